What follows belongs to an exercise in optimizing a design on an open flow for small area, a short achievable clock period and few clock cycles; a production flow would make more cautious choices. Where RTL was checked, it was by simulation tests only, not by an equivalence proof against the original. Order is by start time. A run may have started before the one above it ended, and the first run may already hold edits. The series may have gaps, and a smaller design here may also do less where the tests do not look. For runs 3, 6, 7, 9 to 19 and 24, only the layout was checked, not whether the RTL still works.

==> run.sh <==
#!/bin/bash
# synth_recipe.tcl (not shown) runs the flow's synth.tcl, then flattens the netlist and writes it again
# the make line also repeats each setting of config.mk as NAME=value (left out here)
make -C /OpenROAD-flow-scripts/flow DESIGN_CONFIG=/design/flow/config.mk WORK_HOME=/design/flow/orfs CLKGATE_MAP_FILE= SYNTH_SCRIPT=/design/flow/synth_recipe.tcl finish
==> design.v <==
module RFC_CORDIC(
    input wire clk, 
    input wire rst_n, 
    input wire init,
    input wire mode,  
    input wire signed [20 : 0] x_init,  
    input wire signed [20 : 0] y_init,  
    output reg signed [22 : 0] result,  
    output reg done
    );
    parameter iter_num = 5'd16;   
    wire flag;       
    reg frac_done;   
    reg signed  [20 : 0] x, y, z, angle, out;  
    reg signed  [21 : 0 ] x_tmp;
    reg         [3 : 0] exp_int;         
    reg signed  [22 : 0] exp_out;
    (*dont_touch = "yes"*) reg [4:0] i;
    wire condition;  
    reg  [4:0] iter_cnt;     
    assign condition = (i >= iter_num) || (!mode & (y <= 'd1)) || (mode & (z <= 'd1)) || (en & (iter_cnt == 5'd31)); 
    wire flag_exp;   
    assign flag_exp  = (exp_int == 'd0);
    reg en, en_0;
    always @(posedge clk or negedge rst_n) begin
        if(!rst_n)              iter_cnt <= 5'd0;
        else if(init)           iter_cnt <= 5'd0;
        else if(en)             iter_cnt <= iter_cnt + 5'd1;
        else                    iter_cnt <= iter_cnt;
    end
    always @(posedge clk or negedge rst_n) begin
        if(!rst_n)              en <= 1'd0;
        else if(init)           en <= 1'd1;
        else if(condition)      en <= 1'd0;
        else                    en <= en;
    end
    always @(posedge clk or negedge rst_n) begin
        if(!rst_n)                      en_0 <= 1'd0;
        else if(init)                   en_0 <= 1'd1;
        else if(frac_done & flag_exp)   en_0 <= 1'd0;
        else                            en_0 <= en_0;
    end
    always @(posedge clk or negedge rst_n) begin
        if(!rst_n)                                      frac_done <= 1'b0;
        else if(mode & condition & en)                  frac_done <= 1'b1;
        else if(mode & frac_done & flag_exp & en_0)     frac_done <= 1'b0;
        else                                            frac_done <= frac_done;
    end
    always @(posedge clk or negedge rst_n) begin
        if(!rst_n)                                      done <= 1'b0;
        else if((!mode) && condition && en)             done <= 1'b1;
        else if(mode && frac_done && flag_exp && en_0)  done <= 1'b1;
        else                                            done <= 1'b0;
    end
    reg x_sign, y_sign;
    always @(posedge clk or negedge rst_n) begin
        if(!rst_n) begin
            x_sign <= 'd0;
            y_sign <= 'd0;
        end
        else if(init) begin
            x_sign <= x_init[20];
            y_sign <= y_init[20];
        end
        else begin
            x_sign <= x_sign;
            y_sign <= y_sign;
        end
    end
    always @(posedge clk or negedge rst_n) begin
        if(!rst_n)
        begin
            x <= 21'd0;
            y <= 21'd0;
            z <= 21'd0;
        end
        else if(init)
            begin
                if(mode) begin
                    x <= 21'd65536;                               
                    y <= 21'd0;                     
                    z <= { {5{x_init[20]}} , x_init[15:0] };    
                end
                else begin
                    x <= y_init[20] ? ~y_init+1 : y_init;  
                    y <= x_init[20] ? ~x_init+1 : x_init;
                    z <= 21'd0;                              
                end
            end
        else if(en) begin
            if(flag)
                begin
                    x <= mode? x - (y >>> i) : x;
                    y <= y - (x >>> i);
                    z <= z + angle;
                end
            else
                begin
                    x <= mode? x + (y >>> i) : x;
                    y <= y + (x >>> i);
                    z <= z - angle;
                end
        end
    end
    always @(posedge clk or negedge rst_n) begin  
        if(!rst_n)                      x_tmp <= 0;
        else if(init & (mode == 1'b0))  x_tmp <= (x_init[20] ? ~x_init+1 : x_init) + ((x_init[20] ? ~x_init+1 : x_init) >>> 1); 
        else if(en & (mode == 1'b0))    x_tmp <= x + (x >>> 1);
        else                            x_tmp <= 0;
    end
    wire signed [37:0] x_tmp_extend;                             
    assign x_tmp_extend = {{13{x_tmp[21]}}, x_tmp};     
    wire signed [20:0] target;
    wire signed [20:0] target_abs;
    assign target = mode? z: y;
    assign target_abs = target[20] ? ~target+21'd1 : target;     
    assign flag = mode? target[20]: ~target[20];  
    wire [16:0] rank;  
    assign rank[16] = (target_abs >= (mode?'d26369  : x_tmp_extend[22:2]));   
    assign rank[15] = (target_abs >= (mode?'d12487   : x_tmp_extend[23:3]));
    assign rank[14] = (target_abs >= (mode?'d6168   : x_tmp_extend[24:4]));
    assign rank[13] = (target_abs >= (mode?'d3075   : x_tmp_extend[25:5]));
    assign rank[12] = (target_abs >= (mode?'d1537   : x_tmp_extend[26:6]));
    assign rank[11] = (target_abs >= (mode?'d768    : x_tmp_extend[27:7]));
    assign rank[10] = (target_abs >= (mode?'d384    : x_tmp_extend[28:8]));
    assign rank[9] = (target_abs >=  (mode?'d192    : x_tmp_extend[29:9]));
    assign rank[8] = (target_abs >=  (mode?'d96     : x_tmp_extend[30:10]));
    assign rank[7] = (target_abs >=  (mode?'d48     : x_tmp_extend[31:11]));
    assign rank[6] = (target_abs >=  (mode?'d24     : x_tmp_extend[32:12]));
    assign rank[5] = (target_abs >=  (mode?'d12      : x_tmp_extend[33:13]));
    assign rank[4] = (target_abs >=  (mode?'d6      : x_tmp_extend[34:14]));
    assign rank[3] = (target_abs >=  (mode?'d3      : x_tmp_extend[35:15]));
    assign rank[2] = (target_abs >=  (mode?'d1      : x_tmp_extend[36:16]));
    assign rank[1] = (target_abs >=  (mode?'d0       : x_tmp_extend[37:17]));
    assign rank[0] = (target_abs <   (mode?'d0       : x_tmp_extend[37:17]));                                             
    always @(*) begin
        if(en) begin
        casez(rank)
            17'b1????????????????: i = 5'd1;
            17'b01???????????????: i = 5'd2;
            17'b001??????????????: i = 5'd3;
            17'b0001?????????????: i = 5'd4;
            17'b00001????????????: i = 5'd5;
            17'b000001???????????: i = 5'd6;
            17'b0000001??????????: i = 5'd7;
            17'b00000001?????????: i = 5'd8;
            17'b000000001????????: i = 5'd9;
            17'b0000000001???????: i = 5'd10;
            17'b00000000001??????: i = 5'd11;
            17'b000000000001?????: i = 5'd12;
            17'b0000000000001????: i = 5'd13;
            17'b00000000000001???: i = 5'd14;
            17'b000000000000001??: i = 5'd15;
            17'b0000000000000001?: i = 5'd16;
            17'b00000000000000001: i = 5'd17;
            default: i = 5'd0;
        endcase
        end 
        else         i = 5'd0;
    end
    always @(*) begin
        case(i)
            5'd1:  angle = mode? 21'd35999  : (21'b0_0000_1000000000000000);  
            5'd2:  angle = mode? 21'd16738  : (21'b0_0000_0100000000000000);
            5'd3:  angle = mode? 21'd8235   : (21'b0_0000_0010000000000000);
            5'd4:  angle = mode? 21'd4101   : (21'b0_0000_0001000000000000);
            5'd5:  angle = mode? 21'd2048   : (21'b0_0000_0000100000000000); 
            5'd6:  angle = mode? 21'd1024   : (21'b0_0000_0000010000000000);
            5'd7:  angle = 21'd512;
            5'd8:  angle = 21'd256;
            5'd9:  angle = 21'd128;
            5'd10: angle = 21'd64;
            5'd11: angle = 21'd32;
            5'd12: angle = 21'd16;
            5'd13: angle = 21'd8;
            5'd14: angle = 21'd4;
            5'd15: angle = 21'd2;
            5'd16: angle = 21'd1;
            5'd17: angle = 21'd1;
            default: angle = 21'd35999;
        endcase
    end
    reg [4:0] index_mem;
    always @(posedge clk or negedge rst_n) begin
        if (!rst_n)     index_mem <= 5'd0;
        else if(init)   index_mem <= 5'd0;
        else begin
                case (i)
                    4'd1: index_mem <= index_mem + 5'b00001;
                    4'd2: index_mem <= index_mem + 5'b00100;
                    4'd3: index_mem <= index_mem + 5'b01000;
                    4'd4: index_mem <= index_mem + 5'b10000;
                    default: index_mem <= index_mem;
                endcase
        end
    end
    always @(*) begin
        if (mode && condition)
            case (index_mem)  
                        5'd1:  out <= (x + y) + ((x + y) >>> 3) + ((x + y) >>> 5) - ((x + y) >>> 9) + ((x + y) >>> 12) + ((x + y) >>> 13) + ((x + y) >>> 15);
                        5'd4:  out <= (x + y) + ((x + y) >>> 5) + ((x + y) >>> 10) + ((x + y) >>> 11) + ((x + y) >>> 14) + ((x + y) >>> 16);
                        5'd5:  out <= (x + y) + ((x + y) >>> 3) + ((x + y) >>> 4) + ((x + y) >>> 8) + ((x + y) >>> 10) + ((x + y) >>> 13) + ((x + y) >>> 15) + ((x + y) >>> 16);
                        5'd8:  out <= (x + y) + ((x + y) >>> 7) + ((x + y) >>> 14) + ((x + y) >>> 15);
                        5'd9:  out <= (x + y) + ((x + y) >>> 3) + ((x + y) >>> 5) + ((x + y) >>> 7) - ((x + y) >>> 12);
                        5'd10: out <= (x + y) + ((x + y) >>> 2) + ((x + y) >>> 4) + ((x + y) >>> 5) + ((x + y) >>> 13);
                        5'd12: out <= (x + y) + ((x + y) >>> 5) + ((x + y) >>> 7) + ((x + y) >>> 9) - ((x + y) >>> 14);
                        5'd13: out <= (x + y) + ((x + y) >>> 3) + ((x + y) >>> 4) + ((x + y) >>> 6) - ((x + y) >>> 9) + ((x + y) >>> 11) + ((x + y) >>> 12);
                        5'd16: out <= (x + y) + ((x + y) >>> 9);
                        5'd17: out <= (x + y) + ((x + y) >>> 3) + ((x + y) >>> 5) + ((x + y) >>> 11) + ((x + y) >>> 12) - ((x + y) >>> 14);
                        5'd20: out <= (x + y) + ((x + y) >>> 5) + ((x + y) >>> 8) - ((x + y) >>> 11) + ((x + y) >>> 13) + ((x + y) >>> 16);
                        5'd21: out <= (x + y) + ((x + y) >>> 3) + ((x + y) >>> 4) + ((x + y) >>> 7) - ((x + y) >>> 11) + ((x + y) >>> 14);
                        5'd24: out <= (x + y) + ((x + y) >>> 7) + ((x + y) >>> 9) + ((x + y) >>> 13) - ((x + y) >>> 16);
                        5'd25: out <= (x + y) + ((x + y) >>> 3) + ((x + y) >>> 5) + ((x + y) >>> 7) + ((x + y) >>> 9) + ((x + y) >>> 14) + ((x + y) >>> 16);
                        default: out <= x + y;
                    endcase
        else
            out = 21'd0;
    end
    always @(posedge clk or negedge rst_n) begin
        if(!rst_n)   begin
            exp_out <= 'd0;
            exp_int <= 'd0;
        end
        else if(mode) begin
            if(init) begin
                exp_out <= 'd0;
                exp_int <= x_init[20] ? ~(x_init[19 : 16]) : x_init[19 : 16];
            end
            else if(condition) begin
                exp_out <= {3'b0, out};
                exp_int <= exp_int;
            end
            else if(frac_done) begin
                if(!flag_exp) begin
                    if(x_sign) begin
                        exp_out <= (exp_out>>>2) + (exp_out>>>3) - (exp_out>>>7) + (exp_out>>>11) + (exp_out>>>13) + (exp_out>>>16) + (exp_out>>>18) + (exp_out>>>20) + (exp_out>>>21);   
                        exp_int <= exp_int - 1;
                    end
                    else begin
                        exp_out <= (exp_out<<<1) + (exp_out>>>1) + (exp_out>>>3) + (exp_out>>>4) + (exp_out>>>5) - (exp_out>>>11) + (exp_out>>>16) + (exp_out>>>18) + (exp_out>>>20);  
                        exp_int <= exp_int - 1;
                    end
                end
                else begin
                    exp_out <= exp_out;
                    exp_int <= exp_int;
                end
            end
            else begin
                exp_out <= exp_out;
                exp_int <= exp_int;
            end
        end
        else begin
            exp_out <= 'd0;
            exp_int <= 'd0;
        end
    end
    always @(posedge clk or negedge rst_n) begin
        if(!rst_n)                                      result <= 'd0;
        else if(!mode & condition)                      result <= (x_sign ^ y_sign) ? (23'd0 - {3'b0, z[19:0]}) : {3'b0,z[19:0]};  
        else if(mode && frac_done && flag_exp && en_0)  result <= exp_out;   
        else                                            result <= 'd0;
    end
endmodule
module Dual_mode_neuron (
    input wire clk,
    input wire rstn,
    input wire mode,     
    input wire signed [26 : 0] i_in,    
    output reg signed [26 : 0] v,
    output reg signed [26:0] h_0,
    output reg done
);
reg  signed [26 : 0] v_0, w_0;
reg  [26:0] m_0, n_0;
reg  [ 5:0] cnt;
wire    cordic_done1, cordic_done2, cordic_done3;
reg     cordic_done_r1, cordic_done_r2, cordic_done_r3;
reg     cordic_en1, cordic_en2, cordic_en3;
reg     cordic_init1, cordic_init2, cordic_init3;
reg     cordic_mode1, cordic_mode2, cordic_mode3;
reg  signed [20 : 0] cordic_x1, cordic_x2, cordic_x3, cordic_y1, cordic_y2, cordic_y3;   
wire signed [22 : 0] cordic_out1, cordic_out2, cordic_out3;                              
reg  signed [26 : 0] cordic_out_r1, cordic_out_r2, cordic_out_r3;
reg  signed [26 : 0] temp1;
reg  signed [23 : 0] temp2;
reg  signed [20 : 0] temp3, temp4;
reg  signed [22 : 0] temp5;
reg  signed [26 : 0] mult_1, mult_2;
wire signed [26 : 0] mult_out;
reg  signed [27*2-1 : 0] mult_out_temp;
always @(posedge clk or negedge rstn) begin
    if(!rstn) mult_out_temp <= 0;
    else      mult_out_temp <= mult_1 * mult_2;
end
assign mult_out = {mult_out_temp[27*2-1], mult_out_temp[(27 + 19 - 2) : 19]};  
reg signed [26 : 0]  add_1, add_2, add_out1;
always @(posedge clk or negedge rstn) begin
    if(!rstn) add_out1 <= 0;
    else      add_out1 <= add_1 + add_2;
end
always @(posedge clk or negedge rstn) begin
    if(!rstn)                                                                                       cnt <= 0;
    else if(mode) begin  
        if(cnt == 11 && (cordic_done_r1 != 1 || cordic_done_r2 != 1 || cordic_done_r3 != 1))        cnt <= cnt;
        else if(cnt == 21 && (cordic_done_r1 != 1 || cordic_done_r2 != 1 || cordic_done_r3 != 1))   cnt <= cnt;
        else if(cnt == 30 && cordic_done_r3 != 1)                                                   cnt <= cnt;
        else if(cnt == 35)                                                                          cnt <= 0;
        else                                                                                        cnt <= cnt + 1;
    end
    else begin   
        if(cnt == 5 && cordic_done_r1 != 1)                                 cnt <= cnt;
        else if(cnt == 7 || (cnt == 1 && add_out1 >= $signed('d10485760)))   cnt <= 0;    
        else                                                                cnt <= cnt + 1;
    end
end
always @(*) begin
    if(mode) begin   
        case(cnt)
        6'd0:begin
            mult_1 = $signed(27'd52429);    
            mult_2 = v_0;
            add_1  = v_0;
            add_2  = $signed(27'd31457280);   
        end
        6'd1:begin
            mult_1 = add_out1;   
            mult_2 = $signed(27'd26215);    
            add_1  = 0;
            add_2  = 0;
        end
        6'd2:begin
            mult_1 = temp1;  
            mult_2 = $signed(27'd6554);    
            add_1  = 0; 
            add_2  = 0;
        end
        6'd3:begin
            mult_1 = temp1;    
            mult_2 = $signed(27'd29127);  
            add_1  = v_0;
            add_2  = $signed(27'd18350080);   
        end
        6'd4:begin
            mult_1 = add_out1;  
            mult_2 = $signed(27'd52429);  
            add_1  = v_0;
            add_2  = $signed(27'd26214400);   
        end
        6'd5:begin
            mult_1 = add_out1;   
            mult_2 = $signed(27'd5243);   
            add_1  = $signed(-27'd25910313);
            add_2  = ~v_0 + 1;
        end
        6'd6:begin
            mult_1 = $signed(27'd157286);  
            mult_2 = (add_out1 >>> 7);   
            add_1  = 0;
            add_2  = 0;
        end
        6'd7:begin
            mult_1 = n_0;
            mult_2 = n_0;
            add_1  = 0;
            add_2  = 0;
        end
        6'd8:begin 
            mult_1 = mult_out;   
            mult_2 = mult_out;
            add_1  = 0;
            add_2  = 0;
        end
        6'd9:begin
            mult_1 = mult_out;   
            mult_2 = $signed(27'd18874368);
            add_1  = $signed(-27'd37822136);
            add_2  = ~v_0 + 1;
        end
        6'd10:begin
            mult_1 = mult_out;   
            mult_2 = (add_out1 >>> 7);   
            add_1  = 0;
            add_2  = 0;
        end
        6'd11:begin  
            mult_1 = mult_out;   
            mult_2 = $signed(27'd524288);  
            add_1  = 0;
            add_2  = 0;
        end
        6'd12:begin 
            mult_1 = cordic_out_r1;  
            mult_2 = $signed(27'd317997);    
            add_1  = $signed(27'd524288);
            add_2  = cordic_out_r1;
        end
        6'd13:begin
            mult_1 = cordic_out_r1;  
            mult_2 = $signed(27'd70955);    
            add_1  = $signed(27'd524288);
            add_2  = ~mult_out+1;    
        end
        6'd14:begin
            mult_1 = m_0;
            mult_2 = m_0;
            add_1  = $signed(27'd524288);
            add_2  = ~mult_out+1;    
        end
        6'd15:begin 
            mult_1 = mult_out;
            mult_2 = m_0;
            add_1  = 0;
            add_2  = 0;
        end
        6'd16:begin
            mult_1 = mult_out;
            mult_2 = h_0;
            add_1  = 0;
            add_2  = 0;
        end
        6'd17:begin
            mult_1 = mult_out;
            mult_2 = $signed(27'd62914560);
            add_1  = $signed(27'd28898755);
            add_2  = ~v_0+1;
        end
        6'd18:begin
            mult_1 = mult_out;   
            mult_2 = (add_out1 >>> 7);
            add_1  = { {6{temp4[20]}} , temp4};  
            add_2  = { {4{temp5[22]}} , temp5};  
        end
        6'd19:begin
            mult_1 = { {3{temp2[23]}} , temp2};  
            mult_2 = $signed(27'd36700);  
            add_1  = add_out1;   
            add_2  = mult_out;   
        end
        6'd20:begin
            mult_1 = 0;
            mult_2 = 0;
            add_1  = add_out1;   
            add_2  = i_in;   
        end
        6'd21:begin  
            mult_1 = 0;
            mult_2 = 0;
            add_1  = add_out1;   
            add_2  = 0;        
        end
        6'd22:begin
            mult_1 = add_out1;   
            mult_2 = $signed(27'b0_0000001_0000000000000000000);
            add_1  = cordic_out_r1;
            add_2  = { {6{temp3[20]}} , temp3} >>> 3;
        end
        6'd23:begin
            mult_1 = add_out1;   
            mult_2 = n_0;
            add_1  = v_0;
            add_2  = mult_out;   
        end
        6'd24:begin
            mult_1 = 0;
            mult_2 = 0;
            add_1  = cordic_out_r1;
            add_2  = ~mult_out + 1;
        end
        6'd25:begin 
            mult_1 = 0;
            mult_2 = 0;
            add_1  = add_out1 >>> 7;   
            add_2  = n_0;
        end
        6'd26:begin
            mult_1 = 0;
            mult_2 = 0;
            add_1  = cordic_out_r2;
            add_2  = { {3{temp2[23]}} , temp2} <<< 2;
        end
        6'd27:begin
            mult_1 = add_out1;
            mult_2 = m_0;
            add_1  = 0;
            add_2  = 0;
        end
        6'd28:begin
            mult_1 = 0;
            mult_2 = 0;
            add_1  = cordic_out_r2;    
            add_2  = ~mult_out + 1;
        end
        6'd29:begin
            mult_1 = 0;
            mult_2 = 0;
            add_1  = add_out1 >>> 7;
            add_2  = m_0;
        end
        6'd30:begin  
            mult_1 = 0;
            mult_2 = 0;
            add_1  = add_out1;
            add_2  = 0;
        end
        6'd31:begin 
            mult_1 = 0;
            mult_2 = 0;
            add_1  = { {6{temp4[20]}} , temp4};
            add_2  = cordic_out_r3;
        end
        6'd32:begin
            mult_1 = add_out1;
            mult_2 = h_0;
            add_1  = 0;
            add_2  = 0;
        end
        6'd33:begin
            mult_1 = 0;
            mult_2 = 0;
            add_1  = { {6{temp4[20]}} , temp4};
            add_2  = ~mult_out + 1;
        end
        6'd34:begin
            mult_1 = 0;
            mult_2 = 0;
            add_1  = add_out1 >>> 7;     
            add_2  = h_0;
        end
        default:begin
            mult_1 = 0;
            mult_2 = 0;
            add_1  = 0;
            add_2  = 0;
        end
        endcase
    end
    else begin   
        case(cnt)
        6'd0:begin
            mult_1 = 27'd349;  
            mult_2 = v_0;
            add_1  = v_0;
            add_2  = 27'd26214400; 
        end
        6'd1:begin
            mult_1 = 27'd524113;
            mult_2 = w_0;
            add_1  = mult_out;
            add_2  = 27'd24466;
        end
        6'd2:begin
            mult_1 = 27'd524025;
            mult_2 = v_0;
            add_1  = mult_out;
            add_2  = add_out1;
        end
        6'd3:begin
            mult_1 = -27'd53;
            mult_2 = w_0;
            add_1  = mult_out;
            add_2  = i_in;   
        end
        6'd4:begin
            mult_1 = 0;
            mult_2 = 0;
            add_1  = mult_out >>> 1;
            add_2  = add_out1;
        end
        6'd5:begin
            mult_1 = 0;
            mult_2 = 0;
            add_1  = 0;
            add_2  = add_out1;
        end
        6'd6:begin
            mult_1 = 0;
            mult_2 = 0;
            add_1  = cordic_out_r1;
            add_2  = add_out1;
        end
        default:begin
            mult_1 = 0;
            mult_2 = 0;
            add_1  = 0;
            add_2  = 0;
        end
        endcase
    end
end
RFC_CORDIC cordic1(
    .clk(clk),               
    .rst_n(rstn),
    .init(cordic_init1),
    .x_init(cordic_x1),
    .y_init(cordic_y1),
    .mode(cordic_mode1),
    .result(cordic_out1),    
    .done(cordic_done1)
);
always @(posedge clk, negedge rstn) begin
    if(!rstn)                       cordic_en1 <= 0;
    else if(mode) begin
        if(cnt == 1 || cnt == 15)   cordic_en1 <= 1;
        else                        cordic_en1 <= 0;
    end
    else begin
        if(cnt == 1)                cordic_en1 <= 1;
        else                        cordic_en1 <= 0;
    end
end
always @(posedge clk, negedge rstn) begin
    if(!rstn)                       cordic_init1 <= 0;
    else if(cordic_en1)             cordic_init1 <= 1;
    else                            cordic_init1 <= 0;
end
always @(posedge clk, negedge rstn) begin
    if(!rstn)                       cordic_mode1 <= 0;
    else if(mode) begin
        if(cnt == 1)                cordic_mode1 <= 1;
        else if(cnt == 15)          cordic_mode1 <= 0;
        else                        cordic_mode1 <= cordic_mode1;
    end
    else                            cordic_mode1 <= 1;
end
always @(posedge clk, negedge rstn) begin
    if(!rstn) begin
            cordic_x1 <= 0;
            cordic_y1 <= 0;
    end
    else if(mode && cnt == 1) begin
            cordic_x1 <= ~({mult_out[26],mult_out[22:3]} + 21'd196608) + 1;    
            cordic_y1 <= 0;
        end
    else if(mode && cnt == 15) begin
            cordic_x1 <= { {6{temp3[20]}}, temp3[19:5]};        
            cordic_y1 <= {add_out1[26], add_out1[24:5]};     
    end
    else if(!mode && cnt == 1) begin
            cordic_x1 <= ( {add_out1[26], add_out1[23:4]} - $signed(21'd452706));   
            cordic_y1 <= 0;
        end
    else if(cordic_en1) begin
            cordic_x1 <= cordic_x1;
            cordic_y1 <= cordic_y1;
    end
    else begin
            cordic_x1 <= 0;
            cordic_y1 <= 0;
    end
end
always @(posedge clk, negedge rstn) begin
    if(!rstn)                               cordic_done_r1 <= 0;
    else if(cordic_done1)                   cordic_done_r1 <= 1;
    else if(mode &&(cnt == 12 ||cnt == 22)) cordic_done_r1 <= 0;
    else if(!mode && cnt == 6)              cordic_done_r1 <= 0;
    else                                    cordic_done_r1 <= cordic_done_r1;
end
always @(posedge clk, negedge rstn) begin
    if(!rstn)               cordic_out_r1 <= 0;
    else if(cordic_done1)   cordic_out_r1 <= {{2{cordic_out1[22]}}, cordic_out1[21:0], {3{cordic_out1[22]}}};    
    else                    cordic_out_r1 <= cordic_out_r1;
end
RFC_CORDIC cordic2(
    .clk(clk),               
    .rst_n(rstn),
    .init(cordic_init2),
    .x_init(cordic_x2),
    .y_init(cordic_y2),
    .mode(cordic_mode2),
    .result(cordic_out2),    
    .done(cordic_done2)
);
always @(posedge clk, negedge rstn) begin
    if(!rstn)                                   cordic_en2 <= 0;
    else if(mode && (cnt == 2 || cnt == 14))    cordic_en2 <= 1;
    else                                        cordic_en2 <= 0;
end
always @(posedge clk, negedge rstn) begin
    if(!rstn)                                   cordic_init2 <= 0;
    else if(cordic_en2)                         cordic_init2 <= 1;
    else                                        cordic_init2 <= 0;
end
always @(posedge clk, negedge rstn) begin
    if(!rstn)                                   cordic_mode2 <= 0;
    else if(mode && cnt == 2)                   cordic_mode2 <= 1;
    else if(mode && cnt == 14)                  cordic_mode2 <= 0;
    else                                        cordic_mode2 <= cordic_mode2;
end
always @(posedge clk, negedge rstn) begin
    if(!rstn) begin
            cordic_x2 <= 0;
            cordic_y2 <= 0;
    end
    else if(mode && cnt == 2) begin
            cordic_x2 <= ~({mult_out[26],mult_out[22:3]}) + 1;
            cordic_y2 <= 0;
        end
    else if(mode && cnt == 14) begin
            cordic_x2 <= { {3{temp2[23]}}, temp2[22:5]};     
            cordic_y2 <= {add_out1[26], add_out1[24:5]};     
    end
    else begin
            cordic_x2 <= cordic_x2;
            cordic_y2 <= cordic_y2;
    end
end
always @(posedge clk, negedge rstn) begin
    if(!rstn)                               cordic_done_r2 <= 0;
    else if(cordic_done2)                   cordic_done_r2 <= 1;
    else if(mode &&(cnt==12 || cnt==22))    cordic_done_r2 <= 0;
    else                                    cordic_done_r2 <= cordic_done_r2;
end
always @(posedge clk, negedge rstn) begin
    if(!rstn)                               cordic_out_r2 <= 0;
    else if(cordic_done2)                   cordic_out_r2 <= {{2{cordic_out2[22]}}, cordic_out2[21:0], {3{cordic_out2[22]}}};
    else                                    cordic_out_r2 <= cordic_out_r2;
end
RFC_CORDIC cordic3(
    .clk(clk),               
    .rst_n(rstn),
    .init(cordic_init3),
    .x_init(cordic_x3),
    .y_init(cordic_y3),
    .mode(cordic_mode3),
    .result(cordic_out3),    
    .done(cordic_done3)
);
always @(posedge clk, negedge rstn) begin
    if(!rstn)                                               cordic_en3 <= 0;
    else if(mode && (cnt == 3 || cnt == 12 || cnt ==22))    cordic_en3 <= 1;
    else                                                    cordic_en3 <= 0;
end
always @(posedge clk, negedge rstn) begin
    if(!rstn)                                               cordic_init3 <= 0;
    else if(cordic_en3)                                     cordic_init3 <= 1;
    else                                                    cordic_init3 <= 0;
end
always @(posedge clk, negedge rstn) begin
    if(!rstn)                                               cordic_mode3 <= 0;
    else if(mode && (cnt == 3 || cnt == 12))                cordic_mode3 <= 1;
    else if(mode && cnt == 22)                              cordic_mode3 <= 0;
    else                                                    cordic_mode3 <= cordic_mode3;
end
always @(posedge clk, negedge rstn) begin
    if(!rstn) begin
            cordic_x3 <= 0;
            cordic_y3 <= 0;
    end
    else if(mode && cnt == 3) begin
            cordic_x3 <= ~ ({mult_out[26],mult_out[22:3]}) + 1;  
            cordic_y3 <= 0;
        end
    else if(mode && cnt == 12) begin
            cordic_x3 <= {temp1[26],temp1[22:3]};    
            cordic_y3 <= 0;
    end
    else if(mode && cnt == 22) begin
            cordic_x3 <= $signed(21'd16384);        
            cordic_y3 <= {temp1[26],temp1[24:5]};   
    end
    else begin
            cordic_x3 <= cordic_x3;
            cordic_y3 <= cordic_y3;
    end
end
always @(posedge clk, negedge rstn) begin
    if(!rstn)                                       cordic_done_r3 <= 0;
    else if(cordic_done3)                           cordic_done_r3 <= 1;
    else if(mode &&(cnt==12 || cnt==22 || cnt==31)) cordic_done_r3 <= 0;
    else                                            cordic_done_r3 <= cordic_done_r3;
end
always @(posedge clk, negedge rstn) begin
    if(!rstn)                                       cordic_out_r3 <= 0;
    else if(cordic_done3)                           cordic_out_r3 <= {{2{cordic_out3[22]}}, cordic_out3[21:0], {3{cordic_out3[22]}}};
    else                                            cordic_out_r3 <= cordic_out_r3;
end
always @(posedge clk, negedge rstn) begin
    if(!rstn)               temp1 <= 0;
    else if(mode) begin
        if(cnt == 1)        temp1 <= add_out1;           
        else if(cnt == 4)   temp1 <= ~mult_out + 1;      
        else if(cnt == 13)  temp1 <= add_out1;           
        else                temp1 <= temp1;
    end
    else   
        if(cnt == 3)        temp1 <= add_out1;   
        else                temp1 <= temp1;
end
always @(posedge clk, negedge rstn) begin
    if(!rstn)               temp2 <= 0;  
    else if(mode) begin
        if(cnt == 5)        temp2 <= {mult_out[26], mult_out[22 : 0]};           
        else if(cnt == 15)  temp2 <= {cordic_out_r2[26], cordic_out_r2[22 : 0]};  
        else if(cnt == 22)  temp2 <= {cordic_out_r3[26], cordic_out_r3[22 : 0]};  
        else                temp2 <= temp2;
    end
    else                    temp2 <= 0;
end
always @(posedge clk, negedge rstn) begin
    if(!rstn)               temp3 <= 0;  
    else if(mode) begin
        if(cnt == 6)        temp3 <= {mult_out[26], mult_out[19 : 0]};   
        else if(cnt == 19)  temp3 <= {cordic_out_r3[26], cordic_out_r3[19 : 0]};  
        else                temp3 <= temp3;
    end
    else                    temp3 <= 0;
end
always @(posedge clk, negedge rstn) begin
    if(!rstn)                           temp4 <= 0;  
    else if(mode) begin
        if(cnt == 7 || cnt == 20)       temp4 <= {mult_out[26], mult_out[19 : 0]};   
        else                            temp4 <= temp4;
    end
    else                                temp4 <= 0;
end
always @(posedge clk, negedge rstn) begin
    if(!rstn)               temp5 <= 0;  
    else if(mode) begin
        if(cnt == 11)       temp5 <= {mult_out[26], mult_out[21 : 0]};   
        else                temp5 <= temp5;
    end
    else                    temp5 <= 0;
end
always @(posedge clk or negedge rstn) begin
    if(!rstn)                                       v_0 <= 0;
    else if(mode)  begin
        if(cnt == 24)                               v_0 <= add_out1;
        else                                        v_0 <= v_0;
    end
    else begin
        if(cnt == 7 && add_out1 < 0)        v_0 <= add_out1;
        else if((cnt == 7 && add_out1 >= 0) 
        || (cnt == 1 && add_out1 >= $signed('d10485760)))         v_0 <= -27'b0_0111010_0000000000000000000;
        else                                        v_0 <= v_0;
    end
end
always @(posedge clk or negedge rstn) begin
    if(!rstn)                                       w_0 <= 0;
    else if(!mode) begin
        if(cnt == 7 && add_out1 < 0)        w_0 <= temp1;
        else if((cnt == 7 && add_out1 >= 0) 
        || (cnt == 1 && add_out1 >= $signed('d10485760)))         w_0 <= temp1 + 0;
        else                                        w_0 <= w_0;
    end
    else                                            w_0 <= 0;
end
always @(posedge clk or negedge rstn) begin
    if(!rstn)                   m_0 <= 27'b0_0000000_0000110110001010111;
    else if(mode && cnt == 30)  m_0 <= add_out1;
    else                        m_0 <= m_0;
end
always @(posedge clk or negedge rstn) begin
    if(!rstn)                   n_0 <= 27'b0_0000000_0101000101010100110;
    else if(mode && cnt == 26)  n_0 <= add_out1;
    else                        n_0 <= n_0;
end
always @(posedge clk or negedge rstn) begin
    if(!rstn)                   h_0 <= 27'b0_0000000_1001100010011010000;
    else if(mode && cnt == 35)  h_0 <= add_out1;
    else                        h_0 <= h_0;
end
always @(posedge clk or negedge rstn) begin
    if(!rstn)   v <= 0;
    else        v <= v_0;
end
always @(posedge clk or negedge rstn) begin
    if(!rstn)                                   done <= 0;
    else if(mode && cnt == 35)                  done <= 1;
    else if(!mode && cnt == 7)                  done <= 1;
    else if(!mode && (cnt == 1 && add_out1 >= $signed('d10485760))) done <= 1;
    else                                        done <= 0;
end
 reg [20:0] itr_cnt;
 always @(posedge clk or negedge rstn) begin
     if(!rstn)                                   itr_cnt <= 0;
     else if(mode && cnt == 35)                  itr_cnt <= itr_cnt + 1'b1;
     else if(!mode && cnt == 7)                  itr_cnt <= itr_cnt + 1'b1;
     else                                        itr_cnt <= itr_cnt;
 end
endmodule
==> constraint.sdc <==
create_clock -name core_clock -period 11.0 [get_ports {clk}]
set_input_delay 2.2000 -clock core_clock [delete_from_list [all_inputs] [get_ports {clk}]]
set_output_delay 2.2000 -clock core_clock [all_outputs]
set_load 0.01 [all_outputs]
==> config.mk <==
export PLATFORM = sky130hd
export DESIGN_NAME = Dual_mode_neuron
export DESIGN_NICKNAME = Dual_mode_neuron
export VERILOG_FILES = /design/flow/design.v
export SDC_FILE = /design/flow/constraint.sdc
export NUM_CORES = 8
export LEC_CHECK = 0
export CAP_MARGIN = 20
export CORE_MARGIN = 2
export CORE_UTILIZATION = 40
export PLACE_DENSITY = 0.75
export SLEW_MARGIN = 20
==> results.py, run 1 <==
metrics = {
    "run_status": {
        "outcome": "no timing/DRC/antenna violations",
    },
    "worst_setup_path": {
        "r2r_start": "cnt[2]$_DFFE_PN0P_",
        "crit_path_max_fanout": 12,
        "critPathKind": "reg -> reg",
        "critPathSlowestCell": "a2111oi_1",
        "reg2reg_depth": 41,
        "endpoint_kind": "flip-flop",
        "r2r-end": "mult_out_temp[53]$_DFF_PN0_",
        "required_ps": 11770,
        "slowest_delay_ps": 640,
        "start_kind": "flip-flop",
        "startpoint": "cnt[2]$_DFFE_PN0P_",
        "cp_top_family": "adder cells",
        "reg2reg_setup_slack_ps": 270,
        "arrival_ps": 11500,
        "crit_buf_inv": 11,
    },
    "synth": {
        "synthCells": 25700,
        "yosysTopAreaCell": "fa_1",
        "netlist_area_um2": 221000,
        "yosys.cell_types.count": 122,
        "syn_nets": 31300,
        "synth-edff-count": 0,
        "ys_warn_count": 2,
        "synth_top_area_share": 0.197,
        "ys_seq_area_frac": 0.112,
        "async_flop_share": 1.00,
        "synth.avg_cell_area_um2": 8.61,
        "synth-seq-cells": 990,
        "synth_flop_cell": "dfrtp_1",
        "synthTopCellsByArea": "fa_1 (20%), ha_1 (19%), dfrtp_1 (11%)",
    },
    "worst_hold_path": {
        "min_path_type": "reg -> reg",
        "min_to": "cordic_init3$_DFF_PN0_",
        "min_from": "cordic_en3$_DFF_PN0_",
        "holdPathStages": 0,
    },
    "timing": {
        "post-route-min-period_ps": 10730,
        "tightest_slew_ps": 1240,
        "clock_skew_ps": 61.2,
        "fin_crit_sh": 0.975,
        "fmax_mhz": 93.2,
        "timing.hold.ws_ps": 334,
        "finalHoldViolCount": 0,
        "grt_setup_unrepaired": "yes",
        "maxSlewViolCount": 0,
        "setup_viol": 0,
        "relSlewSlack": 0.154,
    },
    "clock_tree": {
        "clockRootBuffer": "clkbuf_16",
        "htreeDepth": 4,
        "cts_buffers": 135,
        "clk_pin_slew_worst_paths_ps": 60,
        "tritoncts": "done",
        "cts.sinks": 990,
        "clk_latency_ps": 900,
        "ctsLongestPathBuffers": 4,
    },
    "route": {
        "avgRoutedWirePerCell_um": 26.6,
        "vias": 209000,
        "wl_um": 908000,
        "drt-initial-drc-count": 22800,
        "viasPerCell": 6.10,
        "first_pass_iters": 13,
        "drc": 0,
        "antenna_left": 0,
    },
    "layout": {
        "layout_commonest_cell": "ha_1",
        "fill_cells": 53000,
        "nets": 32300,
        "utilization": 0.452,
        "drive_gt1_frac": 0.107,
        "layout_common_cells": "ha_1 (3388), inv_1 (2995), nand2_1 (2195)",
        "area_growth_pct": 12.6,
        "fin_area_um2": 249000,
    },
    "global_routing": {
        "grt_max_degree": 154,
        "antenna_found_initial": 65,
        "grt_pass1_vias": 209000,
        "grt_overflow": 0,
        "grt_pass1_wl_um": 1350000,
        "grt_usage": 0.316,
    },
    "flow_run": {
        "max_cap_violations": 0,
    },
    "placed_design": {
        "dpl.hpwl_um": 719000,
        "placed_cell_area_um2": 243000,
        "gp_congestion": 1.07,
        "io_buffers": 84,
    },
    "floorplanning": {
        "fp.dieW_um": 748,
        "dieArea_um2": 559000,
        "die_y_um": 748,
        "initial_core_util": 0.401,
        "row_count": 273,
        "fp.coreArea_um2": 552000,
        "ioPinCount": 85,
    },
}
[state kept, by name (all words and copies together) (netlist names), 24 cells and up]
| signal | flops |
|---|---|
| v_0 | 27 |
| temp1 | 27 |
| add_out1 | 27 |
| m_0 | 27 |
| mult_out_temp | 27 |
| v | 27 |
| h_0 | 27 |
| w_0 | 27 |
| n_0 | 27 |
| temp2 | 24 |
[worst max-delay path by stage]
stage	end	slack (ps)	cells after the start
after floorplan	cordic2.exp_out[18]$_DFFE_PN0P_	-80	38
after global placement	mult_out_temp[53]$_DFF_PN0_	-810	36
after detailed placement	mult_out_temp[53]$_DFF_PN0_	-840	36
after CTS	cordic1.y[20]$_DFFE_PN0P_	40	48
after global routing	cordic3.x[20]$_DFFE_PN0P_	-150	49
final	mult_out_temp[53]$_DFF_PN0_	270	41
[cell type report]
class | instances | area (um^2) | area share
multi-input combinational | 20700 | 184000 | 0.736
sequential | 990 | 24800 | 0.0996
timing repair buffer | 1917 | 15800 | 0.0635
inverter | 3012 | 11300 | 0.0454
tap | 7287 | 9120 | 0.0366
clock buffer | 181 | 3740 | 0.0150
clock inverter | 55 | 875 | 0.00351
antenna | 49 | 123 | 0.000492
[cell families after synthesis]
| kind of cell | after synthesis | synth area share |
|---|---|---|
| xor+xnor | 2184 | 0.0865 |
| buf+inv | 4022 | 0.0688 |
| compound gates | 6670 | 0.197 |
| mux | 567 | 0.0269 |
| fa+ha+maj | 5584 | 0.389 |
| flops | 990 | 0.112 |
| simple gates | 5684 | 0.119 |
[stage by stage]
| step | setup WS [ps] | TNS [ps] | cells |
|---|---|---|---|
| global route | -155 | -297 | 34100 |
| floorplan | -75.3 | -75.3 | 25700 |
| CTS | 44.5 | 0 | 34100 |
| detailed placement | -840 | -3300 | 33800 |
| global placement | -812 | -3990 | 33800 |
| finish | 273 | 0 | 34200 |
[cells in the mapped netlist, drive strengths merged, types with 48 or more instances]
| library cell | number |
|---|---|
| buf | 146 |
| nor3 | 364 |
| nor4 | 113 |
| a22o | 142 |
| inv | 3007 |
| mux2i | 368 |
| nand3 | 315 |
| a21oi | 1893 |
| o21bai | 474 |
| or3 | 118 |
| a211o | 59 |
| o2111ai | 69 |
| a21o | 533 |
| nand2b | 272 |
| xor2 | 653 |
| a221oi | 249 |
| and2 | 152 |
| o21a | 246 |
| a221o | 48 |
| a21boi | 57 |
| nor2b | 253 |
| nor2 | 1292 |
| dfrtp | 966 |
| a222oi | 96 |
| mux2 | 197 |
| fa | 2175 |
| a31oi | 165 |
| clkbuf | 864 |
| a22oi | 219 |
| nand2 | 2199 |
| o21ai | 1216 |
| o211ai | 102 |
| o31ai | 129 |
| nand4 | 115 |
| xnor2 | 1530 |
| and3 | 152 |
| a211oi | 174 |
| or2 | 162 |
| o22ai | 304 |
| a2111oi | 54 |
| o221ai | 110 |
| ha | 3393 |
[per-layer routing]
layer | up-vias | GRT usage | share of wire
li1 | 91400 | - | -
met5 | - | 0.00144 | 0.00045
met3 | 3392 | 0.0752 | 0.10
met1 | 103000 | 0.395 | 0.38
met4 | 40 | 0.214 | 0.084
met2 | 11300 | 0.485 | 0.43
[worst reg2reg max path, delay by kind of cell (launching register included)]
kind	cells	cell delay [ps]
xor gates and xnor gates	1	150
AOI/OAI and AO/OA	9	2480
buffers and inverters	11	1650
DFF	1	470
and+or+nand+nor	12	2180
adders and majority gates	8	3680
[what timing repair did]
item	CTS	global route
setup endpoints to repair	5	76
buffers inserted	0	45
pin swaps	0	42
resized for setup	2	253
hold endpoints to repair	0	0
hold buffers	0	0
gates cloned	0	0
Testbench counts, summed over its fixed seeds: cycles 894,796.
Power of run 1 is left out: the tool's default activity adds up to more than one toggle a clock period on the data nets, which glitch-free logic cannot reach.
==> run 2, diff against run 1 <==
==> design.v (replaced) <==
module RFC_CORDIC(
    input  wire        clk,
    input  wire        rst_n,
    input  wire        start,        
    input  wire        op_div,       
    input  wire        op_leak,      
    input  wire [2:0]  op_tag,
    input  wire signed [20:0] x_init,
    input  wire signed [20:0] y_init,
    input  wire        abort,        
    output wire        ready,
    output wire        busy,
    output wire        cond,         
    output wire        fdone,        
    output wire [2:0]  ftag,
    output wire [22:0] fres,
    output wire        idone,        
    output wire [2:0]  itag,
    output wire [22:0] ires,
    output wire        ishort        
    );
    reg               fb;           
    reg               md;           
    reg signed [20:0] x, y, z;
    reg signed [21:0] x_tmp;
    reg        [4:0]  it;           
    reg        [4:0]  idx;          
    reg               xs, ys;       
    reg        [3:0]  ei;           
    reg               lk;
    reg        [2:0]  tg;
    assign busy = fb;
    wire signed [37:0] x_tmp_extend = {{16{x_tmp[21]}}, x_tmp};
    wire signed [20:0] target = md ? z : y;
    wire signed [20:0] target_abs = target[20] ? ~target + 21'd1 : target;
    wire flag = md ? target[20] : ~target[20];
    wire [16:0] rank;
    assign rank[16] = (target_abs >= (md ? 'd26369 : x_tmp_extend[22:2]));
    assign rank[15] = (target_abs >= (md ? 'd12487 : x_tmp_extend[23:3]));
    assign rank[14] = (target_abs >= (md ? 'd6168  : x_tmp_extend[24:4]));
    assign rank[13] = (target_abs >= (md ? 'd3075  : x_tmp_extend[25:5]));
    assign rank[12] = (target_abs >= (md ? 'd1537  : x_tmp_extend[26:6]));
    assign rank[11] = (target_abs >= (md ? 'd768   : x_tmp_extend[27:7]));
    assign rank[10] = (target_abs >= (md ? 'd384   : x_tmp_extend[28:8]));
    assign rank[9]  = (target_abs >= (md ? 'd192   : x_tmp_extend[29:9]));
    assign rank[8]  = (target_abs >= (md ? 'd96    : x_tmp_extend[30:10]));
    assign rank[7]  = (target_abs >= (md ? 'd48    : x_tmp_extend[31:11]));
    assign rank[6]  = (target_abs >= (md ? 'd24    : x_tmp_extend[32:12]));
    assign rank[5]  = (target_abs >= (md ? 'd12    : x_tmp_extend[33:13]));
    assign rank[4]  = (target_abs >= (md ? 'd6     : x_tmp_extend[34:14]));
    assign rank[3]  = (target_abs >= (md ? 'd3     : x_tmp_extend[35:15]));
    assign rank[2]  = (target_abs >= (md ? 'd1     : x_tmp_extend[36:16]));
    assign rank[1]  = (target_abs >= (md ? 'd0     : x_tmp_extend[37:17]));
    assign rank[0]  = (target_abs <  (md ? 'd0     : x_tmp_extend[37:17]));
    reg [4:0] i;
    always @(*) begin
        casez(rank)
            17'b1????????????????: i = 5'd1;
            17'b01???????????????: i = 5'd2;
            17'b001??????????????: i = 5'd3;
            17'b0001?????????????: i = 5'd4;
            17'b00001????????????: i = 5'd5;
            17'b000001???????????: i = 5'd6;
            17'b0000001??????????: i = 5'd7;
            17'b00000001?????????: i = 5'd8;
            17'b000000001????????: i = 5'd9;
            17'b0000000001???????: i = 5'd10;
            17'b00000000001??????: i = 5'd11;
            17'b000000000001?????: i = 5'd12;
            17'b0000000000001????: i = 5'd13;
            17'b00000000000001???: i = 5'd14;
            17'b000000000000001??: i = 5'd15;
            17'b0000000000000001?: i = 5'd16;
            17'b00000000000000001: i = 5'd17;
            default: i = 5'd0;
        endcase
    end
    reg signed [20:0] angle;
    always @(*) begin
        case(i)
            5'd1:  angle = md ? 21'd35999 : 21'd32768;
            5'd2:  angle = md ? 21'd16738 : 21'd16384;
            5'd3:  angle = md ? 21'd8235  : 21'd8192;
            5'd4:  angle = md ? 21'd4101  : 21'd4096;
            5'd5:  angle = 21'd2048;
            5'd6:  angle = 21'd1024;
            5'd7:  angle = 21'd512;
            5'd8:  angle = 21'd256;
            5'd9:  angle = 21'd128;
            5'd10: angle = 21'd64;
            5'd11: angle = 21'd32;
            5'd12: angle = 21'd16;
            5'd13: angle = 21'd8;
            5'd14: angle = 21'd4;
            5'd15: angle = 21'd2;
            default: angle = 21'd1;
        endcase
    end
    assign cond = fb & ((i >= 5'd16) | (md ? (z <= 'd1) : (y <= 'd1)) | (it == 5'd31));
    wire signed [20:0] s = x + y;
    reg  signed [20:0] out;
    always @(*) begin
        case (idx)
            5'd1:  out = s + (s >>> 3) + (s >>> 5) - (s >>> 9) + (s >>> 12) + (s >>> 13) + (s >>> 15);
            5'd4:  out = s + (s >>> 5) + (s >>> 10) + (s >>> 11) + (s >>> 14) + (s >>> 16);
            5'd5:  out = s + (s >>> 3) + (s >>> 4) + (s >>> 8) + (s >>> 10) + (s >>> 13) + (s >>> 15) + (s >>> 16);
            5'd8:  out = s + (s >>> 7) + (s >>> 14) + (s >>> 15);
            5'd9:  out = s + (s >>> 3) + (s >>> 5) + (s >>> 7) - (s >>> 12);
            5'd10: out = s + (s >>> 2) + (s >>> 4) + (s >>> 5) + (s >>> 13);
            5'd12: out = s + (s >>> 5) + (s >>> 7) + (s >>> 9) - (s >>> 14);
            5'd13: out = s + (s >>> 3) + (s >>> 4) + (s >>> 6) - (s >>> 9) + (s >>> 11) + (s >>> 12);
            5'd16: out = s + (s >>> 9);
            5'd17: out = s + (s >>> 3) + (s >>> 5) + (s >>> 11) + (s >>> 12) - (s >>> 14);
            5'd20: out = s + (s >>> 5) + (s >>> 8) - (s >>> 11) + (s >>> 13) + (s >>> 16);
            5'd21: out = s + (s >>> 3) + (s >>> 4) + (s >>> 7) - (s >>> 11) + (s >>> 14);
            5'd24: out = s + (s >>> 7) + (s >>> 9) + (s >>> 13) - (s >>> 16);
            5'd25: out = s + (s >>> 3) + (s >>> 5) + (s >>> 7) + (s >>> 9) + (s >>> 14) + (s >>> 16);
            default: out = s;
        endcase
    end
    reg               ib;
    reg signed [22:0] eo;
    reg        [3:0]  eic;
    reg               isg;
    reg        [2:0]  itg;
    reg               ish;
    wire ilast = ib & (eic == 4'd0);
    wire ifree = ~ib | ilast;
    wire fin   = cond & (~md | ifree);
    assign ready = ~fb | fin;
    assign fdone = cond & ~md;
    assign ftag  = tg;
    assign fres  = (xs ^ ys) ? (23'd0 - {3'b0, z[19:0]}) : {3'b0, z[19:0]};
    assign idone = ilast;
    assign itag  = itg;
    assign ires  = eo;
    assign ishort = ish;
    wire [3:0] ei_load = lk ? (ei - it[3:0]) : ei;
    always @(posedge clk or negedge rst_n) begin
        if (!rst_n)                 fb <= 1'b0;
        else if (start)             fb <= 1'b1;
        else if (abort)             fb <= 1'b0;
        else if (fin)               fb <= 1'b0;
    end
    always @(posedge clk) begin
        if (start) begin
            md <= ~op_div;
            lk <= op_leak;
            tg <= op_tag;
            it <= 5'd0;
            idx <= 5'd0;
            xs <= x_init[20];
            ys <= y_init[20];
            ei <= x_init[20] ? ~x_init[19:16] : x_init[19:16];
            if (!op_div) begin
                x <= 21'd65536;
                y <= 21'd0;
                z <= {{5{x_init[20]}}, x_init[15:0]};
            end
            else begin
                x <= y_init[20] ? ~y_init + 1 : y_init;
                y <= x_init[20] ? ~x_init + 1 : x_init;
                z <= 21'd0;
                x_tmp <= (x_init[20] ? ~x_init + 1 : x_init) + ((x_init[20] ? ~x_init + 1 : x_init) >>> 1);
            end
        end
        else if (fb & ~cond) begin
            if (flag) begin
                x <= md ? x - (y >>> i) : x;
                y <= y - (x >>> i);
                z <= z + angle;
            end
            else begin
                x <= md ? x + (y >>> i) : x;
                y <= y + (x >>> i);
                z <= z - angle;
            end
            x_tmp <= x + (x >>> 1);
            it <= it + 5'd1;
            case (i)
                5'd1: idx <= idx + 5'b00001;
                5'd2: idx <= idx + 5'b00100;
                5'd3: idx <= idx + 5'b01000;
                5'd4: idx <= idx + 5'b10000;
                default: idx <= idx;
            endcase
        end
    end
    wire iload = fin & md & ~abort;
    always @(posedge clk or negedge rst_n) begin
        if (!rst_n)                 ib <= 1'b0;
        else if (abort)             ib <= 1'b0;
        else if (iload)             ib <= 1'b1;
        else if (ilast)             ib <= 1'b0;
    end
    always @(posedge clk) begin
        if (iload) begin
            eo  <= {2'b00, out};
            eic <= ei_load;
            isg <= xs;
            itg <= tg;
            ish <= (it == 5'd0 && ei <= 4'd1) || (it == 5'd1 && ei == 4'd0);
        end
        else if (ib & ~ilast) begin
            if (isg)
                eo <= (eo>>>2) + (eo>>>3) - (eo>>>7) + (eo>>>11) + (eo>>>13) + (eo>>>16) + (eo>>>18) + (eo>>>20) + (eo>>>21);
            else
                eo <= (eo<<<1) + (eo>>>1) + (eo>>>3) + (eo>>>4) + (eo>>>5) - (eo>>>11) + (eo>>>16) + (eo>>>18) + (eo>>>20);
            eic <= eic - 4'd1;
        end
    end
endmodule
module Dual_mode_neuron (
    input wire clk,
    input wire rstn,
    input wire mode,     
    input wire signed [26 : 0] i_in,    
    output reg signed [26 : 0] v,
    output reg signed [26:0] h_0,
    output reg done
);
reg  signed [26:0] V, W, m_0, n_0;
reg  signed [26:0] TA;
reg         [20:0] TAH;
reg  signed [26:0] ma, mb;
reg  signed [41:0] plo;      
reg  signed [30:0] phi;      
reg                psg;
reg  signed [26:0] MO;
wire               go;       
wire signed [41:0] plo_n = ma * $signed({1'b0, mb[13:0]});
wire signed [39:0] phi_n = ma * $signed(mb[26:14]);
wire signed [44:0] psum  = {{3{plo[41]}}, plo} + {phi, 14'd0};
always @(posedge clk) begin
    if (go) begin
        plo <= plo_n;
        phi <= phi_n[30:0];
        psg <= (ma != 27'sd0) & (mb != 27'sd0) & (ma[26] ^ mb[26]);
        MO  <= {psg, psum[44:19]};
    end
end
reg  signed [26:0] aa, ab;
reg                asub;
reg  signed [26:0] AO;
wire signed [26:0] asum = aa + (asub ? ~ab : ab) + {26'd0, asub};
always @(posedge clk) begin
    if (go) AO <= asum;
end
reg  [20:0] SX1, SX2, SX3, SX4, SD2x, SD2y, SD1x, SD1y, SD3y;
reg  [6:0]  sv;              
reg  [2:0]  ep;              
reg  [22:0] R1, R2, R3, R4, RD1, RD2, RD3;
reg  [6:0]  rv;              
reg         e4s;             
wire        e_ready, e_busy, e_cond, e_fdone, e_idone, e_ishort;
wire [2:0]  e_ftag, e_itag;
wire [22:0] e_fres, e_ires;
reg         ad_start;        
reg  [20:0] ad_x;
reg         ad_leak;
reg         ad_abort;
wire        hh_start = mode & sv[ep] & e_ready;
wire        e_start  = hh_start | (ad_start & go);
reg         e_div;
reg  [20:0] e_x, e_y;
always @(*) begin
    e_div = 1'b0; e_x = SX1; e_y = 21'd0;
    if (mode) begin
        case (ep)
            3'd0: begin e_div = 1'b0; e_x = SX1;  e_y = 21'd0; end
            3'd1: begin e_div = 1'b0; e_x = SX2;  e_y = 21'd0; end
            3'd2: begin e_div = 1'b0; e_x = SX3;  e_y = 21'd0; end
            3'd3: begin e_div = 1'b0; e_x = SX4;  e_y = 21'd0; end
            3'd4: begin e_div = 1'b1; e_x = SD2x; e_y = SD2y;  end
            3'd5: begin e_div = 1'b1; e_x = SD1x; e_y = SD1y;  end
            default: begin e_div = 1'b1; e_x = 21'd16384; e_y = SD3y; end
        endcase
    end
    else begin
        e_div = 1'b0; e_x = ad_x; e_y = 21'd0;
    end
end
RFC_CORDIC engine (
    .clk(clk), .rst_n(rstn),
    .start(e_start), .op_div(e_div), .op_leak(mode ? 1'b0 : ad_leak),
    .op_tag(mode ? ep : 3'd0),
    .x_init(e_x), .y_init(e_y), .abort(ad_abort & go),
    .ready(e_ready), .busy(e_busy), .cond(e_cond),
    .fdone(e_fdone), .ftag(e_ftag), .fres(e_fres),
    .idone(e_idone), .itag(e_itag), .ires(e_ires), .ishort(e_ishort)
);
always @(posedge clk or negedge rstn) begin
    if (!rstn)          ep <= 3'd0;
    else if (hh_start)  ep <= (ep == 3'd6) ? 3'd0 : ep + 3'd1;
end
always @(posedge clk) begin
    if (e_fdone) begin
        case (e_ftag)
            3'd4: RD2 <= e_fres;
            3'd5: RD1 <= e_fres;
            3'd6: RD3 <= e_fres;
            default: ;
        endcase
    end
    if (e_idone) begin
        case (e_itag)
            3'd0: R1 <= e_ires;
            3'd1: R2 <= e_ires;
            3'd2: R3 <= e_ires;
            3'd3: begin R4 <= e_ires; e4s <= e_ishort; end
            default: ;
        endcase
    end
end
wire        r1_now = e_idone & (e_itag == 3'd0);
wire        r1_ok  = rv[0] | r1_now;
wire [22:0] r1_val = r1_now ? e_ires : R1;
function [26:0] ext;     
    input [22:0] c;
    ext = {{2{c[22]}}, c[21:0], {3{c[22]}}};
endfunction
wire signed [26:0] r1  = ext(r1_val);
wire signed [26:0] r2  = ext(R2);
wire signed [26:0] r3  = ext(e4s ? R4 : R3);
wire signed [26:0] r4  = ext(R4);
wire signed [26:0] rd1 = ext(RD1);
wire signed [26:0] rd2 = ext(RD2);
wire signed [26:0] rd3 = ext(RD3);
wire [23:0] t2b = {r2[26], r2[22:0]};
wire [20:0] t3b = {r3[26], r3[19:0]};
wire [23:0] t2c = {r4[26], r4[22:0]};
wire signed [26:0] beta_n = { {6{t3b[20]}} , t3b} >>> 3;
wire signed [26:0] beta_m = { {3{t2c[23]}} , t2c} <<< 2;
wire signed [26:0] ah_ext = { {6{TAH[20]}} , TAH};
localparam [5:0]
    C0 = 6'd0,  C1 = 6'd1,  C2 = 6'd2,  C3 = 6'd3,  C4 = 6'd4,  C5 = 6'd5,  C6 = 6'd6,
    G0 = 6'd7,  G1 = 6'd8,  G2 = 6'd9,  G3 = 6'd10, G4 = 6'd11, G5 = 6'd12, G6 = 6'd13,
    G7 = 6'd14, G8 = 6'd15, G9 = 6'd16, G10 = 6'd17, G11 = 6'd18, G12 = 6'd19,
    D0 = 6'd20, D1 = 6'd21, D2 = 6'd22, D3 = 6'd23, D4 = 6'd24, D5 = 6'd25, D6 = 6'd26, D7 = 6'd27,
    E0 = 6'd28, E1 = 6'd29, E2 = 6'd30,
    F0 = 6'd31, F1 = 6'd32, F2 = 6'd33, F3 = 6'd34, F4 = 6'd35, F5 = 6'd36, F6 = 6'd37, F7 = 6'd38,
    F8 = 6'd39, F9 = 6'd40, F10 = 6'd41, F11 = 6'd42, F12 = 6'd43, F13 = 6'd44, F14 = 6'd45,
    H0 = 6'd48, H1 = 6'd49, H2 = 6'd50, H3 = 6'd51, H4 = 6'd52, H5 = 6'd53, H6 = 6'd54,
    AX = 6'd55, S1 = 6'd56, S2 = 6'd57;
reg [5:0] pc;
reg       first;         
reg       wt;            
reg [6:0] rclr;          
reg [6:0] sset;          
reg       sp_c1, sp_e0;  
wire signed [26:0] ad_p   = (pc == AX) ? 27'sd0 : r1;
wire signed [26:0] ad_q   = (pc == AX) ? V : AO;
wire signed [26:0] a6     = ad_p + ad_q;
wire signed [26:0] a6v    = ad_p + ad_q + $signed(27'd26214400);
wire        [20:0] x_new  = {a6v[26], a6v[23:4]} - $signed(21'd452706);
wire               esp    = a6v >= $signed('d10485760);
wire signed [26:0] a0_vr  = $signed(-27'b0_0111010_0000000000000000000) + $signed(27'd26214400);
wire        [20:0] x_vr   = {a0_vr[26], a0_vr[23:4]} - $signed(21'd452706);
wire        [3:0]  ei_new = x_new[20] ? ~x_new[19:16] : x_new[19:16];
assign go = ~wt;
always @(*) begin
    ma = 27'sd0; mb = 27'sd0;
    aa = 27'sd0; ab = 27'sd0; asub = 1'b0;
    wt = 1'b0; rclr = 7'd0;
    ad_start = 1'b0; ad_x = x_new; ad_leak = 1'b0; ad_abort = 1'b0;
    case (pc)
    C0: begin wt = |sv[3:0];
              ma = $signed(27'd52429); mb = V; aa = V; ab = $signed(27'd31457280); end
    C1: begin ma = AO; mb = $signed(27'd26215); end
    C2: begin ma = TA; mb = $signed(27'd6554);
              aa = {6'd0, ~{MO[26], MO[22:3]}}; ab = $signed(27'd1) - $signed(27'd196608); end
    C3: begin ma = TA; mb = $signed(27'd29127);
              aa = {6'd0, ~{MO[26], MO[22:3]}}; ab = 27'sd1; end
    C4: begin aa = {6'd0, ~{MO[26], MO[22:3]}}; ab = 27'sd1; end
    C5: begin aa = ~MO; ab = 27'sd1; end
    C6: ;
    G0: begin wt = ~(rv[4] & rv[3]); rclr[4] = 1'b1; rclr[3] = 1'b1;
              aa = rd2; ab = beta_m; end
    G1: begin ma = AO; mb = m_0; end
    G2: begin wt = ~(rv[5] & rv[2]); rclr[5] = 1'b1; rclr[2] = 1'b1;
              aa = rd1; ab = beta_n; end
    G3: begin ma = AO; mb = n_0; aa = rd2; ab = MO; asub = 1'b1; end
    G4: begin aa = AO >>> 7; ab = m_0; end
    G5: begin aa = rd1; ab = MO; asub = 1'b1; end
    G6: begin aa = AO >>> 7; ab = n_0; end
    G7: begin wt = ~rv[6]; rclr[6] = 1'b1;
              aa = ah_ext; ab = rd3; end
    G8: begin ma = AO; mb = h_0; end
    G9: ;
    G10: begin aa = ah_ext; ab = MO; asub = 1'b1; end
    G11: begin aa = AO >>> 7; ab = h_0; end
    G12: ;
    D0: begin wt = ~r1_ok | (|sv[6:4]); rclr[0] = 1'b1;
              ma = r1; mb = $signed(27'd317997); aa = $signed(27'd524288); ab = r1; end
    D1: begin ma = ext(R1); mb = $signed(27'd70955); aa = V; ab = $signed(27'd18350080); end
    D2: begin ma = AO; mb = $signed(27'd52429); aa = $signed(27'd524288); ab = MO; asub = 1'b1; end
    D3: begin aa = $signed(27'd524288); ab = MO; asub = 1'b1; end
    D4: begin aa = V; ab = $signed(27'd26214400); end
    D5: begin ma = AO; mb = $signed(27'd5243); end
    D6: ;
    D7: ;
    E0: begin wt = ~rv[1]; rclr[1] = 1'b1;
              ma = { {3{t2b[23]}} , t2b}; mb = $signed(27'd36700); end
    E1: ;
    E2: ;
    F0: begin ma = n_0; mb = n_0; aa = $signed(-27'd25910313); ab = V; asub = 1'b1; end
    F1: begin ma = $signed(27'd157286); mb = AO >>> 7; end
    F2: begin ma = MO; mb = MO; end
    F3: begin ma = m_0; mb = m_0; aa = V; ab = { {6{MO[26]}}, MO[26], MO[19:0]}; end
    F4: begin ma = MO; mb = $signed(27'd18874368); aa = AO; ab = i_in; end
    F5: begin ma = MO; mb = m_0; aa = $signed(-27'd37822136); ab = V; asub = 1'b1; end
    F6: begin ma = MO; mb = AO >>> 7; end
    F7: begin ma = MO; mb = h_0; end
    F8: begin aa = TA; ab = { {4{MO[26]}}, MO[26], MO[21:0]}; end
    F9: begin ma = MO; mb = $signed(27'd62914560); end
    F10: begin aa = $signed(27'd28898755); ab = V; asub = 1'b1; end
    F11: begin ma = MO; mb = AO >>> 7; end
    F12: ;
    F13: begin aa = TA; ab = MO; end
    F14: ;
    H0: begin ma = $signed(27'd349); mb = V; end
    H1: begin ma = $signed(27'd524113); mb = W; end
    H2: begin ma = $signed(27'd524025); mb = V; aa = MO; ab = $signed(27'd24466); end
    H3: begin ma = $signed(-27'd53); mb = W; aa = MO; ab = AO; end
    H4: begin aa = MO; ab = i_in; end
    H5: begin aa = MO >>> 1; ab = AO; end
    H6: begin wt = ~r1_ok; rclr[0] = 1'b1;
              ad_start = 1'b1; ad_x = (a6 >= 27'sd0) ? x_vr : x_new; end
    AX: begin ad_start = 1'b1; ad_x = x_new; end
    S1: ;
    S2: begin ad_abort = ~(sp_c1 & sp_e0);
              ad_start = ~(sp_c1 & sp_e0); ad_x = x_vr;
              ad_leak = sp_c1 | e_cond; end
    default: ;
    endcase
end
reg [5:0] pc_n;
always @(*) begin
    pc_n = pc + 6'd1;
    case (pc)
        C6:  pc_n = first ? D0 : G0;
        G12: pc_n = D0;
        F14: pc_n = C0;
        H6:  pc_n = ((a6 < 27'sd0) & esp) ? S1 : H0;
        AX:  pc_n = esp ? S1 : H0;
        S2:  pc_n = H0;
        default: ;
    endcase
end
always @(posedge clk or negedge rstn) begin
    if (!rstn) begin
        pc    <= 6'd0;
        first <= 1'b1;
    end
    else if (go) begin
        if (pc == 6'd0 && first && !mode) pc <= AX;    
        else                              pc <= pc_n;
        if (pc == C6) first <= 1'b0;
    end
end
always @(*) begin
    sset = 7'd0;
    if (go) case (pc)
        C3: sset[0] = 1'b1;
        C4: sset[1] = 1'b1;
        C5: sset[2] = 1'b1;
        C6: sset[3] = 1'b1;
        D4: sset[4] = 1'b1;
        D5: sset[6] = 1'b1;
        D7: sset[5] = 1'b1;
        default: ;
    endcase
end
always @(posedge clk or negedge rstn) begin
    if (!rstn) sv <= 7'd0;
    else begin
        sv <= (sv & ~(hh_start ? (7'd1 << ep) : 7'd0)) | sset;
    end
end
always @(posedge clk) begin
    if (go) case (pc)
        C1: TA <= AO;
        C3: SX1 <= AO[20:0];
        C4: SX2 <= AO[20:0];
        C5: SX3 <= AO[20:0];
        C6: SX4 <= {AO[26], AO[22:3]};
        D1: SD3y <= {AO[26], AO[24:5]};
        D3: SD2y <= {AO[26], AO[24:5]};
        D4: begin SD1y <= {AO[26], AO[24:5]}; SD2x <= { {3{MO[26]}}, MO[22:5]}; end
        D7: SD1x <= { {6{MO[26]}}, MO[19:5]};
        E2: TAH <= {MO[26], MO[19:0]};
        F5: TA <= AO;
        F9: TA <= AO;
        H4: TA <= AO;
        default: ;
    endcase
end
always @(posedge clk or negedge rstn) begin
    if (!rstn) rv <= 7'd0;
    else begin
        rv <= (rv | (e_fdone ? (7'd1 << e_ftag) : 7'd0) | (e_idone ? (7'd1 << e_itag) : 7'd0))
              & ~(go ? rclr : 7'd0);
    end
end
always @(posedge clk) begin
    if (pc == H6 || pc == AX) sp_e0 <= (ei_new == 4'd0);
    if (pc == S1) sp_c1 <= e_cond;
end
always @(posedge clk or negedge rstn) begin
    if (!rstn) begin
        V    <= 0;
        W    <= 0;
        m_0  <= 27'b0_0000000_0000110110001010111;
        n_0  <= 27'b0_0000000_0101000101010100110;
        h_0  <= 27'b0_0000000_1001100010011010000;
        done <= 1'b0;
    end
    else begin
        done <= 1'b0;
        if (go) case (pc)
            G5:  m_0 <= AO;
            G7:  n_0 <= AO;
            G12: begin h_0 <= AO; done <= 1'b1; end
            F14: V <= AO;
            H6:  begin
                    V <= (a6 < 27'sd0) ? a6 : $signed(-27'b0_0111010_0000000000000000000);
                    W <= TA;
                    done <= 1'b1;
                 end
            S2:  begin V <= $signed(-27'b0_0111010_0000000000000000000); done <= 1'b1; end
            default: ;
        endcase
    end
end
always @(posedge clk or negedge rstn) begin
    if (!rstn)  v <= 0;
    else        v <= V;
end
endmodule
==> run 2 against run 1 <==
Compared with the run above: wire length down 53%; maximum frequency grew 0.64%; first-iteration DRC count shrank 45%; count of clock-buffer cells in the layout decreased by 66; critical path type unchanged; largest cell class unchanged.
==> results.py, run 2 <==
metrics = {
    "worst_setup_path": {
        "endpoint_kind": "flip-flop",
        "crit_path_max_fanout": 21,
        "critPathKind": "reg -> reg",
        "path_common_cell": "a21o_1",
        "slowest_delay_ps": 690,
        "required_ps": 11460,
        "start_kind": "flip-flop",
        "arrival_ps": 11120,
        "critPathSlowestCell": "or4_1",
    },
    "global_routing": {
        "grt_overflow": 0,
        "grt_pass1_wl_um": 636000,
        "grt_usage": 0.297,
        "antenna_found_initial": 20,
        "grt_pass1_vias": 96600,
        "grt_max_degree": 91,
    },
    "synth": {
        "yosys.cell_types.count": 110,
        "yosysTopAreaCell": "fa_1",
        "async_flop_share": 0.231,
        "netlist_area_um2": 112000,
        "synthCells": 12100,
        "ys_seq_area_frac": 0.210,
        "synth_top_area_share": 0.194,
        "synth_flop_cell": "edfxtp_1",
        "synth-seq-cells": 818,
        "synth.most_common_cell": "inv_1",
        "yosys-top-cells-count": "inv_1 (1394), ha_1 (1307), nand2_1 (1141)",
        "synth-edff-count": 617,
        "ys_warn_count": 2,
        "synthTopCellsByArea": "fa_1 (19%), edfxtp_1 (17%), ha_1 (15%)",
        "synth.avg_cell_area_um2": 9.26,
        "syn_nets": 14500,
    },
    "layout": {
        "largest_reg_flops": 31,
        "fin_area_um2": 124000,
        "area_growth_pct": 10.8,
        "drive_gt1_frac": 0.0873,
        "fill_cells": 26700,
        "top_register": "phi",
        "reg_top3": "phi: 31 flops, plo: 28 flops",
        "nets": 14700,
        "layout_common_cells": "inv_1 (1390), ha_1 (1306), nand2_1 (1138)",
        "layout_commonest_cell": "inv_1",
        "fin_cells": 16100,
    },
    "clock_tree": {
        "tritoncts": "done",
        "clk_latency_ps": 780,
        "ctsLongestPathBuffers": 3,
        "htreeDepth": 3,
        "cts_buffers": 94,
        "cts.sinks": 818,
        "clk_pin_slew_worst_paths_ps": 70,
        "clockRootBuffer": "clkbuf_16",
    },
    "placed_design": {
        "gp_congestion": 1.07,
        "post-place-ws_ps": 20.0,
        "io_buffers": 84,
        "placed_cell_area_um2": 120000,
        "dpl.hpwl_um": 335000,
        "dp_cells": 15900,
    },
    "timing": {
        "clock_skew_ps": 67.4,
        "relSlewSlack": 0.188,
        "layout_setup_ws_ps": 341,
        "fin_crit_sh": 0.969,
        "tightest_slew_ps": 1190,
        "post-route-min-period_ps": 10660,
        "setup_viol": 0,
        "fmax_mhz": 93.8,
        "finalHoldViolCount": 0,
        "maxSlewViolCount": 0,
    },
    "floorplanning": {
        "fp.coreArea_um2": 279000,
        "die_y_um": 533,
        "dieArea_um2": 284000,
        "ioPinCount": 85,
        "row_count": 194,
        "fp.dieW_um": 533,
        "initial_core_util": 0.401,
    },
    "route": {
        "drc": 0,
        "avgRoutedWirePerCell_um": 26.7,
        "vias": 98600,
        "first_pass_iters": 10,
        "wl_um": 430000,
        "drt-initial-drc-count": 12600,
        "antenna_left": 0,
        "viasPerCell": 6.12,
    },
    "run_status": {
        "outcome": "no timing/DRC/antenna violations",
    },
    "flow_run": {
        "max_cap_violations": 0,
    },
    "worst_hold_path": {
        "min_path_type": "reg -> reg",
    },
}
run 2: cell types whose count changed in the layout (fill, tap and decap cells not counted), sizes merged, moves of 1056 or more:
cell   previous run  this run
inv            3013      1410
buf            1834       528
ha             3393      1307
a21oi          1893       691
nand2          2199      1143
fa             2175      1085
run 2: layer usage:
layer  up-vias  part of all wire  GRT usage
li1      42900                 -          -
met3      1564              0.12     0.0705
met1     48000              0.38      0.381
met5         -           0.00089   0.000675
met2      6183              0.42      0.441
met4        28             0.085      0.205
run 2: logic make-up (layout without fill, tap and decap cells):
family,after synthesis,in the layout,share of synthesized area
muxes,254,254,0.0241
and+or+nand+nor,3096,3096,0.128
xor gates and xnor gates,827,827,0.0648
adders and majority gates,2395,2395,0.341
buffers and inverters,1878,2189,0.0635
AOI/OAI and AO/OA,2810,2810,0.169
DFF,818,818,0.210
other,0,7,0
run 2: critical path: cells and delay by family (launching register included):
kind | cells | cell delay, ps
AOI/OAI and AO/OA | 17 | 3220
xor gates and xnor gates | 1 | 80
adders and majority gates | 7 | 3310
buffers and inverters | 4 | 1000
DFF | 1 | 640
and+or+nand+nor | 7 | 2030
run 2: repair_timing:
action | in CTS | in global routing
endpoints found under the setup margin | 0 | 24
hold buffers | 0 | 0
setup buffers | 0 | 8
gates resized for setup | 0 | 46
run 2: per-stage QoR:
stage	util	TNS [ps]	hold WS, ps
after CTS	0.443	0	421
after detailed placement	0.431	0	405
after floorplan	-	0	400
after global placement	0.431	0	402
final	0.444	0	419
after global routing	0.444	-82.8	438
run 2: worst paths after layout:
path	startpoint	to	slack, ps	cells after the start
setup / recovery	pc[5]$_DFFE_PN0N_	plo[41]$_DFFE_PN_	340	36
hold / removal	engine.ish$_DFFE_PP_	e4s$_DFFE_PP_	420	0
setup reg to reg	pc[5]$_DFFE_PN0N_	plo[41]$_DFFE_PN_	340	36
hold reg to reg	engine.ish$_DFFE_PP_	e4s$_DFFE_PP_	420	0
max in group asynchronous	rstn	rv[2]$_DFF_PN0_	8120	2
min in group asynchronous	rstn	pc[1]$_DFFE_PN0N_	1490	1
run 2: cell type report:
cell class                 count  area, um^2  share of cell area
tap                         3724        4660              0.0376
multi-input combinational   9382       81900               0.661
inverter                    1398        5260              0.0424
antenna                        7        17.5            0.000141
timing repair buffer         613        5050              0.0408
sequential                   818       23500               0.190
clock buffer                 115        2620              0.0211
clock inverter                63         826             0.00667
Testbench counts for the RTL of run 2, summed over its fixed seeds: cycles 779,498.
Power of run 2 is left out for the same reason.
==> run 3, diff against run 2 <==
--- a/design.v
+++ b/design.v
@@ -98,26 +98,99 @@
     end
     assign cond = fb & ((i >= 5'd16) | (md ? (z <= 'd1) : (y <= 'd1)) | (it == 5'd31));
     wire signed [20:0] s = x + y;
-    reg  signed [20:0] out;
+    wire [20:0] su0 = {~s[20], s[19:0]};
+    wire [18:0] su2 = {~s[20], s[19:2]};
+    wire gp2 = (idx == 5'd10);
+    wire [18:0] sw2 = gp2 ? su2 : 19'd0;
+    wire [17:0] su3 = {~s[20], s[19:3]};
+    wire gp3 = (idx == 5'd1) | (idx == 5'd5) | (idx == 5'd9) | (idx == 5'd13) | (idx == 5'd17) | (idx == 5'd21) | (idx == 5'd25);
+    wire [17:0] sw3 = gp3 ? su3 : 18'd0;
+    wire [16:0] su4 = {~s[20], s[19:4]};
+    wire gp4 = (idx == 5'd5) | (idx == 5'd10) | (idx == 5'd13) | (idx == 5'd21);
+    wire [16:0] sw4 = gp4 ? su4 : 17'd0;
+    wire [15:0] su5 = {~s[20], s[19:5]};
+    wire gp5 = (idx == 5'd1) | (idx == 5'd4) | (idx == 5'd9) | (idx == 5'd10) | (idx == 5'd12) | (idx == 5'd17) | (idx == 5'd20) | (idx == 5'd25);
+    wire [15:0] sw5 = gp5 ? su5 : 16'd0;
+    wire [14:0] su6 = {~s[20], s[19:6]};
+    wire gp6 = (idx == 5'd13);
+    wire [14:0] sw6 = gp6 ? su6 : 15'd0;
+    wire [13:0] su7 = {~s[20], s[19:7]};
+    wire gp7 = (idx == 5'd8) | (idx == 5'd9) | (idx == 5'd12) | (idx == 5'd21) | (idx == 5'd24) | (idx == 5'd25);
+    wire [13:0] sw7 = gp7 ? su7 : 14'd0;
+    wire [12:0] su8 = {~s[20], s[19:8]};
+    wire gp8 = (idx == 5'd5) | (idx == 5'd20);
+    wire [12:0] sw8 = gp8 ? su8 : 13'd0;
+    wire [11:0] su9 = {~s[20], s[19:9]};
+    wire gp9 = (idx == 5'd12) | (idx == 5'd16) | (idx == 5'd24) | (idx == 5'd25);
+    wire gn9 = (idx == 5'd1) | (idx == 5'd13);
+    wire [11:0] sw9 = gp9 ? su9 : gn9 ? ~su9 : 12'd0;
+    wire [10:0] su10 = {~s[20], s[19:10]};
+    wire gp10 = (idx == 5'd4) | (idx == 5'd5);
+    wire [10:0] sw10 = gp10 ? su10 : 11'd0;
+    wire [9:0] su11 = {~s[20], s[19:11]};
+    wire gp11 = (idx == 5'd4) | (idx == 5'd13) | (idx == 5'd17);
+    wire gn11 = (idx == 5'd20) | (idx == 5'd21);
+    wire [9:0] sw11 = gp11 ? su11 : gn11 ? ~su11 : 10'd0;
+    wire [8:0] su12 = {~s[20], s[19:12]};
+    wire gp12 = (idx == 5'd1) | (idx == 5'd13) | (idx == 5'd17);
+    wire gn12 = (idx == 5'd9);
+    wire [8:0] sw12 = gp12 ? su12 : gn12 ? ~su12 : 9'd0;
+    wire [7:0] su13 = {~s[20], s[19:13]};
+    wire gp13 = (idx == 5'd1) | (idx == 5'd5) | (idx == 5'd10) | (idx == 5'd20) | (idx == 5'd24);
+    wire [7:0] sw13 = gp13 ? su13 : 8'd0;
+    wire [6:0] su14 = {~s[20], s[19:14]};
+    wire gp14 = (idx == 5'd4) | (idx == 5'd8) | (idx == 5'd21) | (idx == 5'd25);
+    wire gn14 = (idx == 5'd12) | (idx == 5'd17);
+    wire [6:0] sw14 = gp14 ? su14 : gn14 ? ~su14 : 7'd0;
+    wire [5:0] su15 = {~s[20], s[19:15]};
+    wire gp15 = (idx == 5'd1) | (idx == 5'd5) | (idx == 5'd8);
+    wire [5:0] sw15 = gp15 ? su15 : 6'd0;
+    wire [4:0] su16 = {~s[20], s[19:16]};
+    wire gp16 = (idx == 5'd4) | (idx == 5'd5) | (idx == 5'd20) | (idx == 5'd25);
+    wire gn16 = (idx == 5'd24);
+    wire [4:0] sw16 = gp16 ? su16 : gn16 ? ~su16 : 5'd0;
+    reg [20:0] sc;
     always @(*) begin
         case (idx)
-            5'd1:  out = s + (s >>> 3) + (s >>> 5) - (s >>> 9) + (s >>> 12) + (s >>> 13) + (s >>> 15);
-            5'd4:  out = s + (s >>> 5) + (s >>> 10) + (s >>> 11) + (s >>> 14) + (s >>> 16);
-            5'd5:  out = s + (s >>> 3) + (s >>> 4) + (s >>> 8) + (s >>> 10) + (s >>> 13) + (s >>> 15) + (s >>> 16);
-            5'd8:  out = s + (s >>> 7) + (s >>> 14) + (s >>> 15);
-            5'd9:  out = s + (s >>> 3) + (s >>> 5) + (s >>> 7) - (s >>> 12);
-            5'd10: out = s + (s >>> 2) + (s >>> 4) + (s >>> 5) + (s >>> 13);
-            5'd12: out = s + (s >>> 5) + (s >>> 7) + (s >>> 9) - (s >>> 14);
-            5'd13: out = s + (s >>> 3) + (s >>> 4) + (s >>> 6) - (s >>> 9) + (s >>> 11) + (s >>> 12);
-            5'd16: out = s + (s >>> 9);
-            5'd17: out = s + (s >>> 3) + (s >>> 5) + (s >>> 11) + (s >>> 12) - (s >>> 14);
-            5'd20: out = s + (s >>> 5) + (s >>> 8) - (s >>> 11) + (s >>> 13) + (s >>> 16);
-            5'd21: out = s + (s >>> 3) + (s >>> 4) + (s >>> 7) - (s >>> 11) + (s >>> 14);
-            5'd24: out = s + (s >>> 7) + (s >>> 9) + (s >>> 13) - (s >>> 16);
-            5'd25: out = s + (s >>> 3) + (s >>> 5) + (s >>> 7) + (s >>> 9) + (s >>> 14) + (s >>> 16);
-            default: out = s;
+            5'd1: sc = 21'd882273;
+            5'd4: sc = 21'd1014192;
+            5'd5: sc = 21'd846672;
+            5'd8: sc = 21'd1040288;
+            5'd9: sc = 21'd876289;
+            5'd10: sc = 21'd688000;
+            5'd12: sc = 21'd1005505;
+            5'd13: sc = 21'd832769;
+            5'd16: sc = 21'd1046528;
+            5'd17: sc = 21'd883905;
+            5'd20: sc = 21'd1011057;
+            5'd21: sc = 21'd843201;
+            5'd24: sc = 21'd1038193;
+            5'd25: sc = 21'd874416;
+            default: sc = 21'd1048576;
         endcase
     end
+    wire [20:0] out = su0 + sw2 + sw3 + sw4 + sw5 + sw6 + sw7 + sw8 + sw9 + sw10 + sw11 + sw12 + sw13 + sw14 + sw15 + sw16 + sc;
+    wire [21:0] eo_e_t1 = {~eo[22], eo[21:1]};
+    wire [19:0] eo_e_t3 = {~eo[22], eo[21:3]};
+    wire [18:0] eo_e_t4 = {~eo[22], eo[21:4]};
+    wire [17:0] eo_e_t5 = {~eo[22], eo[21:5]};
+    wire [11:0] eo_e_t11_u = {~eo[22], eo[21:11]};
+    wire [11:0] eo_e_t11 = ~eo_e_t11_u;
+    wire [6:0] eo_e_t16 = {~eo[22], eo[21:16]};
+    wire [4:0] eo_e_t18 = {~eo[22], eo[21:18]};
+    wire [2:0] eo_e_t20 = {~eo[22], eo[21:20]};
+    wire [22:0] eo_e = {eo[21:0], 1'b0} + eo_e_t1 + eo_e_t3 + eo_e_t4 + eo_e_t5 + eo_e_t11 + eo_e_t16 + eo_e_t18 + eo_e_t20 + 23'd5371821;
+    wire [20:0] eo_ie_t2 = {~eo[22], eo[21:2]};
+    wire [19:0] eo_ie_t3 = {~eo[22], eo[21:3]};
+    wire [15:0] eo_ie_t7_u = {~eo[22], eo[21:7]};
+    wire [15:0] eo_ie_t7 = ~eo_ie_t7_u;
+    wire [11:0] eo_ie_t11 = {~eo[22], eo[21:11]};
+    wire [9:0] eo_ie_t13 = {~eo[22], eo[21:13]};
+    wire [6:0] eo_ie_t16 = {~eo[22], eo[21:16]};
+    wire [4:0] eo_ie_t18 = {~eo[22], eo[21:18]};
+    wire [2:0] eo_ie_t20 = {~eo[22], eo[21:20]};
+    wire [1:0] eo_ie_t21 = {~eo[22], eo[21:21]};
+    wire [22:0] eo_ie = eo_ie_t2 + eo_ie_t3 + eo_ie_t7 + eo_ie_t11 + eo_ie_t13 + eo_ie_t16 + eo_ie_t18 + eo_ie_t20 + eo_ie_t21 + 23'd6780331;
     reg               ib;
     reg signed [22:0] eo;
     reg        [3:0]  eic;
@@ -202,10 +275,7 @@
             ish <= (it == 5'd0 && ei <= 4'd1) || (it == 5'd1 && ei == 4'd0);
         end
         else if (ib & ~ilast) begin
-            if (isg)
-                eo <= (eo>>>2) + (eo>>>3) - (eo>>>7) + (eo>>>11) + (eo>>>13) + (eo>>>16) + (eo>>>18) + (eo>>>20) + (eo>>>21);
-            else
-                eo <= (eo<<<1) + (eo>>>1) + (eo>>>3) + (eo>>>4) + (eo>>>5) - (eo>>>11) + (eo>>>16) + (eo>>>18) + (eo>>>20);
+            eo <= isg ? eo_ie : eo_e;    
             eic <= eic - 4'd1;
         end
     end
--- a/config.mk
+++ b/config.mk
@@ -5,8 +5,10 @@
 export SDC_FILE = /design/flow/constraint.sdc
 export NUM_CORES = 8
 export LEC_CHECK = 0
+export ABC_CLOCK_PERIOD_IN_PS = 5000
 export CAP_MARGIN = 20
 export CORE_MARGIN = 2
 export CORE_UTILIZATION = 40
 export PLACE_DENSITY = 0.75
+export SETUP_SLACK_MARGIN = 5
 export SLEW_MARGIN = 20
==> run 3 against run 2 <==
Compared with the run above: via count shrank 9.3%; still clean on timing, DRC and antenna; critical path depth up 11; non-clock buffer count up 928; die area decreased by 17%; highest routed layer unchanged; first-iteration DRC count grew 4.6%; cell count shrank 12%; register-to-register slack improved by 570 ps; critical path type unchanged; global-route usage up 6.7 points.
==> results.py, run 3 <==
metrics = {
    "worst_setup_path": {
        "slowest_delay_ps": 570,
        "critPathSlowestCell": "edfxtp_1",
        "crit_path_max_fanout": 6,
        "endpoint_kind": "flip-flop",
        "r2r_start": "engine.z[8]$_DFFE_PP_",
        "reg2reg_depth": 47,
        "required_ps": 11560,
        "critPathKind": "reg -> reg",
        "startpoint": "engine.z[8]$_DFFE_PP_",
        "start_kind": "flip-flop",
        "path_common_cell": "a21oi_2",
        "arrival_ps": 10650,
    },
    "floorplanning": {
        "fp.coreArea_um2": 230000,
        "ioPinCount": 85,
        "die_y_um": 484,
        "row_count": 176,
        "fp.dieW_um": 484,
        "dieArea_um2": 235000,
        "initial_core_util": 0.402,
    },
    "route": {
        "wl_um": 452000,
        "antenna_left": 0,
        "viasPerCell": 6.34,
        "avgRoutedWirePerCell_um": 32.0,
        "drc": 0,
        "vias": 89500,
        "drt-initial-drc-count": 13200,
        "first_pass_iters": 10,
    },
    "global_routing": {
        "grt_pass1_vias": 85800,
        "grt_max_degree": 81,
        "grt_overflow": 0,
        "antenna_found_initial": 46,
        "grt_pass1_wl_um": 620000,
        "grt_usage": 0.364,
    },
    "synth": {
        "synth-edff-count": 617,
        "synthCells": 9774,
        "synth.avg_cell_area_um2": 9.44,
        "synth-simple-area-share": 0.136,
        "synth_compound_area_frac": 0.152,
        "muxShareOfSynthArea": 0.0362,
        "synth_top_area_share": 0.201,
        "ys_seq_area_frac": 0.259,
        "yosys.cell_types.count": 118,
        "synth-xor-area-share": 0.0454,
        "yosys-top-cells-count": "inv_1 (1111), nand2_1 (1096), fa_1 (899)",
        "ys_warn_count": 2,
        "netlist_area_um2": 92300,
        "synth.most_common_cell": "inv_1",
        "async_flop_share": 0.226,
        "syn_nets": 11500,
        "synthTopCellsByArea": "edfxtp_1 (20%), fa_1 (19%), ha_1 (11%)",
        "synth-seq-cells": 836,
        "synth_flop_cell": "edfxtp_1",
        "yosysTopAreaCell": "edfxtp_1",
        "synth_fa_ha_area_frac": 0.307,
        "synth_top_family_by_area": "adder cells",
    },
    "timing": {
        "finalHoldViolCount": 0,
        "setup_tns_ps": 0,
        "tightest_slew_ps": 1270,
        "fin_crit_sh": 0.917,
        "fmax_mhz": 99.2,
        "setup_viol": 0,
        "clock_skew_ps": 85.5,
        "relSlewSlack": 0.156,
        "maxSlewViolCount": 0,
        "post-route-min-period_ps": 10080,
        "grt_setup_unrepaired": "yes",
        "layout_setup_ws_ps": 916,
    },
    "layout": {
        "nets": 12700,
        "drive_gt1_frac": 0.274,
        "area_growth_pct": 30.3,
        "fill_cells": 19400,
        "layout_commonest_cell": "buf_4",
        "top_register": "phi",
        "fin_cells": 14100,
        "layout_common_cells": "buf_4 (1067), inv_1 (1061), nand2_1 (1032)",
        "largest_reg_flops": 31,
        "reg_top3": "phi: 31 flops, plo: 28 flops",
    },
    "worst_hold_path": {
        "min_from": "V[23]$_DFFE_PN0P_",
        "holdPathStages": 0,
        "min_path_type": "reg -> reg",
    },
    "clock_tree": {
        "clockRootBuffer": "clkbuf_16",
        "cts_buffers": 95,
        "ctsLongestPathBuffers": 3,
        "hold_buffers": 0,
        "tritoncts": "done",
        "clk_pin_slew_worst_paths_ps": 70,
        "clk_latency_ps": 800,
        "htreeDepth": 3,
        "cts.sinks": 836,
    },
    "placed_design": {
        "io_buffers": 84,
        "gp_congestion": 1.11,
        "dpl.hpwl_um": 308000,
        "post-place-ws_ps": 223,
        "dp_cells": 12900,
    },
    "run_status": {
        "outcome": "no timing/DRC/antenna violations",
    },
    "flow_run": {
        "max_cap_violations": 0,
    },
}
run 3: metrics by stage:
stage	hold slack (ps)	utilization	area [um^2]
after floorplan	400	-	93900
after global placement	376	0.437	100000
after detailed placement	371	0.437	100000
after CTS	383	0.499	115000
after global routing	391	0.523	120000
final	388	0.524	120000
run 3: critical path: cells and delay by family, from the launching register on:
kind | cells | cell delay, ps
AO/OA/AOI/OAI | 21 | 4050
AND/OR/NAND/NOR | 13 | 2720
XOR/XNOR | 4 | 810
adder cells (fa/ha/maj) | 2 | 610
buffers and inverters | 6 | 610
flip-flops | 1 | 570
multiplexers | 1 | 490
run 3: kinds of logic after synthesis:
family	count (synthesis)
buffers and inverters	1576
xor gates and xnor gates	478
muxes	304
and+or+nand+nor	2778
DFF	836
adders and majority gates	1722
AOI/OAI and AO/OA	2080
run 3: worst paths after layout:
check                                         end  slack [ps]
min in group asynchronous       V[24]$_DFFE_PN0P_        1490
max reg2reg                engine.y[20]$_DFFE_PP_         920
max                        engine.y[20]$_DFFE_PP_         920
max in group asynchronous       W[20]$_DFFE_PN0P_        7270
min                               v[23]$_DFF_PN0_         390
min reg2reg                       v[23]$_DFF_PN0_         390
run 3: area by class of cell:
| class | instances | area (um^2) | share of cell area |
|---|---|---|---|
| inverter | 1120 | 4300 | 0.0358 |
| timing repair buffer | 1541 | 14600 | 0.122 |
| tap | 3026 | 3790 | 0.0315 |
| clock buffer | 124 | 2600 | 0.0216 |
| clock inverter | 55 | 668 | 0.00556 |
| antenna | 25 | 62.6 | 0.000520 |
| sequential | 836 | 23900 | 0.199 |
| multi-input combinational | 7380 | 70300 | 0.584 |
| timing repair inverter | 4 | 61.3 | 0.000510 |
run 3: what timing repair did:
item	in CTS	in global routing
cloned	45	8
setup endpoints to repair	439	411
setup buffers	635	291
endpoints found under the hold margin	0	0
pin swaps	442	475
resized for setup	1054	648
run 3: metal layers:
| layer | vias up | GRT usage | part of all wire |
|---|---|---|---|
| li1 | 36500 | - | - |
| met1 | 43600 | 0.429 | 0.34 |
| met2 | 7091 | 0.523 | 0.41 |
| met3 | 2312 | 0.139 | 0.14 |
| met4 | 34 | 0.304 | 0.11 |
| met5 | - | 0.000816 | 0.00058 |
Power of run 3 is left out for the same reason.
## Run 4: large edit since run 3, in outline
design.v: 609 -> 1722 lines; modules unchanged: 0
  RFC_CORDIC: edited, 282 -> 314 lines, not shown
  Dual_mode_neuron: edited, 327 -> 331 lines, not shown
  mul27_cs: new, 1077 lines, shown in part
==> module mul27_cs as of run 4, first 31 of 1077 lines <==
module mul27_cs(input wire [26:0] a, input wire [26:0] b, output wire [44:0] r0, output wire [44:0] r1);
    wire [27:0] ax = {a[26], a};
    wire [28:0] bx = {b[26], b, 1'b0};    
    wire one0 = bx[1] ^ bx[0];
    wire two0 = (bx[2] ^ bx[1]) & ~(bx[1] ^ bx[0]);
    wire neg0 = bx[2];
    wire pp0_0 = (one0 & ax[0]) ^ neg0;
    wire pp0_1 = ((one0 & ax[1]) | (two0 & ax[0])) ^ neg0;
    wire pp0_2 = ((one0 & ax[2]) | (two0 & ax[1])) ^ neg0;
    wire pp0_3 = ((one0 & ax[3]) | (two0 & ax[2])) ^ neg0;
    wire pp0_4 = ((one0 & ax[4]) | (two0 & ax[3])) ^ neg0;
    wire pp0_5 = ((one0 & ax[5]) | (two0 & ax[4])) ^ neg0;
    wire pp0_6 = ((one0 & ax[6]) | (two0 & ax[5])) ^ neg0;
    wire pp0_7 = ((one0 & ax[7]) | (two0 & ax[6])) ^ neg0;
    wire pp0_8 = ((one0 & ax[8]) | (two0 & ax[7])) ^ neg0;
    wire pp0_9 = ((one0 & ax[9]) | (two0 & ax[8])) ^ neg0;
    wire pp0_10 = ((one0 & ax[10]) | (two0 & ax[9])) ^ neg0;
    wire pp0_11 = ((one0 & ax[11]) | (two0 & ax[10])) ^ neg0;
    wire pp0_12 = ((one0 & ax[12]) | (two0 & ax[11])) ^ neg0;
    wire pp0_13 = ((one0 & ax[13]) | (two0 & ax[12])) ^ neg0;
    wire pp0_14 = ((one0 & ax[14]) | (two0 & ax[13])) ^ neg0;
    wire pp0_15 = ((one0 & ax[15]) | (two0 & ax[14])) ^ neg0;
    wire pp0_16 = ((one0 & ax[16]) | (two0 & ax[15])) ^ neg0;
    wire pp0_17 = ((one0 & ax[17]) | (two0 & ax[16])) ^ neg0;
    wire pp0_18 = ((one0 & ax[18]) | (two0 & ax[17])) ^ neg0;
    wire pp0_19 = ((one0 & ax[19]) | (two0 & ax[18])) ^ neg0;
    wire pp0_20 = ((one0 & ax[20]) | (two0 & ax[19])) ^ neg0;
    wire pp0_21 = ((one0 & ax[21]) | (two0 & ax[20])) ^ neg0;
    wire pp0_22 = ((one0 & ax[22]) | (two0 & ax[21])) ^ neg0;
    wire pp0_23 = ((one0 & ax[23]) | (two0 & ax[22])) ^ neg0;
    wire pp0_24 = ((one0 & ax[24]) | (two0 & ax[23])) ^ neg0;
--- a/config.mk
+++ b/config.mk
@@ -5,10 +5,9 @@
 export SDC_FILE = /design/flow/constraint.sdc
 export NUM_CORES = 8
 export LEC_CHECK = 0
-export ABC_CLOCK_PERIOD_IN_PS = 5000
 export CAP_MARGIN = 20
 export CORE_MARGIN = 2
 export CORE_UTILIZATION = 40
 export PLACE_DENSITY = 0.75
-export SETUP_SLACK_MARGIN = 5
+export SETUP_SLACK_MARGIN = 2
 export SLEW_MARGIN = 20
==> run 4 against run 3 <==
Compared with the run above: global-route usage decreased by 3.8 points; count of clock-buffer cells in the layout increased by 8; flip-flop and latch count increased by 75; hold slack got worse by 40 ps; register-to-register slack improved by 980 ps; wire length decreased by 14%; utilization decreased by 7.6 points; critical endpoint is now TA[26]$_DFFE_PP_; largest cell class unchanged.
==> results.py, run 4 <==
metrics = {
    "route": {
        "drc": 0,
        "drt-initial-drc-count": 14300,
        "wl_um": 390000,
        "avgRoutedWirePerCell_um": 29.3,
        "viasPerCell": 6.52,
        "first_pass_iters": 22,
        "antenna_left": 0,
        "vias": 86800,
    },
    "timing": {
        "fmax_mhz": 110,
        "relSlewSlack": 0.134,
        "post-route-min-period_ps": 9100,
        "clock_skew_ps": 132,
        "maxSlewViolCount": 0,
        "setup_tns_ps": 0,
        "tightest_slew_ps": 1290,
        "setup_viol": 0,
        "fin_crit_sh": 0.827,
        "finalHoldViolCount": 0,
        "grt_setup_unrepaired": "yes",
        "layout_setup_ws_ps": 1900,
    },
    "clock_tree": {
        "clk_pin_slew_worst_paths_ps": 60,
        "ctsLongestPathBuffers": 3,
        "tritoncts": "done",
        "clockRootBuffer": "clkbuf_16",
        "cts.sinks": 911,
        "cts_buffers": 104,
        "htreeDepth": 3,
        "clk_latency_ps": 860,
    },
    "floorplanning": {
        "die_y_um": 482,
        "fp.coreArea_um2": 227000,
        "row_count": 175,
        "fp.dieW_um": 482,
        "initial_core_util": 0.402,
        "ioPinCount": 85,
        "dieArea_um2": 232000,
    },
    "worst_setup_path": {
        "required_ps": 11520,
        "start_kind": "flip-flop",
        "reg2reg_setup_slack_ps": 1900,
        "reg2reg_depth": 26,
        "crit_path_max_fanout": 24,
        "endpoint_kind": "flip-flop",
        "critPathKind": "reg -> reg",
        "arrival_ps": 9620,
        "r2r-end": "TA[26]$_DFFE_PP_",
        "r2r_start": "engine.eic[0]$_DFFE_PP_",
    },
    "synth": {
        "syn_nets": 11600,
        "synthCells": 10200,
        "yosys.cell_types.count": 110,
        "yosys-top-cells-count": "nand2_1 (923), inv_1 (890), ha_1 (777)",
        "synth_flop_cell": "edfxtp_1",
        "synth-seq-cells": 911,
        "ys_warn_count": 2,
        "synth-edff-count": 548,
        "synth.avg_cell_area_um2": 8.97,
        "synth_top_area_share": 0.180,
        "synthTopCellsByArea": "edfxtp_1 (18%), fa_1 (14%), ha_1 (11%)",
        "synth.most_common_cell": "nand2_1",
        "yosysTopAreaCell": "edfxtp_1",
        "netlist_area_um2": 91400,
        "ys_seq_area_frac": 0.270,
        "async_flop_share": 0.207,
    },
    "run_status": {
        "outcome": "no timing/DRC/antenna violations",
    },
    "global_routing": {
        "grt_usage": 0.326,
        "grt_pass1_vias": 81700,
        "grt_max_degree": 75,
        "antenna_found_initial": 45,
        "grt_pass1_wl_um": 560000,
        "grt_overflow": 0,
    },
    "layout": {
        "largest_reg_flops": 45,
        "drive_gt1_frac": 0.0970,
        "nets": 11600,
        "layout_common_cells": "nand2_1 (916), inv_1 (883), ha_1 (774)",
        "layout_commonest_cell": "nand2_1",
        "area_growth_pct": 11.2,
        "fill_cells": 21600,
        "top_register": "pr0",
        "reg_top3": "pr0: 45 flops, pr1: 44 flops",
    },
    "worst_hold_path": {
        "min_to": "MO[26]$_DFF_P_",
        "min_path_type": "reg -> reg",
        "min_from": "psg$_DFF_P_",
        "holdPathStages": 0,
    },
    "placed_design": {
        "post-place-ws_ps": 1710,
        "gp_congestion": 1.13,
        "dpl.hpwl_um": 278000,
        "io_buffers": 84,
    },
    "flow_run": {
        "max_cap_violations": 0,
    },
}
==> run 4: logic make-up after synthesis <==
family / count (synthesis) / share of synthesized area
AO/OA/AOI/OAI: 2657 / 0.188
XOR/XNOR: 730 / 0.0699
adder cells (fa/ha/maj): 1399 / 0.242
buffers and inverters: 1549 / 0.0645
flip-flops: 911 / 0.270
multiplexers: 209 / 0.0243
AND/OR/NAND/NOR: 2743 / 0.141
==> run 4: how the worst max path moves through the flow <==
stage,from,end,cells after the start
detailed placement,engine.idx[3]$_SDFFE_PN0P_,engine.eo[20]$_DFFE_PP_,35
finish,engine.eic[0]$_DFFE_PP_,TA[26]$_DFFE_PP_,26
global route,engine.idx[3]$_SDFFE_PN0P_,engine.eo[20]$_DFFE_PP_,36
global placement,engine.x_tmp[21]$_DFFE_PP_,engine.s[20]$_SDFFCE_PN0P_,38
floorplan,engine.x_tmp[21]$_DFFE_PP_,engine.y[15]$_DFFE_PP_,37
CTS,engine.idx[3]$_SDFFE_PN0P_,engine.eo[20]$_DFFE_PP_,36
==> run 4: worst max-delay path, stage by stage, from the launching register on <==
cell and delay, ps:
edfxtp_1 410, inv_1 80, ha_1 210, nor4bb_2 580
nand2_1 410, buf_4 470, mux2i_1 400, nand2b_1 480
nand4_1 150, a21oi_1 270, xor2_1 440, ha_1 360
a21oi_1 230, o21bai_1 170, a21oi_1 280, o21bai_1 290
a21oi_1 690, o311ai_0 320, a311o_1 410, a21o_1 230
a2111o_1 430, a31oi_1 290, nor2b_1 140, o21ai_0 330
a21oi_1 180, xnor2_1 370, o21ai_0 130
==> run 4: final cells by class <==
type                       count  area (um^2)  area share
multi-input combinational   7738        61800       0.607
sequential                   911        24700       0.243
timing repair buffer         503         4120      0.0405
tap                         3009         3760      0.0370
inverter                     913         3450      0.0339
clock buffer                 132         2990      0.0294
clock inverter                66          764     0.00752
antenna                       47          118     0.00116
timing repair inverter         1         7.51   0.0000738
==> run 4: per-layer routing <==
metal,up-vias,track usage,part of all wire
met5,-,0.00817,0.00095
met4,32,0.210,0.082
met3,2035,0.148,0.16
met2,7264,0.452,0.40
met1,41300,0.405,0.36
li1,36200,-,-
==> run 4: metrics by stage <==
| step | instance area (um^2) | instances | utilization | hold WS [ps] |
|---|---|---|---|---|
| 3_3_place_gp | 96600 | 13000 | 0.425 | 312 |
| 3_5_place_dp | 96600 | 13000 | 0.425 | 318 |
| 6_report | 102000 | 13300 | 0.447 | 348 |
| 4_1_cts | 100000 | 13200 | 0.442 | 333 |
| 5_1_grt | 102000 | 13300 | 0.447 | 345 |
| 2_1_floorplan | 91400 | 10200 | - | 310 |
==> run 4: repair_timing <==
item / CTS / global route
pin swaps: 0 / 6
gates resized for setup: 18 / 67
buffers inserted: 0 / 91
gates cloned: 0 / 1
hold buffers: 0 / 0
endpoints found under the setup margin: 15 / 59
endpoints found under the hold margin: 0 / 0
Testbench counts for the RTL of run 4, summed over its fixed seeds: cycles 801,219.
Power of run 4 is left out for the same reason.
==> run 5, diff against run 4 <==
--- a/config.mk
+++ b/config.mk
@@ -9,5 +9,5 @@
 export CORE_MARGIN = 2
 export CORE_UTILIZATION = 40
 export PLACE_DENSITY = 0.75
-export SETUP_SLACK_MARGIN = 2
+export SETUP_SLACK_MARGIN = 4
 export SLEW_MARGIN = 20
==> run 5 against run 4 <==
Compared with the run above: first-iteration DRC count is 8.5% higher; critical path depth rose by 12; cell count increased by 3.9%; maximum frequency rose by 17%; count of clock-buffer cells in the layout rose by 10; still clean.
==> results.py, run 5 <==
metrics = {
    "global_routing": {
        "grt_pass1_wl_um": 588000,
        "grtUsageMet1": 0.422,
        "use_met2": 0.476,
        "grt_usage": 0.342,
        "met3_usage": 0.156,
        "busiest_layer": "met2",
        "antenna_found_initial": 37,
        "grt_pass1_vias": 86000,
        "grt_max_degree": 107,
        "grt_overflow": 0,
    },
    "route": {
        "avgRoutedWirePerCell_um": 29.8,
        "viasPerCell": 6.55,
        "wl_um": 413000,
        "antenna_left": 0,
        "drt-initial-drc-count": 15600,
        "vias": 90600,
        "first_pass_iters": 17,
        "drc": 0,
    },
    "timing": {
        "setup_viol": 0,
        "clock_skew_ps": 82.6,
        "finalHoldViolCount": 0,
        "maxSlewViolCount": 0,
        "fmax_mhz": 129,
        "relSlewSlack": 0.0924,
        "tightest_slew_ps": 1350,
        "fin_crit_sh": 0.707,
        "layout_setup_ws_ps": 3220,
        "grt_setup_unrepaired": "yes",
        "post-route-min-period_ps": 7780,
        "timing.hold.ws_ps": 330,
        "setup_tns_ps": 0,
    },
    "worst_setup_path": {
        "path_common_cell": "buf_4",
        "r2r_start": "engine.y[2]$_DFFE_PP_",
        "arrival_ps": 8320,
        "slowest_delay_ps": 630,
        "endpoint_kind": "flip-flop",
        "crit_buf_inv": 9,
        "reg2reg_setup_slack_ps": 3220,
        "critPathSlowestCell": "edfxtp_1",
        "cp_top_family": "compound AO/OA/AOI/OAI gates",
        "critPathKind": "reg -> reg",
        "start_kind": "flip-flop",
        "required_ps": 11550,
        "r2r-end": "engine.y[7]$_DFFE_PP_",
        "reg2reg_depth": 38,
        "crit_path_max_fanout": 10,
    },
    "synth": {
        "ys_warn_count": 2,
        "synth_top_area_share": 0.180,
        "yosys-top-cells-count": "nand2_1 (923), inv_1 (890), ha_1 (777)",
        "synth.avg_cell_area_um2": 8.97,
        "yosysTopAreaCell": "edfxtp_1",
        "synth-edff-count": 548,
        "syn_nets": 11600,
        "synthCells": 10200,
        "yosys.cell_types.count": 110,
        "synth.most_common_cell": "nand2_1",
        "synth_flop_cell": "edfxtp_1",
        "ys_seq_area_frac": 0.270,
        "async_flop_share": 0.207,
        "synthTopCellsByArea": "edfxtp_1 (18%), fa_1 (14%), ha_1 (11%)",
        "synth-seq-cells": 911,
        "netlist_area_um2": 91400,
    },
    "placed_design": {
        "gp_congestion": 1.09,
        "dpl.hpwl_um": 279000,
        "io_buffers": 84,
        "dp_cells": 13000,
        "post-place-ws_ps": 1750,
    },
    "clock_tree": {
        "cts.sinks": 911,
        "clk_pin_slew_worst_paths_ps": 70,
        "tritoncts": "done",
        "clk_latency_ps": 820,
        "hold_buffers": 0,
        "cts_buffers": 106,
        "htreeDepth": 3,
        "clockRootBuffer": "clkbuf_16",
        "ctsLongestPathBuffers": 3,
    },
    "run_status": {
        "outcome": "no timing/DRC/antenna violations",
    },
    "layout": {
        "layout_common_cells": "nand2_1 (885), inv_1 (849), buf_4 (782)",
        "fin_cells": 13800,
        "nets": 12100,
        "top_register": "pr0",
        "reg_top3": "pr0: 45 flops, pr1: 44 flops",
        "fill_cells": 20700,
        "largest_reg_flops": 45,
        "area_growth_pct": 20.2,
        "drive_gt1_frac": 0.189,
        "layout_commonest_cell": "nand2_1",
    },
    "floorplanning": {
        "initial_core_util": 0.402,
        "fp.coreArea_um2": 227000,
        "row_count": 175,
        "die_y_um": 482,
        "ioPinCount": 85,
        "fp.dieW_um": 482,
        "dieArea_um2": 232000,
    },
    "worst_hold_path": {
        "holdPathStages": 0,
        "min_from": "psg$_DFF_P_",
        "min_path_type": "reg -> reg",
        "min_to": "MO[26]$_DFF_P_",
    },
    "flow_run": {
        "max_cap_violations": 0,
    },
}
-- run 5: cell type report --
class	instances	area (um^2)	area share
inverters	913	3560	0.0324
clock buffers	142	3040	0.0276
well taps	3009	3760	0.0343
diodes	38	95.1	0.000865
clock inverters	59	648	0.00590
repair inverters	2	38.8	0.000353
flip-flops and latches	911	24700	0.225
multi-input cells	7744	65000	0.592
repair buffers	1021	9000	0.0819
-- run 5: cells by family (layout without fill, tap and decap cells) --
logic type                 Yosys count  count (layout)  share of synthesized area
xor gates and xnor gates           730             733                     0.0699
DFF                                911             911                      0.270
adders and majority gates         1399            1399                      0.242
muxes                              209             209                     0.0243
AOI/OAI and AO/OA                 2657            2657                      0.188
and+or+nand+nor                   2743            2746                      0.141
buffers and inverters             1549            2137                     0.0645
other                                0              38                          0
-- run 5: what timing repair did --
action,4_1_cts,5_1_grt
gates cloned,16,5
gates resized for setup,622,351
endpoints found under the hold margin,0,0
pin swaps,245,180
setup endpoints to repair,249,134
buffers inserted,454,152
-- run 5: metal layers --
metal  wire length, um  share of wire
met5               570         0.0014
met4             36700          0.089
met3             68100           0.17
met2            162000           0.39
met1            145000           0.35
-- run 5: worst max path at each step --
stage                     slack (ps)  cells after the start                        from                          to
after detailed placement        1750                     32       engine.z[5]$_DFFE_PP_      engine.y[18]$_DFFE_PP_
after CTS                       3580                     38  engine.x_tmp[21]$_DFFE_PP_  engine.s[20]$_SDFFCE_PN0P_
after global routing            3150                     40       engine.y[0]$_DFFE_PP_       engine.y[7]$_DFFE_PP_
after floorplan                 3840                     38       engine.y[0]$_DFFE_PP_  engine.s[20]$_SDFFCE_PN0P_
after global placement          1870                     32       engine.z[5]$_DFFE_PP_      engine.y[18]$_DFFE_PP_
final                           3220                     38       engine.y[2]$_DFFE_PP_       engine.y[7]$_DFFE_PP_
-- run 5: through the flow --
stage / util / cell area (um^2)
after CTS: 0.471 / 107000
after global routing: 0.483 / 110000
after detailed placement: 0.426 / 96900
final: 0.484 / 110000
after global placement: 0.426 / 96900
after floorplan: - / 92000
Power of run 5 is left out for the same reason.
## Run 6: large edit since run 5, in outline
design.v: 1722 -> 1764 lines; modules unchanged: 0
  RFC_CORDIC_exp: new, 261 lines, not shown
  RFC_CORDIC_div: new, 132 lines
  Dual_mode_neuron: edited, 331 -> 460 lines, not shown
  mul27_cs4: new, 911 lines, shown in part
  removed: RFC_CORDIC, mul27_cs
==> module RFC_CORDIC_div as of run 6 <==
module RFC_CORDIC_div(
    input  wire        clk,
    input  wire        rst_n,
    input  wire        start,        
    input  wire [1:0]  op_tag,
    input  wire signed [20:0] x_init,
    input  wire signed [20:0] y_init,
    output wire        ready,
    output wire        fdone,        
    output wire [1:0]  ftag,
    output wire [22:0] fres
    );
    reg               fb;
    reg signed [20:0] x;            
    reg signed [20:0] y;            
    reg               ysg;          
    reg signed [20:0] z;
    reg signed [21:0] x_tmp;        
    reg        [4:0]  it;
    reg               xs, ys;
    reg        [1:0]  tg;
    wire signed [37:0] x_tmp_extend = {3'b000, {13{x_tmp[21]}}, x_tmp};    
    function ge21;
        input [20:0] a, b;
        reg [31:0] g, l;
        integer k, w;
        begin
            g = 32'd0; l = 32'd0;
            for (k = 0; k < 21; k = k + 1) begin
                g[k] = a[k] & ~b[k];
                l[k] = ~a[k] & b[k];
            end
            for (w = 1; w < 32; w = w * 2)
                for (k = 0; k + w < 32; k = k + 2 * w) begin
                    g[k] = g[k + w] | (~l[k + w] & g[k]);
                    l[k] = l[k + w] | (~g[k + w] & l[k]);
                end
            ge21 = ~l[0];
        end
    endfunction
    wire [16:0] rk;
    assign rk[16] = ge21(y, x_tmp_extend[22:2]);
    assign rk[15] = ge21(y, x_tmp_extend[23:3]);
    assign rk[14] = ge21(y, x_tmp_extend[24:4]);
    assign rk[13] = ge21(y, x_tmp_extend[25:5]);
    assign rk[12] = ge21(y, x_tmp_extend[26:6]);
    assign rk[11] = ge21(y, x_tmp_extend[27:7]);
    assign rk[10] = ge21(y, x_tmp_extend[28:8]);
    assign rk[9] = ge21(y, x_tmp_extend[29:9]);
    assign rk[8] = ge21(y, x_tmp_extend[30:10]);
    assign rk[7] = ge21(y, x_tmp_extend[31:11]);
    assign rk[6] = ge21(y, x_tmp_extend[32:12]);
    assign rk[5] = ge21(y, x_tmp_extend[33:13]);
    assign rk[4] = ge21(y, x_tmp_extend[34:14]);
    assign rk[3] = ge21(y, x_tmp_extend[35:15]);
    assign rk[2] = ge21(y, x_tmp_extend[36:16]);
    assign rk[1] = ge21(y, x_tmp_extend[37:17]);
    assign rk[0] = ~ge21(y, x_tmp_extend[37:17]);
    wire [16:0] rank = (it == 5'd0) ? 17'h10000 : rk;
    wire [17:1] oh;
    assign oh[1] = rank[16];
    assign oh[2] = rank[15] & ~(|rank[16:16]);
    assign oh[3] = rank[14] & ~(|rank[16:15]);
    assign oh[4] = rank[13] & ~(|rank[16:14]);
    assign oh[5] = rank[12] & ~(|rank[16:13]);
    assign oh[6] = rank[11] & ~(|rank[16:12]);
    assign oh[7] = rank[10] & ~(|rank[16:11]);
    assign oh[8] = rank[9] & ~(|rank[16:10]);
    assign oh[9] = rank[8] & ~(|rank[16:9]);
    assign oh[10] = rank[7] & ~(|rank[16:8]);
    assign oh[11] = rank[6] & ~(|rank[16:7]);
    assign oh[12] = rank[5] & ~(|rank[16:6]);
    assign oh[13] = rank[4] & ~(|rank[16:5]);
    assign oh[14] = rank[3] & ~(|rank[16:4]);
    assign oh[15] = rank[2] & ~(|rank[16:3]);
    assign oh[16] = rank[1] & ~(|rank[16:2]);
    assign oh[17] = rank[0] & ~(|rank[16:1]);
    wire flag = ~ysg;
    assign cond = fb & (oh[16] | oh[17] | (~ysg & (y <= 'd1)) | (it == 5'd31));
    wire signed [20:0] xs1 = x >>> 1;
    wire signed [20:0] xs2 = x >>> 2;
    wire signed [20:0] xs3 = x >>> 3;
    wire signed [20:0] xs4 = x >>> 4;
    wire signed [20:0] xs5 = x >>> 5;
    wire signed [20:0] xs6 = x >>> 6;
    wire signed [20:0] xs7 = x >>> 7;
    wire signed [20:0] xs8 = x >>> 8;
    wire signed [20:0] xs9 = x >>> 9;
    wire signed [20:0] xs10 = x >>> 10;
    wire signed [20:0] xs11 = x >>> 11;
    wire signed [20:0] xs12 = x >>> 12;
    wire signed [20:0] xs13 = x >>> 13;
    wire signed [20:0] xs14 = x >>> 14;
    wire signed [20:0] xs15 = x >>> 15;
    wire signed [20:0] xs16 = x >>> 16;
    wire signed [20:0] xs17 = x >>> 17;
    wire signed [20:0] xsh = ({21{oh[1]}} & xs1) | ({21{oh[2]}} & xs2) | ({21{oh[3]}} & xs3) | ({21{oh[4]}} & xs4) | ({21{oh[5]}} & xs5) | ({21{oh[6]}} & xs6) | ({21{oh[7]}} & xs7) | ({21{oh[8]}} & xs8) | ({21{oh[9]}} & xs9) | ({21{oh[10]}} & xs10) | ({21{oh[11]}} & xs11) | ({21{oh[12]}} & xs12) | ({21{oh[13]}} & xs13) | ({21{oh[14]}} & xs14) | ({21{oh[15]}} & xs15) | ({21{oh[16]}} & xs16) | ({21{oh[17]}} & xs17);
    wire [20:0] angle = ({21{oh[1]}} & 21'd32768) | ({21{oh[2]}} & 21'd16384) | ({21{oh[3]}} & 21'd8192) | ({21{oh[4]}} & 21'd4096) | ({21{oh[5]}} & 21'd2048) | ({21{oh[6]}} & 21'd1024) | ({21{oh[7]}} & 21'd512) | ({21{oh[8]}} & 21'd256) | ({21{oh[9]}} & 21'd128) | ({21{oh[10]}} & 21'd64) | ({21{oh[11]}} & 21'd32) | ({21{oh[12]}} & 21'd16) | ({21{oh[13]}} & 21'd8) | ({21{oh[14]}} & 21'd4) | ({21{oh[15]}} & 21'd2) | ({21{oh[16]}} & 21'd1) | ({21{oh[17]}} & 21'd1);
    wire signed [20:0] yd = y - xsh;         
    wire signed [20:0] ye = xsh - y;         
    wire cond_w = cond;
    assign ready = ~fb | cond_w;
    assign fdone = cond_w;
    assign ftag  = tg;
    assign fres  = (xs ^ ys) ? (23'd0 - {3'b0, z[19:0]}) : {3'b0, z[19:0]};
    wire signed [20:0] ax = x_init[20] ? ~x_init + 21'sd1 : x_init;    
    wire signed [20:0] ay = y_init[20] ? ~y_init + 21'sd1 : y_init;    
    always @(posedge clk or negedge rst_n) begin
        if (!rst_n)                 fb <= 1'b0;
        else if (start)             fb <= 1'b1;
        else if (cond_w)            fb <= 1'b0;
    end
    always @(posedge clk) begin
        if (start) begin
            tg <= op_tag;
            it <= 5'd0;
            xs <= x_init[20];
            ys <= y_init[20];
            x <= ay;
            y <= ax;
            ysg <= ax[20];
            z <= 21'sd0;
        end
        else if (fb & ~cond_w) begin
            y <= yd[20] ? ye : yd;                  
            ysg <= ysg ? ye[20] : yd[20];           
            z <= flag ? z + $signed(angle) : z - $signed(angle);
            x_tmp <= x + (x >>> 1);
            it <= it + 5'd1;
        end
    end
endmodule
==> module mul27_cs4 as of run 6, first 30 of 911 lines <==
module mul27_cs4(input wire [26:0] a, input wire [26:0] b, output wire [44:0] r0, output wire [44:0] r1, output wire [44:0] r2, output wire [44:0] r3);
    wire [27:0] ax = {a[26], a};
    wire [28:0] bx = {b[26], b, 1'b0};    
    wire one0 = bx[1] ^ bx[0];
    wire two0 = (bx[2] ^ bx[1]) & ~(bx[1] ^ bx[0]);
    wire neg0 = bx[2];
    wire pp0_0 = (one0 & ax[0]) ^ neg0;
    wire pp0_1 = ((one0 & ax[1]) | (two0 & ax[0])) ^ neg0;
    wire pp0_2 = ((one0 & ax[2]) | (two0 & ax[1])) ^ neg0;
    wire pp0_3 = ((one0 & ax[3]) | (two0 & ax[2])) ^ neg0;
    wire pp0_4 = ((one0 & ax[4]) | (two0 & ax[3])) ^ neg0;
    wire pp0_5 = ((one0 & ax[5]) | (two0 & ax[4])) ^ neg0;
    wire pp0_6 = ((one0 & ax[6]) | (two0 & ax[5])) ^ neg0;
    wire pp0_7 = ((one0 & ax[7]) | (two0 & ax[6])) ^ neg0;
    wire pp0_8 = ((one0 & ax[8]) | (two0 & ax[7])) ^ neg0;
    wire pp0_9 = ((one0 & ax[9]) | (two0 & ax[8])) ^ neg0;
    wire pp0_10 = ((one0 & ax[10]) | (two0 & ax[9])) ^ neg0;
    wire pp0_11 = ((one0 & ax[11]) | (two0 & ax[10])) ^ neg0;
    wire pp0_12 = ((one0 & ax[12]) | (two0 & ax[11])) ^ neg0;
    wire pp0_13 = ((one0 & ax[13]) | (two0 & ax[12])) ^ neg0;
    wire pp0_14 = ((one0 & ax[14]) | (two0 & ax[13])) ^ neg0;
    wire pp0_15 = ((one0 & ax[15]) | (two0 & ax[14])) ^ neg0;
    wire pp0_16 = ((one0 & ax[16]) | (two0 & ax[15])) ^ neg0;
    wire pp0_17 = ((one0 & ax[17]) | (two0 & ax[16])) ^ neg0;
    wire pp0_18 = ((one0 & ax[18]) | (two0 & ax[17])) ^ neg0;
    wire pp0_19 = ((one0 & ax[19]) | (two0 & ax[18])) ^ neg0;
    wire pp0_20 = ((one0 & ax[20]) | (two0 & ax[19])) ^ neg0;
    wire pp0_21 = ((one0 & ax[21]) | (two0 & ax[20])) ^ neg0;
    wire pp0_22 = ((one0 & ax[22]) | (two0 & ax[21])) ^ neg0;
    wire pp0_23 = ((one0 & ax[23]) | (two0 & ax[22])) ^ neg0;
==> run 6 against run 5 <==
Compared with the run above: synthesized cell count grew 11%; flip-flop and latch count increased by 391; design area rose by 13%; non-clock buffer count decreased by 95; cell count increased by 11%; clock skew increased by 25 ps; utilization is 1.0 points lower.
==> results.py, run 6 <==
metrics = {
    "clock_tree": {
        "ctsLongestPathBuffers": 4,
        "clockRootBuffer": "clkbuf_16",
        "cts.sinks": 1302,
        "clk_latency_ps": 920,
        "cts_buffers": 164,
        "clk_pin_slew_worst_paths_ps": 60,
        "tritoncts": "done",
        "htreeDepth": 4,
    },
    "synth": {
        "ys_warn_count": 5,
        "synth-edff-count": 824,
        "ys_seq_area_frac": 0.337,
        "synth.avg_cell_area_um2": 9.30,
        "synth.most_common_cell": "nand2_1",
        "netlist_area_um2": 105000,
        "synthCells": 11300,
        "syn_nets": 12500,
        "synth_flop_cell": "edfxtp_1",
        "synth-seq-cells": 1302,
        "yosysTopAreaCell": "edfxtp_1",
        "yosys-top-cells-count": "nand2_1 (1214), edfxtp_1 (824), inv_1 (760)",
        "synth_top_area_share": 0.235,
        "async_flop_share": 0.166,
        "synthTopCellsByArea": "edfxtp_1 (24%), fa_1 (11%), ha_1 (6.9%)",
        "yosys.cell_types.count": 113,
    },
    "worst_setup_path": {
        "crit_end": "uexp.eo[20]$_DFFE_PP_",
        "required_ps": 11620,
        "arrival_ps": 8010,
        "endpoint_kind": "flip-flop",
        "slowest_delay_ps": 620,
        "start_kind": "flip-flop",
        "path_common_cell": "fa_1",
        "reg2reg_setup_slack_ps": 3610,
        "r2r_start": "uexp.sidx_oh[4]$_SDFFCE_PP0P_",
        "crit_path_max_fanout": 3,
        "r2r-end": "uexp.eo[20]$_DFFE_PP_",
        "critPathSlowestCell": "fa_1",
        "critPathKind": "reg -> reg",
        "reg2reg_depth": 28,
        "startpoint": "uexp.sidx_oh[4]$_SDFFCE_PP0P_",
    },
    "timing": {
        "setup_tns_ps": 0,
        "clock_skew_ps": 108,
        "setup_viol": 0,
        "relSlewSlack": 0.0922,
        "tightest_slew_ps": 1350,
        "finalHoldViolCount": 0,
        "fin_crit_sh": 0.672,
        "post-route-min-period_ps": 7390,
        "grt_setup_unrepaired": "yes",
        "fmax_mhz": 135,
        "maxSlewViolCount": 0,
    },
    "floorplanning": {
        "fp.coreArea_um2": 262000,
        "die_y_um": 517,
        "dieArea_um2": 267000,
        "row_count": 188,
        "fp.dieW_um": 517,
        "ioPinCount": 85,
        "initial_core_util": 0.401,
    },
    "flow_run": {
        "max_cap_violations": 0,
    },
    "global_routing": {
        "grt_pass1_vias": 93500,
        "antenna_found_initial": 93,
        "grt_overflow": 0,
        "grt_usage": 0.388,
        "grt_max_degree": 98,
        "grt_pass1_wl_um": 734000,
    },
    "route": {
        "first_pass_iters": 14,
        "antenna_left": 0,
        "drc": 0,
        "drt-initial-drc-count": 18500,
        "wl_um": 533000,
        "viasPerCell": 6.60,
        "vias": 101000,
        "avgRoutedWirePerCell_um": 34.7,
    },
    "worst_hold_path": {
        "min_path_type": "reg -> reg",
    },
    "run_status": {
        "outcome": "no timing/DRC/antenna violations",
    },
    "layout": {
        "nets": 12800,
        "drive_gt1_frac": 0.164,
        "area_growth_pct": 17.9,
        "largest_reg_flops": 45,
        "layout_common_cells": "nand2_1 (1194), edfxtp_1 (824), inv_1 (723)",
        "reg_top3": "pr0: 45 flops, pr1: 44 flops, pr2: 42 flops",
        "layout_commonest_cell": "nand2_1",
        "top_register": "pr0",
        "fill_cells": 24400,
    },
    "placed_design": {
        "dpl.hpwl_um": 380000,
        "io_buffers": 84,
        "gp_congestion": 1.11,
    },
}
-- run 6: cell count changes in the layout (fill, tap and decap cells not counted), moves of 91 or more --
cell,delta
edfxtp_1,+276
dfxtp_1,+93
nor2_1,+135
ha_1,-182
a222oi_1,+91
nand2_1,+309
inv_1,-126
-- run 6: how the worst min path moves through the flow --
stage                     depth (start not counted)                     start               endpoint  slack [ps]
after floorplan                                   0        uexp.ish$_DFFE_PP_          e4s$_DFFE_PP_         400
after CTS                                         0  uexp.tg[1]$_SDFFCE_PN0N_  uexp.itg[1]$_DFFE_PP_         440
after detailed placement                          0  uexp.tg[0]$_SDFFCE_PN0N_  uexp.itg[0]$_DFFE_PP_         420
after global placement                            0  uexp.tg[0]$_SDFFCE_PN0N_  uexp.itg[0]$_DFFE_PP_         420
after global routing                              0  uexp.tg[1]$_SDFFCE_PN0N_  uexp.itg[1]$_DFFE_PP_         440
final                                             0  uexp.tg[1]$_SDFFCE_PN0N_  uexp.itg[1]$_DFFE_PP_         430
-- run 6: area by class of cell --
cell class | count | area [um^2] | area share
Multi-Input combinational cell | 8441 | 67300 | 0.542
Sequential cell | 1302 | 35400 | 0.286
Timing Repair Buffer | 926 | 8180 | 0.0659
Clock buffer | 205 | 4470 | 0.0361
Tap cell | 3515 | 4400 | 0.0355
Inverter | 783 | 3090 | 0.0249
Clock inverter | 88 | 943 | 0.00761
Antenna cell | 88 | 220 | 0.00178
Timing Repair inverter | 2 | 10.0 | 0.0000807
-- run 6: per-stage QoR --
stage | hold slack [ps] | instance area (um^2) | instances | setup WS [ps] | util
after floorplan | 400 | 105000 | 11300 | 3950 | -
after global placement | 415 | 111000 | 14500 | 1750 | 0.425
after detailed placement | 422 | 111000 | 14500 | 1680 | 0.425
after CTS | 436 | 121000 | 15100 | 3720 | 0.461
after global routing | 441 | 124000 | 15300 | 3310 | 0.473
final | 428 | 124000 | 15400 | 3610 | 0.473
-- run 6: what timing repair did --
action / CTS / global route
endpoints found under the setup margin: 425 / 277
buffers inserted: 242 / 171
gates resized for setup: 410 / 334
gates cloned: 15 / 5
hold buffers: 0 / 0
pin swaps: 148 / 186
-- run 6: logic make-up (layout without fill, tap and decap cells) --
kind of cell | Yosys count | after routing | share of synthesized area
AO/OA/AOI/OAI | 2955 | 2956 | 0.188
XOR/XNOR | 726 | 729 | 0.0605
adder cells (fa/ha/maj) | 1216 | 1216 | 0.185
buffers and inverters | 1581 | 2004 | 0.0579
flip-flops | 1302 | 1302 | 0.337
multiplexers | 313 | 313 | 0.0313
other | 0 | 88 | 0
AND/OR/NAND/NOR | 3223 | 3227 | 0.141
-- run 6: critical path, delay by kind of cell (launching register included) --
family,cells,cell delay [ps]
DFF,1,440
and+or+nand+nor,4,840
xor gates and xnor gates,1,140
adders and majority gates,8,3570
AOI/OAI and AO/OA,11,1760
buffers and inverters,4,330
-- run 6: layer usage --
metal,wire (um),share of wire,GRT usage,vias up
li1,-,-,-,41500
met1,193000,0.36,0.480,49200
met2,212000,0.40,0.537,8338
met3,78000,0.15,0.164,2190
met4,48600,0.091,0.283,56
met5,1160,0.0022,0.00973,-
Power of run 6 is left out for the same reason.
==> run 7, diff against run 6 <==
--- a/design.v
+++ b/design.v
@@ -396,7 +396,7 @@
     input wire rstn,
     input wire mode,     
     input wire signed [26 : 0] i_in,    
-    output reg signed [26 : 0] v,
+    output wire signed [26 : 0] v,
     output reg signed [26:0] h_0,
     output reg done
 );
@@ -404,9 +404,8 @@
     input [22:0] c;
     ext = {{2{c[22]}}, c[21:0], {3{c[22]}}};
 endfunction
-reg  signed [26:0] V, W, m_0, n_0;
-reg  signed [26:0] TA, TB;           
-reg  signed [26:0] ACC, P15;         
+reg  signed [26:0] V, m_0, n_0;      
+reg  signed [26:0] ACC;              
 reg         [20:0] TAH;              
 reg                aflag;            
 reg                pflag;            
@@ -417,8 +416,8 @@
 reg         [44:0] pr0, pr1, pr2, pr3;
 reg                psg;
 reg         [2:0]  tag1;
-reg  signed [26:0] MO_X, MO_M, MO_N, MO_Z;
-reg                mvM, mvN, mvZ;
+reg  signed [26:0] MO_X, MO_M, MO_N;
+reg                mvM, mvN;
 wire [44:0] pr0_n, pr1_n, pr2_n, pr3_n;
 mul27_cs4 mul (.a(ma), .b(mb), .r0(pr0_n), .r1(pr1_n), .r2(pr2_n), .r3(pr3_n));
 wire [44:0] psum = pr0 + pr1 + pr2 + pr3;
@@ -431,7 +430,6 @@
     psg <= (ma != 27'sd0) & (mb != 27'sd0) & (ma[26] ^ mb[26]);
     if (tag1 == 3'd1) MO_X <= mres;
     if (tag1 == 3'd2) MO_M <= mres;
-    if (tag1 == 3'd3) MO_Z <= mres;
     if (tag1 == 3'd4) MO_N <= mres;
 end
 always @(posedge clk or negedge rstn) begin
@@ -564,10 +562,10 @@
 reg               okZ, umZ, uaZ;  reg signed [26:0] maZ, mbZ, aaZ, abZ; reg asZ;
 reg       sp_c1, sp_c2, sp_e0;
 wire signed [26:0] tb_p   = (pcX == AX) ? 27'sd0 : r1;
-wire signed [26:0] tb_q   = (pcX == AX) ? V : TA;
+wire signed [26:0] tb_q   = (pcX == AX) ? V : AO_X;
 wire signed [26:0] tb_n   = tb_p + tb_q + $signed(27'd26214400);
-wire        [20:0] x_new  = {TB[26], TB[23:4]} - $signed(21'd452706);
-wire               esp    = TB >= $signed('d10485760);
+wire        [20:0] x_new  = {ACC[26], ACC[23:4]} - $signed(21'd452706);
+wire               esp    = ACC >= $signed('d10485760);
 wire signed [26:0] a0_vr  = $signed(-27'b0_0111010_0000000000000000000) + $signed(27'd26214400);
 wire        [20:0] x_vr   = {a0_vr[26], a0_vr[23:4]} - $signed(21'd452706);
 wire        [3:0]  ei_new = x_new[20] ? ~x_new[19:16] : x_new[19:16];
@@ -581,36 +579,36 @@
     XT0: begin okX = ~(|sxv) & ~sd1xv & ~sd2xv;
                umX = 1'b1; maX = $signed(27'd52429); mbX = AO_X;
                uaX = 1'b1; aaX = AO_X; abX = $signed(27'd31457280); end
-    XT1: begin okX = mvX; umX = 1'b1; maX = AO_X; mbX = $signed(27'd29127);
+    XT1: begin okX = mvX; umX = 1'b1; maX = AO_X; mbX = $signed(27'd29127); end
+    XT2: begin okX = mvX; umX = 1'b1; maX = AO_X; mbX = $signed(27'd6554); end
+    XT3: begin okX = mvX; umX = 1'b1; maX = AO_X; mbX = $signed(27'd26215);
                uaX = 1'b1; aaX = V; abX = $signed(27'd26214400); end
-    XT2: begin okX = mvX; umX = 1'b1; maX = TB; mbX = $signed(27'd5243); end
-    XT3: begin okX = mvX; umX = 1'b1; maX = AO_X; mbX = $signed(27'd6554);
+    XT4: begin okX = mvX; umX = 1'b1; maX = AO_X; mbX = $signed(27'd5243);
                uaX = 1'b1; aaX = V; abX = $signed(27'd18350080); end
-    XT4: begin okX = mvX; umX = 1'b1; maX = TB; mbX = $signed(27'd52429); end
-    XT5: begin okX = mvX; umX = 1'b1; maX = AO_X; mbX = $signed(27'd26215);
+    XT5: begin okX = mvX; umX = 1'b1; maX = AO_X; mbX = $signed(27'd52429);
                uaX = 1'b1; aaX = $signed(-27'd25910313); abX = V; asX = 1'b1; end
-    XT6: begin okX = mvX; umX = 1'b1; maX = $signed(27'd157286); mbX = TB >>> 7; end
+    XT6: begin okX = mvX; umX = 1'b1; maX = $signed(27'd157286); mbX = AO_X >>> 7; end
     XT7: begin okX = mvX & ~bflag; uaX = 1'b1; aaX = V; abX = { {6{MO_X[26]}}, MO_X[26], MO_X[19:0]}; end
-    XQ0: begin okX = pflag; umX = 1'b1; maX = P15; mbX = h_0;
-               uaX = 1'b1; aaX = $signed(27'd28898755); abX = V; asX = 1'b1; end
+    XQ0: begin okX = pflag; umX = 1'b1; maX = MO_M; mbX = h_0; end
     XH0: begin okX = rdv[2] & tah_v; uaX = 1'b1; aaX = ah_ext; abX = rd3; end
     XH1: begin umX = 1'b1; maX = AO_X; mbX = h_0; end
-    XH2: begin uaX = 1'b1; aaX = $signed(27'd28898755); abX = V; asX = 1'b1; end
+    XH2: ;
     XH3: begin okX = mvX; uaX = 1'b1; aaX = ah_ext; abX = MO_X; asX = 1'b1; end
     XH4: begin uaX = 1'b1; aaX = AO_X >>> 7; abX = h_0; end
     XH5: ;
-    XH6: begin okX = pflag; umX = 1'b1; maX = P15; mbX = h_0; end
-    XV1: begin okX = mvX; umX = 1'b1; maX = MO_X; mbX = $signed(27'd62914560); end
-    XV3: begin okX = mvX & aflag; umX = 1'b1; maX = MO_X; mbX = TA >>> 7;
+    XH6: begin okX = pflag; umX = 1'b1; maX = MO_M; mbX = h_0; end
+    XV1: begin okX = mvX; umX = 1'b1; maX = MO_X; mbX = $signed(27'd62914560);
+               uaX = 1'b1; aaX = $signed(27'd28898755); abX = V; asX = 1'b1; end
+    XV3: begin okX = mvX & aflag; umX = 1'b1; maX = MO_X; mbX = AO_X >>> 7;
                uaX = 1'b1; aaX = ACC; abX = i_in; end
     XV5: begin okX = mvX; uaX = 1'b1; aaX = AO_X; abX = MO_X; end
     H0: begin umX = 1'b1; maX = $signed(27'd349); mbX = V; end
-    H1: begin umX = 1'b1; maX = $signed(27'd524113); mbX = W; end
+    H1: begin umX = 1'b1; maX = $signed(27'd524113); mbX = m_0; end
     H2: begin umX = 1'b1; maX = $signed(27'd524025); mbX = V; uaX = 1'b1; aaX = MO_X; abX = $signed(27'd24466); end
-    H3: begin umX = 1'b1; maX = $signed(-27'd53); mbX = W; uaX = 1'b1; aaX = MO_X; abX = AO_X; end
+    H3: begin umX = 1'b1; maX = $signed(-27'd53); mbX = m_0; uaX = 1'b1; aaX = MO_X; abX = AO_X; end
     H4: begin uaX = 1'b1; aaX = MO_X; abX = i_in; end
     H5: begin uaX = 1'b1; aaX = MO_X >>> 1; abX = AO_X; end
-    H6: begin okX = r1_ok; uaX = 1'b1; aaX = r1; abX = TA; end
+    H6: begin okX = r1_ok; uaX = 1'b1; aaX = r1; abX = AO_X; end
     H7: begin ad_start = 1'b1; ad_x = vneg ? x_new : x_vr; end
     AX: ;
     AXS: begin ad_start = 1'b1; ad_x = x_new; end
@@ -626,7 +624,7 @@
     maM = 27'sd0; mbM = 27'sd0; aaM = 27'sd0; abM = 27'sd0; asM = 1'b0;
     case (pcM)
     YP0: begin umM = 1'b1; maM = m_0; mbM = m_0; end
-    YA0: begin okM = rxv[1] & ~tah_v; umM = 1'b1; maM = { {3{t2b[23]}} , t2b}; mbM = $signed(27'd36700); end
+    YA0: begin okM = rxv[1] & ~tah_v & ~pflag; umM = 1'b1; maM = { {3{t2b[23]}} , t2b}; mbM = $signed(27'd36700); end
     YA1: begin okM = mvM; end
     YM0: begin okM = rdv[1] & rxv[3]; uaM = 1'b1; aaM = rd2; abM = beta_m; end
     YM1: begin umM = 1'b1; maM = AO_M; mbM = m_0; end
@@ -634,7 +632,7 @@
     YM3: begin uaM = 1'b1; aaM = AO_M >>> 7; abM = m_0; end
     YM4: begin umM = 1'b1; maM = AO_M; mbM = AO_M; end
     YM5: begin okM = mvM; umM = 1'b1; maM = MO_M; mbM = m_0; end
-    YM6: begin okM = mvM & ~pflag; end
+    YM6: begin okM = mvM; end
     default: ;
     endcase
 end
@@ -663,9 +661,9 @@
     Z0: begin okZ = r1_ok & ~sd2yv & ~sd1yv & ~sd3yv;
               umZ = 1'b1; maZ = r1; mbZ = $signed(27'd70955);
               uaZ = 1'b1; aaZ = $signed(27'd524288); abZ = r1; end
-    Z1: begin okZ = mvZ; umZ = 1'b1; maZ = ext(R1); mbZ = $signed(27'd317997);
-              uaZ = 1'b1; aaZ = $signed(27'd524288); abZ = MO_Z; asZ = 1'b1; end
-    Z2: begin okZ = mvZ; uaZ = 1'b1; aaZ = $signed(27'd524288); abZ = MO_Z; asZ = 1'b1; end
+    Z1: begin umZ = 1'b1; maZ = ext(R1); mbZ = $signed(27'd317997);
+              uaZ = 1'b1; aaZ = $signed(27'd524288); abZ = mres; asZ = 1'b1; end
+    Z2: begin uaZ = 1'b1; aaZ = $signed(27'd524288); abZ = mres; asZ = 1'b1; end
     default: ;
     endcase
 end
@@ -694,17 +692,16 @@
 end
 always @(posedge clk or negedge rstn) begin
     if (!rstn) begin
-        mvX <= 1'b0; mvM <= 1'b0; mvN <= 1'b0; mvZ <= 1'b0;
+        mvX <= 1'b0; mvM <= 1'b0; mvN <= 1'b0;
     end
     else begin
         if (gX & umX) mvX <= 1'b0; else if (tag1 == 3'd1) mvX <= 1'b1;
         if (gM & umM) mvM <= 1'b0; else if (tag1 == 3'd2) mvM <= 1'b1;
         if (gN & umN) mvN <= 1'b0; else if (tag1 == 3'd4) mvN <= 1'b1;
-        if (gZ & umZ) mvZ <= 1'b0; else if (tag1 == 3'd3) mvZ <= 1'b1;
     end
 end
 always @(posedge clk) begin
-    if (gX & uaX & ~(pcX == XT1 || pcX == XT3 || pcX == XT5)) AO_X <= asum;    
+    if (gX & uaX) AO_X <= asum;
     if (gM & uaM) AO_M <= asum;
     if (gN & uaN) AO_N <= asum;
 end
@@ -753,22 +750,18 @@
 end
 always @(posedge clk) begin
     if (gX) case (pcX)
-        XT1: begin SX1 <= ou_x1; TB <= asum; end
+        XT1: SX1 <= ou_x1;
         XT2: SX4 <= ou_x4;
-        XT3: begin SD1x <= { {6{MO_X[26]}}, MO_X[19:5]}; TB <= asum; end
-        XT4: SX3 <= ou_x23;
-        XT5: begin SD2x <= { {3{MO_X[26]}}, MO_X[22:5]}; TB <= asum; end
-        XT6: SX2 <= ou_x23;
+        XT3: SX3 <= ou_x23;
+        XT4: SX2 <= ou_x23;
+        XT5: SD1x <= { {6{MO_X[26]}}, MO_X[19:5]};
+        XT6: SD2x <= { {3{MO_X[26]}}, MO_X[22:5]};
         XT7: ACC <= asum;
-        XQ0: TA <= asum;
-        XH2: TA <= asum;
-        H5:  TA <= asum;
-        H6:  TB <= tb_n;
-        AX:  TB <= tb_n;
+        H6:  ACC <= tb_n;
+        AX:  ACC <= tb_n;
         default: ;
     endcase
     if (gM && pcM == YA1) TAH <= {MO_M[26], MO_M[19:0]};
-    if (gM && pcM == YM6) P15 <= MO_M;
     if (gN && pcN == YK4) ACC <= asum;
     if (gZ) case (pcZ)
         Z0:  SD3y <= {asum[26], asum[24:5]};
@@ -778,7 +771,7 @@
     endcase
 end
 wire [3:0] sx_set = (gX && pcX == XT1) ? 4'b0001 : (gX && pcX == XT2) ? 4'b1000 :
-                    (gX && pcX == XT4) ? 4'b0100 : (gX && pcX == XT6) ? 4'b0010 : 4'b0000;
+                    (gX && pcX == XT3) ? 4'b0100 : (gX && pcX == XT4) ? 4'b0010 : 4'b0000;
 wire [3:0] rx_clr = {(gM && pcM == YM0), (gN && pcN == YN0), (gM && pcM == YA0), (gZ && pcZ == Z1) | (gX && pcX == H6)};
 wire [2:0] rd_clr = {(gX && pcX == XH0), (gM && pcM == YM2), (gN && pcN == YN2)};
 always @(posedge clk or negedge rstn) begin
@@ -792,12 +785,12 @@
         sxv <= (sxv & ~(hx_start ? (4'd1 << xtag) : 4'd0)) | sx_set;
         if (hd_start && dtag == 2'd0) begin sd1xv <= 1'b0; sd1yv <= 1'b0; end
         else begin
-            if (gX && pcX == XT3) sd1xv <= 1'b1;
+            if (gX && pcX == XT5) sd1xv <= 1'b1;
             if (gZ && pcZ == Z1)  sd1yv <= 1'b1;
         end
         if (hd_start && dtag == 2'd1) begin sd2xv <= 1'b0; sd2yv <= 1'b0; end
         else begin
-            if (gX && pcX == XT5) sd2xv <= 1'b1;
+            if (gX && pcX == XT6) sd2xv <= 1'b1;
             if (gZ && pcZ == Z2)  sd2yv <= 1'b1;
         end
         if (hd_start && dtag == 2'd2) sd3yv <= 1'b0;
@@ -823,7 +816,6 @@
 always @(posedge clk or negedge rstn) begin
     if (!rstn) begin
         V    <= 0;
-        W    <= 0;
         m_0  <= 27'b0_0000000_0000110110001010111;
         n_0  <= 27'b0_0000000_0101000101010100110;
         h_0  <= 27'b0_0000000_1001100010011010000;
@@ -832,24 +824,21 @@
     else begin
         done <= 1'b0;
         if (gX) case (pcX)
+            XP0: if (!mode) m_0 <= 0;
             XH5: begin h_0 <= AO_X; done <= 1'b1; end
             XT0: V <= AO_X;
-            H4:  W <= AO_X;
-            H7:  begin
-                    V <= vneg ? AO_X : $signed(-27'b0_0111010_0000000000000000000);
-                    done <= 1'b1;
-                 end
-            S2:  begin V <= $signed(-27'b0_0111010_0000000000000000000); done <= 1'b1; end
+            H4:  m_0 <= AO_X;
+            H6:  done <= 1'b1;                   
+            H7:  V <= vneg ? AO_X : $signed(-27'b0_0111010_0000000000000000000);
+            S1:  done <= 1'b1;
+            S2:  V <= $signed(-27'b0_0111010_0000000000000000000);
             default: ;
         endcase
         if (gM && pcM == YM4) m_0 <= AO_M;
         if (gN && pcN == YN4 && !nfirst) n_0 <= AO_N;
     end
 end
-always @(posedge clk or negedge rstn) begin
-    if (!rstn)  v <= 0;
-    else        v <= V;
-end
+assign v = V;
 endmodule
 module mul27_cs4(input wire [26:0] a, input wire [26:0] b, output wire [44:0] r0, output wire [44:0] r1, output wire [44:0] r2, output wire [44:0] r3);
     wire [27:0] ax = {a[26], a};
==> run 7 against run 6 <==
Compared with the run above: still clean on timing, DRC and antenna; global-route usage decreased by 2.4 points; maximum frequency increased by 2.0%; first-iteration DRC count decreased by 15%; clock skew decreased by 35 ps; non-clock buffer count decreased by 121.
==> results.py, run 7 <==
metrics = {
    "synth": {
        "yosys.cell_types.count": 114,
        "synth_fa_ha_area_frac": 0.194,
        "synth-seq-cells": 1139,
        "netlist_area_um2": 100000,
        "synth_flop_cell": "edfxtp_1",
        "yosysTopAreaCell": "edfxtp_1",
        "synth_top_area_share": 0.215,
        "synth_compound_area_frac": 0.199,
        "synth-simple-area-share": 0.151,
        "synth-xor-area-share": 0.0643,
        "synthTopCellsByArea": "edfxtp_1 (21%), fa_1 (12%), ha_1 (7.2%)",
        "synth.most_common_cell": "nand2_1",
        "async_flop_share": 0.141,
        "syn_nets": 12300,
        "synth_top_family_by_area": "compound AO/OA/AOI/OAI gates",
        "synth-edff-count": 716,
        "ys_warn_count": 5,
        "synth.avg_cell_area_um2": 9.00,
        "muxShareOfSynthArea": 0.0240,
        "ys_seq_area_frac": 0.308,
        "yosys-top-cells-count": "nand2_1 (1271), o21ai_0 (762), inv_1 (720)",
        "synthCells": 11100,
    },
    "layout": {
        "layout_common_cells": "nand2_1 (1249), edfxtp_1 (716), o21ai_0 (704)",
        "multi_input_area_um2": 66400,
        "nets": 12400,
        "layout_commonest_cell": "nand2_1",
        "drive_gt1_frac": 0.146,
        "regArea_um2": 30800,
        "reg_top3": "pr0: 45 flops, pr1: 44 flops, pr2: 42 flops",
        "fin_cells": 14700,
        "top_register": "pr0",
        "utilization": 0.466,
        "largest_reg_flops": 45,
        "fill_cells": 23300,
        "area_growth_pct": 15.8,
    },
    "timing": {
        "fin_crit_sh": 0.659,
        "tightest_slew_ps": 1300,
        "fmax_mhz": 138,
        "post-route-min-period_ps": 7250,
        "setup_tns_ps": 0,
        "setup_viol": 0,
        "clock_skew_ps": 72.7,
        "timing.hold.ws_ps": 466,
        "relSlewSlack": 0.128,
        "maxSlewViolCount": 0,
        "finalHoldViolCount": 0,
        "grt_setup_unrepaired": "yes",
    },
    "global_routing": {
        "grt_pass1_wl_um": 674000,
        "grt_usage": 0.364,
        "antenna_found_initial": 36,
        "grt_pass1_vias": 90800,
        "grt_overflow": 0,
        "grt_max_degree": 83,
    },
    "floorplanning": {
        "die_y_um": 504,
        "dieArea_um2": 254000,
        "ioPinCount": 85,
        "row_count": 183,
        "initial_core_util": 0.403,
        "fp.dieW_um": 504,
        "fp.coreArea_um2": 249000,
    },
    "worst_setup_path": {
        "r2r_start": "uexp.sidx_oh[24]$_SDFFCE_PN0P_",
        "critPathSlowestCell": "o31ai_2",
        "crit_path_max_fanout": 6,
        "arrival_ps": 7720,
        "start_kind": "flip-flop",
        "startpoint": "uexp.sidx_oh[24]$_SDFFCE_PN0P_",
        "endpoint_kind": "flip-flop",
        "required_ps": 11470,
        "slowest_delay_ps": 1000,
        "critPathKind": "reg -> reg",
        "path_cells": "nor2_1 > nand2_1 > or2_4 > and2_1 > fa_1 > fa_1 > fa_1 > fa_1 > fa_1 > fa_1 > inv_1 > fa_2 > nor2b_4 > o21ai_4 > a21boi_2 > o21ai_2 > a21boi_2 > o21ai_2 > nand2_1 > nor2_1 > o31ai_2",
        "path_common_cell": "fa_1",
    },
    "route": {
        "drt-initial-drc-count": 15700,
        "viasPerCell": 6.62,
        "vias": 97400,
        "wl_um": 485000,
        "antenna_left": 0,
        "avgRoutedWirePerCell_um": 32.9,
        "drc": 0,
        "first_pass_iters": 13,
    },
    "worst_hold_path": {
        "min_from": "uexp.tg[1]$_SDFFCE_PN0N_",
        "min_path_type": "reg -> reg",
    },
    "placed_design": {
        "io_buffers": 84,
        "dpl.hpwl_um": 339000,
        "dp_cells": 14100,
        "gp_congestion": 1.10,
    },
    "clock_tree": {
        "cts.sinks": 1139,
        "hold_buffers": 0,
        "tritoncts": "done",
        "htreeDepth": 4,
        "clk_pin_slew_worst_paths_ps": 60,
        "clk_latency_ps": 880,
        "cts_buffers": 140,
        "ctsLongestPathBuffers": 3,
        "clockRootBuffer": "clkbuf_16",
    },
    "flow_run": {
        "max_cap_violations": 0,
    },
    "run_status": {
        "outcome": "no timing/DRC/antenna violations",
    },
}
## run 7: cell types whose count changed in the layout (fill, tap and decap cells not counted), sizes merged, moves of 31 or more
cell,delta
dfrtp,-55
inv,-44
buf,-119
mux2,-51
diode,-62
mux2i,-31
a21oi,-130
a22oi,-37
o21ai,+94
nand2,+58
a221o,+31
edfxtp,-108
## run 7: worst paths after layout
check	slack, ps	endpoint	cells past startpoint
worst max-delay path	3750	uexp.eo[10]$_DFFE_PP_	21
worst min-delay path	470	uexp.itg[1]$_DFFE_PP_	0
worst max register to register	3750	uexp.eo[10]$_DFFE_PP_	21
worst min register to register	470	uexp.itg[1]$_DFFE_PP_	0
max in group asynchronous	7560	pcX[3]$_DFFE_PN0P_	3
min in group asynchronous	1420	V[10]$_DFFE_PN0P_	1
## run 7: logic make-up after synthesis
logic type | after synthesis
flip-flops | 1139
adder cells (fa/ha/maj) | 1212
multiplexers | 230
AO/OA/AOI/OAI | 2961
AND/OR/NAND/NOR | 3287
buffers and inverters | 1568
XOR/XNOR | 733
## run 7: per-stage QoR
| step | worst slack, ps | cell area (um^2) |
|---|---|---|
| after global placement | 2280 | 106000 |
| after CTS | 3770 | 113000 |
| final | 3750 | 116000 |
| after detailed placement | 1990 | 106000 |
| after floorplan | 3890 | 100000 |
| after global routing | 3400 | 116000 |
## run 7: critical path: cells and delay by family, from the launching register on
kind / cells / cell delay, ps
AO/OA/AOI/OAI: 6 / 1600
adder cells (fa/ha/maj): 7 / 3580
buffers and inverters: 1 / 70
flip-flops: 1 / 480
AND/OR/NAND/NOR: 7 / 1130
## run 7: cell type report
| cell class | instances | area share |
|---|---|---|
| multi-input combinational | 8425 | 0.573 |
| inverter | 740 | 0.0249 |
| clock buffer | 184 | 0.0329 |
| timing repair buffer | 805 | 0.0596 |
| sequential | 1139 | 0.266 |
| timing repair inverter | 1 | 0.0000431 |
| tap | 3330 | 0.0359 |
| clock inverter | 76 | 0.00785 |
| antenna | 26 | 0.000561 |
## run 7: repair_timing
action,4_1_cts,5_1_grt
buffers inserted,167,153
gates cloned,5,8
gates resized for setup,304,352
pin swaps,84,127
endpoints found under the setup margin,365,307
## run 7: layer usage
layer	GRT usage	wire length (um)	vias to the layer above
met4	0.289	49300	32
met1	0.432	169000	46900
met5	0.000563	291	-
li1	-	-	40300
met2	0.520	197000	7901
met3	0.147	69400	2334
Power of run 7 is left out for the same reason.
==> run 8, diff against run 7 <==
--- a/design.v
+++ b/design.v
@@ -57,7 +57,7 @@
     assign oh[14] = rank[3] & ~rank[4];
     assign oh[15] = rank[2] & ~rank[3];
     assign oh[16] = rank[1] & ~rank[2];
-    wire flag = z[20];
+    wire flag = z[17];
     assign cond = fb & ((z == 18'sd0) | (z == 18'sd1) | (it == 5'd31));
     wire signed [17:0] xs1 = x >>> 1;
     wire signed [17:0] xs2 = x >>> 2;
@@ -96,57 +96,36 @@
     wire signed [17:0] angle = ({18{oh[1]}} & 18'd35999) | ({18{oh[2]}} & 18'd16738) | ({18{oh[3]}} & 18'd8235) | ({18{oh[4]}} & 18'd4101) | ({18{oh[5]}} & 18'd2048) | ({18{oh[6]}} & 18'd1024) | ({18{oh[7]}} & 18'd512) | ({18{oh[8]}} & 18'd256) | ({18{oh[9]}} & 18'd128) | ({18{oh[10]}} & 18'd64) | ({18{oh[11]}} & 18'd32) | ({18{oh[12]}} & 18'd16) | ({18{oh[13]}} & 18'd8) | ({18{oh[14]}} & 18'd4) | ({18{oh[15]}} & 18'd2) | ({18{oh[16]}} & 18'd1);
     wire [20:0] su0 = {~ss[20], ss[19:0]};
     wire [18:0] su2 = {~ss[20], ss[19:2]};
-    wire gp2 = sidx_oh[10];
-    wire [18:0] sw2 = gp2 ? su2 : 19'd0;
+    wire [18:0] sw2 = sgates[19] ? su2 : 19'd0;
     wire [17:0] su3 = {~ss[20], ss[19:3]};
-    wire gp3 = sidx_oh[1] | sidx_oh[5] | sidx_oh[9] | sidx_oh[13] | sidx_oh[17] | sidx_oh[21] | sidx_oh[25];
-    wire [17:0] sw3 = gp3 ? su3 : 18'd0;
+    wire [17:0] sw3 = sgates[18] ? su3 : 18'd0;
     wire [16:0] su4 = {~ss[20], ss[19:4]};
-    wire gp4 = sidx_oh[5] | sidx_oh[10] | sidx_oh[13] | sidx_oh[21];
-    wire [16:0] sw4 = gp4 ? su4 : 17'd0;
+    wire [16:0] sw4 = sgates[17] ? su4 : 17'd0;
     wire [15:0] su5 = {~ss[20], ss[19:5]};
-    wire gp5 = sidx_oh[1] | sidx_oh[4] | sidx_oh[9] | sidx_oh[10] | sidx_oh[12] | sidx_oh[17] | sidx_oh[20] | sidx_oh[25];
-    wire [15:0] sw5 = gp5 ? su5 : 16'd0;
+    wire [15:0] sw5 = sgates[16] ? su5 : 16'd0;
     wire [14:0] su6 = {~ss[20], ss[19:6]};
-    wire gp6 = sidx_oh[13];
-    wire [14:0] sw6 = gp6 ? su6 : 15'd0;
+    wire [14:0] sw6 = sgates[15] ? su6 : 15'd0;
     wire [13:0] su7 = {~ss[20], ss[19:7]};
-    wire gp7 = sidx_oh[8] | sidx_oh[9] | sidx_oh[12] | sidx_oh[21] | sidx_oh[24] | sidx_oh[25];
-    wire [13:0] sw7 = gp7 ? su7 : 14'd0;
+    wire [13:0] sw7 = sgates[14] ? su7 : 14'd0;
     wire [12:0] su8 = {~ss[20], ss[19:8]};
-    wire gp8 = sidx_oh[5] | sidx_oh[20];
-    wire [12:0] sw8 = gp8 ? su8 : 13'd0;
+    wire [12:0] sw8 = sgates[13] ? su8 : 13'd0;
     wire [11:0] su9 = {~ss[20], ss[19:9]};
-    wire gp9 = sidx_oh[12] | sidx_oh[16] | sidx_oh[24] | sidx_oh[25];
-    wire gn9 = sidx_oh[1] | sidx_oh[13];
-    wire [11:0] sw9 = gp9 ? su9 : gn9 ? ~su9 : 12'd0;
+    wire [11:0] sw9 = sgates[12] ? su9 : sgates[11] ? ~su9 : 12'd0;
     wire [10:0] su10 = {~ss[20], ss[19:10]};
-    wire gp10 = sidx_oh[4] | sidx_oh[5];
-    wire [10:0] sw10 = gp10 ? su10 : 11'd0;
+    wire [10:0] sw10 = sgates[10] ? su10 : 11'd0;
     wire [9:0] su11 = {~ss[20], ss[19:11]};
-    wire gp11 = sidx_oh[4] | sidx_oh[13] | sidx_oh[17];
-    wire gn11 = sidx_oh[20] | sidx_oh[21];
-    wire [9:0] sw11 = gp11 ? su11 : gn11 ? ~su11 : 10'd0;
+    wire [9:0] sw11 = sgates[9] ? su11 : sgates[8] ? ~su11 : 10'd0;
     wire [8:0] su12 = {~ss[20], ss[19:12]};
-    wire gp12 = sidx_oh[1] | sidx_oh[13] | sidx_oh[17];
-    wire gn12 = sidx_oh[9];
-    wire [8:0] sw12 = gp12 ? su12 : gn12 ? ~su12 : 9'd0;
+    wire [8:0] sw12 = sgates[7] ? su12 : sgates[6] ? ~su12 : 9'd0;
     wire [7:0] su13 = {~ss[20], ss[19:13]};
-    wire gp13 = sidx_oh[1] | sidx_oh[5] | sidx_oh[10] | sidx_oh[20] | sidx_oh[24];
-    wire [7:0] sw13 = gp13 ? su13 : 8'd0;
+    wire [7:0] sw13 = sgates[5] ? su13 : 8'd0;
     wire [6:0] su14 = {~ss[20], ss[19:14]};
-    wire gp14 = sidx_oh[4] | sidx_oh[8] | sidx_oh[21] | sidx_oh[25];
-    wire gn14 = sidx_oh[12] | sidx_oh[17];
-    wire [6:0] sw14 = gp14 ? su14 : gn14 ? ~su14 : 7'd0;
+    wire [6:0] sw14 = sgates[4] ? su14 : sgates[3] ? ~su14 : 7'd0;
     wire [5:0] su15 = {~ss[20], ss[19:15]};
-    wire gp15 = sidx_oh[1] | sidx_oh[5] | sidx_oh[8];
-    wire [5:0] sw15 = gp15 ? su15 : 6'd0;
+    wire [5:0] sw15 = sgates[2] ? su15 : 6'd0;
     wire [4:0] su16 = {~ss[20], ss[19:16]};
-    wire gp16 = sidx_oh[4] | sidx_oh[5] | sidx_oh[20] | sidx_oh[25];
-    wire gn16 = sidx_oh[24];
-    wire [4:0] sw16 = gp16 ? su16 : gn16 ? ~su16 : 5'd0;
-    wire [20:0] sc = ({21{sidx_oh[1]}} & 21'd882273) | ({21{sidx_oh[4]}} & 21'd1014192) | ({21{sidx_oh[5]}} & 21'd846672) | ({21{sidx_oh[8]}} & 21'd1040288) | ({21{sidx_oh[9]}} & 21'd876289) | ({21{sidx_oh[10]}} & 21'd688000) | ({21{sidx_oh[12]}} & 21'd1005505) | ({21{sidx_oh[13]}} & 21'd832769) | ({21{sidx_oh[16]}} & 21'd1046528) | ({21{sidx_oh[17]}} & 21'd883905) | ({21{sidx_oh[20]}} & 21'd1011057) | ({21{sidx_oh[21]}} & 21'd843201) | ({21{sidx_oh[24]}} & 21'd1038193) | ({21{sidx_oh[25]}} & 21'd874416) | ({21{|{sidx_oh[0], sidx_oh[2], sidx_oh[3], sidx_oh[6], sidx_oh[7], sidx_oh[11], sidx_oh[14], sidx_oh[15], sidx_oh[18], sidx_oh[19], sidx_oh[22], sidx_oh[23], sidx_oh[26], sidx_oh[27], sidx_oh[28], sidx_oh[29], sidx_oh[30], sidx_oh[31]}}} & 21'd1048576);
-    wire [20:0] out = su0 + sw2 + sw3 + sw4 + sw5 + sw6 + sw7 + sw8 + sw9 + sw10 + sw11 + sw12 + sw13 + sw14 + sw15 + sw16 + sc;
+    wire [4:0] sw16 = sgates[1] ? su16 : sgates[0] ? ~su16 : 5'd0;
+    wire [20:0] out = su0 + sw2 + sw3 + sw4 + sw5 + sw6 + sw7 + sw8 + sw9 + sw10 + sw11 + sw12 + sw13 + sw14 + sw15 + sw16 + ssc;
     wire [21:0] eo_e_t1 = {~eo[22], eo[21:1]};
     wire [19:0] eo_e_t3 = {~eo[22], eo[21:3]};
     wire [18:0] eo_e_t4 = {~eo[22], eo[21:4]};
@@ -178,7 +157,8 @@
     reg               ib;
     reg               isc;          
     reg        [17:0] ssr;          
-    reg        [31:0] sidx_oh;      
+    reg        [19:0] sgates;       
+    reg        [20:0] ssc;          
     wire signed [20:0] ss = {3'b000, ssr};
     reg signed [22:0] eo;
     reg        [3:0]  eic;
@@ -198,6 +178,47 @@
     wire        [17:0] s_h  = cond ? s : s_n;
     wire        [4:0]  idx_h = cond ? idx : idx_n;
     wire        [4:0]  it_h = cond ? it : it_n;
+    wire hgp2 = (idx_h == 5'd10);
+    wire hgp3 = (idx_h == 5'd1) | (idx_h == 5'd5) | (idx_h == 5'd9) | (idx_h == 5'd13) | (idx_h == 5'd17) | (idx_h == 5'd21) | (idx_h == 5'd25);
+    wire hgp4 = (idx_h == 5'd5) | (idx_h == 5'd10) | (idx_h == 5'd13) | (idx_h == 5'd21);
+    wire hgp5 = (idx_h == 5'd1) | (idx_h == 5'd4) | (idx_h == 5'd9) | (idx_h == 5'd10) | (idx_h == 5'd12) | (idx_h == 5'd17) | (idx_h == 5'd20) | (idx_h == 5'd25);
+    wire hgp6 = (idx_h == 5'd13);
+    wire hgp7 = (idx_h == 5'd8) | (idx_h == 5'd9) | (idx_h == 5'd12) | (idx_h == 5'd21) | (idx_h == 5'd24) | (idx_h == 5'd25);
+    wire hgp8 = (idx_h == 5'd5) | (idx_h == 5'd20);
+    wire hgp9 = (idx_h == 5'd12) | (idx_h == 5'd16) | (idx_h == 5'd24) | (idx_h == 5'd25);
+    wire hgn9 = (idx_h == 5'd1) | (idx_h == 5'd13);
+    wire hgp10 = (idx_h == 5'd4) | (idx_h == 5'd5);
+    wire hgp11 = (idx_h == 5'd4) | (idx_h == 5'd13) | (idx_h == 5'd17);
+    wire hgn11 = (idx_h == 5'd20) | (idx_h == 5'd21);
+    wire hgp12 = (idx_h == 5'd1) | (idx_h == 5'd13) | (idx_h == 5'd17);
+    wire hgn12 = (idx_h == 5'd9);
+    wire hgp13 = (idx_h == 5'd1) | (idx_h == 5'd5) | (idx_h == 5'd10) | (idx_h == 5'd20) | (idx_h == 5'd24);
+    wire hgp14 = (idx_h == 5'd4) | (idx_h == 5'd8) | (idx_h == 5'd21) | (idx_h == 5'd25);
+    wire hgn14 = (idx_h == 5'd12) | (idx_h == 5'd17);
+    wire hgp15 = (idx_h == 5'd1) | (idx_h == 5'd5) | (idx_h == 5'd8);
+    wire hgp16 = (idx_h == 5'd4) | (idx_h == 5'd5) | (idx_h == 5'd20) | (idx_h == 5'd25);
+    wire hgn16 = (idx_h == 5'd24);
+    reg [20:0] hsc;
+    always @(*) begin
+        case (idx_h)
+            5'd1: hsc = 21'd882273;
+            5'd4: hsc = 21'd1014192;
+            5'd5: hsc = 21'd846672;
+            5'd8: hsc = 21'd1040288;
+            5'd9: hsc = 21'd876289;
+            5'd10: hsc = 21'd688000;
+            5'd12: hsc = 21'd1005505;
+            5'd13: hsc = 21'd832769;
+            5'd16: hsc = 21'd1046528;
+            5'd17: hsc = 21'd883905;
+            5'd20: hsc = 21'd1011057;
+            5'd21: hsc = 21'd843201;
+            5'd24: hsc = 21'd1038193;
+            5'd25: hsc = 21'd874416;
+            default: hsc = 21'd1048576;
+        endcase
+    end
+    wire [19:0] hgates = {hgp2, hgp3, hgp4, hgp5, hgp6, hgp7, hgp8, hgp9, hgn9, hgp10, hgp11, hgn11, hgp12, hgn12, hgp13, hgp14, hgn14, hgp15, hgp16, hgn16};
     always @(posedge clk or negedge rst_n) begin
         if (!rst_n)         hand <= 1'b0;
         else if (start)     hand <= 1'b0;
@@ -243,7 +264,8 @@
         if (iload) begin
             isc <= 1'b1;
             ssr <= s_h;
-            sidx_oh <= 32'd1 << idx_h;
+            sgates <= hgates;
+            ssc <= hsc;
             eic <= ei_load;
             isg <= xs;
             itg <= tg;
@@ -336,6 +358,7 @@
     assign oh[15] = rank[2] & ~(|rank[16:3]);
     assign oh[16] = rank[1] & ~(|rank[16:2]);
     assign oh[17] = rank[0] & ~(|rank[16:1]);
+    wire cond;
     wire flag = ~ysg;
     assign cond = fb & (oh[16] | oh[17] | (~ysg & (y <= 'd1)) | (it == 5'd31));
     wire signed [20:0] xs1 = x >>> 1;
@@ -404,7 +427,7 @@
     input [22:0] c;
     ext = {{2{c[22]}}, c[21:0], {3{c[22]}}};
 endfunction
-reg  signed [26:0] V, m_0, n_0;      
+reg  signed [26:0] Vm, m_0, n_0;      
 reg  signed [26:0] ACC;              
 reg         [20:0] TAH;              
 reg                aflag;            
@@ -419,7 +442,7 @@
 reg  signed [26:0] MO_X, MO_M, MO_N;
 reg                mvM, mvN;
 wire [44:0] pr0_n, pr1_n, pr2_n, pr3_n;
-mul27_cs4 mul (.a(ma), .b(mb), .r0(pr0_n), .r1(pr1_n), .r2(pr2_n), .r3(pr3_n));
+mul27_cs4 mul (.a(ma), .b(mb), .r0(pr0_n), .e1r(pr1_n), .e2r(pr2_n), .e3r(pr3_n));
 wire [44:0] psum = pr0 + pr1 + pr2 + pr3;
 wire signed [26:0] mres = {psg, psum[44:19]};
 always @(posedge clk) begin
@@ -513,16 +536,16 @@
 wire        r1_now = x_idone & (x_itag == 2'd0);
 wire        r1_ok  = rxv[0] | r1_now;
 wire [22:0] r1_val = r1_now ? x_ires : R1;
-wire signed [26:0] r1  = ext(r1_val);
-wire signed [26:0] r2  = ext(R2);
-wire signed [26:0] r3  = ext(R3);
-wire signed [26:0] r4  = ext(R4);
-wire signed [26:0] rd1 = ext(RD1);
-wire signed [26:0] rd2 = ext(RD2);
-wire signed [26:0] rd3 = ext(RD3);
-wire [23:0] t2b = {r2[26], r2[22:0]};
-wire [20:0] t3b = {r3[26], r3[19:0]};
-wire [23:0] t2c = {r4[26], r4[22:0]};
+wire signed [26:0] e1r  = ext(r1_val);
+wire signed [26:0] e2r  = ext(R2);
+wire signed [26:0] e3r  = ext(R3);
+wire signed [26:0] e4r  = ext(R4);
+wire signed [26:0] d1r = ext(RD1);
+wire signed [26:0] d2r = ext(RD2);
+wire signed [26:0] d3r = ext(RD3);
+wire [23:0] t2b = {e2r[26], e2r[22:0]};
+wire [20:0] t3b = {e3r[26], e3r[19:0]};
+wire [23:0] t2c = {e4r[26], e4r[22:0]};
 wire signed [26:0] beta_n = { {6{t3b[20]}} , t3b} >>> 3;
 wire signed [26:0] beta_m = { {3{t2c[23]}} , t2c} <<< 2;
 wire signed [26:0] ah_ext = { {6{TAH[20]}} , TAH};
@@ -561,8 +584,8 @@
 reg               okN, umN, uaN;  reg signed [26:0] maN, mbN, aaN, abN; reg asN;
 reg               okZ, umZ, uaZ;  reg signed [26:0] maZ, mbZ, aaZ, abZ; reg asZ;
 reg       sp_c1, sp_c2, sp_e0;
-wire signed [26:0] tb_p   = (pcX == AX) ? 27'sd0 : r1;
-wire signed [26:0] tb_q   = (pcX == AX) ? V : AO_X;
+wire signed [26:0] tb_p   = (pcX == AX) ? 27'sd0 : e1r;
+wire signed [26:0] tb_q   = (pcX == AX) ? Vm : AO_X;
 wire signed [26:0] tb_n   = tb_p + tb_q + $signed(27'd26214400);
 wire        [20:0] x_new  = {ACC[26], ACC[23:4]} - $signed(21'd452706);
 wire               esp    = ACC >= $signed('d10485760);
@@ -575,22 +598,22 @@
     maX = 27'sd0; mbX = 27'sd0; aaX = 27'sd0; abX = 27'sd0; asX = 1'b0;
     ad_start = 1'b0; ad_x = x_new; ad_leak = 1'b0; ad_abort = 1'b0;
     case (pcX)
-    XP0: begin uaX = mode; aaX = V; end
+    XP0: begin uaX = mode; aaX = Vm; end
     XT0: begin okX = ~(|sxv) & ~sd1xv & ~sd2xv;
                umX = 1'b1; maX = $signed(27'd52429); mbX = AO_X;
                uaX = 1'b1; aaX = AO_X; abX = $signed(27'd31457280); end
     XT1: begin okX = mvX; umX = 1'b1; maX = AO_X; mbX = $signed(27'd29127); end
     XT2: begin okX = mvX; umX = 1'b1; maX = AO_X; mbX = $signed(27'd6554); end
     XT3: begin okX = mvX; umX = 1'b1; maX = AO_X; mbX = $signed(27'd26215);
-               uaX = 1'b1; aaX = V; abX = $signed(27'd26214400); end
+               uaX = 1'b1; aaX = Vm; abX = $signed(27'd26214400); end
     XT4: begin okX = mvX; umX = 1'b1; maX = AO_X; mbX = $signed(27'd5243);
-               uaX = 1'b1; aaX = V; abX = $signed(27'd18350080); end
+               uaX = 1'b1; aaX = Vm; abX = $signed(27'd18350080); end
     XT5: begin okX = mvX; umX = 1'b1; maX = AO_X; mbX = $signed(27'd52429);
-               uaX = 1'b1; aaX = $signed(-27'd25910313); abX = V; asX = 1'b1; end
+               uaX = 1'b1; aaX = $signed(-27'd25910313); abX = Vm; asX = 1'b1; end
     XT6: begin okX = mvX; umX = 1'b1; maX = $signed(27'd157286); mbX = AO_X >>> 7; end
-    XT7: begin okX = mvX & ~bflag; uaX = 1'b1; aaX = V; abX = { {6{MO_X[26]}}, MO_X[26], MO_X[19:0]}; end
+    XT7: begin okX = mvX & ~bflag; uaX = 1'b1; aaX = Vm; abX = { {6{MO_X[26]}}, MO_X[26], MO_X[19:0]}; end
     XQ0: begin okX = pflag; umX = 1'b1; maX = MO_M; mbX = h_0; end
-    XH0: begin okX = rdv[2] & tah_v; uaX = 1'b1; aaX = ah_ext; abX = rd3; end
+    XH0: begin okX = rdv[2] & tah_v; uaX = 1'b1; aaX = ah_ext; abX = d3r; end
     XH1: begin umX = 1'b1; maX = AO_X; mbX = h_0; end
     XH2: ;
     XH3: begin okX = mvX; uaX = 1'b1; aaX = ah_ext; abX = MO_X; asX = 1'b1; end
@@ -598,17 +621,17 @@
     XH5: ;
     XH6: begin okX = pflag; umX = 1'b1; maX = MO_M; mbX = h_0; end
     XV1: begin okX = mvX; umX = 1'b1; maX = MO_X; mbX = $signed(27'd62914560);
-               uaX = 1'b1; aaX = $signed(27'd28898755); abX = V; asX = 1'b1; end
+               uaX = 1'b1; aaX = $signed(27'd28898755); abX = Vm; asX = 1'b1; end
     XV3: begin okX = mvX & aflag; umX = 1'b1; maX = MO_X; mbX = AO_X >>> 7;
                uaX = 1'b1; aaX = ACC; abX = i_in; end
     XV5: begin okX = mvX; uaX = 1'b1; aaX = AO_X; abX = MO_X; end
-    H0: begin umX = 1'b1; maX = $signed(27'd349); mbX = V; end
+    H0: begin umX = 1'b1; maX = $signed(27'd349); mbX = Vm; end
     H1: begin umX = 1'b1; maX = $signed(27'd524113); mbX = m_0; end
-    H2: begin umX = 1'b1; maX = $signed(27'd524025); mbX = V; uaX = 1'b1; aaX = MO_X; abX = $signed(27'd24466); end
+    H2: begin umX = 1'b1; maX = $signed(27'd524025); mbX = Vm; uaX = 1'b1; aaX = MO_X; abX = $signed(27'd24466); end
     H3: begin umX = 1'b1; maX = $signed(-27'd53); mbX = m_0; uaX = 1'b1; aaX = MO_X; abX = AO_X; end
     H4: begin uaX = 1'b1; aaX = MO_X; abX = i_in; end
     H5: begin uaX = 1'b1; aaX = MO_X >>> 1; abX = AO_X; end
-    H6: begin okX = r1_ok; uaX = 1'b1; aaX = r1; abX = AO_X; end
+    H6: begin okX = r1_ok; uaX = 1'b1; aaX = e1r; abX = AO_X; end
     H7: begin ad_start = 1'b1; ad_x = vneg ? x_new : x_vr; end
     AX: ;
     AXS: begin ad_start = 1'b1; ad_x = x_new; end
@@ -626,9 +649,9 @@
     YP0: begin umM = 1'b1; maM = m_0; mbM = m_0; end
     YA0: begin okM = rxv[1] & ~tah_v & ~pflag; umM = 1'b1; maM = { {3{t2b[23]}} , t2b}; mbM = $signed(27'd36700); end
     YA1: begin okM = mvM; end
-    YM0: begin okM = rdv[1] & rxv[3]; uaM = 1'b1; aaM = rd2; abM = beta_m; end
+    YM0: begin okM = rdv[1] & rxv[3]; uaM = 1'b1; aaM = d2r; abM = beta_m; end
     YM1: begin umM = 1'b1; maM = AO_M; mbM = m_0; end
-    YM2: begin okM = mvM; uaM = 1'b1; aaM = rd2; abM = MO_M; asM = 1'b1; end
+    YM2: begin okM = mvM; uaM = 1'b1; aaM = d2r; abM = MO_M; asM = 1'b1; end
     YM3: begin uaM = 1'b1; aaM = AO_M >>> 7; abM = m_0; end
     YM4: begin umM = 1'b1; maM = AO_M; mbM = AO_M; end
     YM5: begin okM = mvM; umM = 1'b1; maM = MO_M; mbM = m_0; end
@@ -640,12 +663,12 @@
     okN = 1'b1; umN = 1'b0; uaN = 1'b0;
     maN = 27'sd0; mbN = 27'sd0; aaN = 27'sd0; abN = 27'sd0; asN = 1'b0;
     case (pcN)
-    YN0: begin okN = rdv[0] & rxv[2]; uaN = 1'b1; aaN = rd1; abN = beta_n; end
+    YN0: begin okN = rdv[0] & rxv[2]; uaN = 1'b1; aaN = d1r; abN = beta_n; end
     YN1: begin umN = 1'b1; maN = AO_N; mbN = n_0; end
-    YN2: begin okN = mvN; uaN = 1'b1; aaN = rd1; abN = MO_N; asN = 1'b1; end
+    YN2: begin okN = mvN; uaN = 1'b1; aaN = d1r; abN = MO_N; asN = 1'b1; end
     YN3: begin uaN = 1'b1; aaN = AO_N >>> 7; abN = n_0; end
     YN4: begin umN = 1'b1; maN = nfirst ? n_0 : AO_N; mbN = nfirst ? n_0 : AO_N; end
-    YK0: begin okN = vflag | nfirst; uaN = 1'b1; aaN = $signed(-27'd37822136); abN = V; asN = 1'b1; end
+    YK0: begin okN = vflag | nfirst; uaN = 1'b1; aaN = $signed(-27'd37822136); abN = Vm; asN = 1'b1; end
     YK1: begin okN = mvN; umN = 1'b1; maN = MO_N; mbN = MO_N; end
     YK2: begin okN = mvN; umN = 1'b1; maN = MO_N; mbN = $signed(27'd18874368); end
     YK3: begin okN = mvN; umN = 1'b1; maN = MO_N; mbN = AO_N >>> 7; end
@@ -659,8 +682,8 @@
     maZ = 27'sd0; mbZ = 27'sd0; aaZ = 27'sd0; abZ = 27'sd0; asZ = 1'b0;
     case (pcZ)
     Z0: begin okZ = r1_ok & ~sd2yv & ~sd1yv & ~sd3yv;
-              umZ = 1'b1; maZ = r1; mbZ = $signed(27'd70955);
-              uaZ = 1'b1; aaZ = $signed(27'd524288); abZ = r1; end
+              umZ = 1'b1; maZ = e1r; mbZ = $signed(27'd70955);
+              uaZ = 1'b1; aaZ = $signed(27'd524288); abZ = e1r; end
     Z1: begin umZ = 1'b1; maZ = ext(R1); mbZ = $signed(27'd317997);
               uaZ = 1'b1; aaZ = $signed(27'd524288); abZ = mres; asZ = 1'b1; end
     Z2: begin uaZ = 1'b1; aaZ = $signed(27'd524288); abZ = mres; asZ = 1'b1; end
@@ -815,7 +838,7 @@
 end
 always @(posedge clk or negedge rstn) begin
     if (!rstn) begin
-        V    <= 0;
+        Vm    <= 0;
         m_0  <= 27'b0_0000000_0000110110001010111;
         n_0  <= 27'b0_0000000_0101000101010100110;
         h_0  <= 27'b0_0000000_1001100010011010000;
@@ -826,21 +849,21 @@
         if (gX) case (pcX)
             XP0: if (!mode) m_0 <= 0;
             XH5: begin h_0 <= AO_X; done <= 1'b1; end
-            XT0: V <= AO_X;
+            XT0: Vm <= AO_X;
             H4:  m_0 <= AO_X;
             H6:  done <= 1'b1;                   
-            H7:  V <= vneg ? AO_X : $signed(-27'b0_0111010_0000000000000000000);
+            H7:  Vm <= vneg ? AO_X : $signed(-27'b0_0111010_0000000000000000000);
             S1:  done <= 1'b1;
-            S2:  V <= $signed(-27'b0_0111010_0000000000000000000);
+            S2:  Vm <= $signed(-27'b0_0111010_0000000000000000000);
             default: ;
         endcase
         if (gM && pcM == YM4) m_0 <= AO_M;
         if (gN && pcN == YN4 && !nfirst) n_0 <= AO_N;
     end
 end
-assign v = V;
+assign v = Vm;
 endmodule
-module mul27_cs4(input wire [26:0] a, input wire [26:0] b, output wire [44:0] r0, output wire [44:0] r1, output wire [44:0] r2, output wire [44:0] r3);
+module mul27_cs4(input wire [26:0] a, input wire [26:0] b, output wire [44:0] r0, output wire [44:0] e1r, output wire [44:0] e2r, output wire [44:0] e3r);
     wire [27:0] ax = {a[26], a};
     wire [28:0] bx = {b[26], b, 1'b0};    
     wire one0 = bx[1] ^ bx[0];
@@ -1747,7 +1770,7 @@
     wire fs493 = 1'b1 ^ hs341 ^ fc340;
     wire fc494 = (1'b1 & hs341) | (1'b1 & fc340) | (hs341 & fc340);
     assign r0 = {fs491, fs487, fs483, fs479, fs475, fs471, fs467, fs463, fs459, fs455, fs451, fs447, fs443, fs439, fs435, fs431, fs427, fs423, fs419, fs415, fs411, fs407, fs403, fs399, fs395, fs391, fs387, fs383, fs379, fs375, fs371, fs367, fs363, fs359, fs355, fs351, neg4, pp2_3, pp2_2, pp0_5, pp0_4, pp0_3, pp0_2, pp0_1, pp0_0};
-    assign r1 = {fs493, fs489, fs485, fs481, fs477, fs473, fs469, fs465, fs461, fs457, fs453, fs449, fs445, fs441, fs437, fs433, fs429, fs425, fs421, fs417, fs413, fs409, fs405, fs401, fs397, fs393, fs389, fs385, fs381, fs377, fs373, fs369, fs365, fs361, fs357, hs353, fs347, pp3_1, pp3_0, pp1_3, pp1_2, pp1_1, pp1_0, 1'b0, neg0};
-    assign r2 = {fc488, fc484, fc480, fc476, fc472, fc468, fc464, fc460, fc456, fc452, fc448, fc444, fc440, fc436, fc432, fc428, fc424, fc420, fc416, fc412, fc408, fc404, fc400, fc396, fc392, fc388, fc384, fc380, fc376, fc372, fc368, fc364, fc360, fc356, fc352, fc348, hs349, hs345, neg3, pp2_1, pp2_0, 1'b0, neg1, 1'b0, 1'b0};
-    assign r3 = {fc490, fc486, fc482, fc478, fc474, fc470, fc466, fc462, fc458, fc454, fc450, fc446, fc442, fc438, fc434, fc430, fc426, fc422, fc418, fc414, fc410, fc406, fc402, fc398, fc394, fc390, fc386, fc382, fc378, fc374, fc370, fc366, fc362, fc358, hc354, hc350, hc346, hc344, hs343, 1'b0, neg2, 1'b0, 1'b0, 1'b0, 1'b0};
+    assign e1r = {fs493, fs489, fs485, fs481, fs477, fs473, fs469, fs465, fs461, fs457, fs453, fs449, fs445, fs441, fs437, fs433, fs429, fs425, fs421, fs417, fs413, fs409, fs405, fs401, fs397, fs393, fs389, fs385, fs381, fs377, fs373, fs369, fs365, fs361, fs357, hs353, fs347, pp3_1, pp3_0, pp1_3, pp1_2, pp1_1, pp1_0, 1'b0, neg0};
+    assign e2r = {fc488, fc484, fc480, fc476, fc472, fc468, fc464, fc460, fc456, fc452, fc448, fc444, fc440, fc436, fc432, fc428, fc424, fc420, fc416, fc412, fc408, fc404, fc400, fc396, fc392, fc388, fc384, fc380, fc376, fc372, fc368, fc364, fc360, fc356, fc352, fc348, hs349, hs345, neg3, pp2_1, pp2_0, 1'b0, neg1, 1'b0, 1'b0};
+    assign e3r = {fc490, fc486, fc482, fc478, fc474, fc470, fc466, fc462, fc458, fc454, fc450, fc446, fc442, fc438, fc434, fc430, fc426, fc422, fc418, fc414, fc410, fc406, fc402, fc398, fc394, fc390, fc386, fc382, fc378, fc374, fc370, fc366, fc362, fc358, hc354, hc350, hc346, hc344, hs343, 1'b0, neg2, 1'b0, 1'b0, 1'b0, 1'b0};
 endmodule
==> run 8 against run 7 <==
Compared with the run above: still clean; wire length rose by 5.3%; via count grew 4.7%; die area rose by 1.7%; cell count grew 3.3%; clock skew grew 30 ps.
==> results.py, run 8 <==
metrics = {
    "synth": {
        "async_flop_share": 0.141,
        "ys_warn_count": 3,
        "yosys-top-cells-count": "nand2_1 (1035), nor2_1 (806), a21oi_1 (765)",
        "yosys.cell_types.count": 107,
        "syn_nets": 12500,
        "synth_top_area_share": 0.213,
        "synth-seq-cells": 1145,
        "synth-edff-count": 722,
        "synth_flop_cell": "edfxtp_1",
        "synthCells": 11300,
        "yosysTopAreaCell": "edfxtp_1",
        "synth.most_common_cell": "nand2_1",
        "netlist_area_um2": 102000,
        "synth.avg_cell_area_um2": 9.00,
        "synthTopCellsByArea": "edfxtp_1 (21%), fa_1 (12%), ha_1 (7.4%)",
        "ys_seq_area_frac": 0.304,
    },
    "global_routing": {
        "busiest_layer": "met2",
        "met3_usage": 0.158,
        "grt_max_degree": 77,
        "grt_pass1_vias": 93800,
        "grt_pass1_wl_um": 702000,
        "grt_overflow": 0,
        "grt_usage": 0.377,
        "grtUsageMet1": 0.458,
        "antenna_found_initial": 59,
        "use_met2": 0.535,
    },
    "clock_tree": {
        "ctsLongestPathBuffers": 3,
        "cts_buffers": 142,
        "tritoncts": "done",
        "clk_pin_slew_worst_paths_ps": 70,
        "clk_latency_ps": 900,
        "clockRootBuffer": "clkbuf_16",
        "cts.sinks": 1145,
        "hold_buffers": 0,
        "htreeDepth": 4,
    },
    "layout": {
        "largest_reg_flops": 45,
        "drive_gt1_frac": 0.177,
        "fill_cells": 23400,
        "top_register": "pr0",
        "layout_common_cells": "nand2_1 (1016), buf_4 (797), nor2_1 (740)",
        "nets": 12900,
        "fin_cells": 15200,
        "reg_top3": "pr0: 45 flops, pr1: 44 flops, pr2: 42 flops",
        "multi_input_area_um2": 68900,
        "layout_commonest_cell": "nand2_1",
        "regArea_um2": 31000,
        "area_growth_pct": 19.2,
    },
    "route": {
        "wl_um": 510000,
        "avgRoutedWirePerCell_um": 33.6,
        "vias": 102000,
        "drt-initial-drc-count": 18200,
        "viasPerCell": 6.71,
        "antenna_left": 0,
        "drc": 0,
        "first_pass_iters": 14,
    },
    "timing": {
        "relSlewSlack": 0.0563,
        "tightest_slew_ps": 1420,
        "timing.hold.ws_ps": 429,
        "grt_setup_unrepaired": "yes",
        "post-route-min-period_ps": 7570,
        "fmax_mhz": 132,
        "fin_crit_sh": 0.688,
        "setup_viol": 0,
        "finalHoldViolCount": 0,
        "clock_skew_ps": 103,
        "maxSlewViolCount": 0,
        "setup_tns_ps": 0,
    },
    "floorplanning": {
        "row_count": 185,
        "die_y_um": 509,
        "fp.dieW_um": 509,
        "fp.coreArea_um2": 254000,
        "dieArea_um2": 259000,
        "initial_core_util": 0.402,
        "ioPinCount": 85,
    },
    "flow_run": {
        "max_cap_violations": 0,
    },
    "worst_setup_path": {
        "critPathKind": "reg -> reg",
        "arrival_ps": 8200,
        "critPathSlowestCell": "xor2_1",
        "start_kind": "flip-flop",
        "endpoint_kind": "flip-flop",
        "required_ps": 11630,
        "slowest_delay_ps": 710,
        "path_common_cell": "a21o_1",
        "crit_path_max_fanout": 5,
    },
    "placed_design": {
        "gp_congestion": 1.12,
        "dp_cells": 14400,
        "io_buffers": 84,
        "dpl.hpwl_um": 358000,
    },
    "worst_hold_path": {
        "min_path_type": "reg -> reg",
    },
    "run_status": {
        "outcome": "no timing/DRC/antenna violations",
    },
}
## run 8: cell types whose count changed after synthesis, sizes merged, moves of 40 or more
cell    before   now
a21oi      601   766
a221oi     210   154
buf        202   153
clkbuf     626   680
mux2i      150   110
nand2     1272  1035
nor2       700   806
o21ai      797   757
xnor2      541   647
## run 8: worst paths after layout
path	start	to	slack [ps]	cells after the start
setup / recovery	pr2[16]$_DFF_P_	ACC[26]$_DFFE_PP_	3430	25
hold / removal	uexp.ish$_DFFE_PP_	e4s$_DFFE_PP_	430	0
setup reg to reg	pr2[16]$_DFF_P_	ACC[26]$_DFFE_PP_	3430	25
hold reg to reg	uexp.ish$_DFFE_PP_	e4s$_DFFE_PP_	430	0
max in group asynchronous	rstn	pcX[3]$_DFFE_PN0P_	7250	3
min in group asynchronous	rstn	uexp.hand$_DFFE_PN0P_	1300	1
## run 8: critical path, delay by kind of cell (launching register included)
family,cells,cell delay [ps]
AOI/OAI and AO/OA,15,3520
muxes,1,270
adders and majority gates,4,1800
xor gates and xnor gates,2,820
DFF,1,320
buffers and inverters,2,310
and+or+nand+nor,1,250
## run 8: logic make-up after synthesis
family | share of synthesized area
XOR/XNOR | 0.0688
adder cells (fa/ha/maj) | 0.197
buffers and inverters | 0.0601
multiplexers | 0.0199
AND/OR/NAND/NOR | 0.145
flip-flops | 0.304
AO/OA/AOI/OAI | 0.205
## run 8: metrics by stage
step                      worst slack (ps)  instance area, um^2   util
after floorplan                       3820               102000      -
after global placement                2410               108000  0.425
after detailed placement              2320               108000  0.425
after CTS                             3630               117000  0.462
after global routing                  3350               121000  0.478
final                                 3430               121000  0.479
## run 8: final cells by class
class                      count  area share
timing repair inverter         1   0.0000618
clock buffer                 173      0.0314
clock inverter                90      0.0110
tap                         3366      0.0347
multi-input combinational   8578       0.567
timing repair buffer        1036      0.0749
inverter                     769      0.0245
sequential                  1145       0.255
antenna                       48    0.000989
## run 8: metal layers
layer | routed length (um) | vias to the layer above
met2 | 207000 | 8589
met4 | 47500 | 24
met5 | 295 | -
met1 | 181000 | 49200
met3 | 74500 | 2507
li1 | - | 41600
## run 8: timing repair
action,in CTS,in global routing
endpoints found under the hold margin,0,0
cloned,8,13
setup buffers,289,229
pin swaps,203,279
setup endpoints to repair,395,330
gates resized for setup,462,507
Testbench counts for the RTL of run 8, summed over its fixed seeds: cycles 571,752.
Power of run 8 is left out for the same reason.
==> run 9, diff against run 8 <==
--- a/design.v
+++ b/design.v
@@ -728,6 +728,68 @@
     if (gM & uaM) AO_M <= asum;
     if (gN & uaN) AO_N <= asum;
 end
+function [4:0] succX;
+    input [4:0] p;
+    begin
+        case (p)
+            5'd0: succX = 5'd1;
+            5'd1: succX = 5'd2;
+            5'd2: succX = 5'd3;
+            5'd3: succX = 5'd4;
+            5'd4: succX = 5'd5;
+            5'd5: succX = 5'd6;
+            5'd6: succX = 5'd7;
+            5'd7: succX = 5'd8;
+            5'd8: succX = 5'd9;
+            5'd9: succX = 5'd10;
+            5'd10: succX = 5'd11;
+            5'd11: succX = 5'd12;
+            5'd12: succX = 5'd13;
+            5'd13: succX = 5'd14;
+            5'd14: succX = 5'd15;
+            5'd15: succX = 5'd16;
+            5'd16: succX = 5'd17;
+            5'd17: succX = 5'd18;
+            5'd18: succX = 5'd19;
+            5'd19: succX = 5'd20;
+            5'd20: succX = 5'd21;
+            5'd21: succX = 5'd22;
+            5'd22: succX = 5'd23;
+            5'd23: succX = 5'd24;
+            5'd24: succX = 5'd25;
+            5'd25: succX = 5'd26;
+            5'd26: succX = 5'd27;
+            5'd27: succX = 5'd28;
+            5'd28: succX = 5'd29;
+            5'd29: succX = 5'd30;
+            5'd30: succX = 5'd31;
+            default: succX = 5'd0;
+        endcase
+    end
+endfunction
+function [3:0] succ4;
+    input [3:0] p;
+    begin
+        case (p)
+            4'd0: succ4 = 4'd1;
+            4'd1: succ4 = 4'd2;
+            4'd2: succ4 = 4'd3;
+            4'd3: succ4 = 4'd4;
+            4'd4: succ4 = 4'd5;
+            4'd5: succ4 = 4'd6;
+            4'd6: succ4 = 4'd7;
+            4'd7: succ4 = 4'd8;
+            4'd8: succ4 = 4'd9;
+            4'd9: succ4 = 4'd10;
+            4'd10: succ4 = 4'd11;
+            4'd11: succ4 = 4'd12;
+            4'd12: succ4 = 4'd13;
+            4'd13: succ4 = 4'd14;
+            4'd14: succ4 = 4'd15;
+            default: succ4 = 4'd0;
+        endcase
+    end
+endfunction
 always @(posedge clk or negedge rstn) begin
     if (!rstn) begin
         pcX <= XP0;
@@ -751,7 +813,7 @@
                 H7:   pcX <= (vneg & esp) ? S1 : H0;
                 AXS:  pcX <= esp ? S1 : H0;
                 S2:   pcX <= H0;
-                default: pcX <= pcX + 5'd1;
+                default: pcX <= succX(pcX);
             endcase
         end
         if (gM) begin
@@ -759,16 +821,16 @@
                 YP0:  pcM <= YM5;
                 YA1:  pcM <= YM0;
                 YM6:  pcM <= YA0;
-                default: pcM <= pcM + 4'd1;
+                default: pcM <= succ4(pcM);
             endcase
         end
         if (gN) begin
             case (pcN)
                 YK4:  begin pcN <= YN0; nfirst <= 1'b0; end
-                default: pcN <= pcN + 4'd1;
+                default: pcN <= succ4(pcN);
             endcase
         end
-        if (gZ) pcZ <= (pcZ == Z2) ? Z0 : pcZ + 2'd1;
+        if (gZ) pcZ <= (pcZ == Z0) ? Z1 : (pcZ == Z1) ? Z2 : Z0;
     end
 end
 always @(posedge clk) begin
==> run 9 against run 8 <==
Compared with the run above: register-to-register slack lost 410 ps; wire length fell by 0.23%; global-route usage grew 0.37 points; design area fell by 0.44%; count of clock-buffer cells in the layout grew 5; largest cell class unchanged; first-iteration DRC count fell by 1.8%.
==> results.py, run 9 <==
metrics = {
    "placed_design": {
        "dpl.hpwl_um": 354000,
        "io_buffers": 84,
        "gp_congestion": 1.15,
    },
    "route": {
        "antenna_left": 0,
        "drt-initial-drc-count": 17900,
        "first_pass_iters": 17,
        "viasPerCell": 6.65,
        "drc": 0,
        "wl_um": 509000,
        "avgRoutedWirePerCell_um": 33.8,
        "vias": 100000,
    },
    "layout": {
        "reg_top3": "pr0: 45 flops, pr1: 44 flops, pr2: 42 flops",
        "top_register": "pr0",
        "drive_gt1_frac": 0.176,
        "layout_commonest_cell": "nand2_1",
        "layout_common_cells": "nand2_1 (1107), buf_4 (759), inv_1 (735)",
        "fill_cells": 22900,
        "multi_input_area_um2": 68400,
        "nets": 12800,
        "area_growth_pct": 19.4,
        "largest_reg_flops": 45,
        "regArea_um2": 31000,
    },
    "worst_setup_path": {
        "crit_buf_inv": 4,
        "critPathSlowestCell": "a2111o_1",
        "slowest_delay_ps": 450,
        "cp_top_family": "compound AO/OA/AOI/OAI gates",
        "endpoint_kind": "flip-flop",
        "required_ps": 11600,
        "startpoint": "udiv.y[0]$_DFFE_PP_",
        "critPathKind": "reg -> reg",
        "reg2reg_depth": 33,
        "start_kind": "flip-flop",
        "crit_path_max_fanout": 14,
        "path_common_cell": "a21o_1",
        "r2r_start": "udiv.y[0]$_DFFE_PP_",
        "arrival_ps": 8590,
        "reg2reg_setup_slack_ps": 3020,
        "crit_end": "udiv.y[17]$_DFFE_PP_",
        "worst-path-stages": 33,
        "r2r-end": "udiv.y[17]$_DFFE_PP_",
    },
    "global_routing": {
        "grt_pass1_vias": 92600,
        "grt_overflow": 0,
        "grt_pass1_wl_um": 700000,
        "grt_usage": 0.380,
        "grt_max_degree": 71,
        "antenna_found_initial": 52,
    },
    "floorplanning": {
        "initial_core_util": 0.402,
        "dieArea_um2": 257000,
        "row_count": 184,
        "die_y_um": 507,
        "ioPinCount": 85,
        "fp.coreArea_um2": 252000,
        "fp.dieW_um": 507,
    },
    "clock_tree": {
        "tritoncts": "done",
        "cts_buffers": 138,
        "clk_pin_slew_worst_paths_ps": 60,
        "clk_latency_ps": 890,
        "cts.sinks": 1145,
        "clockRootBuffer": "clkbuf_16",
        "ctsLongestPathBuffers": 3,
        "htreeDepth": 4,
        "hold_buffers": 0,
    },
    "synth": {
        "netlist_area_um2": 101000,
        "syn_nets": 12400,
        "synth_top_area_share": 0.214,
        "yosys-top-cells-count": "nand2_1 (1128), inv_1 (767), a21oi_1 (729)",
        "yosysTopAreaCell": "edfxtp_1",
        "synthTopCellsByArea": "edfxtp_1 (21%), fa_1 (12%), ha_1 (7.5%)",
        "synthCells": 11200,
        "synth-edff-count": 722,
        "synth.most_common_cell": "nand2_1",
        "async_flop_share": 0.141,
        "synth-seq-cells": 1145,
        "synth.avg_cell_area_um2": 9.04,
        "ys_seq_area_frac": 0.306,
        "yosys.cell_types.count": 115,
        "ys_warn_count": 3,
        "synth_flop_cell": "edfxtp_1",
    },
    "timing": {
        "clock_skew_ps": 59.3,
        "tightest_slew_ps": 1340,
        "fin_crit_sh": 0.726,
        "relSlewSlack": 0.107,
        "maxSlewViolCount": 0,
        "setup_viol": 0,
        "fmax_mhz": 125,
        "post-route-min-period_ps": 7980,
        "grt_setup_unrepaired": "yes",
        "setup_tns_ps": 0,
        "finalHoldViolCount": 0,
    },
    "worst_hold_path": {
        "holdPathStages": 2,
        "min_path_type": "reg -> reg",
    },
    "run_status": {
        "outcome": "no timing/DRC/antenna violations",
    },
    "flow_run": {
        "max_cap_violations": 0,
    },
}
-- run 9: cell type report --
class | instances | share of cell area
Antenna cell | 42 | 0.000869
Inverter | 789 | 0.0253
Clock buffer | 178 | 0.0310
Sequential cell | 1145 | 0.256
Multi-Input combinational cell | 8449 | 0.565
Timing Repair inverter | 5 | 0.000310
Clock inverter | 79 | 0.00947
Tap cell | 3348 | 0.0346
Timing Repair Buffer | 1020 | 0.0765
-- run 9: routing by layer --
metal,track usage,share of wire,vias to the layer above
li1,-,-,41100
met1,0.450,0.35,48300
met2,0.543,0.41,8365
met3,0.155,0.14,2463
met4,0.301,0.10,23
met5,0.00519,0.00063,-
-- run 9: kinds of logic after synthesis --
logic type | count (synthesis) | synth area share
compound gates | 3109 | 0.204
xor+xnor | 780 | 0.0682
fa+ha+maj | 1263 | 0.199
buf+inv | 1618 | 0.0618
flops | 1145 | 0.306
mux | 205 | 0.0213
simple gates | 3080 | 0.140
-- run 9: metrics by stage --
stage          area, um^2  setup slack, ps  cells  utilization  hold WS [ps]
2_1_floorplan      102000             3640  11200            -           400
3_3_place_gp       107000             1460  14200        0.426           463
3_5_place_dp       107000             1550  14200        0.426           465
4_1_cts            117000             3210  14800        0.464           477
5_1_grt            121000             2860  15000        0.480           498
6_report           121000             3020  15100        0.480           479
-- run 9: worst reg2reg max path, delay by kind of cell, from the launching register on --
kind,cells,cell delay [ps]
AO/OA/AOI/OAI,18,4220
XOR/XNOR,1,190
adder cells (fa/ha/maj),5,1780
buffers and inverters,4,690
flip-flops,1,400
multiplexers,1,120
AND/OR/NAND/NOR,4,320
-- run 9: worst min-delay path by stage --
| stage | from | end | slack [ps] |
|---|---|---|---|
| after CTS | uexp.it[4]$_SDFFE_PN0P_ | uexp.it[4]$_SDFFE_PN0P_ | 480 |
| after detailed placement | uexp.ish$_DFFE_PP_ | e4s$_DFFE_PP_ | 470 |
| after floorplan | uexp.ish$_DFFE_PP_ | e4s$_DFFE_PP_ | 400 |
| after global routing | uexp.it[4]$_SDFFE_PN0P_ | uexp.it[4]$_SDFFE_PN0P_ | 500 |
| after global placement | uexp.it[4]$_SDFFE_PN0P_ | uexp.it[4]$_SDFFE_PN0P_ | 460 |
| final | uexp.it[4]$_SDFFE_PN0P_ | uexp.it[4]$_SDFFE_PN0P_ | 480 |
-- run 9: timing repair --
| action | 4_1_cts | 5_1_grt |
|---|---|---|
| gates resized for setup | 451 | 418 |
| hold endpoints to repair | 0 | 0 |
| gates cloned | 20 | 19 |
| buffers inserted | 313 | 186 |
| setup endpoints to repair | 495 | 326 |
| pin swaps | 178 | 259 |
Power of run 9 is left out for the same reason.
==> run 10, diff against run 9 <==
--- a/design.v
+++ b/design.v
@@ -153,7 +153,8 @@
     wire signed [17:0] z_n = flag ? z + angle : z - angle;
     wire        [4:0]  idx_n = idx + {oh[4], oh[3], oh[2], 1'b0, oh[1]};
     wire        [4:0]  it_n = it + 5'd1;
-    assign la = fb & ~cond & ((z_n == 18'sd0) | (z_n == 18'sd1) | (it_n == 5'd31));
+    wire z_last = (z == -18'sd35999) | (z == -18'sd35998) | (z == -18'sd16738) | (z == -18'sd16737) | (z == -18'sd8235) | (z == -18'sd8234) | (z == -18'sd4101) | (z == -18'sd4100) | (z == -18'sd2048) | (z == -18'sd2047) | (z == -18'sd1024) | (z == -18'sd1023) | (z == -18'sd512) | (z == -18'sd511) | (z == -18'sd256) | (z == -18'sd255) | (z == -18'sd128) | (z == -18'sd127) | (z == -18'sd64) | (z == -18'sd63) | (z == -18'sd32) | (z == -18'sd31) | (z == -18'sd16) | (z == -18'sd15) | (z == -18'sd8) | (z == -18'sd7) | (z == -18'sd4) | (z == -18'sd3) | (z == -18'sd2) | (z == -18'sd1) | (z == 18'sd2) | (z == 18'sd4) | (z == 18'sd5) | (z == 18'sd8) | (z == 18'sd9) | (z == 18'sd16) | (z == 18'sd17) | (z == 18'sd32) | (z == 18'sd33) | (z == 18'sd64) | (z == 18'sd65) | (z == 18'sd128) | (z == 18'sd129) | (z == 18'sd256) | (z == 18'sd257) | (z == 18'sd512) | (z == 18'sd513) | (z == 18'sd1024) | (z == 18'sd1025) | (z == 18'sd2048) | (z == 18'sd2049) | (z == 18'sd4101) | (z == 18'sd4102) | (z == 18'sd8235) | (z == 18'sd8236) | (z == 18'sd16738) | (z == 18'sd16739) | (z == 18'sd35999) | (z == 18'sd36000);    
+    assign la = fb & ~cond & (z_last | (it == 5'd30));
     reg               ib;
     reg               isc;          
     reg        [17:0] ssr;          
@@ -170,7 +171,7 @@
     reg  hand;                      
     wire lah   = la & ifree;        
     wire fin   = cond & (hand | ifree);
-    assign ready = ~fb | fin;
+    assign ready = ~fb | fin | lah;    
     assign idone = ilast;
     assign itag  = itg;
     assign ires  = eo;
@@ -439,8 +440,8 @@
 reg         [44:0] pr0, pr1, pr2, pr3;
 reg                psg;
 reg         [2:0]  tag1;
-reg  signed [26:0] MO_X, MO_M, MO_N;
-reg                mvM, mvN;
+reg  signed [26:0] MO_X, MO_M, MO_N, MO_H;
+reg                mvM, mvN, mvH;
 wire [44:0] pr0_n, pr1_n, pr2_n, pr3_n;
 mul27_cs4 mul (.a(ma), .b(mb), .r0(pr0_n), .e1r(pr1_n), .e2r(pr2_n), .e3r(pr3_n));
 wire [44:0] psum = pr0 + pr1 + pr2 + pr3;
@@ -454,7 +455,13 @@
     if (tag1 == 3'd1) MO_X <= mres;
     if (tag1 == 3'd2) MO_M <= mres;
     if (tag1 == 3'd4) MO_N <= mres;
+    if (tag1 == 3'd5) MO_H <= mres;
 end
+wire t1 = (tag1 == 3'd1), t2 = (tag1 == 3'd2), t4 = (tag1 == 3'd4), t5 = (tag1 == 3'd5);
+wire signed [26:0] PX = t1 ? mres : MO_X;
+wire signed [26:0] PM = t2 ? mres : MO_M;
+wire signed [26:0] PN = t4 ? mres : MO_N;
+wire signed [26:0] PH = t5 ? mres : MO_H;
 always @(posedge clk or negedge rstn) begin
     if (!rstn) tag1 <= 3'd0;
     else       tag1 <= mtag;
@@ -462,7 +469,10 @@
 reg  signed [26:0] aa, ab;
 reg                asub;
 wire signed [26:0] asum = aa + (asub ? ~ab : ab) + {26'd0, asub};
-reg  signed [26:0] AO_X, AO_M, AO_N;
+reg  signed [26:0] ba, bb;
+reg                bsub;
+wire signed [26:0] bsum = ba + (bsub ? ~bb : bb) + {26'd0, bsub};
+reg  signed [26:0] AO_X, AO_M, AO_N, AO_H;
 reg  [20:0] SX1, SX2, SX3, SX4;
 reg  [3:0]  sxv;                 
 reg  [1:0]  xp;                  
@@ -549,17 +559,15 @@
 wire signed [26:0] beta_n = { {6{t3b[20]}} , t3b} >>> 3;
 wire signed [26:0] beta_m = { {3{t2c[23]}} , t2c} <<< 2;
 wire signed [26:0] ah_ext = { {6{TAH[20]}} , TAH};
-wire [20:0] sl_n   = ~{MO_X[26], MO_X[22:3]};                        
+wire [20:0] sl_n   = ~{PX[26], PX[22:3]};                        
 wire [20:0] ou_x1  = sl_n + 21'd1 - 21'd196608;                     
 wire [20:0] ou_x23 = sl_n + 21'd1;                                  
-wire signed [26:0] mneg = -MO_X;
+wire signed [26:0] mneg = -PX;
 wire [20:0] ou_x4  = {mneg[26], mneg[22:3]};                        
 localparam [4:0]
     XT0 = 5'd0,  XT1 = 5'd1,  XT2 = 5'd2,  XT3 = 5'd3,                 
     XT4 = 5'd4,  XT5 = 5'd5,  XT6 = 5'd6,  XT7 = 5'd7,                 
-    XH0 = 5'd8,  XH1 = 5'd9,  XH2 = 5'd10, XH3 = 5'd11, XH4 = 5'd12, XH5 = 5'd13, XH6 = 5'd14,  
-    XV1 = 5'd15, XV3 = 5'd16, XV5 = 5'd17,                             
-    XP0 = 5'd18, XQ0 = 5'd19,                                          
+    XP0 = 5'd18,                                                       
     H0 = 5'd20, H1 = 5'd21, H2 = 5'd22, H3 = 5'd23, H4 = 5'd24, H5 = 5'd25, H6 = 5'd26, H7 = 5'd27,
     AX = 5'd28, AXS = 5'd29, S1 = 5'd30, S2 = 5'd31;
 localparam [3:0]
@@ -569,12 +577,20 @@
 localparam [3:0]
     YN0 = 4'd0,  YN1 = 4'd1,  YN2 = 4'd2,  YN3 = 4'd3,  YN4 = 4'd4,
     YK0 = 4'd5,  YK1 = 4'd6,  YK2 = 4'd7,  YK3 = 4'd8,  YK4 = 4'd9;
-localparam [1:0]
-    Z0  = 2'd0, Z1  = 2'd1, Z2  = 2'd2;                                
+localparam [2:0]
+    Z0  = 3'd0, Z1  = 3'd1, Z2  = 3'd2,                                
+    ZA0 = 3'd3, ZA1 = 3'd4;                                            
+localparam [3:0]
+    HH0 = 4'd0, HH1 = 4'd1, HH2 = 4'd2, HH3 = 4'd3, HH4 = 4'd4, HH5 = 4'd5,   
+    HV1 = 4'd6, HV3 = 4'd7, HV5 = 4'd8,                                 
+    HQ0 = 4'd9;                                                        
 reg [4:0] pcX;
 reg [3:0] pcM;
 reg [3:0] pcN;
-reg [1:0] pcZ;
+reg [2:0] pcZ;
+reg [3:0] pcH;
+reg       vr;            
+reg       xtb;           
 reg       xfirst;        
 reg       nfirst;        
 reg       tah_v;         
@@ -583,6 +599,7 @@
 reg               okM, umM, uaM;  reg signed [26:0] maM, mbM, aaM, abM; reg asM;
 reg               okN, umN, uaN;  reg signed [26:0] maN, mbN, aaN, abN; reg asN;
 reg               okZ, umZ, uaZ;  reg signed [26:0] maZ, mbZ, aaZ, abZ; reg asZ;
+reg               okH, umH, uaH;  reg signed [26:0] maH, mbH, aaH, abH; reg asH;
 reg       sp_c1, sp_c2, sp_e0;
 wire signed [26:0] tb_p   = (pcX == AX) ? 27'sd0 : e1r;
 wire signed [26:0] tb_q   = (pcX == AX) ? Vm : AO_X;
@@ -593,46 +610,38 @@
 wire        [20:0] x_vr   = {a0_vr[26], a0_vr[23:4]} - $signed(21'd452706);
 wire        [3:0]  ei_new = x_new[20] ? ~x_new[19:16] : x_new[19:16];
 wire               vneg   = AO_X[26];
+wire        [20:0] x_newc = {tb_n[26], tb_n[23:4]} - $signed(21'd452706);
+wire               espc   = tb_n >= $signed('d10485760);
+wire               vnegc  = bsum[26];
+wire        [3:0]  ei_newc = x_newc[20] ? ~x_newc[19:16] : x_newc[19:16];
 always @(*) begin
     okX = 1'b1; umX = 1'b0; uaX = 1'b0;
     maX = 27'sd0; mbX = 27'sd0; aaX = 27'sd0; abX = 27'sd0; asX = 1'b0;
     ad_start = 1'b0; ad_x = x_new; ad_leak = 1'b0; ad_abort = 1'b0;
     case (pcX)
     XP0: begin uaX = mode; aaX = Vm; end
-    XT0: begin okX = ~(|sxv) & ~sd1xv & ~sd2xv;
-               umX = 1'b1; maX = $signed(27'd52429); mbX = AO_X;
-               uaX = 1'b1; aaX = AO_X; abX = $signed(27'd31457280); end
-    XT1: begin okX = mvX; umX = 1'b1; maX = AO_X; mbX = $signed(27'd29127); end
-    XT2: begin okX = mvX; umX = 1'b1; maX = AO_X; mbX = $signed(27'd6554); end
-    XT3: begin okX = mvX; umX = 1'b1; maX = AO_X; mbX = $signed(27'd26215);
+    XT0: begin okX = ~(|sxv) & ~sd1xv & ~sd2xv & (vr | xfirst);
+               umX = 1'b1; maX = $signed(27'd52429); mbX = Vm;
+               uaX = 1'b1; aaX = Vm; abX = $signed(27'd31457280); end
+    XT1: begin okX = mvX | t1; umX = 1'b1; maX = AO_X; mbX = $signed(27'd29127); end
+    XT2: begin okX = mvX | t1; umX = 1'b1; maX = AO_X; mbX = $signed(27'd6554); end
+    XT3: begin okX = mvX | t1; umX = 1'b1; maX = AO_X; mbX = $signed(27'd26215);
                uaX = 1'b1; aaX = Vm; abX = $signed(27'd26214400); end
-    XT4: begin okX = mvX; umX = 1'b1; maX = AO_X; mbX = $signed(27'd5243);
+    XT4: begin okX = mvX | t1; umX = 1'b1; maX = AO_X; mbX = $signed(27'd5243);
                uaX = 1'b1; aaX = Vm; abX = $signed(27'd18350080); end
-    XT5: begin okX = mvX; umX = 1'b1; maX = AO_X; mbX = $signed(27'd52429);
+    XT5: begin okX = mvX | t1; umX = 1'b1; maX = AO_X; mbX = $signed(27'd52429);
                uaX = 1'b1; aaX = $signed(-27'd25910313); abX = Vm; asX = 1'b1; end
-    XT6: begin okX = mvX; umX = 1'b1; maX = $signed(27'd157286); mbX = AO_X >>> 7; end
-    XT7: begin okX = mvX & ~bflag; uaX = 1'b1; aaX = Vm; abX = { {6{MO_X[26]}}, MO_X[26], MO_X[19:0]}; end
-    XQ0: begin okX = pflag; umX = 1'b1; maX = MO_M; mbX = h_0; end
-    XH0: begin okX = rdv[2] & tah_v; uaX = 1'b1; aaX = ah_ext; abX = d3r; end
-    XH1: begin umX = 1'b1; maX = AO_X; mbX = h_0; end
-    XH2: ;
-    XH3: begin okX = mvX; uaX = 1'b1; aaX = ah_ext; abX = MO_X; asX = 1'b1; end
-    XH4: begin uaX = 1'b1; aaX = AO_X >>> 7; abX = h_0; end
-    XH5: ;
-    XH6: begin okX = pflag; umX = 1'b1; maX = MO_M; mbX = h_0; end
-    XV1: begin okX = mvX; umX = 1'b1; maX = MO_X; mbX = $signed(27'd62914560);
-               uaX = 1'b1; aaX = $signed(27'd28898755); abX = Vm; asX = 1'b1; end
-    XV3: begin okX = mvX & aflag; umX = 1'b1; maX = MO_X; mbX = AO_X >>> 7;
-               uaX = 1'b1; aaX = ACC; abX = i_in; end
-    XV5: begin okX = mvX; uaX = 1'b1; aaX = AO_X; abX = MO_X; end
-    H0: begin umX = 1'b1; maX = $signed(27'd349); mbX = Vm; end
-    H1: begin umX = 1'b1; maX = $signed(27'd524113); mbX = m_0; end
+    XT6: begin okX = mvX | t1; umX = 1'b1; maX = $signed(27'd157286); mbX = AO_X >>> 7; end
+    XT7: begin okX = (mvX | t1) & ~bflag; uaX = 1'b1; aaX = Vm; abX = { {6{PX[26]}}, PX[26], PX[19:0]}; end
+    H0: begin umX = 1'b1; maX = $signed(27'd524113); mbX = m_0; end
+    H1: begin umX = 1'b1; maX = $signed(27'd349); mbX = Vm; end
     H2: begin umX = 1'b1; maX = $signed(27'd524025); mbX = Vm; uaX = 1'b1; aaX = MO_X; abX = $signed(27'd24466); end
     H3: begin umX = 1'b1; maX = $signed(-27'd53); mbX = m_0; uaX = 1'b1; aaX = MO_X; abX = AO_X; end
     H4: begin uaX = 1'b1; aaX = MO_X; abX = i_in; end
     H5: begin uaX = 1'b1; aaX = MO_X >>> 1; abX = AO_X; end
-    H6: begin okX = r1_ok; uaX = 1'b1; aaX = e1r; abX = AO_X; end
-    H7: begin ad_start = 1'b1; ad_x = vneg ? x_new : x_vr; end
+    H6: begin okX = r1_ok; uaX = 1'b1; aaX = e1r; abX = AO_X;
+              ad_start = 1'b1; ad_x = vnegc ? x_newc : x_vr; end
+    H7: begin umX = 1'b1; maX = $signed(27'd524113); mbX = m_0; end     
     AX: ;
     AXS: begin ad_start = 1'b1; ad_x = x_new; end
     S1: ;
@@ -647,15 +656,13 @@
     maM = 27'sd0; mbM = 27'sd0; aaM = 27'sd0; abM = 27'sd0; asM = 1'b0;
     case (pcM)
     YP0: begin umM = 1'b1; maM = m_0; mbM = m_0; end
-    YA0: begin okM = rxv[1] & ~tah_v & ~pflag; umM = 1'b1; maM = { {3{t2b[23]}} , t2b}; mbM = $signed(27'd36700); end
-    YA1: begin okM = mvM; end
     YM0: begin okM = rdv[1] & rxv[3]; uaM = 1'b1; aaM = d2r; abM = beta_m; end
-    YM1: begin umM = 1'b1; maM = AO_M; mbM = m_0; end
-    YM2: begin okM = mvM; uaM = 1'b1; aaM = d2r; abM = MO_M; asM = 1'b1; end
+    YM1: begin okM = ~pflag; umM = 1'b1; maM = AO_M; mbM = m_0; end
+    YM2: begin okM = mvM | t2; uaM = 1'b1; aaM = d2r; abM = PM; asM = 1'b1; end
     YM3: begin uaM = 1'b1; aaM = AO_M >>> 7; abM = m_0; end
     YM4: begin umM = 1'b1; maM = AO_M; mbM = AO_M; end
     YM5: begin okM = mvM; umM = 1'b1; maM = MO_M; mbM = m_0; end
-    YM6: begin okM = mvM; end
+    YM6: begin okM = mvM | t2; end
     default: ;
     endcase
 end
@@ -665,15 +672,15 @@
     case (pcN)
     YN0: begin okN = rdv[0] & rxv[2]; uaN = 1'b1; aaN = d1r; abN = beta_n; end
     YN1: begin umN = 1'b1; maN = AO_N; mbN = n_0; end
-    YN2: begin okN = mvN; uaN = 1'b1; aaN = d1r; abN = MO_N; asN = 1'b1; end
+    YN2: begin okN = mvN | t4; uaN = 1'b1; aaN = d1r; abN = PN; asN = 1'b1; end
     YN3: begin uaN = 1'b1; aaN = AO_N >>> 7; abN = n_0; end
     YN4: begin umN = 1'b1; maN = nfirst ? n_0 : AO_N; mbN = nfirst ? n_0 : AO_N; end
     YK0: begin okN = vflag | nfirst; uaN = 1'b1; aaN = $signed(-27'd37822136); abN = Vm; asN = 1'b1; end
     YK1: begin okN = mvN; umN = 1'b1; maN = MO_N; mbN = MO_N; end
     YK2: begin okN = mvN; umN = 1'b1; maN = MO_N; mbN = $signed(27'd18874368); end
     YK3: begin okN = mvN; umN = 1'b1; maN = MO_N; mbN = AO_N >>> 7; end
-    YK4: begin okN = mvN & bflag & ~aflag;
-               uaN = 1'b1; aaN = ACC; abN = { {4{MO_N[26]}}, MO_N[26], MO_N[21:0]}; end
+    YK4: begin okN = (mvN | t4) & bflag & ~aflag;
+               uaN = 1'b1; aaN = ACC; abN = { {4{PN[26]}}, PN[26], PN[21:0]}; end
     default: ;
     endcase
 end
@@ -687,46 +694,75 @@
     Z1: begin umZ = 1'b1; maZ = ext(R1); mbZ = $signed(27'd317997);
               uaZ = 1'b1; aaZ = $signed(27'd524288); abZ = mres; asZ = 1'b1; end
     Z2: begin uaZ = 1'b1; aaZ = $signed(27'd524288); abZ = mres; asZ = 1'b1; end
+    ZA0: begin okZ = rxv[1] & ~tah_v; umZ = 1'b1; maZ = { {3{t2b[23]}} , t2b}; mbZ = $signed(27'd36700); end
+    ZA1: ;
+    default: ;
+    endcase
+end
+always @(*) begin
+    okH = 1'b1; umH = 1'b0; uaH = 1'b0;
+    maH = 27'sd0; mbH = 27'sd0; aaH = 27'sd0; abH = 27'sd0; asH = 1'b0;
+    case (pcH)
+    HQ0: begin okH = pflag; umH = 1'b1; maH = MO_M; mbH = h_0; end
+    HH0: begin okH = rdv[2] & tah_v; uaH = 1'b1; aaH = ah_ext; abH = d3r; end
+    HH1: begin umH = 1'b1; maH = AO_H; mbH = h_0; end
+    HH2: ;
+    HH3: begin okH = mvH | t5; uaH = 1'b1; aaH = ah_ext; abH = PH; asH = 1'b1; end
+    HH4: begin uaH = 1'b1; aaH = AO_H >>> 7; abH = h_0; end
+    HH5: begin okH = pflag; umH = 1'b1; maH = MO_M; mbH = AO_H; end
+    HV1: begin okH = mvH; umH = 1'b1; maH = MO_H; mbH = $signed(27'd62914560);
+               uaH = 1'b1; aaH = $signed(27'd28898755); abH = Vm; asH = 1'b1; end
+    HV3: begin okH = mvH & aflag; umH = 1'b1; maH = MO_H; mbH = AO_H >>> 7;
+               uaH = 1'b1; aaH = ACC; abH = i_in; end
+    HV5: begin okH = (mvH | t5) & ~vr & ~xtb & ~vflag; uaH = 1'b1; aaH = AO_H; abH = PH; end
     default: ;
     endcase
 end
 wire hh = mode;
-wire rZ = hh & okZ, rX = okX, rM = hh & okM, rN = hh & okN;
+wire rZ = hh & okZ, rH = hh & okH, rX = okX, rM = hh & okM, rN = hh & okN;
 wire sMZ = rZ & umZ;
-wire sMX = rX & umX & ~sMZ;
-wire sMM = rM & umM & ~sMZ & ~(rX & umX);
-wire sMN = rN & umN & ~sMZ & ~(rX & umX) & ~(rM & umM);
+wire sMH = rH & umH & ~sMZ;
+wire sMX = rX & umX & ~sMZ & ~(rH & umH);
+wire sMM = rM & umM & ~sMZ & ~(rH & umH) & ~(rX & umX);
+wire sMN = rN & umN & ~sMZ & ~(rH & umH) & ~(rX & umX) & ~(rM & umM);
 wire sAZ = rZ & uaZ;
-wire sAX = rX & uaX & ~sAZ;
-wire sAM = rM & uaM & ~sAZ & ~(rX & uaX);
-wire sAN = rN & uaN & ~sAZ & ~(rX & uaX) & ~(rM & uaM);
+wire sAM = rM & uaM & ~sAZ;
+wire sAN = rN & uaN & ~sAZ & ~(rM & uaM);
+wire sAH = rH & uaH;
+wire sAX = rX & uaX & ~(rH & uaH);
 wire gZ = rZ & (~umZ | sMZ) & (~uaZ | sAZ);
+wire gH = rH & (~umH | sMH) & (~uaH | sAH);
 wire gX = rX & (~umX | sMX) & (~uaX | sAX);
 wire gM = rM & (~umM | sMM) & (~uaM | sAM);
 wire gN = rN & (~umN | sMN) & (~uaN | sAN);
 assign xgo = gX;
 always @(*) begin
-    ma = sMZ ? maZ : sMX ? maX : sMM ? maM : maN;
-    mb = sMZ ? mbZ : sMX ? mbX : sMM ? mbM : mbN;
-    mtag = (sMZ & gZ) ? 3'd3 : (sMX & gX) ? 3'd1 : (sMM & gM) ? 3'd2 : (sMN & gN) ? 3'd4 : 3'd0;
-    aa = sAZ ? aaZ : sAX ? aaX : sAM ? aaM : aaN;
-    ab = sAZ ? abZ : sAX ? abX : sAM ? abM : abN;
-    asub = sAZ ? asZ : sAX ? asX : sAM ? asM : asN;
+    ma = sMZ ? maZ : sMH ? maH : sMX ? maX : sMM ? maM : maN;
+    mb = sMZ ? mbZ : sMH ? mbH : sMX ? mbX : sMM ? mbM : mbN;
+    mtag = (sMZ & gZ) ? 3'd3 : (sMH & gH) ? 3'd5 : (sMX & gX) ? 3'd1 : (sMM & gM) ? 3'd2 : (sMN & gN) ? 3'd4 : 3'd0;
+    aa = sAZ ? aaZ : sAM ? aaM : aaN;
+    ab = sAZ ? abZ : sAM ? abM : abN;
+    asub = sAZ ? asZ : sAM ? asM : asN;
+    ba = sAH ? aaH : aaX;
+    bb = sAH ? abH : abX;
+    bsub = sAH ? asH : asX;
 end
 always @(posedge clk or negedge rstn) begin
     if (!rstn) begin
-        mvX <= 1'b0; mvM <= 1'b0; mvN <= 1'b0;
+        mvX <= 1'b0; mvM <= 1'b0; mvN <= 1'b0; mvH <= 1'b0;
     end
     else begin
+        if (gH & umH) mvH <= 1'b0; else if (tag1 == 3'd5) mvH <= 1'b1;
         if (gX & umX) mvX <= 1'b0; else if (tag1 == 3'd1) mvX <= 1'b1;
         if (gM & umM) mvM <= 1'b0; else if (tag1 == 3'd2) mvM <= 1'b1;
         if (gN & umN) mvN <= 1'b0; else if (tag1 == 3'd4) mvN <= 1'b1;
     end
 end
 always @(posedge clk) begin
-    if (gX & uaX) AO_X <= asum;
+    if (gX & uaX) AO_X <= bsum;
     if (gM & uaM) AO_M <= asum;
     if (gN & uaN) AO_N <= asum;
+    if (gH & uaH) AO_H <= bsum;
 end
 function [4:0] succX;
     input [4:0] p;
@@ -796,6 +832,7 @@
         pcM <= YP0;
         pcN <= YN4;
         pcZ <= Z0;
+        pcH <= HQ0;
         xfirst <= 1'b1;
         nfirst <= 1'b1;
     end
@@ -803,14 +840,9 @@
         if (gX) begin
             case (pcX)
                 XP0:  pcX <= mode ? XT0 : AX;
-                XT7:  pcX <= xfirst ? XQ0 : XH0;
-                XQ0:  begin pcX <= XV1; xfirst <= 1'b0; end
-                XH5:  pcX <= XH6;
-                XH6:  pcX <= XV1;
-                XV1:  pcX <= XV3;
-                XV3:  pcX <= XV5;
-                XV5:  pcX <= XT0;
-                H7:   pcX <= (vneg & esp) ? S1 : H0;
+                XT7:  begin pcX <= XT0; xfirst <= 1'b0; end
+                H6:   pcX <= (vnegc & espc) ? S1 : H7;
+                H7:   pcX <= H1;
                 AXS:  pcX <= esp ? S1 : H0;
                 S2:   pcX <= H0;
                 default: pcX <= succX(pcX);
@@ -819,8 +851,7 @@
         if (gM) begin
             case (pcM)
                 YP0:  pcM <= YM5;
-                YA1:  pcM <= YM0;
-                YM6:  pcM <= YA0;
+                YM6:  pcM <= YM0;
                 default: pcM <= succ4(pcM);
             endcase
         end
@@ -830,7 +861,18 @@
                 default: pcN <= succ4(pcN);
             endcase
         end
-        if (gZ) pcZ <= (pcZ == Z0) ? Z1 : (pcZ == Z1) ? Z2 : Z0;
+        if (gZ) pcZ <= (pcZ == Z0) ? Z1 : (pcZ == Z1) ? Z2 : (pcZ == Z2) ? ZA0 : (pcZ == ZA0) ? ZA1 : Z0;
+        if (gH) begin
+            case (pcH)
+                HQ0:  pcH <= HV1;
+                HH1:  pcH <= HH3;
+                HH5:  pcH <= HV1;
+                HV1:  pcH <= HV3;
+                HV3:  pcH <= HV5;
+                HV5:  pcH <= HH0;
+                default: pcH <= succ4(pcH);
+            endcase
+        end
     end
 end
 always @(posedge clk) begin
@@ -839,14 +881,14 @@
         XT2: SX4 <= ou_x4;
         XT3: SX3 <= ou_x23;
         XT4: SX2 <= ou_x23;
-        XT5: SD1x <= { {6{MO_X[26]}}, MO_X[19:5]};
-        XT6: SD2x <= { {3{MO_X[26]}}, MO_X[22:5]};
-        XT7: ACC <= asum;
+        XT5: SD1x <= { {6{PX[26]}}, PX[19:5]};
+        XT6: SD2x <= { {3{PX[26]}}, PX[22:5]};
+        XT7: ACC <= bsum;
         H6:  ACC <= tb_n;
         AX:  ACC <= tb_n;
         default: ;
     endcase
-    if (gM && pcM == YA1) TAH <= {MO_M[26], MO_M[19:0]};
+    if (gZ && pcZ == ZA1) TAH <= {mres[26], mres[19:0]};
     if (gN && pcN == YK4) ACC <= asum;
     if (gZ) case (pcZ)
         Z0:  SD3y <= {asum[26], asum[24:5]};
@@ -857,14 +899,15 @@
 end
 wire [3:0] sx_set = (gX && pcX == XT1) ? 4'b0001 : (gX && pcX == XT2) ? 4'b1000 :
                     (gX && pcX == XT3) ? 4'b0100 : (gX && pcX == XT4) ? 4'b0010 : 4'b0000;
-wire [3:0] rx_clr = {(gM && pcM == YM0), (gN && pcN == YN0), (gM && pcM == YA0), (gZ && pcZ == Z1) | (gX && pcX == H6)};
-wire [2:0] rd_clr = {(gX && pcX == XH0), (gM && pcM == YM2), (gN && pcN == YN2)};
+wire [3:0] rx_clr = {(gM && pcM == YM0), (gN && pcN == YN0), (gZ && pcZ == ZA0), (gZ && pcZ == Z1) | (gX && pcX == H6)};
+wire [2:0] rd_clr = {(gH && pcH == HH0), (gM && pcM == YM2), (gN && pcN == YN2)};
 always @(posedge clk or negedge rstn) begin
     if (!rstn) begin
         sxv <= 4'd0;
         sd1xv <= 1'b0; sd1yv <= 1'b0; sd2xv <= 1'b0; sd2yv <= 1'b0; sd3yv <= 1'b0;
         rxv <= 4'd0; rdv <= 3'd0;
         aflag <= 1'b0; pflag <= 1'b0; vflag <= 1'b0; bflag <= 1'b0; tah_v <= 1'b0;
+        vr <= 1'b0; xtb <= 1'b0;
     end
     else begin
         sxv <= (sxv & ~(hx_start ? (4'd1 << xtag) : 4'd0)) | sx_set;
@@ -883,19 +926,26 @@
         rxv <= (rxv | (x_idone ? (4'd1 << x_itag) : 4'd0)) & ~rx_clr;
         rdv <= (rdv | (d_fdone ? (3'd1 << d_ftag) : 3'd0)) & ~rd_clr;
         if (gN && pcN == YK4) aflag <= 1'b1;
-        else if (gX && pcX == XV3) aflag <= 1'b0;
+        else if (gH && pcH == HV3) aflag <= 1'b0;
         if (gM && pcM == YM6) pflag <= 1'b1;
-        else if (gX && (pcX == XH6 || pcX == XQ0)) pflag <= 1'b0;
-        if (gX && pcX == XT0 && !xfirst) vflag <= 1'b1;
+        else if (gH && (pcH == HH5 || pcH == HQ0)) pflag <= 1'b0;
+        if (gH && pcH == HV5) vflag <= 1'b1;
         else if (gN && pcN == YK0 && !nfirst) vflag <= 1'b0;
         if (gX && pcX == XT7) bflag <= 1'b1;
         else if (gN && pcN == YK4) bflag <= 1'b0;
-        if (gM && pcM == YA1) tah_v <= 1'b1;
-        else if (gX && pcX == XH3) tah_v <= 1'b0;
+        if (gZ && pcZ == ZA1) tah_v <= 1'b1;
+        else if (gH && pcH == HH3) tah_v <= 1'b0;
+        if (gH && pcH == HV5) vr <= 1'b1;
+        else if (gX && pcX == XT0) vr <= 1'b0;
+        if (gX && pcX == XT0 && mode) xtb <= 1'b1;
+        else if (gX && pcX == XT7) xtb <= 1'b0;
     end
 end
+reg x6;                  
 always @(posedge clk) begin
-    if (pcX == H7 || pcX == AXS) sp_e0 <= (ei_new == 4'd0);
+    x6 <= gX & (pcX == H6);
+    if (pcX == H6) sp_e0 <= (ei_newc == 4'd0);
+    if (pcX == AXS) sp_e0 <= (ei_new == 4'd0);
     if (pcX == S1) begin sp_c1 <= x_cond; sp_c2 <= x_la; end    
 end
 always @(posedge clk or negedge rstn) begin
@@ -910,15 +960,15 @@
         done <= 1'b0;
         if (gX) case (pcX)
             XP0: if (!mode) m_0 <= 0;
-            XH5: begin h_0 <= AO_X; done <= 1'b1; end
-            XT0: Vm <= AO_X;
             H4:  m_0 <= AO_X;
             H6:  done <= 1'b1;                   
             H7:  Vm <= vneg ? AO_X : $signed(-27'b0_0111010_0000000000000000000);
-            S1:  done <= 1'b1;
+            S1:  begin done <= 1'b1; if (x6) Vm <= AO_X; end    
             S2:  Vm <= $signed(-27'b0_0111010_0000000000000000000);
             default: ;
         endcase
+        if (gH && pcH == HH5) begin h_0 <= AO_H; done <= 1'b1; end
+        if (gH && pcH == HV5) Vm <= bsum;
         if (gM && pcM == YM4) m_0 <= AO_M;
         if (gN && pcN == YN4 && !nfirst) n_0 <= AO_N;
     end
--- a/config.mk
+++ b/config.mk
@@ -9,5 +9,5 @@
 export CORE_MARGIN = 2
 export CORE_UTILIZATION = 40
 export PLACE_DENSITY = 0.75
-export SETUP_SLACK_MARGIN = 4
+export SETUP_SLACK_MARGIN = 3.5
 export SLEW_MARGIN = 20
==> run 10 against run 9 <==
Compared with the run above: non-clock buffer count down 189; critical path type unchanged; clock skew up 45 ps; sequential share of layout area decreased by 0.30 points; largest cell class unchanged; critical path depth decreased by 15; wire length grew 10%; setup slack improved by 280 ps; flip-flop and latch count up 63; hold slack got worse by 51 ps; area after synthesis is 7.3% higher; maximum frequency is 3.7% higher; design area up 3.7%.
==> results.py, run 10 <==
metrics = {
    "run_status": {
        "outcome": "no timing/DRC/antenna violations",
    },
    "synth": {
        "netlist_area_um2": 109000,
        "yosys.cell_types.count": 129,
        "synth-edff-count": 668,
        "synth_flop_cell": "edfxtp_1",
        "synth.avg_cell_area_um2": 8.77,
        "synthCells": 12400,
        "async_flop_share": 0.140,
        "yosysTopAreaCell": "edfxtp_1",
        "yosys-top-cells-count": "nand2_1 (1326), nor2_1 (945), a21oi_1 (928)",
        "ys_seq_area_frac": 0.292,
        "synthTopCellsByArea": "edfxtp_1 (18%), fa_1 (11%), ha_1 (7.3%)",
        "ys_warn_count": 3,
        "synth-seq-cells": 1208,
        "syn_nets": 13700,
        "synth.most_common_cell": "nand2_1",
        "synth_top_area_share": 0.185,
    },
    "timing": {
        "fin_crit_sh": 0.700,
        "layout_setup_ws_ps": 3300,
        "clock_skew_ps": 104,
        "grt_setup_unrepaired": "yes",
        "fmax_mhz": 130,
        "setup_tns_ps": 0,
        "tightest_slew_ps": 1380,
        "post-route-min-period_ps": 7700,
        "setup_viol": 0,
        "relSlewSlack": 0.0774,
        "finalHoldViolCount": 0,
        "maxSlewViolCount": 0,
    },
    "worst_setup_path": {
        "arrival_ps": 8450,
        "start_kind": "flip-flop",
        "reg2reg_depth": 18,
        "required_ps": 11750,
        "crit_path_max_fanout": 31,
        "critPathKind": "reg -> reg",
        "endpoint_kind": "flip-flop",
    },
    "placed_design": {
        "io_buffers": 84,
        "gp_congestion": 1.19,
        "dpl.hpwl_um": 408000,
        "post-place-ws_ps": 1370,
    },
    "layout": {
        "fill_cells": 25500,
        "top_register": "pr0",
        "layout_commonest_cell": "nand2_1",
        "reg_top3": "pr0: 45 flops, pr1: 44 flops, pr2: 42 flops",
        "area_growth_pct": 15.3,
        "regArea_um2": 31800,
        "drive_gt1_frac": 0.140,
        "largest_reg_flops": 45,
        "nets": 13800,
        "multi_input_area_um2": 73500,
        "layout_common_cells": "nand2_1 (1304), nor2_1 (905), a21oi_1 (864)",
    },
    "floorplanning": {
        "ioPinCount": 85,
        "fp.coreArea_um2": 271000,
        "row_count": 191,
        "fp.dieW_um": 525,
        "initial_core_util": 0.402,
        "die_y_um": 525,
        "dieArea_um2": 276000,
    },
    "clock_tree": {
        "clk_pin_slew_worst_paths_ps": 60,
        "clockRootBuffer": "clkbuf_16",
        "clk_latency_ps": 940,
        "htreeDepth": 4,
        "cts.sinks": 1208,
        "ctsLongestPathBuffers": 4,
        "tritoncts": "done",
        "hold_buffers": 0,
        "cts_buffers": 156,
    },
    "worst_hold_path": {
        "holdPathStages": 0,
        "min_path_type": "reg -> reg",
    },
    "route": {
        "antenna_left": 0,
        "wl_um": 561000,
        "viasPerCell": 6.67,
        "drt-initial-drc-count": 18700,
        "first_pass_iters": 17,
        "drc": 0,
        "vias": 108000,
        "avgRoutedWirePerCell_um": 34.6,
    },
    "global_routing": {
        "grt_usage": 0.391,
        "grt_overflow": 0,
        "grt_pass1_wl_um": 774000,
        "antenna_found_initial": 68,
        "grt_pass1_vias": 101000,
        "grt_max_degree": 102,
    },
    "flow_run": {
        "max_cap_violations": 0,
    },
}
[run 10: worst max-delay path, cell delays in order, from the launching register on]
cell and delay [ps]:
dfstp_2 720, nor2b_1 270, and2_1 170, buf_6 430, or3_1 450, nand2_1 360
or4_2 920, a311oi_1 740, nor3_1 130, nor3_2 220, inv_1 350, ha_1 800
nand3_1 120, o21ai_0 180, xnor2_1 200, fa_1 480, fa_1 520, inv_1 50
fa_1 450
[run 10: routing by layer]
layer / vias to the layer above / track usage / wire, um
met5: - / 0.00502 / 428
met4: 28 / 0.323 / 59300
met3: 2515 / 0.161 / 78600
met2: 8697 / 0.555 / 227000
met1: 52200 / 0.459 / 196000
li1: 44900 / - / -
[run 10: path summary, 6_finish.rpt]
path                                     from                  to  slack (ps)
max in group asynchronous                rstn  Vm[19]$_DFFE_PN0P_        8310
setup reg to reg           pcM[3]$_DFFE_PN1P_     pr0[31]$_DFF_P_        3300
setup / recovery           pcM[3]$_DFFE_PN1P_     pr0[31]$_DFF_P_        3300
hold / removal             uexp.ish$_DFFE_PN_       e4s$_DFFE_PP_         430
hold reg to reg            uexp.ish$_DFFE_PN_       e4s$_DFFE_PP_         430
min in group asynchronous                rstn   sd2xv$_DFFE_PN0P_        1380
[run 10: final cells by class]
cell class,instances,share of cell area
Antenna cell,62,0.00124
Clock inverter,90,0.00971
Clock buffer,191,0.0337
Sequential cell,1208,0.253
Multi-Input combinational cell,9487,0.587
Tap cell,3570,0.0356
Timing Repair Buffer,831,0.0548
Inverter,809,0.0247
[run 10: cells by family after synthesis]
group                    Yosys count  synth area share
AO/OA/AOI/OAI                   3569             0.217
XOR/XNOR                         874            0.0708
adder cells (fa/ha/maj)         1275             0.187
buffers and inverters           1699            0.0615
flip-flops                      1208             0.292
multiplexers                     224            0.0217
AND/OR/NAND/NOR                 3539             0.149
[run 10: stage by stage]
| step | area (um^2) | instances | util | hold WS [ps] |
|---|---|---|---|---|
| 3_5_place_dp | 115000 | 15600 | 0.425 | 417 |
| 6_report | 125000 | 16200 | 0.463 | 428 |
| 4_1_cts | 122000 | 16000 | 0.452 | 437 |
| 3_3_place_gp | 115000 | 15600 | 0.425 | 412 |
| 5_1_grt | 125000 | 16200 | 0.463 | 453 |
| 2_1_floorplan | 109000 | 12400 | - | 400 |
[run 10: what timing repair did]
action | in CTS | in global routing
resized for setup | 243 | 362
endpoints found under the setup margin | 291 | 226
setup buffers | 104 | 155
gates cloned | 3 | 5
pin swaps | 47 | 119
hold endpoints to repair | 0 | 0
Power of run 10 is left out for the same reason.
==> run 11, diff against run 10 <==
--- a/config.mk
+++ b/config.mk
@@ -9,5 +9,5 @@
 export CORE_MARGIN = 2
 export CORE_UTILIZATION = 40
 export PLACE_DENSITY = 0.75
-export SETUP_SLACK_MARGIN = 3.5
+export SETUP_SLACK_MARGIN = 4
 export SLEW_MARGIN = 20
==> run 11 against run 10 <==
Compared with the run above: still clean on timing, DRC and antenna; critical endpoint is now uexp.z[10]$_DFFE_PP_; clock skew is 12 ps higher; design area is 4.4% higher; via count is 3.7% higher; utilization is 2.0 points higher; register-to-register slack better by 120 ps; count of clock-buffer cells in the layout is 6 lower; hold slack worse by 0.81 ps; highest routed layer unchanged; maximum frequency is 1.6% higher; sequential share of layout area is 1.1 points lower.
==> results.py, run 11 <==
metrics = {
    "route": {
        "drc": 0,
        "wl_um": 562000,
        "viasPerCell": 6.75,
        "drt-initial-drc-count": 20400,
        "avgRoutedWirePerCell_um": 33.8,
        "first_pass_iters": 22,
        "antenna_left": 0,
        "vias": 112000,
    },
    "clock_tree": {
        "clockRootBuffer": "clkbuf_16",
        "cts_buffers": 152,
        "tritoncts": "done",
        "cts.sinks": 1208,
        "clk_pin_slew_worst_paths_ps": 60,
        "hold_buffers": 0,
        "clk_latency_ps": 980,
        "ctsLongestPathBuffers": 4,
        "htreeDepth": 4,
    },
    "layout": {
        "nets": 14100,
        "reg_top3": "pr0: 45 flops, pr1: 44 flops, pr2: 42 flops",
        "fill_cells": 24700,
        "top_register": "pr0",
        "layout_common_cells": "nand2_1 (1291), buf_4 (908), nor2_1 (877)",
        "largest_reg_flops": 45,
        "area_growth_pct": 20.4,
        "drive_gt1_frac": 0.189,
        "layout_commonest_cell": "nand2_1",
    },
    "synth": {
        "synth.avg_cell_area_um2": 8.77,
        "yosys-top-cells-count": "nand2_1 (1326), nor2_1 (945), a21oi_1 (928)",
        "ys_warn_count": 3,
        "synth_top_area_share": 0.185,
        "yosys.cell_types.count": 129,
        "synth.most_common_cell": "nand2_1",
        "synthCells": 12400,
        "synth-edff-count": 668,
        "syn_nets": 13700,
        "ys_seq_area_frac": 0.292,
        "synth_flop_cell": "edfxtp_1",
        "async_flop_share": 0.140,
        "netlist_area_um2": 109000,
        "yosysTopAreaCell": "edfxtp_1",
        "synth-seq-cells": 1208,
        "synthTopCellsByArea": "edfxtp_1 (18%), fa_1 (11%), ha_1 (7.3%)",
    },
    "global_routing": {
        "grt_usage": 0.388,
        "grt_pass1_vias": 101000,
        "grt_max_degree": 78,
        "antenna_found_initial": 75,
        "grt_pass1_wl_um": 771000,
        "grt_overflow": 0,
    },
    "worst_setup_path": {
        "arrival_ps": 8210,
        "r2r-end": "uexp.z[10]$_DFFE_PP_",
        "slowest_delay_ps": 620,
        "path_common_cell": "buf_4",
        "crit_path_max_fanout": 9,
        "required_ps": 11630,
        "reg2reg_depth": 31,
        "critPathSlowestCell": "a2111oi_4",
        "start_kind": "flip-flop",
        "reg2reg_setup_slack_ps": 3420,
        "endpoint_kind": "flip-flop",
        "critPathKind": "reg -> reg",
        "startpoint": "pr0[20]$_DFF_P_",
        "r2r_start": "pr0[20]$_DFF_P_",
    },
    "timing": {
        "fmax_mhz": 132,
        "post-route-min-period_ps": 7580,
        "fin_crit_sh": 0.689,
        "maxSlewViolCount": 0,
        "grt_setup_unrepaired": "yes",
        "clock_skew_ps": 116,
        "setup_tns_ps": 0,
        "relSlewSlack": 0.0989,
        "tightest_slew_ps": 1350,
        "finalHoldViolCount": 0,
        "setup_viol": 0,
    },
    "floorplanning": {
        "dieArea_um2": 276000,
        "initial_core_util": 0.402,
        "fp.dieW_um": 525,
        "fp.coreArea_um2": 271000,
        "row_count": 191,
        "ioPinCount": 85,
        "die_y_um": 525,
    },
    "worst_hold_path": {
        "min_from": "uexp.tg[1]$_SDFFCE_PN0N_",
        "holdPathStages": 0,
        "min_path_type": "reg -> reg",
        "min_to": "uexp.itg[1]$_DFFE_PN_",
    },
    "placed_design": {
        "dpl.hpwl_um": 388000,
        "gp_congestion": 1.15,
        "io_buffers": 84,
    },
    "flow_run": {
        "max_cap_violations": 0,
    },
    "run_status": {
        "outcome": "no timing/DRC/antenna violations",
    },
}
run 11: cell counts after synthesis:
No cell type changed its count.
run 11: final cells by class:
cell class / count / area (um^2) / share of cell area
tap: 3570 / 4470 / 0.0341
multi-input combinational: 9495 / 75900 / 0.580
timing repair buffer: 1175 / 10300 / 0.0785
clock inverter: 85 / 835 / 0.00638
clock buffer: 185 / 4090 / 0.0313
timing repair inverter: 4 / 20.0 / 0.000153
antenna: 103 / 258 / 0.00197
sequential: 1208 / 31800 / 0.243
inverter: 809 / 3190 / 0.0244
run 11: worst max-delay path: cells and delay by family, from the launching register on:
kind	cells	cell delay (ps)
flip-flops	1	320
buffers and inverters	5	870
adder cells (fa/ha/maj)	4	1700
AND/OR/NAND/NOR	7	1070
XOR/XNOR	3	460
AO/OA/AOI/OAI	12	2820
run 11: cells by family (layout without fill, tap and decap cells):
group / after synthesis / in the layout / share of synthesized area
fa+ha+maj: 1275 / 1275 / 0.187
simple gates: 3539 / 3548 / 0.149
mux: 224 / 224 / 0.0217
buf+inv: 1699 / 2258 / 0.0615
xor+xnor: 874 / 878 / 0.0708
compound gates: 3569 / 3570 / 0.217
other cells: 0 / 103 / 0
flops: 1208 / 1208 / 0.292
run 11: per-stage QoR:
stage | std cells | hold WS (ps) | worst slack [ps] | utilization | instance area (um^2)
final | 16600 | 427 | 3420 | 0.484 | 131000
after global routing | 16600 | 446 | 3180 | 0.483 | 131000
after CTS | 16200 | 426 | 3440 | 0.462 | 125000
after detailed placement | 15600 | 411 | 1620 | 0.423 | 114000
after global placement | 15600 | 402 | 1620 | 0.423 | 114000
after floorplan | 12400 | 400 | 3510 | - | 109000
run 11: how the worst max path moves through the flow:
stage	endpoint	slack, ps	depth (start not counted)
after floorplan	pr0[26]$_DFF_P_	3510	29
after global placement	uexp.z[8]$_DFFE_PP_	1620	21
after detailed placement	uexp.z[3]$_DFFE_PP_	1620	21
after CTS	uexp.eo[20]$_DFFE_PP_	3440	29
after global routing	uexp.z[10]$_DFFE_PP_	3180	33
final	uexp.z[10]$_DFFE_PP_	3420	31
run 11: repair_timing:
action / in CTS / in global routing
pin swaps: 218 / 344
endpoints found under the hold margin: 0 / 0
resized for setup: 645 / 591
setup endpoints to repair: 422 / 311
cloned: 16 / 9
buffers inserted: 347 / 316
run 11: per-layer routing:
layer / wire length [um] / share of wire / GRT usage / vias up
li1: - / - / - / 45700
met1: 192000 / 0.34 / 0.452 / 53500
met2: 222000 / 0.39 / 0.533 / 10100
met3: 86500 / 0.15 / 0.184 / 3013
met4: 60600 / 0.11 / 0.316 / 44
met5: 918 / 0.0016 / 0.0391 / -
Power of run 11 is left out for the same reason.
==> run 12, diff against run 11 <==
--- a/design.v
+++ b/design.v
@@ -125,7 +125,6 @@
     wire [5:0] sw15 = sgates[2] ? su15 : 6'd0;
     wire [4:0] su16 = {~ss[20], ss[19:16]};
     wire [4:0] sw16 = sgates[1] ? su16 : sgates[0] ? ~su16 : 5'd0;
-    wire [20:0] out = su0 + sw2 + sw3 + sw4 + sw5 + sw6 + sw7 + sw8 + sw9 + sw10 + sw11 + sw12 + sw13 + sw14 + sw15 + sw16 + ssc;
     wire [21:0] eo_e_t1 = {~eo[22], eo[21:1]};
     wire [19:0] eo_e_t3 = {~eo[22], eo[21:3]};
     wire [18:0] eo_e_t4 = {~eo[22], eo[21:4]};
@@ -135,7 +134,6 @@
     wire [6:0] eo_e_t16 = {~eo[22], eo[21:16]};
     wire [4:0] eo_e_t18 = {~eo[22], eo[21:18]};
     wire [2:0] eo_e_t20 = {~eo[22], eo[21:20]};
-    wire [22:0] eo_e = {eo[21:0], 1'b0} + eo_e_t1 + eo_e_t3 + eo_e_t4 + eo_e_t5 + eo_e_t11 + eo_e_t16 + eo_e_t18 + eo_e_t20 + 23'd5371821;
     wire [20:0] eo_ie_t2 = {~eo[22], eo[21:2]};
     wire [19:0] eo_ie_t3 = {~eo[22], eo[21:3]};
     wire [15:0] eo_ie_t7_u = {~eo[22], eo[21:7]};
@@ -146,7 +144,17 @@
     wire [4:0] eo_ie_t18 = {~eo[22], eo[21:18]};
     wire [2:0] eo_ie_t20 = {~eo[22], eo[21:20]};
     wire [1:0] eo_ie_t21 = {~eo[22], eo[21:21]};
-    wire [22:0] eo_ie = eo_ie_t2 + eo_ie_t3 + eo_ie_t7 + eo_ie_t11 + eo_ie_t13 + eo_ie_t16 + eo_ie_t18 + eo_ie_t20 + eo_ie_t21 + 23'd6780331;
+    wire [22:0] a0  = isc ? {2'b00, su0} : isg ? {2'b00, eo_ie_t2} : {eo[21:0], 1'b0};
+    wire [22:0] a1  = isc ? {4'd0, sw2} : isg ? {7'd0, eo_ie_t7} : {1'b0, eo_e_t1};
+    wire [22:0] a2  = isc ? {5'd0, sw3} : {3'd0, eo_e_t3};
+    wire [22:0] a3  = isc ? {6'd0, sw4} : isg ? {11'd0, eo_ie_t11} : {4'd0, eo_e_t4};
+    wire [22:0] a4  = isc ? {7'd0, sw5} : isg ? {13'd0, eo_ie_t13} : {5'd0, eo_e_t5};
+    wire [22:0] a5  = isc ? {8'd0, sw6} : isg ? {21'd0, eo_ie_t21} : {11'd0, eo_e_t11};
+    wire [22:0] a6  = isc ? {9'd0, sw7} : {16'd0, eo_e_t16};
+    wire [22:0] a7  = isc ? {10'd0, sw8} : {18'd0, eo_e_t18};
+    wire [22:0] a8  = isc ? {11'd0, sw9} : {20'd0, eo_e_t20};
+    wire [22:0] a16 = isc ? {2'b00, ssc} : isg ? 23'd6780331 : 23'd5371821;
+    wire [22:0] uni = a0 + a1 + a2 + a3 + a4 + a5 + a6 + a7 + a8 + sw10 + sw11 + sw12 + sw13 + sw14 + sw15 + sw16 + a16;
     wire signed [17:0] x_n = flag ? x - ysh : x + ysh;
     wire signed [17:0] y_n = flag ? y - xsh : y + xsh;
     wire        [17:0] s_n = flag ? s - xsh - ysh : s + xsh + ysh;
@@ -273,11 +281,12 @@
             ish <= (it_h == 5'd0 && ei <= 4'd1) || (it_h == 5'd1 && ei == 4'd0);
         end
         else if (ib & isc) begin
-            eo  <= {2'b00, out};
+            eo  <= {2'b00, uni[20:0]};
             isc <= 1'b0;
+            sgates <= 20'd0;
         end
         else if (ib & ~ilast) begin
-            eo <= isg ? eo_ie : eo_e;    
+            eo <= uni;                   
             eic <= eic - 4'd1;
         end
     end
==> run 12 against run 11 <==
Compared with the run above: now fails the layout checks on max-capacitance violations, max-slew violations; sequential share of layout area up 1.3 points; maximum frequency up 0.39%; first-iteration DRC count down 3.0%; via count down 4.3%; hold slack worse by 11 ps; non-clock buffer count down 158; global-route usage up 2.5 points; register-to-register slack better by 30 ps; critical path depth down 4; clock skew down 69 ps; area after synthesis down 5.0%; critical path type unchanged; largest cell class unchanged.
==> results.py, run 12 <==
metrics = {
    "synth": {
        "synth_compound_area_frac": 0.225,
        "synth-xor-area-share": 0.0707,
        "synth_top_area_share": 0.194,
        "syn_nets": 12900,
        "yosys.cell_types.count": 123,
        "synth.most_common_cell": "nand2_1",
        "ys_warn_count": 3,
        "ys_seq_area_frac": 0.307,
        "synth-simple-area-share": 0.156,
        "netlist_area_um2": 103000,
        "synth-edff-count": 668,
        "synthCells": 11900,
        "synth_flop_cell": "edfxtp_1",
        "async_flop_share": 0.140,
        "synth-seq-cells": 1208,
        "synth.avg_cell_area_um2": 8.70,
        "synth_fa_ha_area_frac": 0.160,
        "synth_top_family_by_area": "compound AO/OA/AOI/OAI gates",
        "synthTopCellsByArea": "edfxtp_1 (19%), fa_1 (9.7%), dfxtp_1 (7.2%)",
        "muxShareOfSynthArea": 0.0233,
        "yosys-top-cells-count": "nand2_1 (1266), o21ai_0 (878), nor2_1 (861)",
        "yosysTopAreaCell": "edfxtp_1",
    },
    "layout": {
        "drive_gt1_frac": 0.177,
        "fill_cells": 23900,
        "area_growth_pct": 20.0,
        "layout_commonest_cell": "nand2_1",
        "layout_common_cells": "nand2_1 (1234), nor2_1 (809), buf_4 (771)",
        "nets": 13200,
        "reg_top3": "pr0: 45 flops, pr1: 44 flops, pr2: 42 flops",
        "largest_reg_flops": 45,
        "top_register": "pr0",
        "fin_area_um2": 124000,
    },
    "worst_setup_path": {
        "r2r-end": "uexp.ei[2]$_DFFE_PN_",
        "reg2reg_setup_slack_ps": 3450,
        "reg2reg_depth": 27,
        "arrival_ps": 8170,
        "start_kind": "flip-flop",
        "crit_path_max_fanout": 7,
        "endpoint_kind": "flip-flop",
        "slowest_delay_ps": 570,
        "required_ps": 11620,
        "r2r_start": "pr0[22]$_DFF_P_",
        "critPathSlowestCell": "fa_1",
        "critPathKind": "reg -> reg",
    },
    "timing": {
        "fmax_mhz": 132,
        "setup_viol": 0,
        "timing.hold.ws_ps": 417,
        "relSlewSlack": -0.0567,
        "setup_tns_ps": 0,
        "finalHoldViolCount": 0,
        "grt_setup_unrepaired": "yes",
        "clock_skew_ps": 47.2,
        "maxSlewViolCount": 2,
        "fin_crit_sh": 0.686,
        "layout_setup_ws_ps": 3450,
        "tightest_slew_ps": 1570,
        "post-route-min-period_ps": 7550,
    },
    "route": {
        "drc": 0,
        "wl_um": 563000,
        "viasPerCell": 6.82,
        "first_pass_iters": 15,
        "antenna_left": 0,
        "avgRoutedWirePerCell_um": 35.7,
        "vias": 108000,
        "drt-initial-drc-count": 19800,
    },
    "run_status": {
        "outcome": "failed layout checks",
        "so_faults": "max-capacitance violations, max-slew violations",
    },
    "placed_design": {
        "placed_cell_area_um2": 109000,
        "post-place-ws_ps": 1890,
        "gp_congestion": 1.14,
        "io_buffers": 84,
        "dpl.hpwl_um": 397000,
    },
    "flow_run": {
        "max_cap_violations": 1,
    },
    "worst_hold_path": {
        "min_to": "e4s$_DFFE_PP_",
        "min_from": "uexp.ish$_DFFE_PP_",
        "min_path_type": "reg -> reg",
        "holdPathStages": 0,
    },
    "global_routing": {
        "grt_pass1_vias": 97800,
        "grt_max_degree": 100,
        "grt_usage": 0.412,
        "grt_pass1_wl_um": 770000,
        "antenna_found_initial": 88,
        "grt_overflow": 0,
    },
    "floorplanning": {
        "row_count": 186,
        "initial_core_util": 0.402,
        "dieArea_um2": 262000,
        "fp.dieW_um": 512,
        "ioPinCount": 85,
        "fp.coreArea_um2": 257000,
        "die_y_um": 512,
    },
    "clock_tree": {
        "clockRootBuffer": "clkbuf_16",
        "cts.sinks": 1208,
        "tritoncts": "done",
        "clk_latency_ps": 900,
        "htreeDepth": 4,
        "clk_pin_slew_worst_paths_ps": 60,
        "ctsLongestPathBuffers": 3,
        "cts_buffers": 150,
    },
}
-- run 12: changes by cell type in the layout (fill, tap and decap cells not counted), moves of 66 or more --
cell     previous run  this run
a21oi_1           802       731
buf_4             908       771
fa_1              576       493
ha_1              589       439
inv_1             744       615
nand3_1           351       484
nor2_1            877       809
o21ai_0           605       721
o21ai_1           160        94
xnor2_1           622       556
-- run 12: worst max-delay path, delay by kind of cell, from the launching register on --
| kind | cells | cell delay [ps] |
|---|---|---|
| AO/OA/AOI/OAI | 9 | 2370 |
| flip-flops | 1 | 310 |
| XOR/XNOR | 3 | 440 |
| buffers and inverters | 3 | 750 |
| AND/OR/NAND/NOR | 8 | 1570 |
| adder cells (fa/ha/maj) | 4 | 1820 |
-- run 12: cell type report --
class | count | area [um^2] | area share
Antenna cell | 91 | 228 | 0.00184
Inverter | 677 | 2660 | 0.0214
Tap cell | 3384 | 4230 | 0.0342
Sequential cell | 1208 | 31800 | 0.256
Clock inverter | 81 | 1080 | 0.00873
Timing Repair Buffer | 1017 | 9090 | 0.0733
Clock buffer | 199 | 4150 | 0.0335
Timing Repair inverter | 1 | 5.00 | 0.0000404
Multi-Input combinational cell | 9105 | 70700 | 0.571
-- run 12: kinds of logic after synthesis --
family                     count (synthesis)
and+or+nand+nor                         3489
buffers and inverters                   1565
muxes                                    230
adders and majority gates               1029
DFF                                     1208
AOI/OAI and AO/OA                       3521
xor gates and xnor gates                 830
-- run 12: per-layer routing --
layer	wire, um	vias to the layer above	GRT usage
met4	61600	48	0.347
met1	192000	51400	0.478
met5	549	-	0.00840
met3	84400	2860	0.190
li1	-	43800	-
met2	224000	9464	0.572
-- run 12: how the worst max path moves through the flow --
stage | startpoint | endpoint | slack (ps) | cells past startpoint
floorplan | mode | ACC[26]$_DFFE_PP_ | 3900 | 23
global placement | mode | pr0[27]$_DFF_P_ | 1930 | 21
detailed placement | mode | pr0[27]$_DFF_P_ | 1890 | 21
CTS | pr0[4]$_DFF_P_ | ACC[26]$_DFFE_PP_ | 3770 | 33
global route | udiv.y[0]$_DFFE_PP_ | udiv.y[9]$_DFFE_PP_ | 3370 | 35
finish | pr0[22]$_DFF_P_ | uexp.ei[2]$_DFFE_PN_ | 3450 | 27
-- run 12: timing repair --
item                       CTS  global route
hold buffers                 0             0
setup buffers              305           167
pin swaps                  186           244
setup endpoints to repair  433           284
resized for setup          673           497
gates cloned                11             6
-- run 12: metrics by stage --
| stage | utilization | cells |
|---|---|---|
| after floorplan | - | 11900 |
| after global placement | 0.425 | 14900 |
| after detailed placement | 0.425 | 14900 |
| after CTS | 0.467 | 15500 |
| after global routing | 0.482 | 15700 |
| final | 0.482 | 15800 |
Power of run 12 is left out for the same reason.
==> run 13, diff against run 12 <==
--- a/design.v
+++ b/design.v
@@ -578,7 +578,7 @@
     XT4 = 5'd4,  XT5 = 5'd5,  XT6 = 5'd6,  XT7 = 5'd7,                 
     XP0 = 5'd18,                                                       
     H0 = 5'd20, H1 = 5'd21, H2 = 5'd22, H3 = 5'd23, H4 = 5'd24, H5 = 5'd25, H6 = 5'd26, H7 = 5'd27,
-    AX = 5'd28, AXS = 5'd29, S1 = 5'd30, S2 = 5'd31;
+    AX = 5'd28, S1 = 5'd30, S2 = 5'd31;
 localparam [3:0]
     YA0 = 4'd0,  YA1 = 4'd1,                                           
     YM0 = 4'd2,  YM1 = 4'd3,  YM2 = 4'd4,  YM3 = 4'd5,  YM4 = 4'd6,  YM5 = 4'd7,  YM6 = 4'd8,
@@ -613,11 +613,8 @@
 wire signed [26:0] tb_p   = (pcX == AX) ? 27'sd0 : e1r;
 wire signed [26:0] tb_q   = (pcX == AX) ? Vm : AO_X;
 wire signed [26:0] tb_n   = tb_p + tb_q + $signed(27'd26214400);
-wire        [20:0] x_new  = {ACC[26], ACC[23:4]} - $signed(21'd452706);
-wire               esp    = ACC >= $signed('d10485760);
 wire signed [26:0] a0_vr  = $signed(-27'b0_0111010_0000000000000000000) + $signed(27'd26214400);
 wire        [20:0] x_vr   = {a0_vr[26], a0_vr[23:4]} - $signed(21'd452706);
-wire        [3:0]  ei_new = x_new[20] ? ~x_new[19:16] : x_new[19:16];
 wire               vneg   = AO_X[26];
 wire        [20:0] x_newc = {tb_n[26], tb_n[23:4]} - $signed(21'd452706);
 wire               espc   = tb_n >= $signed('d10485760);
@@ -626,7 +623,7 @@
 always @(*) begin
     okX = 1'b1; umX = 1'b0; uaX = 1'b0;
     maX = 27'sd0; mbX = 27'sd0; aaX = 27'sd0; abX = 27'sd0; asX = 1'b0;
-    ad_start = 1'b0; ad_x = x_new; ad_leak = 1'b0; ad_abort = 1'b0;
+    ad_start = 1'b0; ad_x = x_newc; ad_leak = 1'b0; ad_abort = 1'b0;
     case (pcX)
     XP0: begin uaX = mode; aaX = Vm; end
     XT0: begin okX = ~(|sxv) & ~sd1xv & ~sd2xv & (vr | xfirst);
@@ -651,8 +648,7 @@
     H6: begin okX = r1_ok; uaX = 1'b1; aaX = e1r; abX = AO_X;
               ad_start = 1'b1; ad_x = vnegc ? x_newc : x_vr; end
     H7: begin umX = 1'b1; maX = $signed(27'd524113); mbX = m_0; end     
-    AX: ;
-    AXS: begin ad_start = 1'b1; ad_x = x_new; end
+    AX: begin ad_start = 1'b1; ad_x = x_newc; end
     S1: ;
     S2: begin ad_abort = ~(sp_c1 & sp_e0);
               ad_start = ~(sp_c1 & sp_e0); ad_x = x_vr;
@@ -852,7 +848,7 @@
                 XT7:  begin pcX <= XT0; xfirst <= 1'b0; end
                 H6:   pcX <= (vnegc & espc) ? S1 : H7;
                 H7:   pcX <= H1;
-                AXS:  pcX <= esp ? S1 : H0;
+                AX:   pcX <= espc ? S1 : H0;
                 S2:   pcX <= H0;
                 default: pcX <= succX(pcX);
             endcase
@@ -893,8 +889,6 @@
         XT5: SD1x <= { {6{PX[26]}}, PX[19:5]};
         XT6: SD2x <= { {3{PX[26]}}, PX[22:5]};
         XT7: ACC <= bsum;
-        H6:  ACC <= tb_n;
-        AX:  ACC <= tb_n;
         default: ;
     endcase
     if (gZ && pcZ == ZA1) TAH <= {mres[26], mres[19:0]};
@@ -953,8 +947,7 @@
 reg x6;                  
 always @(posedge clk) begin
     x6 <= gX & (pcX == H6);
-    if (pcX == H6) sp_e0 <= (ei_newc == 4'd0);
-    if (pcX == AXS) sp_e0 <= (ei_new == 4'd0);
+    if (pcX == H6 || pcX == AX) sp_e0 <= (ei_newc == 4'd0);
     if (pcX == S1) begin sp_c1 <= x_cond; sp_c2 <= x_la; end    
 end
 always @(posedge clk or negedge rstn) begin
--- a/config.mk
+++ b/config.mk
@@ -9,5 +9,5 @@
 export CORE_MARGIN = 2
 export CORE_UTILIZATION = 40
 export PLACE_DENSITY = 0.75
-export SETUP_SLACK_MARGIN = 4
+export SETUP_SLACK_MARGIN = 3.5
 export SLEW_MARGIN = 20
==> run 13 against run 12 <==
Compared with the run above: the run now finishes clean; register-to-register slack worse by 240 ps; synthesized cell count is 1.7% lower; wire length is 7.3% lower; area after synthesis is 0.94% lower; global-route usage is 2.5 points lower; non-clock buffer count is 218 lower; hold slack better by 2.6 ps; clock skew is 29 ps higher; largest cell class unchanged.
==> results.py, run 13 <==
metrics = {
    "layout": {
        "fill_cells": 23800,
        "drive_gt1_frac": 0.145,
        "layout_commonest_cell": "nand2_1",
        "reg_top3": "pr0: 45 flops, pr1: 44 flops, pr2: 42 flops",
        "area_growth_pct": 16.0,
        "top_register": "pr0",
        "largest_reg_flops": 45,
        "nets": 12700,
        "layout_common_cells": "nand2_1 (1188), o21ai_0 (794), a21oi_1 (768)",
    },
    "global_routing": {
        "grt_overflow": 0,
        "grt_pass1_wl_um": 722000,
        "grt_max_degree": 82,
        "grt_usage": 0.387,
        "grt_pass1_vias": 95000,
        "antenna_found_initial": 55,
    },
    "placed_design": {
        "io_buffers": 84,
        "post-place-ws_ps": 1760,
        "gp_congestion": 1.16,
        "dpl.hpwl_um": 367000,
    },
    "timing": {
        "setup_tns_ps": 0,
        "layout_setup_ws_ps": 3210,
        "clock_skew_ps": 75.8,
        "grt_setup_unrepaired": "yes",
        "fin_crit_sh": 0.708,
        "finalHoldViolCount": 0,
        "post-route-min-period_ps": 7790,
        "maxSlewViolCount": 0,
        "setup_viol": 0,
        "tightest_slew_ps": 1260,
        "relSlewSlack": 0.149,
        "fmax_mhz": 128,
    },
    "synth": {
        "synth_flop_cell": "edfxtp_1",
        "synth.avg_cell_area_um2": 8.77,
        "ys_warn_count": 3,
        "synth.most_common_cell": "nand2_1",
        "netlist_area_um2": 102000,
        "yosys.cell_types.count": 121,
        "yosys-top-cells-count": "nand2_1 (1207), o21ai_0 (879), a21oi_1 (837)",
        "synthCells": 11700,
        "synth-seq-cells": 1208,
        "syn_nets": 12700,
        "yosysTopAreaCell": "edfxtp_1",
        "async_flop_share": 0.140,
        "synthTopCellsByArea": "edfxtp_1 (20%), fa_1 (9.8%), dfxtp_1 (7.3%)",
        "synth-edff-count": 668,
        "synth_top_area_share": 0.196,
        "ys_seq_area_frac": 0.310,
    },
    "clock_tree": {
        "htreeDepth": 4,
        "tritoncts": "done",
        "clk_latency_ps": 900,
        "cts_buffers": 146,
        "clockRootBuffer": "clkbuf_16",
        "ctsLongestPathBuffers": 3,
        "clk_pin_slew_worst_paths_ps": 60,
        "cts.sinks": 1208,
    },
    "worst_setup_path": {
        "endpoint_kind": "flip-flop",
        "critPathKind": "reg -> reg",
        "r2r_start": "udiv.y[0]$_DFFE_PP_",
        "slowest_delay_ps": 490,
        "cp_top_family": "compound AO/OA/AOI/OAI gates",
        "crit_path_max_fanout": 7,
        "startpoint": "udiv.y[0]$_DFFE_PP_",
        "reg2reg_depth": 32,
        "crit_buf_inv": 4,
        "start_kind": "flip-flop",
        "path_common_cell": "maj3_2",
        "reg2reg_setup_slack_ps": 3210,
        "crit_end": "udiv.y[19]$_DFFE_PP_",
        "r2r-end": "udiv.y[19]$_DFFE_PP_",
        "critPathSlowestCell": "edfxtp_1",
        "arrival_ps": 8420,
        "worst-path-stages": 32,
        "required_ps": 11630,
    },
    "floorplanning": {
        "dieArea_um2": 260000,
        "initial_core_util": 0.403,
        "row_count": 185,
        "die_y_um": 510,
        "fp.coreArea_um2": 254000,
        "ioPinCount": 85,
        "fp.dieW_um": 510,
    },
    "run_status": {
        "outcome": "no timing/DRC/antenna violations",
    },
    "route": {
        "vias": 103000,
        "antenna_left": 0,
        "wl_um": 522000,
        "viasPerCell": 6.78,
        "drt-initial-drc-count": 19100,
        "drc": 0,
        "first_pass_iters": 15,
        "avgRoutedWirePerCell_um": 34.2,
    },
    "worst_hold_path": {
        "min_path_type": "reg -> reg",
    },
    "flow_run": {
        "max_cap_violations": 0,
    },
}
run 13: worst reg2reg max path, delay by kind of cell (launching register included):
| kind | cells | cell delay (ps) |
|---|---|---|
| AOI/OAI and AO/OA | 13 | 2660 |
| adders and majority gates | 6 | 1850 |
| buffers and inverters | 4 | 560 |
| DFF | 1 | 490 |
| muxes | 1 | 100 |
| and+or+nand+nor | 8 | 1870 |
run 13: worst min path at each step:
stage                                        start               endpoint  slack [ps]  cells past startpoint
after detailed placement  uexp.tg[1]$_SDFFCE_PN0N_  uexp.itg[1]$_DFFE_PP_         410                      0
final                     uexp.tg[1]$_SDFFCE_PN0N_  uexp.itg[1]$_DFFE_PP_         420                      0
after global placement    uexp.tg[1]$_SDFFCE_PN0N_  uexp.itg[1]$_DFFE_PP_         400                      0
after CTS                 uexp.tg[1]$_SDFFCE_PN0N_  uexp.itg[1]$_DFFE_PP_         430                      0
after floorplan                 uexp.ish$_DFFE_PP_          e4s$_DFFE_PP_         400                      0
after global routing      uexp.tg[1]$_SDFFCE_PN0N_  uexp.itg[1]$_DFFE_PP_         440                      0
run 13: area by class of cell:
class	count	area [um^2]	area share
Antenna cell	41	103	0.000864
Clock buffer	178	3870	0.0326
Clock inverter	94	1100	0.00924
Inverter	664	2560	0.0216
Multi-Input combinational cell	8918	67900	0.572
Sequential cell	1208	31800	0.268
Tap cell	3366	4210	0.0355
Timing Repair Buffer	799	7120	0.0600
Timing Repair inverter	2	12.5	0.000105
run 13: metrics by stage:
step	instance area [um^2]	util	instances	hold WS, ps
finish	119000	0.467	15300	419
detailed placement	108000	0.424	14600	407
CTS	115000	0.454	15100	428
floorplan	102000	-	11700	400
global route	119000	0.467	15200	437
global placement	108000	0.424	14600	404
run 13: what timing repair did:
action,CTS,global route
endpoints found under the setup margin,334,249
setup buffers,147,155
pin swaps,84,176
cloned,10,12
resized for setup,299,409
hold buffers,0,0
run 13: routing by layer:
metal,vias to the layer above,global-route usage,share of wire
met2,9015,0.541,0.40
met4,40,0.308,0.10
li1,42500,-,-
met3,2523,0.158,0.15
met5,-,0,0.00076
met1,49400,0.468,0.35
run 13: cell families after synthesis:
family / share of synthesized area
XOR/XNOR: 0.0678
multiplexers: 0.0245
buffers and inverters: 0.0582
flip-flops: 0.310
adder cells (fa/ha/maj): 0.162
AO/OA/AOI/OAI: 0.222
AND/OR/NAND/NOR: 0.155
Power of run 13 is not shown: the default activity estimate is doubtful for this run.
==> run 14, diff against run 13 <==
--- a/design.v
+++ b/design.v
@@ -135,14 +135,10 @@
     wire [4:0] eo_e_t18 = {~eo[22], eo[21:18]};
     wire [2:0] eo_e_t20 = {~eo[22], eo[21:20]};
     wire [20:0] eo_ie_t2 = {~eo[22], eo[21:2]};
-    wire [19:0] eo_ie_t3 = {~eo[22], eo[21:3]};
     wire [15:0] eo_ie_t7_u = {~eo[22], eo[21:7]};
     wire [15:0] eo_ie_t7 = ~eo_ie_t7_u;
     wire [11:0] eo_ie_t11 = {~eo[22], eo[21:11]};
     wire [9:0] eo_ie_t13 = {~eo[22], eo[21:13]};
-    wire [6:0] eo_ie_t16 = {~eo[22], eo[21:16]};
-    wire [4:0] eo_ie_t18 = {~eo[22], eo[21:18]};
-    wire [2:0] eo_ie_t20 = {~eo[22], eo[21:20]};
     wire [1:0] eo_ie_t21 = {~eo[22], eo[21:21]};
     wire [22:0] a0  = isc ? {2'b00, su0} : isg ? {2'b00, eo_ie_t2} : {eo[21:0], 1'b0};
     wire [22:0] a1  = isc ? {4'd0, sw2} : isg ? {7'd0, eo_ie_t7} : {1'b0, eo_e_t1};
@@ -448,7 +444,7 @@
 reg         [2:0]  mtag;             
 reg         [44:0] pr0, pr1, pr2, pr3;
 reg                psg;
-reg         [2:0]  tag1;
+reg                t1, t2, t4, t5;   
 reg  signed [26:0] MO_X, MO_M, MO_N, MO_H;
 reg                mvM, mvN, mvH;
 wire [44:0] pr0_n, pr1_n, pr2_n, pr3_n;
@@ -461,19 +457,22 @@
     pr2 <= pr2_n;
     pr3 <= pr3_n;
     psg <= (ma != 27'sd0) & (mb != 27'sd0) & (ma[26] ^ mb[26]);
-    if (tag1 == 3'd1) MO_X <= mres;
-    if (tag1 == 3'd2) MO_M <= mres;
-    if (tag1 == 3'd4) MO_N <= mres;
-    if (tag1 == 3'd5) MO_H <= mres;
+    if (t1) MO_X <= mres;
+    if (t2) MO_M <= mres;
+    if (t4) MO_N <= mres;
+    if (t5) MO_H <= mres;
 end
-wire t1 = (tag1 == 3'd1), t2 = (tag1 == 3'd2), t4 = (tag1 == 3'd4), t5 = (tag1 == 3'd5);
 wire signed [26:0] PX = t1 ? mres : MO_X;
 wire signed [26:0] PM = t2 ? mres : MO_M;
 wire signed [26:0] PN = t4 ? mres : MO_N;
 wire signed [26:0] PH = t5 ? mres : MO_H;
 always @(posedge clk or negedge rstn) begin
-    if (!rstn) tag1 <= 3'd0;
-    else       tag1 <= mtag;
+    if (!rstn) begin
+        t1 <= 1'b0; t2 <= 1'b0; t4 <= 1'b0; t5 <= 1'b0;
+    end
+    else begin
+        t1 <= (mtag == 3'd1); t2 <= (mtag == 3'd2); t4 <= (mtag == 3'd4); t5 <= (mtag == 3'd5);
+    end
 end
 reg  signed [26:0] aa, ab;
 reg                asub;
@@ -487,6 +486,7 @@
 reg  [1:0]  xp;                  
 reg  [20:0] SD1x, SD1y, SD2x, SD2y, SD3y;
 reg         sd1xv, sd1yv, sd2xv, sd2yv, sd3yv;
+reg         zfree;               
 reg  [1:0]  dp;                  
 reg  [22:0] R1, R2, R3, R4, RD1, RD2, RD3;
 reg  [3:0]  rxv;                 
@@ -580,7 +580,6 @@
     H0 = 5'd20, H1 = 5'd21, H2 = 5'd22, H3 = 5'd23, H4 = 5'd24, H5 = 5'd25, H6 = 5'd26, H7 = 5'd27,
     AX = 5'd28, S1 = 5'd30, S2 = 5'd31;
 localparam [3:0]
-    YA0 = 4'd0,  YA1 = 4'd1,                                           
     YM0 = 4'd2,  YM1 = 4'd3,  YM2 = 4'd4,  YM3 = 4'd5,  YM4 = 4'd6,  YM5 = 4'd7,  YM6 = 4'd8,
     YP0 = 4'd9;                                                        
 localparam [3:0]
@@ -693,7 +692,7 @@
     okZ = 1'b1; umZ = 1'b0; uaZ = 1'b0;
     maZ = 27'sd0; mbZ = 27'sd0; aaZ = 27'sd0; abZ = 27'sd0; asZ = 1'b0;
     case (pcZ)
-    Z0: begin okZ = r1_ok & ~sd2yv & ~sd1yv & ~sd3yv;
+    Z0: begin okZ = r1_ok & zfree;
               umZ = 1'b1; maZ = e1r; mbZ = $signed(27'd70955);
               uaZ = 1'b1; aaZ = $signed(27'd524288); abZ = e1r; end
     Z1: begin umZ = 1'b1; maZ = ext(R1); mbZ = $signed(27'd317997);
@@ -757,10 +756,10 @@
         mvX <= 1'b0; mvM <= 1'b0; mvN <= 1'b0; mvH <= 1'b0;
     end
     else begin
-        if (gH & umH) mvH <= 1'b0; else if (tag1 == 3'd5) mvH <= 1'b1;
-        if (gX & umX) mvX <= 1'b0; else if (tag1 == 3'd1) mvX <= 1'b1;
-        if (gM & umM) mvM <= 1'b0; else if (tag1 == 3'd2) mvM <= 1'b1;
-        if (gN & umN) mvN <= 1'b0; else if (tag1 == 3'd4) mvN <= 1'b1;
+        if (gH & umH) mvH <= 1'b0; else if (t5) mvH <= 1'b1;
+        if (gX & umX) mvX <= 1'b0; else if (t1) mvX <= 1'b1;
+        if (gM & umM) mvM <= 1'b0; else if (t2) mvM <= 1'b1;
+        if (gN & umN) mvN <= 1'b0; else if (t4) mvN <= 1'b1;
     end
 end
 always @(posedge clk) begin
@@ -908,6 +907,7 @@
     if (!rstn) begin
         sxv <= 4'd0;
         sd1xv <= 1'b0; sd1yv <= 1'b0; sd2xv <= 1'b0; sd2yv <= 1'b0; sd3yv <= 1'b0;
+        zfree <= 1'b1;
         rxv <= 4'd0; rdv <= 3'd0;
         aflag <= 1'b0; pflag <= 1'b0; vflag <= 1'b0; bflag <= 1'b0; tah_v <= 1'b0;
         vr <= 1'b0; xtb <= 1'b0;
@@ -926,6 +926,8 @@
         end
         if (hd_start && dtag == 2'd2) sd3yv <= 1'b0;
         else if (gZ && pcZ == Z0)     sd3yv <= 1'b1;
+        if (gZ && pcZ == Z0)               zfree <= 1'b0;
+        else if (hd_start && dtag == 2'd2) zfree <= 1'b1;
         rxv <= (rxv | (x_idone ? (4'd1 << x_itag) : 4'd0)) & ~rx_clr;
         rdv <= (rdv | (d_fdone ? (3'd1 << d_ftag) : 3'd0)) & ~rd_clr;
         if (gN && pcN == YK4) aflag <= 1'b1;
==> run 14 against run 13 <==
Compared with the run above: synthesized cell count decreased by 1.2%; first-iteration DRC count decreased by 6.4%; clock skew decreased by 12 ps; largest cell class unchanged; utilization increased by 0.93 points; count of clock-buffer cells in the layout increased by 17; critical path depth decreased by 3; critical path type unchanged; still clean; via count decreased by 0.30%; global-route usage increased by 2.2 points; die area decreased by 0.35%.
==> results.py, run 14 <==
metrics = {
    "run_status": {
        "outcome": "no timing/DRC/antenna violations",
    },
    "synth": {
        "syn_nets": 12500,
        "synth.most_common_cell": "nand2_1",
        "ys_warn_count": 3,
        "synth-seq-cells": 1210,
        "yosys-top-cells-count": "nand2_1 (1072), a21oi_1 (911), nor2_1 (871)",
        "netlist_area_um2": 102000,
        "synthTopCellsByArea": "edfxtp_1 (20%), fa_1 (9.8%), dfxtp_1 (7.3%)",
        "synth_top_area_share": 0.197,
        "ys_seq_area_frac": 0.312,
        "synthCells": 11500,
        "yosys.cell_types.count": 113,
        "synth-edff-count": 668,
        "async_flop_share": 0.141,
        "yosysTopAreaCell": "edfxtp_1",
        "synth_flop_cell": "edfxtp_1",
        "synth.avg_cell_area_um2": 8.84,
    },
    "worst_setup_path": {
        "crit_buf_inv": 1,
        "slowest_delay_ps": 1030,
        "path_common_cell": "a21oi_1",
        "start_kind": "flip-flop",
        "reg2reg_setup_slack_ps": 3080,
        "required_ps": 11600,
        "critPathSlowestCell": "a2111oi_0",
        "critPathKind": "reg -> reg",
        "cp_top_family": "compound AO/OA/AOI/OAI gates",
        "arrival_ps": 8520,
        "crit_path_max_fanout": 7,
        "endpoint_kind": "flip-flop",
    },
    "route": {
        "wl_um": 548000,
        "drt-initial-drc-count": 17900,
        "vias": 103000,
        "avgRoutedWirePerCell_um": 35.8,
        "viasPerCell": 6.75,
        "antenna_left": 0,
        "drc": 0,
        "first_pass_iters": 15,
    },
    "timing": {
        "finalHoldViolCount": 0,
        "post-route-min-period_ps": 7920,
        "tightest_slew_ps": 1370,
        "setup_tns_ps": 0,
        "clock_skew_ps": 64.1,
        "relSlewSlack": 0.0818,
        "grt_setup_unrepaired": "yes",
        "maxSlewViolCount": 0,
        "layout_setup_ws_ps": 3080,
        "fmax_mhz": 126,
        "fin_crit_sh": 0.720,
        "setup_viol": 0,
    },
    "layout": {
        "reg_top3": "pr0: 45 flops, pr1: 44 flops, pr2: 42 flops",
        "largest_reg_flops": 45,
        "top_register": "pr0",
        "nets": 12700,
        "layout_common_cells": "nand2_1 (1045), a21oi_1 (835), nor2_1 (815)",
        "layout_commonest_cell": "nand2_1",
        "drive_gt1_frac": 0.169,
        "area_growth_pct": 18.5,
    },
    "floorplanning": {
        "dieArea_um2": 259000,
        "fp.dieW_um": 509,
        "fp.coreArea_um2": 254000,
        "row_count": 185,
        "die_y_um": 509,
        "ioPinCount": 85,
        "initial_core_util": 0.402,
    },
    "global_routing": {
        "grt_pass1_wl_um": 751000,
        "grt_pass1_vias": 95500,
        "grt_max_degree": 73,
        "grt_overflow": 0,
        "grt_usage": 0.409,
        "antenna_found_initial": 73,
    },
    "placed_design": {
        "post-place-ws_ps": 1100,
        "io_buffers": 84,
        "dpl.hpwl_um": 395000,
        "gp_congestion": 1.16,
    },
    "clock_tree": {
        "cts_buffers": 148,
        "clk_pin_slew_worst_paths_ps": 90,
        "htreeDepth": 4,
        "cts.sinks": 1210,
        "clockRootBuffer": "clkbuf_16",
        "ctsLongestPathBuffers": 3,
        "clk_latency_ps": 900,
        "tritoncts": "done",
    },
    "worst_hold_path": {
        "min_path_type": "reg -> reg",
    },
    "flow_run": {
        "max_cap_violations": 0,
    },
}
run 14: changes by cell type after synthesis, moves of 41 or more:
cell      change
nand2_1     -135
o21ai_0      -89
a21oi_1      +74
o21ai_1      +69
mux2_2       +68
nor2_1       +66
a211oi_1     -41
run 14: per-stage QoR:
step | util | hold slack (ps) | cell area, um^2 | cells
2_1_floorplan | - | 400 | 102000 | 11500
3_3_place_gp | 0.424 | 405 | 108000 | 14600
3_5_place_dp | 0.424 | 405 | 108000 | 14600
4_1_cts | 0.462 | 419 | 117000 | 15100
5_1_grt | 0.476 | 442 | 121000 | 15200
6_report | 0.476 | 419 | 121000 | 15300
run 14: cell type report:
class	instances	area, um^2
clock buffer	195	4100
clock inverter	83	1140
tap	3366	4210
timing repair buffer	899	7980
antenna	66	165
sequential	1210	31800
fill	23800	133000
inverter	692	2680
timing repair inverter	1	5.00
multi-input combinational	8781	68700
run 14: cell families (layout without fill, tap and decap cells):
group,after synthesis,after routing,share of synthesized area
other cells,0,66,0
compound gates,3483,3484,0.225
fa+ha+maj,1044,1044,0.163
flops,1210,1210,0.312
simple gates,3137,3140,0.140
buf+inv,1547,1870,0.0585
xor+xnor,796,799,0.0685
mux,313,314,0.0327
run 14: routing by layer:
metal	up-vias	wire length (um)	GRT usage
li1	42400	-	-
met3	2305	77300	0.173
met1	50000	193000	0.487
met2	8433	225000	0.585
met4	30	51700	0.307
met5	-	494	0.00833
run 14: path summary, 6_finish.rpt:
kind | from | end | cells after the start
worst max-delay path | pr0[36]$_DFF_P_ | uexp.ei[1]$_DFFE_PN_ | 29
worst min-delay path | uexp.tg[0]$_SDFFCE_PN0N_ | uexp.itg[0]$_DFFE_PP_ | 0
worst max register to register | pr0[36]$_DFF_P_ | uexp.ei[1]$_DFFE_PN_ | 29
worst min register to register | uexp.tg[0]$_SDFFCE_PN0N_ | uexp.itg[0]$_DFFE_PP_ | 0
max in group asynchronous | rstn | m_0[7]$_DFFE_PN0P_ | 3
min in group asynchronous | rstn | n_0[0]$_DFFE_PN0P_ | 1
run 14: what timing repair did:
| action | CTS | global route |
|---|---|---|
| setup endpoints to repair | 394 | 279 |
| hold buffers | 0 | 0 |
| buffers inserted | 219 | 152 |
| pin swaps | 94 | 255 |
| gates cloned | 13 | 6 |
| gates resized for setup | 509 | 465 |
Power of run 14 is left out: the tool's default activity adds up to more than one toggle a clock period on the data nets, which glitch-free logic cannot reach.
==> run 15, diff against run 14 <==
--- a/design.v
+++ b/design.v
@@ -461,6 +461,8 @@
     if (t2) MO_M <= mres;
     if (t4) MO_N <= mres;
     if (t5) MO_H <= mres;
+    if (gN && pcN == YK2) MO_N <= {PN[26], asum[25:0]};
+    if (gH && pcH == HV1) MO_H <= {PH[26], bsum[25:0]};
 end
 wire signed [26:0] PX = t1 ? mres : MO_X;
 wire signed [26:0] PM = t2 ? mres : MO_M;
@@ -591,7 +593,8 @@
 localparam [3:0]
     HH0 = 4'd0, HH1 = 4'd1, HH2 = 4'd2, HH3 = 4'd3, HH4 = 4'd4, HH5 = 4'd5,   
     HV1 = 4'd6, HV3 = 4'd7, HV5 = 4'd8,                                 
-    HQ0 = 4'd9;                                                        
+    HQ0 = 4'd9,                                                        
+    HV2 = 4'd10;
 reg [4:0] pcX;
 reg [3:0] pcM;
 reg [3:0] pcN;
@@ -681,7 +684,7 @@
     YN4: begin umN = 1'b1; maN = nfirst ? n_0 : AO_N; mbN = nfirst ? n_0 : AO_N; end
     YK0: begin okN = vflag | nfirst; uaN = 1'b1; aaN = $signed(-27'd37822136); abN = Vm; asN = 1'b1; end
     YK1: begin okN = mvN; umN = 1'b1; maN = MO_N; mbN = MO_N; end
-    YK2: begin okN = mvN; umN = 1'b1; maN = MO_N; mbN = $signed(27'd18874368); end
+    YK2: begin okN = mvN | t4; uaN = 1'b1; aaN = PN <<< 5; abN = PN <<< 2; end      
     YK3: begin okN = mvN; umN = 1'b1; maN = MO_N; mbN = AO_N >>> 7; end
     YK4: begin okN = (mvN | t4) & bflag & ~aflag;
                uaN = 1'b1; aaN = ACC; abN = { {4{PN[26]}}, PN[26], PN[21:0]}; end
@@ -714,8 +717,8 @@
     HH3: begin okH = mvH | t5; uaH = 1'b1; aaH = ah_ext; abH = PH; asH = 1'b1; end
     HH4: begin uaH = 1'b1; aaH = AO_H >>> 7; abH = h_0; end
     HH5: begin okH = pflag; umH = 1'b1; maH = MO_M; mbH = AO_H; end
-    HV1: begin okH = mvH; umH = 1'b1; maH = MO_H; mbH = $signed(27'd62914560);
-               uaH = 1'b1; aaH = $signed(27'd28898755); abH = Vm; asH = 1'b1; end
+    HV1: begin okH = mvH | t5; uaH = 1'b1; aaH = PH <<< 7; abH = PH <<< 3; asH = 1'b1; end    
+    HV2: begin uaH = 1'b1; aaH = $signed(27'd28898755); abH = Vm; asH = 1'b1; end
     HV3: begin okH = mvH & aflag; umH = 1'b1; maH = MO_H; mbH = AO_H >>> 7;
                uaH = 1'b1; aaH = ACC; abH = i_in; end
     HV5: begin okH = (mvH | t5) & ~vr & ~xtb & ~vflag; uaH = 1'b1; aaH = AO_H; abH = PH; end
@@ -756,16 +759,16 @@
         mvX <= 1'b0; mvM <= 1'b0; mvN <= 1'b0; mvH <= 1'b0;
     end
     else begin
-        if (gH & umH) mvH <= 1'b0; else if (t5) mvH <= 1'b1;
+        if (gH & umH) mvH <= 1'b0; else if (t5 | (gH && pcH == HV1)) mvH <= 1'b1;
         if (gX & umX) mvX <= 1'b0; else if (t1) mvX <= 1'b1;
         if (gM & umM) mvM <= 1'b0; else if (t2) mvM <= 1'b1;
-        if (gN & umN) mvN <= 1'b0; else if (t4) mvN <= 1'b1;
+        if (gN & umN) mvN <= 1'b0; else if (t4 | (gN && pcN == YK2)) mvN <= 1'b1;
     end
 end
 always @(posedge clk) begin
     if (gX & uaX) AO_X <= bsum;
     if (gM & uaM) AO_M <= asum;
-    if (gN & uaN) AO_N <= asum;
+    if (gN & uaN & (pcN != YK2)) AO_N <= asum;
     if (gH & uaH) AO_H <= bsum;
 end
 function [4:0] succX;
@@ -871,7 +874,8 @@
                 HQ0:  pcH <= HV1;
                 HH1:  pcH <= HH3;
                 HH5:  pcH <= HV1;
-                HV1:  pcH <= HV3;
+                HV1:  pcH <= HV2;
+                HV2:  pcH <= HV3;
                 HV3:  pcH <= HV5;
                 HV5:  pcH <= HH0;
                 default: pcH <= succ4(pcH);
==> run 15 against run 14 <==
Compared with the run above: still clean on timing, DRC and antenna; critical endpoint is now ACC[26]$_DFFE_PP_; register-to-register slack barely moved; setup slack improved by 12 ps; count of clock-buffer cells in the layout rose by 7; highest routed layer unchanged.
==> results.py, run 15 <==
metrics = {
    "layout": {
        "nets": 12900,
        "top_register": "pr0",
        "drive_gt1_frac": 0.148,
        "reg_top3": "pr0: 45 flops, pr1: 44 flops, pr2: 42 flops",
        "layout_commonest_cell": "nand2_1",
        "largest_reg_flops": 45,
        "layout_common_cells": "nand2_1 (1087), nor2_1 (859), a21oi_1 (740)",
        "area_growth_pct": 15.9,
        "fin_area_um2": 120000,
        "fill_cells": 24200,
    },
    "route": {
        "wl_um": 545000,
        "viasPerCell": 6.80,
        "first_pass_iters": 16,
        "drc": 0,
        "drt-initial-drc-count": 20100,
        "vias": 105000,
        "avgRoutedWirePerCell_um": 35.3,
        "antenna_left": 0,
    },
    "global_routing": {
        "grt_usage": 0.397,
        "grt_pass1_vias": 95700,
        "grt_overflow": 0,
        "grt_pass1_wl_um": 748000,
        "antenna_found_initial": 70,
        "grt_max_degree": 75,
    },
    "synth": {
        "synth.most_common_cell": "nand2_1",
        "yosys-top-cells-count": "nand2_1 (1098), nor2_1 (897), o21ai_0 (807)",
        "synthCells": 11800,
        "synth-seq-cells": 1210,
        "async_flop_share": 0.141,
        "synth_top_area_share": 0.193,
        "syn_nets": 12800,
        "yosys.cell_types.count": 123,
        "synth_flop_cell": "edfxtp_1",
        "netlist_area_um2": 104000,
        "synth.avg_cell_area_um2": 8.81,
        "ys_seq_area_frac": 0.307,
        "synth-edff-count": 668,
        "synthTopCellsByArea": "edfxtp_1 (19%), fa_1 (9.7%), dfxtp_1 (7.2%)",
        "yosysTopAreaCell": "edfxtp_1",
        "ys_warn_count": 3,
    },
    "worst_setup_path": {
        "critPathKind": "reg -> reg",
        "required_ps": 11610,
        "critPathSlowestCell": "fa_2",
        "crit_path_max_fanout": 6,
        "slowest_delay_ps": 670,
        "arrival_ps": 8510,
        "reg2reg_setup_slack_ps": 3090,
        "start_kind": "flip-flop",
        "endpoint_kind": "flip-flop",
        "reg2reg_depth": 31,
    },
    "placed_design": {
        "io_buffers": 84,
        "placed_cell_area_um2": 109000,
        "dpl.hpwl_um": 395000,
        "gp_congestion": 1.14,
        "post-place-ws_ps": 1320,
    },
    "clock_tree": {
        "clk_latency_ps": 880,
        "clockRootBuffer": "clkbuf_16",
        "cts.sinks": 1210,
        "ctsLongestPathBuffers": 3,
        "hold_buffers": 0,
        "clk_pin_slew_worst_paths_ps": 60,
        "tritoncts": "done",
        "htreeDepth": 4,
        "cts_buffers": 145,
    },
    "worst_hold_path": {
        "holdPathStages": 0,
        "min_path_type": "reg -> reg",
    },
    "timing": {
        "setup_tns_ps": 0,
        "maxSlewViolCount": 0,
        "tightest_slew_ps": 1300,
        "finalHoldViolCount": 0,
        "setup_viol": 0,
        "fin_crit_sh": 0.719,
        "clock_skew_ps": 54.2,
        "fmax_mhz": 126,
        "relSlewSlack": 0.135,
        "grt_setup_unrepaired": "yes",
        "layout_setup_ws_ps": 3090,
        "post-route-min-period_ps": 7910,
    },
    "floorplanning": {
        "fp.coreArea_um2": 257000,
        "dieArea_um2": 263000,
        "die_y_um": 513,
        "ioPinCount": 85,
        "fp.dieW_um": 513,
        "row_count": 186,
        "initial_core_util": 0.403,
    },
    "run_status": {
        "outcome": "no timing/DRC/antenna violations",
    },
    "flow_run": {
        "max_cap_violations": 0,
    },
}
-- run 15: changes by cell type after synthesis, moves of 35 or more --
cell	before	now
a21oi_1	911	795
o21ai_1	120	32
mux2i_1	162	233
clkbuf_1	656	709
a22o_1	35	86
o31ai_1	30	81
and3_1	134	85
a31oi_1	130	175
mux2_2	150	108
nand2b_1	56	98
nand3_1	411	450
a221oi_1	176	138
nor3_1	154	189
-- run 15: cells by family (layout without fill, tap and decap cells) --
| logic type | count (synthesis) | count (layout) | synth area share |
|---|---|---|---|
| mux | 341 | 341 | 0.0342 |
| fa+ha+maj | 1041 | 1041 | 0.160 |
| flops | 1210 | 1210 | 0.307 |
| simple gates | 3375 | 3377 | 0.152 |
| compound gates | 3435 | 3435 | 0.222 |
| other cells | 0 | 64 | 0 |
| xor+xnor | 803 | 807 | 0.0679 |
| buf+inv | 1567 | 1789 | 0.0578 |
-- run 15: routing by layer --
metal | GRT usage | share of wire | up-vias
met3 | 0.155 | 0.14 | 2349
li1 | - | - | 43100
met2 | 0.557 | 0.40 | 8912
met4 | 0.299 | 0.096 | 36
met1 | 0.490 | 0.36 | 50600
met5 | 0 | 0.00085 | -
-- run 15: per-stage QoR --
step	hold slack (ps)	cells	utilization
final	407	15400	0.467
after global routing	420	15400	0.467
after CTS	409	15200	0.455
after detailed placement	407	14800	0.425
after global placement	406	14800	0.425
after floorplan	400	11800	-
-- run 15: worst max-delay path: cells and delay by family (launching register included) --
kind | cells | cell delay (ps)
buffers and inverters | 5 | 730
adder cells (fa/ha/maj) | 4 | 1810
flip-flops | 1 | 330
multiplexers | 1 | 270
XOR/XNOR | 2 | 400
AND/OR/NAND/NOR | 7 | 1090
AO/OA/AOI/OAI | 12 | 3000
-- run 15: worst paths after layout --
check                                         startpoint                    end
worst max-delay path                     pr2[25]$_DFF_P_      ACC[26]$_DFFE_PP_
worst min-delay path            uexp.tg[1]$_SDFFCE_PN0N_  uexp.itg[1]$_DFFE_PP_
worst max register to register           pr2[25]$_DFF_P_      ACC[26]$_DFFE_PP_
worst min register to register  uexp.tg[1]$_SDFFCE_PN0N_  uexp.itg[1]$_DFFE_PP_
max in group asynchronous                           rstn     pcX[3]$_DFFE_PN0P_
min in group asynchronous                           rstn    udiv.fb$_DFFE_PN0P_
-- run 15: timing repair --
item	CTS	global route
pin swaps	78	172
gates cloned	2	5
setup buffers	157	156
gates resized for setup	352	370
endpoints found under the setup margin	386	252
-- run 15: area by class of cell --
cell class	instances	area, um^2	area share
Multi-Input combinational cell	9001	69400	0.577
Sequential cell	1210	31800	0.265
Timing Repair Buffer	840	7030	0.0585
Tap cell	3384	4230	0.0352
Clock buffer	202	4190	0.0349
Inverter	678	2620	0.0218
Clock inverter	69	828	0.00689
Antenna cell	64	160	0.00133
Power of run 15 is left out for the same reason.
==> run 16, diff against run 15 <==
--- a/config.mk
+++ b/config.mk
@@ -9,5 +9,5 @@
 export CORE_MARGIN = 2
 export CORE_UTILIZATION = 40
 export PLACE_DENSITY = 0.75
-export SETUP_SLACK_MARGIN = 3.5
+export SETUP_SLACK_MARGIN = 3
 export SLEW_MARGIN = 20
==> run 16 against run 15 <==
Compared with the run above: clock skew up 40 ps; hold slack better by 14 ps; synthesized cell count unchanged; non-clock buffer count decreased by 127; area after synthesis stayed put; global-route usage decreased by 0.26 points; die area is the same; still clean on timing, DRC and antenna; highest routed layer unchanged; flip-flop and latch count unchanged; sequential share of layout area up 0.47 points.
==> results.py, run 16 <==
metrics = {
    "run_status": {
        "outcome": "no timing/DRC/antenna violations",
    },
    "timing": {
        "setup_viol": 0,
        "clock_skew_ps": 93.8,
        "tightest_slew_ps": 1410,
        "setup_tns_ps": 0,
        "grt_setup_unrepaired": "yes",
        "maxSlewViolCount": 0,
        "relSlewSlack": 0.0614,
        "post-route-min-period_ps": 8000,
        "fin_crit_sh": 0.727,
        "fmax_mhz": 125,
        "finalHoldViolCount": 0,
    },
    "synth": {
        "synth_top_area_share": 0.193,
        "synth.avg_cell_area_um2": 8.81,
        "yosys-top-cells-count": "nand2_1 (1098), nor2_1 (897), o21ai_0 (807)",
        "synth-edff-count": 668,
        "ys_warn_count": 3,
        "async_flop_share": 0.141,
        "synth-seq-cells": 1210,
        "syn_nets": 12800,
        "yosys.cell_types.count": 123,
        "synth.most_common_cell": "nand2_1",
        "synth_flop_cell": "edfxtp_1",
        "yosysTopAreaCell": "edfxtp_1",
        "netlist_area_um2": 104000,
        "ys_seq_area_frac": 0.307,
        "synthCells": 11800,
        "synthTopCellsByArea": "edfxtp_1 (19%), fa_1 (9.7%), dfxtp_1 (7.2%)",
    },
    "layout": {
        "drive_gt1_frac": 0.127,
        "layout_commonest_cell": "nand2_1",
        "utilization": 0.459,
        "nets": 12800,
        "top_register": "pr0",
        "fill_cells": 24600,
        "largest_reg_flops": 45,
        "layout_common_cells": "nand2_1 (1086), nor2_1 (866), o21ai_0 (765)",
        "reg_top3": "pr0: 45 flops, pr1: 44 flops, pr2: 42 flops",
        "area_growth_pct": 13.9,
    },
    "global_routing": {
        "antenna_found_initial": 61,
        "grt_pass1_vias": 94500,
        "grt_pass1_wl_um": 743000,
        "grt_usage": 0.395,
        "grt_max_degree": 113,
        "grt_overflow": 0,
    },
    "route": {
        "vias": 103000,
        "antenna_left": 0,
        "wl_um": 539000,
        "drt-initial-drc-count": 18600,
        "avgRoutedWirePerCell_um": 35.2,
        "viasPerCell": 6.71,
        "drc": 0,
        "first_pass_iters": 14,
    },
    "flow_run": {
        "max_cap_violations": 0,
    },
    "worst_setup_path": {
        "arrival_ps": 8640,
        "critPathSlowestCell": "o211ai_1",
        "cp_top_family": "compound AO/OA/AOI/OAI gates",
        "crit_path_max_fanout": 6,
        "endpoint_kind": "flip-flop",
        "required_ps": 11640,
        "slowest_delay_ps": 610,
        "start_kind": "flip-flop",
        "critPathKind": "reg -> reg",
        "crit_buf_inv": 4,
    },
    "clock_tree": {
        "ctsLongestPathBuffers": 3,
        "cts.sinks": 1210,
        "tritoncts": "done",
        "clk_latency_ps": 900,
        "htreeDepth": 4,
        "hold_buffers": 0,
        "cts_buffers": 150,
        "clk_pin_slew_worst_paths_ps": 60,
        "clockRootBuffer": "clkbuf_16",
    },
    "floorplanning": {
        "dieArea_um2": 263000,
        "initial_core_util": 0.403,
        "row_count": 186,
        "fp.dieW_um": 513,
        "ioPinCount": 85,
        "fp.coreArea_um2": 257000,
        "die_y_um": 513,
    },
    "placed_design": {
        "dpl.hpwl_um": 400000,
        "io_buffers": 84,
        "gp_congestion": 1.13,
    },
    "worst_hold_path": {
        "min_path_type": "reg -> reg",
    },
}
run 16: cell counts after synthesis:
No cell type changed its count.
run 16: through the flow:
stage          instance area, um^2  hold slack (ps)  setup WS (ps)  std cells
2_1_floorplan               104000              400           3100      11800
3_3_place_gp                110000              406            999      14800
3_5_place_dp                110000              406            933      14800
4_1_cts                     116000              421           3000      15100
5_1_grt                     118000              431           2910      15300
6_report                    118000              421           3000      15300
run 16: layer usage:
| layer | vias to the layer above | share of wire | global-route usage |
|---|---|---|---|
| li1 | 42900 | - | - |
| met3 | 1936 | 0.14 | 0.143 |
| met5 | - | 0.00046 | 0 |
| met4 | 32 | 0.090 | 0.291 |
| met2 | 8053 | 0.40 | 0.554 |
| met1 | 49800 | 0.37 | 0.495 |
run 16: layout make-up:
class                      instances  area [um^2]  share of cell area
multi-input combinational       8996        68200               0.577
sequential                      1210        31800               0.269
timing repair buffer             713         5860              0.0496
tap                             3384         4230              0.0358
clock buffer                     179         3930              0.0333
inverter                         678         2600              0.0220
clock inverter                   102         1360              0.0115
antenna                           48          120             0.00102
run 16: cells by family after synthesis:
family | Yosys count | synth area share
compound gates | 3435 | 0.222
buf+inv | 1567 | 0.0578
simple gates | 3375 | 0.152
fa+ha+maj | 1041 | 0.160
mux | 341 | 0.0342
xor+xnor | 803 | 0.0679
flops | 1210 | 0.307
run 16: worst reg2reg max path, delay by kind of cell (launching register included):
kind	cells	cell delay [ps]
fa+ha+maj	4	1810
xor+xnor	2	440
flops	1	320
buf+inv	4	730
mux	1	290
compound gates	12	3380
simple gates	7	830
run 16: what timing repair did:
item | 4_1_cts | 5_1_grt
setup endpoints to repair | 292 | 201
gates resized for setup | 154 | 248
setup buffers | 50 | 122
gates cloned | 1 | 1
pin swaps | 19 | 74
run 16: final timing paths:
| check | from | to | slack [ps] | depth (start not counted) |
|---|---|---|---|---|
| worst max-delay path | pr2[20]$_DFF_P_ | ACC[26]$_DFFE_PP_ | 3000 | 30 |
| min in group asynchronous | rstn | udiv.fb$_DFFE_PN0P_ | 1340 | 1 |
| worst min register to register | uexp.tg[1]$_SDFFCE_PN0N_ | uexp.itg[1]$_DFFE_PP_ | 420 | 0 |
| worst min-delay path | uexp.tg[1]$_SDFFCE_PN0N_ | uexp.itg[1]$_DFFE_PP_ | 420 | 0 |
| max in group asynchronous | rstn | m_0[20]$_DFFE_PN0P_ | 8280 | 2 |
| worst max register to register | pr2[20]$_DFF_P_ | ACC[26]$_DFFE_PP_ | 3000 | 30 |
Power of run 16 is left out for the same reason.
==> run 17, diff against run 16 <==
--- a/design.v
+++ b/design.v
@@ -479,9 +479,13 @@
 reg  signed [26:0] aa, ab;
 reg                asub;
 wire signed [26:0] asum = aa + (asub ? ~ab : ab) + {26'd0, asub};
+wire signed [26:0] zsum = (pcZ == Z0) ? $signed(27'd524288) + e1r : $signed(27'd524288) - mres;
 reg  signed [26:0] ba, bb;
 reg                bsub;
 wire signed [26:0] bsum = ba + (bsub ? ~bb : bb) + {26'd0, bsub};
+reg  signed [26:0] aaX, abX;         
+reg                asX;
+wire signed [26:0] xsum = aaX + (asX ? ~abX : abX) + {26'd0, asX};
 reg  signed [26:0] AO_X, AO_M, AO_N, AO_H;
 reg  [20:0] SX1, SX2, SX3, SX4;
 reg  [3:0]  sxv;                 
@@ -606,10 +610,10 @@
 reg       nfirst;        
 reg       tah_v;         
 reg       mvX;
-reg               okX, umX, uaX;  reg signed [26:0] maX, mbX, aaX, abX; reg asX;
+reg               okX, umX, uaX;  reg signed [26:0] maX, mbX;
 reg               okM, umM, uaM;  reg signed [26:0] maM, mbM, aaM, abM; reg asM;
 reg               okN, umN, uaN;  reg signed [26:0] maN, mbN, aaN, abN; reg asN;
-reg               okZ, umZ, uaZ;  reg signed [26:0] maZ, mbZ, aaZ, abZ; reg asZ;
+reg               okZ, umZ;  reg signed [26:0] maZ, mbZ;
 reg               okH, umH, uaH;  reg signed [26:0] maH, mbH, aaH, abH; reg asH;
 reg       sp_c1, sp_c2, sp_e0;
 wire signed [26:0] tb_p   = (pcX == AX) ? 27'sd0 : e1r;
@@ -620,7 +624,7 @@
 wire               vneg   = AO_X[26];
 wire        [20:0] x_newc = {tb_n[26], tb_n[23:4]} - $signed(21'd452706);
 wire               espc   = tb_n >= $signed('d10485760);
-wire               vnegc  = bsum[26];
+wire               vnegc  = xsum[26];
 wire        [3:0]  ei_newc = x_newc[20] ? ~x_newc[19:16] : x_newc[19:16];
 always @(*) begin
     okX = 1'b1; umX = 1'b0; uaX = 1'b0;
@@ -640,7 +644,7 @@
     XT5: begin okX = mvX | t1; umX = 1'b1; maX = AO_X; mbX = $signed(27'd52429);
                uaX = 1'b1; aaX = $signed(-27'd25910313); abX = Vm; asX = 1'b1; end
     XT6: begin okX = mvX | t1; umX = 1'b1; maX = $signed(27'd157286); mbX = AO_X >>> 7; end
-    XT7: begin okX = (mvX | t1) & ~bflag; uaX = 1'b1; aaX = Vm; abX = { {6{PX[26]}}, PX[26], PX[19:0]}; end
+    XT7: begin okX = mvX & ~bflag; uaX = 1'b1; aaX = Vm; abX = { {6{MO_X[26]}}, MO_X[26], MO_X[19:0]}; end
     H0: begin umX = 1'b1; maX = $signed(27'd524113); mbX = m_0; end
     H1: begin umX = 1'b1; maX = $signed(27'd349); mbX = Vm; end
     H2: begin umX = 1'b1; maX = $signed(27'd524025); mbX = Vm; uaX = 1'b1; aaX = MO_X; abX = $signed(27'd24466); end
@@ -692,15 +696,12 @@
     endcase
 end
 always @(*) begin
-    okZ = 1'b1; umZ = 1'b0; uaZ = 1'b0;
-    maZ = 27'sd0; mbZ = 27'sd0; aaZ = 27'sd0; abZ = 27'sd0; asZ = 1'b0;
+    okZ = 1'b1; umZ = 1'b0;
+    maZ = 27'sd0; mbZ = 27'sd0;
     case (pcZ)
-    Z0: begin okZ = r1_ok & zfree;
-              umZ = 1'b1; maZ = e1r; mbZ = $signed(27'd70955);
-              uaZ = 1'b1; aaZ = $signed(27'd524288); abZ = e1r; end
-    Z1: begin umZ = 1'b1; maZ = ext(R1); mbZ = $signed(27'd317997);
-              uaZ = 1'b1; aaZ = $signed(27'd524288); abZ = mres; asZ = 1'b1; end
-    Z2: begin uaZ = 1'b1; aaZ = $signed(27'd524288); abZ = mres; asZ = 1'b1; end
+    Z0: begin okZ = r1_ok & zfree; umZ = 1'b1; maZ = e1r; mbZ = $signed(27'd70955); end
+    Z1: begin umZ = 1'b1; maZ = ext(R1); mbZ = $signed(27'd317997); end
+    Z2: ;
     ZA0: begin okZ = rxv[1] & ~tah_v; umZ = 1'b1; maZ = { {3{t2b[23]}} , t2b}; mbZ = $signed(27'd36700); end
     ZA1: ;
     default: ;
@@ -732,12 +733,11 @@
 wire sMX = rX & umX & ~sMZ & ~(rH & umH);
 wire sMM = rM & umM & ~sMZ & ~(rH & umH) & ~(rX & umX);
 wire sMN = rN & umN & ~sMZ & ~(rH & umH) & ~(rX & umX) & ~(rM & umM);
-wire sAZ = rZ & uaZ;
-wire sAM = rM & uaM & ~sAZ;
-wire sAN = rN & uaN & ~sAZ & ~(rM & uaM);
+wire sAM = rM & uaM;
+wire sAN = rN & uaN & ~(rM & uaM);
 wire sAH = rH & uaH;
-wire sAX = rX & uaX & ~(rH & uaH);
-wire gZ = rZ & (~umZ | sMZ) & (~uaZ | sAZ);
+wire sAX = rX & uaX;
+wire gZ = rZ & (~umZ | sMZ);
 wire gH = rH & (~umH | sMH) & (~uaH | sAH);
 wire gX = rX & (~umX | sMX) & (~uaX | sAX);
 wire gM = rM & (~umM | sMM) & (~uaM | sAM);
@@ -747,12 +747,12 @@
     ma = sMZ ? maZ : sMH ? maH : sMX ? maX : sMM ? maM : maN;
     mb = sMZ ? mbZ : sMH ? mbH : sMX ? mbX : sMM ? mbM : mbN;
     mtag = (sMZ & gZ) ? 3'd3 : (sMH & gH) ? 3'd5 : (sMX & gX) ? 3'd1 : (sMM & gM) ? 3'd2 : (sMN & gN) ? 3'd4 : 3'd0;
-    aa = sAZ ? aaZ : sAM ? aaM : aaN;
-    ab = sAZ ? abZ : sAM ? abM : abN;
-    asub = sAZ ? asZ : sAM ? asM : asN;
-    ba = sAH ? aaH : aaX;
-    bb = sAH ? abH : abX;
-    bsub = sAH ? asH : asX;
+    aa = sAM ? aaM : aaN;
+    ab = sAM ? abM : abN;
+    asub = sAM ? asM : asN;
+    ba = aaH;
+    bb = abH;
+    bsub = asH;
 end
 always @(posedge clk or negedge rstn) begin
     if (!rstn) begin
@@ -766,7 +766,7 @@
     end
 end
 always @(posedge clk) begin
-    if (gX & uaX) AO_X <= bsum;
+    if (gX & uaX) AO_X <= xsum;
     if (gM & uaM) AO_M <= asum;
     if (gN & uaN & (pcN != YK2)) AO_N <= asum;
     if (gH & uaH) AO_H <= bsum;
@@ -891,15 +891,15 @@
         XT4: SX2 <= ou_x23;
         XT5: SD1x <= { {6{PX[26]}}, PX[19:5]};
         XT6: SD2x <= { {3{PX[26]}}, PX[22:5]};
-        XT7: ACC <= bsum;
+        XT7: ACC <= xsum;
         default: ;
     endcase
     if (gZ && pcZ == ZA1) TAH <= {mres[26], mres[19:0]};
     if (gN && pcN == YK4) ACC <= asum;
     if (gZ) case (pcZ)
-        Z0:  SD3y <= {asum[26], asum[24:5]};
-        Z1:  SD1y <= {asum[26], asum[24:5]};     
-        Z2:  SD2y <= {asum[26], asum[24:5]};     
+        Z0:  SD3y <= {zsum[26], zsum[24:5]};
+        Z1:  SD1y <= {zsum[26], zsum[24:5]};     
+        Z2:  SD2y <= {zsum[26], zsum[24:5]};     
         default: ;
     endcase
 end
--- a/config.mk
+++ b/config.mk
@@ -9,5 +9,5 @@
 export CORE_MARGIN = 2
 export CORE_UTILIZATION = 40
 export PLACE_DENSITY = 0.75
-export SETUP_SLACK_MARGIN = 3
+export SETUP_SLACK_MARGIN = 3.5
 export SLEW_MARGIN = 20
==> run 17 against run 16 <==
Compared with the run above: still clean; clock skew shrank 18 ps; first-iteration DRC count grew 9.4%; die area grew 0.82%; register-to-register slack gained 30 ps; flip-flop and latch count is the same; synthesized cell count grew 1.0%; wire length shrank 0.60%; cell count grew 2.1%; area after synthesis grew 0.83%; design area grew 2.1%; via count grew 2.9%; hold slack gained 3.4 ps; critical path type unchanged; highest routed layer unchanged.
==> results.py, run 17 <==
metrics = {
    "layout": {
        "largest_reg_flops": 45,
        "layout_commonest_cell": "nand2_1",
        "drive_gt1_frac": 0.139,
        "area_growth_pct": 15.3,
        "top_register": "pr0",
        "nets": 13000,
        "fill_cells": 24500,
        "layout_common_cells": "nand2_1 (1082), nor2_1 (905), o21ai_0 (812)",
        "reg_top3": "pr0: 45 flops, pr1: 44 flops, pr2: 42 flops",
    },
    "clock_tree": {
        "clk_latency_ps": 890,
        "cts_buffers": 151,
        "clockRootBuffer": "clkbuf_16",
        "htreeDepth": 4,
        "clk_pin_slew_worst_paths_ps": 60,
        "ctsLongestPathBuffers": 3,
        "cts.sinks": 1210,
        "tritoncts": "done",
        "hold_buffers": 0,
    },
    "worst_setup_path": {
        "critPathKind": "reg -> reg",
        "endpoint_kind": "flip-flop",
        "reg2reg_depth": 28,
        "startpoint": "pr0[25]$_DFF_P_",
        "arrival_ps": 8590,
        "slowest_delay_ps": 880,
        "crit_end": "ACC[26]$_DFFE_PP_",
        "required_ps": 11630,
        "critPathSlowestCell": "a222oi_1",
        "r2r_start": "pr0[25]$_DFF_P_",
        "r2r-end": "ACC[26]$_DFFE_PP_",
        "start_kind": "flip-flop",
        "reg2reg_setup_slack_ps": 3030,
        "crit_path_max_fanout": 5,
    },
    "synth": {
        "synth_flop_cell": "edfxtp_1",
        "async_flop_share": 0.141,
        "synth-edff-count": 668,
        "synth_top_area_share": 0.192,
        "yosys-top-cells-count": "nand2_1 (1089), nor2_1 (947), o21ai_0 (865)",
        "synthTopCellsByArea": "edfxtp_1 (19%), fa_1 (9.6%), dfxtp_1 (7.1%)",
        "synth.most_common_cell": "nand2_1",
        "yosys.cell_types.count": 122,
        "synthCells": 11900,
        "synth-seq-cells": 1210,
        "synth.avg_cell_area_um2": 8.80,
        "syn_nets": 12900,
        "ys_warn_count": 3,
        "ys_seq_area_frac": 0.304,
        "netlist_area_um2": 105000,
        "yosysTopAreaCell": "edfxtp_1",
    },
    "global_routing": {
        "antenna_found_initial": 54,
        "grt_pass1_vias": 95800,
        "grt_overflow": 0,
        "grt_pass1_wl_um": 735000,
        "grt_usage": 0.386,
        "grt_max_degree": 77,
    },
    "placed_design": {
        "dpl.hpwl_um": 389000,
        "io_buffers": 84,
        "gp_congestion": 1.14,
    },
    "floorplanning": {
        "die_y_um": 515,
        "initial_core_util": 0.402,
        "fp.coreArea_um2": 260000,
        "ioPinCount": 85,
        "fp.dieW_um": 515,
        "dieArea_um2": 266000,
        "row_count": 187,
    },
    "run_status": {
        "outcome": "no timing/DRC/antenna violations",
    },
    "timing": {
        "finalHoldViolCount": 0,
        "fin_crit_sh": 0.724,
        "clock_skew_ps": 75.7,
        "maxSlewViolCount": 0,
        "setup_tns_ps": 0,
        "fmax_mhz": 126,
        "post-route-min-period_ps": 7970,
        "setup_viol": 0,
        "tightest_slew_ps": 1410,
        "grt_setup_unrepaired": "yes",
        "relSlewSlack": 0.0626,
    },
    "flow_run": {
        "max_cap_violations": 0,
    },
    "worst_hold_path": {
        "min_path_type": "reg -> reg",
    },
    "route": {
        "drc": 0,
        "antenna_left": 0,
        "viasPerCell": 6.76,
        "first_pass_iters": 14,
        "drt-initial-drc-count": 20400,
        "wl_um": 536000,
        "vias": 106000,
        "avgRoutedWirePerCell_um": 34.3,
    },
}
[run 17: cell types whose count changed after synthesis, moves of 28 or more]
cell | before | now
a22o_1 | 86 | 58
mux2_2 | 108 | 136
nor2_1 | 897 | 947
o21a_1 | 44 | 72
o21ai_0 | 807 | 865
o31ai_1 | 81 | 53
xnor2_1 | 608 | 636
[run 17: cell families after synthesis]
logic type      synth area share
compound gates             0.221
simple gates               0.149
buf+inv                   0.0575
flops                      0.304
fa+ha+maj                  0.161
xor+xnor                  0.0686
mux                       0.0395
[run 17: what timing repair did]
| action | 4_1_cts | 5_1_grt |
|---|---|---|
| resized for setup | 291 | 313 |
| gates cloned | 5 | 6 |
| endpoints found under the setup margin | 348 | 221 |
| buffers inserted | 162 | 118 |
| pin swaps | 87 | 160 |
[run 17: worst min-delay path by stage]
stage	start	endpoint	slack, ps	depth (start not counted)
6_report	uexp.tg[1]$_SDFFCE_PN0N_	uexp.itg[1]$_DFFE_PP_	420	0
5_1_grt	uexp.tg[1]$_SDFFCE_PN0N_	uexp.itg[1]$_DFFE_PP_	440	0
2_1_floorplan	uexp.ish$_DFFE_PP_	e4s$_DFFE_PP_	400	0
3_5_place_dp	uexp.tg[1]$_SDFFCE_PN0N_	uexp.itg[1]$_DFFE_PP_	410	0
4_1_cts	uexp.tg[1]$_SDFFCE_PN0N_	uexp.itg[1]$_DFFE_PP_	420	0
3_3_place_gp	uexp.tg[1]$_SDFFCE_PN0N_	uexp.itg[1]$_DFFE_PP_	410	0
[run 17: metrics by stage]
stage / hold WS, ps / cells / area (um^2) / utilization / setup slack, ps
detailed placement: 409 / 15000 / 110000 / 0.423 / 1330
global placement: 408 / 15000 / 110000 / 0.423 / 1140
floorplan: 400 / 11900 / 105000 / - / 3480
global route: 439 / 15600 / 120000 / 0.463 / 2990
finish: 424 / 15600 / 121000 / 0.464 / 3030
CTS: 425 / 15400 / 118000 / 0.454 / 3040
[run 17: per-layer routing]
metal	part of all wire	up-vias	routed length (um)	global-route usage
met4	0.089	30	47900	0.272
met1	0.36	50700	194000	0.478
li1	-	43400	-	-
met5	0.0010	-	536	0.00658
met2	0.39	9172	211000	0.534
met3	0.15	2326	81900	0.165
[run 17: area by class of cell]
| class | count | area [um^2] | share of cell area |
|---|---|---|---|
| Antenna cell | 64 | 160 | 0.00133 |
| Clock buffer | 189 | 4030 | 0.0334 |
| Clock inverter | 95 | 1280 | 0.0106 |
| Inverter | 686 | 2690 | 0.0223 |
| Multi-Input combinational cell | 9114 | 69800 | 0.579 |
| Sequential cell | 1210 | 31800 | 0.264 |
| Tap cell | 3496 | 4370 | 0.0363 |
| Timing Repair Buffer | 768 | 6380 | 0.0529 |
| Timing Repair inverter | 2 | 13.8 | 0.000114 |
[run 17: worst max-delay path: cells and delay by family, from the launching register on]
kind | cells | cell delay (ps)
muxes | 2 | 540
AOI/OAI and AO/OA | 13 | 3600
and+or+nand+nor | 4 | 710
xor gates and xnor gates | 3 | 560
adders and majority gates | 4 | 1650
DFF | 1 | 320
buffers and inverters | 2 | 300
Power of run 17 is left out for the same reason.
==> run 18, diff against run 17 <==
--- a/config.mk
+++ b/config.mk
@@ -5,9 +5,10 @@
 export SDC_FILE = /design/flow/constraint.sdc
 export NUM_CORES = 8
 export LEC_CHECK = 0
-export CAP_MARGIN = 20
+export CAP_MARGIN = 30
 export CORE_MARGIN = 2
 export CORE_UTILIZATION = 40
+export CTS_BUF_LIST = sky130_fd_sc_hd__clkbuf_8
 export PLACE_DENSITY = 0.75
 export SETUP_SLACK_MARGIN = 3.5
-export SLEW_MARGIN = 20
+export SLEW_MARGIN = 30
==> run 18 against run 17 <==
Compared with the run above: largest cell class unchanged; hold slack got worse by 1.8 ps; first-iteration DRC count rose by 2.4%; via count is 0.72% higher; area after synthesis unchanged; design area fell by 0.15%; still clean; synthesized cell count did not move; die area unchanged; maximum frequency fell by 1.8%.
==> results.py, run 18 <==
metrics = {
    "run_status": {
        "outcome": "no timing/DRC/antenna violations",
    },
    "clock_tree": {
        "clk_latency_ps": 1180,
        "clockRootBuffer": "clkbuf_8",
        "cts_buffers": 227,
        "tritoncts": "done",
        "hold_buffers": 0,
        "clk_pin_slew_worst_paths_ps": 70,
        "htreeDepth": 4,
        "cts.sinks": 1210,
        "ctsLongestPathBuffers": 4,
    },
    "layout": {
        "top_register": "pr0",
        "layout_commonest_cell": "nand2_1",
        "area_growth_pct": 15.1,
        "multi_input_area_um2": 69800,
        "fill_cells": 24600,
        "regArea_um2": 31800,
        "layout_common_cells": "nand2_1 (1079), nor2_1 (905), o21ai_0 (804)",
        "reg_top3": "pr0: 45 flops, pr1: 44 flops, pr2: 42 flops",
        "largest_reg_flops": 45,
        "nets": 13100,
        "drive_gt1_frac": 0.147,
    },
    "timing": {
        "setup_tns_ps": 0,
        "setup_viol": 0,
        "finalHoldViolCount": 0,
        "fin_crit_sh": 0.737,
        "grt_setup_unrepaired": "yes",
        "fmax_mhz": 123,
        "post-route-min-period_ps": 8110,
        "clock_skew_ps": 166,
        "relSlewSlack": 0.116,
        "maxSlewViolCount": 0,
        "tightest_slew_ps": 1330,
    },
    "synth": {
        "syn_nets": 12900,
        "ys_warn_count": 3,
        "synth.avg_cell_area_um2": 8.80,
        "synthCells": 11900,
        "yosysTopAreaCell": "edfxtp_1",
        "synth-seq-cells": 1210,
        "synth-edff-count": 668,
        "synth.most_common_cell": "nand2_1",
        "async_flop_share": 0.141,
        "netlist_area_um2": 105000,
        "synth_top_area_share": 0.192,
        "synthTopCellsByArea": "edfxtp_1 (19%), fa_1 (9.6%), dfxtp_1 (7.1%)",
        "ys_seq_area_frac": 0.304,
        "yosys.cell_types.count": 122,
        "yosys-top-cells-count": "nand2_1 (1089), nor2_1 (947), o21ai_0 (865)",
        "synth_flop_cell": "edfxtp_1",
    },
    "global_routing": {
        "antenna_found_initial": 59,
        "grt_max_degree": 77,
        "grt_pass1_vias": 97100,
        "grt_overflow": 0,
        "grt_usage": 0.388,
        "grt_pass1_wl_um": 742000,
    },
    "floorplanning": {
        "ioPinCount": 85,
        "fp.coreArea_um2": 260000,
        "row_count": 187,
        "die_y_um": 515,
        "fp.dieW_um": 515,
        "initial_core_util": 0.402,
        "dieArea_um2": 266000,
    },
    "route": {
        "wl_um": 537000,
        "drt-initial-drc-count": 20800,
        "vias": 106000,
        "first_pass_iters": 15,
        "viasPerCell": 6.74,
        "drc": 0,
        "antenna_left": 0,
        "avgRoutedWirePerCell_um": 34.1,
    },
    "worst_setup_path": {
        "cp_top_family": "compound AO/OA/AOI/OAI gates",
        "required_ps": 11870,
        "arrival_ps": 8980,
        "crit_path_max_fanout": 9,
        "endpoint_kind": "flip-flop",
        "critPathKind": "reg -> reg",
        "start_kind": "flip-flop",
        "crit_buf_inv": 0,
        "slowest_delay_ps": 850,
        "critPathSlowestCell": "a222oi_1",
    },
    "placed_design": {
        "io_buffers": 84,
        "dpl.hpwl_um": 389000,
        "gp_congestion": 1.14,
    },
    "flow_run": {
        "max_cap_violations": 0,
    },
    "worst_hold_path": {
        "min_path_type": "reg -> reg",
    },
}
## run 18: cell counts after synthesis
No cell type changed its count.
## run 18: final timing paths
kind	startpoint	slack [ps]	cells after the start	to
min reg2reg	uexp.tg[1]$_SDFFCE_PN0N_	420	0	uexp.itg[1]$_DFFE_PP_
min in group asynchronous	rstn	1160	1	n_0[13]$_DFFE_PN0P_
max in group asynchronous	rstn	8240	2	pcZ[1]$_DFFE_PN0P_
min	uexp.tg[1]$_SDFFCE_PN0N_	420	0	uexp.itg[1]$_DFFE_PP_
max	pr0[18]$_DFF_P_	2890	26	ACC[26]$_DFFE_PP_
max reg2reg	pr0[18]$_DFF_P_	2890	26	ACC[26]$_DFFE_PP_
## run 18: layout make-up
| class | count | area share |
|---|---|---|
| Antenna cell | 64 | 0.00133 |
| Clock buffer | 260 | 0.0297 |
| Clock inverter | 166 | 0.0115 |
| Inverter | 686 | 0.0225 |
| Multi-Input combinational cell | 9112 | 0.580 |
| Sequential cell | 1210 | 0.264 |
| Tap cell | 3496 | 0.0363 |
| Timing Repair Buffer | 779 | 0.0546 |
| Timing Repair inverter | 1 | 0.0000416 |
## run 18: kinds of logic after synthesis
family,Yosys count,synth area share
compound gates,3467,0.221
simple gates,3381,0.149
buf+inv,1570,0.0575
flops,1210,0.304
fa+ha+maj,1050,0.161
xor+xnor,817,0.0686
mux,396,0.0395
## run 18: worst reg2reg max path: cells and delay by family, from the launching register on
kind | cells | cell delay [ps]
muxes | 2 | 570
and+or+nand+nor | 3 | 660
xor gates and xnor gates | 2 | 580
adders and majority gates | 4 | 1720
AOI/OAI and AO/OA | 15 | 3960
DFF | 1 | 320
## run 18: routing by layer
metal  vias to the layer above  share of wire  routed length (um)  global-route usage
li1                      43600              -                   -                   -
met2                      9294           0.39              210000               0.534
met5                         -        0.00051                 276             0.00201
met4                        23          0.091               48600               0.270
met1                     51000           0.36              194000               0.481
met3                      2470           0.16               83700               0.173
## run 18: timing repair
item,in CTS,in global routing
cloned,6,4
endpoints found under the hold margin,0,0
setup buffers,164,117
pin swaps,96,161
gates resized for setup,272,338
endpoints found under the setup margin,306,213
## run 18: stage by stage
stage               instances  setup slack, ps  utilization  instance area, um^2  hold slack, ps
global route            15700             2910        0.463               120000             437
global placement        15000             1140        0.423               110000             408
finish                  15800             2890        0.463               120000             422
floorplan               11900             3480            -               105000             400
detailed placement      15000             1430        0.424               110000             409
CTS                     15600             3030        0.453               118000             424
Power of run 18 is left out for the same reason.
==> run 19, diff against run 18 <==
==> config.mk (replaced) <==
export PLATFORM = sky130hd
export DESIGN_NAME = Dual_mode_neuron
export DESIGN_NICKNAME = Dual_mode_neuron
export VERILOG_FILES = /design/flow/design.v
export SDC_FILE = /design/flow/constraint.sdc
export NUM_CORES = 8
export LEC_CHECK = 0
export CAP_MARGIN = 20
export CORE_MARGIN = 2
export CORE_UTILIZATION = 50
export PLACE_DENSITY = 0.75
export SETUP_SLACK_MARGIN = 3.5
export SLEW_MARGIN = 20
==> run 19 against run 18 <==
Compared with the run above: still clean; wire length shrank 2.1%; setup slack better by 62 ps; die area fell by 20%; cell count fell by 5.5%; sequential share of layout area rose by 0.27 points; global-route usage rose by 8.8 points; clock skew decreased by 120 ps; critical endpoint unchanged; largest cell class unchanged.
==> results.py, run 19 <==
metrics = {
    "run_status": {
        "outcome": "no timing/DRC/antenna violations",
    },
    "route": {
        "wirelength_met1_um": 182000,
        "vias": 107000,
        "topRoutingLayerUsed": "met5",
        "antenna_left": 0,
        "wl_met2_um": 212000,
        "first_pass_iters": 14,
        "drt-initial-drc-count": 19800,
        "dr_wl_met3_um": 79000,
        "drc": 0,
        "avgRoutedWirePerCell_um": 35.3,
        "wl_um": 526000,
        "viasPerCell": 7.20,
    },
    "synth": {
        "synth_top_family_by_area": "compound AO/OA/AOI/OAI gates",
        "synthTopCellsByArea": "edfxtp_1 (19%), fa_1 (9.6%), dfxtp_1 (7.1%)",
        "synth-xor-area-share": 0.0686,
        "netlist_area_um2": 105000,
        "yosys-top-cells-count": "nand2_1 (1089), nor2_1 (947), o21ai_0 (865)",
        "synthCells": 11900,
        "synth_top_area_share": 0.192,
        "synth-simple-area-share": 0.149,
        "synth_fa_ha_area_frac": 0.161,
        "async_flop_share": 0.141,
        "ys_warn_count": 3,
        "yosys.cell_types.count": 122,
        "synth_compound_area_frac": 0.221,
        "synth.avg_cell_area_um2": 8.80,
        "syn_nets": 12900,
        "muxShareOfSynthArea": 0.0395,
        "ys_seq_area_frac": 0.304,
        "synth-seq-cells": 1210,
        "synth-edff-count": 668,
        "synth_flop_cell": "edfxtp_1",
        "yosysTopAreaCell": "edfxtp_1",
        "synth.most_common_cell": "nand2_1",
    },
    "clock_tree": {
        "clockRootBuffer": "clkbuf_16",
        "hold_buffers": 0,
        "htreeDepth": 4,
        "ctsLongestPathBuffers": 3,
        "cts.sinks": 1210,
        "cts_buffers": 149,
        "tritoncts": "done",
        "clk_latency_ps": 850,
        "clk_pin_slew_worst_paths_ps": 60,
    },
    "floorplanning": {
        "dieArea_um2": 213000,
        "initial_core_util": 0.504,
        "ioPinCount": 85,
        "row_count": 167,
        "fp.dieW_um": 461,
        "die_y_um": 461,
        "fp.coreArea_um2": 207000,
    },
    "placed_design": {
        "dpl.hpwl_um": 380000,
        "gp_congestion": 1.16,
        "io_buffers": 84,
        "placed_cell_area_um2": 109000,
    },
    "flow_run": {
        "max_cap_violations": 0,
    },
    "worst_hold_path": {
        "min_from": "uexp.tg[0]$_SDFFCE_PN0N_",
        "holdPathStages": 0,
        "min_path_type": "reg -> reg",
    },
    "layout": {
        "reg_top3": "pr0: 45 flops, pr1: 44 flops, pr2: 42 flops",
        "layout_common_cells": "nand2_1 (1078), nor2_1 (901), o21ai_0 (804)",
        "multi_input_area_um2": 69600,
        "utilization": 0.574,
        "fill_cells": 18200,
        "area_growth_pct": 13.9,
        "drive_gt1_frac": 0.136,
        "nets": 13000,
        "largest_reg_flops": 45,
        "fin_area_um2": 119000,
        "regArea_um2": 31800,
        "top_register": "pr0",
        "layout_commonest_cell": "nand2_1",
    },
    "timing": {
        "setup_viol": 0,
        "setup_tns_ps": 0,
        "fin_crit_sh": 0.732,
        "finalHoldViolCount": 0,
        "relSlewSlack": 0.0662,
        "tightest_slew_ps": 1400,
        "maxSlewViolCount": 0,
        "fmax_mhz": 124,
        "clock_skew_ps": 47.5,
        "post-route-min-period_ps": 8050,
        "grt_setup_unrepaired": "yes",
    },
    "worst_setup_path": {
        "start_kind": "flip-flop",
        "cp_top_family": "compound AO/OA/AOI/OAI gates",
        "critPathKind": "reg -> reg",
        "arrival_ps": 8630,
        "endpoint_kind": "flip-flop",
        "slowest_delay_ps": 540,
        "critPathSlowestCell": "fa_2",
        "crit_buf_inv": 3,
        "reg2reg_depth": 32,
        "crit_path_max_fanout": 5,
        "r2r_start": "pr0[4]$_DFF_P_",
        "worst-path-stages": 32,
        "startpoint": "pr0[4]$_DFF_P_",
        "required_ps": 11580,
    },
    "global_routing": {
        "antenna_found_initial": 72,
        "grt_usage": 0.476,
        "grt_overflow": 0,
        "grt_max_degree": 73,
        "grt_pass1_wl_um": 733000,
        "grt_pass1_vias": 100000,
    },
}
[run 19: cell types whose count changed in the layout (fill, tap and decap cells not counted), moves of 14 or more]
cell       delta
clkbuf_8    -242
clkbuf_16   +153
inv_1        -53
clkbuf_1     +22
buf_2        -21
clkinv_1     -18
clkinv_2     -14
[run 19: cell families (layout without fill, tap and decap cells)]
kind of cell / count (synthesis) / after routing
flops: 1210 / 1210
buf+inv: 1570 / 1721
fa+ha+maj: 1050 / 1050
xor+xnor: 817 / 817
other cells: 0 / 73
simple gates: 3381 / 3384
mux: 396 / 396
compound gates: 3467 / 3467
[run 19: layout make-up]
type,count,area share
timing repair inverter,2,0.0000840
sequential,1210,0.267
timing repair buffer,759,0.0536
antenna,73,0.00153
clock inverter,81,0.00736
clock buffer,193,0.0348
tap,2788,0.0293
multi-input combinational,9114,0.584
inverter,686,0.0226
[run 19: final timing paths]
path | endpoint | slack (ps)
worst max-delay path | ACC[26]$_DFFE_PP_ | 2950
worst min register to register | uexp.itg[0]$_DFFE_PP_ | 420
worst min-delay path | uexp.itg[0]$_DFFE_PP_ | 420
max in group asynchronous | dp[0]$_DFFE_PN0P_ | 7930
worst max register to register | ACC[26]$_DFFE_PP_ | 2950
min in group asynchronous | pcH[2]$_DFFE_PN0P_ | 1420
[run 19: per-stage QoR]
step	hold slack, ps	cells	setup slack [ps]
2_1_floorplan	400	11900	3480
3_3_place_gp	409	14300	1230
3_5_place_dp	405	14300	1330
4_1_cts	419	14700	3070
5_1_grt	433	14800	2820
6_report	421	14900	2950
[run 19: worst register-to-register path: cells and delay by family (launching register included)]
family	cells	cell delay, ps
fa+ha+maj	4	1640
simple gates	2	240
buf+inv	3	320
xor+xnor	3	580
compound gates	18	4110
flops	1	320
mux	2	580
[run 19: layer usage]
metal / up-vias / global-route usage
met1: 51400 / 0.574
met4: 34 / 0.368
met2: 9686 / 0.677
met5: - / 0.00459
met3: 2858 / 0.189
li1: 43400 / -
[run 19: timing repair]
item,in CTS,in global routing
endpoints found under the hold margin,0,0
pin swaps,50,139
gates resized for setup,237,319
cloned,2,10
buffers inserted,148,128
endpoints found under the setup margin,328,220
Power of run 19 is left out for the same reason.
## Run 20: large edit since run 19, in outline
design.v: 1896 -> 2200 lines; modules unchanged: 1
  RFC_CORDIC_exp: edited, 289 -> 300 lines
  Dual_mode_neuron: edited, 563 -> 775 lines, not shown
  mul27_cs3: new, 992 lines, shown in part
  removed: mul27_cs4
==> module RFC_CORDIC_exp, changes in run 20 <==
@@ -10,6 +10,7 @@
     output wire        cond,         
     output wire        la,           
     output wire        idone,        
+    output reg         idone0,       
     output wire [1:0]  itag,
     output wire [22:0] ires,
     output wire        ishort        
@@ -170,7 +171,7 @@
     reg               isg;
     reg        [1:0]  itg;
     reg               ish;
-    wire ilast = ib & ~isc & (eic == 4'd0);
+    reg  ilast;                     
     wire ifree = ~ib | ilast;
     reg  hand;                      
     wire lah   = la & ifree;        
@@ -265,6 +266,16 @@
         else if (iload)             ib <= 1'b1;
         else if (ilast)             ib <= 1'b0;
     end
+    always @(posedge clk or negedge rst_n) begin
+        if (!rst_n) begin
+            ilast <= 1'b0;
+            idone0 <= 1'b0;
+        end
+        else begin
+            ilast <= ~abort & ~iload & ~ilast & ib & (isc ? (eic == 4'd0) : (eic == 4'd1));
+            idone0 <= ~abort & ~iload & ~ilast & ib & (isc ? (eic == 4'd0) : (eic == 4'd1)) & (itg == 2'd0);
+        end
+    end
     always @(posedge clk) begin
         if (iload) begin
             isc <= 1'b1;
==> module mul27_cs3 as of run 20, first 30 of 992 lines <==
module mul27_cs3(input wire [26:0] a, input wire [26:0] b, output wire [44:0] r0, output wire [44:0] e1r, output wire [44:0] e2r);
    wire [27:0] ax = {a[26], a};
    wire [28:0] bx = {b[26], b, 1'b0};    
    wire one0 = bx[1] ^ bx[0];
    wire two0 = (bx[2] ^ bx[1]) & ~(bx[1] ^ bx[0]);
    wire neg0 = bx[2];
    wire pp0_0 = (one0 & ax[0]) ^ neg0;
    wire pp0_1 = ((one0 & ax[1]) | (two0 & ax[0])) ^ neg0;
    wire pp0_2 = ((one0 & ax[2]) | (two0 & ax[1])) ^ neg0;
    wire pp0_3 = ((one0 & ax[3]) | (two0 & ax[2])) ^ neg0;
    wire pp0_4 = ((one0 & ax[4]) | (two0 & ax[3])) ^ neg0;
    wire pp0_5 = ((one0 & ax[5]) | (two0 & ax[4])) ^ neg0;
    wire pp0_6 = ((one0 & ax[6]) | (two0 & ax[5])) ^ neg0;
    wire pp0_7 = ((one0 & ax[7]) | (two0 & ax[6])) ^ neg0;
    wire pp0_8 = ((one0 & ax[8]) | (two0 & ax[7])) ^ neg0;
    wire pp0_9 = ((one0 & ax[9]) | (two0 & ax[8])) ^ neg0;
    wire pp0_10 = ((one0 & ax[10]) | (two0 & ax[9])) ^ neg0;
    wire pp0_11 = ((one0 & ax[11]) | (two0 & ax[10])) ^ neg0;
    wire pp0_12 = ((one0 & ax[12]) | (two0 & ax[11])) ^ neg0;
    wire pp0_13 = ((one0 & ax[13]) | (two0 & ax[12])) ^ neg0;
    wire pp0_14 = ((one0 & ax[14]) | (two0 & ax[13])) ^ neg0;
    wire pp0_15 = ((one0 & ax[15]) | (two0 & ax[14])) ^ neg0;
    wire pp0_16 = ((one0 & ax[16]) | (two0 & ax[15])) ^ neg0;
    wire pp0_17 = ((one0 & ax[17]) | (two0 & ax[16])) ^ neg0;
    wire pp0_18 = ((one0 & ax[18]) | (two0 & ax[17])) ^ neg0;
    wire pp0_19 = ((one0 & ax[19]) | (two0 & ax[18])) ^ neg0;
    wire pp0_20 = ((one0 & ax[20]) | (two0 & ax[19])) ^ neg0;
    wire pp0_21 = ((one0 & ax[21]) | (two0 & ax[20])) ^ neg0;
    wire pp0_22 = ((one0 & ax[22]) | (two0 & ax[21])) ^ neg0;
    wire pp0_23 = ((one0 & ax[23]) | (two0 & ax[22])) ^ neg0;
--- a/config.mk
+++ b/config.mk
@@ -5,9 +5,9 @@
 export SDC_FILE = /design/flow/constraint.sdc
 export NUM_CORES = 8
 export LEC_CHECK = 0
-export CAP_MARGIN = 20
+export CAP_MARGIN = 30
 export CORE_MARGIN = 2
-export CORE_UTILIZATION = 50
+export CORE_UTILIZATION = 40
 export PLACE_DENSITY = 0.75
 export SETUP_SLACK_MARGIN = 3.5
-export SLEW_MARGIN = 20
+export SLEW_MARGIN = 30
==> run 20 against run 19 <==
Compared with the run above: maximum frequency increased by 5.0%; critical endpoint is now pr1[27]$_DFF_P_; global-route usage is 12 points lower; flip-flop and latch count is 37 higher; largest cell class unchanged.
==> results.py, run 20 <==
metrics = {
    "placed_design": {
        "post-place-ws_ps": 1540,
        "io_buffers": 84,
        "placed_cell_area_um2": 113000,
        "dpl.hpwl_um": 376000,
        "gp_congestion": 1.13,
    },
    "global_routing": {
        "grt_max_degree": 88,
        "antenna_found_initial": 68,
        "grt_pass1_wl_um": 714000,
        "grt_overflow": 0,
        "use_met2": 0.502,
        "grt_pass1_vias": 95200,
        "grtUsageMet1": 0.459,
        "busiest_layer": "met2",
        "met3_usage": 0.142,
        "grt_usage": 0.361,
    },
    "floorplanning": {
        "ioPinCount": 85,
        "fp.coreArea_um2": 268000,
        "initial_core_util": 0.402,
        "dieArea_um2": 273000,
        "fp.dieW_um": 522,
        "row_count": 190,
        "die_y_um": 522,
    },
    "timing": {
        "maxSlewViolCount": 0,
        "grt_setup_unrepaired": "yes",
        "layout_setup_ws_ps": 3340,
        "finalHoldViolCount": 0,
        "relSlewSlack": 0.197,
        "clock_skew_ps": 88.8,
        "tightest_slew_ps": 1200,
        "fmax_mhz": 130,
        "setup_tns_ps": 0,
        "setup_viol": 0,
        "fin_crit_sh": 0.697,
        "post-route-min-period_ps": 7660,
    },
    "route": {
        "drc": 0,
        "drt-initial-drc-count": 19600,
        "first_pass_iters": 19,
        "avgRoutedWirePerCell_um": 32.2,
        "vias": 105000,
        "wl_um": 511000,
        "antenna_left": 0,
        "viasPerCell": 6.63,
    },
    "layout": {
        "top_register": "pr0",
        "layout_common_cells": "nand2_1 (1098), nor2_1 (909), a21oi_1 (871)",
        "reg_top3": "pr0: 45 flops, pr1: 44 flops, pr2: 42 flops",
        "nets": 13200,
        "layout_commonest_cell": "nand2_1",
        "largest_reg_flops": 45,
        "fill_cells": 25600,
        "drive_gt1_frac": 0.118,
        "fin_area_um2": 121000,
        "area_growth_pct": 12.9,
    },
    "clock_tree": {
        "clockRootBuffer": "clkbuf_16",
        "ctsLongestPathBuffers": 4,
        "cts.sinks": 1247,
        "htreeDepth": 4,
        "clk_latency_ps": 900,
        "clk_pin_slew_worst_paths_ps": 60,
        "tritoncts": "done",
        "cts_buffers": 159,
    },
    "synth": {
        "synthCells": 12200,
        "synth_top_area_share": 0.187,
        "ys_warn_count": 3,
        "synth.most_common_cell": "nand2_1",
        "synth-edff-count": 668,
        "synthTopCellsByArea": "edfxtp_1 (19%), fa_1 (9.3%), ha_1 (6.2%)",
        "yosysTopAreaCell": "edfxtp_1",
        "async_flop_share": 0.199,
        "synth_flop_cell": "edfxtp_1",
        "yosys.cell_types.count": 116,
        "syn_nets": 13300,
        "ys_seq_area_frac": 0.307,
        "yosys-top-cells-count": "nand2_1 (1105), nor2_1 (936), a21oi_1 (890)",
        "netlist_area_um2": 107000,
        "synth.avg_cell_area_um2": 8.79,
        "synth-seq-cells": 1247,
    },
    "worst_setup_path": {
        "required_ps": 11690,
        "start_kind": "flip-flop",
        "arrival_ps": 8360,
        "startpoint": "sH[7]$_DFF_PN0_",
        "path_cells": "buf_4 > buf_4 > a222oi_1 > nor2_1 > nor3_1 > o22ai_1 > a21oi_2 > buf_4 > nand2b_1 > buf_4 > nor2_1 > a21oi_1 > fa_1 > inv_1 > fa_1 > inv_1 > fa_1 > fa_1 > fa_1",
        "path_common_cell": "fa_1",
        "endpoint_kind": "flip-flop",
        "reg2reg_setup_slack_ps": 3340,
        "slowest_delay_ps": 940,
        "crit_path_max_fanout": 51,
        "critPathSlowestCell": "a222oi_1",
        "critPathKind": "reg -> reg",
        "r2r_start": "sH[7]$_DFF_PN0_",
    },
    "run_status": {
        "outcome": "no timing/DRC/antenna violations",
    },
    "flow_run": {
        "max_cap_violations": 0,
    },
    "worst_hold_path": {
        "min_path_type": "reg -> reg",
        "min_from": "uexp.xs$_DFFE_PN_",
    },
}
-- run 20: cell types whose count changed in the layout (fill, tap and decap cells not counted), sizes merged, moves of 50 or more --
| cell | previous run | this run |
|---|---|---|
| a21oi | 811 | 891 |
| a22o | 58 | 108 |
| buf | 669 | 550 |
| dfrtp | 137 | 201 |
| inv | 676 | 771 |
| mux2i | 260 | 161 |
| nand3 | 450 | 523 |
| o21ai | 892 | 829 |
-- run 20: worst paths after layout --
| path | depth (start not counted) | to |
|---|---|---|
| min in group asynchronous | 1 | udiv.fb$_DFFE_PN0P_ |
| worst min-delay path | 0 | uexp.isg$_DFFE_PP_ |
| worst max register to register | 19 | pr1[27]$_DFF_P_ |
| worst min register to register | 0 | uexp.isg$_DFFE_PP_ |
| max in group asynchronous | 3 | pcM[2]$_DFF_PN0_ |
| worst max-delay path | 19 | pr1[27]$_DFF_P_ |
-- run 20: through the flow --
step	std cells	util	hold WS, ps
finish	15900	0.454	429
global route	15800	0.453	446
CTS	15700	0.446	427
detailed placement	15400	0.422	412
global placement	15300	0.422	412
floorplan	12200	-	400
-- run 20: worst max-delay path, delay by kind of cell (launching register included) --
family | cells | cell delay, ps
AO/OA/AOI/OAI | 4 | 1610
AND/OR/NAND/NOR | 4 | 1050
buffers and inverters | 6 | 1550
flip-flops | 1 | 650
adder cells (fa/ha/maj) | 5 | 2570
-- run 20: routing by layer --
metal / vias to the layer above / wire, um
li1: 44200 / -
met1: 50500 / 187000
met2: 8481 / 202000
met3: 2060 / 77500
met4: 26 / 43400
met5: - / 794
-- run 20: cell families after synthesis --
logic type | after synthesis | share of synthesized area
compound gates | 3497 | 0.218
xor+xnor | 841 | 0.0688
fa+ha+maj | 1072 | 0.159
buf+inv | 1661 | 0.0590
flops | 1247 | 0.307
mux | 332 | 0.0329
simple gates | 3578 | 0.156
-- run 20: final cells by class --
class / count / area (um^2) / area share
sequential: 1247 / 33000 / 0.272
timing repair buffer: 639 / 5360 / 0.0441
antenna: 54 / 135 / 0.00111
clock buffer: 192 / 4360 / 0.0359
inverter: 784 / 3040 / 0.0250
clock inverter: 87 / 960 / 0.00791
multi-input combinational: 9324 / 70100 / 0.578
tap: 3552 / 4440 / 0.0366
-- run 20: what timing repair did --
| action | in CTS | in global routing |
|---|---|---|
| gates cloned | 6 | 2 |
| setup buffers | 55 | 126 |
| hold buffers | 0 | 0 |
| endpoints found under the hold margin | 0 | 0 |
| resized for setup | 117 | 173 |
| pin swaps | 11 | 35 |
| setup endpoints to repair | 159 | 139 |
Testbench counts for the RTL of run 20, summed over its fixed seeds: cycles 489,012.
Power of run 20 is not shown: the default activity estimate is doubtful for this run.
--- run 21: outline of the changes from run 20 ---
design.v: 2200 -> 1899 lines; modules unchanged: 1
  RFC_CORDIC_exp: edited, 300 -> 289 lines
  Dual_mode_neuron: edited, 775 -> 566 lines, not shown
  mul27_cs4: new, 911 lines, shown in part
  removed: mul27_cs3
==> module RFC_CORDIC_exp, changes in run 21 <==
@@ -10,7 +10,6 @@
     output wire        cond,         
     output wire        la,           
     output wire        idone,        
-    output reg         idone0,       
     output wire [1:0]  itag,
     output wire [22:0] ires,
     output wire        ishort        
@@ -171,7 +170,7 @@
     reg               isg;
     reg        [1:0]  itg;
     reg               ish;
-    reg  ilast;                     
+    wire ilast = ib & ~isc & (eic == 4'd0);
     wire ifree = ~ib | ilast;
     reg  hand;                      
     wire lah   = la & ifree;        
@@ -266,16 +265,6 @@
         else if (iload)             ib <= 1'b1;
         else if (ilast)             ib <= 1'b0;
     end
-    always @(posedge clk or negedge rst_n) begin
-        if (!rst_n) begin
-            ilast <= 1'b0;
-            idone0 <= 1'b0;
-        end
-        else begin
-            ilast <= ~abort & ~iload & ~ilast & ib & (isc ? (eic == 4'd0) : (eic == 4'd1));
-            idone0 <= ~abort & ~iload & ~ilast & ib & (isc ? (eic == 4'd0) : (eic == 4'd1)) & (itg == 2'd0);
-        end
-    end
     always @(posedge clk) begin
         if (iload) begin
             isc <= 1'b1;
==> module mul27_cs4 as of run 21, first 30 of 911 lines <==
module mul27_cs4(input wire [26:0] a, input wire [26:0] b, output wire [44:0] r0, output wire [44:0] e1r, output wire [44:0] e2r, output wire [44:0] e3r);
    wire [27:0] ax = {a[26], a};
    wire [28:0] bx = {b[26], b, 1'b0};    
    wire one0 = bx[1] ^ bx[0];
    wire two0 = (bx[2] ^ bx[1]) & ~(bx[1] ^ bx[0]);
    wire neg0 = bx[2];
    wire pp0_0 = (one0 & ax[0]) ^ neg0;
    wire pp0_1 = ((one0 & ax[1]) | (two0 & ax[0])) ^ neg0;
    wire pp0_2 = ((one0 & ax[2]) | (two0 & ax[1])) ^ neg0;
    wire pp0_3 = ((one0 & ax[3]) | (two0 & ax[2])) ^ neg0;
    wire pp0_4 = ((one0 & ax[4]) | (two0 & ax[3])) ^ neg0;
    wire pp0_5 = ((one0 & ax[5]) | (two0 & ax[4])) ^ neg0;
    wire pp0_6 = ((one0 & ax[6]) | (two0 & ax[5])) ^ neg0;
    wire pp0_7 = ((one0 & ax[7]) | (two0 & ax[6])) ^ neg0;
    wire pp0_8 = ((one0 & ax[8]) | (two0 & ax[7])) ^ neg0;
    wire pp0_9 = ((one0 & ax[9]) | (two0 & ax[8])) ^ neg0;
    wire pp0_10 = ((one0 & ax[10]) | (two0 & ax[9])) ^ neg0;
    wire pp0_11 = ((one0 & ax[11]) | (two0 & ax[10])) ^ neg0;
    wire pp0_12 = ((one0 & ax[12]) | (two0 & ax[11])) ^ neg0;
    wire pp0_13 = ((one0 & ax[13]) | (two0 & ax[12])) ^ neg0;
    wire pp0_14 = ((one0 & ax[14]) | (two0 & ax[13])) ^ neg0;
    wire pp0_15 = ((one0 & ax[15]) | (two0 & ax[14])) ^ neg0;
    wire pp0_16 = ((one0 & ax[16]) | (two0 & ax[15])) ^ neg0;
    wire pp0_17 = ((one0 & ax[17]) | (two0 & ax[16])) ^ neg0;
    wire pp0_18 = ((one0 & ax[18]) | (two0 & ax[17])) ^ neg0;
    wire pp0_19 = ((one0 & ax[19]) | (two0 & ax[18])) ^ neg0;
    wire pp0_20 = ((one0 & ax[20]) | (two0 & ax[19])) ^ neg0;
    wire pp0_21 = ((one0 & ax[21]) | (two0 & ax[20])) ^ neg0;
    wire pp0_22 = ((one0 & ax[22]) | (two0 & ax[21])) ^ neg0;
    wire pp0_23 = ((one0 & ax[23]) | (two0 & ax[22])) ^ neg0;
--- a/config.mk
+++ b/config.mk
@@ -5,6 +5,7 @@
 export SDC_FILE = /design/flow/constraint.sdc
 export NUM_CORES = 8
 export LEC_CHECK = 0
+export ABC_AREA = 1
 export CAP_MARGIN = 30
 export CORE_MARGIN = 2
 export CORE_UTILIZATION = 40
==> run 21 against run 20 <==
Compared with the run above: sequential share of layout area fell by 1.6 points; maximum frequency is 2.3% higher; cell count up 21%; hold slack got worse by 7.5 ps; synthesized cell count increased by 25%; flip-flop and latch count is 37 lower; via count up 14%; critical path depth increased by 8; critical path type unchanged; highest routed layer unchanged.
==> results.py, run 21 <==
metrics = {
    "synth": {
        "yosysTopAreaCell": "edfxtp_1",
        "synth-xor-area-share": 0.0482,
        "synth_top_area_share": 0.180,
        "syn_nets": 16400,
        "synth_compound_area_frac": 0.175,
        "async_flop_share": 0.141,
        "synth.most_common_cell": "nand2_1",
        "muxShareOfSynthArea": 0.000448,
        "yosys-top-cells-count": "nand2_1 (3760), inv_1 (1770), nor2_1 (1180)",
        "synth.avg_cell_area_um2": 7.29,
        "netlist_area_um2": 112000,
        "synth_flop_cell": "edfxtp_1",
        "synth_top_family_by_area": "simple AND/OR/NAND/NOR gates",
        "ys_seq_area_frac": 0.285,
        "synth_fa_ha_area_frac": 0.149,
        "yosys.cell_types.count": 92,
        "synthCells": 15300,
        "synth-edff-count": 668,
        "synth-seq-cells": 1210,
        "synthTopCellsByArea": "edfxtp_1 (18%), nand2_1 (13%), fa_1 (9.0%)",
        "ys_warn_count": 3,
        "synth-simple-area-share": 0.252,
    },
    "worst_setup_path": {
        "crit_path_max_fanout": 30,
        "start_kind": "flip-flop",
        "required_ps": 11770,
        "arrival_ps": 8260,
        "endpoint_kind": "flip-flop",
        "critPathKind": "reg -> reg",
    },
    "placed_design": {
        "dpl.hpwl_um": 478000,
        "gp_congestion": 1.12,
        "io_buffers": 84,
        "post-place-ws_ps": 1760,
    },
    "route": {
        "topRoutingLayerUsed": "met5",
        "avgRoutedWirePerCell_um": 32.1,
        "antenna_left": 0,
        "vias": 120000,
        "wl_met2_um": 254000,
        "drt-initial-drc-count": 18900,
        "wl_um": 620000,
        "drc": 0,
        "viasPerCell": 6.21,
        "dr_wl_met3_um": 81000,
        "first_pass_iters": 9,
        "wirelength_met1_um": 231000,
    },
    "layout": {
        "fill_cells": 28500,
        "drive_gt1_frac": 0.0841,
        "layout_commonest_cell": "nand2_1",
        "reg_top3": "pr0: 45 flops, pr1: 44 flops, pr2: 42 flops",
        "regArea_um2": 31800,
        "nets": 16400,
        "layout_common_cells": "nand2_1 (3740), inv_1 (1743), nor2_1 (1136)",
        "multi_input_area_um2": 70800,
        "largest_reg_flops": 45,
        "area_growth_pct": 11.3,
        "top_register": "pr0",
    },
    "global_routing": {
        "grt_usage": 0.420,
        "grt_max_degree": 80,
        "antenna_found_initial": 92,
        "grt_overflow": 0,
        "grt_pass1_vias": 108000,
        "grt_pass1_wl_um": 848000,
    },
    "clock_tree": {
        "clockRootBuffer": "clkbuf_16",
        "clk_latency_ps": 920,
        "cts_buffers": 156,
        "htreeDepth": 4,
        "hold_buffers": 0,
        "tritoncts": "done",
        "ctsLongestPathBuffers": 4,
        "clk_pin_slew_worst_paths_ps": 60,
        "cts.sinks": 1210,
    },
    "timing": {
        "layout_setup_ws_ps": 3510,
        "post-route-min-period_ps": 7490,
        "grt_setup_unrepaired": "no",
        "fmax_mhz": 133,
        "relSlewSlack": 0.159,
        "clock_skew_ps": 65.6,
        "fin_crit_sh": 0.681,
        "setup_viol": 0,
        "timing.hold.ws_ps": 422,
        "finalHoldViolCount": 0,
        "setup_tns_ps": 0,
        "maxSlewViolCount": 0,
        "tightest_slew_ps": 1250,
    },
    "floorplanning": {
        "die_y_um": 533,
        "row_count": 194,
        "ioPinCount": 85,
        "fp.coreArea_um2": 279000,
        "initial_core_util": 0.401,
        "dieArea_um2": 284000,
        "fp.dieW_um": 533,
    },
    "worst_hold_path": {
        "min_path_type": "reg -> reg",
    },
    "flow_run": {
        "max_cap_violations": 0,
    },
    "run_status": {
        "outcome": "no timing/DRC/antenna violations",
    },
}
-- run 21: cell count changes in the layout (fill, tap and decap cells not counted), sizes merged, moves of 156 or more --
cell / change
o22ai: +263
xor2: +285
nand3: +610
a222oi: -207
nand2: +2713
o21ai: +372
mux2i: -156
xnor2: -510
inv: +1064
nor2: +291
mux2: -171
-- run 21: path summary, 6_finish.rpt --
kind                                           from               endpoint  slack (ps)  cells after the start
setup / recovery                 pcX[0]$_DFFE_PN0P_        pr0[27]$_DFF_P_        3510                     27
hold / removal             uexp.tg[0]$_SDFFCE_PN0N_  uexp.itg[0]$_DFFE_PP_         420                      0
setup reg to reg                 pcX[0]$_DFFE_PN0P_        pr0[27]$_DFF_P_        3510                     27
hold reg to reg            uexp.tg[0]$_SDFFCE_PN0N_  uexp.itg[0]$_DFFE_PP_         420                      0
max in group asynchronous                      rstn      Vm[8]$_DFFE_PN0P_        7790                      3
min in group asynchronous                      rstn     h_0[5]$_DFFE_PN0P_        1290                      1
-- run 21: kinds of logic after synthesis --
kind of cell	after synthesis
simple gates	6665
compound gates	3221
buf+inv	2581
flops	1210
fa+ha+maj	1033
xor+xnor	615
mux	5
-- run 21: worst max-delay path, cell delays in order (launching register included) --
cell	delay, ps
dfrtp_1	420
inv_1	170
ha_1	210
nand2_1	100
nor2_2	590
nor2_2	210
nand2_4	280
nor2_2	110
nand3_1	160
nand3_4	250
nand2_8	290
clkinvlp_4	110
buf_4	170
a21oi_1	670
nand2_1	150
nand3_1	310
nand3_1	230
nand2_2	150
buf_4	340
o22ai_2	150
nand2_1	90
nand2_1	90
fa_1	500
inv_1	60
fa_1	540
inv_1	80
fa_1	530
fa_1	410
-- run 21: timing repair --
action / in CTS / in global routing
endpoints found under the setup margin: 182 / 145
pin swaps: 4 / 9
gates cloned: 4 / 5
resized for setup: 71 / 159
buffers inserted: 29 / 88
-- run 21: cell type report --
class | instances | share of cell area
diodes | 84 | 0.00169
well taps | 3724 | 0.0375
flip-flops and latches | 1210 | 0.256
clock inverters | 72 | 0.00664
inverters | 1885 | 0.0582
clock buffers | 211 | 0.0346
repair buffers | 548 | 0.0362
multi-input cells | 11500 | 0.569
repair inverters | 6 | 0.000262
-- run 21: through the flow --
step                instances  utilization  area, um^2
global route            19200        0.446      124000
CTS                     19100        0.441      123000
detailed placement      18800        0.421      117000
floorplan               15300            -      112000
global placement        18800        0.420      117000
finish                  19300        0.446      124000
-- run 21: per-layer routing --
metal | vias up | global-route usage
li1 | 51600 | -
met1 | 56900 | 0.526
met2 | 9101 | 0.602
met3 | 2106 | 0.139
met4 | 36 | 0.306
met5 | - | 0.00118
Testbench counts for the RTL of run 21, summed over its fixed seeds: cycles 489,012.
Power of run 21 is not shown: default switching activity piles up to over one toggle a cycle in this logic, so the estimate is an artifact.
==> run 22, diff against run 21 <==
==> design.v: back to that of run 20 <==
==> run 22 against run 21 <==
Compared with the run above: clock skew shrank 4.4 ps; flip-flop and latch count grew 37; setup slack lost 65 ps; utilization is essentially flat; first-iteration DRC count shrank 1.3%; area after synthesis shrank 0.55%; wire length shrank 9.7%; maximum frequency shrank 0.86%; synthesized cell count shrank 3.1%; die area shrank 0.55%; critical path depth shrank 3; global-route usage shrank 3.6 points.
==> results.py, run 22 <==
metrics = {
    "timing": {
        "fmax_mhz": 132,
        "grt_setup_unrepaired": "yes",
        "relSlewSlack": 0.168,
        "clock_skew_ps": 61.2,
        "post-route-min-period_ps": 7560,
        "maxSlewViolCount": 0,
        "finalHoldViolCount": 0,
        "setup_viol": 0,
        "fin_crit_sh": 0.687,
        "setup_tns_ps": 0,
        "tightest_slew_ps": 1250,
    },
    "placed_design": {
        "io_buffers": 84,
        "dp_cells": 18300,
        "dpl.hpwl_um": 436000,
        "gp_congestion": 1.13,
    },
    "clock_tree": {
        "tritoncts": "done",
        "cts.sinks": 1247,
        "ctsLongestPathBuffers": 4,
        "clockRootBuffer": "clkbuf_16",
        "htreeDepth": 4,
        "cts_buffers": 157,
        "clk_pin_slew_worst_paths_ps": 60,
        "hold_buffers": 0,
        "clk_latency_ps": 900,
    },
    "worst_setup_path": {
        "critPathSlowestCell": "fa_1",
        "reg2reg_depth": 26,
        "slowest_delay_ps": 520,
        "crit_end": "pr1[28]$_DFF_P_",
        "crit_path_max_fanout": 24,
        "endpoint_kind": "flip-flop",
        "arrival_ps": 8280,
        "reg2reg_setup_slack_ps": 3470,
        "r2r-end": "Vm[16]$_DFFE_PN0P_",
        "critPathKind": "in -> reg",
        "startpoint": "mode",
        "required_ps": 11720,
        "path_cells": "clkdlybuf4s15_2 > buf_12 > inv_2 > a21oi_1 > nand2_2 > inv_1 > nor2_1 > nand2_2 > buf_6 > nor2_1 > nor2_4 > buf_4 > nand2_1 > nand2_1 > buf_4 > nand2_2 > buf_4 > o22ai_1 > xor2_1 > fa_1 > fa_1 > inv_1 > fa_1 > fa_1",
        "r2r_start": "pr1[2]$_DFF_P_",
        "start_kind": "input port",
        "path_common_cell": "fa_1",
    },
    "route": {
        "first_pass_iters": 10,
        "wl_um": 560000,
        "viasPerCell": 6.15,
        "avgRoutedWirePerCell_um": 29.8,
        "drc": 0,
        "antenna_left": 0,
        "vias": 115000,
        "drt-initial-drc-count": 18600,
    },
    "synth": {
        "synth-seq-cells": 1247,
        "yosys-top-cells-count": "nand2_1 (3272), inv_1 (1801), nor2_1 (1267)",
        "synth.avg_cell_area_um2": 7.48,
        "synth_top_area_share": 0.180,
        "yosysTopAreaCell": "edfxtp_1",
        "netlist_area_um2": 111000,
        "async_flop_share": 0.199,
        "syn_nets": 15900,
        "synthTopCellsByArea": "edfxtp_1 (18%), nand2_1 (11%), fa_1 (9.0%)",
        "synthCells": 14900,
        "synth_flop_cell": "edfxtp_1",
        "ys_warn_count": 3,
        "synth.most_common_cell": "nand2_1",
        "synth-edff-count": 668,
        "yosys.cell_types.count": 97,
        "ys_seq_area_frac": 0.296,
    },
    "layout": {
        "layout_common_cells": "nand2_1 (3250), inv_1 (1777), nor2_1 (1236)",
        "drive_gt1_frac": 0.0786,
        "fin_cells": 18800,
        "layout_commonest_cell": "nand2_1",
        "fill_cells": 27900,
        "area_growth_pct": 11.1,
        "largest_reg_flops": 45,
        "multi_input_area_um2": 69000,
        "reg_top3": "pr0: 45 flops, pr1: 44 flops, pr2: 42 flops",
        "regArea_um2": 33000,
        "nets": 15900,
        "top_register": "pr0",
    },
    "floorplanning": {
        "dieArea_um2": 282000,
        "initial_core_util": 0.402,
        "fp.dieW_um": 531,
        "die_y_um": 531,
        "row_count": 193,
        "fp.coreArea_um2": 276000,
        "ioPinCount": 85,
    },
    "global_routing": {
        "grtUsageMet1": 0.507,
        "met3_usage": 0.141,
        "busiest_layer": "met2",
        "use_met2": 0.539,
        "grt_usage": 0.384,
        "grt_pass1_wl_um": 779000,
        "antenna_found_initial": 83,
        "grt_pass1_vias": 104000,
        "grt_overflow": 0,
        "grt_max_degree": 88,
    },
    "worst_hold_path": {
        "min_path_type": "reg -> reg",
    },
    "flow_run": {
        "max_cap_violations": 0,
    },
    "run_status": {
        "outcome": "no timing/DRC/antenna violations",
    },
}
run 22: cell types whose count changed after synthesis, moves of 38 or more:
cell     before   now
nand2_1    3760  3272
nand3_1    1101   616
xor2_1      499   694
o22ai_1     293   448
o21ai_0    1138  1233
nor2_1     1180  1267
dfrtp_1     137   201
a21oi_1     790   853
a22o_1       14    70
o22ai_2      48     0
dfxtp_1     371   331
a22oi_1      64    26
run 22: area by class of cell:
cell class,instances,area share
Antenna cell,85,0.00172
Multi-Input combinational cell,11100,0.559
Clock buffer,206,0.0350
Timing Repair Buffer,483,0.0332
Sequential cell,1247,0.267
Inverter,1904,0.0594
Tap cell,3705,0.0375
Clock inverter,81,0.00731
Timing Repair inverter,3,0.000162
run 22: critical path: cells and delay by family:
| kind | cells | cell delay (ps) |
|---|---|---|
| buf+inv | 9 | 2210 |
| fa+ha+maj | 4 | 1990 |
| simple gates | 8 | 1230 |
| compound gates | 2 | 330 |
| xor+xnor | 1 | 250 |
run 22: kinds of logic (layout without fill, tap and decap cells):
group                    after synthesis  count (layout)  synth area share
adder cells (fa/ha/maj)             1034            1034             0.150
AO/OA/AOI/OAI                       3418            3418             0.180
AND/OR/NAND/NOR                     5785            5787             0.218
multiplexers                           6               6          0.000585
flip-flops                          1247            1247             0.296
XOR/XNOR                             808             808            0.0639
buffers and inverters               2556            2677            0.0899
other                                  0              85                 0
run 22: timing repair:
| action | 4_1_cts | 5_1_grt |
|---|---|---|
| buffers inserted | 31 | 88 |
| setup endpoints to repair | 146 | 102 |
| gates resized for setup | 95 | 116 |
| pin swaps | 8 | 12 |
| hold endpoints to repair | 0 | 0 |
| cloned | 6 | 1 |
run 22: worst min-delay path by stage:
stage	cells after the start	endpoint	startpoint
after floorplan	0	e4s$_DFFE_PP_	uexp.ish$_DFFE_PP_
after global placement	0	uexp.itg[1]$_DFFE_PP_	uexp.tg[1]$_SDFFCE_PN0N_
after detailed placement	0	uexp.itg[1]$_DFFE_PP_	uexp.tg[1]$_SDFFCE_PN0N_
after CTS	2	xfirst$_DFFE_PN1P_	xfirst$_DFFE_PN1P_
after global routing	0	uexp.itg[1]$_DFFE_PP_	uexp.tg[1]$_SDFFCE_PN0N_
final	2	uexp.s[3]$_SDFFE_PN0P_	uexp.s[3]$_SDFFE_PN0P_
run 22: stage by stage:
stage	hold slack, ps	worst slack [ps]	utilization	area, um^2
final	460	3440	0.447	123000
after floorplan	400	3660	-	111000
after CTS	457	3510	0.442	122000
after global routing	465	3440	0.446	123000
after detailed placement	416	1010	0.420	116000
after global placement	433	1020	0.420	116000
run 22: routing by layer:
layer / share of wire / wire (um)
met5: 0.00039 / 218
met1: 0.39 / 218000
met4: 0.066 / 37100
met3: 0.14 / 80500
met2: 0.40 / 224000
Testbench counts for the RTL of run 22, summed over its fixed seeds: cycles 489,012.
Power of run 22 is left out for the same reason.
==> run 23, diff against run 22 <==
--- a/config.mk
+++ b/config.mk
@@ -9,6 +9,6 @@
 export CAP_MARGIN = 30
 export CORE_MARGIN = 2
 export CORE_UTILIZATION = 40
-export PLACE_DENSITY = 0.75
+export PLACE_DENSITY = 0.65
 export SETUP_SLACK_MARGIN = 3.5
 export SLEW_MARGIN = 30
==> run 23 against run 22 <==
Compared with the run above: still clean on timing, DRC and antenna; die area unchanged; wire length up 3.3%; maximum frequency up 1.0%; flip-flop and latch count unchanged; count of clock-buffer cells in the layout down 9; global-route usage up 1.4 points; first-iteration DRC count down 3.3%; hold slack worse by 38 ps; utilization about the same; setup slack better by 76 ps; area after synthesis unchanged; design area about the same; largest cell class unchanged.
==> results.py, run 23 <==
metrics = {
    "flow_run": {
        "max_cap_violations": 0,
    },
    "worst_setup_path": {
        "reg2reg_setup_slack_ps": 3520,
        "required_ps": 11710,
        "endpoint_kind": "flip-flop",
        "reg2reg_depth": 16,
        "critPathKind": "in -> reg",
        "arrival_ps": 8200,
        "r2r_start": "nfirst$_DFFE_PN1P_",
        "start_kind": "input port",
        "crit_path_max_fanout": 26,
        "startpoint": "mode",
        "crit_end": "pr1[30]$_DFF_P_",
        "r2r-end": "pr1[27]$_DFF_P_",
    },
    "synth": {
        "synth_top_area_share": 0.180,
        "syn_nets": 15900,
        "yosys-top-cells-count": "nand2_1 (3272), inv_1 (1801), nor2_1 (1267)",
        "yosys.cell_types.count": 97,
        "synthTopCellsByArea": "edfxtp_1 (18%), nand2_1 (11%), fa_1 (9.0%)",
        "synth-xor-area-share": 0.0639,
        "synth-edff-count": 668,
        "ys_warn_count": 3,
        "synth.most_common_cell": "nand2_1",
        "netlist_area_um2": 111000,
        "synth_flop_cell": "edfxtp_1",
        "yosysTopAreaCell": "edfxtp_1",
        "synth-seq-cells": 1247,
        "synth-simple-area-share": 0.218,
        "synth_top_family_by_area": "simple AND/OR/NAND/NOR gates",
        "ys_seq_area_frac": 0.296,
        "synthCells": 14900,
        "synth.avg_cell_area_um2": 7.48,
        "async_flop_share": 0.199,
        "synth_compound_area_frac": 0.180,
        "synth_fa_ha_area_frac": 0.150,
        "muxShareOfSynthArea": 0.000585,
    },
    "layout": {
        "top_register": "pr0",
        "multi_input_area_um2": 68800,
        "layout_commonest_cell": "nand2_1",
        "nets": 15900,
        "area_growth_pct": 11.0,
        "drive_gt1_frac": 0.0788,
        "regArea_um2": 33000,
        "largest_reg_flops": 45,
        "reg_top3": "pr0: 45 flops, pr1: 44 flops, pr2: 42 flops",
        "layout_common_cells": "nand2_1 (3256), inv_1 (1778), nor2_1 (1237)",
        "fill_cells": 28300,
    },
    "clock_tree": {
        "clk_pin_slew_worst_paths_ps": 60,
        "cts.sinks": 1247,
        "ctsLongestPathBuffers": 4,
        "cts_buffers": 159,
        "clockRootBuffer": "clkbuf_16",
        "tritoncts": "done",
        "htreeDepth": 4,
        "clk_latency_ps": 900,
    },
    "global_routing": {
        "grt_max_degree": 141,
        "grt_usage": 0.399,
        "antenna_found_initial": 90,
        "grt_pass1_vias": 104000,
        "grt_pass1_wl_um": 800000,
        "grt_overflow": 0,
    },
    "timing": {
        "fin_crit_sh": 0.680,
        "relSlewSlack": 0.142,
        "fmax_mhz": 134,
        "tightest_slew_ps": 1290,
        "clock_skew_ps": 67.0,
        "post-route-min-period_ps": 7480,
        "setup_viol": 0,
        "maxSlewViolCount": 0,
        "grt_setup_unrepaired": "yes",
        "setup_tns_ps": 0,
        "finalHoldViolCount": 0,
    },
    "route": {
        "wl_um": 578000,
        "viasPerCell": 6.07,
        "drt-initial-drc-count": 18000,
        "first_pass_iters": 10,
        "vias": 114000,
        "antenna_left": 0,
        "drc": 0,
        "avgRoutedWirePerCell_um": 30.8,
    },
    "floorplanning": {
        "dieArea_um2": 282000,
        "die_y_um": 531,
        "initial_core_util": 0.402,
        "fp.coreArea_um2": 276000,
        "ioPinCount": 85,
        "fp.dieW_um": 531,
        "row_count": 193,
    },
    "placed_design": {
        "dpl.hpwl_um": 456000,
        "io_buffers": 84,
        "gp_congestion": 1.11,
    },
    "worst_hold_path": {
        "min_path_type": "reg -> reg",
    },
    "run_status": {
        "outcome": "no timing/DRC/antenna violations",
    },
}
-- run 23: final cells by class --
class / instances / area share
Sequential cell: 1247 / 0.267
Clock inverter: 94 / 0.00880
Tap cell: 3705 / 0.0376
Clock buffer: 197 / 0.0353
Timing Repair inverter: 2 / 0.000101
Timing Repair Buffer: 485 / 0.0329
Multi-Input combinational cell: 11100 / 0.558
Inverter: 1904 / 0.0590
Antenna cell: 68 / 0.00138
-- run 23: stage by stage --
step           instances  area, um^2  setup slack, ps  utilization  hold WS (ps)
2_1_floorplan      14900      111000             3660            -           400
3_3_place_gp       18300      116000             1380        0.420           403
3_5_place_dp       18300      116000             1190        0.421           406
4_1_cts            18600      122000             3500        0.442           421
5_1_grt            18700      123000             3450        0.446           429
6_report           18800      123000             3520        0.446           421
-- run 23: worst min-delay path by stage --
stage	from	endpoint	slack, ps	cells past startpoint
after floorplan	uexp.ish$_DFFE_PP_	e4s$_DFFE_PP_	400	0
after global placement	uexp.tg[0]$_SDFFCE_PN0N_	uexp.itg[0]$_DFFE_PP_	400	0
after detailed placement	uexp.tg[0]$_SDFFCE_PN0N_	uexp.itg[0]$_DFFE_PP_	410	0
after CTS	uexp.tg[0]$_SDFFCE_PN0N_	uexp.itg[0]$_DFFE_PP_	420	0
after global routing	uexp.tg[0]$_SDFFCE_PN0N_	uexp.itg[0]$_DFFE_PP_	430	0
final	uexp.tg[0]$_SDFFCE_PN0N_	uexp.itg[0]$_DFFE_PP_	420	0
-- run 23: logic make-up (layout without fill, tap and decap cells) --
group | Yosys count | count (layout)
fa+ha+maj | 1034 | 1034
xor+xnor | 808 | 808
mux | 6 | 6
other cells | 0 | 68
flops | 1247 | 1247
buf+inv | 2556 | 2682
simple gates | 5785 | 5787
compound gates | 3418 | 3418
-- run 23: critical path: stages --
cell and delay (ps):
clkbuf_4 240, nand2_4 120, inv_2 130, nand2_8 130, inv_8 210, nor2_1 90, nand2_2 100, buf_6 300
a21oi_1 110, nor3_1 900, nand2_1 630, inv_2 430, o22ai_1 160, xor2_1 200, fa_1 510, inv_1 60
fa_1 530, inv_1 50, fa_1 520, fa_1 500
-- run 23: routing by layer --
layer | wire length (um) | GRT usage | share of wire
met5 | 477 | 0.00171 | 0.00082
met4 | 37000 | 0.213 | 0.064
met3 | 75400 | 0.139 | 0.13
met2 | 235000 | 0.569 | 0.41
met1 | 231000 | 0.526 | 0.40
-- run 23: what timing repair did --
action	4_1_cts	5_1_grt
buffers inserted	10	88
hold buffers	0	0
hold endpoints to repair	0	0
cloned	2	2
endpoints found under the setup margin	136	88
resized for setup	59	79
pin swaps	5	7
Power of run 23 is left out for the same reason.
==> run 24, diff against run 23 <==
--- a/design.v
+++ b/design.v
@@ -6,6 +6,8 @@
     input  wire [1:0]  op_tag,
     input  wire signed [20:0] x_init,
     input  wire        abort,        
+    input  wire        pre,          
+    input  wire signed [20:0] x_pre,   
     output wire        ready,
     output wire        cond,         
     output wire        la,           
@@ -237,6 +239,49 @@
         else if (abort)             fb <= 1'b0;
         else if (fin)               fb <= 1'b0;
     end
+    wire signed [17:0] z0 = {{2{x_pre[20]}}, x_pre[15:0]};
+    wire [16:1] rk0;
+    assign rk0[16] = (z0 >= $signed(18'sd26369)) | (z0 <= -$signed(18'sd26369));
+    assign rk0[15] = (z0 >= $signed(18'sd12487)) | (z0 <= -$signed(18'sd12487));
+    assign rk0[14] = (z0 >= $signed(18'sd6168)) | (z0 <= -$signed(18'sd6168));
+    assign rk0[13] = (z0 >= $signed(18'sd3075)) | (z0 <= -$signed(18'sd3075));
+    assign rk0[12] = (z0 >= $signed(18'sd1537)) | (z0 <= -$signed(18'sd1537));
+    assign rk0[11] = (z0 >= $signed(18'sd768)) | (z0 <= -$signed(18'sd768));
+    assign rk0[10] = (z0 >= $signed(18'sd384)) | (z0 <= -$signed(18'sd384));
+    assign rk0[9] = (z0 >= $signed(18'sd192)) | (z0 <= -$signed(18'sd192));
+    assign rk0[8] = (z0 >= $signed(18'sd96)) | (z0 <= -$signed(18'sd96));
+    assign rk0[7] = (z0 >= $signed(18'sd48)) | (z0 <= -$signed(18'sd48));
+    assign rk0[6] = (z0 >= $signed(18'sd24)) | (z0 <= -$signed(18'sd24));
+    assign rk0[5] = (z0 >= $signed(18'sd12)) | (z0 <= -$signed(18'sd12));
+    assign rk0[4] = (z0 >= $signed(18'sd6)) | (z0 <= -$signed(18'sd6));
+    assign rk0[3] = (z0 >= $signed(18'sd3)) | (z0 <= -$signed(18'sd3));
+    assign rk0[2] = (z0 >= $signed(18'sd1)) | (z0 <= -$signed(18'sd1));
+    assign rk0[1] = 1'b1;
+    wire [16:1] oh0;
+    assign oh0[1] = rk0[16];
+    assign oh0[2] = rk0[15] & ~rk0[16];
+    assign oh0[3] = rk0[14] & ~rk0[15];
+    assign oh0[4] = rk0[13] & ~rk0[14];
+    assign oh0[5] = rk0[12] & ~rk0[13];
+    assign oh0[6] = rk0[11] & ~rk0[12];
+    assign oh0[7] = rk0[10] & ~rk0[11];
+    assign oh0[8] = rk0[9] & ~rk0[10];
+    assign oh0[9] = rk0[8] & ~rk0[9];
+    assign oh0[10] = rk0[7] & ~rk0[8];
+    assign oh0[11] = rk0[6] & ~rk0[7];
+    assign oh0[12] = rk0[5] & ~rk0[6];
+    assign oh0[13] = rk0[4] & ~rk0[5];
+    assign oh0[14] = rk0[3] & ~rk0[4];
+    assign oh0[15] = rk0[2] & ~rk0[3];
+    assign oh0[16] = rk0[1] & ~rk0[2];
+    wire signed [17:0] ang0 = ({18{oh0[1]}} & 18'd35999) | ({18{oh0[2]}} & 18'd16738) | ({18{oh0[3]}} & 18'd8235) | ({18{oh0[4]}} & 18'd4101) | ({18{oh0[5]}} & 18'd2048) | ({18{oh0[6]}} & 18'd1024) | ({18{oh0[7]}} & 18'd512) | ({18{oh0[8]}} & 18'd256) | ({18{oh0[9]}} & 18'd128) | ({18{oh0[10]}} & 18'd64) | ({18{oh0[11]}} & 18'd32) | ({18{oh0[12]}} & 18'd16) | ({18{oh0[13]}} & 18'd8) | ({18{oh0[14]}} & 18'd4) | ({18{oh0[15]}} & 18'd2) | ({18{oh0[16]}} & 18'd1);
+    wire signed [17:0] p0   = ({18{oh0[1]}} & 18'd32768) | ({18{oh0[2]}} & 18'd16384) | ({18{oh0[3]}} & 18'd8192) | ({18{oh0[4]}} & 18'd4096) | ({18{oh0[5]}} & 18'd2048) | ({18{oh0[6]}} & 18'd1024) | ({18{oh0[7]}} & 18'd512) | ({18{oh0[8]}} & 18'd256) | ({18{oh0[9]}} & 18'd128) | ({18{oh0[10]}} & 18'd64) | ({18{oh0[11]}} & 18'd32) | ({18{oh0[12]}} & 18'd16) | ({18{oh0[13]}} & 18'd8) | ({18{oh0[14]}} & 18'd4) | ({18{oh0[15]}} & 18'd2) | ({18{oh0[16]}} & 18'd1);    
+    wire               fl0  = z0[17];
+    wire               cond0 = (z0 == 18'sd0) | (z0 == 18'sd1);
+    wire signed [17:0] y1   = fl0 ? -p0 : p0;
+    wire        [17:0] s1   = fl0 ? 18'd65536 - p0 : 18'd65536 + p0;
+    wire signed [17:0] z1   = fl0 ? z0 + ang0 : z0 - ang0;
+    wire        [4:0]  idx1 = {oh0[4], oh0[3], oh0[2], 1'b0, oh0[1]};
     always @(posedge clk) begin
         if (start) begin
             lk <= op_leak;
@@ -246,9 +291,18 @@
             xs <= x_init[20];
             ei <= x_init[20] ? ~x_init[19:16] : x_init[19:16];
             x <= 18'sd65536;
-            y <= 18'sd0;
-            s <= 18'd65536;
-            z <= {{2{x_init[20]}}, x_init[15:0]};
+            if (pre & ~cond0) begin
+                y <= y1;
+                s <= s1;
+                z <= z1;
+                it <= 5'd1;
+                idx <= idx1;
+            end
+            else begin
+                y <= 18'sd0;
+                s <= 18'd65536;
+                z <= {{2{x_init[20]}}, x_init[15:0]};
+            end
         end
         else if (fb & ~cond) begin
             x <= x_n;
@@ -411,16 +465,29 @@
         else if (start)             fb <= 1'b1;
         else if (cond_w)            fb <= 1'b0;
     end
+    wire               cond0 = ~ax[20] & (ax <= 'd1);
+    wire signed [20:0] xsh0 = ay >>> 1;
+    wire signed [20:0] yd0 = ax - xsh0;
+    wire signed [20:0] ye0 = xsh0 - ax;
     always @(posedge clk) begin
         if (start) begin
             tg <= op_tag;
-            it <= 5'd0;
             xs <= x_init[20];
             ys <= y_init[20];
             x <= ay;
-            y <= ax;
-            ysg <= ax[20];
-            z <= 21'sd0;
+            if (cond0) begin
+                it <= 5'd0;
+                y <= ax;
+                ysg <= ax[20];
+                z <= 21'sd0;
+            end
+            else begin
+                it <= 5'd1;
+                y <= yd0[20] ? ye0 : yd0;
+                ysg <= ax[20] ? ye0[20] : yd0[20];
+                z <= ax[20] ? -21'sd32768 : 21'sd32768;
+                x_tmp <= ay + (ay >>> 1);
+            end
         end
         else if (fb & ~cond_w) begin
             y <= yd[20] ? ye : yd;                  
@@ -534,7 +601,7 @@
     .clk(clk), .rst_n(rstn),
     .start(hx_start | (ad_start & xgo)), .op_leak(mode ? 1'b0 : ad_leak),
     .op_tag(mode ? xtag : 2'd0),
-    .x_init(mode ? xslot : ad_x), .abort(ad_abort & xgo),
+    .x_init(mode ? xslot : ad_x), .abort(ad_abort & xgo), .pre(mode), .x_pre(xslot),
     .ready(x_ready), .cond(x_cond), .la(x_la),
     .idone(x_idone), .idone0(x_idone0), .itag(x_itag), .ires(x_ires), .ishort(x_ishort)
 );
--- a/config.mk
+++ b/config.mk
@@ -9,6 +9,6 @@
 export CAP_MARGIN = 30
 export CORE_MARGIN = 2
 export CORE_UTILIZATION = 40
-export PLACE_DENSITY = 0.65
-export SETUP_SLACK_MARGIN = 3.5
+export PLACE_DENSITY = 0.75
+export SETUP_SLACK_MARGIN = 4
 export SLEW_MARGIN = 30
==> run 24 against run 23 <==
Compared with the run above: still clean; setup slack better by 270 ps; hold slack better by 24 ps; maximum frequency is 3.8% higher; global-route usage is 1.5 points higher; wire length is 9.0% higher; non-clock buffer count is 175 higher; critical path depth is 13 higher; sequential share of layout area is 1.3 points lower; area after synthesis is 5.0% higher; design area is 7.5% higher; critical path type is now reg -> reg.
==> results.py, run 24 <==
metrics = {
    "timing": {
        "layout_setup_ws_ps": 3790,
        "clock_skew_ps": 69.6,
        "maxSlewViolCount": 0,
        "fmax_mhz": 139,
        "post-route-min-period_ps": 7210,
        "setup_tns_ps": 0,
        "setup_viol": 0,
        "finalHoldViolCount": 0,
        "fin_crit_sh": 0.656,
        "tightest_slew_ps": 1190,
        "relSlewSlack": 0.205,
        "grt_setup_unrepaired": "yes",
    },
    "worst_hold_path": {
        "min_from": "xfirst$_DFFE_PN1P_",
        "min_to": "xfirst$_DFFE_PN1P_",
        "min_path_type": "reg -> reg",
        "holdPathStages": 2,
    },
    "clock_tree": {
        "clockRootBuffer": "clkbuf_16",
        "htreeDepth": 4,
        "ctsLongestPathBuffers": 4,
        "clk_pin_slew_worst_paths_ps": 60,
        "cts.sinks": 1247,
        "cts_buffers": 159,
        "clk_latency_ps": 910,
        "tritoncts": "done",
    },
    "worst_setup_path": {
        "critPathSlowestCell": "nand2_1",
        "path_common_cell": "nand2_1",
        "start_kind": "flip-flop",
        "endpoint_kind": "flip-flop",
        "r2r_start": "pr0[7]$_DFF_P_",
        "crit_path_max_fanout": 6,
        "required_ps": 11790,
        "r2r-end": "Vm[26]$_DFFE_PN0P_",
        "reg2reg_setup_slack_ps": 3790,
        "critPathKind": "reg -> reg",
        "slowest_delay_ps": 620,
        "arrival_ps": 8000,
        "reg2reg_depth": 33,
    },
    "global_routing": {
        "grt_usage": 0.414,
        "grt_pass1_vias": 112000,
        "grt_overflow": 0,
        "grt_max_degree": 77,
        "grt_pass1_wl_um": 866000,
        "antenna_found_initial": 72,
    },
    "synth": {
        "ys_warn_count": 3,
        "yosys-top-cells-count": "nand2_1 (3402), inv_1 (1934), o21ai_0 (1357)",
        "syn_nets": 16800,
        "ys_seq_area_frac": 0.289,
        "synth-seq-cells": 1247,
        "synth_flop_cell": "edfxtp_1",
        "async_flop_share": 0.199,
        "synth.most_common_cell": "nand2_1",
        "synthTopCellsByArea": "edfxtp_1 (19%), nand2_1 (11%), fa_1 (8.7%)",
        "synth-edff-count": 739,
        "netlist_area_um2": 117000,
        "synthCells": 15700,
        "yosysTopAreaCell": "edfxtp_1",
        "synth.avg_cell_area_um2": 7.44,
        "yosys.cell_types.count": 88,
        "synth_top_area_share": 0.190,
    },
    "flow_run": {
        "max_cap_violations": 0,
    },
    "placed_design": {
        "post-place-ws_ps": 620,
        "io_buffers": 84,
        "gp_congestion": 1.22,
        "dpl.hpwl_um": 486000,
        "dp_cells": 19300,
    },
    "floorplanning": {
        "ioPinCount": 85,
        "initial_core_util": 0.401,
        "fp.dieW_um": 544,
        "fp.coreArea_um2": 291000,
        "dieArea_um2": 296000,
        "die_y_um": 544,
        "row_count": 198,
    },
    "layout": {
        "fin_cells": 19900,
        "utilization": 0.456,
        "fill_cells": 29000,
        "reg_top3": "pr0: 45 flops, pr1: 44 flops, pr2: 42 flops",
        "nets": 17000,
        "top_register": "pr0",
        "drive_gt1_frac": 0.0974,
        "layout_common_cells": "nand2_1 (3339), inv_1 (1886), nor2_1 (1283)",
        "area_growth_pct": 13.7,
        "largest_reg_flops": 45,
        "layout_commonest_cell": "nand2_1",
    },
    "route": {
        "drt-initial-drc-count": 17600,
        "antenna_left": 0,
        "drc": 0,
        "viasPerCell": 6.15,
        "wl_um": 631000,
        "first_pass_iters": 9,
        "vias": 123000,
        "avgRoutedWirePerCell_um": 31.6,
    },
    "run_status": {
        "outcome": "no timing/DRC/antenna violations",
    },
}
[run 24: cell types whose count changed in the layout (fill, tap and decap cells not counted), sizes merged, moves of 71 or more]
cell	change
o21ai	+164
buf	+161
nand2	+114
inv	+92
ha	+76
dfxtp	-71
edfxtp	+71
[run 24: how the worst max path moves through the flow]
stage	start	depth (start not counted)	endpoint	slack [ps]
finish	pr0[7]$_DFF_P_	33	Vm[26]$_DFFE_PN0P_	3790
global route	pr0[7]$_DFF_P_	33	Vm[26]$_DFFE_PN0P_	3590
CTS	mode	26	pr1[28]$_DFF_P_	3990
floorplan	mode	24	pr1[29]$_DFF_P_	3970
global placement	mode	24	pr1[34]$_DFF_P_	650
detailed placement	mode	25	pr1[28]$_DFF_P_	620
[run 24: timing repair]
item,4_1_cts,5_1_grt
pin swaps,19,65
gates resized for setup,261,310
hold endpoints to repair,0,0
buffers inserted,102,114
endpoints found under the setup margin,269,162
hold buffers,0,0
cloned,11,12
[run 24: final cells by class]
class	count	area [um^2]	share of cell area
Clock buffer	222	4540	0.0343
Antenna cell	79	198	0.00149
Sequential cell	1247	33700	0.254
Timing Repair Buffer	660	6030	0.0455
Tap cell	3900	4880	0.0368
Clock inverter	66	905	0.00682
Inverter	2026	7870	0.0594
Multi-Input combinational cell	11700	74400	0.561
Timing Repair inverter	7	38.8	0.000293
[run 24: through the flow]
| step | hold slack, ps | cell area [um^2] |
|---|---|---|
| 3_5_place_dp | 437 | 122000 |
| 3_3_place_gp | 432 | 122000 |
| 6_report | 445 | 133000 |
| 4_1_cts | 445 | 130000 |
| 2_1_floorplan | 400 | 117000 |
| 5_1_grt | 461 | 132000 |
[run 24: kinds of logic (layout without fill, tap and decap cells)]
| logic type | Yosys count | after routing | synth area share |
|---|---|---|---|
| compound gates | 3706 | 3706 | 0.188 |
| xor+xnor | 828 | 828 | 0.0624 |
| fa+ha+maj | 1113 | 1113 | 0.152 |
| buf+inv | 2708 | 2981 | 0.0911 |
| flops | 1247 | 1247 | 0.289 |
| mux | 15 | 15 | 0.00135 |
| other cells | 2 | 81 | 0.0000644 |
| simple gates | 6064 | 6067 | 0.217 |
[run 24: worst max-delay path: cells and delay by family, from the launching register on]
family	cells	cell delay [ps]
AO/OA/AOI/OAI	5	1290
adder cells (fa/ha/maj)	3	1380
buffers and inverters	4	890
flip-flops	1	310
AND/OR/NAND/NOR	21	3170
[run 24: routing by layer]
layer / track usage / up-vias / share of wire
met5: 0.00357 / - / 0.00085
met4: 0.345 / 36 / 0.10
met3: 0.135 / 2316 / 0.12
met2: 0.602 / 8807 / 0.41
met1: 0.494 / 58200 / 0.36
li1: - / 53200 / -
Power of run 24 is left out for the same reason.
==> run 25, diff against run 24 <==
==> design.v: back to that of run 20 <==
--- a/config.mk
+++ b/config.mk
@@ -10,5 +10,5 @@
 export CORE_MARGIN = 2
 export CORE_UTILIZATION = 40
 export PLACE_DENSITY = 0.75
-export SETUP_SLACK_MARGIN = 4
+export SETUP_SLACK_MARGIN = 5
 export SLEW_MARGIN = 30
==> run 25 against run 24 <==
Compared with the run above: area after synthesis decreased by 4.7%; sequential share of layout area down 1.6 points; via count fell by 0.33%; utilization up 4.5 points; wire length is 4.2% lower; global-route usage is 0.90 points lower; maximum frequency grew 4.3%; non-clock buffer count is 569 higher; count of clock-buffer cells in the layout decreased by 13; register-to-register slack better by 290 ps; setup slack better by 290 ps; critical endpoint is now uexp.eo[22]$_SDFFCE_PP0P_.
==> results.py, run 25 <==
metrics = {
    "layout": {
        "area_growth_pct": 24.6,
        "reg_top3": "pr0: 45 flops, pr1: 44 flops, pr2: 42 flops",
        "fin_area_um2": 138000,
        "layout_common_cells": "nand2_1 (3040), inv_1 (1666), nor2_1 (1115)",
        "layout_commonest_cell": "nand2_1",
        "drive_gt1_frac": 0.194,
        "fin_cells": 19500,
        "largest_reg_flops": 45,
        "nets": 16700,
        "top_register": "pr0",
    },
    "synth": {
        "synth.most_common_cell": "nand2_1",
        "yosys-top-cells-count": "nand2_1 (3272), inv_1 (1801), nor2_1 (1267)",
        "netlist_area_um2": 111000,
        "yosys.cell_types.count": 97,
        "synth-seq-cells": 1247,
        "synthCells": 14900,
        "synthTopCellsByArea": "edfxtp_1 (18%), nand2_1 (11%), fa_1 (9.0%)",
        "async_flop_share": 0.199,
        "syn_nets": 15900,
        "synth_flop_cell": "edfxtp_1",
        "synth-edff-count": 668,
        "synth_top_area_share": 0.180,
        "yosysTopAreaCell": "edfxtp_1",
        "ys_seq_area_frac": 0.296,
        "ys_warn_count": 3,
        "synth.avg_cell_area_um2": 7.48,
    },
    "global_routing": {
        "grt_overflow": 0,
        "grt_pass1_wl_um": 817000,
        "grt_usage": 0.405,
        "antenna_found_initial": 69,
        "grt_pass1_vias": 109000,
        "grt_max_degree": 111,
    },
    "worst_setup_path": {
        "reg2reg_setup_slack_ps": 4080,
        "r2r-end": "uexp.eo[22]$_SDFFCE_PP0P_",
        "slowest_delay_ps": 620,
        "reg2reg_depth": 28,
        "start_kind": "flip-flop",
        "required_ps": 11620,
        "r2r_start": "uexp.eo[16]$_DFFE_PP_",
        "path_common_cell": "fa_1",
        "critPathKind": "reg -> reg",
        "critPathSlowestCell": "fa_1",
        "startpoint": "uexp.eo[16]$_DFFE_PP_",
        "crit_path_max_fanout": 7,
        "endpoint_kind": "flip-flop",
        "arrival_ps": 7530,
    },
    "clock_tree": {
        "cts_buffers": 160,
        "clockRootBuffer": "clkbuf_16",
        "hold_buffers": 0,
        "cts.sinks": 1247,
        "clk_pin_slew_worst_paths_ps": 60,
        "clk_latency_ps": 910,
        "htreeDepth": 4,
        "ctsLongestPathBuffers": 4,
        "tritoncts": "done",
    },
    "run_status": {
        "outcome": "no timing/DRC/antenna violations",
    },
    "floorplanning": {
        "initial_core_util": 0.402,
        "fp.dieW_um": 531,
        "row_count": 193,
        "die_y_um": 531,
        "fp.coreArea_um2": 276000,
        "dieArea_um2": 282000,
        "ioPinCount": 85,
    },
    "flow_run": {
        "max_cap_violations": 0,
    },
    "timing": {
        "fmax_mhz": 145,
        "relSlewSlack": 0.180,
        "post-route-min-period_ps": 6920,
        "clock_skew_ps": 78.5,
        "layout_setup_ws_ps": 4080,
        "grt_setup_unrepaired": "yes",
        "fin_crit_sh": 0.629,
        "tightest_slew_ps": 1230,
        "maxSlewViolCount": 0,
        "finalHoldViolCount": 0,
        "setup_viol": 0,
        "setup_tns_ps": 0,
    },
    "placed_design": {
        "gp_congestion": 1.14,
        "post-place-ws_ps": 1380,
        "io_buffers": 84,
        "dp_cells": 18200,
        "dpl.hpwl_um": 434000,
        "placed_cell_area_um2": 116000,
    },
    "worst_hold_path": {
        "min_path_type": "reg -> reg",
        "min_to": "uexp.itg[1]$_DFFE_PP_",
        "holdPathStages": 0,
        "min_from": "uexp.tg[1]$_SDFFCE_PN0N_",
    },
    "route": {
        "antenna_left": 0,
        "first_pass_iters": 15,
        "drc": 0,
        "viasPerCell": 6.26,
        "avgRoutedWirePerCell_um": 31.0,
        "wl_um": 604000,
        "vias": 122000,
        "drt-initial-drc-count": 21100,
    },
}
==> run 25: cell types whose count changed in the layout (fill, tap and decap cells not counted), moves of 122 or more <==
cell / change
buf_4: +393
nand2_1: -299
o21ai_0: -248
inv_1: -220
nor2_1: -168
ha_1: -141
nand2_2: +122
==> run 25: metrics by stage <==
stage / util / hold WS (ps)
finish: 0.501 / 418
floorplan: - / 400
global route: 0.501 / 429
CTS: 0.474 / 418
global placement: 0.421 / 402
detailed placement: 0.421 / 405
==> run 25: kinds of logic after synthesis <==
logic type	after synthesis	synth area share
simple gates	5785	0.218
compound gates	3418	0.180
buf+inv	2556	0.0899
flops	1247	0.296
fa+ha+maj	1034	0.150
xor+xnor	808	0.0639
mux	6	0.000585
==> run 25: critical path: cells and delay by family, from the launching register on <==
family	cells	cell delay, ps
flip-flops	1	610
buffers and inverters	2	430
XOR/XNOR	1	130
AND/OR/NAND/NOR	13	1360
AO/OA/AOI/OAI	5	750
adder cells (fa/ha/maj)	7	3370
==> run 25: cell type report <==
class	count	area, um^2
Antenna cell	48	120
Clock buffer	209	4470
Clock inverter	80	796
Fill cell	26000	138000
Inverter	1904	7810
Multi-Input combinational cell	11100	75400
Sequential cell	1247	33000
Tap cell	3705	4640
Timing Repair Buffer	1229	12100
Timing Repair inverter	17	158
==> run 25: worst max path at each step <==
stage                           endpoint  slack [ps]
2_1_floorplan            pr1[27]$_DFF_P_        4460
3_3_place_gp             pr1[27]$_DFF_P_        1490
3_5_place_dp             pr1[25]$_DFF_P_        1380
4_1_cts        uexp.eo[22]$_SDFFCE_PP0P_        4250
5_1_grt        uexp.eo[22]$_SDFFCE_PP0P_        3910
6_report       uexp.eo[22]$_SDFFCE_PP0P_        4080
==> run 25: timing repair <==
action | in CTS | in global routing
resized for setup | 1036 | 1131
cloned | 58 | 14
setup endpoints to repair | 502 | 251
pin swaps | 252 | 495
endpoints found under the hold margin | 0 | 0
setup buffers | 509 | 345
==> run 25: routing by layer <==
| metal | up-vias | track usage | share of wire |
|---|---|---|---|
| met4 | 58 | 0.253 | 0.083 |
| met2 | 9999 | 0.555 | 0.39 |
| met3 | 2679 | 0.177 | 0.16 |
| li1 | 51300 | - | - |
| met5 | - | 0.00803 | 0.0017 |
| met1 | 58100 | 0.516 | 0.37 |
Testbench counts for the RTL of run 25, summed over its fixed seeds: cycles 489,012.
Power of run 25 is left out for the same reason.
==> run 26, diff against run 25 <==
--- a/config.mk
+++ b/config.mk
@@ -10,5 +10,5 @@
 export CORE_MARGIN = 2
 export CORE_UTILIZATION = 40
 export PLACE_DENSITY = 0.75
-export SETUP_SLACK_MARGIN = 5
+export SETUP_SLACK_MARGIN = 4
 export SLEW_MARGIN = 30
==> run 26 against run 25 <==
Compared with the run above: flip-flop and latch count unchanged; critical path depth is 10 lower; synthesized cell count unchanged; clock skew is 16 ps lower; cell count fell by 3.5%; first-iteration DRC count fell by 6.9%; utilization decreased by 4.8 points; sequential share of layout area grew 2.5 points; setup slack worse by 180 ps; count of clock-buffer cells in the layout shrank 9; register-to-register slack worse by 180 ps; non-clock buffer count fell by 664; highest routed layer unchanged.
==> results.py, run 26 <==
metrics = {
    "run_status": {
        "outcome": "no timing/DRC/antenna violations",
    },
    "route": {
        "wl_um": 576000,
        "first_pass_iters": 9,
        "antenna_left": 0,
        "drt-initial-drc-count": 19700,
        "avgRoutedWirePerCell_um": 30.6,
        "drc": 0,
        "vias": 116000,
        "viasPerCell": 6.14,
    },
    "timing": {
        "timing.hold.ws_ps": 444,
        "fin_crit_sh": 0.645,
        "post-route-min-period_ps": 7100,
        "fmax_mhz": 141,
        "clock_skew_ps": 62.1,
        "maxSlewViolCount": 0,
        "setup_tns_ps": 0,
        "tightest_slew_ps": 1210,
        "setup_viol": 0,
        "grt_setup_unrepaired": "yes",
        "finalHoldViolCount": 0,
        "relSlewSlack": 0.187,
    },
    "clock_tree": {
        "clockRootBuffer": "clkbuf_16",
        "cts.sinks": 1247,
        "cts_buffers": 156,
        "tritoncts": "done",
        "clk_latency_ps": 900,
        "clk_pin_slew_worst_paths_ps": 60,
        "htreeDepth": 4,
        "hold_buffers": 0,
        "ctsLongestPathBuffers": 4,
    },
    "layout": {
        "drive_gt1_frac": 0.0923,
        "nets": 16000,
        "area_growth_pct": 12.6,
        "top_register": "pr0",
        "fill_cells": 27700,
        "largest_reg_flops": 45,
        "layout_common_cells": "nand2_1 (3241), inv_1 (1754), nor2_1 (1216)",
        "multi_input_area_um2": 69700,
        "reg_top3": "pr0: 45 flops, pr1: 44 flops, pr2: 42 flops",
        "layout_commonest_cell": "nand2_1",
        "regArea_um2": 33000,
    },
    "synth": {
        "syn_nets": 15900,
        "synth-seq-cells": 1247,
        "synth_flop_cell": "edfxtp_1",
        "ys_seq_area_frac": 0.296,
        "synth_top_area_share": 0.180,
        "ys_warn_count": 3,
        "synth-edff-count": 668,
        "yosys.cell_types.count": 97,
        "synthTopCellsByArea": "edfxtp_1 (18%), nand2_1 (11%), fa_1 (9.0%)",
        "async_flop_share": 0.199,
        "synth.avg_cell_area_um2": 7.48,
        "netlist_area_um2": 111000,
        "synth.most_common_cell": "nand2_1",
        "yosys-top-cells-count": "nand2_1 (3272), inv_1 (1801), nor2_1 (1267)",
        "synthCells": 14900,
        "yosysTopAreaCell": "edfxtp_1",
    },
    "worst_setup_path": {
        "endpoint_kind": "flip-flop",
        "arrival_ps": 7870,
        "critPathKind": "reg -> reg",
        "required_ps": 11770,
        "crit_path_max_fanout": 15,
        "start_kind": "flip-flop",
    },
    "worst_hold_path": {
        "min_path_type": "reg -> reg",
    },
    "floorplanning": {
        "fp.coreArea_um2": 276000,
        "initial_core_util": 0.402,
        "dieArea_um2": 282000,
        "ioPinCount": 85,
        "die_y_um": 531,
        "row_count": 193,
        "fp.dieW_um": 531,
    },
    "global_routing": {
        "antenna_found_initial": 81,
        "grt_usage": 0.395,
        "grt_pass1_vias": 104000,
        "grt_max_degree": 78,
        "grt_pass1_wl_um": 797000,
        "grt_overflow": 0,
    },
    "placed_design": {
        "io_buffers": 84,
        "dpl.hpwl_um": 446000,
        "gp_congestion": 1.13,
    },
    "flow_run": {
        "max_cap_violations": 0,
    },
}
[run 26: kinds of logic (layout without fill, tap and decap cells)]
logic type / Yosys count / count (layout) / share of synthesized area
multiplexers: 6 / 6 / 0.000585
AND/OR/NAND/NOR: 5785 / 5789 / 0.218
buffers and inverters: 2556 / 2756 / 0.0899
AO/OA/AOI/OAI: 3418 / 3418 / 0.180
adder cells (fa/ha/maj): 1034 / 1034 / 0.150
other: 0 / 68 / 0
XOR/XNOR: 808 / 808 / 0.0639
flip-flops: 1247 / 1247 / 0.296
[run 26: cell type report]
cell class	count	share of cell area
clock inverters	84	0.00842
repair inverters	3	0.000170
well taps	3705	0.0371
flip-flops and latches	1247	0.263
diodes	68	0.00136
clock buffers	200	0.0345
inverters	1904	0.0592
repair buffers	565	0.0391
multi-input cells	11100	0.557
[run 26: per-stage QoR]
| stage | cells | util | setup WS (ps) | area, um^2 |
|---|---|---|---|---|
| after floorplan | 14900 | - | 3990 | 111000 |
| after global placement | 18300 | 0.421 | 1420 | 116000 |
| after detailed placement | 18300 | 0.421 | 1230 | 117000 |
| after CTS | 18600 | 0.445 | 4000 | 123000 |
| after global routing | 18800 | 0.452 | 3870 | 125000 |
| final | 18800 | 0.452 | 3900 | 125000 |
[run 26: final timing paths]
path	slack [ps]	start	to	cells after the start
hold / removal	440	uexp.tg[1]$_SDFFCE_PN0N_	uexp.itg[1]$_DFFE_PP_	0
max in group asynchronous	8140	rstn	Vm[11]$_DFFE_PN0P_	2
hold reg to reg	440	uexp.tg[1]$_SDFFCE_PN0N_	uexp.itg[1]$_DFFE_PP_	0
min in group asynchronous	1330	rstn	sN[7]$_DFF_PN0_	1
setup reg to reg	3900	sH[5]$_DFF_PN0_	pr1[20]$_DFF_P_	18
setup / recovery	3900	sH[5]$_DFF_PN0_	pr1[20]$_DFF_P_	18
[run 26: timing repair]
| item | in CTS | in global routing |
|---|---|---|
| pin swaps | 19 | 45 |
| setup buffers | 66 | 110 |
| cloned | 5 | 6 |
| resized for setup | 169 | 252 |
| setup endpoints to repair | 200 | 146 |
[run 26: per-layer routing]
metal	up-vias	wire length, um	track usage
li1	50000	-	-
met5	-	574	0
met2	8669	230000	0.550
met3	1902	83500	0.156
met4	74	40300	0.227
met1	54900	222000	0.516
[run 26: worst max-delay path, cell delays in order, from the launching register on]
cell	delay [ps]
dfrtp_1	690
nor2_2	190
buf_4	310
inv_1	530
nand2_1	480
and3_1	330
o21ai_0	140
a31oi_1	570
nand2_1	180
nor2_2	820
buf_4	370
o22ai_1	130
xor2_1	190
fa_1	490
inv_1	50
fa_1	480
inv_1	50
fa_1	480
fa_1	470
Power of run 26 is left out for the same reason.
==> run 27, diff against run 26 <==
--- a/config.mk
+++ b/config.mk
@@ -9,6 +9,6 @@
 export CAP_MARGIN = 30
 export CORE_MARGIN = 2
 export CORE_UTILIZATION = 40
-export PLACE_DENSITY = 0.75
+export PLACE_DENSITY = 0.65
 export SETUP_SLACK_MARGIN = 4
 export SLEW_MARGIN = 30
==> run 27 against run 26 <==
Compared with the run above: design area about the same; sequential share of layout area about the same; setup slack better by 110 ps; still clean on timing, DRC and antenna; critical endpoint is now pr1[27]$_DFF_P_; first-iteration DRC count down 9.8%; critical path depth up 2; wire length up 2.5%; global-route usage up 1.0 points; non-clock buffer count down 9; hold slack worse by 32 ps.
==> results.py, run 27 <==
metrics = {
    "synth": {
        "synth_top_area_share": 0.180,
        "synth.avg_cell_area_um2": 7.48,
        "yosysTopAreaCell": "edfxtp_1",
        "ys_seq_area_frac": 0.296,
        "synthCells": 14900,
        "syn_nets": 15900,
        "synth-edff-count": 668,
        "synth_flop_cell": "edfxtp_1",
        "yosys.cell_types.count": 97,
        "async_flop_share": 0.199,
        "synth-seq-cells": 1247,
        "synthTopCellsByArea": "edfxtp_1 (18%), nand2_1 (11%), fa_1 (9.0%)",
        "synth.most_common_cell": "nand2_1",
        "yosys-top-cells-count": "nand2_1 (3272), inv_1 (1801), nor2_1 (1267)",
        "ys_warn_count": 3,
        "netlist_area_um2": 111000,
    },
    "route": {
        "drt-initial-drc-count": 17700,
        "drc": 0,
        "avgRoutedWirePerCell_um": 31.4,
        "wl_um": 591000,
        "antenna_left": 0,
        "first_pass_iters": 7,
        "viasPerCell": 6.12,
        "vias": 115000,
    },
    "worst_setup_path": {
        "endpoint_kind": "flip-flop",
        "r2r_start": "uexp.isg$_DFFE_PP_",
        "critPathKind": "in -> reg",
        "required_ps": 11700,
        "reg2reg_setup_slack_ps": 4040,
        "start_kind": "input port",
        "crit_path_max_fanout": 26,
        "arrival_ps": 7690,
        "reg2reg_depth": 31,
        "r2r-end": "uexp.eo[22]$_SDFFCE_PP0P_",
    },
    "timing": {
        "fin_crit_sh": 0.635,
        "setup_viol": 0,
        "maxSlewViolCount": 0,
        "tightest_slew_ps": 1260,
        "clock_skew_ps": 76.8,
        "finalHoldViolCount": 0,
        "relSlewSlack": 0.151,
        "setup_tns_ps": 0,
        "fmax_mhz": 143,
        "post-route-min-period_ps": 6990,
        "grt_setup_unrepaired": "yes",
    },
    "floorplanning": {
        "fp.dieW_um": 531,
        "initial_core_util": 0.402,
        "dieArea_um2": 282000,
        "row_count": 193,
        "ioPinCount": 85,
        "fp.coreArea_um2": 276000,
        "die_y_um": 531,
    },
    "run_status": {
        "outcome": "no timing/DRC/antenna violations",
    },
    "layout": {
        "fill_cells": 28200,
        "top_register": "pr0",
        "nets": 16000,
        "largest_reg_flops": 45,
        "fin_area_um2": 125000,
        "area_growth_pct": 12.6,
        "reg_top3": "pr0: 45 flops, pr1: 44 flops, pr2: 42 flops",
        "multi_input_area_um2": 69700,
        "regArea_um2": 33000,
        "drive_gt1_frac": 0.0915,
        "layout_commonest_cell": "nand2_1",
        "layout_common_cells": "nand2_1 (3236), inv_1 (1763), nor2_1 (1217)",
    },
    "worst_hold_path": {
        "min_path_type": "reg -> reg",
        "min_from": "uexp.ish$_DFFE_PP_",
        "min_to": "e4s$_DFFE_PP_",
        "holdPathStages": 0,
    },
    "placed_design": {
        "dpl.hpwl_um": 458000,
        "placed_cell_area_um2": 116000,
        "gp_congestion": 1.12,
        "io_buffers": 84,
    },
    "global_routing": {
        "grt_pass1_vias": 104000,
        "antenna_found_initial": 94,
        "grt_max_degree": 75,
        "grt_pass1_wl_um": 812000,
        "grt_overflow": 0,
        "grt_usage": 0.406,
    },
    "clock_tree": {
        "hold_buffers": 0,
        "htreeDepth": 4,
        "cts.sinks": 1247,
        "tritoncts": "done",
        "clk_pin_slew_worst_paths_ps": 60,
        "clk_latency_ps": 890,
        "cts_buffers": 159,
        "clockRootBuffer": "clkbuf_16",
        "ctsLongestPathBuffers": 4,
    },
    "flow_run": {
        "max_cap_violations": 0,
    },
}
run 27: cell counts after synthesis:
No cell type changed its count.
run 27: worst max-delay path by stage:
stage | start | end | slack, ps | cells after the start
6_report | mode | pr1[27]$_DFF_P_ | 4010 | 20
5_1_grt | uexp.isc$_SDFFE_PP1P_ | uexp.eo[22]$_SDFFCE_PP0P_ | 3850 | 30
4_1_cts | mode | pr1[27]$_DFF_P_ | 4000 | 22
3_5_place_dp | mode | pr1[27]$_DFF_P_ | 1350 | 22
3_3_place_gp | mode | pr1[27]$_DFF_P_ | 1390 | 22
2_1_floorplan | mode | pr1[29]$_DFF_P_ | 3990 | 24
run 27: what timing repair did:
item / in CTS / in global routing
gates cloned: 4 / 8
setup buffers: 68 / 108
pin swaps: 13 / 50
resized for setup: 173 / 293
endpoints found under the setup margin: 192 / 134
run 27: critical path, stage by stage:
cell     delay [ps]
buf_4           170
nand2_4         110
inv_2           140
nand2_8         130
inv_12          160
nor2_1           80
nand2_2         230
buf_12          250
a21oi_1          80
nor4_1          560
nand2_2         310
inv_6           320
o22ai_1         150
xor2_1          210
fa_1            510
fa_1            520
inv_1            50
fa_1            530
fa_1            450
fa_1            490
run 27: cells by family after synthesis:
family,count (synthesis),share of synthesized area
buf+inv,2556,0.0899
mux,6,0.000585
flops,1247,0.296
simple gates,5785,0.218
xor+xnor,808,0.0639
fa+ha+maj,1034,0.150
compound gates,3418,0.180
run 27: area by class of cell:
type                            count  area share
Antenna cell                       73     0.00146
Tap cell                         3705      0.0370
Sequential cell                  1247       0.263
Inverter                         1904      0.0592
Multi-Input combinational cell  11100       0.556
Timing Repair inverter              4    0.000260
Timing Repair Buffer              556      0.0398
Clock buffer                      206      0.0349
Clock inverter                     86     0.00765
run 27: per-layer routing:
layer,routed length (um),GRT usage,up-vias,part of all wire
li1,-,-,49900,-
met1,233000,0.535,55400,0.39
met2,243000,0.587,8044,0.41
met3,75600,0.131,1748,0.13
met4,39200,0.218,70,0.066
met5,473,0,-,0.00080
run 27: stage by stage:
stage	std cells	hold WS (ps)	worst slack (ps)	util
after floorplan	14900	400	3990	-
after detailed placement	18300	405	1350	0.421
final	18800	412	4010	0.453
after global routing	18800	440	3850	0.452
after CTS	18600	415	4000	0.444
after global placement	18300	417	1390	0.420
Power of run 27 is left out for the same reason.
==> run 28, diff against run 27 <==
--- a/config.mk
+++ b/config.mk
@@ -8,7 +8,7 @@
 export ABC_AREA = 1
 export CAP_MARGIN = 30
 export CORE_MARGIN = 2
-export CORE_UTILIZATION = 40
-export PLACE_DENSITY = 0.65
+export CORE_UTILIZATION = 47
+export PLACE_DENSITY = 0.75
 export SETUP_SLACK_MARGIN = 4
 export SLEW_MARGIN = 30
==> run 28 against run 27 <==
Compared with the run above: still clean; flip-flop and latch count did not move; cell count down 3.1%; synthesized cell count stayed put; utilization increased by 7.4 points; largest cell class unchanged.
==> results.py, run 28 <==
metrics = {
    "synth": {
        "netlist_area_um2": 111000,
        "yosysTopAreaCell": "edfxtp_1",
        "yosys-top-cells-count": "nand2_1 (3272), inv_1 (1801), nor2_1 (1267)",
        "synth.most_common_cell": "nand2_1",
        "ys_seq_area_frac": 0.296,
        "synth.avg_cell_area_um2": 7.48,
        "synth_fa_ha_area_frac": 0.150,
        "synth-xor-area-share": 0.0639,
        "yosys.cell_types.count": 97,
        "synthCells": 14900,
        "ys_warn_count": 3,
        "synth_top_family_by_area": "simple AND/OR/NAND/NOR gates",
        "synthTopCellsByArea": "edfxtp_1 (18%), nand2_1 (11%), fa_1 (9.0%)",
        "synth_compound_area_frac": 0.180,
        "synth_flop_cell": "edfxtp_1",
        "syn_nets": 15900,
        "synth_top_area_share": 0.180,
        "synth-seq-cells": 1247,
        "synth-simple-area-share": 0.218,
        "async_flop_share": 0.199,
        "synth-edff-count": 668,
        "muxShareOfSynthArea": 0.000585,
    },
    "layout": {
        "layout_commonest_cell": "nand2_1",
        "largest_reg_flops": 45,
        "top_register": "pr0",
        "nets": 16000,
        "layout_common_cells": "nand2_1 (3234), inv_1 (1765), nor2_1 (1214)",
        "reg_top3": "pr0: 45 flops, pr1: 44 flops, pr2: 42 flops",
        "fin_area_um2": 124000,
        "fin_cells": 18200,
        "fill_cells": 22700,
        "drive_gt1_frac": 0.0880,
        "area_growth_pct": 11.6,
    },
    "worst_setup_path": {
        "cp_top_family": "compound AO/OA/AOI/OAI gates",
        "required_ps": 11710,
        "start_kind": "flip-flop",
        "endpoint_kind": "flip-flop",
        "worst-path-stages": 18,
        "critPathKind": "reg -> reg",
        "slowest_delay_ps": 740,
        "reg2reg_depth": 18,
        "arrival_ps": 7810,
        "path_cells": "inv_1 > nand2_1 > nor2_1 > inv_1 > buf_4 > a221oi_1 > o211ai_1 > ha_1 > a21oi_1 > o21ai_0 > a21boi_0 > o21ai_0 > a21oi_1 > o21bai_1 > a21oi_1 > xnor2_1 > nand2_1 > nand2_1",
        "crit_buf_inv": 3,
        "critPathSlowestCell": "xnor2_1",
        "crit_path_max_fanout": 17,
    },
    "floorplanning": {
        "dieArea_um2": 240000,
        "row_count": 178,
        "ioPinCount": 85,
        "initial_core_util": 0.473,
        "die_y_um": 490,
        "fp.dieW_um": 490,
        "fp.coreArea_um2": 235000,
    },
    "placed_design": {
        "dpl.hpwl_um": 424000,
        "dp_cells": 17700,
        "placed_cell_area_um2": 115000,
        "post-place-ws_ps": 1540,
        "io_buffers": 84,
        "gp_congestion": 1.18,
    },
    "route": {
        "avgRoutedWirePerCell_um": 30.3,
        "wl_um": 553000,
        "antenna_left": 0,
        "drt-initial-drc-count": 20500,
        "vias": 117000,
        "viasPerCell": 6.39,
        "first_pass_iters": 12,
        "drc": 0,
    },
    "timing": {
        "tightest_slew_ps": 1290,
        "fmax_mhz": 141,
        "setup_viol": 0,
        "fin_crit_sh": 0.645,
        "layout_setup_ws_ps": 3900,
        "finalHoldViolCount": 0,
        "clock_skew_ps": 33.9,
        "setup_tns_ps": 0,
        "post-route-min-period_ps": 7100,
        "maxSlewViolCount": 0,
        "grt_setup_unrepaired": "yes",
        "relSlewSlack": 0.137,
    },
    "run_status": {
        "outcome": "no timing/DRC/antenna violations",
    },
    "clock_tree": {
        "ctsLongestPathBuffers": 3,
        "cts.sinks": 1247,
        "clk_latency_ps": 880,
        "hold_buffers": 0,
        "htreeDepth": 4,
        "cts_buffers": 150,
        "clk_pin_slew_worst_paths_ps": 60,
        "tritoncts": "done",
        "clockRootBuffer": "clkbuf_16",
    },
    "global_routing": {
        "grt_pass1_vias": 105000,
        "antenna_found_initial": 75,
        "grt_overflow": 0,
        "grt_usage": 0.440,
        "grt_pass1_wl_um": 767000,
        "grt_max_degree": 152,
    },
    "worst_hold_path": {
        "min_path_type": "reg -> reg",
        "holdPathStages": 0,
    },
    "flow_run": {
        "max_cap_violations": 0,
    },
}
## run 28: cell types whose count changed in the layout (fill, tap and decap cells not counted), sizes merged
cell / delta
inv: -3
buf: -32
bufinv: -8
clkinvlp: +4
clkbuf: -8
dlymetal6s2s: -2
clkdlybuf4s50: +2
nand2: +3
clkinv: +10
## run 28: area by class of cell
| cell class | count | area, um^2 | area share |
|---|---|---|---|
| Sequential cell | 1247 | 33000 | 0.266 |
| Timing Repair inverter | 8 | 48.8 | 0.000394 |
| Inverter | 1904 | 7390 | 0.0596 |
| Tap cell | 3150 | 3940 | 0.0318 |
| Antenna cell | 73 | 183 | 0.00147 |
| Multi-Input combinational cell | 11100 | 69600 | 0.561 |
| Clock buffer | 195 | 4160 | 0.0336 |
| Clock inverter | 85 | 902 | 0.00728 |
| Timing Repair Buffer | 527 | 4840 | 0.0390 |
## run 28: per-stage QoR
stage,util,hold WS [ps]
global placement,0.490,406
floorplan,-,400
CTS,0.518,422
detailed placement,0.491,408
global route,0.526,431
finish,0.527,419
## run 28: cell families (layout without fill, tap and decap cells)
logic type,Yosys count,after routing
XOR/XNOR,808,808
other,0,73
AO/OA/AOI/OAI,3418,3418
adder cells (fa/ha/maj),1034,1034
buffers and inverters,2556,2719
multiplexers,6,6
AND/OR/NAND/NOR,5785,5791
flip-flops,1247,1247
## run 28: what timing repair did
item                                   CTS  global route
pin swaps                               16            44
setup endpoints to repair              174           142
endpoints found under the hold margin    0             0
setup buffers                           71           106
resized for setup                      190           259
cloned                                  11            11
## run 28: final timing paths
kind	from	end	slack, ps
worst min register to register	uexp.tg[1]$_SDFFCE_PN0N_	uexp.itg[1]$_DFFE_PP_	420
worst max register to register	sX[22]$_DFF_PN0_	ACC[22]$_DFFE_PP_	3900
max in group asynchronous	rstn	rxv[2]$_DFF_PN0_	7610
min in group asynchronous	rstn	h_0[1]$_DFFE_PN0P_	1270
worst min-delay path	uexp.tg[1]$_SDFFCE_PN0N_	uexp.itg[1]$_DFFE_PP_	420
worst max-delay path	sX[22]$_DFF_PN0_	ACC[22]$_DFFE_PP_	3900
## run 28: layer usage
metal,vias to the layer above,track usage,wire [um]
li1,49900,-,-
met1,54700,0.561,204000
met2,9616,0.606,217000
met3,2337,0.181,84200
met4,66,0.294,47100
met5,-,0.0105,871
Power of run 28 is left out for the same reason.
==> run 29, diff against run 28 <==
--- a/config.mk
+++ b/config.mk
@@ -8,7 +8,8 @@
 export ABC_AREA = 1
 export CAP_MARGIN = 30
 export CORE_MARGIN = 2
-export CORE_UTILIZATION = 47
+export CORE_UTILIZATION = 40
 export PLACE_DENSITY = 0.75
 export SETUP_SLACK_MARGIN = 4
 export SLEW_MARGIN = 30
+export TNS_END_PERCENT = 30
==> run 29 against run 28 <==
Compared with the run above: still clean on timing, DRC and antenna; sequential share of layout area fell by 0.27 points; count of clock-buffer cells in the layout rose by 5; via count fell by 0.97%; area after synthesis did not move; register-to-register slack got worse by 40 ps; global-route usage fell by 4.5 points; critical path depth rose by 2; wire length rose by 4.0%; maximum frequency fell by 0.74%; critical path type is now in -> reg.
==> results.py, run 29 <==
metrics = {
    "timing": {
        "maxSlewViolCount": 0,
        "setup_viol": 0,
        "finalHoldViolCount": 0,
        "clock_skew_ps": 63.1,
        "fmax_mhz": 140,
        "relSlewSlack": 0.160,
        "grt_setup_unrepaired": "yes",
        "setup_tns_ps": 0,
        "tightest_slew_ps": 1260,
        "post-route-min-period_ps": 7150,
        "fin_crit_sh": 0.650,
    },
    "synth": {
        "synth_top_area_share": 0.180,
        "synthCells": 14900,
        "ys_warn_count": 3,
        "syn_nets": 15900,
        "synth.avg_cell_area_um2": 7.48,
        "yosys.cell_types.count": 97,
        "yosys-top-cells-count": "nand2_1 (3272), inv_1 (1801), nor2_1 (1267)",
        "synth_flop_cell": "edfxtp_1",
        "async_flop_share": 0.199,
        "synth-edff-count": 668,
        "synthTopCellsByArea": "edfxtp_1 (18%), nand2_1 (11%), fa_1 (9.0%)",
        "ys_seq_area_frac": 0.296,
        "synth-seq-cells": 1247,
        "netlist_area_um2": 111000,
        "synth.most_common_cell": "nand2_1",
        "yosysTopAreaCell": "edfxtp_1",
    },
    "run_status": {
        "outcome": "no timing/DRC/antenna violations",
    },
    "layout": {
        "utilization": 0.453,
        "fin_cells": 18800,
        "area_growth_pct": 12.7,
        "largest_reg_flops": 45,
        "top_register": "pr0",
        "layout_commonest_cell": "nand2_1",
        "nets": 16000,
        "reg_top3": "pr0: 45 flops, pr1: 44 flops, pr2: 42 flops",
        "fill_cells": 27600,
        "drive_gt1_frac": 0.0935,
        "fin_area_um2": 125000,
        "layout_common_cells": "nand2_1 (3241), inv_1 (1750), nor2_1 (1214)",
    },
    "route": {
        "avgRoutedWirePerCell_um": 30.5,
        "vias": 115000,
        "first_pass_iters": 9,
        "drt-initial-drc-count": 19500,
        "antenna_left": 0,
        "wl_um": 575000,
        "viasPerCell": 6.13,
        "drc": 0,
    },
    "floorplanning": {
        "ioPinCount": 85,
        "fp.coreArea_um2": 276000,
        "row_count": 193,
        "dieArea_um2": 282000,
        "die_y_um": 531,
        "fp.dieW_um": 531,
        "initial_core_util": 0.402,
    },
    "worst_hold_path": {
        "min_from": "uexp.tg[1]$_SDFFCE_PN0N_",
        "min_path_type": "reg -> reg",
    },
    "clock_tree": {
        "cts.sinks": 1247,
        "clk_pin_slew_worst_paths_ps": 70,
        "clk_latency_ps": 900,
        "ctsLongestPathBuffers": 4,
        "clockRootBuffer": "clkbuf_16",
        "cts_buffers": 156,
        "tritoncts": "done",
        "htreeDepth": 4,
        "hold_buffers": 0,
    },
    "placed_design": {
        "dp_cells": 18300,
        "placed_cell_area_um2": 117000,
        "gp_congestion": 1.13,
        "io_buffers": 84,
        "dpl.hpwl_um": 446000,
    },
    "global_routing": {
        "grt_usage": 0.395,
        "grt_max_degree": 78,
        "grt_pass1_wl_um": 796000,
        "grt_pass1_vias": 104000,
        "grt_overflow": 0,
        "antenna_found_initial": 82,
    },
    "worst_setup_path": {
        "start_kind": "input port",
        "crit_path_max_fanout": 25,
        "endpoint_kind": "flip-flop",
        "required_ps": 11780,
        "r2r_start": "Vm[5]$_DFFE_PN0P_",
        "critPathKind": "in -> reg",
        "startpoint": "mode",
        "arrival_ps": 7930,
    },
    "flow_run": {
        "max_cap_violations": 0,
    },
}
-- run 29: worst paths after layout --
path                                         end  slack (ps)  depth (start not counted)
max reg2reg                      pr1[29]$_DFF_P_        3860                         18
max                              pr1[30]$_DFF_P_        3850                         20
min in group asynchronous           t2$_DFF_PN0_        1340                          1
min reg2reg                uexp.itg[1]$_DFFE_PP_         440                          0
max in group asynchronous    h_0[24]$_DFFE_PN0P_        8160                          2
min                        uexp.itg[1]$_DFFE_PP_         440                          0
-- run 29: timing repair --
item,in CTS,in global routing
pin swaps,18,54
setup endpoints to repair,200,172
setup buffers,58,128
endpoints found under the hold margin,0,0
gates resized for setup,156,288
cloned,5,5
-- run 29: metal layers --
layer / up-vias / GRT usage / wire, um
li1: 50000 / - / -
met1: 54900 / 0.516 / 222000
met2: 8611 / 0.552 / 230000
met3: 1894 / 0.153 / 82600
met4: 78 / 0.224 / 39800
met5: - / 0 / 731
-- run 29: stage by stage --
step,hold slack [ps],setup WS [ps]
2_1_floorplan,400,3990
3_5_place_dp,429,1230
4_1_cts,443,3800
6_report,440,3850
3_3_place_gp,417,1420
5_1_grt,447,3910
-- run 29: cell type report --
class | instances | area, um^2 | area share
multi-input combinational | 11100 | 69700 | 0.557
sequential | 1247 | 33000 | 0.263
inverter | 1904 | 7400 | 0.0591
tap | 3705 | 4640 | 0.0370
clock buffer | 200 | 4320 | 0.0345
antenna | 70 | 175 | 0.00140
timing repair buffer | 575 | 4990 | 0.0398
timing repair inverter | 2 | 12.5 | 0.0000999
clock inverter | 84 | 1050 | 0.00841
-- run 29: cells by family after synthesis --
kind of cell,after synthesis,synth area share
adder cells (fa/ha/maj),1034,0.150
multiplexers,6,0.000585
XOR/XNOR,808,0.0639
AND/OR/NAND/NOR,5785,0.218
buffers and inverters,2556,0.0899
flip-flops,1247,0.296
AO/OA/AOI/OAI,3418,0.180
-- run 29: critical path, cell delays in order --
cell      delay [ps]
clkbuf_4         200
nand2_2          160
inv_2            150
nand2_8          160
inv_16           160
nor2_1           100
nand2_4          200
buf_12           240
a21oi_1           80
nor3_1           520
nand2_1          430
inv_2            630
o22ai_1          210
xor2_1           210
fa_1             540
inv_1             50
fa_1             540
inv_1             60
fa_1             520
fa_1             490
Power of run 29 is left out for the same reason.
==> run 30, diff against run 29 <==
--- a/config.mk
+++ b/config.mk
@@ -9,7 +9,6 @@
 export CAP_MARGIN = 30
 export CORE_MARGIN = 2
 export CORE_UTILIZATION = 40
-export PLACE_DENSITY = 0.75
-export SETUP_SLACK_MARGIN = 4
+export PLACE_DENSITY = 0.65
+export SETUP_SLACK_MARGIN = 4.25
 export SLEW_MARGIN = 30
-export TNS_END_PERCENT = 30
==> run 30 against run 29 <==
Compared with the run above: wire length increased by 0.54%; global-route usage increased by 0.17 points; utilization rose by 0.68 points; maximum frequency grew 0.18%; via count fell by 0.18%; area after synthesis unchanged; sequential share of layout area is 0.39 points lower; synthesized cell count stayed put; die area is the same.
==> results.py, run 30 <==
metrics = {
    "run_status": {
        "outcome": "no timing/DRC/antenna violations",
    },
    "layout": {
        "regArea_um2": 33000,
        "layout_common_cells": "nand2_1 (3224), inv_1 (1753), nor2_1 (1197)",
        "nets": 16100,
        "reg_top3": "pr0: 45 flops, pr1: 44 flops, pr2: 42 flops",
        "fill_cells": 27900,
        "multi_input_area_um2": 70400,
        "top_register": "pr0",
        "fin_area_um2": 127000,
        "layout_commonest_cell": "nand2_1",
        "area_growth_pct": 14.4,
        "drive_gt1_frac": 0.106,
        "utilization": 0.460,
        "largest_reg_flops": 45,
    },
    "route": {
        "antenna_left": 0,
        "drt-initial-drc-count": 17900,
        "wl_um": 578000,
        "vias": 115000,
        "first_pass_iters": 9,
        "drc": 0,
        "avgRoutedWirePerCell_um": 30.5,
        "viasPerCell": 6.09,
    },
    "clock_tree": {
        "tritoncts": "done",
        "clk_pin_slew_worst_paths_ps": 60,
        "clockRootBuffer": "clkbuf_16",
        "cts.sinks": 1247,
        "htreeDepth": 4,
        "ctsLongestPathBuffers": 4,
        "cts_buffers": 158,
        "hold_buffers": 0,
        "clk_latency_ps": 890,
    },
    "synth": {
        "ys_seq_area_frac": 0.296,
        "synth-simple-area-share": 0.218,
        "synth.most_common_cell": "nand2_1",
        "netlist_area_um2": 111000,
        "async_flop_share": 0.199,
        "synth_fa_ha_area_frac": 0.150,
        "synth_flop_cell": "edfxtp_1",
        "synth-seq-cells": 1247,
        "yosys-top-cells-count": "nand2_1 (3272), inv_1 (1801), nor2_1 (1267)",
        "synth.avg_cell_area_um2": 7.48,
        "synthCells": 14900,
        "synth_compound_area_frac": 0.180,
        "muxShareOfSynthArea": 0.000585,
        "synth-xor-area-share": 0.0639,
        "syn_nets": 15900,
        "synth_top_area_share": 0.180,
        "synth_top_family_by_area": "simple AND/OR/NAND/NOR gates",
        "yosys.cell_types.count": 97,
        "ys_warn_count": 3,
        "yosysTopAreaCell": "edfxtp_1",
        "synth-edff-count": 668,
        "synthTopCellsByArea": "edfxtp_1 (18%), nand2_1 (11%), fa_1 (9.0%)",
    },
    "worst_setup_path": {
        "path_common_cell": "fa_1",
        "required_ps": 11610,
        "crit_end": "uexp.eo[22]$_SDFFCE_PP0P_",
        "start_kind": "flip-flop",
        "slowest_delay_ps": 570,
        "crit_path_max_fanout": 3,
        "reg2reg_setup_slack_ps": 3860,
        "crit_buf_inv": 6,
        "r2r_start": "uexp.isg$_DFFE_PP_",
        "cp_top_family": "adder cells",
        "r2r-end": "uexp.eo[22]$_SDFFCE_PP0P_",
        "worst-path-stages": 31,
        "startpoint": "uexp.isg$_DFFE_PP_",
        "endpoint_kind": "flip-flop",
        "critPathSlowestCell": "o211ai_1",
        "reg2reg_depth": 31,
        "critPathKind": "reg -> reg",
        "arrival_ps": 7750,
    },
    "global_routing": {
        "grt_overflow": 0,
        "grt_max_degree": 131,
        "antenna_found_initial": 85,
        "grt_usage": 0.397,
        "grt_pass1_vias": 105000,
        "grt_pass1_wl_um": 799000,
    },
    "timing": {
        "fmax_mhz": 140,
        "grt_setup_unrepaired": "yes",
        "finalHoldViolCount": 0,
        "post-route-min-period_ps": 7140,
        "fin_crit_sh": 0.649,
        "setup_tns_ps": 0,
        "maxSlewViolCount": 0,
        "relSlewSlack": 0.148,
        "tightest_slew_ps": 1270,
        "clock_skew_ps": 74.3,
        "setup_viol": 0,
    },
    "floorplanning": {
        "row_count": 193,
        "die_y_um": 531,
        "fp.coreArea_um2": 276000,
        "dieArea_um2": 282000,
        "fp.dieW_um": 531,
        "initial_core_util": 0.402,
        "ioPinCount": 85,
    },
    "flow_run": {
        "max_cap_violations": 0,
    },
    "placed_design": {
        "dpl.hpwl_um": 446000,
        "gp_congestion": 1.10,
        "placed_cell_area_um2": 116000,
        "io_buffers": 84,
    },
    "worst_hold_path": {
        "min_path_type": "reg -> reg",
    },
}
run 30: cell counts after synthesis:
No cell type changed its count.
run 30: what timing repair did:
action,4_1_cts,5_1_grt
endpoints found under the setup margin,226,146
setup buffers,142,148
cloned,20,8
gates resized for setup,400,308
pin swaps,70,83
run 30: worst min path at each step:
stage / from / end / cells after the start
final: uexp.tg[1]$_SDFFCE_PN0N_ / uexp.itg[1]$_DFFE_PP_ / 0
after global routing: uexp.ish$_DFFE_PP_ / e4s$_DFFE_PP_ / 0
after CTS: uexp.ish$_DFFE_PP_ / e4s$_DFFE_PP_ / 0
after detailed placement: uexp.ish$_DFFE_PP_ / e4s$_DFFE_PP_ / 0
after global placement: uexp.ish$_DFFE_PP_ / e4s$_DFFE_PP_ / 0
after floorplan: uexp.ish$_DFFE_PP_ / e4s$_DFFE_PP_ / 0
run 30: area by class of cell:
class,count,area share
well taps,3705,0.0365
multi-input cells,11100,0.554
repair inverters,7,0.000335
diodes,67,0.00132
repair buffers,659,0.0482
clock inverters,82,0.00659
inverters,1904,0.0591
flip-flops and latches,1247,0.259
clock buffers,205,0.0346
run 30: layer usage:
layer  routed length [um]  vias to the layer above  GRT usage
li1                     -                    50200          -
met1               227000                    55200      0.521
met2               236000                     8027      0.567
met3                74000                     1736      0.125
met4                40600                       66      0.240
met5                  624                        -    0.00274
run 30: through the flow:
step                setup WS (ps)  cells  hold slack (ps)
finish                       3860  18900              437
global placement             1490  18300              423
floorplan                    4230  14900              400
detailed placement           1390  18300              427
CTS                          3960  18700              445
global route                 3710  18900              449
run 30: cell families (layout without fill, tap and decap cells):
family	count (synthesis)	in the layout
xor+xnor	808	808
compound gates	3418	3418
other cells	0	67
mux	6	6
fa+ha+maj	1034	1034
buf+inv	2556	2857
flops	1247	1247
simple gates	5785	5796
Power of run 30 is left out for the same reason.
==> run 31, diff against run 30 <==
--- a/config.mk
+++ b/config.mk
@@ -9,6 +9,6 @@
 export CAP_MARGIN = 30
 export CORE_MARGIN = 2
 export CORE_UTILIZATION = 40
-export PLACE_DENSITY = 0.65
-export SETUP_SLACK_MARGIN = 4.25
+export PLACE_DENSITY = 0.45
+export SETUP_SLACK_MARGIN = 4
 export SLEW_MARGIN = 30
==> run 31 against run 30 <==
Compared with the run above: first-iteration DRC count decreased by 6.1%; setup slack better by 39 ps; maximum frequency grew 0.55%; via count is 1.4% higher; critical path type unchanged; still clean; cell count down 0.22%; clock skew increased by 73 ps; utilization is 0.36 points lower; largest cell class unchanged.
==> results.py, run 31 <==
metrics = {
    "run_status": {
        "outcome": "no timing/DRC/antenna violations",
    },
    "timing": {
        "tightest_slew_ps": 1450,
        "post-route-min-period_ps": 7100,
        "setup_viol": 0,
        "maxSlewViolCount": 0,
        "layout_setup_ws_ps": 3900,
        "relSlewSlack": 0.0329,
        "finalHoldViolCount": 0,
        "fin_crit_sh": 0.645,
        "fmax_mhz": 141,
        "clock_skew_ps": 147,
        "setup_tns_ps": 0,
        "grt_setup_unrepaired": "yes",
    },
    "route": {
        "wl_um": 627000,
        "antenna_left": 0,
        "avgRoutedWirePerCell_um": 33.2,
        "viasPerCell": 6.18,
        "first_pass_iters": 9,
        "drc": 0,
        "drt-initial-drc-count": 16800,
        "vias": 117000,
    },
    "global_routing": {
        "busiest_layer": "met2",
        "met3_usage": 0.131,
        "antenna_found_initial": 82,
        "grt_overflow": 0,
        "grt_max_degree": 75,
        "grt_pass1_wl_um": 859000,
        "grtUsageMet1": 0.543,
        "use_met2": 0.635,
        "grt_usage": 0.432,
        "grt_pass1_vias": 109000,
    },
    "clock_tree": {
        "clk_pin_slew_worst_paths_ps": 80,
        "clockRootBuffer": "clkbuf_16",
        "htreeDepth": 4,
        "tritoncts": "done",
        "ctsLongestPathBuffers": 4,
        "hold_buffers": 0,
        "cts_buffers": 161,
        "clk_latency_ps": 960,
        "cts.sinks": 1247,
    },
    "layout": {
        "layout_common_cells": "nand2_1 (3229), inv_1 (1753), nor2_1 (1219)",
        "nets": 16100,
        "regArea_um2": 33000,
        "layout_commonest_cell": "nand2_1",
        "area_growth_pct": 13.5,
        "drive_gt1_frac": 0.0995,
        "reg_top3": "pr0: 45 flops, pr1: 44 flops, pr2: 42 flops",
        "fill_cells": 27900,
        "top_register": "pr0",
        "largest_reg_flops": 45,
        "multi_input_area_um2": 70000,
        "fin_area_um2": 126000,
    },
    "worst_setup_path": {
        "reg2reg_depth": 22,
        "r2r-end": "uexp.z[2]$_DFFE_PP_",
        "arrival_ps": 7730,
        "crit_path_max_fanout": 20,
        "required_ps": 11630,
        "r2r_start": "sX[23]$_DFF_PN0_",
        "critPathKind": "reg -> reg",
        "endpoint_kind": "flip-flop",
        "reg2reg_setup_slack_ps": 3900,
        "start_kind": "flip-flop",
    },
    "floorplanning": {
        "initial_core_util": 0.402,
        "dieArea_um2": 282000,
        "die_y_um": 531,
        "ioPinCount": 85,
        "fp.dieW_um": 531,
        "fp.coreArea_um2": 276000,
        "row_count": 193,
    },
    "synth": {
        "synth.avg_cell_area_um2": 7.48,
        "ys_warn_count": 3,
        "syn_nets": 15900,
        "synth.most_common_cell": "nand2_1",
        "yosysTopAreaCell": "edfxtp_1",
        "synthCells": 14900,
        "synthTopCellsByArea": "edfxtp_1 (18%), nand2_1 (11%), fa_1 (9.0%)",
        "synth-seq-cells": 1247,
        "synth-edff-count": 668,
        "synth_flop_cell": "edfxtp_1",
        "yosys-top-cells-count": "nand2_1 (3272), inv_1 (1801), nor2_1 (1267)",
        "synth_top_area_share": 0.180,
        "ys_seq_area_frac": 0.296,
        "netlist_area_um2": 111000,
        "yosys.cell_types.count": 97,
        "async_flop_share": 0.199,
    },
    "worst_hold_path": {
        "min_path_type": "reg -> reg",
        "min_to": "e4s$_DFFE_PP_",
        "min_from": "uexp.ish$_DFFE_PP_",
        "holdPathStages": 0,
    },
    "placed_design": {
        "post-place-ws_ps": 1250,
        "io_buffers": 84,
        "placed_cell_area_um2": 117000,
        "gp_congestion": 1.12,
        "dpl.hpwl_um": 487000,
    },
    "flow_run": {
        "max_cap_violations": 0,
    },
}
## run 31: final cells by class
type | instances | area share
clock inverters | 87 | 0.00749
repair inverters | 5 | 0.000238
repair buffers | 613 | 0.0438
diodes | 70 | 0.00139
clock buffers | 208 | 0.0351
flip-flops and latches | 1247 | 0.261
multi-input cells | 11100 | 0.555
inverters | 1904 | 0.0588
well taps | 3705 | 0.0368
## run 31: what timing repair did
action,in CTS,in global routing
setup endpoints to repair,215,159
setup buffers,114,91
cloned,9,9
gates resized for setup,301,267
pin swaps,47,71
## run 31: through the flow
stage / instances / hold WS, ps / utilization
CTS: 18700 / 439 / 0.448
detailed placement: 18300 / 421 / 0.422
global placement: 18300 / 422 / 0.421
global route: 18800 / 453 / 0.456
floorplan: 14900 / 400 / -
finish: 18900 / 433 / 0.456
## run 31: how the worst max path moves through the flow
stage | slack, ps | startpoint | cells past startpoint | to
2_1_floorplan | 3990 | mode | 24 | pr1[29]$_DFF_P_
3_3_place_gp | 1230 | mode | 25 | pr1[26]$_DFF_P_
5_1_grt | 3760 | uexp.isg$_DFFE_PP_ | 31 | uexp.eo[22]$_SDFFCE_PP0P_
3_5_place_dp | 1250 | mode | 23 | pr1[29]$_DFF_P_
6_report | 3900 | sX[23]$_DFF_PN0_ | 22 | uexp.z[2]$_DFFE_PP_
4_1_cts | 3970 | mode | 22 | pr1[27]$_DFF_P_
## run 31: worst max-delay path: stages (launching register included)
cell and delay, ps:
dfrtp_1 750, clkinvlp_4 630, nand2_1 500, inv_1 450
o21ai_0 360, xor2_1 180, inv_1 60, ha_1 370
a21oi_1 160, nand2_1 110, a21oi_1 210, o21ai_0 150
a21boi_0 370, o21ai_0 290, nand2_1 130, nand3_1 250
xnor2_4 560, o21ai_1 110, buf_4 210, o21ai_0 160
inv_1 50, o21ai_1 510, o21ai_0 210
## run 31: kinds of logic after synthesis
| kind of cell | Yosys count | share of synthesized area |
|---|---|---|
| XOR/XNOR | 808 | 0.0639 |
| buffers and inverters | 2556 | 0.0899 |
| AND/OR/NAND/NOR | 5785 | 0.218 |
| flip-flops | 1247 | 0.296 |
| multiplexers | 6 | 0.000585 |
| AO/OA/AOI/OAI | 3418 | 0.180 |
| adder cells (fa/ha/maj) | 1034 | 0.150 |
## run 31: layer usage
layer  share of wire  vias to the layer above
met4           0.084                       32
li1                -                    50100
met1            0.38                    56800
met5         0.00053                        -
met2            0.42                     7972
met3            0.12                     1956
Power of run 31 is left out for the same reason.
==> run 32, diff against run 31 <==
--- a/config.mk
+++ b/config.mk
@@ -9,6 +9,6 @@
 export CAP_MARGIN = 30
 export CORE_MARGIN = 2
 export CORE_UTILIZATION = 40
-export PLACE_DENSITY = 0.45
-export SETUP_SLACK_MARGIN = 4
+export PLACE_DENSITY = 0.55
+export SETUP_SLACK_MARGIN = 3.75
 export SLEW_MARGIN = 30
==> run 32 against run 31 <==
Compared with the run above: flip-flop and latch count stayed put; wire length shrank 4.4%; first-iteration DRC count fell by 6.2%; count of clock-buffer cells in the layout unchanged; area after synthesis unchanged; global-route usage is 1.8 points lower; register-to-register slack worse by 160 ps; clock skew fell by 71 ps; design area fell by 1.5%; hold slack worse by 6.9 ps; utilization is 0.70 points lower; critical path depth is 1 lower; largest cell class unchanged.
==> results.py, run 32 <==
metrics = {
    "route": {
        "antenna_left": 0,
        "wl_met2_um": 247000,
        "first_pass_iters": 9,
        "drc": 0,
        "avgRoutedWirePerCell_um": 31.9,
        "wl_um": 599000,
        "dr_wl_met3_um": 69800,
        "topRoutingLayerUsed": "met5",
        "vias": 113000,
        "drt-initial-drc-count": 15800,
        "wirelength_met1_um": 244000,
        "viasPerCell": 6.01,
    },
    "floorplanning": {
        "die_y_um": 531,
        "row_count": 193,
        "ioPinCount": 85,
        "dieArea_um2": 282000,
        "fp.coreArea_um2": 276000,
        "fp.dieW_um": 531,
        "initial_core_util": 0.402,
    },
    "worst_setup_path": {
        "critPathKind": "in -> reg",
        "required_ps": 11740,
        "critPathSlowestCell": "nor3_1",
        "path_cells": "buf_4 > nand2_2 > inv_2 > nand2_2 > buf_4 > nor2_4 > clkinvlp_4 > buf_4 > nor2_1 > a211o_1 > nor3_1 > nand2_1 > clkinv_2 > o22ai_1 > xor2_1 > fa_1 > inv_1 > fa_1 > inv_1 > fa_1 > fa_1",
        "cp_top_family": "adder cells",
        "r2r_start": "pr0[21]$_DFF_P_",
        "start_kind": "input port",
        "reg2reg_setup_slack_ps": 3740,
        "slowest_delay_ps": 620,
        "reg2reg_depth": 26,
        "crit_buf_inv": 8,
        "endpoint_kind": "flip-flop",
        "crit_path_max_fanout": 25,
        "arrival_ps": 8030,
        "path_common_cell": "fa_1",
        "r2r-end": "ACC[26]$_DFFE_PP_",
    },
    "clock_tree": {
        "cts.sinks": 1247,
        "htreeDepth": 4,
        "cts_buffers": 157,
        "clockRootBuffer": "clkbuf_16",
        "tritoncts": "done",
        "hold_buffers": 0,
        "clk_pin_slew_worst_paths_ps": 60,
        "ctsLongestPathBuffers": 4,
        "clk_latency_ps": 890,
    },
    "synth": {
        "synth_flop_cell": "edfxtp_1",
        "syn_nets": 15900,
        "ys_seq_area_frac": 0.296,
        "netlist_area_um2": 111000,
        "synthTopCellsByArea": "edfxtp_1 (18%), nand2_1 (11%), fa_1 (9.0%)",
        "yosysTopAreaCell": "edfxtp_1",
        "synth_top_area_share": 0.180,
        "yosys-top-cells-count": "nand2_1 (3272), inv_1 (1801), nor2_1 (1267)",
        "synth-seq-cells": 1247,
        "async_flop_share": 0.199,
        "yosys.cell_types.count": 97,
        "synth.most_common_cell": "nand2_1",
        "synth-edff-count": 668,
        "ys_warn_count": 3,
        "synthCells": 14900,
        "synth.avg_cell_area_um2": 7.48,
    },
    "global_routing": {
        "grt_pass1_wl_um": 824000,
        "antenna_found_initial": 80,
        "grt_overflow": 0,
        "grt_usage": 0.414,
        "grt_pass1_vias": 104000,
        "grt_max_degree": 81,
    },
    "timing": {
        "setup_tns_ps": 0,
        "clock_skew_ps": 75.9,
        "setup_viol": 0,
        "fmax_mhz": 137,
        "maxSlewViolCount": 0,
        "timing.hold.ws_ps": 426,
        "post-route-min-period_ps": 7290,
        "relSlewSlack": 0.198,
        "fin_crit_sh": 0.663,
        "finalHoldViolCount": 0,
        "grt_setup_unrepaired": "yes",
        "tightest_slew_ps": 1200,
    },
    "layout": {
        "drive_gt1_frac": 0.0854,
        "largest_reg_flops": 45,
        "multi_input_area_um2": 69200,
        "nets": 16000,
        "reg_top3": "pr0: 45 flops, pr1: 44 flops, pr2: 42 flops",
        "regArea_um2": 33000,
        "fill_cells": 28400,
        "top_register": "pr0",
        "utilization": 0.449,
        "layout_common_cells": "nand2_1 (3241), inv_1 (1767), nor2_1 (1224)",
        "area_growth_pct": 11.8,
        "layout_commonest_cell": "nand2_1",
    },
    "worst_hold_path": {
        "min_path_type": "reg -> reg",
        "min_from": "uexp.tg[1]$_SDFFCE_PN0N_",
        "min_to": "uexp.itg[1]$_DFFE_PP_",
        "holdPathStages": 0,
    },
    "placed_design": {
        "gp_congestion": 1.09,
        "dpl.hpwl_um": 474000,
        "io_buffers": 84,
    },
    "run_status": {
        "outcome": "no timing/DRC/antenna violations",
    },
    "flow_run": {
        "max_cap_violations": 0,
    },
}
## run 32: repair_timing
action                     in CTS  in global routing
setup buffers                  34                114
gates cloned                    4                  6
pin swaps                       9                 29
resized for setup             115                180
setup endpoints to repair     150                100
hold endpoints to repair        0                  0
## run 32: worst register-to-register path, delay by kind of cell, from the launching register on
| family | cells | cell delay [ps] |
|---|---|---|
| xor+xnor | 3 | 1010 |
| fa+ha+maj | 3 | 1350 |
| compound gates | 3 | 1070 |
| buf+inv | 2 | 370 |
| simple gates | 15 | 2880 |
| flops | 1 | 310 |
## run 32: layout make-up
type / instances / share of cell area
clock buffer: 208 / 0.0358
multi-input combinational: 11100 / 0.557
timing repair buffer: 525 / 0.0364
tap: 3705 / 0.0373
sequential: 1247 / 0.265
inverter: 1904 / 0.0592
clock inverter: 76 / 0.00729
timing repair inverter: 5 / 0.000292
antenna: 63 / 0.00127
## run 32: kinds of logic after synthesis
kind of cell             share of synthesized area
adder cells (fa/ha/maj)                      0.150
AND/OR/NAND/NOR                              0.218
multiplexers                              0.000585
XOR/XNOR                                    0.0639
flip-flops                                   0.296
AO/OA/AOI/OAI                                0.180
buffers and inverters                       0.0899
## run 32: layer usage
layer	up-vias	global-route usage
li1	49900	-
met1	54400	0.553
met2	7110	0.592
met3	1421	0.122
met4	52	0.235
met5	-	0
## run 32: through the flow
step	instances	worst slack, ps	cell area (um^2)
final	18800	3710	124000
after floorplan	14900	3780	111000
after CTS	18600	3610	122000
after global placement	18300	1540	116000
after global routing	18700	3690	124000
after detailed placement	18300	1330	116000
## run 32: worst max path at each step
stage	cells past startpoint	slack [ps]	start	end
finish	21	3710	mode	pr1[26]$_DFF_P_
global route	25	3690	mode	pr1[29]$_DFF_P_
floorplan	24	3780	mode	pr1[29]$_DFF_P_
detailed placement	23	1330	mode	pr1[27]$_DFF_P_
global placement	23	1540	mode	pr1[31]$_DFF_P_
CTS	32	3610	uexp.isg$_DFFE_PP_	uexp.eo[22]$_SDFFCE_PP0P_
Power of run 32 is left out for the same reason.
==> run 33, diff against run 32 <==
--- a/config.mk
+++ b/config.mk
@@ -10,5 +10,5 @@
 export CORE_MARGIN = 2
 export CORE_UTILIZATION = 40
 export PLACE_DENSITY = 0.55
-export SETUP_SLACK_MARGIN = 3.75
+export SETUP_SLACK_MARGIN = 4
 export SLEW_MARGIN = 30
==> run 33 against run 32 <==
Compared with the run above: critical path type unchanged; area after synthesis unchanged; largest cell class unchanged; critical path depth fell by 1; critical endpoint is now pr1[29]$_DFF_P_; hold slack improved by 5.8 ps; maximum frequency rose by 4.3%; highest routed layer unchanged; die area unchanged; first-iteration DRC count up 2.7%.
==> results.py, run 33 <==
metrics = {
    "synth": {
        "yosys.cell_types.count": 97,
        "synth-seq-cells": 1247,
        "synth_compound_area_frac": 0.180,
        "synth_flop_cell": "edfxtp_1",
        "async_flop_share": 0.199,
        "netlist_area_um2": 111000,
        "synthCells": 14900,
        "synth-edff-count": 668,
        "ys_seq_area_frac": 0.296,
        "synthTopCellsByArea": "edfxtp_1 (18%), nand2_1 (11%), fa_1 (9.0%)",
        "ys_warn_count": 3,
        "synth.most_common_cell": "nand2_1",
        "yosys-top-cells-count": "nand2_1 (3272), inv_1 (1801), nor2_1 (1267)",
        "syn_nets": 15900,
        "synth_top_area_share": 0.180,
        "synth-xor-area-share": 0.0639,
        "muxShareOfSynthArea": 0.000585,
        "yosysTopAreaCell": "edfxtp_1",
        "synth.avg_cell_area_um2": 7.48,
        "synth_fa_ha_area_frac": 0.150,
        "synth_top_family_by_area": "simple AND/OR/NAND/NOR gates",
        "synth-simple-area-share": 0.218,
    },
    "worst_setup_path": {
        "critPathKind": "in -> reg",
        "start_kind": "input port",
        "arrival_ps": 7710,
        "crit_path_max_fanout": 25,
        "reg2reg_setup_slack_ps": 4020,
        "endpoint_kind": "flip-flop",
        "reg2reg_depth": 19,
        "required_ps": 11720,
        "startpoint": "mode",
        "r2r-end": "pr1[28]$_DFF_P_",
        "r2r_start": "sH[7]$_DFF_PN0_",
    },
    "global_routing": {
        "grt_max_degree": 137,
        "antenna_found_initial": 74,
        "grt_pass1_vias": 103000,
        "grt_overflow": 0,
        "grt_pass1_wl_um": 804000,
        "grt_usage": 0.402,
    },
    "floorplanning": {
        "dieArea_um2": 282000,
        "initial_core_util": 0.402,
        "fp.coreArea_um2": 276000,
        "row_count": 193,
        "fp.dieW_um": 531,
        "ioPinCount": 85,
        "die_y_um": 531,
    },
    "layout": {
        "reg_top3": "pr0: 45 flops, pr1: 44 flops, pr2: 42 flops",
        "regArea_um2": 33000,
        "largest_reg_flops": 45,
        "fill_cells": 28500,
        "multi_input_area_um2": 69500,
        "layout_common_cells": "nand2_1 (3233), inv_1 (1757), nor2_1 (1219)",
        "top_register": "pr0",
        "layout_commonest_cell": "nand2_1",
        "nets": 16000,
        "area_growth_pct": 12.5,
        "utilization": 0.452,
        "drive_gt1_frac": 0.0933,
    },
    "timing": {
        "fin_crit_sh": 0.636,
        "tightest_slew_ps": 1200,
        "post-route-min-period_ps": 6990,
        "grt_setup_unrepaired": "yes",
        "finalHoldViolCount": 0,
        "maxSlewViolCount": 0,
        "setup_tns_ps": 0,
        "timing.hold.ws_ps": 431,
        "setup_viol": 0,
        "fmax_mhz": 143,
        "clock_skew_ps": 91.5,
        "relSlewSlack": 0.195,
    },
    "flow_run": {
        "max_cap_violations": 0,
    },
    "clock_tree": {
        "clk_latency_ps": 910,
        "htreeDepth": 4,
        "clockRootBuffer": "clkbuf_16",
        "cts_buffers": 161,
        "hold_buffers": 0,
        "clk_pin_slew_worst_paths_ps": 60,
        "cts.sinks": 1247,
        "ctsLongestPathBuffers": 4,
        "tritoncts": "done",
    },
    "route": {
        "drc": 0,
        "vias": 113000,
        "drt-initial-drc-count": 16200,
        "first_pass_iters": 8,
        "antenna_left": 0,
        "wl_um": 584000,
        "avgRoutedWirePerCell_um": 31.0,
        "viasPerCell": 6.01,
    },
    "placed_design": {
        "dpl.hpwl_um": 457000,
        "gp_congestion": 1.11,
        "io_buffers": 84,
    },
    "run_status": {
        "outcome": "no timing/DRC/antenna violations",
    },
    "worst_hold_path": {
        "min_to": "uexp.itg[1]$_DFFE_PP_",
        "holdPathStages": 0,
        "min_path_type": "reg -> reg",
        "min_from": "uexp.tg[1]$_SDFFCE_PN0N_",
    },
}
[run 33: changes by cell type in the layout (fill, tap and decap cells not counted), sizes merged, moves of 3 or more]
| cell | before | now |
|---|---|---|
| clkinv | 75 | 81 |
| inv | 1847 | 1859 |
| nand2 | 3330 | 3333 |
| buf | 439 | 493 |
| bufinv | 15 | 12 |
[run 33: cell families after synthesis]
group                      Yosys count
buffers and inverters             2556
and+or+nand+nor                   5785
adders and majority gates         1034
xor gates and xnor gates           808
DFF                               1247
muxes                                6
AOI/OAI and AO/OA                 3418
[run 33: through the flow]
step / std cells / setup slack, ps / instance area, um^2
2_1_floorplan: 14900 / 3990 / 111000
4_1_cts: 18700 / 4000 / 123000
5_1_grt: 18800 / 3930 / 125000
6_report: 18900 / 4010 / 125000
3_3_place_gp: 18300 / 1200 / 116000
3_5_place_dp: 18300 / 1080 / 116000
[run 33: worst max-delay path by stage]
stage,cells after the start,to,slack [ps]
2_1_floorplan,24,pr1[29]$_DFF_P_,3990
3_3_place_gp,26,pr1[26]$_DFF_P_,1200
3_5_place_dp,22,pr1[27]$_DFF_P_,1080
4_1_cts,31,ACC[24]$_DFFE_PP_,4000
5_1_grt,32,uexp.eo[22]$_SDFFCE_PP0P_,3930
6_report,20,pr1[29]$_DFF_P_,4010
[run 33: worst max-delay path, stage by stage]
cell     delay, ps
buf_6          170
nand2_4        110
inv_2          110
nand2_4        130
inv_4          170
nor2_2          80
nand3_4        130
buf_4          320
a21oi_1        120
nor3_1         720
nand2_2        440
inv_4          440
o22ai_1        170
xor2_1         180
fa_1           510
inv_1           50
fa_1           540
inv_1           50
fa_1           490
fa_1           490
[run 33: cell type report]
class                   count  area share
clock buffers             205      0.0354
repair inverters            6    0.000310
inverters                1904      0.0591
clock inverters            92     0.00768
multi-input cells       11100       0.556
diodes                     63     0.00126
well taps                3705      0.0371
repair buffers            581      0.0396
flip-flops and latches   1247       0.264
[run 33: metal layers]
layer / GRT usage / up-vias / routed length, um
met5: 0 / - / 166
met4: 0.228 / 28 / 39000
met3: 0.114 / 1407 / 68100
met2: 0.576 / 7286 / 240000
met1: 0.538 / 54700 / 236000
li1: - / 50000 / -
[run 33: what timing repair did]
action | 4_1_cts | 5_1_grt
pin swaps | 27 | 58
gates cloned | 9 | 7
setup endpoints to repair | 190 | 125
setup buffers | 73 | 136
gates resized for setup | 195 | 227
Power of run 33 is left out for the same reason.

[re-timing with driven ports]
No port has a modelled driver above. Below, the same layouts with a new extraction and two added sets of constraints.
Step 1: set_driving_cell puts a clkbuf_16 on clk and a buf_2 on each other input, an assumption about the parent block.
Step 2 also shifts input and output timing later by t, the mid clock arrival at the registers, as if the neighbouring blocks saw the same clock.
Slacks: ideal ports / drivers / drivers and shift; pairs: ideal ports / drivers.
run	t (ns)	setup WS [ns]	worst setup path at the end	cell pins on the clock port's net
run 1	0.958	0.273 / 0.273 / -0.429	input to register	1
run 2	0.835	0.341 / 0.341 / 0.341	register to register	1
run 3	0.856	0.916 / 0.916 / 0.916	register to register	1
run 4	0.873	1.898 / 1.898 / 1.642	input to register	1
run 5	0.857	3.222 / 3.222 / 3.216	input to register	1
run 6	0.962	3.607 / 3.607 / 3.022	input to register	1
run 7	0.951	3.750 / 3.750 / 3.084	input to register	1
run 8	0.976	3.427 / 3.427 / 2.795	input to register	1
run 9	0.968	3.016 / 3.016 / 2.566	input to register	1
run 10	0.992	3.299 / 3.299 / 2.396	input to register	1
run 11	1.036	3.422 / 3.422 / 2.703	input to register	1
run 12	0.971	3.451 / 3.451 / 2.970	input to register	1
run 13	0.971	3.212 / 3.212 / 2.524	input to register	1
run 14	0.974	3.081 / 3.081 / 2.330	input to register	1
run 15	0.961	3.093 / 3.093 / 2.691	input to register	1
run 16	0.961	3.005 / 3.005 / 2.206	input to register	1
run 17	0.959	3.033 / 3.033 / 2.540	input to register	1
run 18	1.197	2.890 / 2.890 / 2.355	input to register	1
run 19	0.931	2.952 / 2.952 / 2.670	input to register	1
run 20	0.960	3.337 / 3.337 / 2.590	input to register	1
run 21	0.996	3.508 / 3.508 / 2.649	input to register	1
run 22	0.966	3.442 / 3.474 / 2.548	input to register	1
run 23	0.966	3.518 / 3.523 / 2.618	input to register	1
run 24	0.994	3.789 / 3.789 / 2.906	input to register	1
run 25	0.977	4.084 / 4.084 / 3.650	input to register	1
run 26	0.972	3.902 / 3.902 / 3.006	input to register	1
run 27	0.957	4.013 / 4.037 / 3.132	input to register	1
run 28	0.958	3.901 / 3.901 / 3.062	input to register	1
run 29	0.963	3.848 / 3.859 / 2.950	input to register	1
run 30	0.957	3.860 / 3.860 / 3.274	input to register	1
run 31	0.988	3.900 / 3.900 / 3.053	input to register	1
run 32	0.971	3.711 / 3.742 / 2.829	input to register	1
run 33	0.962	4.009 / 4.023 / 3.111	input to register	1
Met with ideal ports but missed after step 2: setup timing in run 1. For run 10, which loses most, drivers alone change the setup slack by 0.000 ns; drivers and shift together by -0.903 ns.
